This is an optimization exercise on Yosys and OpenROAD, whose aim is small area and a short achievable clock period, not a production implementation.
RTL that was checked went through simulation tests only; none was proved equivalent to the original.
The runs stand in the order in which they began. Some may have run side by side, so a run need not build on the results above it, and the first need not be the original design.
Some runs may be left out. An edit can pass the tests and still lose a function that they never use.
For runs 3 to 6, 8, 11, 13 to 16, 18, 21, 22, 24 and 25, only the layout was checked, not whether the RTL still works.
Power and IR drop assume default switching activity.

==> design/flow/design.v <==
`timescale 1ns/1ps
module fir_low_pass_filter(Data_out,
                           Data_in,
                           clk,
                           rst);
      parameter order = 32;
      parameter word_size_in = 8;
      parameter word_size_out = 2*word_size_in;
      parameter b0 = 8'd0;
      parameter b1 = 8'd2;
      parameter b2 = 8'd3;
      parameter b3 = 8'd4;
      parameter b4 = 8'd4;
      parameter b5 = 8'd2;
      parameter b6 = 8'd0;
      parameter b7 = 8'd0;
      parameter b8 = 8'd0;
      parameter b9 = 8'd0;
      parameter b10 = 8'd0;
      parameter b11 = 8'd5;
      parameter b12 = 8'd18;
      parameter b13 = 8'd32;
      parameter b14 = 8'd44;
      parameter b15 = 8'd50;
      parameter b16 = 8'd50;
      parameter b17 = 8'd44;
      parameter b18 = 8'd32;
      parameter b19 = 8'd18;
      parameter b20 = 8'd5;
      parameter b21 = 8'd0;
      parameter b22 = 8'd0;
      parameter b23 = 8'd0;
      parameter b24 = 8'd0;
      parameter b25 = 8'd0;
      parameter b26 = 8'd2;
      parameter b27 = 8'd4;
      parameter b28 = 8'd4;
      parameter b29 = 8'd3;
      parameter b30 = 8'd2;
      parameter b31 = 8'd0;
      output [word_size_out-1:0] Data_out;
      input [word_size_in-1:0] Data_in;
      input clk,rst;
      reg [word_size_in-1:0] Samples [1:order];
      integer k;
      assign Data_out = b0 * Data_in +
                        b1 * Samples[1] +
                        b2 * Samples[2] +
                        b3 * Samples[3] +
                        b4 * Samples[4] +
                        b5 * Samples[5] +
                        b6 * Samples[6] +
                        b7 * Samples[7] +
                        b8 * Samples[8] +
                        b9 * Samples[9] +
                        b10 * Samples[10] +
                        b11 * Samples[11] +
                        b12 * Samples[12] +
                        b13 * Samples[13] +
                        b14 * Samples[14] +
                        b15 * Samples[15] +
                        b16 * Samples[16] +
                        b17 * Samples[17] +
                        b18 * Samples[18] +
                        b19 * Samples[19] +
                        b20 * Samples[20] +
                        b21 * Samples[21] +
                        b22 * Samples[22] +
                        b23 * Samples[23] +
                        b24 * Samples[24] +
                        b25 * Samples[25] +
                        b26 * Samples[26] +
                        b27 * Samples[27] +
                        b28 * Samples[28] +
                        b29 * Samples[29] +
                        b30 * Samples[30] +
        				b31 * Samples[31];
      always @ (posedge clk)
        if(rst == 1)
          begin
            for(k=1;k<=order;k=k+1)
              Samples[k] <= 0;
          end
      else
        begin
          Samples[1] <= Data_in;
          for(k=2;k<=order;k=k+1)
            Samples[k] <= Samples[k-1];
        end
endmodule
==> design/flow/run.sh <==
#!/bin/bash
# synth_recipe.tcl (not shown) runs the flow's synth.tcl, then flattens the netlist and writes it again
# the make line also repeats each setting of config.mk as NAME=value (left out here)
make -C /OpenROAD-flow-scripts/flow DESIGN_CONFIG=/design/flow/config.mk WORK_HOME=/design/flow/orfs CLKGATE_MAP_FILE= SYNTH_SCRIPT=/design/flow/synth_recipe.tcl finish
==> design/flow/config.mk <==
export PLATFORM = sky130hd
export DESIGN_NAME = fir_low_pass_filter
export DESIGN_NICKNAME = fir_low_pass_filter
export VERILOG_FILES = /design/flow/design.v
export SDC_FILE = /design/flow/constraint.sdc
export NUM_CORES = 4
export LEC_CHECK = 0
export CAP_MARGIN = 20
export CORE_MARGIN = 2
export CORE_UTILIZATION = 40
export SLEW_MARGIN = 20
==> design/flow/constraint.sdc <==
create_clock -name core_clock -period 11.0 [get_ports {clk}]
set_input_delay 2.2000 -clock core_clock [delete_from_list [all_inputs] [get_ports {clk}]]
set_output_delay 2.2000 -clock core_clock [all_outputs]
set_load 0.01 [all_outputs]
==> results of run 1 <==
[logic make-up (layout without fill, tap and decap cells)]
group / Yosys count / after routing / share of synthesized area (%)
compound gates: 83 / 83 / 3.52
xor+xnor: 52 / 52 / 3.00
fa+ha+maj: 386 / 386 / 41.9
buf+inv: 347 / 391 / 8.57
flops: 240 / 240 / 31.6
mux: 1 / 1 / 0.0659
simple gates: 306 / 306 / 11.3
[repair_timing]
item                                    CTS  global route
resized for setup                         0             7
endpoints found under the hold margin     0             0
endpoints found under the setup margin    0             4
[layout make-up]
type	instances	area, um2
clock inverters	6	110
fillers	3478	20700
flip-flops and latches	240	4800
clock buffers	37	723
well taps	511	639
inverters	321	1200
repair buffers	27	267
multi-input cells	828	9120
[synth_stat cells, types with 3 or more instances]
cell      number  area, um2
o21ai_0       20        100
xor2_1        17        149
a21o_1        11       82.6
nor2b_1      218       1360
ha_1         181       2260
a21oi_1       27        135
a211oi_1       3       22.5
inv_1        321       1200
xnor2_1       35        307
nor2_1        62        233
nor3_1         7       35.0
fa_1         205       4100
o21bai_1       4       30.0
dfxtp_1      240       4800
nand2_1       11       41.3
or3_1          3       18.8
clkbuf_1      25       93.8
[path summary, 6_finish.rpt]
path	from	end	slack, ns
hold / removal	Samples[23][5]	Samples[24][5]	0.43
hold reg to reg	Samples[23][5]	Samples[24][5]	0.43
setup reg to reg	Samples[17][4]	Samples[18][4]	10.10
setup / recovery	Samples[16][4]	Data_out[13]	0.41
[metrics by stage]
step           util, %  hold slack [ns]  cell area (um2)  instances
2_1_floorplan        -            0.414            15200       1415
3_3_place_gp      42.6            0.416            16000       1927
3_5_place_dp      42.6            0.420            16000       1927
4_1_cts           44.8            0.432            16800       1970
5_1_grt           44.9            0.451            16900       1970
6_report          44.9            0.427            16900       1970
[worst max-delay path, cell delays in order, from the launching register on]
cell and delay [ns]:
dfxtp_1 0.39, ha_1 0.25, ha_1 0.27, inv_1 0.05, fa_1 0.50, inv_1 0.04
ha_1 0.32, o21ai_0 0.21, nor2_1 0.10, nor2_1 0.19, xor2_2 0.23, fa_1 0.51
fa_1 0.51, inv_1 0.05, ha_1 0.29, fa_1 0.48, fa_1 0.53, fa_1 0.54
inv_1 0.05, fa_1 0.54, inv_1 0.05, ha_1 0.37, a21o_1 0.21, a31o_1 0.21
o21ai_0 0.23, mux2i_1 0.21, nand2_1 0.06, clkdlybuf4s50_1 0.47
[power groups by stage]
stage	Clock [mW]	Sequential (mW)	Combinational (mW)
after floorplan	0	0.896	0.0794
after global placement	0	0.898	0.126
after detailed placement	0	0.897	0.127
after CTS	0.888	0.878	0.128
after global routing	0.921	0.878	0.142
final	0.866	0.878	0.125
[layer usage]
metal	vias to the layer above	part of all wire, %
li1	4302	-
met1	4276	45
met2	146	47
met3	54	4.8
met4	0	3.3
met5	-	0
==> flow_summary.yaml, run 1 <==
die:
  ioPinCount: 26
  fp.coreArea_um2: 37600
  die_area_um2: 39600
  start_util_pct: 40.5
  row_count: 71
  die_w_um: 199
  die_h_um: 199
power:
  peakVddDrop_uv: 96.3
  swShare_pct: 22.4
  internal_power_mw: 1.45
  p_total_mw: 1.87
  power_density_nw_per_um2: 111
  cellLeakagePower_nw: 8.09
  clockPowerShare_pct: 46.3
  p_switching_mw: 0.418
  comb_power_share_pct: 6.7
  power_frac_seq_pct: 47.0
synth:
  ys_types: 35
  ys_seq_elements: 240
  seq_area_frac_synth_pct: 31.6
  synth_edf_count: 0
  synthArstFlopShare_pct: 0
  avgSynthCellArea_um2: 10.7
  ys_warn_count: 2
  syn_inst: 1415
  ys.flop_type: "dfxtp_1"
  netlist_area_um2: 15200
placement:
  gp_congestion: 0.884
  hpwl_um: 25000
  io_buffers: 25
  post-place-ws_ns: 0.834
final_layout:
  diodes: 0
  largestRegisters: "Samples: 240 flops"
  mostFrequentLayoutCells: "321 x inv_1, 240 x dfxtp_1, 217 x nor2b_1"
  largest_register_ffs: 240
  final_common_cell: "inv_1"
  drive_gt1_share_pct: 3.29
  regMostFlops: "Samples"
  fin_nets: 1840
  area_growth_pct: 11.0
clock_tree:
  clock_sinks: 240
  root_buffer: "clkbuf_16"
  clk_pin_slew_ns: 0.06
  post_cts_buffers: 0
  cts_buffers: 26
  htree_levels: 1
  cts_tree: "done"
  clk_latency_ns: 0.52
  cts_buffer_depth: 3
  cts_hold_buffers: 0
timing:
  post-route-min-period_ns: 10.59
  rsz0062_at_grt: "false"
  timing.fmax_mhz: 94.4
  setup_ws_ns: 0.407
  fin_tns_setup_ns: 0
  final-hold-violation-count: 0
  slew_headroom_pct: 34.9
  worstMarginPinSlew_ns: 0.976
  fin_skew_ns: 0.0100
  drv_slew: 0
  fin_crit_sh_pct: 96.3
  finalSetupViolCount: 0
job:
  drv_cap: 0
grt:
  use_met3_pct: 2.41
  met2_usage_pct: 27.5
  busiest_layer: "met2"
  grt_pass1_vias: 9556
  grt_pass1_wl_um: 50000
  grt_use_met1_pct: 22.5
  grt_usage_pct: 16.6
  overflow: 0
  antenna_found_initial: 0
  grt_start_max_net_pins: 90
hold_path:
  hold_path.class: "flop to flop"
  whs_path_depth: 1
routing:
  drtIter0Drc: 343
  drc: 0
  ant_nets: 0
  detail_route.wl_per_cell_um: 15.6
  drt_pre_antenna_iters: 4
  viasPerCell: 4.46
  routed_wl_um: 30600
  via_count: 8778
run_status:
  status: "complete, no violations"
setup_path:
  crit_path_end_kind: "output port"
  cp-start-kind: "flop"
  crit_fanout: 6
  worstPathRequired_ns: 8.80
  worstPathArrival_ns: 8.39
  rr_worst_depth: 1
  critical_path_class: "flop to output port"
==> run 2, diff against run 1 <==
==> design/flow/design.v (replaced) <==
`timescale 1ns/1ps
module fir_low_pass_filter(Data_out, Data_in, clk, rst);
  output [15:0] Data_out;
  input [7:0] Data_in;
  input clk, rst;
  reg [7:0] x1;
  reg [7:0] x2;
  reg [7:0] x3;
  reg [7:0] x4;
  reg [7:0] x5;
  reg [7:0] x6;
  reg [7:0] x7;
  reg [7:0] x8;
  reg [7:0] x9;
  reg [7:0] x10;
  reg [7:0] x11;
  reg [7:0] x12;
  reg [7:0] x13;
  reg [7:0] x14;
  reg [7:0] x15;
  reg [7:0] x16;
  reg [7:0] x17;
  reg [7:0] x18;
  reg [7:0] x19;
  reg [7:0] x20;
  reg [7:0] x21;
  reg [7:0] x22;
  reg [7:0] x23;
  reg [7:0] x24;
  reg [7:0] x25;
  reg [7:0] x26;
  reg [15:0] P1a;
  reg [15:0] P1b;
  reg [15:0] P2a;
  reg [15:0] P2b;
  reg [15:0] Q;
  reg [15:0] Y;
  wire hs_P1_1 = x11[0] ^ x11[3];
  wire hc_P1_2 = x11[0] & x11[3];
  wire x_P1_3 = x11[0] ^ x11[1];
  wire s_P1_4 = x_P1_3 ^ x11[4];
  wire c_P1_5 = (x11[0] & x11[1]) | (x_P1_3 & x11[4]);
  wire x_P1_6 = x12[0] ^ x12[1];
  wire s_P1_7 = x_P1_6 ^ x12[4];
  wire c_P1_8 = (x12[0] & x12[1]) | (x_P1_6 & x12[4]);
  wire hs_P1_9 = x22[4] ^ x23[3];
  wire hc_P1_10 = x22[4] & x23[3];
  wire x_P1_11 = x11[1] ^ x11[2];
  wire s_P1_12 = x_P1_11 ^ x11[5];
  wire c_P1_13 = (x11[1] & x11[2]) | (x_P1_11 & x11[5]);
  wire x_P1_14 = x12[1] ^ x12[2];
  wire s_P1_15 = x_P1_14 ^ x12[5];
  wire c_P1_16 = (x12[1] & x12[2]) | (x_P1_14 & x12[5]);
  wire x_P1_17 = x22[5] ^ x23[4];
  wire s_P1_18 = x_P1_17 ^ x24[4];
  wire c_P1_19 = (x22[5] & x23[4]) | (x_P1_17 & x24[4]);
  wire hs_P1_20 = x25[5] ^ x25[6];
  wire hc_P1_21 = x25[5] & x25[6];
  wire x_P1_22 = x11[2] ^ x11[3];
  wire s_P1_23 = x_P1_22 ^ x11[6];
  wire c_P1_24 = (x11[2] & x11[3]) | (x_P1_22 & x11[6]);
  wire x_P1_25 = x12[2] ^ x12[3];
  wire s_P1_26 = x_P1_25 ^ x12[6];
  wire c_P1_27 = (x12[2] & x12[3]) | (x_P1_25 & x12[6]);
  wire x_P1_28 = x22[6] ^ x23[5];
  wire s_P1_29 = x_P1_28 ^ x24[5];
  wire c_P1_30 = (x22[6] & x23[5]) | (x_P1_28 & x24[5]);
  wire x_P1_31 = x25[6] ^ x25[7];
  wire s_P1_32 = x_P1_31 ^ x26[6];
  wire c_P1_33 = (x25[6] & x25[7]) | (x_P1_31 & x26[6]);
  wire x_P1_34 = x11[3] ^ x11[4];
  wire s_P1_35 = x_P1_34 ^ x11[7];
  wire c_P1_36 = (x11[3] & x11[4]) | (x_P1_34 & x11[7]);
  wire x_P1_37 = x12[3] ^ x12[4];
  wire s_P1_38 = x_P1_37 ^ x12[7];
  wire c_P1_39 = (x12[3] & x12[4]) | (x_P1_37 & x12[7]);
  wire x_P1_40 = x22[7] ^ x23[6];
  wire s_P1_41 = x_P1_40 ^ x24[6];
  wire c_P1_42 = (x22[7] & x23[6]) | (x_P1_40 & x24[6]);
  wire hs_P1_43 = x25[7] ^ x26[7];
  wire hc_P1_44 = x25[7] & x26[7];
  wire x_P1_45 = x11[4] ^ x11[5];
  wire s_P1_46 = x_P1_45 ^ x12[4];
  wire c_P1_47 = (x11[4] & x11[5]) | (x_P1_45 & x12[4]);
  wire x_P1_48 = x11[1] ^ x12[1];
  wire s_P1_49 = x_P1_48 ^ x22[1];
  wire c_P1_50 = (x11[1] & x12[1]) | (x_P1_48 & x22[1]);
  wire x_P1_51 = x11[2] ^ x12[2];
  wire s_P1_52 = x_P1_51 ^ x22[2];
  wire c_P1_53 = (x11[2] & x12[2]) | (x_P1_51 & x22[2]);
  wire hs_P1_54 = x23[1] ^ x24[1];
  wire hc_P1_55 = x23[1] & x24[1];
  wire x_P1_56 = x12[0] ^ x12[3];
  wire s_P1_57 = x_P1_56 ^ x22[3];
  wire c_P1_58 = (x12[0] & x12[3]) | (x_P1_56 & x22[3]);
  wire x_P1_59 = x23[2] ^ x24[2];
  wire s_P1_60 = x_P1_59 ^ x25[3];
  wire c_P1_61 = (x23[2] & x24[2]) | (x_P1_59 & x25[3]);
  wire hs_P1_62 = x25[4] ^ x26[3];
  wire hc_P1_63 = x25[4] & x26[3];
  wire x_P1_64 = x24[3] ^ x25[4];
  wire s_P1_65 = x_P1_64 ^ x25[5];
  wire c_P1_66 = (x24[3] & x25[4]) | (x_P1_64 & x25[5]);
  wire x_P1_67 = x26[4] ^ x9[0];
  wire s_P1_68 = x_P1_67 ^ hc_P1_2;
  wire c_P1_69 = (x26[4] & x9[0]) | (x_P1_67 & hc_P1_2);
  wire x_P1_70 = hs_P1_9 ^ s_P1_4;
  wire s_P1_71 = x_P1_70 ^ s_P1_7;
  wire c_P1_72 = (hs_P1_9 & s_P1_4) | (x_P1_70 & s_P1_7);
  wire x_P1_73 = x26[5] ^ x9[1];
  wire s_P1_74 = x_P1_73 ^ hc_P1_10;
  wire c_P1_75 = (x26[5] & x9[1]) | (x_P1_73 & hc_P1_10);
  wire x_P1_76 = hs_P1_20 ^ c_P1_5;
  wire s_P1_77 = x_P1_76 ^ c_P1_8;
  wire c_P1_78 = (hs_P1_20 & c_P1_5) | (x_P1_76 & c_P1_8);
  wire x_P1_79 = s_P1_12 ^ s_P1_15;
  wire s_P1_80 = x_P1_79 ^ s_P1_18;
  wire c_P1_81 = (s_P1_12 & s_P1_15) | (x_P1_79 & s_P1_18);
  wire x_P1_82 = x9[2] ^ hc_P1_21;
  wire s_P1_83 = x_P1_82 ^ c_P1_13;
  wire c_P1_84 = (x9[2] & hc_P1_21) | (x_P1_82 & c_P1_13);
  wire x_P1_85 = c_P1_16 ^ c_P1_19;
  wire s_P1_86 = x_P1_85 ^ s_P1_23;
  wire c_P1_87 = (c_P1_16 & c_P1_19) | (x_P1_85 & s_P1_23);
  wire x_P1_88 = s_P1_26 ^ s_P1_29;
  wire s_P1_89 = x_P1_88 ^ s_P1_32;
  wire c_P1_90 = (s_P1_26 & s_P1_29) | (x_P1_88 & s_P1_32);
  wire x_P1_91 = x9[3] ^ hs_P1_43;
  wire s_P1_92 = x_P1_91 ^ c_P1_24;
  wire c_P1_93 = (x9[3] & hs_P1_43) | (x_P1_91 & c_P1_24);
  wire x_P1_94 = c_P1_27 ^ c_P1_30;
  wire s_P1_95 = x_P1_94 ^ c_P1_33;
  wire c_P1_96 = (c_P1_27 & c_P1_30) | (x_P1_94 & c_P1_33);
  wire x_P1_97 = s_P1_35 ^ s_P1_38;
  wire s_P1_98 = x_P1_97 ^ s_P1_41;
  wire c_P1_99 = (s_P1_35 & s_P1_38) | (x_P1_97 & s_P1_41);
  wire x_P1_100 = x12[5] ^ x23[7];
  wire s_P1_101 = x_P1_100 ^ x24[7];
  wire c_P1_102 = (x12[5] & x23[7]) | (x_P1_100 & x24[7]);
  wire x_P1_103 = x9[4] ^ hc_P1_44;
  wire s_P1_104 = x_P1_103 ^ c_P1_36;
  wire c_P1_105 = (x9[4] & hc_P1_44) | (x_P1_103 & c_P1_36);
  wire x_P1_106 = c_P1_39 ^ c_P1_42;
  wire s_P1_107 = x_P1_106 ^ s_P1_46;
  wire c_P1_108 = (c_P1_39 & c_P1_42) | (x_P1_106 & s_P1_46);
  wire x_P1_109 = x11[5] ^ x11[6];
  wire s_P1_110 = x_P1_109 ^ x12[5];
  wire c_P1_111 = (x11[5] & x11[6]) | (x_P1_109 & x12[5]);
  wire hs_P1_112 = x12[6] ^ x9[5];
  wire hc_P1_113 = x12[6] & x9[5];
  wire hs_P1_114 = x11[6] ^ x11[7];
  wire hc_P1_115 = x11[6] & x11[7];
  wire x_P1_116 = x11[0] ^ x12[0];
  wire s_P1_117 = x_P1_116 ^ x22[0];
  wire c_P1_118 = (x11[0] & x12[0]) | (x_P1_116 & x22[0]);
  wire x_P1_119 = x23[0] ^ x24[0];
  wire s_P1_120 = x_P1_119 ^ x25[1];
  wire c_P1_121 = (x23[0] & x24[0]) | (x_P1_119 & x25[1]);
  wire hs_P1_122 = x25[2] ^ x26[1];
  wire hc_P1_123 = x25[2] & x26[1];
  wire x_P1_124 = x25[2] ^ x25[3];
  wire s_P1_125 = x_P1_124 ^ x26[2];
  wire c_P1_126 = (x25[2] & x25[3]) | (x_P1_124 & x26[2]);
  wire x_P1_127 = hs_P1_54 ^ c_P1_50;
  wire s_P1_128 = x_P1_127 ^ s_P1_52;
  wire c_P1_129 = (hs_P1_54 & c_P1_50) | (x_P1_127 & s_P1_52);
  wire x_P1_130 = hc_P1_55 ^ hs_P1_1;
  wire s_P1_131 = x_P1_130 ^ hs_P1_62;
  wire c_P1_132 = (hc_P1_55 & hs_P1_1) | (x_P1_130 & hs_P1_62);
  wire x_P1_133 = c_P1_53 ^ s_P1_57;
  wire s_P1_134 = x_P1_133 ^ s_P1_60;
  wire c_P1_135 = (c_P1_53 & s_P1_57) | (x_P1_133 & s_P1_60);
  wire x_P1_136 = hc_P1_63 ^ c_P1_58;
  wire s_P1_137 = x_P1_136 ^ c_P1_61;
  wire c_P1_138 = (hc_P1_63 & c_P1_58) | (x_P1_136 & c_P1_61);
  wire x_P1_139 = s_P1_65 ^ s_P1_68;
  wire s_P1_140 = x_P1_139 ^ s_P1_71;
  wire c_P1_141 = (s_P1_65 & s_P1_68) | (x_P1_139 & s_P1_71);
  wire x_P1_142 = c_P1_66 ^ c_P1_69;
  wire s_P1_143 = x_P1_142 ^ s_P1_74;
  wire c_P1_144 = (c_P1_66 & c_P1_69) | (x_P1_142 & s_P1_74);
  wire x_P1_145 = c_P1_72 ^ s_P1_77;
  wire s_P1_146 = x_P1_145 ^ s_P1_80;
  wire c_P1_147 = (c_P1_72 & s_P1_77) | (x_P1_145 & s_P1_80);
  wire x_P1_148 = c_P1_75 ^ c_P1_78;
  wire s_P1_149 = x_P1_148 ^ c_P1_81;
  wire c_P1_150 = (c_P1_75 & c_P1_78) | (x_P1_148 & c_P1_81);
  wire x_P1_151 = s_P1_83 ^ s_P1_86;
  wire s_P1_152 = x_P1_151 ^ s_P1_89;
  wire c_P1_153 = (s_P1_83 & s_P1_86) | (x_P1_151 & s_P1_89);
  wire x_P1_154 = c_P1_84 ^ c_P1_87;
  wire s_P1_155 = x_P1_154 ^ c_P1_90;
  wire c_P1_156 = (c_P1_84 & c_P1_87) | (x_P1_154 & c_P1_90);
  wire x_P1_157 = s_P1_92 ^ s_P1_95;
  wire s_P1_158 = x_P1_157 ^ s_P1_98;
  wire c_P1_159 = (s_P1_92 & s_P1_95) | (x_P1_157 & s_P1_98);
  wire x_P1_160 = s_P1_101 ^ c_P1_93;
  wire s_P1_161 = x_P1_160 ^ c_P1_96;
  wire c_P1_162 = (s_P1_101 & c_P1_93) | (x_P1_160 & c_P1_96);
  wire x_P1_163 = c_P1_99 ^ s_P1_104;
  wire s_P1_164 = x_P1_163 ^ s_P1_107;
  wire c_P1_165 = (c_P1_99 & s_P1_104) | (x_P1_163 & s_P1_107);
  wire x_P1_166 = hs_P1_112 ^ c_P1_102;
  wire s_P1_167 = x_P1_166 ^ c_P1_47;
  wire c_P1_168 = (hs_P1_112 & c_P1_102) | (x_P1_166 & c_P1_47);
  wire x_P1_169 = s_P1_110 ^ c_P1_105;
  wire s_P1_170 = x_P1_169 ^ c_P1_108;
  wire c_P1_171 = (s_P1_110 & c_P1_105) | (x_P1_169 & c_P1_108);
  wire x_P1_172 = x12[6] ^ x12[7];
  wire s_P1_173 = x_P1_172 ^ x9[6];
  wire c_P1_174 = (x12[6] & x12[7]) | (x_P1_172 & x9[6]);
  wire x_P1_175 = hc_P1_113 ^ hs_P1_114;
  wire s_P1_176 = x_P1_175 ^ c_P1_111;
  wire c_P1_177 = (hc_P1_113 & hs_P1_114) | (x_P1_175 & c_P1_111);
  wire x_P1_178 = x11[7] ^ x12[7];
  wire s_P1_179 = x_P1_178 ^ x9[7];
  wire c_P1_180 = (x11[7] & x12[7]) | (x_P1_178 & x9[7]);
  wire hs_P1_181 = x25[0] ^ x25[1];
  wire hc_P1_182 = x25[0] & x25[1];
  wire x_P1_183 = hs_P1_122 ^ c_P1_118;
  wire s_P1_184 = x_P1_183 ^ s_P1_120;
  wire c_P1_185 = (hs_P1_122 & c_P1_118) | (x_P1_183 & s_P1_120);
  wire x_P1_186 = hc_P1_123 ^ c_P1_121;
  wire s_P1_187 = x_P1_186 ^ s_P1_125;
  wire c_P1_188 = (hc_P1_123 & c_P1_121) | (x_P1_186 & s_P1_125);
  wire x_P1_189 = c_P1_126 ^ s_P1_131;
  wire s_P1_190 = x_P1_189 ^ c_P1_129;
  wire c_P1_191 = (c_P1_126 & s_P1_131) | (x_P1_189 & c_P1_129);
  wire x_P1_192 = c_P1_132 ^ c_P1_135;
  wire s_P1_193 = x_P1_192 ^ s_P1_137;
  wire c_P1_194 = (c_P1_132 & c_P1_135) | (x_P1_192 & s_P1_137);
  wire x_P1_195 = c_P1_138 ^ s_P1_143;
  wire s_P1_196 = x_P1_195 ^ c_P1_141;
  wire c_P1_197 = (c_P1_138 & s_P1_143) | (x_P1_195 & c_P1_141);
  wire x_P1_198 = c_P1_144 ^ c_P1_147;
  wire s_P1_199 = x_P1_198 ^ s_P1_149;
  wire c_P1_200 = (c_P1_144 & c_P1_147) | (x_P1_198 & s_P1_149);
  wire x_P1_201 = c_P1_150 ^ c_P1_153;
  wire s_P1_202 = x_P1_201 ^ s_P1_155;
  wire c_P1_203 = (c_P1_150 & c_P1_153) | (x_P1_201 & s_P1_155);
  wire x_P1_204 = c_P1_156 ^ s_P1_161;
  wire s_P1_205 = x_P1_204 ^ c_P1_159;
  wire c_P1_206 = (c_P1_156 & s_P1_161) | (x_P1_204 & c_P1_159);
  wire x_P1_207 = s_P1_167 ^ c_P1_162;
  wire s_P1_208 = x_P1_207 ^ c_P1_165;
  wire c_P1_209 = (s_P1_167 & c_P1_162) | (x_P1_207 & c_P1_165);
  wire x_P1_210 = s_P1_173 ^ c_P1_168;
  wire s_P1_211 = x_P1_210 ^ s_P1_176;
  wire c_P1_212 = (s_P1_173 & c_P1_168) | (x_P1_210 & s_P1_176);
  wire x_P1_213 = hc_P1_115 ^ c_P1_174;
  wire s_P1_214 = x_P1_213 ^ s_P1_179;
  wire c_P1_215 = (hc_P1_115 & c_P1_174) | (x_P1_213 & s_P1_179);
  wire hs_P1_216 = x26[0] ^ hs_P1_181;
  wire hc_P1_217 = x26[0] & hs_P1_181;
  wire x_P1_218 = hc_P1_182 ^ s_P1_49;
  wire s_P1_219 = x_P1_218 ^ s_P1_184;
  wire c_P1_220 = (hc_P1_182 & s_P1_49) | (x_P1_218 & s_P1_184);
  wire x_P1_221 = c_P1_185 ^ s_P1_128;
  wire s_P1_222 = x_P1_221 ^ s_P1_187;
  wire c_P1_223 = (c_P1_185 & s_P1_128) | (x_P1_221 & s_P1_187);
  wire x_P1_224 = c_P1_188 ^ s_P1_134;
  wire s_P1_225 = x_P1_224 ^ s_P1_190;
  wire c_P1_226 = (c_P1_188 & s_P1_134) | (x_P1_224 & s_P1_190);
  wire x_P1_227 = c_P1_191 ^ s_P1_193;
  wire s_P1_228 = x_P1_227 ^ s_P1_140;
  wire c_P1_229 = (c_P1_191 & s_P1_193) | (x_P1_227 & s_P1_140);
  wire x_P1_230 = c_P1_194 ^ s_P1_146;
  wire s_P1_231 = x_P1_230 ^ s_P1_196;
  wire c_P1_232 = (c_P1_194 & s_P1_146) | (x_P1_230 & s_P1_196);
  wire x_P1_233 = s_P1_152 ^ c_P1_197;
  wire s_P1_234 = x_P1_233 ^ s_P1_199;
  wire c_P1_235 = (s_P1_152 & c_P1_197) | (x_P1_233 & s_P1_199);
  wire x_P1_236 = s_P1_158 ^ c_P1_200;
  wire s_P1_237 = x_P1_236 ^ s_P1_202;
  wire c_P1_238 = (s_P1_158 & c_P1_200) | (x_P1_236 & s_P1_202);
  wire x_P1_239 = s_P1_164 ^ c_P1_203;
  wire s_P1_240 = x_P1_239 ^ s_P1_205;
  wire c_P1_241 = (s_P1_164 & c_P1_203) | (x_P1_239 & s_P1_205);
  wire x_P1_242 = s_P1_170 ^ c_P1_206;
  wire s_P1_243 = x_P1_242 ^ s_P1_208;
  wire c_P1_244 = (s_P1_170 & c_P1_206) | (x_P1_242 & s_P1_208);
  wire x_P1_245 = c_P1_171 ^ s_P1_211;
  wire s_P1_246 = x_P1_245 ^ c_P1_209;
  wire c_P1_247 = (c_P1_171 & s_P1_211) | (x_P1_245 & c_P1_209);
  wire x_P1_248 = c_P1_177 ^ s_P1_214;
  wire s_P1_249 = x_P1_248 ^ c_P1_212;
  wire c_P1_250 = (c_P1_177 & s_P1_214) | (x_P1_248 & c_P1_212);
  wire hs_P1_251 = c_P1_180 ^ c_P1_215;
  wire hc_P1_252 = c_P1_180 & c_P1_215;
  wire [15:0] P1_na253 = {1'b0, hc_P1_252, c_P1_250, c_P1_247, c_P1_244, c_P1_241, c_P1_238, c_P1_235, c_P1_232, c_P1_229, c_P1_226, c_P1_223, c_P1_220, hc_P1_217, hs_P1_216, x25[0]};
  wire [15:0] P1_nb254 = {1'b0, 1'b0, hs_P1_251, s_P1_249, s_P1_246, s_P1_243, s_P1_240, s_P1_237, s_P1_234, s_P1_231, s_P1_228, s_P1_225, s_P1_222, s_P1_219, s_P1_117, 1'b0};
  wire hs_P2_255 = P1a[4] ^ P1b[4];
  wire hc_P2_256 = P1a[4] & P1b[4];
  wire x_P2_257 = P1a[5] ^ P1b[5];
  wire s_P2_258 = x_P2_257 ^ x11[0];
  wire c_P2_259 = (P1a[5] & P1b[5]) | (x_P2_257 & x11[0]);
  wire x_P2_260 = x11[2] ^ x11[3];
  wire s_P2_261 = x_P2_260 ^ x14[0];
  wire c_P2_262 = (x11[2] & x11[3]) | (x_P2_260 & x14[0]);
  wire hs_P2_263 = x14[2] ^ x14[3];
  wire hc_P2_264 = x14[2] & x14[3];
  wire x_P2_265 = P1a[6] ^ P1b[6];
  wire s_P2_266 = x_P2_265 ^ x11[1];
  wire c_P2_267 = (P1a[6] & P1b[6]) | (x_P2_265 & x11[1]);
  wire x_P2_268 = x11[3] ^ x11[4];
  wire s_P2_269 = x_P2_268 ^ x14[1];
  wire c_P2_270 = (x11[3] & x11[4]) | (x_P2_268 & x14[1]);
  wire x_P2_271 = x14[3] ^ x14[4];
  wire s_P2_272 = x_P2_271 ^ x15[1];
  wire c_P2_273 = (x14[3] & x14[4]) | (x_P2_271 & x15[1]);
  wire hs_P2_274 = x16[2] ^ x16[5];
  wire hc_P2_275 = x16[2] & x16[5];
  wire x_P2_276 = P1a[7] ^ P1b[7];
  wire s_P2_277 = x_P2_276 ^ x11[2];
  wire c_P2_278 = (P1a[7] & P1b[7]) | (x_P2_276 & x11[2]);
  wire x_P2_279 = x11[4] ^ x11[5];
  wire s_P2_280 = x_P2_279 ^ x14[2];
  wire c_P2_281 = (x11[4] & x11[5]) | (x_P2_279 & x14[2]);
  wire x_P2_282 = x14[4] ^ x14[5];
  wire s_P2_283 = x_P2_282 ^ x15[2];
  wire c_P2_284 = (x14[4] & x14[5]) | (x_P2_282 & x15[2]);
  wire x_P2_285 = x16[3] ^ x16[6];
  wire s_P2_286 = x_P2_285 ^ x9[3];
  wire c_P2_287 = (x16[3] & x16[6]) | (x_P2_285 & x9[3]);
  wire x_P2_288 = P1a[8] ^ P1b[8];
  wire s_P2_289 = x_P2_288 ^ x11[3];
  wire c_P2_290 = (P1a[8] & P1b[8]) | (x_P2_288 & x11[3]);
  wire x_P2_291 = x11[5] ^ x11[6];
  wire s_P2_292 = x_P2_291 ^ x14[3];
  wire c_P2_293 = (x11[5] & x11[6]) | (x_P2_291 & x14[3]);
  wire x_P2_294 = x14[5] ^ x14[6];
  wire s_P2_295 = x_P2_294 ^ x15[3];
  wire c_P2_296 = (x14[5] & x14[6]) | (x_P2_294 & x15[3]);
  wire x_P2_297 = x16[4] ^ x16[7];
  wire s_P2_298 = x_P2_297 ^ x9[4];
  wire c_P2_299 = (x16[4] & x16[7]) | (x_P2_297 & x9[4]);
  wire x_P2_300 = P1a[9] ^ P1b[9];
  wire s_P2_301 = x_P2_300 ^ x11[4];
  wire c_P2_302 = (P1a[9] & P1b[9]) | (x_P2_300 & x11[4]);
  wire x_P2_303 = x11[6] ^ x11[7];
  wire s_P2_304 = x_P2_303 ^ x14[4];
  wire c_P2_305 = (x11[6] & x11[7]) | (x_P2_303 & x14[4]);
  wire x_P2_306 = x14[6] ^ x14[7];
  wire s_P2_307 = x_P2_306 ^ x15[4];
  wire c_P2_308 = (x14[6] & x14[7]) | (x_P2_306 & x15[4]);
  wire x_P2_309 = P1a[10] ^ P1b[10];
  wire s_P2_310 = x_P2_309 ^ x11[5];
  wire c_P2_311 = (P1a[10] & P1b[10]) | (x_P2_309 & x11[5]);
  wire hs_P2_312 = x11[7] ^ x14[5];
  wire hc_P2_313 = x11[7] & x14[5];
  wire x_P2_314 = P1a[3] ^ P1b[3];
  wire s_P2_315 = x_P2_314 ^ x11[0];
  wire c_P2_316 = (P1a[3] & P1b[3]) | (x_P2_314 & x11[0]);
  wire x_P2_317 = x11[1] ^ x11[2];
  wire s_P2_318 = x_P2_317 ^ x14[1];
  wire c_P2_319 = (x11[1] & x11[2]) | (x_P2_317 & x14[1]);
  wire x_P2_320 = x14[2] ^ x16[0];
  wire s_P2_321 = x_P2_320 ^ x16[3];
  wire c_P2_322 = (x14[2] & x16[0]) | (x_P2_320 & x16[3]);
  wire x_P2_323 = x15[0] ^ x16[1];
  wire s_P2_324 = x_P2_323 ^ x16[4];
  wire c_P2_325 = (x15[0] & x16[1]) | (x_P2_323 & x16[4]);
  wire x_P2_326 = x9[1] ^ x9[4];
  wire s_P2_327 = x_P2_326 ^ hc_P2_256;
  wire c_P2_328 = (x9[1] & x9[4]) | (x_P2_326 & hc_P2_256);
  wire hs_P2_329 = hs_P2_263 ^ s_P2_258;
  wire hc_P2_330 = hs_P2_263 & s_P2_258;
  wire x_P2_331 = x9[2] ^ x9[5];
  wire s_P2_332 = x_P2_331 ^ hc_P2_264;
  wire c_P2_333 = (x9[2] & x9[5]) | (x_P2_331 & hc_P2_264);
  wire x_P2_334 = hs_P2_274 ^ c_P2_259;
  wire s_P2_335 = x_P2_334 ^ c_P2_262;
  wire c_P2_336 = (hs_P2_274 & c_P2_259) | (x_P2_334 & c_P2_262);
  wire x_P2_337 = s_P2_266 ^ s_P2_269;
  wire s_P2_338 = x_P2_337 ^ s_P2_272;
  wire c_P2_339 = (s_P2_266 & s_P2_269) | (x_P2_337 & s_P2_272);
  wire x_P2_340 = x9[6] ^ hc_P2_275;
  wire s_P2_341 = x_P2_340 ^ c_P2_267;
  wire c_P2_342 = (x9[6] & hc_P2_275) | (x_P2_340 & c_P2_267);
  wire x_P2_343 = c_P2_270 ^ c_P2_273;
  wire s_P2_344 = x_P2_343 ^ s_P2_277;
  wire c_P2_345 = (c_P2_270 & c_P2_273) | (x_P2_343 & s_P2_277);
  wire x_P2_346 = s_P2_280 ^ s_P2_283;
  wire s_P2_347 = x_P2_346 ^ s_P2_286;
  wire c_P2_348 = (s_P2_280 & s_P2_283) | (x_P2_346 & s_P2_286);
  wire x_P2_349 = x9[7] ^ c_P2_278;
  wire s_P2_350 = x_P2_349 ^ c_P2_281;
  wire c_P2_351 = (x9[7] & c_P2_278) | (x_P2_349 & c_P2_281);
  wire x_P2_352 = c_P2_284 ^ c_P2_287;
  wire s_P2_353 = x_P2_352 ^ s_P2_289;
  wire c_P2_354 = (c_P2_284 & c_P2_287) | (x_P2_352 & s_P2_289);
  wire x_P2_355 = s_P2_292 ^ s_P2_295;
  wire s_P2_356 = x_P2_355 ^ s_P2_298;
  wire c_P2_357 = (s_P2_292 & s_P2_295) | (x_P2_355 & s_P2_298);
  wire x_P2_358 = x16[5] ^ x9[5];
  wire s_P2_359 = x_P2_358 ^ c_P2_290;
  wire c_P2_360 = (x16[5] & x9[5]) | (x_P2_358 & c_P2_290);
  wire x_P2_361 = c_P2_293 ^ c_P2_296;
  wire s_P2_362 = x_P2_361 ^ c_P2_299;
  wire c_P2_363 = (c_P2_293 & c_P2_296) | (x_P2_361 & c_P2_299);
  wire x_P2_364 = s_P2_301 ^ s_P2_304;
  wire s_P2_365 = x_P2_364 ^ s_P2_307;
  wire c_P2_366 = (s_P2_301 & s_P2_304) | (x_P2_364 & s_P2_307);
  wire x_P2_367 = x14[7] ^ x15[5];
  wire s_P2_368 = x_P2_367 ^ x16[6];
  wire c_P2_369 = (x14[7] & x15[5]) | (x_P2_367 & x16[6]);
  wire x_P2_370 = x9[6] ^ hs_P2_312;
  wire s_P2_371 = x_P2_370 ^ c_P2_302;
  wire c_P2_372 = (x9[6] & hs_P2_312) | (x_P2_370 & c_P2_302);
  wire x_P2_373 = c_P2_305 ^ c_P2_308;
  wire s_P2_374 = x_P2_373 ^ s_P2_310;
  wire c_P2_375 = (c_P2_305 & c_P2_308) | (x_P2_373 & s_P2_310);
  wire x_P2_376 = P1a[11] ^ P1b[11];
  wire s_P2_377 = x_P2_376 ^ x11[6];
  wire c_P2_378 = (P1a[11] & P1b[11]) | (x_P2_376 & x11[6]);
  wire x_P2_379 = x14[6] ^ x15[6];
  wire s_P2_380 = x_P2_379 ^ x16[7];
  wire c_P2_381 = (x14[6] & x15[6]) | (x_P2_379 & x16[7]);
  wire x_P2_382 = x9[7] ^ hc_P2_313;
  wire s_P2_383 = x_P2_382 ^ c_P2_311;
  wire c_P2_384 = (x9[7] & hc_P2_313) | (x_P2_382 & c_P2_311);
  wire x_P2_385 = P1a[12] ^ P1b[12];
  wire s_P2_386 = x_P2_385 ^ x11[7];
  wire c_P2_387 = (P1a[12] & P1b[12]) | (x_P2_385 & x11[7]);
  wire x_P2_388 = P1a[2] ^ P1b[2];
  wire s_P2_389 = x_P2_388 ^ x11[0];
  wire c_P2_390 = (P1a[2] & P1b[2]) | (x_P2_388 & x11[0]);
  wire x_P2_391 = x11[1] ^ x14[0];
  wire s_P2_392 = x_P2_391 ^ x14[1];
  wire c_P2_393 = (x11[1] & x14[0]) | (x_P2_391 & x14[1]);
  wire hs_P2_394 = x16[2] ^ x9[2];
  wire hc_P2_395 = x16[2] & x9[2];
  wire x_P2_396 = x9[0] ^ x9[3];
  wire s_P2_397 = x_P2_396 ^ hs_P2_255;
  wire c_P2_398 = (x9[0] & x9[3]) | (x_P2_396 & hs_P2_255);
  wire x_P2_399 = c_P2_316 ^ s_P2_318;
  wire s_P2_400 = x_P2_399 ^ s_P2_321;
  wire c_P2_401 = (c_P2_316 & s_P2_318) | (x_P2_399 & s_P2_321);
  wire x_P2_402 = c_P2_319 ^ c_P2_322;
  wire s_P2_403 = x_P2_402 ^ s_P2_261;
  wire c_P2_404 = (c_P2_319 & c_P2_322) | (x_P2_402 & s_P2_261);
  wire x_P2_405 = s_P2_324 ^ hs_P2_329;
  wire s_P2_406 = x_P2_405 ^ s_P2_327;
  wire c_P2_407 = (s_P2_324 & hs_P2_329) | (x_P2_405 & s_P2_327);
  wire x_P2_408 = c_P2_325 ^ c_P2_328;
  wire s_P2_409 = x_P2_408 ^ hc_P2_330;
  wire c_P2_410 = (c_P2_325 & c_P2_328) | (x_P2_408 & hc_P2_330);
  wire x_P2_411 = s_P2_332 ^ s_P2_335;
  wire s_P2_412 = x_P2_411 ^ s_P2_338;
  wire c_P2_413 = (s_P2_332 & s_P2_335) | (x_P2_411 & s_P2_338);
  wire x_P2_414 = c_P2_333 ^ c_P2_336;
  wire s_P2_415 = x_P2_414 ^ c_P2_339;
  wire c_P2_416 = (c_P2_333 & c_P2_336) | (x_P2_414 & c_P2_339);
  wire x_P2_417 = s_P2_341 ^ s_P2_344;
  wire s_P2_418 = x_P2_417 ^ s_P2_347;
  wire c_P2_419 = (s_P2_341 & s_P2_344) | (x_P2_417 & s_P2_347);
  wire x_P2_420 = c_P2_342 ^ c_P2_345;
  wire s_P2_421 = x_P2_420 ^ c_P2_348;
  wire c_P2_422 = (c_P2_342 & c_P2_345) | (x_P2_420 & c_P2_348);
  wire x_P2_423 = s_P2_350 ^ s_P2_353;
  wire s_P2_424 = x_P2_423 ^ s_P2_356;
  wire c_P2_425 = (s_P2_350 & s_P2_353) | (x_P2_423 & s_P2_356);
  wire x_P2_426 = c_P2_351 ^ c_P2_354;
  wire s_P2_427 = x_P2_426 ^ c_P2_357;
  wire c_P2_428 = (c_P2_351 & c_P2_354) | (x_P2_426 & c_P2_357);
  wire x_P2_429 = s_P2_359 ^ s_P2_362;
  wire s_P2_430 = x_P2_429 ^ s_P2_365;
  wire c_P2_431 = (s_P2_359 & s_P2_362) | (x_P2_429 & s_P2_365);
  wire x_P2_432 = s_P2_368 ^ c_P2_360;
  wire s_P2_433 = x_P2_432 ^ c_P2_363;
  wire c_P2_434 = (s_P2_368 & c_P2_360) | (x_P2_432 & c_P2_363);
  wire x_P2_435 = c_P2_366 ^ s_P2_371;
  wire s_P2_436 = x_P2_435 ^ s_P2_374;
  wire c_P2_437 = (c_P2_366 & s_P2_371) | (x_P2_435 & s_P2_374);
  wire x_P2_438 = c_P2_369 ^ s_P2_377;
  wire s_P2_439 = x_P2_438 ^ s_P2_380;
  wire c_P2_440 = (c_P2_369 & s_P2_377) | (x_P2_438 & s_P2_380);
  wire x_P2_441 = c_P2_372 ^ c_P2_375;
  wire s_P2_442 = x_P2_441 ^ s_P2_383;
  wire c_P2_443 = (c_P2_372 & c_P2_375) | (x_P2_441 & s_P2_383);
  wire x_P2_444 = x14[7] ^ x15[7];
  wire s_P2_445 = x_P2_444 ^ c_P2_378;
  wire c_P2_446 = (x14[7] & x15[7]) | (x_P2_444 & c_P2_378);
  wire x_P2_447 = c_P2_381 ^ s_P2_386;
  wire s_P2_448 = x_P2_447 ^ c_P2_384;
  wire c_P2_449 = (c_P2_381 & s_P2_386) | (x_P2_447 & c_P2_384);
  wire hs_P2_450 = P1a[13] ^ P1b[13];
  wire hc_P2_451 = P1a[13] & P1b[13];
  wire hs_P2_452 = P1a[1] ^ P1b[1];
  wire hc_P2_453 = P1a[1] & P1b[1];
  wire x_P2_454 = x14[0] ^ x16[1];
  wire s_P2_455 = x_P2_454 ^ x9[1];
  wire c_P2_456 = (x14[0] & x16[1]) | (x_P2_454 & x9[1]);
  wire x_P2_457 = hs_P2_394 ^ c_P2_390;
  wire s_P2_458 = x_P2_457 ^ s_P2_315;
  wire c_P2_459 = (hs_P2_394 & c_P2_390) | (x_P2_457 & s_P2_315);
  wire x_P2_460 = hc_P2_395 ^ c_P2_393;
  wire s_P2_461 = x_P2_460 ^ s_P2_397;
  wire c_P2_462 = (hc_P2_395 & c_P2_393) | (x_P2_460 & s_P2_397);
  wire x_P2_463 = c_P2_398 ^ c_P2_401;
  wire s_P2_464 = x_P2_463 ^ s_P2_403;
  wire c_P2_465 = (c_P2_398 & c_P2_401) | (x_P2_463 & s_P2_403);
  wire x_P2_466 = c_P2_404 ^ c_P2_407;
  wire s_P2_467 = x_P2_466 ^ s_P2_409;
  wire c_P2_468 = (c_P2_404 & c_P2_407) | (x_P2_466 & s_P2_409);
  wire x_P2_469 = c_P2_410 ^ c_P2_413;
  wire s_P2_470 = x_P2_469 ^ s_P2_415;
  wire c_P2_471 = (c_P2_410 & c_P2_413) | (x_P2_469 & s_P2_415);
  wire x_P2_472 = c_P2_416 ^ c_P2_419;
  wire s_P2_473 = x_P2_472 ^ s_P2_421;
  wire c_P2_474 = (c_P2_416 & c_P2_419) | (x_P2_472 & s_P2_421);
  wire x_P2_475 = c_P2_422 ^ c_P2_425;
  wire s_P2_476 = x_P2_475 ^ s_P2_427;
  wire c_P2_477 = (c_P2_422 & c_P2_425) | (x_P2_475 & s_P2_427);
  wire x_P2_478 = c_P2_428 ^ s_P2_433;
  wire s_P2_479 = x_P2_478 ^ c_P2_431;
  wire c_P2_480 = (c_P2_428 & s_P2_433) | (x_P2_478 & c_P2_431);
  wire x_P2_481 = s_P2_439 ^ c_P2_434;
  wire s_P2_482 = x_P2_481 ^ c_P2_437;
  wire c_P2_483 = (s_P2_439 & c_P2_434) | (x_P2_481 & c_P2_437);
  wire x_P2_484 = c_P2_440 ^ s_P2_445;
  wire s_P2_485 = x_P2_484 ^ c_P2_443;
  wire c_P2_486 = (c_P2_440 & s_P2_445) | (x_P2_484 & c_P2_443);
  wire x_P2_487 = hs_P2_450 ^ c_P2_387;
  wire s_P2_488 = x_P2_487 ^ c_P2_446;
  wire c_P2_489 = (hs_P2_450 & c_P2_387) | (x_P2_487 & c_P2_446);
  wire hs_P2_490 = P1a[14] ^ P1b[14];
  wire hc_P2_491 = P1a[14] & P1b[14];
  wire hs_P2_492 = x16[0] ^ x9[0];
  wire hc_P2_493 = x16[0] & x9[0];
  wire x_P2_494 = hc_P2_453 ^ s_P2_389;
  wire s_P2_495 = x_P2_494 ^ s_P2_455;
  wire c_P2_496 = (hc_P2_453 & s_P2_389) | (x_P2_494 & s_P2_455);
  wire x_P2_497 = c_P2_456 ^ s_P2_392;
  wire s_P2_498 = x_P2_497 ^ s_P2_458;
  wire c_P2_499 = (c_P2_456 & s_P2_392) | (x_P2_497 & s_P2_458);
  wire x_P2_500 = c_P2_459 ^ s_P2_400;
  wire s_P2_501 = x_P2_500 ^ s_P2_461;
  wire c_P2_502 = (c_P2_459 & s_P2_400) | (x_P2_500 & s_P2_461);
  wire x_P2_503 = c_P2_462 ^ s_P2_406;
  wire s_P2_504 = x_P2_503 ^ s_P2_464;
  wire c_P2_505 = (c_P2_462 & s_P2_406) | (x_P2_503 & s_P2_464);
  wire x_P2_506 = c_P2_465 ^ s_P2_412;
  wire s_P2_507 = x_P2_506 ^ s_P2_467;
  wire c_P2_508 = (c_P2_465 & s_P2_412) | (x_P2_506 & s_P2_467);
  wire x_P2_509 = s_P2_418 ^ c_P2_468;
  wire s_P2_510 = x_P2_509 ^ s_P2_470;
  wire c_P2_511 = (s_P2_418 & c_P2_468) | (x_P2_509 & s_P2_470);
  wire x_P2_512 = s_P2_424 ^ c_P2_471;
  wire s_P2_513 = x_P2_512 ^ s_P2_473;
  wire c_P2_514 = (s_P2_424 & c_P2_471) | (x_P2_512 & s_P2_473);
  wire x_P2_515 = s_P2_430 ^ c_P2_474;
  wire s_P2_516 = x_P2_515 ^ s_P2_476;
  wire c_P2_517 = (s_P2_430 & c_P2_474) | (x_P2_515 & s_P2_476);
  wire x_P2_518 = s_P2_436 ^ c_P2_477;
  wire s_P2_519 = x_P2_518 ^ s_P2_479;
  wire c_P2_520 = (s_P2_436 & c_P2_477) | (x_P2_518 & s_P2_479);
  wire x_P2_521 = s_P2_442 ^ c_P2_480;
  wire s_P2_522 = x_P2_521 ^ s_P2_482;
  wire c_P2_523 = (s_P2_442 & c_P2_480) | (x_P2_521 & s_P2_482);
  wire x_P2_524 = s_P2_448 ^ c_P2_483;
  wire s_P2_525 = x_P2_524 ^ s_P2_485;
  wire c_P2_526 = (s_P2_448 & c_P2_483) | (x_P2_524 & s_P2_485);
  wire x_P2_527 = c_P2_449 ^ s_P2_488;
  wire s_P2_528 = x_P2_527 ^ c_P2_486;
  wire c_P2_529 = (c_P2_449 & s_P2_488) | (x_P2_527 & c_P2_486);
  wire x_P2_530 = hc_P2_451 ^ hs_P2_490;
  wire s_P2_531 = x_P2_530 ^ c_P2_489;
  wire c_P2_532 = (hc_P2_451 & hs_P2_490) | (x_P2_530 & c_P2_489);
  wire x_P2_533 = P1a[15] ^ P1b[15];
  wire s_P2_534 = x_P2_533 ^ hc_P2_491;
  wire c_P2_535 = (P1a[15] & P1b[15]) | (x_P2_533 & hc_P2_491);
  wire [15:0] P2_na536 = {c_P2_532, c_P2_529, c_P2_526, c_P2_523, c_P2_520, c_P2_517, c_P2_514, c_P2_511, c_P2_508, c_P2_505, c_P2_502, c_P2_499, c_P2_496, hc_P2_493, hs_P2_492, P1a[0]};
  wire [15:0] P2_nb537 = {s_P2_534, s_P2_531, s_P2_528, s_P2_525, s_P2_522, s_P2_519, s_P2_516, s_P2_513, s_P2_510, s_P2_507, s_P2_504, s_P2_501, s_P2_498, s_P2_495, hs_P2_452, P1b[0]};
  wire x_Q_538 = P2a[2] ^ P2b[2];
  wire s_Q_539 = x_Q_538 ^ x18[0];
  wire c_Q_540 = (P2a[2] & P2b[2]) | (x_Q_538 & x18[0]);
  wire hs_Q_541 = x18[2] ^ x1[0];
  wire hc_Q_542 = x18[2] & x1[0];
  wire x_Q_543 = P2a[3] ^ P2b[3];
  wire s_Q_544 = x_Q_543 ^ x18[1];
  wire c_Q_545 = (P2a[3] & P2b[3]) | (x_Q_543 & x18[1]);
  wire x_Q_546 = x18[3] ^ x1[1];
  wire s_Q_547 = x_Q_546 ^ x2[1];
  wire c_Q_548 = (x18[3] & x1[1]) | (x_Q_546 & x2[1]);
  wire hs_Q_549 = x3[2] ^ x9[1];
  wire hc_Q_550 = x3[2] & x9[1];
  wire x_Q_551 = P2a[4] ^ P2b[4];
  wire s_Q_552 = x_Q_551 ^ x18[2];
  wire c_Q_553 = (P2a[4] & P2b[4]) | (x_Q_551 & x18[2]);
  wire x_Q_554 = x18[4] ^ x1[2];
  wire s_Q_555 = x_Q_554 ^ x2[2];
  wire c_Q_556 = (x18[4] & x1[2]) | (x_Q_554 & x2[2]);
  wire x_Q_557 = x3[3] ^ x9[2];
  wire s_Q_558 = x_Q_557 ^ x9[4];
  wire c_Q_559 = (x3[3] & x9[2]) | (x_Q_557 & x9[4]);
  wire x_Q_560 = P2a[5] ^ P2b[5];
  wire s_Q_561 = x_Q_560 ^ x18[3];
  wire c_Q_562 = (P2a[5] & P2b[5]) | (x_Q_560 & x18[3]);
  wire x_Q_563 = x18[5] ^ x1[3];
  wire s_Q_564 = x_Q_563 ^ x2[3];
  wire c_Q_565 = (x18[5] & x1[3]) | (x_Q_563 & x2[3]);
  wire x_Q_566 = x3[4] ^ x9[3];
  wire s_Q_567 = x_Q_566 ^ x9[5];
  wire c_Q_568 = (x3[4] & x9[3]) | (x_Q_566 & x9[5]);
  wire x_Q_569 = P2a[6] ^ P2b[6];
  wire s_Q_570 = x_Q_569 ^ x18[4];
  wire c_Q_571 = (P2a[6] & P2b[6]) | (x_Q_569 & x18[4]);
  wire x_Q_572 = x18[6] ^ x1[4];
  wire s_Q_573 = x_Q_572 ^ x2[4];
  wire c_Q_574 = (x18[6] & x1[4]) | (x_Q_572 & x2[4]);
  wire x_Q_575 = x3[5] ^ x9[4];
  wire s_Q_576 = x_Q_575 ^ x9[6];
  wire c_Q_577 = (x3[5] & x9[4]) | (x_Q_575 & x9[6]);
  wire x_Q_578 = P2a[7] ^ P2b[7];
  wire s_Q_579 = x_Q_578 ^ x18[5];
  wire c_Q_580 = (P2a[7] & P2b[7]) | (x_Q_578 & x18[5]);
  wire x_Q_581 = x18[7] ^ x1[5];
  wire s_Q_582 = x_Q_581 ^ x2[5];
  wire c_Q_583 = (x18[7] & x1[5]) | (x_Q_581 & x2[5]);
  wire x_Q_584 = x3[6] ^ x9[5];
  wire s_Q_585 = x_Q_584 ^ x9[7];
  wire c_Q_586 = (x3[6] & x9[5]) | (x_Q_584 & x9[7]);
  wire x_Q_587 = P2a[8] ^ P2b[8];
  wire s_Q_588 = x_Q_587 ^ x18[6];
  wire c_Q_589 = (P2a[8] & P2b[8]) | (x_Q_587 & x18[6]);
  wire x_Q_590 = x1[6] ^ x2[6];
  wire s_Q_591 = x_Q_590 ^ x3[7];
  wire c_Q_592 = (x1[6] & x2[6]) | (x_Q_590 & x3[7]);
  wire x_Q_593 = P2a[9] ^ P2b[9];
  wire s_Q_594 = x_Q_593 ^ x18[7];
  wire c_Q_595 = (P2a[9] & P2b[9]) | (x_Q_593 & x18[7]);
  wire hs_Q_596 = P2a[1] ^ P2b[1];
  wire hc_Q_597 = P2a[1] & P2b[1];
  wire x_Q_598 = x2[0] ^ x3[1];
  wire s_Q_599 = x_Q_598 ^ x9[0];
  wire c_Q_600 = (x2[0] & x3[1]) | (x_Q_598 & x9[0]);
  wire hs_Q_601 = x9[2] ^ hs_Q_541;
  wire hc_Q_602 = x9[2] & hs_Q_541;
  wire x_Q_603 = x9[3] ^ hc_Q_542;
  wire s_Q_604 = x_Q_603 ^ hs_Q_549;
  wire c_Q_605 = (x9[3] & hc_Q_542) | (x_Q_603 & hs_Q_549);
  wire x_Q_606 = c_Q_540 ^ s_Q_544;
  wire s_Q_607 = x_Q_606 ^ s_Q_547;
  wire c_Q_608 = (c_Q_540 & s_Q_544) | (x_Q_606 & s_Q_547);
  wire x_Q_609 = hc_Q_550 ^ c_Q_545;
  wire s_Q_610 = x_Q_609 ^ c_Q_548;
  wire c_Q_611 = (hc_Q_550 & c_Q_545) | (x_Q_609 & c_Q_548);
  wire x_Q_612 = s_Q_552 ^ s_Q_555;
  wire s_Q_613 = x_Q_612 ^ s_Q_558;
  wire c_Q_614 = (s_Q_552 & s_Q_555) | (x_Q_612 & s_Q_558);
  wire x_Q_615 = c_Q_553 ^ c_Q_556;
  wire s_Q_616 = x_Q_615 ^ c_Q_559;
  wire c_Q_617 = (c_Q_553 & c_Q_556) | (x_Q_615 & c_Q_559);
  wire x_Q_618 = s_Q_561 ^ s_Q_564;
  wire s_Q_619 = x_Q_618 ^ s_Q_567;
  wire c_Q_620 = (s_Q_561 & s_Q_564) | (x_Q_618 & s_Q_567);
  wire x_Q_621 = c_Q_562 ^ c_Q_565;
  wire s_Q_622 = x_Q_621 ^ c_Q_568;
  wire c_Q_623 = (c_Q_562 & c_Q_565) | (x_Q_621 & c_Q_568);
  wire x_Q_624 = s_Q_570 ^ s_Q_573;
  wire s_Q_625 = x_Q_624 ^ s_Q_576;
  wire c_Q_626 = (s_Q_570 & s_Q_573) | (x_Q_624 & s_Q_576);
  wire x_Q_627 = c_Q_571 ^ c_Q_574;
  wire s_Q_628 = x_Q_627 ^ c_Q_577;
  wire c_Q_629 = (c_Q_571 & c_Q_574) | (x_Q_627 & c_Q_577);
  wire x_Q_630 = s_Q_579 ^ s_Q_582;
  wire s_Q_631 = x_Q_630 ^ s_Q_585;
  wire c_Q_632 = (s_Q_579 & s_Q_582) | (x_Q_630 & s_Q_585);
  wire x_Q_633 = x9[6] ^ c_Q_580;
  wire s_Q_634 = x_Q_633 ^ c_Q_583;
  wire c_Q_635 = (x9[6] & c_Q_580) | (x_Q_633 & c_Q_583);
  wire x_Q_636 = c_Q_586 ^ s_Q_588;
  wire s_Q_637 = x_Q_636 ^ s_Q_591;
  wire c_Q_638 = (c_Q_586 & s_Q_588) | (x_Q_636 & s_Q_591);
  wire x_Q_639 = x1[7] ^ x2[7];
  wire s_Q_640 = x_Q_639 ^ x9[7];
  wire c_Q_641 = (x1[7] & x2[7]) | (x_Q_639 & x9[7]);
  wire x_Q_642 = c_Q_589 ^ c_Q_592;
  wire s_Q_643 = x_Q_642 ^ s_Q_594;
  wire c_Q_644 = (c_Q_589 & c_Q_592) | (x_Q_642 & s_Q_594);
  wire hs_Q_645 = P2a[10] ^ P2b[10];
  wire hc_Q_646 = P2a[10] & P2b[10];
  wire hs_Q_647 = P2a[0] ^ P2b[0];
  wire hc_Q_648 = P2a[0] & P2b[0];
  wire x_Q_649 = x18[1] ^ x3[0];
  wire s_Q_650 = x_Q_649 ^ x9[1];
  wire c_Q_651 = (x18[1] & x3[0]) | (x_Q_649 & x9[1]);
  wire x_Q_652 = hc_Q_597 ^ hs_Q_601;
  wire s_Q_653 = x_Q_652 ^ s_Q_539;
  wire c_Q_654 = (hc_Q_597 & hs_Q_601) | (x_Q_652 & s_Q_539);
  wire x_Q_655 = c_Q_600 ^ hc_Q_602;
  wire s_Q_656 = x_Q_655 ^ s_Q_604;
  wire c_Q_657 = (c_Q_600 & hc_Q_602) | (x_Q_655 & s_Q_604);
  wire x_Q_658 = c_Q_605 ^ c_Q_608;
  wire s_Q_659 = x_Q_658 ^ s_Q_610;
  wire c_Q_660 = (c_Q_605 & c_Q_608) | (x_Q_658 & s_Q_610);
  wire x_Q_661 = c_Q_611 ^ c_Q_614;
  wire s_Q_662 = x_Q_661 ^ s_Q_616;
  wire c_Q_663 = (c_Q_611 & c_Q_614) | (x_Q_661 & s_Q_616);
  wire x_Q_664 = c_Q_617 ^ c_Q_620;
  wire s_Q_665 = x_Q_664 ^ s_Q_622;
  wire c_Q_666 = (c_Q_617 & c_Q_620) | (x_Q_664 & s_Q_622);
  wire x_Q_667 = c_Q_623 ^ c_Q_626;
  wire s_Q_668 = x_Q_667 ^ s_Q_628;
  wire c_Q_669 = (c_Q_623 & c_Q_626) | (x_Q_667 & s_Q_628);
  wire x_Q_670 = c_Q_629 ^ c_Q_632;
  wire s_Q_671 = x_Q_670 ^ s_Q_634;
  wire c_Q_672 = (c_Q_629 & c_Q_632) | (x_Q_670 & s_Q_634);
  wire x_Q_673 = s_Q_640 ^ c_Q_635;
  wire s_Q_674 = x_Q_673 ^ c_Q_638;
  wire c_Q_675 = (s_Q_640 & c_Q_635) | (x_Q_673 & c_Q_638);
  wire x_Q_676 = hs_Q_645 ^ c_Q_595;
  wire s_Q_677 = x_Q_676 ^ c_Q_641;
  wire c_Q_678 = (hs_Q_645 & c_Q_595) | (x_Q_676 & c_Q_641);
  wire hs_Q_679 = P2a[11] ^ P2b[11];
  wire hc_Q_680 = P2a[11] & P2b[11];
  wire hs_Q_681 = x18[0] ^ x9[0];
  wire hc_Q_682 = x18[0] & x9[0];
  wire x_Q_683 = hc_Q_648 ^ hs_Q_596;
  wire s_Q_684 = x_Q_683 ^ s_Q_650;
  wire c_Q_685 = (hc_Q_648 & hs_Q_596) | (x_Q_683 & s_Q_650);
  wire x_Q_686 = c_Q_651 ^ s_Q_599;
  wire s_Q_687 = x_Q_686 ^ s_Q_653;
  wire c_Q_688 = (c_Q_651 & s_Q_599) | (x_Q_686 & s_Q_653);
  wire x_Q_689 = c_Q_654 ^ s_Q_607;
  wire s_Q_690 = x_Q_689 ^ s_Q_656;
  wire c_Q_691 = (c_Q_654 & s_Q_607) | (x_Q_689 & s_Q_656);
  wire x_Q_692 = s_Q_613 ^ c_Q_657;
  wire s_Q_693 = x_Q_692 ^ s_Q_659;
  wire c_Q_694 = (s_Q_613 & c_Q_657) | (x_Q_692 & s_Q_659);
  wire x_Q_695 = s_Q_619 ^ c_Q_660;
  wire s_Q_696 = x_Q_695 ^ s_Q_662;
  wire c_Q_697 = (s_Q_619 & c_Q_660) | (x_Q_695 & s_Q_662);
  wire x_Q_698 = s_Q_625 ^ c_Q_663;
  wire s_Q_699 = x_Q_698 ^ s_Q_665;
  wire c_Q_700 = (s_Q_625 & c_Q_663) | (x_Q_698 & s_Q_665);
  wire x_Q_701 = s_Q_631 ^ c_Q_666;
  wire s_Q_702 = x_Q_701 ^ s_Q_668;
  wire c_Q_703 = (s_Q_631 & c_Q_666) | (x_Q_701 & s_Q_668);
  wire x_Q_704 = s_Q_637 ^ c_Q_669;
  wire s_Q_705 = x_Q_704 ^ s_Q_671;
  wire c_Q_706 = (s_Q_637 & c_Q_669) | (x_Q_704 & s_Q_671);
  wire x_Q_707 = s_Q_643 ^ c_Q_672;
  wire s_Q_708 = x_Q_707 ^ s_Q_674;
  wire c_Q_709 = (s_Q_643 & c_Q_672) | (x_Q_707 & s_Q_674);
  wire x_Q_710 = c_Q_644 ^ s_Q_677;
  wire s_Q_711 = x_Q_710 ^ c_Q_675;
  wire c_Q_712 = (c_Q_644 & s_Q_677) | (x_Q_710 & c_Q_675);
  wire x_Q_713 = hc_Q_646 ^ hs_Q_679;
  wire s_Q_714 = x_Q_713 ^ c_Q_678;
  wire c_Q_715 = (hc_Q_646 & hs_Q_679) | (x_Q_713 & c_Q_678);
  wire x_Q_716 = P2a[12] ^ P2b[12];
  wire s_Q_717 = x_Q_716 ^ hc_Q_680;
  wire c_Q_718 = (P2a[12] & P2b[12]) | (x_Q_716 & hc_Q_680);
  wire hs_Q_719 = P2a[13] ^ P2b[13];
  wire hc_Q_720 = P2a[13] & P2b[13];
  wire hs_Q_721 = P2a[14] ^ P2b[14];
  wire hc_Q_722 = P2a[14] & P2b[14];
  wire hs_Q_723 = P2a[15] ^ P2b[15];
  wire hc_Q_724 = P2a[15] & P2b[15];
  wire [15:0] Q_n = {hc_Q_722, hc_Q_720, c_Q_718, c_Q_715, c_Q_712, c_Q_709, c_Q_706, c_Q_703, c_Q_700, c_Q_697, c_Q_694, c_Q_691, c_Q_688, c_Q_685, hc_Q_682, hs_Q_681} + {hs_Q_723, hs_Q_721, hs_Q_719, s_Q_717, s_Q_714, s_Q_711, s_Q_708, s_Q_705, s_Q_702, s_Q_699, s_Q_696, s_Q_693, s_Q_690, s_Q_687, s_Q_684, hs_Q_647};
  wire hs_Y_725 = Q[1] ^ x1[0];
  wire hc_Y_726 = Q[1] & x1[0];
  wire x_Y_727 = Q[2] ^ x1[1];
  wire s_Y_728 = x_Y_727 ^ x1[2];
  wire c_Y_729 = (Q[2] & x1[1]) | (x_Y_727 & x1[2]);
  wire x_Y_730 = Q[3] ^ x1[2];
  wire s_Y_731 = x_Y_730 ^ x1[3];
  wire c_Y_732 = (Q[3] & x1[2]) | (x_Y_730 & x1[3]);
  wire x_Y_733 = Q[4] ^ x1[3];
  wire s_Y_734 = x_Y_733 ^ x1[4];
  wire c_Y_735 = (Q[4] & x1[3]) | (x_Y_733 & x1[4]);
  wire x_Y_736 = Q[5] ^ x1[4];
  wire s_Y_737 = x_Y_736 ^ x1[5];
  wire c_Y_738 = (Q[5] & x1[4]) | (x_Y_736 & x1[5]);
  wire x_Y_739 = Q[6] ^ x1[5];
  wire s_Y_740 = x_Y_739 ^ x1[6];
  wire c_Y_741 = (Q[6] & x1[5]) | (x_Y_739 & x1[6]);
  wire x_Y_742 = Q[7] ^ x1[6];
  wire s_Y_743 = x_Y_742 ^ x1[7];
  wire c_Y_744 = (Q[7] & x1[6]) | (x_Y_742 & x1[7]);
  wire hs_Y_745 = Q[8] ^ x1[7];
  wire hc_Y_746 = Q[8] & x1[7];
  wire [15:0] R = {Q[15], Q[14], Q[13], Q[12], Q[11], Q[10], hc_Y_746, c_Y_744, c_Y_741, c_Y_738, c_Y_735, c_Y_732, c_Y_729, hc_Y_726, hs_Y_725, Q[0]} + {1'b0, 1'b0, 1'b0, 1'b0, 1'b0, 1'b0, Q[9], hs_Y_745, s_Y_743, s_Y_740, s_Y_737, s_Y_734, s_Y_731, s_Y_728, x1[1], x1[0]};
  wire g_Y_747 = R[1] & Data_in[0];
  wire p_Y_748 = R[1] ^ Data_in[0];
  wire g_Y_749 = R[2] & Data_in[1];
  wire p_Y_750 = R[2] ^ Data_in[1];
  wire g_Y_751 = R[3] & Data_in[2];
  wire p_Y_752 = R[3] ^ Data_in[2];
  wire g_Y_753 = R[4] & Data_in[3];
  wire p_Y_754 = R[4] ^ Data_in[3];
  wire g_Y_755 = R[5] & Data_in[4];
  wire p_Y_756 = R[5] ^ Data_in[4];
  wire g_Y_757 = R[6] & Data_in[5];
  wire p_Y_758 = R[6] ^ Data_in[5];
  wire g_Y_759 = R[7] & Data_in[6];
  wire p_Y_760 = R[7] ^ Data_in[6];
  wire g_Y_761 = R[8] & Data_in[7];
  wire p_Y_762 = R[8] ^ Data_in[7];
  wire P_Y_763 = p_Y_748 & R[0];
  wire G_Y_764 = g_Y_751 | (p_Y_752 & g_Y_749);
  wire P_Y_765 = p_Y_752 & p_Y_750;
  wire G_Y_766 = g_Y_755 | (p_Y_756 & g_Y_753);
  wire P_Y_767 = p_Y_756 & p_Y_754;
  wire G_Y_768 = g_Y_759 | (p_Y_760 & g_Y_757);
  wire P_Y_769 = p_Y_760 & p_Y_758;
  wire G_Y_770 = R[9] & g_Y_761;
  wire P_Y_771 = R[9] & p_Y_762;
  wire P_Y_772 = R[11] & R[10];
  wire P_Y_773 = R[13] & R[12];
  wire G_Y_774 = g_Y_749 | (p_Y_750 & g_Y_747);
  wire P_Y_775 = p_Y_750 & P_Y_763;
  wire G_Y_776 = G_Y_764 | (P_Y_765 & g_Y_747);
  wire P_Y_777 = P_Y_765 & P_Y_763;
  wire G_Y_778 = g_Y_757 | (p_Y_758 & G_Y_766);
  wire P_Y_779 = p_Y_758 & P_Y_767;
  wire G_Y_780 = G_Y_768 | (P_Y_769 & G_Y_766);
  wire P_Y_781 = P_Y_769 & P_Y_767;
  wire G_Y_782 = R[10] & G_Y_770;
  wire P_Y_783 = R[10] & P_Y_771;
  wire G_Y_784 = P_Y_772 & G_Y_770;
  wire P_Y_785 = P_Y_772 & P_Y_771;
  wire P_Y_786 = R[14] & P_Y_773;
  wire G_Y_787 = g_Y_753 | (p_Y_754 & G_Y_776);
  wire P_Y_788 = p_Y_754 & P_Y_777;
  wire G_Y_789 = G_Y_766 | (P_Y_767 & G_Y_776);
  wire P_Y_790 = P_Y_767 & P_Y_777;
  wire G_Y_791 = G_Y_778 | (P_Y_779 & G_Y_776);
  wire P_Y_792 = P_Y_779 & P_Y_777;
  wire G_Y_793 = G_Y_780 | (P_Y_781 & G_Y_776);
  wire P_Y_794 = P_Y_781 & P_Y_777;
  wire G_Y_795 = R[12] & G_Y_784;
  wire P_Y_796 = R[12] & P_Y_785;
  wire G_Y_797 = P_Y_773 & G_Y_784;
  wire P_Y_798 = P_Y_773 & P_Y_785;
  wire G_Y_799 = P_Y_786 & G_Y_784;
  wire P_Y_800 = P_Y_786 & P_Y_785;
  wire G_Y_801 = R[15] & G_Y_784;
  wire G_Y_802 = g_Y_761 | (p_Y_762 & G_Y_793);
  wire P_Y_803 = p_Y_762 & P_Y_794;
  wire G_Y_804 = G_Y_770 | (P_Y_771 & G_Y_793);
  wire P_Y_805 = P_Y_771 & P_Y_794;
  wire G_Y_806 = G_Y_782 | (P_Y_783 & G_Y_793);
  wire P_Y_807 = P_Y_783 & P_Y_794;
  wire G_Y_808 = G_Y_784 | (P_Y_785 & G_Y_793);
  wire P_Y_809 = P_Y_785 & P_Y_794;
  wire G_Y_810 = G_Y_795 | (P_Y_796 & G_Y_793);
  wire P_Y_811 = P_Y_796 & P_Y_794;
  wire G_Y_812 = G_Y_797 | (P_Y_798 & G_Y_793);
  wire P_Y_813 = P_Y_798 & P_Y_794;
  wire G_Y_814 = G_Y_799 | (P_Y_800 & G_Y_793);
  wire P_Y_815 = P_Y_800 & P_Y_794;
  wire G_Y_816 = G_Y_801 | (R[15] & G_Y_793);
  wire S_Y_817 = p_Y_750 ^ g_Y_747;
  wire S_Y_818 = p_Y_752 ^ G_Y_774;
  wire S_Y_819 = p_Y_754 ^ G_Y_776;
  wire S_Y_820 = p_Y_756 ^ G_Y_787;
  wire S_Y_821 = p_Y_758 ^ G_Y_789;
  wire S_Y_822 = p_Y_760 ^ G_Y_791;
  wire S_Y_823 = p_Y_762 ^ G_Y_793;
  wire S_Y_824 = R[9] ^ G_Y_802;
  wire S_Y_825 = R[10] ^ G_Y_804;
  wire S_Y_826 = R[11] ^ G_Y_806;
  wire S_Y_827 = R[12] ^ G_Y_808;
  wire S_Y_828 = R[13] ^ G_Y_810;
  wire S_Y_829 = R[14] ^ G_Y_812;
  wire S_Y_830 = R[15] ^ G_Y_814;
  wire [15:0] Y_n = {S_Y_830, S_Y_829, S_Y_828, S_Y_827, S_Y_826, S_Y_825, S_Y_824, S_Y_823, S_Y_822, S_Y_821, S_Y_820, S_Y_819, S_Y_818, S_Y_817, p_Y_748, R[0]};
  always @(posedge clk)
    if (rst) begin
      x1 <= 8'd0;
      x2 <= 8'd0;
      x3 <= 8'd0;
      x4 <= 8'd0;
      x5 <= 8'd0;
      x6 <= 8'd0;
      x7 <= 8'd0;
      x8 <= 8'd0;
      x9 <= 8'd0;
      x10 <= 8'd0;
      x11 <= 8'd0;
      x12 <= 8'd0;
      x13 <= 8'd0;
      x14 <= 8'd0;
      x15 <= 8'd0;
      x16 <= 8'd0;
      x17 <= 8'd0;
      x18 <= 8'd0;
      x19 <= 8'd0;
      x20 <= 8'd0;
      x21 <= 8'd0;
      x22 <= 8'd0;
      x23 <= 8'd0;
      x24 <= 8'd0;
      x25 <= 8'd0;
      x26 <= 8'd0;
      P1a <= 16'd0;
      P1b <= 16'd0;
      P2a <= 16'd0;
      P2b <= 16'd0;
      Q <= 16'd0;
      Y <= 16'd0;
    end else begin
      x1 <= Data_in;
      x2 <= x1;
      x3 <= x2;
      x4 <= x3;
      x5 <= x4;
      x6 <= x5;
      x7 <= x6;
      x8 <= x7;
      x9 <= x8;
      x10 <= x9;
      x11 <= x10;
      x12 <= x11;
      x13 <= x12;
      x14 <= x13;
      x15 <= x14;
      x16 <= x15;
      x17 <= x16;
      x18 <= x17;
      x19 <= x18;
      x20 <= x19;
      x21 <= x20;
      x22 <= x21;
      x23 <= x22;
      x24 <= x23;
      x25 <= x24;
      x26 <= x25;
      P1a <= P1_na253;
      P1b <= P1_nb254;
      P2a <= P2_na536;
      P2b <= P2_nb537;
      Q <= Q_n;
      Y <= Y_n;
    end
  assign Data_out = Y;
endmodule
==> flow_summary.yaml, run 2 <==
grt:
  overflow: 0
  grt_pass1_wl_um: 44500
  antenna_found_initial: 1
  grt_pass1_vias: 8935
  grt_start_max_net_pins: 129
  grt_usage_pct: 14.3
timing:
  rsz0062_at_grt: "false"
  fin_tns_setup_ns: 0
  slew_headroom_pct: 30.6
  fin_skew_ns: 0.00731
  worstMarginPinSlew_ns: 1.04
  timing.fmax_mhz: 203
  post-route-min-period_ns: 4.93
  final-hold-violation-count: 0
  fin_crit_sh_pct: 44.8
  finalSetupViolCount: 0
  drv_slew: 0
setup_path:
  worstPathRequired_ns: 11.45
  crit_path_end_kind: "flop"
  critical_path_class: "flop to flop"
  worstPathArrival_ns: 5.38
  cp-start-kind: "flop"
  crit_fanout: 6
final_layout:
  area_growth_pct: 12.6
  fin_nets: 1673
  diodes: 0
  final_common_cell: "dfxtp_1"
  largestRegisters: "P2a: 16 flops, Q: 16 flops, Y: 16 flops"
  multiInputGateArea_um2: 8170
  drive_gt1_share_pct: 4.31
  seq_area_um2: 5950
  fin_cells: 1903
  num-fill-cells: 3515
  mostFrequentLayoutCells: "297 x dfxtp_1, 247 x inv_1, 227 x fa_1"
placement:
  hpwl_um: 19600
  io_buffers: 25
  gp_congestion: 0.783
  dp_cells: 1848
clock_tree:
  cts_buffers: 31
  clk_latency_ns: 0.57
  clock_sinks: 297
  htree_levels: 1
  post_cts_buffers: 0
  cts_hold_buffers: 0
  cts_buffer_depth: 3
  clk_pin_slew_ns: 0.06
  root_buffer: "clkbuf_16"
  cts_tree: "done"
  cts.repair.resized: 0
hold_path:
  hold_path.class: "flop to flop"
power:
  power_density_nw_per_um2: 144
  power_frac_seq_pct: 44.9
  cellLeakagePower_nw: 6.75
  p_switching_mw: 0.548
  peakVddDrop_uv: 111
  internal_power_mw: 1.92
  clockPowerShare_pct: 46.8
  swShare_pct: 22.3
  comb_power_share_pct: 8.3
synth:
  ys.flop_type: "dfxtp_1"
  netlist_area_um2: 15200
  synth_common_cells: "297 x dfxtp_1, 247 x inv_1, 227 x fa_1"
  syn_inst: 1345
  yosysTopAreaCell: "dfxtp_1"
  synth_edf_count: 0
  avgSynthCellArea_um2: 11.3
  synth_most_common_cell: "dfxtp_1"
  ys_types: 45
  seq_area_frac_synth_pct: 39.2
  ys_seq_elements: 297
  synth_top_area_share_pct: 39.2
  ys_warn_count: 1
  synthArstFlopShare_pct: 0
  synthTopCellsByArea: "dfxtp_1 39%, fa_1 30%, nor2b_1 9.2%"
die:
  die_w_um: 199
  start_util_pct: 40.5
  die_h_um: 199
  row_count: 71
  ioPinCount: 26
  die_area_um2: 39500
  fp.coreArea_um2: 37500
routing:
  routed_wl_um: 25700
  via_count: 8344
  detail_route.wl_per_cell_um: 13.5
  ant_nets: 0
  viasPerCell: 4.38
  drtIter0Drc: 262
  drc: 0
  drt_pre_antenna_iters: 4
run_status:
  status: "complete, no violations"
job:
  drv_cap: 0
## run 2: stage by stage
step / hold slack (ns) / util [%] / setup slack [ns] / power, mW / cell area (um2)
2_1_floorplan: 0.414 / - / 6.75 / 1.28 / 15200
3_5_place_dp: 0.420 / 42.5 / 5.96 / 1.34 / 16000
6_report: 0.432 / 45.6 / 6.07 / 2.46 / 17100
3_3_place_gp: 0.416 / 42.5 / 6.01 / 1.33 / 16000
5_1_grt: 0.446 / 45.6 / 5.76 / 2.57 / 17100
4_1_cts: 0.434 / 45.6 / 6.04 / 2.50 / 17100
## run 2: worst max-delay path, cell delays in order, from the launching register on
cell and delay, ns:
dfxtp_1 0.65, ha_1 0.35, fa_1 0.51, inv_1 0.06
fa_1 0.50, fa_1 0.54, inv_1 0.04, ha_1 0.34
o21ai_0 0.24, o21bai_1 0.14, a31oi_1 0.26, o21ai_0 0.22
o41ai_1 0.49, o21ai_0 0.18, mux2_2 0.29
## run 2: logic make-up after synthesis
family / count (synthesis) / synth area share, %
DFF: 297 / 39.2
muxes: 3 / 0.214
xor gates and xnor gates: 26 / 1.50
and+or+nand+nor: 368 / 13.4
buffers and inverters: 282 / 6.98
adders and majority gates: 293 / 35.4
AOI/OAI and AO/OA: 76 / 3.30
## run 2: area by class of cell
class                           instances  share of cell area, %
Timing Repair Buffer                   27                   1.58
Tap cell                              511                   3.74
Clock inverter                         16                   1.68
Sequential cell                       297                   34.8
Clock buffer                           39                   4.95
Inverter                              247                   5.43
Multi-Input combinational cell        766                   47.8
## run 2: path summary, 6_finish.rpt
check,startpoint,slack (ns),depth (start not counted),end
setup / recovery,x9[1],6.07,14,Q[14]
setup reg to reg,x9[1],6.07,14,Q[14]
hold reg to reg,x13[6],0.43,1,x14[6]
hold / removal,x13[6],0.43,1,x14[6]
## run 2: metal layers
layer | GRT usage (%) | up-vias | share of wire (%)
li1 | - | 4066 | -
met1 | 20.0 | 4154 | 47
met2 | 22.9 | 83 | 47
met3 | 2.63 | 41 | 3.8
met4 | 3.40 | 0 | 2.3
met5 | 0 | - | 0
## run 2: power by group through the flow
stage                     clock [mW]  combinational (mW)  sequential [mW]
after detailed placement           0               0.206             1.13
after global placement             0               0.202             1.13
after floorplan                    0               0.142             1.13
after CTS                       1.19               0.207             1.11
after global routing            1.23               0.234             1.11
final                           1.15               0.205             1.11
## Run 3: large edit since run 2, in outline
design/flow/design.v: 940 -> 975 lines; modules unchanged: 0
  fir_low_pass_filter: edited, 939 -> 946 lines, shown in part
  fir_fa: new, 6 lines
  fir_ha: new, 6 lines
  fir_add16: new, 5 lines
  fir_mul3: new, 5 lines
  fir_addy: new, 6 lines
==> module fir_low_pass_filter, changes in run 3, first 52 of 1821 lines <==
@@ -28,911 +28,918 @@
   reg [7:0] x24;
-  reg [7:0] x25;
-  reg [7:0] x26;
-  reg [15:0] P1a;
-  reg [15:0] P1b;
+  reg [12:0] P4a;
+  reg [12:0] P4b;
+  reg [15:0] P3a;
+  reg [15:0] P3b;
   reg [15:0] P2a;
   reg [15:0] P2b;
+  reg [15:0] Pa;
+  reg [15:0] Pb;
   reg [15:0] Q;
+  reg [9:0] V;
   reg [15:0] Y;
-  wire hs_P1_1 = x11[0] ^ x11[3];
-  wire hc_P1_2 = x11[0] & x11[3];
-  wire x_P1_3 = x11[0] ^ x11[1];
-  wire s_P1_4 = x_P1_3 ^ x11[4];
-  wire c_P1_5 = (x11[0] & x11[1]) | (x_P1_3 & x11[4]);
-  wire x_P1_6 = x12[0] ^ x12[1];
-  wire s_P1_7 = x_P1_6 ^ x12[4];
-  wire c_P1_8 = (x12[0] & x12[1]) | (x_P1_6 & x12[4]);
-  wire hs_P1_9 = x22[4] ^ x23[3];
-  wire hc_P1_10 = x22[4] & x23[3];
-  wire x_P1_11 = x11[1] ^ x11[2];
-  wire s_P1_12 = x_P1_11 ^ x11[5];
-  wire c_P1_13 = (x11[1] & x11[2]) | (x_P1_11 & x11[5]);
-  wire x_P1_14 = x12[1] ^ x12[2];
-  wire s_P1_15 = x_P1_14 ^ x12[5];
-  wire c_P1_16 = (x12[1] & x12[2]) | (x_P1_14 & x12[5]);
-  wire x_P1_17 = x22[5] ^ x23[4];
-  wire s_P1_18 = x_P1_17 ^ x24[4];
-  wire c_P1_19 = (x22[5] & x23[4]) | (x_P1_17 & x24[4]);
-  wire hs_P1_20 = x25[5] ^ x25[6];
-  wire hc_P1_21 = x25[5] & x25[6];
-  wire x_P1_22 = x11[2] ^ x11[3];
-  wire s_P1_23 = x_P1_22 ^ x11[6];
-  wire c_P1_24 = (x11[2] & x11[3]) | (x_P1_22 & x11[6]);
-  wire x_P1_25 = x12[2] ^ x12[3];
-  wire s_P1_26 = x_P1_25 ^ x12[6];
-  wire c_P1_27 = (x12[2] & x12[3]) | (x_P1_25 & x12[6]);
-  wire x_P1_28 = x22[6] ^ x23[5];
-  wire s_P1_29 = x_P1_28 ^ x24[5];
-  wire c_P1_30 = (x22[6] & x23[5]) | (x_P1_28 & x24[5]);
-  wire x_P1_31 = x25[6] ^ x25[7];
-  wire s_P1_32 = x_P1_31 ^ x26[6];
-  wire c_P1_33 = (x25[6] & x25[7]) | (x_P1_31 & x26[6]);
-  wire x_P1_34 = x11[3] ^ x11[4];
-  wire s_P1_35 = x_P1_34 ^ x11[7];
==> module fir_fa as of run 3 <==
module fir_fa(a, b, c, s, co);
  input a, b, c;
  output s, co;
  assign s = a ^ b ^ c;
  assign co = (a & b) | (a & c) | (b & c);
endmodule
==> module fir_ha as of run 3 <==
module fir_ha(a, b, s, co);
  input a, b;
  output s, co;
  assign s = a ^ b;
  assign co = a & b;
endmodule
==> module fir_add16 as of run 3 <==
module fir_add16(a, b, s);
  input [15:0] a, b;
  output [15:0] s;
  assign s = a + b;
endmodule
==> module fir_mul3 as of run 3 <==
module fir_mul3(d, v);
  input [7:0] d;
  output [9:0] v;
  assign v = {2'd0, d} + {1'd0, d, 1'b0};
endmodule
==> module fir_addy as of run 3 <==
module fir_addy(r, d, y);
  input [15:0] r;
  input [7:0] d;
  output [15:0] y;
  assign y = r + {7'd0, d, 1'b0};
endmodule
--- a/design/flow/config.mk
+++ b/design/flow/config.mk
@@ -11 +11,2 @@
 export SLEW_MARGIN = 20
+export SYNTH_HIERARCHICAL = 1
==> flow_summary.yaml, run 3 <==
routing:
  drc: 0
  drtIter0Drc: 466
  wl_met3_um: 1000
  drt_pre_antenna_iters: 5
  met2_wirelength_um: 13500
  detail_route.wl_per_cell_um: 14.3
  viasPerCell: 4.54
  ant_nets: 0
  wl_met1_um: 14100
  routed_wl_um: 29300
  via_count: 9296
  topRoutingLayerUsed: "met4"
setup_path:
  worstSetupEndpoint: "Y[15]"
  reg2reg_to: "Y[10]"
  crit_fanout: 4
  worstPathArrival_ns: 4.44
  r2r_slack_ns: 7.47
  startpoint: "Data_in[0]"
  rr_worst_depth: 13
  crit_path_end_kind: "flop"
  cp-start-kind: "input port"
  r2r_start: "Q[0]"
  worstPathRequired_ns: 11.39
  critical_path_class: "input port to flop"
die:
  start_util_pct: 40.7
  die_h_um: 209
  die_area_um2: 43500
  ioPinCount: 26
  die_w_um: 209
  fp.coreArea_um2: 41100
  row_count: 74
power:
  cellLeakagePower_nw: 8.34
  peakVddDrop_uv: 110
  power_density_nw_per_um2: 152
final_layout:
  fin_nets: 1809
  drive_gt1_share_pct: 5.34
  mostFrequentLayoutCells: "347 x dfxtp_1, 222 x fa_1, 176 x inv_1"
  finish.utilization_pct: 45.8
  diodes: 0
  area_growth_pct: 12.4
  final_common_cell: "dfxtp_1"
  num-fill-cells: 3826
grt:
  grt_start_max_net_pins: 131
  overflow: 0
  antenna_found_initial: 0
  grt_pass1_wl_um: 51100
  grt_usage_pct: 14.6
  grt_pass1_vias: 10200
clock_tree:
  post_cts_buffers: 0
  cts_tree: "done"
  htree_levels: 2
  cts_buffers: 38
  root_buffer: "clkbuf_16"
  clk_pin_slew_ns: 0.06
  clk_latency_ns: 0.53
  cts_buffer_depth: 3
  cts_hold_buffers: 0
  cts.repair.resized: 0
  clock_sinks: 347
synth:
  ys_types: 46
  synth_most_common_cell: "dfxtp_1"
  avgSynthCellArea_um2: 11.5
  syn_inst: 1452
  seq_area_frac_synth_pct: 41.5
  synth_top_area_share_pct: 41.5
  synthArstFlopShare_pct: 0
  synth_edf_count: 0
  yosysTopAreaCell: "dfxtp_1"
  netlist_area_um2: 16700
  ys.flop_type: "dfxtp_1"
  synth_common_cells: "347 x dfxtp_1, 222 x fa_1, 176 x inv_1"
  ys_seq_elements: 347
  ys_warn_count: 7
  synthTopCellsByArea: "dfxtp_1 41%, fa_1 27%, nand2b_1 6.5%"
timing:
  worstMarginPinSlew_ns: 0.795
  fin_hold_ws_ns: 0.373
  timing.fmax_mhz: 247
  fin_skew_ns: 0.0125
  fin_tns_setup_ns: 0
  final-hold-violation-count: 0
  slew_headroom_pct: 47.0
  finalSetupViolCount: 0
  drv_slew: 0
  rsz0062_at_grt: "false"
  fin_crit_sh_pct: 36.8
  post-route-min-period_ns: 4.05
placement:
  gp_congestion: 0.821
  hpwl_um: 21400
  io_buffers: 25
hold_path:
  hold_path.class: "flop to flop"
  worstHoldStart: "x10[5]"
job:
  drv_cap: 0
run_status:
  status: "complete, no violations"
-- run 3: cell types whose count changed after synthesis, moves of 21 or more --
cell / delta
dfxtp_1: +50
nand2b_1: +172
a21oi_1: +23
nor2_1: +56
nor2b_1: -172
inv_1: -71
ha_1: +21
-- run 3: kinds of logic after synthesis --
family / synth area share (%)
AND/OR/NAND/NOR: 13.4
flip-flops: 41.5
adder cells (fa/ha/maj): 33.0
buffers and inverters: 5.28
AO/OA/AOI/OAI: 4.23
XOR/XNOR: 2.46
multiplexers: 0.120
other: 0.0224
-- run 3: worst min-delay path by stage --
stage,to,depth (start not counted),slack (ns)
final,x11[5],1,0.37
after global routing,x15[0],1,0.38
after CTS,x15[6],1,0.37
after detailed placement,x9[5],1,0.36
after global placement,P3a[1],1,0.36
after floorplan,P3a[1],1,0.36
-- run 3: per-layer routing --
metal / global-route usage [%] / vias to the layer above
li1: - / 4525
met1: 20.4 / 4604
met2: 23.7 / 121
met3: 2.51 / 46
met4: 4.09 / 0
met5: 0 / -
-- run 3: worst max-delay path, cell delays in order --
cell	delay [ns]
clkdlybuf4s50_1	0.54
ha_1	0.23
inv_1	0.07
fa_1	0.39
nand2b_1	0.17
a21oi_1	0.19
nand3b_1	0.22
nand4_1	0.14
xnor2_1	0.15
nor2b_1	0.13
-- run 3: cell type report --
| cell class | count | area, um2 | area share, % |
|---|---|---|---|
| Clock inverter | 7 | 91.3 | 0.486 |
| Tap cell | 532 | 666 | 3.54 |
| Sequential cell | 347 | 6950 | 36.9 |
| Clock buffer | 60 | 1210 | 6.46 |
| Multi-Input combinational cell | 900 | 8950 | 47.6 |
| Inverter | 176 | 661 | 3.51 |
| Timing Repair Buffer | 27 | 278 | 1.48 |
-- run 3: power by group --
group / internal [mW] / switching [mW] / total [mW]
Clock: 0.802 / 0.495 / 1.30
Combinational: 0.124 / 0.136 / 0.260
Sequential: 1.29 / 0.0124 / 1.30
-- run 3: Yosys stat by module (local to each module, per instance) --
module               copies in the design  cells inside  cell area (um2)  flops+latches
fir_add16                               2            98              724              0
fir_low_pass_filter                     1           891             9590            347
fir_ha                                 40             1             12.5              0
fir_addy                                1            59              468              0
fir_mul3                                1            48              370              0
fir_fa                                218             1             20.0              0
-- run 3: metrics by stage --
step                cell area [um2]  worst slack (ns)  power [mW]  std cells
floorplan                     16800              7.24        1.52       1463
global placement              17500              6.41        1.58       1982
detailed placement            17500              6.42        1.59       1982
CTS                           18800              6.96        2.90       2049
global route                  18800              6.75        2.98       2049
finish                        18800              6.95        2.86       2049
## Run 4: large edit since run 3, in outline
design/flow/design.v: 975 -> 987 lines; modules unchanged: 5
  fir_low_pass_filter: edited, 946 -> 953 lines, shown in part
  fir_inv: new, 5 lines
==> module fir_low_pass_filter, changes in run 4, first 34 of 1292 lines <==
@@ -40,41 +40,41 @@
   wire fs1, fc1;
-  fir_fa u_fa1 (.a(x20[1]), .b(x22[0]), .c(x24[1]), .s(fs1), .co(fc1));
+  fir_fa u_fa1 (.a(x21[0]), .b(x23[1]), .c(x23[2]), .s(fs1), .co(fc1));
   wire fs2, fc2;
-  fir_fa u_fa2 (.a(x20[2]), .b(x22[1]), .c(x24[2]), .s(fs2), .co(fc2));
+  fir_fa u_fa2 (.a(x21[1]), .b(x23[2]), .c(x23[3]), .s(fs2), .co(fc2));
   wire hs3, hc3;
-  fir_ha u_ha3 (.a(~x21[1]), .b(~x23[2]), .s(hs3), .co(hc3));
+  fir_ha u_ha3 (.a(x5[1]), .b(x5[3]), .s(hs3), .co(hc3));
   wire fs4, fc4;
-  fir_fa u_fa4 (.a(x20[3]), .b(x22[2]), .c(x24[3]), .s(fs4), .co(fc4));
+  fir_fa u_fa4 (.a(x21[2]), .b(x23[3]), .c(x23[4]), .s(fs4), .co(fc4));
   wire fs5, fc5;
-  fir_fa u_fa5 (.a(x21[2]), .b(x23[3]), .c(x23[4]), .s(fs5), .co(fc5));
+  fir_fa u_fa5 (.a(x20[3]), .b(x22[2]), .c(x24[3]), .s(fs5), .co(fc5));
   wire fs6, fc6;
-  fir_fa u_fa6 (.a(x20[4]), .b(x22[3]), .c(x24[4]), .s(fs6), .co(fc6));
+  fir_fa u_fa6 (.a(x21[3]), .b(x23[4]), .c(x23[5]), .s(fs6), .co(fc6));
   wire fs7, fc7;
-  fir_fa u_fa7 (.a(x21[3]), .b(x23[4]), .c(x23[5]), .s(fs7), .co(fc7));
+  fir_fa u_fa7 (.a(x5[3]), .b(x5[5]), .c(x7[0]), .s(fs7), .co(fc7));
   wire hs8, hc8;
-  fir_ha u_ha8 (.a(~x5[3]), .b(~x5[5]), .s(hs8), .co(hc8));
+  fir_ha u_ha8 (.a(~x20[4]), .b(~x22[3]), .s(hs8), .co(hc8));
   wire fs9, fc9;
-  fir_fa u_fa9 (.a(x20[5]), .b(x22[4]), .c(x24[5]), .s(fs9), .co(fc9));
+  fir_fa u_fa9 (.a(x21[4]), .b(x23[5]), .c(x23[6]), .s(fs9), .co(fc9));
   wire fs10, fc10;
-  fir_fa u_fa10 (.a(x21[4]), .b(x23[5]), .c(x23[6]), .s(fs10), .co(fc10));
+  fir_fa u_fa10 (.a(x5[4]), .b(x5[6]), .c(x7[1]), .s(fs10), .co(fc10));
   wire fs11, fc11;
-  fir_fa u_fa11 (.a(x5[4]), .b(x5[6]), .c(x7[1]), .s(fs11), .co(fc11));
+  fir_fa u_fa11 (.a(x20[5]), .b(x22[4]), .c(x24[5]), .s(fs11), .co(fc11));
==> module fir_inv as of run 4 <==
module fir_inv(a, y);
  input a;
  output y;
  assign y = ~a;
endmodule
removed: design/flow/run.sh
==> design/flow/flow/run.sh (new file) <==
#!/bin/bash
set -euo pipefail
export BUFFER_PORTS_ARGS="-buffer_cell sky130_fd_sc_hd__buf_4"
bash standard.sh finish > layout.log 2>&1
==> design/flow/standard.sh (new file) <==
#!/bin/bash
# synth_recipe.tcl (not shown) runs the flow's synth.tcl, then flattens the netlist and writes it again
# the make line also repeats each setting of config.mk as NAME=value (left out here)
make -C /OpenROAD-flow-scripts/flow DESIGN_CONFIG=/design/flow/config.mk WORK_HOME=/design/flow/orfs CLKGATE_MAP_FILE= SYNTH_SCRIPT=/design/flow/synth_recipe.tcl "${@:-finish}"
--- a/design/flow/config.mk
+++ b/design/flow/config.mk
@@ -10,2 +10,3 @@
 export CORE_UTILIZATION = 40
+export CTS_BUF_LIST = sky130_fd_sc_hd__clkbuf_4 sky130_fd_sc_hd__clkbuf_8
 export SLEW_MARGIN = 20
==> flow_summary.yaml, run 4 <==
synth:
  syn_inst: 1413
  synth_top_area_share_pct: 42.8
  synth_common_cells: "349 x dfxtp_1, 222 x fa_1, 197 x nand2_1"
  ys_seq_elements: 349
  avgSynthCellArea_um2: 11.5
  ys_types: 42
  synthArstFlopShare_pct: 0
  netlist_area_um2: 16300
  synth_edf_count: 0
  ys_warn_count: 7
  yosysTopAreaCell: "dfxtp_1"
  synthTopCellsByArea: "dfxtp_1 43%, fa_1 27%, ha_1 6.7%"
  ys.flop_type: "dfxtp_1"
  seq_area_frac_synth_pct: 42.8
  synth_most_common_cell: "dfxtp_1"
die:
  fp.coreArea_um2: 40000
  die_w_um: 206
  start_util_pct: 40.8
  die_h_um: 206
  ioPinCount: 26
  row_count: 73
  die_area_um2: 42400
power:
  swShare_pct: 24.1
  internal_power_mw: 2.01
  comb_power_share_pct: 9.2
  peakVddDrop_uv: 116
  cellLeakagePower_nw: 8.39
  clockPowerShare_pct: 41.5
  power_density_nw_per_um2: 147
  p_switching_mw: 0.639
  p_total_mw: 2.65
  power_frac_seq_pct: 49.3
clock_tree:
  cts.repair.resized: 0
  cts_tree: "done"
  clk_pin_slew_ns: 0.06
  cts_hold_buffers: 0
  cts_buffers: 55
  post_cts_buffers: 0
  htree_levels: 2
  clk_latency_ns: 0.62
  clock_sinks: 349
  cts_buffer_depth: 3
  root_buffer: "clkbuf_8"
timing:
  fin_crit_sh_pct: 33.8
  post-route-min-period_ns: 3.71
  slew_headroom_pct: 37.9
  final-hold-violation-count: 0
  finalSetupViolCount: 0
  worstMarginPinSlew_ns: 0.931
  fin_tns_setup_ns: 0
  setup_ws_ns: 7.29
  fin_skew_ns: 0.0348
  rsz0062_at_grt: "false"
  timing.fmax_mhz: 269
  drv_slew: 0
placement:
  gp_congestion: 0.888
  place_area_um2: 16900
  post-place-ws_ns: 6.69
  io_buffers: 25
  hpwl_um: 20900
grt:
  grt_start_max_net_pins: 113
  grt_pass1_wl_um: 48900
  grt_usage_pct: 14.6
  overflow: 0
  grt_pass1_vias: 10000
  antenna_found_initial: 0
job:
  drv_cap: 0
routing:
  detail_route.wl_per_cell_um: 14.3
  via_count: 9170
  drtIter0Drc: 352
  drc: 0
  routed_wl_um: 28900
  ant_nets: 0
  viasPerCell: 4.52
  drt_pre_antenna_iters: 4
final_layout:
  diodes: 0
  final_common_cell: "dfxtp_1"
  fin_area_um2: 18000
  fin_nets: 1786
  area_growth_pct: 10.6
  num-fill-cells: 3718
  multiInputGateArea_um2: 8550
  seq_area_um2: 6990
  drive_gt1_share_pct: 9.12
  mostFrequentLayoutCells: "349 x dfxtp_1, 222 x fa_1, 197 x nand2_1"
setup_path:
  crit_fanout: 112
  worstPathRequired_ns: 11.46
  worstPathArrival_ns: 4.17
  r2r_slack_ns: 7.43
  critical_path_class: "input port to flop"
  crit_path_end_kind: "flop"
  cp-start-kind: "input port"
hold_path:
  hold_path.class: "flop to flop"
run_status:
  status: "complete, no violations"
-- run 4: critical path, stage by stage --
cell and delay (ns):
buf_6 0.25, inv_6 0.70, buf_4 0.67, nand2_1 0.13
-- run 4: cell families after synthesis --
group	Yosys count	synth area share, %
simple gates	417	11.1
flops	349	42.8
fa+ha+maj	309	33.9
buf+inv	181	5.02
compound gates	105	4.34
xor+xnor	49	2.63
mux	2	0.123
other cells	1	0.0230
-- run 4: layer usage --
metal	vias to the layer above	routed length, um	GRT usage, %
li1	4456	-	-
met1	4534	13300	19.0
met2	130	13800	24.7
met3	50	1190	2.76
met4	0	594	4.29
met5	-	0	0
-- run 4: cell type report --
type                    instances  area share [%]
clock buffers                  85            5.82
clock inverters                 8           0.361
inverters                     140            2.94
multi-input cells             894            47.4
flip-flops and latches        349            38.7
well taps                     525            3.64
repair buffers                 27            1.14
-- run 4: final timing paths --
kind,to,cells past startpoint,startpoint
min reg2reg,x11[6],1,x10[6]
max,P4b[1],4,rst
max reg2reg,Y[14],13,Q[0]
min,x11[6],1,x10[6]
-- run 4: per-stage QoR --
step | cells | util [%] | hold WS (ns)
after floorplan | 1424 | - | 0.343
after global placement | 1935 | 42.3 | 0.345
after detailed placement | 1935 | 42.3 | 0.349
after CTS | 2028 | 45.1 | 0.356
after global routing | 2028 | 45.1 | 0.371
final | 2028 | 45.1 | 0.361
-- run 4: power by group through the flow --
stage	sequential, mW	clock [mW]	combinational (mW)
after global placement	1.33	0	0.240
after detailed placement	1.33	0	0.244
after global routing	1.31	1.19	0.278
final	1.31	1.10	0.243
after CTS	1.31	1.14	0.245
after floorplan	1.34	0	0.183
-- run 4: modules after synthesis, one instance, submodules excluded --
module,cells inside,cell area (um2)
fir_add16,98,724
fir_addy,59,468
fir_fa,1,20.0
fir_ha,1,12.5
fir_inv,1,3.75
fir_low_pass_filter,864,9220
fir_mul3,35,312
==> run 5, diff against run 4 <==
--- a/design/flow/config.mk
+++ b/design/flow/config.mk
@@ -10,3 +10,2 @@
 export CORE_UTILIZATION = 40
-export CTS_BUF_LIST = sky130_fd_sc_hd__clkbuf_4 sky130_fd_sc_hd__clkbuf_8
 export SLEW_MARGIN = 20
==> flow_summary.yaml, run 5 <==
synth:
  seq_area_frac_synth_pct: 42.8
  yosysTopAreaCell: "dfxtp_1"
  synth_top_area_share_pct: 42.8
  synth-simple-area-share_pct: 11.1
  synthTopCellsByArea: "dfxtp_1 43%, fa_1 27%, ha_1 6.7%"
  synth_xor_area_share_pct: 2.63
  synth_most_common_cell: "dfxtp_1"
  ys_warn_count: 7
  synthArstFlopShare_pct: 0
  ys.flop_type: "dfxtp_1"
  synth_common_cells: "349 x dfxtp_1, 222 x fa_1, 197 x nand2_1"
  ys_seq_elements: 349
  syn_inst: 1413
  synth_edf_count: 0
  synth.area.mux_share_pct: 0.123
  ys_types: 42
  synth_fa_ha_area_share_pct: 33.9
  avgSynthCellArea_um2: 11.5
  synth_compound_area_share_pct: 4.34
  netlist_area_um2: 16300
  synth_top_family_by_area: "adder cells"
hold_path:
  hold_path.class: "flop to flop"
  worstHoldStart: "x7[7]"
  whs_path_depth: 1
  hold_end: "x8[7]"
power:
  swShare_pct: 22.6
  cellLeakagePower_nw: 8.48
  power_frac_seq_pct: 44.4
  peakVddDrop_uv: 121
  comb_power_share_pct: 8.3
  p_switching_mw: 0.664
  internal_power_mw: 2.28
  clockPowerShare_pct: 47.3
  p_total_mw: 2.94
  power_density_nw_per_um2: 161
placement:
  hpwl_um: 20900
  io_buffers: 25
  gp_congestion: 0.888
  place_area_um2: 16900
  post-place-ws_ns: 6.69
run_status:
  status: "complete, no violations"
timing:
  post-route-min-period_ns: 3.83
  drv_slew: 0
  final-hold-violation-count: 0
  fin_hold_ws_ns: 0.363
  finalSetupViolCount: 0
  timing.fmax_mhz: 261
  setup_ws_ns: 7.17
  rsz0062_at_grt: "false"
  slew_headroom_pct: 39.1
  fin_tns_setup_ns: 0
  fin_skew_ns: 0.0211
  worstMarginPinSlew_ns: 0.914
  fin_crit_sh_pct: 34.8
setup_path:
  reg2reg_to: "Y[10]"
  r2r_start: "Q[0]"
  critical_path_class: "input port to flop"
  worstPathArrival_ns: 4.21
  crit_path_end_kind: "flop"
  r2r_slack_ns: 7.43
  crit_fanout: 112
  cp_cell_sequence: "buf_6 -> inv_6 -> buf_4 -> nand2_1"
  rr_worst_depth: 13
  cpMaxStageDelayCell: "inv_6"
  worstPathRequired_ns: 11.38
  cp-start-kind: "input port"
  cpPeakStageDelay_ns: 0.71
job:
  drv_cap: 0
final_layout:
  area_growth_pct: 12.4
  final_common_cell: "dfxtp_1"
  fin_nets: 1770
  diodes: 0
  mostFrequentLayoutCells: "349 x dfxtp_1, 222 x fa_1, 197 x nand2_1"
  fin_area_um2: 18300
  num-fill-cells: 3673
  drive_gt1_share_pct: 7.49
clock_tree:
  post_cts_buffers: 0
  cts_buffer_depth: 3
  cts_hold_buffers: 0
  root_buffer: "clkbuf_16"
  clk_latency_ns: 0.54
  clock_sinks: 349
  clk_pin_slew_ns: 0.06
  cts_tree: "done"
  cts_buffers: 39
  htree_levels: 2
  cts.repair.resized: 0
routing:
  detail_route.wl_per_cell_um: 14.4
  via_count: 9104
  ant_nets: 0
  drt_pre_antenna_iters: 5
  routed_wl_um: 28900
  drc: 0
  drtIter0Drc: 340
  viasPerCell: 4.54
die:
  start_util_pct: 40.8
  ioPinCount: 26
  die_h_um: 206
  row_count: 73
  die_area_um2: 42400
  die_w_um: 206
  fp.coreArea_um2: 40000
grt:
  antenna_found_initial: 2
  grt_usage_pct: 14.7
  overflow: 0
  grt_start_max_net_pins: 113
  grt_pass1_vias: 9994
  grt_pass1_wl_um: 48900
## run 5: cell count changes in the layout (fill, tap and decap cells not counted)
| cell | change |
|---|---|
| bufinv_16 | +8 |
| clkbuf_1 | +4 |
| clkbuf_16 | +39 |
| clkbuf_4 | -19 |
| clkbuf_8 | -61 |
| clkinv_2 | +6 |
| clkinv_8 | +1 |
| clkinvlp_4 | +1 |
| inv_12 | -1 |
## run 5: metal layers
metal  GRT usage (%)  share of wire [%]
met5               0                  0
met3            2.43                3.7
met1            19.0                 46
met2            25.0                 48
met4            4.59                2.4
## run 5: logic make-up after synthesis
| kind of cell | after synthesis |
|---|---|
| XOR/XNOR | 49 |
| other | 1 |
| adder cells (fa/ha/maj) | 309 |
| multiplexers | 2 |
| AND/OR/NAND/NOR | 417 |
| AO/OA/AOI/OAI | 105 |
| buffers and inverters | 181 |
| flip-flops | 349 |
## run 5: per-module statistics from Yosys (local to each module, per instance), excerpt
module | cells inside | times used | area [um2] | flip-flops and latches
fir_add16 | 98 | 2 | 724 | 0
fir_mul3 | 35 | 1 | 312 | 0
fir_inv | 1 | 1 | 3.75 | 0
fir_fa | 1 | 218 | 20.0 | 0
fir_low_pass_filter | 864 | 1 | 9220 | 349
fir_addy | 59 | 1 | 468 | 0
## run 5: how the worst max path moves through the flow
stage	startpoint	cells past startpoint	end	slack, ns
CTS	rst	4	P3a[6]	7.22
global route	rst	4	x11[3]	7.02
floorplan	Data_in[0]	9	Y[11]	7.25
global placement	rst	4	x18[6]	6.73
finish	rst	4	P3a[6]	7.17
detailed placement	rst	4	x8[2]	6.69
## run 5: power by group through the flow
| stage | registers (mW) | logic, mW | clock network (mW) |
|---|---|---|---|
| 3_5_place_dp | 1.33 | 0.244 | 0 |
| 4_1_cts | 1.31 | 0.246 | 1.43 |
| 6_report | 1.31 | 0.243 | 1.39 |
| 5_1_grt | 1.31 | 0.278 | 1.48 |
| 2_1_floorplan | 1.34 | 0.183 | 0 |
| 3_3_place_gp | 1.33 | 0.240 | 0 |
## run 5: final cells by class
| cell class | instances | area [um2] | area share, % |
|---|---|---|---|
| clock buffer | 48 | 1060 | 5.78 |
| inverter | 140 | 531 | 2.89 |
| timing repair buffer | 27 | 206 | 1.13 |
| clock inverter | 23 | 343 | 1.87 |
| sequential | 349 | 6990 | 38.1 |
| tap | 525 | 657 | 3.58 |
| multi-input combinational | 894 | 8550 | 46.6 |
## run 5: per-stage QoR
| step | instances | util, % |
|---|---|---|
| final | 2006 | 45.8 |
| after global routing | 2006 | 45.8 |
| after CTS | 2006 | 45.8 |
| after detailed placement | 1935 | 42.3 |
| after global placement | 1935 | 42.3 |
| after floorplan | 1424 | - |
## run 5: critical path: cells and delay by family
family        cells  cell delay (ns)
buf+inv           3             1.63
simple gates      1             0.17
==> run 6, diff against run 5 <==
==> design/flow/design.v (replaced) <==
`timescale 1ns/1ps
module fir_low_pass_filter(Data_out, Data_in, clk, rst);
  output [15:0] Data_out;
  input [7:0] Data_in;
  input clk, rst;
  reg [7:0] x1;
  reg [7:0] x2;
  reg [7:0] x3;
  reg [7:0] x4;
  reg [7:0] x5;
  reg [7:0] x6;
  reg [7:0] x7;
  reg [7:0] x8;
  reg [7:0] x9;
  reg [7:0] x10;
  reg [7:0] x11;
  reg [7:0] x12;
  reg [7:0] x13;
  reg [7:0] x14;
  reg [7:0] x15;
  reg [7:0] x16;
  reg [7:0] x17;
  reg [7:0] x18;
  reg [7:0] x19;
  reg [7:0] x20;
  reg [7:0] x21;
  reg [7:0] x22;
  reg [7:0] x23;
  reg [7:0] x24;
  reg [7:0] x25;
  reg [13:0] P3a;
  reg [13:0] P3b;
  reg [15:0] P2a;
  reg [15:0] P2b;
  reg [15:0] Pa;
  reg [15:0] Pb;
  reg [15:0] Q;
  reg [9:0] V;
  reg [15:0] Y;
  wire hs1, hc1;
  fir_ha u_ha1 (.a(x21[2]), .b(x22[1]), .s(hs1), .co(hc1));
  wire fs2, fc2;
  fir_fa u_fa2 (.a(x21[3]), .b(x22[2]), .c(x24[3]), .s(fs2), .co(fc2));
  wire fs3, fc3;
  fir_fa u_fa3 (.a(x21[4]), .b(x22[3]), .c(x24[4]), .s(fs3), .co(fc3));
  wire fs4, fc4;
  fir_fa u_fa4 (.a(x24[5]), .b(x6[3]), .c(x6[5]), .s(fs4), .co(fc4));
  wire hs5, hc5;
  fir_ha u_ha5 (.a(x8[0]), .b(x9[0]), .s(hs5), .co(hc5));
  wire fs6, fc6;
  fir_fa u_fa6 (.a(x21[5]), .b(x22[4]), .c(x24[5]), .s(fs6), .co(fc6));
  wire fs7, fc7;
  fir_fa u_fa7 (.a(x24[6]), .b(x6[4]), .c(x6[6]), .s(fs7), .co(fc7));
  wire fs8, fc8;
  fir_fa u_fa8 (.a(x8[1]), .b(x9[1]), .c(x9[3]), .s(fs8), .co(fc8));
  wire hs9, hc9;
  fir_ha u_ha9 (.a(~x13[1]), .b(~x23[4]), .s(hs9), .co(hc9));
  wire fs10, fc10;
  fir_fa u_fa10 (.a(x21[6]), .b(x22[5]), .c(x24[6]), .s(fs10), .co(fc10));
  wire fs11, fc11;
  fir_fa u_fa11 (.a(x24[7]), .b(x6[5]), .c(x6[7]), .s(fs11), .co(fc11));
  wire fs12, fc12;
  fir_fa u_fa12 (.a(x8[2]), .b(x9[2]), .c(x9[4]), .s(fs12), .co(fc12));
  wire fs13, fc13;
  fir_fa u_fa13 (.a(x13[2]), .b(x23[5]), .c(x25[6]), .s(fs13), .co(fc13));
  wire fs14, fc14;
  fir_fa u_fa14 (.a(x21[7]), .b(x22[6]), .c(x24[7]), .s(fs14), .co(fc14));
  wire fs15, fc15;
  fir_fa u_fa15 (.a(x6[6]), .b(x8[3]), .c(x9[3]), .s(fs15), .co(fc15));
  wire fs16, fc16;
  fir_fa u_fa16 (.a(x13[3]), .b(x23[6]), .c(x25[7]), .s(fs16), .co(fc16));
  wire fs17, fc17;
  fir_fa u_fa17 (.a(x22[7]), .b(x6[7]), .c(x8[4]), .s(fs17), .co(fc17));
  wire fs18, fc18;
  fir_fa u_fa18 (.a(x21[1]), .b(x22[0]), .c(x24[1]), .s(fs18), .co(fc18));
  wire hs19, hc19;
  fir_ha u_ha19 (.a(x24[2]), .b(x6[0]), .s(hs19), .co(hc19));
  wire fs20, fc20;
  fir_fa u_fa20 (.a(x24[2]), .b(x24[3]), .c(x6[1]), .s(fs20), .co(fc20));
  wire fs21, fc21;
  fir_fa u_fa21 (.a(x6[3]), .b(x9[0]), .c(x9[1]), .s(fs21), .co(fc21));
  wire hs22, hc22;
  fir_ha u_ha22 (.a(~x23[1]), .b(~x25[2]), .s(hs22), .co(hc22));
  wire fs23, fc23;
  fir_fa u_fa23 (.a(x24[4]), .b(x6[2]), .c(x6[4]), .s(fs23), .co(fc23));
  wire fs24, fc24;
  fir_fa u_fa24 (.a(x9[1]), .b(x9[2]), .c(hc1), .s(fs24), .co(fc24));
  wire fs25, fc25;
  fir_fa u_fa25 (.a(x23[2]), .b(x25[3]), .c(~fs2), .s(fs25), .co(fc25));
  wire fs26, fc26;
  fir_fa u_fa26 (.a(x13[0]), .b(x23[3]), .c(x25[4]), .s(fs26), .co(fc26));
  wire fs27, fc27;
  fir_fa u_fa27 (.a(x9[2]), .b(x9[3]), .c(hs5), .s(fs27), .co(fc27));
  wire fs28, fc28;
  fir_fa u_fa28 (.a(fc2), .b(fs3), .c(fs4), .s(fs28), .co(fc28));
  wire fs29, fc29;
  fir_fa u_fa29 (.a(x9[4]), .b(hc5), .c(hs9), .s(fs29), .co(fc29));
  wire fs30, fc30;
  fir_fa u_fa30 (.a(fc3), .b(fc4), .c(fs6), .s(fs30), .co(fc30));
  wire fs31, fc31;
  fir_fa u_fa31 (.a(~x25[5]), .b(fs7), .c(fs8), .s(fs31), .co(fc31));
  wire fs32, fc32;
  fir_fa u_fa32 (.a(x9[5]), .b(hc9), .c(fc6), .s(fs32), .co(fc32));
  wire fs33, fc33;
  fir_fa u_fa33 (.a(fc7), .b(fc8), .c(fs10), .s(fs33), .co(fc33));
  wire fs34, fc34;
  fir_fa u_fa34 (.a(fs11), .b(fs12), .c(~fs13), .s(fs34), .co(fc34));
  wire fs35, fc35;
  fir_fa u_fa35 (.a(x9[5]), .b(x9[6]), .c(fc10), .s(fs35), .co(fc35));
  wire fs36, fc36;
  fir_fa u_fa36 (.a(fc11), .b(fc12), .c(fs14), .s(fs36), .co(fc36));
  wire fs37, fc37;
  fir_fa u_fa37 (.a(fc13), .b(~fs15), .c(fs16), .s(fs37), .co(fc37));
  wire fs38, fc38;
  fir_fa u_fa38 (.a(x9[4]), .b(x9[6]), .c(x9[7]), .s(fs38), .co(fc38));
  wire fs39, fc39;
  fir_fa u_fa39 (.a(x13[4]), .b(x23[7]), .c(fc16), .s(fs39), .co(fc39));
  wire fs40, fc40;
  fir_fa u_fa40 (.a(fc14), .b(fc15), .c(fs17), .s(fs40), .co(fc40));
  wire fs41, fc41;
  fir_fa u_fa41 (.a(x8[5]), .b(x9[5]), .c(x9[7]), .s(fs41), .co(fc41));
  wire hs42, hc42;
  fir_ha u_ha42 (.a(x21[0]), .b(x24[0]), .s(hs42), .co(hc42));
  wire fs43, fc43;
  fir_fa u_fa43 (.a(x6[2]), .b(x9[0]), .c(hs19), .s(fs43), .co(fc43));
  wire hs44, hc44;
  fir_ha u_ha44 (.a(~x23[0]), .b(~x25[1]), .s(hs44), .co(hc44));
  wire fs45, fc45;
  fir_fa u_fa45 (.a(hc19), .b(hs1), .c(hs22), .s(fs45), .co(fc45));
  wire fs46, fc46;
  fir_fa u_fa46 (.a(fc18), .b(fs20), .c(fs21), .s(fs46), .co(fc46));
  wire fs47, fc47;
  fir_fa u_fa47 (.a(hc22), .b(fc20), .c(fc21), .s(fs47), .co(fc47));
  wire fs48, fc48;
  fir_fa u_fa48 (.a(fs23), .b(fs24), .c(~fs25), .s(fs48), .co(fc48));
  wire fs49, fc49;
  fir_fa u_fa49 (.a(fc23), .b(fc24), .c(fs27), .s(fs49), .co(fc49));
  wire fs50, fc50;
  fir_fa u_fa50 (.a(fs26), .b(fc25), .c(~fs28), .s(fs50), .co(fc50));
  wire fs51, fc51;
  fir_fa u_fa51 (.a(fc27), .b(fs29), .c(fc28), .s(fs51), .co(fc51));
  wire fs52, fc52;
  fir_fa u_fa52 (.a(~fc26), .b(fs30), .c(fs31), .s(fs52), .co(fc52));
  wire fs53, fc53;
  fir_fa u_fa53 (.a(fc29), .b(fc30), .c(fc31), .s(fs53), .co(fc53));
  wire fs54, fc54;
  fir_fa u_fa54 (.a(fs32), .b(fs33), .c(fs34), .s(fs54), .co(fc54));
  wire fs55, fc55;
  fir_fa u_fa55 (.a(fc32), .b(fc33), .c(fc34), .s(fs55), .co(fc55));
  wire fs56, fc56;
  fir_fa u_fa56 (.a(fs35), .b(fs36), .c(~fs37), .s(fs56), .co(fc56));
  wire fs57, fc57;
  fir_fa u_fa57 (.a(fs38), .b(fc35), .c(fc36), .s(fs57), .co(fc57));
  wire fs58, fc58;
  fir_fa u_fa58 (.a(fc37), .b(fs39), .c(~fs40), .s(fs58), .co(fc58));
  wire fs59, fc59;
  fir_fa u_fa59 (.a(fc17), .b(fc38), .c(fs41), .s(fs59), .co(fc59));
  wire fs60, fc60;
  fir_fa u_fa60 (.a(x13[5]), .b(fc39), .c(~fc40), .s(fs60), .co(fc60));
  wire fs61, fc61;
  fir_fa u_fa61 (.a(x8[6]), .b(x9[6]), .c(fc41), .s(fs61), .co(fc61));
  wire hs62, hc62;
  fir_ha u_ha62 (.a(x24[1]), .b(x6[1]), .s(hs62), .co(hc62));
  wire fs63, fc63;
  fir_fa u_fa63 (.a(hc42), .b(hs44), .c(fs18), .s(fs63), .co(fc63));
  wire fs64, fc64;
  fir_fa u_fa64 (.a(hc44), .b(fc43), .c(fs45), .s(fs64), .co(fc64));
  wire fs65, fc65;
  fir_fa u_fa65 (.a(fc45), .b(fc46), .c(fs47), .s(fs65), .co(fc65));
  wire fs66, fc66;
  fir_fa u_fa66 (.a(fc47), .b(fs49), .c(fc48), .s(fs66), .co(fc66));
  wire fs67, fc67;
  fir_fa u_fa67 (.a(fc49), .b(fs51), .c(fs52), .s(fs67), .co(fc67));
  wire fs68, fc68;
  fir_fa u_fa68 (.a(fc51), .b(fc52), .c(fs53), .s(fs68), .co(fc68));
  wire fs69, fc69;
  fir_fa u_fa69 (.a(fc53), .b(fc54), .c(fs55), .s(fs69), .co(fc69));
  wire fs70, fc70;
  fir_fa u_fa70 (.a(fc55), .b(fc56), .c(fs57), .s(fs70), .co(fc70));
  wire fs71, fc71;
  fir_fa u_fa71 (.a(fs59), .b(fc57), .c(~fc58), .s(fs71), .co(fc71));
  wire fs72, fc72;
  fir_fa u_fa72 (.a(~x13[6]), .b(fc59), .c(fs61), .s(fs72), .co(fc72));
  wire fs73, fc73;
  fir_fa u_fa73 (.a(x8[7]), .b(x9[7]), .c(fc61), .s(fs73), .co(fc73));
  wire hs74, hc74;
  fir_ha u_ha74 (.a(hs42), .b(hs62), .s(hs74), .co(hc74));
  wire fs75, fc75;
  fir_fa u_fa75 (.a(hc62), .b(fs43), .c(fs63), .s(fs75), .co(fc75));
  wire fs76, fc76;
  fir_fa u_fa76 (.a(fc63), .b(fs46), .c(fs64), .s(fs76), .co(fc76));
  wire fs77, fc77;
  fir_fa u_fa77 (.a(fc64), .b(fs65), .c(fs48), .s(fs77), .co(fc77));
  wire fs78, fc78;
  fir_fa u_fa78 (.a(fc65), .b(~fs50), .c(fs66), .s(fs78), .co(fc78));
  wire fs79, fc79;
  fir_fa u_fa79 (.a(~fc50), .b(fc66), .c(fs67), .s(fs79), .co(fc79));
  wire fs80, fc80;
  fir_fa u_fa80 (.a(fs54), .b(fc67), .c(fs68), .s(fs80), .co(fc80));
  wire fs81, fc81;
  fir_fa u_fa81 (.a(fs56), .b(fc68), .c(fs69), .s(fs81), .co(fc81));
  wire fs82, fc82;
  fir_fa u_fa82 (.a(~fs58), .b(fc69), .c(fs70), .s(fs82), .co(fc82));
  wire fs83, fc83;
  fir_fa u_fa83 (.a(~fs60), .b(fc70), .c(fs71), .s(fs83), .co(fc83));
  wire fs84, fc84;
  fir_fa u_fa84 (.a(~fc60), .b(fs72), .c(fc71), .s(fs84), .co(fc84));
  wire fs85, fc85;
  fir_fa u_fa85 (.a(~x13[7]), .b(fc72), .c(fs73), .s(fs85), .co(fc85));
  wire hs86, hc86;
  fir_ha u_ha86 (.a(x12[0]), .b(x12[3]), .s(hs86), .co(hc86));
  wire fs87, fc87;
  fir_fa u_fa87 (.a(x12[0]), .b(x12[1]), .c(x12[4]), .s(fs87), .co(fc87));
  wire fs88, fc88;
  fir_fa u_fa88 (.a(P3a[5]), .b(P3b[5]), .c(x11[0]), .s(fs88), .co(fc88));
  wire hs89, hc89;
  fir_ha u_ha89 (.a(x8[1]), .b(x8[4]), .s(hs89), .co(hc89));
  wire fs90, fc90;
  fir_fa u_fa90 (.a(x12[1]), .b(x12[2]), .c(x12[5]), .s(fs90), .co(fc90));
  wire fs91, fc91;
  fir_fa u_fa91 (.a(P3a[6]), .b(P3b[6]), .c(x11[1]), .s(fs91), .co(fc91));
  wire fs92, fc92;
  fir_fa u_fa92 (.a(x11[2]), .b(x11[5]), .c(x13[1]), .s(fs92), .co(fc92));
  wire hs93, hc93;
  fir_ha u_ha93 (.a(x8[2]), .b(x8[5]), .s(hs93), .co(hc93));
  wire fs94, fc94;
  fir_fa u_fa94 (.a(x12[2]), .b(x12[3]), .c(x12[6]), .s(fs94), .co(fc94));
  wire fs95, fc95;
  fir_fa u_fa95 (.a(P3a[7]), .b(P3b[7]), .c(x11[2]), .s(fs95), .co(fc95));
  wire fs96, fc96;
  fir_fa u_fa96 (.a(x11[3]), .b(x11[6]), .c(x13[2]), .s(fs96), .co(fc96));
  wire fs97, fc97;
  fir_fa u_fa97 (.a(x13[4]), .b(x13[5]), .c(~x8[3]), .s(fs97), .co(fc97));
  wire fs98, fc98;
  fir_fa u_fa98 (.a(x12[3]), .b(x12[4]), .c(x12[7]), .s(fs98), .co(fc98));
  wire fs99, fc99;
  fir_fa u_fa99 (.a(P3a[8]), .b(P3b[8]), .c(x11[3]), .s(fs99), .co(fc99));
  wire fs100, fc100;
  fir_fa u_fa100 (.a(x11[4]), .b(x11[7]), .c(x13[3]), .s(fs100), .co(fc100));
  wire fs101, fc101;
  fir_fa u_fa101 (.a(x13[5]), .b(x13[6]), .c(~x8[4]), .s(fs101), .co(fc101));
  wire fs102, fc102;
  fir_fa u_fa102 (.a(x12[4]), .b(x12[5]), .c(x8[5]), .s(fs102), .co(fc102));
  wire fs103, fc103;
  fir_fa u_fa103 (.a(P3a[9]), .b(P3b[9]), .c(x11[4]), .s(fs103), .co(fc103));
  wire hs104, hc104;
  fir_ha u_ha104 (.a(~x11[5]), .b(~x13[4]), .s(hs104), .co(hc104));
  wire fs105, fc105;
  fir_fa u_fa105 (.a(x12[5]), .b(x12[6]), .c(x8[6]), .s(fs105), .co(fc105));
  wire hs106, hc106;
  fir_ha u_ha106 (.a(~P3a[10]), .b(~P3b[10]), .s(hs106), .co(hc106));
  wire hs107, hc107;
  fir_ha u_ha107 (.a(x12[6]), .b(x12[7]), .s(hs107), .co(hc107));
  wire hs108, hc108;
  fir_ha u_ha108 (.a(x12[2]), .b(x8[2]), .s(hs108), .co(hc108));
  wire fs109, fc109;
  fir_fa u_fa109 (.a(P3a[4]), .b(P3b[4]), .c(x11[0]), .s(fs109), .co(fc109));
  wire fs110, fc110;
  fir_fa u_fa110 (.a(x11[3]), .b(x13[1]), .c(x13[2]), .s(fs110), .co(fc110));
  wire fs111, fc111;
  fir_fa u_fa111 (.a(x11[1]), .b(x11[4]), .c(x13[0]), .s(fs111), .co(fc111));
  wire fs112, fc112;
  fir_fa u_fa112 (.a(hc86), .b(hs89), .c(fs87), .s(fs112), .co(fc112));
  wire hs113, hc113;
  fir_ha u_ha113 (.a(~x13[2]), .b(~x13[3]), .s(hs113), .co(hc113));
  wire fs114, fc114;
  fir_fa u_fa114 (.a(hc89), .b(hs93), .c(fc87), .s(fs114), .co(fc114));
  wire fs115, fc115;
  fir_fa u_fa115 (.a(x13[3]), .b(x13[4]), .c(fc88), .s(fs115), .co(fc115));
  wire fs116, fc116;
  fir_fa u_fa116 (.a(~fs90), .b(fs91), .c(fs92), .s(fs116), .co(fc116));
  wire fs117, fc117;
  fir_fa u_fa117 (.a(x8[6]), .b(hc93), .c(fc90), .s(fs117), .co(fc117));
  wire fs118, fc118;
  fir_fa u_fa118 (.a(fc91), .b(fc92), .c(fs95), .s(fs118), .co(fc118));
  wire fs119, fc119;
  fir_fa u_fa119 (.a(~fs94), .b(fs96), .c(fs97), .s(fs119), .co(fc119));
  wire fs120, fc120;
  fir_fa u_fa120 (.a(fc95), .b(fc96), .c(fc97), .s(fs120), .co(fc120));
  wire fs121, fc121;
  fir_fa u_fa121 (.a(x8[7]), .b(fc94), .c(fs98), .s(fs121), .co(fc121));
  wire fs122, fc122;
  fir_fa u_fa122 (.a(fs100), .b(fs101), .c(fs99), .s(fs122), .co(fc122));
  wire fs123, fc123;
  fir_fa u_fa123 (.a(x13[6]), .b(x13[7]), .c(fc100), .s(fs123), .co(fc123));
  wire fs124, fc124;
  fir_fa u_fa124 (.a(hs104), .b(fc98), .c(fs102), .s(fs124), .co(fc124));
  wire fs125, fc125;
  fir_fa u_fa125 (.a(fc101), .b(fc99), .c(fs103), .s(fs125), .co(fc125));
  wire fs126, fc126;
  fir_fa u_fa126 (.a(x11[5]), .b(x11[6]), .c(x13[5]), .s(fs126), .co(fc126));
  wire fs127, fc127;
  fir_fa u_fa127 (.a(hc104), .b(hs106), .c(fc102), .s(fs127), .co(fc127));
  wire fs128, fc128;
  fir_fa u_fa128 (.a(x13[7]), .b(fc103), .c(~fs105), .s(fs128), .co(fc128));
  wire fs129, fc129;
  fir_fa u_fa129 (.a(P3a[11]), .b(P3b[11]), .c(x11[6]), .s(fs129), .co(fc129));
  wire fs130, fc130;
  fir_fa u_fa130 (.a(x8[7]), .b(hc106), .c(hs107), .s(fs130), .co(fc130));
  wire fs131, fc131;
  fir_fa u_fa131 (.a(x11[7]), .b(x13[6]), .c(~fc105), .s(fs131), .co(fc131));
  wire fs132, fc132;
  fir_fa u_fa132 (.a(P3a[12]), .b(P3b[12]), .c(x11[7]), .s(fs132), .co(fc132));
  wire hs133, hc133;
  fir_ha u_ha133 (.a(x12[7]), .b(hc107), .s(hs133), .co(hc133));
  wire hs134, hc134;
  fir_ha u_ha134 (.a(P3a[1]), .b(x12[0]), .s(hs134), .co(hc134));
  wire fs135, fc135;
  fir_fa u_fa135 (.a(P3a[2]), .b(P3b[2]), .c(x11[1]), .s(fs135), .co(fc135));
  wire hs136, hc136;
  fir_ha u_ha136 (.a(x12[1]), .b(x8[1]), .s(hs136), .co(hc136));
  wire fs137, fc137;
  fir_fa u_fa137 (.a(P3a[3]), .b(P3b[3]), .c(x11[2]), .s(fs137), .co(fc137));
  wire fs138, fc138;
  fir_fa u_fa138 (.a(x13[0]), .b(x13[1]), .c(~hs108), .s(fs138), .co(fc138));
  wire fs139, fc139;
  fir_fa u_fa139 (.a(x8[0]), .b(x8[3]), .c(hc108), .s(fs139), .co(fc139));
  wire fs140, fc140;
  fir_fa u_fa140 (.a(~hs86), .b(fs109), .c(fs110), .s(fs140), .co(fc140));
  wire fs141, fc141;
  fir_fa u_fa141 (.a(fc109), .b(fc110), .c(fs111), .s(fs141), .co(fc141));
  wire fs142, fc142;
  fir_fa u_fa142 (.a(hs113), .b(~fs88), .c(fs112), .s(fs142), .co(fc142));
  wire fs143, fc143;
  fir_fa u_fa143 (.a(hc113), .b(fc112), .c(fs114), .s(fs143), .co(fc143));
  wire fs144, fc144;
  fir_fa u_fa144 (.a(fc111), .b(fs115), .c(fs116), .s(fs144), .co(fc144));
  wire fs145, fc145;
  fir_fa u_fa145 (.a(fc115), .b(fc116), .c(fs118), .s(fs145), .co(fc145));
  wire fs146, fc146;
  fir_fa u_fa146 (.a(fc114), .b(fs117), .c(~fs119), .s(fs146), .co(fc146));
  wire fs147, fc147;
  fir_fa u_fa147 (.a(fc118), .b(fc119), .c(fs120), .s(fs147), .co(fc147));
  wire fs148, fc148;
  fir_fa u_fa148 (.a(fc117), .b(fs121), .c(~fs122), .s(fs148), .co(fc148));
  wire fs149, fc149;
  fir_fa u_fa149 (.a(fc120), .b(fc122), .c(fs123), .s(fs149), .co(fc149));
  wire fs150, fc150;
  fir_fa u_fa150 (.a(fc121), .b(fs124), .c(~fs125), .s(fs150), .co(fc150));
  wire fs151, fc151;
  fir_fa u_fa151 (.a(fs126), .b(fc123), .c(fc125), .s(fs151), .co(fc151));
  wire fs152, fc152;
  fir_fa u_fa152 (.a(fc124), .b(fs127), .c(~fs128), .s(fs152), .co(fc152));
  wire fs153, fc153;
  fir_fa u_fa153 (.a(fc126), .b(fs129), .c(fc128), .s(fs153), .co(fc153));
  wire fs154, fc154;
  fir_fa u_fa154 (.a(fs130), .b(fc127), .c(~fs131), .s(fs154), .co(fc154));
  wire fs155, fc155;
  fir_fa u_fa155 (.a(x13[7]), .b(fc129), .c(fs132), .s(fs155), .co(fc155));
  wire fs156, fc156;
  fir_fa u_fa156 (.a(hs133), .b(fc130), .c(~fc131), .s(fs156), .co(fc156));
  wire fs157, fc157;
  fir_fa u_fa157 (.a(P3a[13]), .b(P3b[13]), .c(fc132), .s(fs157), .co(fc157));
  wire hs158, hc158;
  fir_ha u_ha158 (.a(x8[0]), .b(hs134), .s(hs158), .co(hc158));
  wire fs159, fc159;
  fir_fa u_fa159 (.a(~x13[0]), .b(hc134), .c(hs136), .s(fs159), .co(fc159));
  wire fs160, fc160;
  fir_fa u_fa160 (.a(fc135), .b(fs137), .c(fs138), .s(fs160), .co(fc160));
  wire fs161, fc161;
  fir_fa u_fa161 (.a(fc137), .b(fc138), .c(fs140), .s(fs161), .co(fc161));
  wire fs162, fc162;
  fir_fa u_fa162 (.a(~fc139), .b(fc140), .c(fs141), .s(fs162), .co(fc162));
  wire fs163, fc163;
  fir_fa u_fa163 (.a(~fc141), .b(fc142), .c(fs143), .s(fs163), .co(fc163));
  wire fs164, fc164;
  fir_fa u_fa164 (.a(~fc143), .b(fc144), .c(fs145), .s(fs164), .co(fc164));
  wire fs165, fc165;
  fir_fa u_fa165 (.a(fc145), .b(~fc146), .c(fs147), .s(fs165), .co(fc165));
  wire fs166, fc166;
  fir_fa u_fa166 (.a(fc147), .b(~fc148), .c(fs149), .s(fs166), .co(fc166));
  wire fs167, fc167;
  fir_fa u_fa167 (.a(fc149), .b(~fc150), .c(fs151), .s(fs167), .co(fc167));
  wire fs168, fc168;
  fir_fa u_fa168 (.a(fc151), .b(~fc152), .c(fs153), .s(fs168), .co(fc168));
  wire fs169, fc169;
  fir_fa u_fa169 (.a(fs155), .b(fc153), .c(~fc154), .s(fs169), .co(fc169));
  wire fs170, fc170;
  fir_fa u_fa170 (.a(~hc133), .b(fc155), .c(fs157), .s(fs170), .co(fc170));
  wire hs171, hc171;
  fir_ha u_ha171 (.a(1'b0), .b(1'b0), .s(hs171), .co(hc171));
  wire hs172, hc172;
  fir_ha u_ha172 (.a(~P3b[1]), .b(~x11[0]), .s(hs172), .co(hc172));
  wire fs173, fc173;
  fir_fa u_fa173 (.a(~fs135), .b(hc158), .c(fs159), .s(fs173), .co(fc173));
  wire fs174, fc174;
  fir_fa u_fa174 (.a(hc136), .b(fc159), .c(~fs160), .s(fs174), .co(fc174));
  wire fs175, fc175;
  fir_fa u_fa175 (.a(~fs139), .b(fc160), .c(fs161), .s(fs175), .co(fc175));
  wire fs176, fc176;
  fir_fa u_fa176 (.a(fc161), .b(~fs142), .c(fs162), .s(fs176), .co(fc176));
  wire fs177, fc177;
  fir_fa u_fa177 (.a(fc162), .b(fs144), .c(~fs163), .s(fs177), .co(fc177));
  wire fs178, fc178;
  fir_fa u_fa178 (.a(fs146), .b(fc163), .c(~fs164), .s(fs178), .co(fc178));
  wire fs179, fc179;
  fir_fa u_fa179 (.a(~fs148), .b(fc164), .c(fs165), .s(fs179), .co(fc179));
  wire fs180, fc180;
  fir_fa u_fa180 (.a(~fs150), .b(fc165), .c(fs166), .s(fs180), .co(fc180));
  wire fs181, fc181;
  fir_fa u_fa181 (.a(~fs152), .b(fc166), .c(fs167), .s(fs181), .co(fc181));
  wire fs182, fc182;
  fir_fa u_fa182 (.a(~fs154), .b(fc167), .c(fs168), .s(fs182), .co(fc182));
  wire fs183, fc183;
  fir_fa u_fa183 (.a(~fs156), .b(fs169), .c(fc168), .s(fs183), .co(fc183));
  wire fs184, fc184;
  fir_fa u_fa184 (.a(~fc156), .b(fs170), .c(fc169), .s(fs184), .co(fc184));
  wire fs185, fc185;
  fir_fa u_fa185 (.a(~hs171), .b(fc157), .c(fc170), .s(fs185), .co(fc185));
  wire fs186, fc186;
  fir_fa u_fa186 (.a(1'b0), .b(1'b0), .c(hc171), .s(fs186), .co(fc186));
  wire hs187, hc187;
  fir_ha u_ha187 (.a(P2b[4]), .b(x16[0]), .s(hs187), .co(hc187));
  wire fs188, fc188;
  fir_fa u_fa188 (.a(P2a[5]), .b(P2b[5]), .c(x16[1]), .s(fs188), .co(fc188));
  wire fs189, fc189;
  fir_fa u_fa189 (.a(P2a[6]), .b(P2b[6]), .c(x16[2]), .s(fs189), .co(fc189));
  wire fs190, fc190;
  fir_fa u_fa190 (.a(P2a[7]), .b(x16[3]), .c(x16[6]), .s(fs190), .co(fc190));
  wire hs191, hc191;
  fir_ha u_ha191 (.a(P2b[8]), .b(x16[4]), .s(hs191), .co(hc191));
  wire hs192, hc192;
  fir_ha u_ha192 (.a(x16[0]), .b(x17[1]), .s(hs192), .co(hc192));
  wire fs193, fc193;
  fir_fa u_fa193 (.a(x16[1]), .b(x17[0]), .c(x17[2]), .s(fs193), .co(fc193));
  wire hs194, hc194;
  fir_ha u_ha194 (.a(~P2a[2]), .b(~P2b[2]), .s(hs194), .co(hc194));
  wire fs195, fc195;
  fir_fa u_fa195 (.a(x16[2]), .b(x17[1]), .c(x17[3]), .s(fs195), .co(fc195));
  wire fs196, fc196;
  fir_fa u_fa196 (.a(P2a[3]), .b(P2b[3]), .c(~x2[2]), .s(fs196), .co(fc196));
  wire fs197, fc197;
  fir_fa u_fa197 (.a(x16[3]), .b(x17[2]), .c(x17[4]), .s(fs197), .co(fc197));
  wire fs198, fc198;
  fir_fa u_fa198 (.a(~P2a[4]), .b(x2[3]), .c(hs187), .s(fs198), .co(fc198));
  wire fs199, fc199;
  fir_fa u_fa199 (.a(x16[4]), .b(x17[3]), .c(x17[5]), .s(fs199), .co(fc199));
  wire fs200, fc200;
  fir_fa u_fa200 (.a(x2[4]), .b(hc187), .c(fs188), .s(fs200), .co(fc200));
  wire fs201, fc201;
  fir_fa u_fa201 (.a(x16[5]), .b(x17[4]), .c(x17[6]), .s(fs201), .co(fc201));
  wire fs202, fc202;
  fir_fa u_fa202 (.a(x2[5]), .b(fc188), .c(fs189), .s(fs202), .co(fc202));
  wire fs203, fc203;
  fir_fa u_fa203 (.a(x17[5]), .b(x17[7]), .c(x2[6]), .s(fs203), .co(fc203));
  wire fs204, fc204;
  fir_fa u_fa204 (.a(~P2b[7]), .b(fc189), .c(fs190), .s(fs204), .co(fc204));
  wire fs205, fc205;
  fir_fa u_fa205 (.a(x16[7]), .b(x17[6]), .c(x2[7]), .s(fs205), .co(fc205));
  wire fs206, fc206;
  fir_fa u_fa206 (.a(~P2a[8]), .b(hs191), .c(fc190), .s(fs206), .co(fc206));
  wire fs207, fc207;
  fir_fa u_fa207 (.a(P2a[9]), .b(P2b[9]), .c(x16[5]), .s(fs207), .co(fc207));
  wire hs208, hc208;
  fir_ha u_ha208 (.a(x17[7]), .b(hc191), .s(hs208), .co(hc208));
  wire hs209, hc209;
  fir_ha u_ha209 (.a(P2a[10]), .b(P2b[10]), .s(hs209), .co(hc209));
  wire hs210, hc210;
  fir_ha u_ha210 (.a(x2[0]), .b(hs192), .s(hs210), .co(hc210));
  wire fs211, fc211;
  fir_fa u_fa211 (.a(x2[1]), .b(hc192), .c(hs194), .s(fs211), .co(fc211));
  wire fs212, fc212;
  fir_fa u_fa212 (.a(hc194), .b(fc193), .c(fs195), .s(fs212), .co(fc212));
  wire fs213, fc213;
  fir_fa u_fa213 (.a(fc195), .b(fs197), .c(fs198), .s(fs213), .co(fc213));
  wire fs214, fc214;
  fir_fa u_fa214 (.a(fc197), .b(fs199), .c(fc198), .s(fs214), .co(fc214));
  wire fs215, fc215;
  fir_fa u_fa215 (.a(fc199), .b(fs201), .c(fc200), .s(fs215), .co(fc215));
  wire fs216, fc216;
  fir_fa u_fa216 (.a(fc201), .b(fs203), .c(fc202), .s(fs216), .co(fc216));
  wire fs217, fc217;
  fir_fa u_fa217 (.a(fc203), .b(fs205), .c(fc204), .s(fs217), .co(fc217));
  wire fs218, fc218;
  fir_fa u_fa218 (.a(fc205), .b(fs207), .c(hs208), .s(fs218), .co(fc218));
  wire fs219, fc219;
  fir_fa u_fa219 (.a(x16[6]), .b(hs209), .c(fc207), .s(fs219), .co(fc219));
  wire fs220, fc220;
  fir_fa u_fa220 (.a(P2a[11]), .b(P2b[11]), .c(x16[7]), .s(fs220), .co(fc220));
  wire hs221, hc221;
  fir_ha u_ha221 (.a(P2a[0]), .b(P2b[0]), .s(hs221), .co(hc221));
  wire fs222, fc222;
  fir_fa u_fa222 (.a(P2a[1]), .b(P2b[1]), .c(~hs210), .s(fs222), .co(fc222));
  wire fs223, fc223;
  fir_fa u_fa223 (.a(fs193), .b(hc210), .c(fs211), .s(fs223), .co(fc223));
  wire fs224, fc224;
  fir_fa u_fa224 (.a(~fs196), .b(fc211), .c(fs212), .s(fs224), .co(fc224));
  wire fs225, fc225;
  fir_fa u_fa225 (.a(~fc196), .b(fc212), .c(fs213), .s(fs225), .co(fc225));
  wire fs226, fc226;
  fir_fa u_fa226 (.a(fs200), .b(fc213), .c(fs214), .s(fs226), .co(fc226));
  wire fs227, fc227;
  fir_fa u_fa227 (.a(fs202), .b(fc214), .c(fs215), .s(fs227), .co(fc227));
  wire fs228, fc228;
  fir_fa u_fa228 (.a(fs204), .b(fc215), .c(fs216), .s(fs228), .co(fc228));
  wire fs229, fc229;
  fir_fa u_fa229 (.a(fs206), .b(fc216), .c(fs217), .s(fs229), .co(fc229));
  wire fs230, fc230;
  fir_fa u_fa230 (.a(fc206), .b(fs218), .c(fc217), .s(fs230), .co(fc230));
  wire fs231, fc231;
  fir_fa u_fa231 (.a(hc208), .b(fs219), .c(fc218), .s(fs231), .co(fc231));
  wire fs232, fc232;
  fir_fa u_fa232 (.a(hc209), .b(fs220), .c(fc219), .s(fs232), .co(fc232));
  wire fs233, fc233;
  fir_fa u_fa233 (.a(P2a[12]), .b(P2b[12]), .c(fc220), .s(fs233), .co(fc233));
  wire hs234, hc234;
  fir_ha u_ha234 (.a(P2a[13]), .b(P2b[13]), .s(hs234), .co(hc234));
  wire hs235, hc235;
  fir_ha u_ha235 (.a(P2a[14]), .b(P2b[14]), .s(hs235), .co(hc235));
  wire hs236, hc236;
  fir_ha u_ha236 (.a(~P2a[15]), .b(P2b[15]), .s(hs236), .co(hc236));
  wire hs237, hc237;
  fir_ha u_ha237 (.a(Pa[2]), .b(x2[0]), .s(hs237), .co(hc237));
  wire fs238, fc238;
  fir_fa u_fa238 (.a(Pa[3]), .b(Pb[3]), .c(x1[1]), .s(fs238), .co(fc238));
  wire fs239, fc239;
  fir_fa u_fa239 (.a(Pa[4]), .b(Pb[4]), .c(x1[2]), .s(fs239), .co(fc239));
  wire fs240, fc240;
  fir_fa u_fa240 (.a(Pa[5]), .b(Pb[5]), .c(x1[3]), .s(fs240), .co(fc240));
  wire fs241, fc241;
  fir_fa u_fa241 (.a(Pa[6]), .b(Pb[6]), .c(x1[4]), .s(fs241), .co(fc241));
  wire fs242, fc242;
  fir_fa u_fa242 (.a(Pa[7]), .b(Pb[7]), .c(x1[5]), .s(fs242), .co(fc242));
  wire fs243, fc243;
  fir_fa u_fa243 (.a(Pa[8]), .b(Pb[8]), .c(x1[6]), .s(fs243), .co(fc243));
  wire fs244, fc244;
  fir_fa u_fa244 (.a(Pa[9]), .b(Pb[9]), .c(x1[7]), .s(fs244), .co(fc244));
  wire hs245, hc245;
  fir_ha u_ha245 (.a(~Pb[2]), .b(~x1[0]), .s(hs245), .co(hc245));
  wire fs246, fc246;
  fir_fa u_fa246 (.a(x2[1]), .b(hc237), .c(~fs238), .s(fs246), .co(fc246));
  wire fs247, fc247;
  fir_fa u_fa247 (.a(~x2[2]), .b(fc238), .c(fs239), .s(fs247), .co(fc247));
  wire fs248, fc248;
  fir_fa u_fa248 (.a(~x2[3]), .b(fc239), .c(fs240), .s(fs248), .co(fc248));
  wire fs249, fc249;
  fir_fa u_fa249 (.a(~x2[4]), .b(fc240), .c(fs241), .s(fs249), .co(fc249));
  wire fs250, fc250;
  fir_fa u_fa250 (.a(~x2[5]), .b(fc241), .c(fs242), .s(fs250), .co(fc250));
  wire fs251, fc251;
  fir_fa u_fa251 (.a(~x2[6]), .b(fc242), .c(fs243), .s(fs251), .co(fc251));
  wire fs252, fc252;
  fir_fa u_fa252 (.a(~x2[7]), .b(fc243), .c(fs244), .s(fs252), .co(fc252));
  wire fs253, fc253;
  fir_fa u_fa253 (.a(Pa[10]), .b(Pb[10]), .c(fc244), .s(fs253), .co(fc253));
  wire hs254, hc254;
  fir_ha u_ha254 (.a(~Pa[11]), .b(~Pb[11]), .s(hs254), .co(hc254));
  wire hs255, hc255;
  fir_ha u_ha255 (.a(~Pa[12]), .b(~Pb[12]), .s(hs255), .co(hc255));
  wire hs256, hc256;
  fir_ha u_ha256 (.a(~Pa[13]), .b(~Pb[13]), .s(hs256), .co(hc256));
  wire hs257, hc257;
  fir_ha u_ha257 (.a(~Pa[14]), .b(~Pb[14]), .s(hs257), .co(hc257));
  wire hs258, hc258;
  fir_ha u_ha258 (.a(~Pa[15]), .b(~Pb[15]), .s(hs258), .co(hc258));
  wire [15:0] Q_sum;
  fir_add16 u_Q_add (.a({hc257, hc256, hc255, hc254, hs254, ~fc252, ~fc251, ~fc250, ~fc249, ~fc248, ~fc247, fc246, hc245, hs237, ~Pa[1], ~Pa[0]}), .b({hs258, hs257, hs256, hs255, ~fc253, ~fs253, ~fs252, ~fs251, ~fs250, ~fs249, ~fs248, ~fs247, fs246, hs245, Pb[1], ~Pb[0]}), .s(Q_sum));
  wire [9:0] V_n;
  fir_mul3 u_v (.d(Data_in), .v(V_n));
  wire [15:0] R;
  fir_add16 u_r_add (.a(Q), .b({6'd0, V}), .s(R));
  wire [15:0] Y_n;
  fir_addy u_y_add (.r(R), .d(Data_in), .y(Y_n));
  wire rst_n;
  fir_inv u_rst_n (.a(rst), .y(rst_n));
  reg rq, rqn;
  always @(posedge clk) begin
    rq <= rst;
    rqn <= ~rst;
  end
  always @(posedge clk) begin
    if (rst) begin
      V[0] <= 1'h0;
      V[1] <= 1'h0;
      V[2] <= 1'h0;
      V[3] <= 1'h0;
      V[4] <= 1'h0;
      V[5] <= 1'h0;
      V[6] <= 1'h0;
      V[7] <= 1'h0;
      V[8] <= 1'h0;
      V[9] <= 1'h0;
      Y[0] <= 1'h0;
      Y[1] <= 1'h0;
      Y[2] <= 1'h0;
      Y[3] <= 1'h0;
      Y[4] <= 1'h0;
      Y[5] <= 1'h0;
      Y[6] <= 1'h0;
      Y[7] <= 1'h0;
      Y[8] <= 1'h0;
      Y[9] <= 1'h0;
      Y[10] <= 1'h0;
      Y[11] <= 1'h0;
      Y[12] <= 1'h0;
      Y[13] <= 1'h0;
      Y[14] <= 1'h0;
      Y[15] <= 1'h0;
    end else begin
      V[0] <= V_n[0];
      V[1] <= V_n[1];
      V[2] <= V_n[2];
      V[3] <= V_n[3];
      V[4] <= V_n[4];
      V[5] <= V_n[5];
      V[6] <= V_n[6];
      V[7] <= V_n[7];
      V[8] <= V_n[8];
      V[9] <= V_n[9];
      Y[0] <= Y_n[0];
      Y[1] <= Y_n[1];
      Y[2] <= Y_n[2];
      Y[3] <= Y_n[3];
      Y[4] <= Y_n[4];
      Y[5] <= Y_n[5];
      Y[6] <= Y_n[6];
      Y[7] <= Y_n[7];
      Y[8] <= Y_n[8];
      Y[9] <= Y_n[9];
      Y[10] <= Y_n[10];
      Y[11] <= Y_n[11];
      Y[12] <= Y_n[12];
      Y[13] <= Y_n[13];
      Y[14] <= Y_n[14];
      Y[15] <= Y_n[15];
    end
  end
  always @(posedge clk) begin
    if (!rst_n) begin
      x1 <= 8'hff;
    end else begin
      x1 <= ~Data_in;
    end
  end
  always @(posedge clk) begin
    if (rst | rq) begin
      Q[0] <= 1'h0;
      Q[1] <= 1'h0;
      Q[2] <= 1'h0;
      Q[3] <= 1'h0;
      Q[4] <= 1'h0;
      Q[5] <= 1'h0;
      Q[6] <= 1'h0;
      Q[7] <= 1'h0;
      Q[8] <= 1'h0;
      Q[9] <= 1'h0;
      Q[10] <= 1'h0;
      Q[11] <= 1'h0;
      Q[12] <= 1'h0;
      Q[13] <= 1'h0;
      Q[14] <= 1'h0;
      Q[15] <= 1'h0;
    end else begin
      Q[0] <= Q_sum[0];
      Q[1] <= Q_sum[1];
      Q[2] <= Q_sum[2];
      Q[3] <= Q_sum[3];
      Q[4] <= Q_sum[4];
      Q[5] <= Q_sum[5];
      Q[6] <= Q_sum[6];
      Q[7] <= Q_sum[7];
      Q[8] <= Q_sum[8];
      Q[9] <= Q_sum[9];
      Q[10] <= Q_sum[10];
      Q[11] <= Q_sum[11];
      Q[12] <= Q_sum[12];
      Q[13] <= Q_sum[13];
      Q[14] <= Q_sum[14];
      Q[15] <= Q_sum[15];
    end
  end
  always @(posedge clk) begin
    if (rq) begin
      x2 <= 8'h0;
      x4 <= 8'h0;
      x6 <= 8'h0;
      x8 <= 8'h0;
      x9 <= 8'h0;
      x10 <= 8'h0;
      x12 <= 8'h0;
      x14 <= 8'h0;
      x16 <= 8'h0;
      x17 <= 8'h0;
      x19 <= 8'h0;
      x21 <= 8'h0;
      x22 <= 8'h0;
      x24 <= 8'h0;
      P3a[1] <= 1'h0;
      P2a[0] <= 1'h0;
      P2a[5] <= 1'h0;
      P2a[6] <= 1'h0;
      P2a[7] <= 1'h0;
      P2a[9] <= 1'h0;
      P2a[10] <= 1'h0;
      P2a[11] <= 1'h0;
      P2a[12] <= 1'h0;
      P2a[13] <= 1'h0;
      P2a[14] <= 1'h0;
      P2b[0] <= 1'h0;
      P2b[4] <= 1'h0;
      P2b[5] <= 1'h0;
      P2b[6] <= 1'h0;
      P2b[8] <= 1'h0;
      P2b[9] <= 1'h0;
      P2b[10] <= 1'h0;
      P2b[11] <= 1'h0;
      P2b[12] <= 1'h0;
      P2b[13] <= 1'h0;
      P2b[14] <= 1'h0;
      P2b[15] <= 1'h0;
      Pa[2] <= 1'h0;
      Pb[1] <= 1'h0;
    end else begin
      x2 <= ~x1;
      x4 <= ~x3;
      x6 <= ~x5;
      x8 <= ~x7;
      x9 <= x8;
      x10 <= x9;
      x12 <= ~x11;
      x14 <= ~x13;
      x16 <= ~x15;
      x17 <= x16;
      x19 <= ~x18;
      x21 <= ~x20;
      x22 <= x21;
      x24 <= ~x23;
      P3a[1] <= ~x25[0];
      P2a[0] <= ~P3a[0];
      P2a[5] <= ~fc175;
      P2a[6] <= ~fc176;
      P2a[7] <= ~fc177;
      P2a[9] <= ~fc179;
      P2a[10] <= ~fc180;
      P2a[11] <= ~fc181;
      P2a[12] <= ~fc182;
      P2a[13] <= ~fc183;
      P2a[14] <= ~fs185;
      P2b[0] <= ~P3b[0];
      P2b[4] <= ~fs175;
      P2b[5] <= ~fs176;
      P2b[6] <= ~fs177;
      P2b[8] <= ~fs179;
      P2b[9] <= ~fs180;
      P2b[10] <= ~fs181;
      P2b[11] <= ~fs182;
      P2b[12] <= ~fs183;
      P2b[13] <= ~fs184;
      P2b[14] <= ~fc184;
      P2b[15] <= ~fc185;
      Pa[2] <= ~fc222;
      Pb[1] <= ~fs222;
    end
  end
  always @(posedge clk) begin
    if (!rqn) begin
      x3 <= 8'hff;
      x5 <= 8'hff;
      x7 <= 8'hff;
      x11 <= 8'hff;
      x13 <= 8'hff;
      x15 <= 8'hff;
      x18 <= 8'hff;
      x20 <= 8'hff;
      x23 <= 8'hff;
      x25 <= 8'hff;
      P3a[0] <= 1'h1;
      P3a[2] <= 1'h1;
      P3a[3] <= 1'h1;
      P3a[4] <= 1'h1;
      P3a[5] <= 1'h1;
      P3a[6] <= 1'h1;
      P3a[7] <= 1'h1;
      P3a[8] <= 1'h1;
      P3a[9] <= 1'h1;
      P3a[10] <= 1'h1;
      P3a[11] <= 1'h1;
      P3a[12] <= 1'h1;
      P3a[13] <= 1'h1;
      P3b[0] <= 1'h1;
      P3b[1] <= 1'h1;
      P3b[2] <= 1'h1;
      P3b[3] <= 1'h1;
      P3b[4] <= 1'h1;
      P3b[5] <= 1'h1;
      P3b[6] <= 1'h1;
      P3b[7] <= 1'h1;
      P3b[8] <= 1'h1;
      P3b[9] <= 1'h1;
      P3b[10] <= 1'h1;
      P3b[11] <= 1'h1;
      P3b[12] <= 1'h1;
      P3b[13] <= 1'h1;
      P2a[1] <= 1'h1;
      P2a[2] <= 1'h1;
      P2a[3] <= 1'h1;
      P2a[4] <= 1'h1;
      P2a[8] <= 1'h1;
      P2a[15] <= 1'h1;
      P2b[1] <= 1'h1;
      P2b[2] <= 1'h1;
      P2b[3] <= 1'h1;
      P2b[7] <= 1'h1;
      Pa[0] <= 1'h1;
      Pa[1] <= 1'h1;
      Pa[3] <= 1'h1;
      Pa[4] <= 1'h1;
      Pa[5] <= 1'h1;
      Pa[6] <= 1'h1;
      Pa[7] <= 1'h1;
      Pa[8] <= 1'h1;
      Pa[9] <= 1'h1;
      Pa[10] <= 1'h1;
      Pa[11] <= 1'h1;
      Pa[12] <= 1'h1;
      Pa[13] <= 1'h1;
      Pa[14] <= 1'h1;
      Pa[15] <= 1'h1;
      Pb[0] <= 1'h1;
      Pb[2] <= 1'h1;
      Pb[3] <= 1'h1;
      Pb[4] <= 1'h1;
      Pb[5] <= 1'h1;
      Pb[6] <= 1'h1;
      Pb[7] <= 1'h1;
      Pb[8] <= 1'h1;
      Pb[9] <= 1'h1;
      Pb[10] <= 1'h1;
      Pb[11] <= 1'h1;
      Pb[12] <= 1'h1;
      Pb[13] <= 1'h1;
      Pb[14] <= 1'h1;
      Pb[15] <= 1'h1;
    end else begin
      x3 <= ~x2;
      x5 <= ~x4;
      x7 <= ~x6;
      x11 <= ~x10;
      x13 <= ~x12;
      x15 <= ~x14;
      x18 <= ~x17;
      x20 <= ~x19;
      x23 <= ~x22;
      x25 <= ~x24;
      P3a[0] <= ~x24[0];
      P3a[2] <= ~hc74;
      P3a[3] <= ~fc75;
      P3a[4] <= ~fc76;
      P3a[5] <= ~fc77;
      P3a[6] <= ~fc78;
      P3a[7] <= ~fc79;
      P3a[8] <= ~fc80;
      P3a[9] <= ~fc81;
      P3a[10] <= ~fc82;
      P3a[11] <= ~fc83;
      P3a[12] <= ~fs85;
      P3a[13] <= ~fc73;
      P3b[0] <= ~x6[0];
      P3b[1] <= ~hs74;
      P3b[2] <= ~fs75;
      P3b[3] <= ~fs76;
      P3b[4] <= ~fs77;
      P3b[5] <= ~fs78;
      P3b[6] <= ~fs79;
      P3b[7] <= ~fs80;
      P3b[8] <= ~fs81;
      P3b[9] <= ~fs82;
      P3b[10] <= ~fs83;
      P3b[11] <= ~fs84;
      P3b[12] <= ~fc84;
      P3b[13] <= ~fc85;
      P2a[1] <= ~hs172;
      P2a[2] <= ~hc172;
      P2a[3] <= ~fc173;
      P2a[4] <= ~fc174;
      P2a[8] <= ~fc178;
      P2a[15] <= ~fs186;
      P2b[1] <= ~hs158;
      P2b[2] <= ~fs173;
      P2b[3] <= ~fs174;
      P2b[7] <= ~fs178;
      Pa[0] <= ~x17[0];
      Pa[1] <= ~hc221;
      Pa[3] <= ~fc223;
      Pa[4] <= ~fc224;
      Pa[5] <= ~fs226;
      Pa[6] <= ~fc226;
      Pa[7] <= ~fc227;
      Pa[8] <= ~fc228;
      Pa[9] <= ~fs230;
      Pa[10] <= ~fs231;
      Pa[11] <= ~fs232;
      Pa[12] <= ~fs233;
      Pa[13] <= ~hs234;
      Pa[14] <= ~hc234;
      Pa[15] <= ~hc235;
      Pb[0] <= ~hs221;
      Pb[2] <= ~fs223;
      Pb[3] <= ~fs224;
      Pb[4] <= ~fs225;
      Pb[5] <= ~fc225;
      Pb[6] <= ~fs227;
      Pb[7] <= ~fs228;
      Pb[8] <= ~fs229;
      Pb[9] <= ~fc229;
      Pb[10] <= ~fc230;
      Pb[11] <= ~fc231;
      Pb[12] <= ~fc232;
      Pb[13] <= ~fc233;
      Pb[14] <= ~hs235;
      Pb[15] <= ~hs236;
    end
  end
  assign Data_out = Y;
endmodule
module fir_fa(a, b, c, s, co);
  input a, b, c;
  output s, co;
  assign s = a ^ b ^ c;
  assign co = (a & b) | (a & c) | (b & c);
endmodule
module fir_ha(a, b, s, co);
  input a, b;
  output s, co;
  assign s = a ^ b;
  assign co = a & b;
endmodule
module fir_add16(a, b, s);
  input [15:0] a, b;
  output [15:0] s;
  assign s = a + b;
endmodule
module fir_inv(a, y);
  input a;
  output y;
  assign y = ~a;
endmodule
module fir_mul3(d, v);
  input [7:0] d;
  output [9:0] v;
  assign v = {2'd0, d} + {1'd0, d, 1'b0};
endmodule
module fir_addy(r, d, y);
  input [15:0] r;
  input [7:0] d;
  output [15:0] y;
  assign y = r + {7'd0, d, 1'b0};
endmodule
--- a/design/flow/config.mk
+++ b/design/flow/config.mk
@@ -10,2 +10,3 @@
 export CORE_UTILIZATION = 40
+export CTS_BUF_LIST = sky130_fd_sc_hd__clkbuf_4 sky130_fd_sc_hd__clkbuf_8
 export SLEW_MARGIN = 20
==> flow_summary.yaml, run 6 <==
synth:
  syn_inst: 1368
  ys_seq_elements: 331
  synth_most_common_cell: "dfxtp_1"
  synthArstFlopShare_pct: 0
  synthTopCellsByArea: "dfxtp_1 42%, fa_1 28%, ha_1 6.9%"
  ys_warn_count: 7
  synth_edf_count: 0
  yosysTopAreaCell: "dfxtp_1"
  seq_area_frac_synth_pct: 41.6
  synth_top_area_share_pct: 41.6
  synth_common_cells: "331 x dfxtp_1, 221 x fa_1, 175 x nand2_1"
  ys.flop_type: "dfxtp_1"
  netlist_area_um2: 15900
  avgSynthCellArea_um2: 11.6
  ys_types: 45
placement:
  io_buffers: 25
  gp_congestion: 0.850
  dp_cells: 1890
  hpwl_um: 22300
routing:
  drc: 0
  drtIter0Drc: 448
  viasPerCell: 4.58
  routed_wl_um: 29800
  detail_route.wl_per_cell_um: 15.0
  via_count: 9139
  ant_nets: 0
  drt_pre_antenna_iters: 5
power:
  peakVddDrop_uv: 107
  power_density_nw_per_um2: 147
  cellLeakagePower_nw: 8.03
timing:
  finalSetupViolCount: 0
  final-hold-violation-count: 0
  timing.fmax_mhz: 276
  drv_slew: 0
  post-route-min-period_ns: 3.63
  fin_tns_setup_ns: 0
  worstMarginPinSlew_ns: 0.867
  rsz0062_at_grt: "false"
  fin_crit_sh_pct: 33.0
  fin_skew_ns: 0.0124
  slew_headroom_pct: 42.2
die:
  row_count: 73
  die_h_um: 204
  die_area_um2: 41400
  start_util_pct: 40.3
  ioPinCount: 26
  fp.coreArea_um2: 39500
  die_w_um: 204
final_layout:
  final_common_cell: "dfxtp_1"
  drive_gt1_share_pct: 10.1
  mostFrequentLayoutCells: "329 x dfxtp_1, 221 x fa_1, 175 x nand2_1"
  fin_cells: 1994
  fin_nets: 1741
  finish.utilization_pct: 45.0
  largestRegisters: "Pb: 16 flops, Q: 16 flops, Y: 16 flops"
  area_growth_pct: 11.7
clock_tree:
  cts_buffer_depth: 3
  clock_sinks: 331
  cts.repair.resized: 0
  clk_latency_ns: 0.60
  cts_tree: "done"
  post_cts_buffers: 0
  cts_buffers: 54
  clk_pin_slew_ns: 0.06
  htree_levels: 2
  cts_hold_buffers: 0
  root_buffer: "clkbuf_8"
setup_path:
  cpLargestDelayFamily: "compound AO/OA/AOI/OAI gates"
  worst-path-buf-inv: 1
  cpPeakStageDelay_ns: 0.40
  cp_cell_sequence: "buf_4 -> ha_1 -> fa_1 -> a21oi_1 -> o21ai_1 -> a211oi_2 -> nor3_1 -> xor2_1 -> nor2b_1"
  crit_fanout: 4
  critical_path_class: "input port to flop"
  worstPathArrival_ns: 4.09
  cpMaxStageDelayCell: "fa_1"
  worstPathRequired_ns: 11.47
  cp-start-kind: "input port"
  crit_path_end_kind: "flop"
grt:
  grt_pass1_vias: 9607
  grt_pass1_wl_um: 50600
  grt_usage_pct: 15.6
  overflow: 0
  antenna_found_initial: 1
  grt_start_max_net_pins: 98
hold_path:
  hold_path.class: "flop to flop"
job:
  drv_cap: 0
run_status:
  status: "complete, no violations"
-- run 6: final timing paths --
path,from,end,slack (ns),depth (start not counted)
max,Data_in[0],Y[13],7.37,9
min reg2reg,x4[0],x5[0],0.36,1
max reg2reg,Q[0],Y[13],7.57,12
min,x4[0],x5[0],0.36,1
-- run 6: area by class of cell --
cell class,count,area (um2)
Sequential cell,331,6630
Timing Repair Buffer,29,230
Antenna cell,1,2.50
Inverter,129,484
Clock inverter,14,131
Clock buffer,88,1100
Fill cell,3738,21800
Tap cell,525,657
Multi-Input combinational cell,877,8530
-- run 6: cells by family after synthesis --
| group | after synthesis | share of synthesized area [%] |
|---|---|---|
| compound gates | 114 | 4.86 |
| xor+xnor | 47 | 2.59 |
| fa+ha+maj | 309 | 34.7 |
| buf+inv | 169 | 4.99 |
| flops | 331 | 41.6 |
| mux | 2 | 0.126 |
| other cells | 1 | 0.0236 |
| simple gates | 395 | 11.1 |
-- run 6: where the power goes --
group / internal, mW / switching [mW]
Combinational: 0.0894 / 0.118
Clock: 0.685 / 0.487
Sequential: 1.22 / 0.0150
-- run 6: routing by layer --
metal	vias to the layer above	track usage, %	wire, um
met2	132	24.3	13700
met4	0	5.06	707
met5	-	0	0
met1	4562	22.4	14300
met3	50	2.48	1050
li1	4395	-	-
-- run 6: modules after synthesis (local to each module, per instance) --
module,flip-flops and latches,times used
fir_fa,0,217
fir_inv,0,1
fir_ha,0,41
fir_mul3,0,1
fir_low_pass_filter,331,1
fir_addy,0,1
fir_add16,0,2
-- run 6: per-stage QoR --
step / worst slack, ns / hold WS (ns) / area (um2) / power [mW]
final: 7.37 / 0.360 / 17800 / 2.62
after global routing: 7.26 / 0.371 / 17800 / 2.73
after CTS: 7.44 / 0.362 / 17800 / 2.65
after detailed placement: 6.78 / 0.348 / 16500 / 1.47
after global placement: 6.84 / 0.345 / 16500 / 1.47
after floorplan: 7.15 / 0.343 / 16000 / 1.42
==> run 7, diff against run 6 <==
==> design/flow/design.v (replaced) <==
`timescale 1ns/1ps
module fir_low_pass_filter(Data_out, Data_in, clk, rst);
  output [15:0] Data_out;
  input [7:0] Data_in;
  input clk, rst;
  reg [7:0] x1;
  reg [7:0] x2;
  reg [7:0] x3;
  reg [7:0] x4;
  reg [7:0] x5;
  reg [7:0] x6;
  reg [7:0] x7;
  reg [7:0] x8;
  reg [7:0] x9;
  reg [7:0] x10;
  reg [7:0] x11;
  reg [7:0] x12;
  reg [7:0] x13;
  reg [7:0] x14;
  reg [7:0] x15;
  reg [7:0] x16;
  reg [7:0] x17;
  reg [7:0] x18;
  reg [7:0] x19;
  reg [7:0] x20;
  reg [7:0] x21;
  reg [7:0] x22;
  reg [7:0] x23;
  reg [7:0] x24;
  reg [7:0] x25;
  reg [7:0] x26;
  reg [14:0] P2a;
  reg [14:0] P2b;
  reg [15:0] Pa;
  reg [15:0] Pb;
  reg [15:0] Q;
  reg [9:0] V;
  reg [15:0] Y;
  wire hs1, hc1;
  fir_ha u_ha1 (.a(x23[2]), .b(x25[3]), .s(hs1), .co(hc1));
  wire fs2, fc2;
  fir_fa u_fa2 (.a(x14[0]), .b(x23[3]), .c(x25[4]), .s(fs2), .co(fc2));
  wire fs3, fc3;
  fir_fa u_fa3 (.a(x10[0]), .b(x10[2]), .c(x10[3]), .s(fs3), .co(fc3));
  wire fs4, fc4;
  fir_fa u_fa4 (.a(x11[0]), .b(x11[1]), .c(x11[4]), .s(fs4), .co(fc4));
  wire hs5, hc5;
  fir_ha u_ha5 (.a(x25[5]), .b(x9[0]), .s(hs5), .co(hc5));
  wire fs6, fc6;
  fir_fa u_fa6 (.a(x14[1]), .b(x23[4]), .c(x25[5]), .s(fs6), .co(fc6));
  wire fs7, fc7;
  fir_fa u_fa7 (.a(x10[1]), .b(x10[3]), .c(x10[4]), .s(fs7), .co(fc7));
  wire fs8, fc8;
  fir_fa u_fa8 (.a(x11[1]), .b(x11[2]), .c(x11[5]), .s(fs8), .co(fc8));
  wire fs9, fc9;
  fir_fa u_fa9 (.a(x12[1]), .b(x12[2]), .c(x12[5]), .s(fs9), .co(fc9));
  wire fs10, fc10;
  fir_fa u_fa10 (.a(x22[5]), .b(x24[4]), .c(x26[5]), .s(fs10), .co(fc10));
  wire fs11, fc11;
  fir_fa u_fa11 (.a(x14[2]), .b(x23[5]), .c(x25[6]), .s(fs11), .co(fc11));
  wire fs12, fc12;
  fir_fa u_fa12 (.a(x10[2]), .b(x10[4]), .c(x10[5]), .s(fs12), .co(fc12));
  wire fs13, fc13;
  fir_fa u_fa13 (.a(x11[2]), .b(x11[3]), .c(x11[6]), .s(fs13), .co(fc13));
  wire fs14, fc14;
  fir_fa u_fa14 (.a(x12[2]), .b(x12[3]), .c(x12[6]), .s(fs14), .co(fc14));
  wire fs15, fc15;
  fir_fa u_fa15 (.a(x22[6]), .b(x24[5]), .c(x26[6]), .s(fs15), .co(fc15));
  wire hs16, hc16;
  fir_ha u_ha16 (.a(x25[7]), .b(x9[2]), .s(hs16), .co(hc16));
  wire fs17, fc17;
  fir_fa u_fa17 (.a(x14[3]), .b(x23[6]), .c(x25[7]), .s(fs17), .co(fc17));
  wire fs18, fc18;
  fir_fa u_fa18 (.a(x10[3]), .b(x10[5]), .c(x10[6]), .s(fs18), .co(fc18));
  wire fs19, fc19;
  fir_fa u_fa19 (.a(x11[3]), .b(x11[4]), .c(x11[7]), .s(fs19), .co(fc19));
  wire fs20, fc20;
  fir_fa u_fa20 (.a(x12[3]), .b(x12[4]), .c(x12[7]), .s(fs20), .co(fc20));
  wire fs21, fc21;
  fir_fa u_fa21 (.a(x22[7]), .b(x24[6]), .c(x26[7]), .s(fs21), .co(fc21));
  wire fs22, fc22;
  fir_fa u_fa22 (.a(x14[4]), .b(x23[7]), .c(x9[4]), .s(fs22), .co(fc22));
  wire fs23, fc23;
  fir_fa u_fa23 (.a(x10[4]), .b(x10[6]), .c(x10[7]), .s(fs23), .co(fc23));
  wire fs24, fc24;
  fir_fa u_fa24 (.a(x23[0]), .b(x25[1]), .c(x25[2]), .s(fs24), .co(fc24));
  wire fs25, fc25;
  fir_fa u_fa25 (.a(x23[1]), .b(x25[2]), .c(x25[3]), .s(fs25), .co(fc25));
  wire fs26, fc26;
  fir_fa u_fa26 (.a(x10[0]), .b(x10[1]), .c(x11[2]), .s(fs26), .co(fc26));
  wire fs27, fc27;
  fir_fa u_fa27 (.a(x10[1]), .b(x10[2]), .c(x11[0]), .s(fs27), .co(fc27));
  wire fs28, fc28;
  fir_fa u_fa28 (.a(x11[3]), .b(x12[0]), .c(x12[3]), .s(fs28), .co(fc28));
  wire fs29, fc29;
  fir_fa u_fa29 (.a(x22[3]), .b(x24[2]), .c(x26[3]), .s(fs29), .co(fc29));
  wire fs30, fc30;
  fir_fa u_fa30 (.a(x12[0]), .b(x12[1]), .c(x12[4]), .s(fs30), .co(fc30));
  wire fs31, fc31;
  fir_fa u_fa31 (.a(x22[4]), .b(x24[3]), .c(x26[4]), .s(fs31), .co(fc31));
  wire fs32, fc32;
  fir_fa u_fa32 (.a(hc1), .b(hs5), .c(fs2), .s(fs32), .co(fc32));
  wire hs33, hc33;
  fir_ha u_ha33 (.a(~x7[3]), .b(~x7[5]), .s(hs33), .co(hc33));
  wire fs34, fc34;
  fir_fa u_fa34 (.a(x25[6]), .b(x9[1]), .c(hc5), .s(fs34), .co(fc34));
  wire fs35, fc35;
  fir_fa u_fa35 (.a(x7[4]), .b(x7[6]), .c(fc3), .s(fs35), .co(fc35));
  wire fs36, fc36;
  fir_fa u_fa36 (.a(fc4), .b(fs10), .c(fs7), .s(fs36), .co(fc36));
  wire fs37, fc37;
  fir_fa u_fa37 (.a(fc2), .b(fs6), .c(~fs8), .s(fs37), .co(fc37));
  wire fs38, fc38;
  fir_fa u_fa38 (.a(x7[5]), .b(x7[7]), .c(fc10), .s(fs38), .co(fc38));
  wire fs39, fc39;
  fir_fa u_fa39 (.a(fc7), .b(fc8), .c(fc9), .s(fs39), .co(fc39));
  wire fs40, fc40;
  fir_fa u_fa40 (.a(hs16), .b(fc6), .c(fs11), .s(fs40), .co(fc40));
  wire fs41, fc41;
  fir_fa u_fa41 (.a(fs12), .b(fs13), .c(fs14), .s(fs41), .co(fc41));
  wire fs42, fc42;
  fir_fa u_fa42 (.a(x9[3]), .b(hc16), .c(fc11), .s(fs42), .co(fc42));
  wire fs43, fc43;
  fir_fa u_fa43 (.a(x7[6]), .b(fc12), .c(fc13), .s(fs43), .co(fc43));
  wire fs44, fc44;
  fir_fa u_fa44 (.a(fc14), .b(fc15), .c(fs18), .s(fs44), .co(fc44));
  wire fs45, fc45;
  fir_fa u_fa45 (.a(fs19), .b(fs20), .c(fs21), .s(fs45), .co(fc45));
  wire fs46, fc46;
  fir_fa u_fa46 (.a(x11[4]), .b(x11[5]), .c(x12[4]), .s(fs46), .co(fc46));
  wire fs47, fc47;
  fir_fa u_fa47 (.a(x12[5]), .b(x24[7]), .c(x7[7]), .s(fs47), .co(fc47));
  wire fs48, fc48;
  fir_fa u_fa48 (.a(fc18), .b(fc19), .c(fc20), .s(fs48), .co(fc48));
  wire fs49, fc49;
  fir_fa u_fa49 (.a(fc17), .b(~fc21), .c(fs22), .s(fs49), .co(fc49));
  wire fs50, fc50;
  fir_fa u_fa50 (.a(x10[5]), .b(x10[7]), .c(x11[5]), .s(fs50), .co(fc50));
  wire fs51, fc51;
  fir_fa u_fa51 (.a(x11[6]), .b(x12[5]), .c(x12[6]), .s(fs51), .co(fc51));
  wire hs52, hc52;
  fir_ha u_ha52 (.a(x14[5]), .b(x9[5]), .s(hs52), .co(hc52));
  wire hs53, hc53;
  fir_ha u_ha53 (.a(x14[6]), .b(x9[6]), .s(hs53), .co(hc53));
  wire hs54, hc54;
  fir_ha u_ha54 (.a(x25[0]), .b(x25[1]), .s(hs54), .co(hc54));
  wire fs55, fc55;
  fir_fa u_fa55 (.a(x10[0]), .b(x11[1]), .c(x12[1]), .s(fs55), .co(fc55));
  wire fs56, fc56;
  fir_fa u_fa56 (.a(x22[1]), .b(x24[0]), .c(x26[1]), .s(fs56), .co(fc56));
  wire fs57, fc57;
  fir_fa u_fa57 (.a(x12[2]), .b(x22[2]), .c(x24[1]), .s(fs57), .co(fc57));
  wire fs58, fc58;
  fir_fa u_fa58 (.a(x26[2]), .b(x7[1]), .c(x7[3]), .s(fs58), .co(fc58));
  wire hs59, hc59;
  fir_ha u_ha59 (.a(fc24), .b(fs25), .s(hs59), .co(hc59));
  wire fs60, fc60;
  fir_fa u_fa60 (.a(x25[4]), .b(hs1), .c(fc25), .s(fs60), .co(fc60));
  wire fs61, fc61;
  fir_fa u_fa61 (.a(x7[2]), .b(x7[4]), .c(fc26), .s(fs61), .co(fc61));
  wire fs62, fc62;
  fir_fa u_fa62 (.a(fs27), .b(fs28), .c(fs29), .s(fs62), .co(fc62));
  wire fs63, fc63;
  fir_fa u_fa63 (.a(fc27), .b(fc28), .c(fc29), .s(fs63), .co(fc63));
  wire fs64, fc64;
  fir_fa u_fa64 (.a(fs3), .b(fs30), .c(fs31), .s(fs64), .co(fc64));
  wire fs65, fc65;
  fir_fa u_fa65 (.a(hs33), .b(~fs4), .c(fs32), .s(fs65), .co(fc65));
  wire fs66, fc66;
  fir_fa u_fa66 (.a(fc30), .b(fc31), .c(fs9), .s(fs66), .co(fc66));
  wire fs67, fc67;
  fir_fa u_fa67 (.a(hc33), .b(fs34), .c(fc32), .s(fs67), .co(fc67));
  wire fs68, fc68;
  fir_fa u_fa68 (.a(fs35), .b(fs36), .c(~fs37), .s(fs68), .co(fc68));
  wire fs69, fc69;
  fir_fa u_fa69 (.a(fs15), .b(fc35), .c(fc36), .s(fs69), .co(fc69));
  wire fs70, fc70;
  fir_fa u_fa70 (.a(fc34), .b(fc37), .c(fs40), .s(fs70), .co(fc70));
  wire fs71, fc71;
  fir_fa u_fa71 (.a(fs38), .b(fs39), .c(fs41), .s(fs71), .co(fc71));
  wire fs72, fc72;
  fir_fa u_fa72 (.a(fs17), .b(fc40), .c(fs42), .s(fs72), .co(fc72));
  wire fs73, fc73;
  fir_fa u_fa73 (.a(fc38), .b(fc39), .c(fc41), .s(fs73), .co(fc73));
  wire fs74, fc74;
  fir_fa u_fa74 (.a(fs43), .b(fs44), .c(fs45), .s(fs74), .co(fc74));
  wire fs75, fc75;
  fir_fa u_fa75 (.a(fs23), .b(fs46), .c(fs47), .s(fs75), .co(fc75));
  wire fs76, fc76;
  fir_fa u_fa76 (.a(fc43), .b(fc44), .c(fc45), .s(fs76), .co(fc76));
  wire fs77, fc77;
  fir_fa u_fa77 (.a(fc42), .b(~fs48), .c(fs49), .s(fs77), .co(fc77));
  wire fs78, fc78;
  fir_fa u_fa78 (.a(fc23), .b(fc46), .c(fc47), .s(fs78), .co(fc78));
  wire fs79, fc79;
  fir_fa u_fa79 (.a(fs50), .b(fs51), .c(fc48), .s(fs79), .co(fc79));
  wire fs80, fc80;
  fir_fa u_fa80 (.a(hs52), .b(fc22), .c(fc49), .s(fs80), .co(fc80));
  wire fs81, fc81;
  fir_fa u_fa81 (.a(x10[6]), .b(x11[6]), .c(x11[7]), .s(fs81), .co(fc81));
  wire fs82, fc82;
  fir_fa u_fa82 (.a(x12[6]), .b(x12[7]), .c(fc50), .s(fs82), .co(fc82));
  wire fs83, fc83;
  fir_fa u_fa83 (.a(hc52), .b(hs53), .c(~fc51), .s(fs83), .co(fc83));
  wire fs84, fc84;
  fir_fa u_fa84 (.a(x10[7]), .b(x11[7]), .c(x12[7]), .s(fs84), .co(fc84));
  wire hs85, hc85;
  fir_ha u_ha85 (.a(x14[7]), .b(x9[7]), .s(hs85), .co(hc85));
  wire fs86, fc86;
  fir_fa u_fa86 (.a(x11[0]), .b(x12[0]), .c(x22[0]), .s(fs86), .co(fc86));
  wire fs87, fc87;
  fir_fa u_fa87 (.a(x7[0]), .b(x7[2]), .c(fs55), .s(fs87), .co(fc87));
  wire hs88, hc88;
  fir_ha u_ha88 (.a(hc54), .b(fs24), .s(hs88), .co(hc88));
  wire fs89, fc89;
  fir_fa u_fa89 (.a(fc55), .b(fc56), .c(fs26), .s(fs89), .co(fc89));
  wire fs90, fc90;
  fir_fa u_fa90 (.a(fs57), .b(fs58), .c(~hs59), .s(fs90), .co(fc90));
  wire fs91, fc91;
  fir_fa u_fa91 (.a(fc57), .b(fc58), .c(fs61), .s(fs91), .co(fc91));
  wire fs92, fc92;
  fir_fa u_fa92 (.a(hc59), .b(fs60), .c(~fs62), .s(fs92), .co(fc92));
  wire fs93, fc93;
  fir_fa u_fa93 (.a(fc61), .b(fc62), .c(fs63), .s(fs93), .co(fc93));
  wire fs94, fc94;
  fir_fa u_fa94 (.a(fc60), .b(~fs64), .c(fs65), .s(fs94), .co(fc94));
  wire fs95, fc95;
  fir_fa u_fa95 (.a(fc63), .b(fc64), .c(fs66), .s(fs95), .co(fc95));
  wire fs96, fc96;
  fir_fa u_fa96 (.a(fc65), .b(fs67), .c(~fs68), .s(fs96), .co(fc96));
  wire fs97, fc97;
  fir_fa u_fa97 (.a(fc66), .b(fc68), .c(fs69), .s(fs97), .co(fc97));
  wire fs98, fc98;
  fir_fa u_fa98 (.a(fc67), .b(fs70), .c(~fs71), .s(fs98), .co(fc98));
  wire fs99, fc99;
  fir_fa u_fa99 (.a(fc69), .b(fc71), .c(fs73), .s(fs99), .co(fc99));
  wire fs100, fc100;
  fir_fa u_fa100 (.a(fc70), .b(fs72), .c(~fs74), .s(fs100), .co(fc100));
  wire fs101, fc101;
  fir_fa u_fa101 (.a(fs75), .b(fc73), .c(fc74), .s(fs101), .co(fc101));
  wire fs102, fc102;
  fir_fa u_fa102 (.a(fc72), .b(~fs76), .c(fs77), .s(fs102), .co(fc102));
  wire fs103, fc103;
  fir_fa u_fa103 (.a(fc75), .b(fs78), .c(fc76), .s(fs103), .co(fc103));
  wire fs104, fc104;
  fir_fa u_fa104 (.a(~fs79), .b(fc77), .c(fs80), .s(fs104), .co(fc104));
  wire fs105, fc105;
  fir_fa u_fa105 (.a(fs81), .b(fc78), .c(fs82), .s(fs105), .co(fc105));
  wire fs106, fc106;
  fir_fa u_fa106 (.a(fs83), .b(~fc79), .c(fc80), .s(fs106), .co(fc106));
  wire fs107, fc107;
  fir_fa u_fa107 (.a(hc53), .b(hs85), .c(fc83), .s(fs107), .co(fc107));
  wire fs108, fc108;
  fir_fa u_fa108 (.a(fc81), .b(fs84), .c(fc82), .s(fs108), .co(fc108));
  wire hs109, hc109;
  fir_ha u_ha109 (.a(~x26[0]), .b(~x7[1]), .s(hs109), .co(hc109));
  wire fs110, fc110;
  fir_fa u_fa110 (.a(fc86), .b(fs56), .c(fs87), .s(fs110), .co(fc110));
  wire fs111, fc111;
  fir_fa u_fa111 (.a(fc87), .b(fs89), .c(fs90), .s(fs111), .co(fc111));
  wire fs112, fc112;
  fir_fa u_fa112 (.a(fc89), .b(fc90), .c(fs91), .s(fs112), .co(fc112));
  wire fs113, fc113;
  fir_fa u_fa113 (.a(fc91), .b(~fc92), .c(fs93), .s(fs113), .co(fc113));
  wire fs114, fc114;
  fir_fa u_fa114 (.a(fc93), .b(fs95), .c(~fc94), .s(fs114), .co(fc114));
  wire fs115, fc115;
  fir_fa u_fa115 (.a(fc95), .b(~fc96), .c(fs97), .s(fs115), .co(fc115));
  wire fs116, fc116;
  fir_fa u_fa116 (.a(fc97), .b(~fc98), .c(fs99), .s(fs116), .co(fc116));
  wire fs117, fc117;
  fir_fa u_fa117 (.a(fc99), .b(~fc100), .c(fs101), .s(fs117), .co(fc117));
  wire fs118, fc118;
  fir_fa u_fa118 (.a(fs103), .b(fc101), .c(~fc102), .s(fs118), .co(fc118));
  wire fs119, fc119;
  fir_fa u_fa119 (.a(fs105), .b(fc103), .c(~fs106), .s(fs119), .co(fc119));
  wire fs120, fc120;
  fir_fa u_fa120 (.a(fc105), .b(~fs107), .c(fs108), .s(fs120), .co(fc120));
  wire fs121, fc121;
  fir_fa u_fa121 (.a(hc85), .b(~fc84), .c(fc107), .s(fs121), .co(fc121));
  wire hs122, hc122;
  fir_ha u_ha122 (.a(hs109), .b(hs54), .s(hs122), .co(hc122));
  wire fs123, fc123;
  fir_fa u_fa123 (.a(hc109), .b(hs88), .c(~fs110), .s(fs123), .co(fc123));
  wire fs124, fc124;
  fir_fa u_fa124 (.a(~hc88), .b(fc110), .c(fs111), .s(fs124), .co(fc124));
  wire fs125, fc125;
  fir_fa u_fa125 (.a(~fs92), .b(fc111), .c(fs112), .s(fs125), .co(fc125));
  wire fs126, fc126;
  fir_fa u_fa126 (.a(fc112), .b(fs113), .c(~fs94), .s(fs126), .co(fc126));
  wire fs127, fc127;
  fir_fa u_fa127 (.a(fc113), .b(~fs96), .c(fs114), .s(fs127), .co(fc127));
  wire fs128, fc128;
  fir_fa u_fa128 (.a(~fs98), .b(fc114), .c(fs115), .s(fs128), .co(fc128));
  wire fs129, fc129;
  fir_fa u_fa129 (.a(~fs100), .b(fc115), .c(fs116), .s(fs129), .co(fc129));
  wire fs130, fc130;
  fir_fa u_fa130 (.a(~fs102), .b(fc116), .c(fs117), .s(fs130), .co(fc130));
  wire fs131, fc131;
  fir_fa u_fa131 (.a(~fs104), .b(fc117), .c(fs118), .s(fs131), .co(fc131));
  wire fs132, fc132;
  fir_fa u_fa132 (.a(~fc104), .b(fc118), .c(fs119), .s(fs132), .co(fc132));
  wire fs133, fc133;
  fir_fa u_fa133 (.a(~fc106), .b(fs120), .c(fc119), .s(fs133), .co(fc133));
  wire fs134, fc134;
  fir_fa u_fa134 (.a(fc108), .b(fc120), .c(~fs121), .s(fs134), .co(fc134));
  wire fs135, fc135;
  fir_fa u_fa135 (.a(P2a[4]), .b(P2b[4]), .c(x14[1]), .s(fs135), .co(fc135));
  wire fs136, fc136;
  fir_fa u_fa136 (.a(P2a[5]), .b(P2b[5]), .c(x14[0]), .s(fs136), .co(fc136));
  wire fs137, fc137;
  fir_fa u_fa137 (.a(x14[2]), .b(x14[3]), .c(x16[1]), .s(fs137), .co(fc137));
  wire fs138, fc138;
  fir_fa u_fa138 (.a(P2a[6]), .b(P2b[6]), .c(x14[1]), .s(fs138), .co(fc138));
  wire fs139, fc139;
  fir_fa u_fa139 (.a(x14[3]), .b(x14[4]), .c(x16[2]), .s(fs139), .co(fc139));
  wire hs140, hc140;
  fir_ha u_ha140 (.a(x16[5]), .b(x17[4]), .s(hs140), .co(hc140));
  wire fs141, fc141;
  fir_fa u_fa141 (.a(P2a[7]), .b(P2b[7]), .c(x14[2]), .s(fs141), .co(fc141));
  wire fs142, fc142;
  fir_fa u_fa142 (.a(x14[4]), .b(x14[5]), .c(x16[3]), .s(fs142), .co(fc142));
  wire fs143, fc143;
  fir_fa u_fa143 (.a(x16[6]), .b(x17[5]), .c(x17[7]), .s(fs143), .co(fc143));
  wire fs144, fc144;
  fir_fa u_fa144 (.a(P2a[8]), .b(P2b[8]), .c(x14[3]), .s(fs144), .co(fc144));
  wire fs145, fc145;
  fir_fa u_fa145 (.a(x14[5]), .b(x14[6]), .c(x16[4]), .s(fs145), .co(fc145));
  wire hs146, hc146;
  fir_ha u_ha146 (.a(x16[7]), .b(x17[6]), .s(hs146), .co(hc146));
  wire fs147, fc147;
  fir_fa u_fa147 (.a(P2a[9]), .b(P2b[9]), .c(x14[4]), .s(fs147), .co(fc147));
  wire fs148, fc148;
  fir_fa u_fa148 (.a(x14[0]), .b(x16[1]), .c(x17[0]), .s(fs148), .co(fc148));
  wire fs149, fc149;
  fir_fa u_fa149 (.a(P2b[3]), .b(x14[0]), .c(x14[1]), .s(fs149), .co(fc149));
  wire fs150, fc150;
  fir_fa u_fa150 (.a(x16[2]), .b(x17[1]), .c(x17[3]), .s(fs150), .co(fc150));
  wire fs151, fc151;
  fir_fa u_fa151 (.a(x14[2]), .b(x16[0]), .c(x16[3]), .s(fs151), .co(fc151));
  wire fs152, fc152;
  fir_fa u_fa152 (.a(x17[2]), .b(x17[4]), .c(x2[3]), .s(fs152), .co(fc152));
  wire hs153, hc153;
  fir_ha u_ha153 (.a(x9[0]), .b(x9[3]), .s(hs153), .co(hc153));
  wire fs154, fc154;
  fir_fa u_fa154 (.a(x16[4]), .b(x17[3]), .c(x17[5]), .s(fs154), .co(fc154));
  wire fs155, fc155;
  fir_fa u_fa155 (.a(x2[4]), .b(x9[1]), .c(x9[4]), .s(fs155), .co(fc155));
  wire fs156, fc156;
  fir_fa u_fa156 (.a(fc135), .b(fs136), .c(fs137), .s(fs156), .co(fc156));
  wire fs157, fc157;
  fir_fa u_fa157 (.a(x17[6]), .b(x2[5]), .c(x9[2]), .s(fs157), .co(fc157));
  wire fs158, fc158;
  fir_fa u_fa158 (.a(x9[5]), .b(hs140), .c(fc136), .s(fs158), .co(fc158));
  wire fs159, fc159;
  fir_fa u_fa159 (.a(fc137), .b(fs138), .c(fs139), .s(fs159), .co(fc159));
  wire fs160, fc160;
  fir_fa u_fa160 (.a(x2[6]), .b(x9[3]), .c(x9[6]), .s(fs160), .co(fc160));
  wire fs161, fc161;
  fir_fa u_fa161 (.a(hc140), .b(fc138), .c(fc139), .s(fs161), .co(fc161));
  wire fs162, fc162;
  fir_fa u_fa162 (.a(fs141), .b(fs142), .c(fs143), .s(fs162), .co(fc162));
  wire fs163, fc163;
  fir_fa u_fa163 (.a(x2[7]), .b(x9[4]), .c(x9[7]), .s(fs163), .co(fc163));
  wire fs164, fc164;
  fir_fa u_fa164 (.a(hs146), .b(fc141), .c(fc142), .s(fs164), .co(fc164));
  wire fs165, fc165;
  fir_fa u_fa165 (.a(fc143), .b(fs144), .c(fs145), .s(fs165), .co(fc165));
  wire fs166, fc166;
  fir_fa u_fa166 (.a(x14[6]), .b(x14[7]), .c(x16[5]), .s(fs166), .co(fc166));
  wire fs167, fc167;
  fir_fa u_fa167 (.a(x17[7]), .b(x9[5]), .c(hc146), .s(fs167), .co(fc167));
  wire fs168, fc168;
  fir_fa u_fa168 (.a(fc144), .b(fc145), .c(fs147), .s(fs168), .co(fc168));
  wire fs169, fc169;
  fir_fa u_fa169 (.a(P2a[10]), .b(P2b[10]), .c(x14[5]), .s(fs169), .co(fc169));
  wire fs170, fc170;
  fir_fa u_fa170 (.a(x14[7]), .b(x16[6]), .c(x9[6]), .s(fs170), .co(fc170));
  wire hs171, hc171;
  fir_ha u_ha171 (.a(P2a[11]), .b(P2b[11]), .s(hs171), .co(hc171));
  wire fs172, fc172;
  fir_fa u_fa172 (.a(P2a[1]), .b(x16[0]), .c(x17[1]), .s(fs172), .co(fc172));
  wire fs173, fc173;
  fir_fa u_fa173 (.a(x17[2]), .b(x2[1]), .c(x9[1]), .s(fs173), .co(fc173));
  wire hs174, hc174;
  fir_ha u_ha174 (.a(~P2a[2]), .b(~P2b[2]), .s(hs174), .co(hc174));
  wire fs175, fc175;
  fir_fa u_fa175 (.a(x2[2]), .b(x9[2]), .c(fc148), .s(fs175), .co(fc175));
  wire fs176, fc176;
  fir_fa u_fa176 (.a(~P2a[3]), .b(fs149), .c(fs150), .s(fs176), .co(fc176));
  wire fs177, fc177;
  fir_fa u_fa177 (.a(hs153), .b(fc149), .c(fc150), .s(fs177), .co(fc177));
  wire fs178, fc178;
  fir_fa u_fa178 (.a(fs135), .b(fs151), .c(fs152), .s(fs178), .co(fc178));
  wire fs179, fc179;
  fir_fa u_fa179 (.a(hc153), .b(fc151), .c(fc152), .s(fs179), .co(fc179));
  wire fs180, fc180;
  fir_fa u_fa180 (.a(fs154), .b(fs155), .c(fs156), .s(fs180), .co(fc180));
  wire fs181, fc181;
  fir_fa u_fa181 (.a(fc154), .b(fc155), .c(fs157), .s(fs181), .co(fc181));
  wire fs182, fc182;
  fir_fa u_fa182 (.a(fc156), .b(fs158), .c(fs159), .s(fs182), .co(fc182));
  wire fs183, fc183;
  fir_fa u_fa183 (.a(fc157), .b(fs160), .c(fc158), .s(fs183), .co(fc183));
  wire fs184, fc184;
  fir_fa u_fa184 (.a(fc159), .b(fs161), .c(fs162), .s(fs184), .co(fc184));
  wire fs185, fc185;
  fir_fa u_fa185 (.a(fc160), .b(fs163), .c(fc161), .s(fs185), .co(fc185));
  wire fs186, fc186;
  fir_fa u_fa186 (.a(fc162), .b(fs164), .c(fs165), .s(fs186), .co(fc186));
  wire fs187, fc187;
  fir_fa u_fa187 (.a(fc163), .b(fs166), .c(fs167), .s(fs187), .co(fc187));
  wire fs188, fc188;
  fir_fa u_fa188 (.a(fc164), .b(fc165), .c(fs168), .s(fs188), .co(fc188));
  wire fs189, fc189;
  fir_fa u_fa189 (.a(fc147), .b(fc166), .c(fs169), .s(fs189), .co(fc189));
  wire fs190, fc190;
  fir_fa u_fa190 (.a(fs170), .b(fc167), .c(fc168), .s(fs190), .co(fc190));
  wire fs191, fc191;
  fir_fa u_fa191 (.a(x14[6]), .b(x16[7]), .c(x9[7]), .s(fs191), .co(fc191));
  wire fs192, fc192;
  fir_fa u_fa192 (.a(hs171), .b(fc169), .c(fc170), .s(fs192), .co(fc192));
  wire fs193, fc193;
  fir_fa u_fa193 (.a(P2a[12]), .b(P2b[12]), .c(x14[7]), .s(fs193), .co(fc193));
  wire hs194, hc194;
  fir_ha u_ha194 (.a(x2[0]), .b(x9[0]), .s(hs194), .co(hc194));
  wire fs195, fc195;
  fir_fa u_fa195 (.a(hs174), .b(fc172), .c(fs148), .s(fs195), .co(fc195));
  wire fs196, fc196;
  fir_fa u_fa196 (.a(hc174), .b(fc173), .c(fs175), .s(fs196), .co(fc196));
  wire fs197, fc197;
  fir_fa u_fa197 (.a(fc175), .b(fc176), .c(fs177), .s(fs197), .co(fc197));
  wire fs198, fc198;
  fir_fa u_fa198 (.a(fc177), .b(fc178), .c(fs179), .s(fs198), .co(fc198));
  wire fs199, fc199;
  fir_fa u_fa199 (.a(fc179), .b(fs181), .c(fc180), .s(fs199), .co(fc199));
  wire fs200, fc200;
  fir_fa u_fa200 (.a(fc181), .b(fs183), .c(fc182), .s(fs200), .co(fc200));
  wire fs201, fc201;
  fir_fa u_fa201 (.a(fc183), .b(fs185), .c(fc184), .s(fs201), .co(fc201));
  wire fs202, fc202;
  fir_fa u_fa202 (.a(fs187), .b(fc185), .c(fc186), .s(fs202), .co(fc202));
  wire fs203, fc203;
  fir_fa u_fa203 (.a(fs189), .b(fc187), .c(fc188), .s(fs203), .co(fc203));
  wire fs204, fc204;
  fir_fa u_fa204 (.a(fs191), .b(fc189), .c(fs192), .s(fs204), .co(fc204));
  wire fs205, fc205;
  fir_fa u_fa205 (.a(hc171), .b(fc191), .c(fs193), .s(fs205), .co(fc205));
  wire hs206, hc206;
  fir_ha u_ha206 (.a(P2a[13]), .b(P2b[13]), .s(hs206), .co(hc206));
  wire hs207, hc207;
  fir_ha u_ha207 (.a(P2b[0]), .b(x17[0]), .s(hs207), .co(hc207));
  wire fs208, fc208;
  fir_fa u_fa208 (.a(~P2b[1]), .b(hs194), .c(fs172), .s(fs208), .co(fc208));
  wire fs209, fc209;
  fir_fa u_fa209 (.a(hc194), .b(fs173), .c(fs195), .s(fs209), .co(fc209));
  wire fs210, fc210;
  fir_fa u_fa210 (.a(fc195), .b(fs176), .c(fs196), .s(fs210), .co(fc210));
  wire fs211, fc211;
  fir_fa u_fa211 (.a(fs178), .b(fc196), .c(fs197), .s(fs211), .co(fc211));
  wire fs212, fc212;
  fir_fa u_fa212 (.a(fc197), .b(fs198), .c(fs180), .s(fs212), .co(fc212));
  wire fs213, fc213;
  fir_fa u_fa213 (.a(fc198), .b(fs182), .c(fs199), .s(fs213), .co(fc213));
  wire fs214, fc214;
  fir_fa u_fa214 (.a(fs184), .b(fc199), .c(fs200), .s(fs214), .co(fc214));
  wire fs215, fc215;
  fir_fa u_fa215 (.a(fs186), .b(fc200), .c(fs201), .s(fs215), .co(fc215));
  wire fs216, fc216;
  fir_fa u_fa216 (.a(fs188), .b(fc201), .c(fs202), .s(fs216), .co(fc216));
  wire fs217, fc217;
  fir_fa u_fa217 (.a(fs190), .b(fc202), .c(fs203), .s(fs217), .co(fc217));
  wire fs218, fc218;
  fir_fa u_fa218 (.a(fc190), .b(fs204), .c(fc203), .s(fs218), .co(fc218));
  wire fs219, fc219;
  fir_fa u_fa219 (.a(fc192), .b(fs205), .c(fc204), .s(fs219), .co(fc219));
  wire fs220, fc220;
  fir_fa u_fa220 (.a(hs206), .b(fc193), .c(fc205), .s(fs220), .co(fc220));
  wire fs221, fc221;
  fir_fa u_fa221 (.a(~P2a[14]), .b(P2b[14]), .c(hc206), .s(fs221), .co(fc221));
  wire hs222, hc222;
  fir_ha u_ha222 (.a(1'b0), .b(1'b0), .s(hs222), .co(hc222));
  wire hs223, hc223;
  fir_ha u_ha223 (.a(~Pa[2]), .b(~Pb[2]), .s(hs223), .co(hc223));
  wire fs224, fc224;
  fir_fa u_fa224 (.a(Pa[3]), .b(Pb[3]), .c(x1[1]), .s(fs224), .co(fc224));
  wire fs225, fc225;
  fir_fa u_fa225 (.a(Pa[4]), .b(Pb[4]), .c(x1[2]), .s(fs225), .co(fc225));
  wire fs226, fc226;
  fir_fa u_fa226 (.a(Pa[5]), .b(Pb[5]), .c(x1[3]), .s(fs226), .co(fc226));
  wire fs227, fc227;
  fir_fa u_fa227 (.a(Pa[6]), .b(Pb[6]), .c(x1[4]), .s(fs227), .co(fc227));
  wire fs228, fc228;
  fir_fa u_fa228 (.a(Pa[7]), .b(Pb[7]), .c(x1[5]), .s(fs228), .co(fc228));
  wire fs229, fc229;
  fir_fa u_fa229 (.a(Pa[8]), .b(Pb[8]), .c(x1[6]), .s(fs229), .co(fc229));
  wire fs230, fc230;
  fir_fa u_fa230 (.a(Pa[9]), .b(Pb[9]), .c(x1[7]), .s(fs230), .co(fc230));
  wire hs231, hc231;
  fir_ha u_ha231 (.a(x2[0]), .b(hs223), .s(hs231), .co(hc231));
  wire fs232, fc232;
  fir_fa u_fa232 (.a(x2[1]), .b(hc223), .c(~fs224), .s(fs232), .co(fc232));
  wire fs233, fc233;
  fir_fa u_fa233 (.a(~x2[2]), .b(fc224), .c(fs225), .s(fs233), .co(fc233));
  wire fs234, fc234;
  fir_fa u_fa234 (.a(~x2[3]), .b(fc225), .c(fs226), .s(fs234), .co(fc234));
  wire fs235, fc235;
  fir_fa u_fa235 (.a(~x2[4]), .b(fc226), .c(fs227), .s(fs235), .co(fc235));
  wire fs236, fc236;
  fir_fa u_fa236 (.a(~x2[5]), .b(fc227), .c(fs228), .s(fs236), .co(fc236));
  wire fs237, fc237;
  fir_fa u_fa237 (.a(~x2[6]), .b(fc228), .c(fs229), .s(fs237), .co(fc237));
  wire fs238, fc238;
  fir_fa u_fa238 (.a(~x2[7]), .b(fc229), .c(fs230), .s(fs238), .co(fc238));
  wire fs239, fc239;
  fir_fa u_fa239 (.a(Pa[10]), .b(Pb[10]), .c(fc230), .s(fs239), .co(fc239));
  wire hs240, hc240;
  fir_ha u_ha240 (.a(~Pa[11]), .b(~Pb[11]), .s(hs240), .co(hc240));
  wire hs241, hc241;
  fir_ha u_ha241 (.a(~Pa[12]), .b(~Pb[12]), .s(hs241), .co(hc241));
  wire hs242, hc242;
  fir_ha u_ha242 (.a(~Pa[13]), .b(~Pb[13]), .s(hs242), .co(hc242));
  wire hs243, hc243;
  fir_ha u_ha243 (.a(~Pa[14]), .b(~Pb[14]), .s(hs243), .co(hc243));
  wire hs244, hc244;
  fir_ha u_ha244 (.a(~Pa[15]), .b(~Pb[15]), .s(hs244), .co(hc244));
  wire [15:0] Q_sum;
  fir_add16 u_Q_add (.a({hc243, hc242, hc241, hc240, hs240, ~fc238, ~fc237, ~fc236, ~fc235, ~fc234, ~fc233, fc232, hc231, ~x1[0], ~Pa[1], Pa[0]}), .b({hs244, hs243, hs242, hs241, ~fc239, ~fs239, ~fs238, ~fs237, ~fs236, ~fs235, ~fs234, ~fs233, fs232, hs231, ~Pb[1], ~Pb[0]}), .s(Q_sum));
  wire [9:0] V_n;
  fir_mul3 u_v (.d(Data_in), .v(V_n));
  wire [15:0] R;
  fir_add16 u_r_add (.a(Q), .b({6'd0, V}), .s(R));
  wire [15:0] Y_n;
  fir_addy u_y_add (.r(R), .d(Data_in), .y(Y_n));
  wire rst_n;
  fir_inv u_rst_n (.a(rst), .y(rst_n));
  reg rq, rqn;
  always @(posedge clk) begin
    rq <= rst;
    rqn <= ~rst;
  end
  always @(posedge clk) begin
    if (rst) begin
      V[0] <= 1'h0;
      V[1] <= 1'h0;
      V[2] <= 1'h0;
      V[3] <= 1'h0;
      V[4] <= 1'h0;
      V[5] <= 1'h0;
      V[6] <= 1'h0;
      V[7] <= 1'h0;
      V[8] <= 1'h0;
      V[9] <= 1'h0;
      Y[0] <= 1'h0;
      Y[1] <= 1'h0;
      Y[2] <= 1'h0;
      Y[3] <= 1'h0;
      Y[4] <= 1'h0;
      Y[5] <= 1'h0;
      Y[6] <= 1'h0;
      Y[7] <= 1'h0;
      Y[8] <= 1'h0;
      Y[9] <= 1'h0;
      Y[10] <= 1'h0;
      Y[11] <= 1'h0;
      Y[12] <= 1'h0;
      Y[13] <= 1'h0;
      Y[14] <= 1'h0;
      Y[15] <= 1'h0;
    end else begin
      V[0] <= V_n[0];
      V[1] <= V_n[1];
      V[2] <= V_n[2];
      V[3] <= V_n[3];
      V[4] <= V_n[4];
      V[5] <= V_n[5];
      V[6] <= V_n[6];
      V[7] <= V_n[7];
      V[8] <= V_n[8];
      V[9] <= V_n[9];
      Y[0] <= Y_n[0];
      Y[1] <= Y_n[1];
      Y[2] <= Y_n[2];
      Y[3] <= Y_n[3];
      Y[4] <= Y_n[4];
      Y[5] <= Y_n[5];
      Y[6] <= Y_n[6];
      Y[7] <= Y_n[7];
      Y[8] <= Y_n[8];
      Y[9] <= Y_n[9];
      Y[10] <= Y_n[10];
      Y[11] <= Y_n[11];
      Y[12] <= Y_n[12];
      Y[13] <= Y_n[13];
      Y[14] <= Y_n[14];
      Y[15] <= Y_n[15];
    end
  end
  always @(posedge clk) begin
    if (!rst_n) begin
      x1 <= 8'hff;
    end else begin
      x1 <= ~Data_in;
    end
  end
  always @(posedge clk) begin
    if (rst | rq) begin
      Q[0] <= 1'h0;
      Q[1] <= 1'h0;
      Q[2] <= 1'h0;
      Q[3] <= 1'h0;
      Q[4] <= 1'h0;
      Q[5] <= 1'h0;
      Q[6] <= 1'h0;
      Q[7] <= 1'h0;
      Q[8] <= 1'h0;
      Q[9] <= 1'h0;
      Q[10] <= 1'h0;
      Q[11] <= 1'h0;
      Q[12] <= 1'h0;
      Q[13] <= 1'h0;
      Q[14] <= 1'h0;
      Q[15] <= 1'h0;
    end else begin
      Q[0] <= Q_sum[0];
      Q[1] <= Q_sum[1];
      Q[2] <= Q_sum[2];
      Q[3] <= Q_sum[3];
      Q[4] <= Q_sum[4];
      Q[5] <= Q_sum[5];
      Q[6] <= Q_sum[6];
      Q[7] <= Q_sum[7];
      Q[8] <= Q_sum[8];
      Q[9] <= Q_sum[9];
      Q[10] <= Q_sum[10];
      Q[11] <= Q_sum[11];
      Q[12] <= Q_sum[12];
      Q[13] <= Q_sum[13];
      Q[14] <= Q_sum[14];
      Q[15] <= Q_sum[15];
    end
  end
  always @(posedge clk) begin
    if (rq) begin
      x2 <= 8'h0;
      x4 <= 8'h0;
      x6 <= 8'h0;
      x9 <= 8'h0;
      x14 <= 8'h0;
      x16 <= 8'h0;
      x17 <= 8'h0;
      x19 <= 8'h0;
      x21 <= 8'h0;
      x23 <= 8'h0;
      x25 <= 8'h0;
      P2a[1] <= 1'h0;
      P2a[4] <= 1'h0;
      P2a[5] <= 1'h0;
      P2a[6] <= 1'h0;
      P2a[7] <= 1'h0;
      P2a[8] <= 1'h0;
      P2a[9] <= 1'h0;
      P2a[10] <= 1'h0;
      P2a[11] <= 1'h0;
      P2a[12] <= 1'h0;
      P2a[13] <= 1'h0;
      P2b[0] <= 1'h0;
      P2b[3] <= 1'h0;
      P2b[4] <= 1'h0;
      P2b[5] <= 1'h0;
      P2b[6] <= 1'h0;
      P2b[7] <= 1'h0;
      P2b[8] <= 1'h0;
      P2b[9] <= 1'h0;
      P2b[10] <= 1'h0;
      P2b[11] <= 1'h0;
      P2b[12] <= 1'h0;
      P2b[13] <= 1'h0;
      P2b[14] <= 1'h0;
      Pa[0] <= 1'h0;
    end else begin
      x2 <= ~x1;
      x4 <= ~x3;
      x6 <= ~x5;
      x9 <= ~x8;
      x14 <= ~x13;
      x16 <= ~x15;
      x17 <= x16;
      x19 <= ~x18;
      x21 <= ~x20;
      x23 <= ~x22;
      x25 <= ~x24;
      P2a[1] <= ~fs86;
      P2a[4] <= ~fc124;
      P2a[5] <= ~fc125;
      P2a[6] <= ~fc126;
      P2a[7] <= ~fc127;
      P2a[8] <= ~fc128;
      P2a[9] <= ~fc129;
      P2a[10] <= ~fc130;
      P2a[11] <= ~fc131;
      P2a[12] <= ~fc132;
      P2a[13] <= ~fs134;
      P2b[0] <= ~x7[0];
      P2b[3] <= ~fs124;
      P2b[4] <= ~fs125;
      P2b[5] <= ~fs126;
      P2b[6] <= ~fs127;
      P2b[7] <= ~fs128;
      P2b[8] <= ~fs129;
      P2b[9] <= ~fs130;
      P2b[10] <= ~fs131;
      P2b[11] <= ~fs132;
      P2b[12] <= ~fs133;
      P2b[13] <= ~fc133;
      P2b[14] <= ~fc134;
      Pa[0] <= ~P2a[0];
    end
  end
  always @(posedge clk) begin
    if (!rqn) begin
      x3 <= 8'hff;
      x5 <= 8'hff;
      x7 <= 8'hff;
      x8 <= 8'hff;
      x10 <= 8'hff;
      x11 <= 8'hff;
      x12 <= 8'hff;
      x13 <= 8'hff;
      x15 <= 8'hff;
      x18 <= 8'hff;
      x20 <= 8'hff;
      x22 <= 8'hff;
      x24 <= 8'hff;
      x26 <= 8'hff;
      P2a[0] <= 1'h1;
      P2a[2] <= 1'h1;
      P2a[3] <= 1'h1;
      P2a[14] <= 1'h1;
      P2b[1] <= 1'h1;
      P2b[2] <= 1'h1;
      Pa[1] <= 1'h1;
      Pa[2] <= 1'h1;
      Pa[3] <= 1'h1;
      Pa[4] <= 1'h1;
      Pa[5] <= 1'h1;
      Pa[6] <= 1'h1;
      Pa[7] <= 1'h1;
      Pa[8] <= 1'h1;
      Pa[9] <= 1'h1;
      Pa[10] <= 1'h1;
      Pa[11] <= 1'h1;
      Pa[12] <= 1'h1;
      Pa[13] <= 1'h1;
      Pa[14] <= 1'h1;
      Pa[15] <= 1'h1;
      Pb[0] <= 1'h1;
      Pb[1] <= 1'h1;
      Pb[2] <= 1'h1;
      Pb[3] <= 1'h1;
      Pb[4] <= 1'h1;
      Pb[5] <= 1'h1;
      Pb[6] <= 1'h1;
      Pb[7] <= 1'h1;
      Pb[8] <= 1'h1;
      Pb[9] <= 1'h1;
      Pb[10] <= 1'h1;
      Pb[11] <= 1'h1;
      Pb[12] <= 1'h1;
      Pb[13] <= 1'h1;
      Pb[14] <= 1'h1;
      Pb[15] <= 1'h1;
    end else begin
      x3 <= ~x2;
      x5 <= ~x4;
      x7 <= ~x6;
      x8 <= x7;
      x10 <= ~x9;
      x11 <= x10;
      x12 <= x11;
      x13 <= x12;
      x15 <= ~x14;
      x18 <= ~x17;
      x20 <= ~x19;
      x22 <= ~x21;
      x24 <= ~x23;
      x26 <= ~x25;
      P2a[0] <= ~x25[0];
      P2a[2] <= ~hc122;
      P2a[3] <= ~fc123;
      P2a[14] <= ~fc121;
      P2b[1] <= ~hs122;
      P2b[2] <= ~fs123;
      Pa[1] <= ~hc207;
      Pa[2] <= ~fc208;
      Pa[3] <= ~fc209;
      Pa[4] <= ~fc210;
      Pa[5] <= ~fc211;
      Pa[6] <= ~fc212;
      Pa[7] <= ~fc213;
      Pa[8] <= ~fc214;
      Pa[9] <= ~fc215;
      Pa[10] <= ~fc216;
      Pa[11] <= ~fc217;
      Pa[12] <= ~fs219;
      Pa[13] <= ~fs220;
      Pa[14] <= ~fs221;
      Pa[15] <= ~hs222;
      Pb[0] <= ~hs207;
      Pb[1] <= ~fs208;
      Pb[2] <= ~fs209;
      Pb[3] <= ~fs210;
      Pb[4] <= ~fs211;
      Pb[5] <= ~fs212;
      Pb[6] <= ~fs213;
      Pb[7] <= ~fs214;
      Pb[8] <= ~fs215;
      Pb[9] <= ~fs216;
      Pb[10] <= ~fs217;
      Pb[11] <= ~fs218;
      Pb[12] <= ~fc218;
      Pb[13] <= ~fc219;
      Pb[14] <= ~fc220;
      Pb[15] <= ~fc221;
    end
  end
  assign Data_out = Y;
endmodule
module fir_fa(a, b, c, s, co);
  input a, b, c;
  output s, co;
  assign s = a ^ b ^ c;
  assign co = (a & b) | (a & c) | (b & c);
endmodule
module fir_ha(a, b, s, co);
  input a, b;
  output s, co;
  assign s = a ^ b;
  assign co = a & b;
endmodule
module fir_add16(a, b, s);
  input [15:0] a, b;
  output [15:0] s;
  assign s = a + b;
endmodule
module fir_inv(a, y);
  input a;
  output y;
  assign y = ~a;
endmodule
module fir_mul3(d, v);
  input [7:0] d;
  output [9:0] v;
  assign v = {2'd0, d} + {1'd0, d, 1'b0};
endmodule
module fir_addy(r, d, y);
  input [15:0] r;
  input [7:0] d;
  output [15:0] y;
  assign y = r + {7'd0, d, 1'b0};
endmodule
==> flow_summary.yaml, run 7 <==
setup_path:
  worstPathArrival_ns: 4.19
  worstPathRequired_ns: 11.46
  r2r_slack_ns: 7.27
  cp_cell_sequence: "fa_1 -> fa_1 -> inv_1 -> fa_1 -> inv_1 -> fa_1 -> inv_1 -> fa_1 -> fa_1 -> nor2_1"
  critical_path_class: "flop to flop"
  reg2reg_to: "P2b[7]"
  r2r_start: "x14[1]"
  rr_worst_depth: 10
  cpPeakStageDelay_ns: 0.60
  crit_path_end_kind: "flop"
  cp-start-kind: "flop"
  worstSetupEndpoint: "P2b[7]"
  crit_path_frequent_cell: "fa_1"
  startpoint: "x14[1]"
  crit_fanout: 5
  cpMaxStageDelayCell: "dfxtp_1"
timing:
  worstMarginPinSlew_ns: 0.958
  fin_crit_sh_pct: 34.0
  fin_tns_setup_ns: 0
  timing.fmax_mhz: 268
  fin_skew_ns: 0.0301
  final-hold-violation-count: 0
  finalSetupViolCount: 0
  post-route-min-period_ns: 3.73
  rsz0062_at_grt: "false"
  slew_headroom_pct: 36.2
  setup_ws_ns: 7.27
  fin_hold_ws_ns: 0.359
  drv_slew: 0
final_layout:
  finish.utilization_pct: 45.3
  diodes: 0
  drive_gt1_share_pct: 10.7
  area_growth_pct: 12.0
  num-fill-cells: 3428
  fin_nets: 1631
  final_common_cell: "dfxtp_1"
  mostFrequentLayoutCells: "311 x dfxtp_1, 220 x fa_1, 146 x nand2_1"
power:
  swShare_pct: 22.7
  power_frac_seq_pct: 46.1
  p_total_mw: 2.55
  peakVddDrop_uv: 74.6
  cellLeakagePower_nw: 7.22
  p_switching_mw: 0.579
  power_density_nw_per_um2: 150
  comb_power_share_pct: 7.6
  clockPowerShare_pct: 46.3
  internal_power_mw: 1.97
synth:
  ys_warn_count: 7
  netlist_area_um2: 15200
  synthArstFlopShare_pct: 0
  ys_types: 49
  avgSynthCellArea_um2: 11.9
  synthTopCellsByArea: "dfxtp_1 41%, fa_1 29%, ha_1 6.2%"
  syn_inst: 1274
  synth_common_cells: "313 x dfxtp_1, 220 x fa_1, 146 x nand2_1"
  yosysTopAreaCell: "dfxtp_1"
  synth_most_common_cell: "dfxtp_1"
  ys_seq_elements: 313
  synth_edf_count: 0
  synth_top_area_share_pct: 41.2
  seq_area_frac_synth_pct: 41.2
  ys.flop_type: "dfxtp_1"
die:
  die_area_um2: 39600
  die_w_um: 199
  row_count: 71
  ioPinCount: 26
  start_util_pct: 40.4
  fp.coreArea_um2: 37600
  die_h_um: 199
placement:
  gp_congestion: 0.833
  hpwl_um: 20900
  io_buffers: 25
  post-place-ws_ns: 6.74
job:
  drv_cap: 0
grt:
  antenna_found_initial: 0
  grt_usage_pct: 15.4
  overflow: 0
  grt_pass1_vias: 8897
  grt_start_max_net_pins: 90
  grt_pass1_wl_um: 46700
run_status:
  status: "complete, no violations"
routing:
  drt_pre_antenna_iters: 5
  routed_wl_um: 28000
  via_count: 8644
  drc: 0
  drtIter0Drc: 389
  detail_route.wl_per_cell_um: 14.9
  viasPerCell: 4.60
  ant_nets: 0
clock_tree:
  clk_latency_ns: 0.62
  cts_tree: "done"
  cts_buffer_depth: 3
  cts_buffers: 53
  root_buffer: "clkbuf_8"
  clock_sinks: 313
  clk_pin_slew_ns: 0.06
  htree_levels: 2
  post_cts_buffers: 0
  cts.repair.resized: 0
  cts_hold_buffers: 0
hold_path:
  hold_path.class: "flop to flop"
==> run 7: cell count changes in the layout (fill, tap and decap cells not counted), sizes merged, moves of 6 or more <==
cell and delta:
ha -13, dfxtp -18, nand2 -29, nand2b +32
clkinv -6, inv -36, nor2b -24
==> run 7: cell type report <==
type	count	area, um2	share of cell area, %
multi-input combinational	839	8310	48.8
timing repair buffer	27	203	1.19
clock inverter	9	155	0.911
tap	511	639	3.76
clock buffer	87	1100	6.45
inverter	92	345	2.03
sequential	313	6270	36.9
==> run 7: critical path: cells and delay by family (launching register included) <==
family / cells / cell delay [ns]
adders and majority gates: 6 / 2.76
buffers and inverters: 3 / 0.18
DFF: 1 / 0.60
and+or+nand+nor: 1 / 0.05
==> run 7: metrics by stage <==
| step | cells | instance area (um2) |
|---|---|---|
| final | 1878 | 17000 |
| after CTS | 1878 | 17000 |
| after detailed placement | 1782 | 15800 |
| after floorplan | 1281 | 15200 |
| after global placement | 1782 | 15800 |
| after global routing | 1878 | 17000 |
==> run 7: Yosys stat by module (local to each module, per instance) <==
module	cell area, um2	flops+latches	copies in the design	cells
fir_inv	3.75	0	1	1
fir_fa	20.0	0	216	1
fir_ha	12.5	0	28	1
fir_low_pass_filter	8280	313	1	743
fir_addy	458	0	1	55
fir_add16	724	0	2	98
fir_mul3	325	0	1	35
==> run 7: how the worst min path moves through the flow <==
stage / start / end / cells after the start / slack [ns]
after floorplan: x19[0] / x20[0] / 1 / 0.34
after CTS: x6[6] / x7[6] / 1 / 0.36
after global placement: x4[5] / x5[5] / 1 / 0.35
after global routing: x21[1] / x22[1] / 1 / 0.37
final: x6[6] / x7[6] / 1 / 0.36
after detailed placement: x6[6] / x7[6] / 1 / 0.35
==> run 7: kinds of logic after synthesis <==
| family | synth area share, % |
|---|---|
| other cells | 0.0247 |
| simple gates | 11.5 |
| flops | 41.2 |
| buf+inv | 4.23 |
| xor+xnor | 2.77 |
| mux | 0.132 |
| fa+ha+maj | 35.2 |
| compound gates | 4.96 |
==> run 7: power groups by stage <==
stage / clock [mW] / sequential [mW] / combinational (mW)
after floorplan: 0 / 1.19 / 0.151
after global placement: 0 / 1.20 / 0.191
after detailed placement: 0 / 1.20 / 0.196
after CTS: 1.22 / 1.17 / 0.196
after global routing: 1.27 / 1.18 / 0.218
final: 1.18 / 1.17 / 0.194
==> run 7: layer usage <==
| metal | global-route usage [%] | routed length (um) | part of all wire (%) |
|---|---|---|---|
| met2 | 23.2 | 12800 | 46 |
| met5 | 0 | 0 | 0 |
| met3 | 3.71 | 1170 | 4.2 |
| met4 | 4.34 | 537 | 1.9 |
| met1 | 22.1 | 13500 | 48 |
## Run 8: large edit since run 7, in outline
design/flow/design.v: 861 -> 974 lines; modules unchanged: 5
  fir_low_pass_filter: edited, 827 -> 935 lines, shown in part
  fir_addlo: new, 6 lines
  fir_inc7: new, 5 lines
  removed: fir_addy
==> module fir_low_pass_filter, changes in run 8, first 46 of 1204 lines <==
@@ -29,5 +29,6 @@
   reg [7:0] x25;
-  reg [7:0] x26;
-  reg [14:0] P2a;
-  reg [14:0] P2b;
+  reg [13:0] P3a;
+  reg [13:0] P3b;
+  reg [15:0] P2a;
+  reg [15:0] P2b;
   reg [15:0] Pa;
@@ -36,493 +37,524 @@
   reg [9:0] V;
-  reg [15:0] Y;
+  reg [8:0] Y;
+  reg [0:0] C9;
+  reg [6:0] YH0;
+  reg [6:0] YH1;
   wire hs1, hc1;
-  fir_ha u_ha1 (.a(x23[2]), .b(x25[3]), .s(hs1), .co(hc1));
+  fir_ha u_ha1 (.a(x21[2]), .b(x22[1]), .s(hs1), .co(hc1));
   wire fs2, fc2;
-  fir_fa u_fa2 (.a(x14[0]), .b(x23[3]), .c(x25[4]), .s(fs2), .co(fc2));
+  fir_fa u_fa2 (.a(x21[3]), .b(x22[2]), .c(x24[3]), .s(fs2), .co(fc2));
   wire fs3, fc3;
-  fir_fa u_fa3 (.a(x10[0]), .b(x10[2]), .c(x10[3]), .s(fs3), .co(fc3));
+  fir_fa u_fa3 (.a(x21[4]), .b(x22[3]), .c(x24[4]), .s(fs3), .co(fc3));
   wire fs4, fc4;
-  fir_fa u_fa4 (.a(x11[0]), .b(x11[1]), .c(x11[4]), .s(fs4), .co(fc4));
+  fir_fa u_fa4 (.a(x24[5]), .b(x6[3]), .c(x6[5]), .s(fs4), .co(fc4));
   wire hs5, hc5;
-  fir_ha u_ha5 (.a(x25[5]), .b(x9[0]), .s(hs5), .co(hc5));
+  fir_ha u_ha5 (.a(x8[0]), .b(x9[0]), .s(hs5), .co(hc5));
   wire fs6, fc6;
-  fir_fa u_fa6 (.a(x14[1]), .b(x23[4]), .c(x25[5]), .s(fs6), .co(fc6));
+  fir_fa u_fa6 (.a(x21[5]), .b(x22[4]), .c(x24[5]), .s(fs6), .co(fc6));
   wire fs7, fc7;
-  fir_fa u_fa7 (.a(x10[1]), .b(x10[3]), .c(x10[4]), .s(fs7), .co(fc7));
+  fir_fa u_fa7 (.a(x24[6]), .b(x6[4]), .c(x6[6]), .s(fs7), .co(fc7));
   wire fs8, fc8;
-  fir_fa u_fa8 (.a(x11[1]), .b(x11[2]), .c(x11[5]), .s(fs8), .co(fc8));
-  wire fs9, fc9;
-  fir_fa u_fa9 (.a(x12[1]), .b(x12[2]), .c(x12[5]), .s(fs9), .co(fc9));
+  fir_fa u_fa8 (.a(x8[1]), .b(x9[1]), .c(x9[3]), .s(fs8), .co(fc8));
+  wire hs9, hc9;
+  fir_ha u_ha9 (.a(~x13[1]), .b(~x23[4]), .s(hs9), .co(hc9));
   wire fs10, fc10;
==> module fir_addlo as of run 8 <==
module fir_addlo(r, d, y);
  input [8:0] r;
  input [7:0] d;
  output [9:0] y;
  assign y = {1'b0, r} + {1'b0, d, 1'b0};
endmodule
==> module fir_inc7 as of run 8 <==
module fir_inc7(a, y);
  input [6:0] a;
  output [6:0] y;
  assign y = a + 7'd1;
endmodule
==> flow_summary.yaml, run 8 <==
job:
  drv_cap: 0
synth:
  avgSynthCellArea_um2: 11.6
  synth_most_common_cell: "dfxtp_1"
  ys.flop_type: "dfxtp_1"
  syn_inst: 1393
  ys_seq_elements: 339
  seq_area_frac_synth_pct: 42.0
  synthTopCellsByArea: "dfxtp_1 42%, fa_1 27%, ha_1 6.9%"
  netlist_area_um2: 16200
  synthArstFlopShare_pct: 0
  ys_types: 44
  yosysTopAreaCell: "dfxtp_1"
  synth_common_cells: "339 x dfxtp_1, 221 x fa_1, 174 x nand2_1"
  ys_warn_count: 7
  synth_edf_count: 0
  synth_top_area_share_pct: 42.0
final_layout:
  fin_nets: 1764
  finish.utilization_pct: 45.1
  drive_gt1_share_pct: 9.77
  diodes: 0
  mostFrequentLayoutCells: "337 x dfxtp_1, 221 x fa_1, 174 x nand2_1"
  largestRegisters: "Pb: 16 flops, Q: 16 flops"
  final_common_cell: "dfxtp_1"
  area_growth_pct: 11.1
grt:
  grt_pass1_vias: 9928
  overflow: 0
  grt_start_max_net_pins: 84
  grt_usage_pct: 15.4
  antenna_found_initial: 0
  grt_pass1_wl_um: 50600
clock_tree:
  cts.repair.resized: 0
  htree_levels: 2
  clk_latency_ns: 0.62
  cts_tree: "done"
  post_cts_buffers: 0
  cts_buffers: 55
  clock_sinks: 339
  cts_buffer_depth: 3
  root_buffer: "clkbuf_8"
  cts_hold_buffers: 0
  clk_pin_slew_ns: 0.06
hold_path:
  hold_end: "x20[1]"
  worstHoldStart: "x19[1]"
  whs_path_depth: 1
  hold_path.class: "flop to flop"
power:
  peakVddDrop_uv: 88.6
  power_density_nw_per_um2: 147
  cellLeakagePower_nw: 8.07
die:
  die_w_um: 205
  ioPinCount: 26
  die_area_um2: 42000
  row_count: 73
  fp.coreArea_um2: 39800
  die_h_um: 205
  start_util_pct: 40.6
timing:
  fin_tns_setup_ns: 0
  timing.fmax_mhz: 259
  drv_slew: 0
  final-hold-violation-count: 0
  worstMarginPinSlew_ns: 0.937
  setup_ws_ns: 7.13
  slew_headroom_pct: 37.6
  finalSetupViolCount: 0
  post-route-min-period_ns: 3.87
  fin_hold_ws_ns: 0.358
  rsz0062_at_grt: "false"
  fin_skew_ns: 0.0224
  fin_crit_sh_pct: 35.2
routing:
  viasPerCell: 4.60
  drc: 0
  ant_nets: 0
  drt_pre_antenna_iters: 5
  routed_wl_um: 29600
  detail_route.wl_per_cell_um: 14.8
  via_count: 9239
  drtIter0Drc: 386
setup_path:
  worstPathRequired_ns: 8.80
  cp-start-kind: "flop"
  startpoint: "C9"
  r2r_slack_ns: 7.70
  reg2reg_to: "Y[8]"
  crit_path_end_kind: "output port"
  rr_worst_depth: 12
  critical_path_class: "flop to output port"
  r2r_start: "Q[0]"
  worstPathArrival_ns: 1.67
  crit_fanout: 7
placement:
  io_buffers: 25
  gp_congestion: 0.838
  post-place-ws_ns: 7.19
  hpwl_um: 21600
run_status:
  status: "complete, no violations"
[run 8: cell count changes after synthesis, moves of 6 or more]
cell | previous run | this run
dfxtp_1 | 313 | 339
inv_1 | 92 | 131
nor3b_1 | 14 | 20
nand3_1 | 8 | 15
mux2_2 | 0 | 7
nor3b_2 | 6 | 0
nand2b_1 | 32 | 0
ha_1 | 75 | 89
nor2b_1 | 38 | 72
nand2_1 | 146 | 174
[run 8: modules after synthesis (local to each module, per instance)]
module | flops+latches | cells inside
fir_mul3 | 0 | 43
fir_ha | 0 | 1
fir_inv | 0 | 1
fir_inc7 | 0 | 12
fir_add16 | 0 | 98
fir_low_pass_filter | 339 | 840
fir_fa | 0 | 1
fir_addlo | 0 | 43
[run 8: per-stage QoR]
stage	std cells	cell area [um2]	power, mW
after floorplan	1402	16200	1.45
after global placement	1912	16800	1.49
after detailed placement	1912	16800	1.50
after CTS	2009	17900	2.67
after global routing	2009	17900	2.76
final	2009	17900	2.63
[run 8: area by class of cell]
class / count / area, um2
multi-input combinational: 889 / 8610
timing repair buffer: 27 / 203
sequential: 339 / 6790
tap: 525 / 657
clock inverter: 11 / 114
fill: 3776 / 21900
inverter: 132 / 495
clock buffer: 86 / 1070
[run 8: power breakdown]
group,total [mW],switching (mW),internal (mW)
clock,1.16,0.494,0.664
sequential,1.28,0.0211,1.25
combinational,0.197,0.107,0.0902
total,2.63,0.622,2.01
[run 8: how the worst max path moves through the flow]
stage / to / slack (ns)
after global routing: Data_out[14] / 7.04
after global placement: C9 / 7.21
after CTS: Data_out[10] / 7.07
after floorplan: C9 / 7.53
after detailed placement: V[9] / 7.19
final: Data_out[10] / 7.13
[run 8: kinds of logic after synthesis]
| kind of cell | count (synthesis) | synth area share (%) |
|---|---|---|
| fa+ha+maj | 310 | 34.3 |
| simple gates | 407 | 11.4 |
| xor+xnor | 43 | 2.33 |
| other cells | 1 | 0.0232 |
| mux | 10 | 0.674 |
| flops | 339 | 42.0 |
| compound gates | 109 | 4.43 |
| buf+inv | 174 | 4.91 |
[run 8: critical path, stage by stage, from the launching register on]
cell     delay (ns)
dfxtp_1        0.52
mux2_2         0.39
buf_4          0.14
[run 8: per-layer routing]
layer  wire, um  vias up  GRT usage [%]  share of wire [%]
met5          0        -              0                  0
met3       1360       57           3.48                4.6
li1           -     4459              -                  -
met1      13500     4568           20.6                 46
met4        733        0           4.98                2.5
met2      14000      155           24.7                 47
==> run 9, diff against run 8 <==
==> design/flow/design.v: back to that of run 7 <==
--- a/design/flow/config.mk
+++ b/design/flow/config.mk
@@ -10,3 +10,4 @@
 export CORE_UTILIZATION = 40
-export CTS_BUF_LIST = sky130_fd_sc_hd__clkbuf_4 sky130_fd_sc_hd__clkbuf_8
+export CTS_BUF_LIST = sky130_fd_sc_hd__clkbuf_2 sky130_fd_sc_hd__clkbuf_4 sky130_fd_sc_hd__clkbuf_8
+export CTS_CLUSTER_SIZE = 30
 export SLEW_MARGIN = 20
==> flow_summary.yaml, run 9 <==
power:
  p_switching_mw: 0.579
  cellLeakagePower_nw: 7.22
  clockPowerShare_pct: 46.3
  comb_power_share_pct: 7.6
  power_density_nw_per_um2: 150
  internal_power_mw: 1.97
  p_total_mw: 2.55
  power_frac_seq_pct: 46.1
  peakVddDrop_uv: 74.6
  swShare_pct: 22.7
synth:
  synthArstFlopShare_pct: 0
  ys.flop_type: "dfxtp_1"
  avgSynthCellArea_um2: 11.9
  seq_area_frac_synth_pct: 41.2
  synth.area.mux_share_pct: 0.132
  syn_inst: 1274
  synth-simple-area-share_pct: 11.5
  synth_common_cells: "313 x dfxtp_1, 220 x fa_1, 146 x nand2_1"
  netlist_area_um2: 15200
  yosysTopAreaCell: "dfxtp_1"
  ys_warn_count: 7
  synth_top_area_share_pct: 41.2
  synthTopCellsByArea: "dfxtp_1 41%, fa_1 29%, ha_1 6.2%"
  synth_xor_area_share_pct: 2.77
  synth_compound_area_share_pct: 4.96
  ys_types: 49
  ys_seq_elements: 313
  synth_most_common_cell: "dfxtp_1"
  synth_fa_ha_area_share_pct: 35.2
  synth_edf_count: 0
  synth_top_family_by_area: "adder cells"
die:
  start_util_pct: 40.4
  die_area_um2: 39600
  die_w_um: 199
  ioPinCount: 26
  row_count: 71
  die_h_um: 199
  fp.coreArea_um2: 37600
placement:
  gp_congestion: 0.833
  place_area_um2: 15800
  hpwl_um: 20900
  io_buffers: 25
routing:
  via_count: 8644
  ant_nets: 0
  drtIter0Drc: 389
  detail_route.wl_per_cell_um: 14.9
  routed_wl_um: 28000
  viasPerCell: 4.60
  drc: 0
  drt_pre_antenna_iters: 5
job:
  drv_cap: 0
clock_tree:
  clk_latency_ns: 0.62
  cts_buffer_depth: 3
  cts_hold_buffers: 0
  cts.repair.resized: 0
  clk_pin_slew_ns: 0.06
  post_cts_buffers: 0
  clock_sinks: 313
  cts_buffers: 53
  htree_levels: 2
  root_buffer: "clkbuf_8"
  cts_tree: "done"
grt:
  busiest_layer: "met2"
  use_met3_pct: 3.71
  grt_start_max_net_pins: 90
  antenna_found_initial: 0
  met2_usage_pct: 23.2
  overflow: 0
  grt_pass1_wl_um: 46700
  grt_pass1_vias: 8897
  grt_use_met1_pct: 22.1
  grt_usage_pct: 15.4
final_layout:
  final_common_cell: "dfxtp_1"
  fin_nets: 1631
  diodes: 0
  drive_gt1_share_pct: 10.7
  mostFrequentLayoutCells: "311 x dfxtp_1, 220 x fa_1, 146 x nand2_1"
  area_growth_pct: 12.0
  fin_area_um2: 17000
setup_path:
  crit_fanout: 5
  crit_path_end_kind: "flop"
  worstPathArrival_ns: 4.19
  cp-start-kind: "flop"
  worstPathRequired_ns: 11.46
  critical_path_class: "flop to flop"
timing:
  post-route-min-period_ns: 3.73
  timing.fmax_mhz: 268
  fin_tns_setup_ns: 0
  final-hold-violation-count: 0
  finalSetupViolCount: 0
  fin_skew_ns: 0.0301
  worstMarginPinSlew_ns: 0.958
  fin_crit_sh_pct: 34.0
  slew_headroom_pct: 36.2
  drv_slew: 0
  rsz0062_at_grt: "false"
run_status:
  status: "complete, no violations"
hold_path:
  hold_path.class: "flop to flop"
## run 9: final timing paths
check,startpoint,cells after the start,slack (ns),endpoint
worst max register to register,x14[1],10,7.27,P2b[7]
worst max-delay path,x14[1],10,7.27,P2b[7]
worst min register to register,x6[6],1,0.36,x7[6]
worst min-delay path,x6[6],1,0.36,x7[6]
## run 9: per-stage QoR
step	utilization, %	hold WS (ns)	worst slack [ns]	instances
2_1_floorplan	-	0.343	7.15	1281
3_3_place_gp	42.0	0.346	6.78	1782
3_5_place_dp	42.0	0.349	6.74	1782
4_1_cts	45.3	0.362	7.24	1878
5_1_grt	45.3	0.369	7.12	1878
6_report	45.3	0.359	7.27	1878
## run 9: modules after synthesis (local to each module, per instance)
module,flops+latches,cells inside,cell area (um2),copies in the design
fir_add16,0,98,724,2
fir_addy,0,55,458,1
fir_fa,0,1,20.0,216
fir_ha,0,1,12.5,28
fir_inv,0,1,3.75,1
fir_low_pass_filter,313,743,8280,1
fir_mul3,0,35,325,1
## run 9: cell type report
type                    count  area, um2
well taps                 511        639
repair buffers             27        203
flip-flops and latches    313       6270
clock inverters             9        155
inverters                  92        345
fillers                  3428      20600
multi-input cells         839       8310
clock buffers              87       1100
## run 9: power by group through the flow
stage / registers [mW] / logic, mW / clock network, mW
detailed placement: 1.20 / 0.196 / 0
floorplan: 1.19 / 0.151 / 0
global route: 1.18 / 0.218 / 1.27
global placement: 1.20 / 0.191 / 0
CTS: 1.17 / 0.196 / 1.22
finish: 1.17 / 0.194 / 1.18
## run 9: cell families (layout without fill, tap and decap cells)
group                    Yosys count  after routing
AND/OR/NAND/NOR                  375            375
flip-flops                       313            313
adder cells (fa/ha/maj)          295            295
buffers and inverters            129            215
AO/OA/AOI/OAI                    111            111
XOR/XNOR                          48             48
multiplexers                       2              2
other                              1              8
## run 9: metal layers
metal / up-vias / share of wire (%)
met1: 4358 / 48
met3: 45 / 4.2
met4: 0 / 1.9
met2: 113 / 46
met5: - / 0
li1: 4128 / -
## run 9: critical path, cell delays in order (launching register included)
cell	delay (ns)
dfxtp_1	0.60
fa_1	0.49
fa_1	0.52
inv_1	0.05
fa_1	0.47
inv_1	0.05
fa_1	0.35
inv_1	0.08
fa_1	0.44
fa_1	0.49
nor2_1	0.05
==> run 10, diff against run 9 <==
--- a/design/flow/config.mk
+++ b/design/flow/config.mk
@@ -10,4 +10,5 @@
 export CORE_UTILIZATION = 40
-export CTS_BUF_LIST = sky130_fd_sc_hd__clkbuf_2 sky130_fd_sc_hd__clkbuf_4 sky130_fd_sc_hd__clkbuf_8
-export CTS_CLUSTER_SIZE = 30
+export CTS_BUF_LIST = sky130_fd_sc_hd__clkbuf_8 sky130_fd_sc_hd__clkbuf_16
+export CTS_CLUSTER_DIAMETER = 80
+export CTS_CLUSTER_SIZE = 40
 export SLEW_MARGIN = 20
==> flow_summary.yaml, run 10 <==
synth:
  synth_top_area_share_pct: 41.2
  syn_inst: 1274
  synth_common_cells: "313 x dfxtp_1, 220 x fa_1, 146 x nand2_1"
  synth_xor_area_share_pct: 2.77
  avgSynthCellArea_um2: 11.9
  ys_types: 49
  synth_compound_area_share_pct: 4.96
  netlist_area_um2: 15200
  synth_top_family_by_area: "adder cells"
  seq_area_frac_synth_pct: 41.2
  synthTopCellsByArea: "dfxtp_1 41%, fa_1 29%, ha_1 6.2%"
  synthArstFlopShare_pct: 0
  ys_warn_count: 7
  synth.area.mux_share_pct: 0.132
  synth_edf_count: 0
  ys.flop_type: "dfxtp_1"
  synth_fa_ha_area_share_pct: 35.2
  synth_most_common_cell: "dfxtp_1"
  yosysTopAreaCell: "dfxtp_1"
  ys_seq_elements: 313
  synth-simple-area-share_pct: 11.5
clock_tree:
  clk_pin_slew_ns: 0.12
  cts_tree: "done"
  cts_buffer_depth: 3
  htree_levels: 1
  root_buffer: "clkbuf_16"
  post_cts_buffers: 0
  clock_sinks: 313
  cts.repair.resized: 0
  cts_buffers: 18
  clk_latency_ns: 0.54
  cts_hold_buffers: 0
die:
  die_area_um2: 39600
  die_h_um: 199
  fp.coreArea_um2: 37600
  row_count: 71
  die_w_um: 199
  ioPinCount: 26
  start_util_pct: 40.4
timing:
  drv_slew: 0
  fin_tns_setup_ns: 0
  final-hold-violation-count: 0
  rsz0062_at_grt: "false"
  fin_crit_sh_pct: 33.9
  post-route-min-period_ns: 3.73
  finalSetupViolCount: 0
  worstMarginPinSlew_ns: 0.943
  timing.fmax_mhz: 268
  slew_headroom_pct: 37.1
  fin_skew_ns: 0.0338
final_layout:
  seq_area_um2: 6270
  fin_cells: 1814
  mostFrequentLayoutCells: "311 x dfxtp_1, 220 x fa_1, 146 x nand2_1"
  drive_gt1_share_pct: 6.29
  fin_area_um2: 16500
  multiInputGateArea_um2: 8310
  final_common_cell: "dfxtp_1"
  num-fill-cells: 3463
  fin_nets: 1596
  diodes: 0
  area_growth_pct: 8.58
power:
  p_switching_mw: 0.584
  swShare_pct: 26.6
  p_total_mw: 2.19
  internal_power_mw: 1.61
  clockPowerShare_pct: 37.7
  cellLeakagePower_nw: 6.90
  comb_power_share_pct: 8.8
  power_frac_seq_pct: 53.4
  power_density_nw_per_um2: 133
  peakVddDrop_uv: 98.8
setup_path:
  crit_fanout: 5
  cp_cell_sequence: "fa_1 -> fa_1 -> inv_1 -> fa_1 -> inv_1 -> fa_1 -> inv_1 -> fa_1 -> fa_1 -> nor2_1"
  worstPathRequired_ns: 11.41
  worstPathArrival_ns: 4.14
  crit_path_frequent_cell: "fa_1"
  cp-start-kind: "flop"
  crit_path_end_kind: "flop"
  critical_path_class: "flop to flop"
  cpPeakStageDelay_ns: 0.62
  cpMaxStageDelayCell: "dfxtp_1"
grt:
  grt_pass1_vias: 8506
  grt_pass1_wl_um: 45300
  grt_start_max_net_pins: 90
  antenna_found_initial: 0
  overflow: 0
  grt_usage_pct: 14.8
routing:
  drtIter0Drc: 405
  via_count: 8412
  routed_wl_um: 27200
  detail_route.wl_per_cell_um: 15.0
  drc: 0
  viasPerCell: 4.64
  drt_pre_antenna_iters: 5
  ant_nets: 0
placement:
  hpwl_um: 20900
  io_buffers: 25
  dp_cells: 1782
  place_area_um2: 15800
  gp_congestion: 0.833
job:
  drv_cap: 0
run_status:
  status: "complete, no violations"
hold_path:
  hold_path.class: "flop to flop"
==> run 10: logic make-up after synthesis <==
kind of cell	count (synthesis)
AOI/OAI and AO/OA	111
xor gates and xnor gates	48
adders and majority gates	295
buffers and inverters	129
DFF	313
muxes	2
other	1
and+or+nand+nor	375
==> run 10: path summary, 6_finish.rpt <==
check	to	slack (ns)	depth (start not counted)	start
min	x14[4]	0.36	1	x13[4]
max reg2reg	P2b[7]	7.27	10	x14[1]
min reg2reg	x14[4]	0.36	1	x13[4]
max	P2b[7]	7.27	10	x14[1]
==> run 10: layout make-up <==
type / count / share of cell area (%)
repair buffers: 27 / 1.23
clock buffers: 19 / 2.88
multi-input cells: 839 / 50.4
well taps: 511 / 3.88
clock inverters: 13 / 1.52
inverters: 92 / 2.09
flip-flops and latches: 313 / 38.0
==> run 10: metal layers <==
metal,track usage [%],vias up,wire length [um]
met5,0,-,0
met4,3.32,0,509
met3,1.85,29,752
met2,22.9,86,12500
met1,22.1,4265,13400
li1,-,4032,-
==> run 10: modules after synthesis, one instance, submodules excluded <==
module | cells | cell area (um2)
fir_ha | 1 | 12.5
fir_inv | 1 | 3.75
fir_addy | 55 | 458
fir_add16 | 98 | 724
fir_low_pass_filter | 743 | 8280
fir_fa | 1 | 20.0
fir_mul3 | 35 | 325
==> run 10: stage by stage <==
step | hold WS [ns] | utilization, % | setup slack (ns)
after global routing | 0.364 | 43.9 | 7.11
after CTS | 0.359 | 43.9 | 7.24
final | 0.359 | 43.9 | 7.27
after global placement | 0.346 | 42.0 | 6.78
after floorplan | 0.343 | - | 7.15
after detailed placement | 0.349 | 42.0 | 6.74
==> run 10: critical path, delay by kind of cell, from the launching register on <==
family / cells / cell delay, ns
DFF: 1 / 0.62
and+or+nand+nor: 1 / 0.04
buffers and inverters: 3 / 0.18
adders and majority gates: 6 / 2.77
==> run 10: power by group through the flow <==
stage | clock, mW | combinational [mW] | sequential, mW
after floorplan | 0 | 0.151 | 1.19
after global placement | 0 | 0.191 | 1.20
after detailed placement | 0 | 0.196 | 1.20
after CTS | 0.860 | 0.196 | 1.17
after global routing | 0.896 | 0.218 | 1.18
final | 0.828 | 0.194 | 1.17
==> run 11: too many edits to list; what changed since run 10 <==
design/flow/design.v: 861 -> 976 lines; modules unchanged: 5
  fir_low_pass_filter: edited, 827 -> 932 lines, shown in part
  fir_addlo: new, 6 lines
  fir_ones7: new, 5 lines
  fir_inc7: new, 5 lines
  removed: fir_addy
==> module fir_low_pass_filter, changes in run 11, first 45 of 1201 lines <==
@@ -29,5 +29,6 @@
   reg [7:0] x25;
-  reg [7:0] x26;
-  reg [14:0] P2a;
-  reg [14:0] P2b;
+  reg [13:0] P3a;
+  reg [13:0] P3b;
+  reg [15:0] P2a;
+  reg [15:0] P2b;
   reg [15:0] Pa;
@@ -36,493 +37,523 @@
   reg [9:0] V;
-  reg [15:0] Y;
+  reg [8:0] Y;
+  reg [6:0] YH;
+  reg [6:0] T;
   wire hs1, hc1;
-  fir_ha u_ha1 (.a(x23[2]), .b(x25[3]), .s(hs1), .co(hc1));
+  fir_ha u_ha1 (.a(x21[2]), .b(x22[1]), .s(hs1), .co(hc1));
   wire fs2, fc2;
-  fir_fa u_fa2 (.a(x14[0]), .b(x23[3]), .c(x25[4]), .s(fs2), .co(fc2));
+  fir_fa u_fa2 (.a(x21[3]), .b(x22[2]), .c(x24[3]), .s(fs2), .co(fc2));
   wire fs3, fc3;
-  fir_fa u_fa3 (.a(x10[0]), .b(x10[2]), .c(x10[3]), .s(fs3), .co(fc3));
+  fir_fa u_fa3 (.a(x21[4]), .b(x22[3]), .c(x24[4]), .s(fs3), .co(fc3));
   wire fs4, fc4;
-  fir_fa u_fa4 (.a(x11[0]), .b(x11[1]), .c(x11[4]), .s(fs4), .co(fc4));
+  fir_fa u_fa4 (.a(x24[5]), .b(x6[3]), .c(x6[5]), .s(fs4), .co(fc4));
   wire hs5, hc5;
-  fir_ha u_ha5 (.a(x25[5]), .b(x9[0]), .s(hs5), .co(hc5));
+  fir_ha u_ha5 (.a(x8[0]), .b(x9[0]), .s(hs5), .co(hc5));
   wire fs6, fc6;
-  fir_fa u_fa6 (.a(x14[1]), .b(x23[4]), .c(x25[5]), .s(fs6), .co(fc6));
+  fir_fa u_fa6 (.a(x21[5]), .b(x22[4]), .c(x24[5]), .s(fs6), .co(fc6));
   wire fs7, fc7;
-  fir_fa u_fa7 (.a(x10[1]), .b(x10[3]), .c(x10[4]), .s(fs7), .co(fc7));
+  fir_fa u_fa7 (.a(x24[6]), .b(x6[4]), .c(x6[6]), .s(fs7), .co(fc7));
   wire fs8, fc8;
-  fir_fa u_fa8 (.a(x11[1]), .b(x11[2]), .c(x11[5]), .s(fs8), .co(fc8));
-  wire fs9, fc9;
-  fir_fa u_fa9 (.a(x12[1]), .b(x12[2]), .c(x12[5]), .s(fs9), .co(fc9));
+  fir_fa u_fa8 (.a(x8[1]), .b(x9[1]), .c(x9[3]), .s(fs8), .co(fc8));
+  wire hs9, hc9;
+  fir_ha u_ha9 (.a(~x13[1]), .b(~x23[4]), .s(hs9), .co(hc9));
   wire fs10, fc10;
==> module fir_addlo as of run 11 <==
module fir_addlo(r, d, y);
  input [8:0] r;
  input [7:0] d;
  output [9:0] y;
  assign y = {1'b0, r} + {1'b0, d, 1'b0};
endmodule
==> module fir_ones7 as of run 11 <==
module fir_ones7(a, k);
  input [6:0] a;
  output [6:0] k;
  assign k = {&a[5:0], &a[4:0], &a[3:0], &a[2:0], &a[1:0], a[0], 1'b1};
endmodule
==> module fir_inc7 as of run 11 <==
module fir_inc7(a, y);
  input [6:0] a;
  output [6:0] y;
  assign y = a + 7'd1;
endmodule
--- a/design/flow/config.mk
+++ b/design/flow/config.mk
@@ -12,3 +12,3 @@
 export CTS_CLUSTER_DIAMETER = 80
-export CTS_CLUSTER_SIZE = 40
+export CTS_CLUSTER_SIZE = 32
 export SLEW_MARGIN = 20
==> flow_summary.yaml, run 11 <==
synth:
  ys_warn_count: 7
  syn_inst: 1389
  synth_most_common_cell: "dfxtp_1"
  yosysTopAreaCell: "dfxtp_1"
  synthTopCellsByArea: "dfxtp_1 42%, fa_1 27%, ha_1 6.8%"
  ys_types: 48
  ys.flop_type: "dfxtp_1"
  netlist_area_um2: 16100
  synth_edf_count: 0
  synthArstFlopShare_pct: 0
  avgSynthCellArea_um2: 11.6
  synth_common_cells: "338 x dfxtp_1, 221 x fa_1, 174 x nand2_1"
  synth_top_area_share_pct: 41.9
  seq_area_frac_synth_pct: 41.9
  ys_seq_elements: 338
setup_path:
  r2r_start: "Q[0]"
  rr_worst_depth: 10
  critical_path_class: "input port to flop"
  r2r_slack_ns: 7.56
  reg2reg_to: "T[0]"
  worstPathArrival_ns: 3.93
  cp-start-kind: "input port"
  worstPathRequired_ns: 11.48
  crit_fanout: 7
  crit_path_end_kind: "flop"
  startpoint: "Data_in[4]"
clock_tree:
  clk_latency_ns: 0.55
  post_cts_buffers: 0
  cts_hold_buffers: 0
  htree_levels: 1
  cts_buffers: 21
  cts_tree: "done"
  clk_pin_slew_ns: 0.11
  cts.repair.resized: 0
  root_buffer: "clkbuf_16"
  clock_sinks: 338
  cts_buffer_depth: 3
die:
  fp.coreArea_um2: 39800
  die_area_um2: 42000
  row_count: 73
  ioPinCount: 26
  die_h_um: 205
  start_util_pct: 40.5
  die_w_um: 205
final_layout:
  diodes: 0
  multiInputGateArea_um2: 8590
  num-fill-cells: 3779
  final_common_cell: "dfxtp_1"
  area_growth_pct: 8.59
  fin_nets: 1724
  drive_gt1_share_pct: 5.64
  largestRegisters: "Pb: 16 flops, Q: 16 flops"
  seq_area_um2: 6770
  mostFrequentLayoutCells: "336 x dfxtp_1, 221 x fa_1, 174 x nand2_1"
routing:
  wl_met1_um: 13600
  met2_wirelength_um: 14200
  via_count: 9064
  drc: 0
  viasPerCell: 4.66
  wl_met3_um: 790
  detail_route.wl_per_cell_um: 14.9
  routed_wl_um: 29000
  drtIter0Drc: 377
  topRoutingLayerUsed: "met4"
  drt_pre_antenna_iters: 5
  ant_nets: 0
grt:
  overflow: 0
  grt_pass1_vias: 9424
  grt_usage_pct: 14.8
  antenna_found_initial: 0
  grt_pass1_wl_um: 49300
  grt_start_max_net_pins: 90
timing:
  fin_skew_ns: 0.0254
  finalSetupViolCount: 0
  drv_slew: 0
  setup_ws_ns: 7.55
  final-hold-violation-count: 0
  timing.fmax_mhz: 290
  slew_headroom_pct: 32.9
  rsz0062_at_grt: "false"
  fin_crit_sh_pct: 31.4
  fin_tns_setup_ns: 0
  worstMarginPinSlew_ns: 1.01
  post-route-min-period_ns: 3.45
hold_path:
  whs_path_depth: 1
  worstHoldStart: "x14[2]"
  hold_end: "x15[2]"
  hold_path.class: "flop to flop"
power:
  peakVddDrop_uv: 138
  p_total_mw: 2.38
  cellLeakagePower_nw: 7.87
  power_density_nw_per_um2: 136
job:
  drv_cap: 0
placement:
  gp_congestion: 0.869
  hpwl_um: 21500
  post-place-ws_ns: 7.01
  io_buffers: 25
run_status:
  status: "complete, no violations"
[run 11: cell types whose count changed in the layout (fill, tap and decap cells not counted), moves of 4 or more]
cell      change
nor3b_2       -6
a21oi_1       +4
a21o_1        -4
inv_1        +40
nand2_1      +28
xnor2_1       -6
nor2b_1      +25
dfxtp_1      +25
and3b_1       +7
nor3b_1       +6
ha_1         +13
nand2b_1     -32
nand3_1       +5
[run 11: per-stage QoR]
step	std cells	util [%]	hold WS, ns	instance area (um2)
5_1_grt	1944	44.0	0.365	17500
6_report	1944	44.0	0.351	17500
3_3_place_gp	1907	42.0	0.344	16700
3_5_place_dp	1907	42.0	0.347	16700
4_1_cts	1944	44.0	0.358	17500
2_1_floorplan	1398	-	0.343	16200
[run 11: cells by family after synthesis]
family,Yosys count,synth area share [%]
AOI/OAI and AO/OA,110,4.56
xor gates and xnor gates,45,2.44
adders and majority gates,309,34.2
buffers and inverters,175,5.12
DFF,338,41.9
muxes,4,0.248
other,2,0.0465
and+or+nand+nor,406,11.5
[run 11: per-module statistics from Yosys, one instance, submodules excluded]
module,copies in the design,area [um2]
fir_add16,2,724
fir_ha,41,12.5
fir_mul3,1,353
fir_inv,1,3.75
fir_low_pass_filter,1,9070
fir_ones7,1,62.6
fir_addlo,1,350
fir_fa,217,20.0
[run 11: worst max-delay path by stage]
stage | end | slack, ns
after floorplan | T[0] | 7.44
after global placement | T[0] | 7.04
after detailed placement | T[0] | 7.01
after CTS | Data_out[10] | 7.53
after global routing | T[0] | 7.34
final | T[0] | 7.55
[run 11: worst max-delay path, cell delays in order]
cell and delay [ns]:
buf_4 0.13, ha_1 0.37, a21o_1 0.19, a21oi_1 0.10
o21a_1 0.14, o31ai_1 0.55, and3b_1 0.26
[run 11: power breakdown]
part | switching, mW | leakage (nW) | internal (mW)
clock network | 0.515 | 0.387 | 0.406
logic | 0.110 | 4.74 | 0.0853
registers | 0.0181 | 2.74 | 1.25
[run 11: routing by layer]
metal  vias to the layer above  global-route usage, %
met5                         -                      0
met4                         0                   3.11
met3                        34                   1.94
met2                       105                   24.7
met1                      4570                   20.7
li1                       4355                      -
[run 11: area by class of cell]
class,count,share of cell area [%]
repair buffers,27,1.16
flip-flops and latches,338,38.6
clock buffers,21,3.00
clock inverters,16,1.66
inverters,132,2.83
multi-input cells,885,49.0
well taps,525,3.75
==> run 12, diff against run 11 <==
==> design/flow/design.v (replaced) <==
`timescale 1ns/1ps
module fir_low_pass_filter(Data_out, Data_in, clk, rst);
  output [15:0] Data_out;
  input [7:0] Data_in;
  input clk, rst;
  reg [7:0] x1;
  reg [7:0] x2;
  reg [7:0] x3;
  reg [7:0] x4;
  reg [7:0] x5;
  reg [7:0] x6;
  reg [7:0] x7;
  reg [7:0] x8;
  reg [7:0] x9;
  reg [7:0] x10;
  reg [7:0] x11;
  reg [7:0] x12;
  reg [7:0] x13;
  reg [7:0] x14;
  reg [7:0] x15;
  reg [7:0] x16;
  reg [7:0] x17;
  reg [7:0] x18;
  reg [7:0] x19;
  reg [7:0] x20;
  reg [7:0] x21;
  reg [7:0] x22;
  reg [7:0] x23;
  reg [7:0] x24;
  reg [7:0] x25;
  reg [7:0] x26;
  reg [14:0] P2a;
  reg [14:0] P2b;
  reg [15:0] Pa;
  reg [15:0] Pb;
  reg [15:0] Q;
  reg [9:0] V;
  reg [8:0] Y;
  reg [6:0] YH;
  reg [6:0] T;
  wire hs1, hc1;
  fir_ha u_ha1 (.a(x23[2]), .b(x25[3]), .s(hs1), .co(hc1));
  wire fs2, fc2;
  fir_fa u_fa2 (.a(x14[0]), .b(x23[3]), .c(x25[4]), .s(fs2), .co(fc2));
  wire fs3, fc3;
  fir_fa u_fa3 (.a(x10[0]), .b(x10[2]), .c(x10[3]), .s(fs3), .co(fc3));
  wire fs4, fc4;
  fir_fa u_fa4 (.a(x11[0]), .b(x11[1]), .c(x11[4]), .s(fs4), .co(fc4));
  wire hs5, hc5;
  fir_ha u_ha5 (.a(x25[5]), .b(x9[0]), .s(hs5), .co(hc5));
  wire fs6, fc6;
  fir_fa u_fa6 (.a(x14[1]), .b(x23[4]), .c(x25[5]), .s(fs6), .co(fc6));
  wire fs7, fc7;
  fir_fa u_fa7 (.a(x10[1]), .b(x10[3]), .c(x10[4]), .s(fs7), .co(fc7));
  wire fs8, fc8;
  fir_fa u_fa8 (.a(x11[1]), .b(x11[2]), .c(x11[5]), .s(fs8), .co(fc8));
  wire fs9, fc9;
  fir_fa u_fa9 (.a(x12[1]), .b(x12[2]), .c(x12[5]), .s(fs9), .co(fc9));
  wire fs10, fc10;
  fir_fa u_fa10 (.a(x22[5]), .b(x24[4]), .c(x26[5]), .s(fs10), .co(fc10));
  wire fs11, fc11;
  fir_fa u_fa11 (.a(x14[2]), .b(x23[5]), .c(x25[6]), .s(fs11), .co(fc11));
  wire fs12, fc12;
  fir_fa u_fa12 (.a(x10[2]), .b(x10[4]), .c(x10[5]), .s(fs12), .co(fc12));
  wire fs13, fc13;
  fir_fa u_fa13 (.a(x11[2]), .b(x11[3]), .c(x11[6]), .s(fs13), .co(fc13));
  wire fs14, fc14;
  fir_fa u_fa14 (.a(x12[2]), .b(x12[3]), .c(x12[6]), .s(fs14), .co(fc14));
  wire fs15, fc15;
  fir_fa u_fa15 (.a(x22[6]), .b(x24[5]), .c(x26[6]), .s(fs15), .co(fc15));
  wire hs16, hc16;
  fir_ha u_ha16 (.a(x25[7]), .b(x9[2]), .s(hs16), .co(hc16));
  wire fs17, fc17;
  fir_fa u_fa17 (.a(x14[3]), .b(x23[6]), .c(x25[7]), .s(fs17), .co(fc17));
  wire fs18, fc18;
  fir_fa u_fa18 (.a(x10[3]), .b(x10[5]), .c(x10[6]), .s(fs18), .co(fc18));
  wire fs19, fc19;
  fir_fa u_fa19 (.a(x11[3]), .b(x11[4]), .c(x11[7]), .s(fs19), .co(fc19));
  wire fs20, fc20;
  fir_fa u_fa20 (.a(x12[3]), .b(x12[4]), .c(x12[7]), .s(fs20), .co(fc20));
  wire fs21, fc21;
  fir_fa u_fa21 (.a(x22[7]), .b(x24[6]), .c(x26[7]), .s(fs21), .co(fc21));
  wire fs22, fc22;
  fir_fa u_fa22 (.a(x14[4]), .b(x23[7]), .c(x9[4]), .s(fs22), .co(fc22));
  wire fs23, fc23;
  fir_fa u_fa23 (.a(x10[4]), .b(x10[6]), .c(x10[7]), .s(fs23), .co(fc23));
  wire fs24, fc24;
  fir_fa u_fa24 (.a(x23[0]), .b(x25[1]), .c(x25[2]), .s(fs24), .co(fc24));
  wire fs25, fc25;
  fir_fa u_fa25 (.a(x23[1]), .b(x25[2]), .c(x25[3]), .s(fs25), .co(fc25));
  wire fs26, fc26;
  fir_fa u_fa26 (.a(x10[0]), .b(x10[1]), .c(x11[2]), .s(fs26), .co(fc26));
  wire fs27, fc27;
  fir_fa u_fa27 (.a(x10[1]), .b(x10[2]), .c(x11[0]), .s(fs27), .co(fc27));
  wire fs28, fc28;
  fir_fa u_fa28 (.a(x11[3]), .b(x12[0]), .c(x12[3]), .s(fs28), .co(fc28));
  wire fs29, fc29;
  fir_fa u_fa29 (.a(x22[3]), .b(x24[2]), .c(x26[3]), .s(fs29), .co(fc29));
  wire fs30, fc30;
  fir_fa u_fa30 (.a(x12[0]), .b(x12[1]), .c(x12[4]), .s(fs30), .co(fc30));
  wire fs31, fc31;
  fir_fa u_fa31 (.a(x22[4]), .b(x24[3]), .c(x26[4]), .s(fs31), .co(fc31));
  wire fs32, fc32;
  fir_fa u_fa32 (.a(hc1), .b(hs5), .c(fs2), .s(fs32), .co(fc32));
  wire hs33, hc33;
  fir_ha u_ha33 (.a(~x7[3]), .b(~x7[5]), .s(hs33), .co(hc33));
  wire fs34, fc34;
  fir_fa u_fa34 (.a(x25[6]), .b(x9[1]), .c(hc5), .s(fs34), .co(fc34));
  wire fs35, fc35;
  fir_fa u_fa35 (.a(x7[4]), .b(x7[6]), .c(fc3), .s(fs35), .co(fc35));
  wire fs36, fc36;
  fir_fa u_fa36 (.a(fc4), .b(fs10), .c(fs7), .s(fs36), .co(fc36));
  wire fs37, fc37;
  fir_fa u_fa37 (.a(fc2), .b(fs6), .c(~fs8), .s(fs37), .co(fc37));
  wire fs38, fc38;
  fir_fa u_fa38 (.a(x7[5]), .b(x7[7]), .c(fc10), .s(fs38), .co(fc38));
  wire fs39, fc39;
  fir_fa u_fa39 (.a(fc7), .b(fc8), .c(fc9), .s(fs39), .co(fc39));
  wire fs40, fc40;
  fir_fa u_fa40 (.a(hs16), .b(fc6), .c(fs11), .s(fs40), .co(fc40));
  wire fs41, fc41;
  fir_fa u_fa41 (.a(fs12), .b(fs13), .c(fs14), .s(fs41), .co(fc41));
  wire fs42, fc42;
  fir_fa u_fa42 (.a(x9[3]), .b(hc16), .c(fc11), .s(fs42), .co(fc42));
  wire fs43, fc43;
  fir_fa u_fa43 (.a(x7[6]), .b(fc12), .c(fc13), .s(fs43), .co(fc43));
  wire fs44, fc44;
  fir_fa u_fa44 (.a(fc14), .b(fc15), .c(fs18), .s(fs44), .co(fc44));
  wire fs45, fc45;
  fir_fa u_fa45 (.a(fs19), .b(fs20), .c(fs21), .s(fs45), .co(fc45));
  wire fs46, fc46;
  fir_fa u_fa46 (.a(x11[4]), .b(x11[5]), .c(x12[4]), .s(fs46), .co(fc46));
  wire fs47, fc47;
  fir_fa u_fa47 (.a(x12[5]), .b(x24[7]), .c(x7[7]), .s(fs47), .co(fc47));
  wire fs48, fc48;
  fir_fa u_fa48 (.a(fc18), .b(fc19), .c(fc20), .s(fs48), .co(fc48));
  wire fs49, fc49;
  fir_fa u_fa49 (.a(fc17), .b(~fc21), .c(fs22), .s(fs49), .co(fc49));
  wire fs50, fc50;
  fir_fa u_fa50 (.a(x10[5]), .b(x10[7]), .c(x11[5]), .s(fs50), .co(fc50));
  wire fs51, fc51;
  fir_fa u_fa51 (.a(x11[6]), .b(x12[5]), .c(x12[6]), .s(fs51), .co(fc51));
  wire hs52, hc52;
  fir_ha u_ha52 (.a(x14[5]), .b(x9[5]), .s(hs52), .co(hc52));
  wire hs53, hc53;
  fir_ha u_ha53 (.a(x14[6]), .b(x9[6]), .s(hs53), .co(hc53));
  wire hs54, hc54;
  fir_ha u_ha54 (.a(x25[0]), .b(x25[1]), .s(hs54), .co(hc54));
  wire fs55, fc55;
  fir_fa u_fa55 (.a(x10[0]), .b(x11[1]), .c(x12[1]), .s(fs55), .co(fc55));
  wire fs56, fc56;
  fir_fa u_fa56 (.a(x22[1]), .b(x24[0]), .c(x26[1]), .s(fs56), .co(fc56));
  wire fs57, fc57;
  fir_fa u_fa57 (.a(x12[2]), .b(x22[2]), .c(x24[1]), .s(fs57), .co(fc57));
  wire fs58, fc58;
  fir_fa u_fa58 (.a(x26[2]), .b(x7[1]), .c(x7[3]), .s(fs58), .co(fc58));
  wire hs59, hc59;
  fir_ha u_ha59 (.a(fc24), .b(fs25), .s(hs59), .co(hc59));
  wire fs60, fc60;
  fir_fa u_fa60 (.a(x25[4]), .b(hs1), .c(fc25), .s(fs60), .co(fc60));
  wire fs61, fc61;
  fir_fa u_fa61 (.a(x7[2]), .b(x7[4]), .c(fc26), .s(fs61), .co(fc61));
  wire fs62, fc62;
  fir_fa u_fa62 (.a(fs27), .b(fs28), .c(fs29), .s(fs62), .co(fc62));
  wire fs63, fc63;
  fir_fa u_fa63 (.a(fc27), .b(fc28), .c(fc29), .s(fs63), .co(fc63));
  wire fs64, fc64;
  fir_fa u_fa64 (.a(fs3), .b(fs30), .c(fs31), .s(fs64), .co(fc64));
  wire fs65, fc65;
  fir_fa u_fa65 (.a(hs33), .b(~fs4), .c(fs32), .s(fs65), .co(fc65));
  wire fs66, fc66;
  fir_fa u_fa66 (.a(fc30), .b(fc31), .c(fs9), .s(fs66), .co(fc66));
  wire fs67, fc67;
  fir_fa u_fa67 (.a(hc33), .b(fs34), .c(fc32), .s(fs67), .co(fc67));
  wire fs68, fc68;
  fir_fa u_fa68 (.a(fs35), .b(fs36), .c(~fs37), .s(fs68), .co(fc68));
  wire fs69, fc69;
  fir_fa u_fa69 (.a(fs15), .b(fc35), .c(fc36), .s(fs69), .co(fc69));
  wire fs70, fc70;
  fir_fa u_fa70 (.a(fc34), .b(fc37), .c(fs40), .s(fs70), .co(fc70));
  wire fs71, fc71;
  fir_fa u_fa71 (.a(fs38), .b(fs39), .c(fs41), .s(fs71), .co(fc71));
  wire fs72, fc72;
  fir_fa u_fa72 (.a(fs17), .b(fc40), .c(fs42), .s(fs72), .co(fc72));
  wire fs73, fc73;
  fir_fa u_fa73 (.a(fc38), .b(fc39), .c(fc41), .s(fs73), .co(fc73));
  wire fs74, fc74;
  fir_fa u_fa74 (.a(fs43), .b(fs44), .c(fs45), .s(fs74), .co(fc74));
  wire fs75, fc75;
  fir_fa u_fa75 (.a(fs23), .b(fs46), .c(fs47), .s(fs75), .co(fc75));
  wire fs76, fc76;
  fir_fa u_fa76 (.a(fc43), .b(fc44), .c(fc45), .s(fs76), .co(fc76));
  wire fs77, fc77;
  fir_fa u_fa77 (.a(fc42), .b(~fs48), .c(fs49), .s(fs77), .co(fc77));
  wire fs78, fc78;
  fir_fa u_fa78 (.a(fc23), .b(fc46), .c(fc47), .s(fs78), .co(fc78));
  wire fs79, fc79;
  fir_fa u_fa79 (.a(fs50), .b(fs51), .c(fc48), .s(fs79), .co(fc79));
  wire fs80, fc80;
  fir_fa u_fa80 (.a(hs52), .b(fc22), .c(fc49), .s(fs80), .co(fc80));
  wire fs81, fc81;
  fir_fa u_fa81 (.a(x10[6]), .b(x11[6]), .c(x11[7]), .s(fs81), .co(fc81));
  wire fs82, fc82;
  fir_fa u_fa82 (.a(x12[6]), .b(x12[7]), .c(fc50), .s(fs82), .co(fc82));
  wire fs83, fc83;
  fir_fa u_fa83 (.a(hc52), .b(hs53), .c(~fc51), .s(fs83), .co(fc83));
  wire fs84, fc84;
  fir_fa u_fa84 (.a(x10[7]), .b(x11[7]), .c(x12[7]), .s(fs84), .co(fc84));
  wire hs85, hc85;
  fir_ha u_ha85 (.a(x14[7]), .b(x9[7]), .s(hs85), .co(hc85));
  wire fs86, fc86;
  fir_fa u_fa86 (.a(x11[0]), .b(x12[0]), .c(x22[0]), .s(fs86), .co(fc86));
  wire fs87, fc87;
  fir_fa u_fa87 (.a(x7[0]), .b(x7[2]), .c(fs55), .s(fs87), .co(fc87));
  wire hs88, hc88;
  fir_ha u_ha88 (.a(hc54), .b(fs24), .s(hs88), .co(hc88));
  wire fs89, fc89;
  fir_fa u_fa89 (.a(fc55), .b(fc56), .c(fs26), .s(fs89), .co(fc89));
  wire fs90, fc90;
  fir_fa u_fa90 (.a(fs57), .b(fs58), .c(~hs59), .s(fs90), .co(fc90));
  wire fs91, fc91;
  fir_fa u_fa91 (.a(fc57), .b(fc58), .c(fs61), .s(fs91), .co(fc91));
  wire fs92, fc92;
  fir_fa u_fa92 (.a(hc59), .b(fs60), .c(~fs62), .s(fs92), .co(fc92));
  wire fs93, fc93;
  fir_fa u_fa93 (.a(fc61), .b(fc62), .c(fs63), .s(fs93), .co(fc93));
  wire fs94, fc94;
  fir_fa u_fa94 (.a(fc60), .b(~fs64), .c(fs65), .s(fs94), .co(fc94));
  wire fs95, fc95;
  fir_fa u_fa95 (.a(fc63), .b(fc64), .c(fs66), .s(fs95), .co(fc95));
  wire fs96, fc96;
  fir_fa u_fa96 (.a(fc65), .b(fs67), .c(~fs68), .s(fs96), .co(fc96));
  wire fs97, fc97;
  fir_fa u_fa97 (.a(fc66), .b(fc68), .c(fs69), .s(fs97), .co(fc97));
  wire fs98, fc98;
  fir_fa u_fa98 (.a(fc67), .b(fs70), .c(~fs71), .s(fs98), .co(fc98));
  wire fs99, fc99;
  fir_fa u_fa99 (.a(fc69), .b(fc71), .c(fs73), .s(fs99), .co(fc99));
  wire fs100, fc100;
  fir_fa u_fa100 (.a(fc70), .b(fs72), .c(~fs74), .s(fs100), .co(fc100));
  wire fs101, fc101;
  fir_fa u_fa101 (.a(fs75), .b(fc73), .c(fc74), .s(fs101), .co(fc101));
  wire fs102, fc102;
  fir_fa u_fa102 (.a(fc72), .b(~fs76), .c(fs77), .s(fs102), .co(fc102));
  wire fs103, fc103;
  fir_fa u_fa103 (.a(fc75), .b(fs78), .c(fc76), .s(fs103), .co(fc103));
  wire fs104, fc104;
  fir_fa u_fa104 (.a(~fs79), .b(fc77), .c(fs80), .s(fs104), .co(fc104));
  wire fs105, fc105;
  fir_fa u_fa105 (.a(fs81), .b(fc78), .c(fs82), .s(fs105), .co(fc105));
  wire fs106, fc106;
  fir_fa u_fa106 (.a(fs83), .b(~fc79), .c(fc80), .s(fs106), .co(fc106));
  wire fs107, fc107;
  fir_fa u_fa107 (.a(hc53), .b(hs85), .c(fc83), .s(fs107), .co(fc107));
  wire fs108, fc108;
  fir_fa u_fa108 (.a(fc81), .b(fs84), .c(fc82), .s(fs108), .co(fc108));
  wire hs109, hc109;
  fir_ha u_ha109 (.a(~x26[0]), .b(~x7[1]), .s(hs109), .co(hc109));
  wire fs110, fc110;
  fir_fa u_fa110 (.a(fc86), .b(fs56), .c(fs87), .s(fs110), .co(fc110));
  wire fs111, fc111;
  fir_fa u_fa111 (.a(fc87), .b(fs89), .c(fs90), .s(fs111), .co(fc111));
  wire fs112, fc112;
  fir_fa u_fa112 (.a(fc89), .b(fc90), .c(fs91), .s(fs112), .co(fc112));
  wire fs113, fc113;
  fir_fa u_fa113 (.a(fc91), .b(~fc92), .c(fs93), .s(fs113), .co(fc113));
  wire fs114, fc114;
  fir_fa u_fa114 (.a(fc93), .b(fs95), .c(~fc94), .s(fs114), .co(fc114));
  wire fs115, fc115;
  fir_fa u_fa115 (.a(fc95), .b(~fc96), .c(fs97), .s(fs115), .co(fc115));
  wire fs116, fc116;
  fir_fa u_fa116 (.a(fc97), .b(~fc98), .c(fs99), .s(fs116), .co(fc116));
  wire fs117, fc117;
  fir_fa u_fa117 (.a(fc99), .b(~fc100), .c(fs101), .s(fs117), .co(fc117));
  wire fs118, fc118;
  fir_fa u_fa118 (.a(fs103), .b(fc101), .c(~fc102), .s(fs118), .co(fc118));
  wire fs119, fc119;
  fir_fa u_fa119 (.a(fs105), .b(fc103), .c(~fs106), .s(fs119), .co(fc119));
  wire fs120, fc120;
  fir_fa u_fa120 (.a(fc105), .b(~fs107), .c(fs108), .s(fs120), .co(fc120));
  wire fs121, fc121;
  fir_fa u_fa121 (.a(hc85), .b(~fc84), .c(fc107), .s(fs121), .co(fc121));
  wire hs122, hc122;
  fir_ha u_ha122 (.a(hs109), .b(hs54), .s(hs122), .co(hc122));
  wire fs123, fc123;
  fir_fa u_fa123 (.a(hc109), .b(hs88), .c(~fs110), .s(fs123), .co(fc123));
  wire fs124, fc124;
  fir_fa u_fa124 (.a(~hc88), .b(fc110), .c(fs111), .s(fs124), .co(fc124));
  wire fs125, fc125;
  fir_fa u_fa125 (.a(~fs92), .b(fc111), .c(fs112), .s(fs125), .co(fc125));
  wire fs126, fc126;
  fir_fa u_fa126 (.a(fc112), .b(fs113), .c(~fs94), .s(fs126), .co(fc126));
  wire fs127, fc127;
  fir_fa u_fa127 (.a(fc113), .b(~fs96), .c(fs114), .s(fs127), .co(fc127));
  wire fs128, fc128;
  fir_fa u_fa128 (.a(~fs98), .b(fc114), .c(fs115), .s(fs128), .co(fc128));
  wire fs129, fc129;
  fir_fa u_fa129 (.a(~fs100), .b(fc115), .c(fs116), .s(fs129), .co(fc129));
  wire fs130, fc130;
  fir_fa u_fa130 (.a(~fs102), .b(fc116), .c(fs117), .s(fs130), .co(fc130));
  wire fs131, fc131;
  fir_fa u_fa131 (.a(~fs104), .b(fc117), .c(fs118), .s(fs131), .co(fc131));
  wire fs132, fc132;
  fir_fa u_fa132 (.a(~fc104), .b(fc118), .c(fs119), .s(fs132), .co(fc132));
  wire fs133, fc133;
  fir_fa u_fa133 (.a(~fc106), .b(fs120), .c(fc119), .s(fs133), .co(fc133));
  wire fs134, fc134;
  fir_fa u_fa134 (.a(fc108), .b(fc120), .c(~fs121), .s(fs134), .co(fc134));
  wire fs135, fc135;
  fir_fa u_fa135 (.a(P2a[4]), .b(P2b[4]), .c(x14[1]), .s(fs135), .co(fc135));
  wire fs136, fc136;
  fir_fa u_fa136 (.a(P2a[5]), .b(P2b[5]), .c(x14[0]), .s(fs136), .co(fc136));
  wire fs137, fc137;
  fir_fa u_fa137 (.a(x14[2]), .b(x14[3]), .c(x16[1]), .s(fs137), .co(fc137));
  wire fs138, fc138;
  fir_fa u_fa138 (.a(P2a[6]), .b(P2b[6]), .c(x14[1]), .s(fs138), .co(fc138));
  wire fs139, fc139;
  fir_fa u_fa139 (.a(x14[3]), .b(x14[4]), .c(x16[2]), .s(fs139), .co(fc139));
  wire hs140, hc140;
  fir_ha u_ha140 (.a(x16[5]), .b(x17[4]), .s(hs140), .co(hc140));
  wire fs141, fc141;
  fir_fa u_fa141 (.a(P2a[7]), .b(P2b[7]), .c(x14[2]), .s(fs141), .co(fc141));
  wire fs142, fc142;
  fir_fa u_fa142 (.a(x14[4]), .b(x14[5]), .c(x16[3]), .s(fs142), .co(fc142));
  wire fs143, fc143;
  fir_fa u_fa143 (.a(x16[6]), .b(x17[5]), .c(x17[7]), .s(fs143), .co(fc143));
  wire fs144, fc144;
  fir_fa u_fa144 (.a(P2a[8]), .b(P2b[8]), .c(x14[3]), .s(fs144), .co(fc144));
  wire fs145, fc145;
  fir_fa u_fa145 (.a(x14[5]), .b(x14[6]), .c(x16[4]), .s(fs145), .co(fc145));
  wire hs146, hc146;
  fir_ha u_ha146 (.a(x16[7]), .b(x17[6]), .s(hs146), .co(hc146));
  wire fs147, fc147;
  fir_fa u_fa147 (.a(P2a[9]), .b(P2b[9]), .c(x14[4]), .s(fs147), .co(fc147));
  wire fs148, fc148;
  fir_fa u_fa148 (.a(x14[0]), .b(x16[1]), .c(x17[0]), .s(fs148), .co(fc148));
  wire fs149, fc149;
  fir_fa u_fa149 (.a(P2b[3]), .b(x14[0]), .c(x14[1]), .s(fs149), .co(fc149));
  wire fs150, fc150;
  fir_fa u_fa150 (.a(x16[2]), .b(x17[1]), .c(x17[3]), .s(fs150), .co(fc150));
  wire fs151, fc151;
  fir_fa u_fa151 (.a(x14[2]), .b(x16[0]), .c(x16[3]), .s(fs151), .co(fc151));
  wire fs152, fc152;
  fir_fa u_fa152 (.a(x17[2]), .b(x17[4]), .c(x2[3]), .s(fs152), .co(fc152));
  wire hs153, hc153;
  fir_ha u_ha153 (.a(x9[0]), .b(x9[3]), .s(hs153), .co(hc153));
  wire fs154, fc154;
  fir_fa u_fa154 (.a(x16[4]), .b(x17[3]), .c(x17[5]), .s(fs154), .co(fc154));
  wire fs155, fc155;
  fir_fa u_fa155 (.a(x2[4]), .b(x9[1]), .c(x9[4]), .s(fs155), .co(fc155));
  wire fs156, fc156;
  fir_fa u_fa156 (.a(fc135), .b(fs136), .c(fs137), .s(fs156), .co(fc156));
  wire fs157, fc157;
  fir_fa u_fa157 (.a(x17[6]), .b(x2[5]), .c(x9[2]), .s(fs157), .co(fc157));
  wire fs158, fc158;
  fir_fa u_fa158 (.a(x9[5]), .b(hs140), .c(fc136), .s(fs158), .co(fc158));
  wire fs159, fc159;
  fir_fa u_fa159 (.a(fc137), .b(fs138), .c(fs139), .s(fs159), .co(fc159));
  wire fs160, fc160;
  fir_fa u_fa160 (.a(x2[6]), .b(x9[3]), .c(x9[6]), .s(fs160), .co(fc160));
  wire fs161, fc161;
  fir_fa u_fa161 (.a(hc140), .b(fc138), .c(fc139), .s(fs161), .co(fc161));
  wire fs162, fc162;
  fir_fa u_fa162 (.a(fs141), .b(fs142), .c(fs143), .s(fs162), .co(fc162));
  wire fs163, fc163;
  fir_fa u_fa163 (.a(x2[7]), .b(x9[4]), .c(x9[7]), .s(fs163), .co(fc163));
  wire fs164, fc164;
  fir_fa u_fa164 (.a(hs146), .b(fc141), .c(fc142), .s(fs164), .co(fc164));
  wire fs165, fc165;
  fir_fa u_fa165 (.a(fc143), .b(fs144), .c(fs145), .s(fs165), .co(fc165));
  wire fs166, fc166;
  fir_fa u_fa166 (.a(x14[6]), .b(x14[7]), .c(x16[5]), .s(fs166), .co(fc166));
  wire fs167, fc167;
  fir_fa u_fa167 (.a(x17[7]), .b(x9[5]), .c(hc146), .s(fs167), .co(fc167));
  wire fs168, fc168;
  fir_fa u_fa168 (.a(fc144), .b(fc145), .c(fs147), .s(fs168), .co(fc168));
  wire fs169, fc169;
  fir_fa u_fa169 (.a(P2a[10]), .b(P2b[10]), .c(x14[5]), .s(fs169), .co(fc169));
  wire fs170, fc170;
  fir_fa u_fa170 (.a(x14[7]), .b(x16[6]), .c(x9[6]), .s(fs170), .co(fc170));
  wire hs171, hc171;
  fir_ha u_ha171 (.a(P2a[11]), .b(P2b[11]), .s(hs171), .co(hc171));
  wire fs172, fc172;
  fir_fa u_fa172 (.a(P2a[1]), .b(x16[0]), .c(x17[1]), .s(fs172), .co(fc172));
  wire fs173, fc173;
  fir_fa u_fa173 (.a(x17[2]), .b(x2[1]), .c(x9[1]), .s(fs173), .co(fc173));
  wire hs174, hc174;
  fir_ha u_ha174 (.a(~P2a[2]), .b(~P2b[2]), .s(hs174), .co(hc174));
  wire fs175, fc175;
  fir_fa u_fa175 (.a(x2[2]), .b(x9[2]), .c(fc148), .s(fs175), .co(fc175));
  wire fs176, fc176;
  fir_fa u_fa176 (.a(~P2a[3]), .b(fs149), .c(fs150), .s(fs176), .co(fc176));
  wire fs177, fc177;
  fir_fa u_fa177 (.a(hs153), .b(fc149), .c(fc150), .s(fs177), .co(fc177));
  wire fs178, fc178;
  fir_fa u_fa178 (.a(fs135), .b(fs151), .c(fs152), .s(fs178), .co(fc178));
  wire fs179, fc179;
  fir_fa u_fa179 (.a(hc153), .b(fc151), .c(fc152), .s(fs179), .co(fc179));
  wire fs180, fc180;
  fir_fa u_fa180 (.a(fs154), .b(fs155), .c(fs156), .s(fs180), .co(fc180));
  wire fs181, fc181;
  fir_fa u_fa181 (.a(fc154), .b(fc155), .c(fs157), .s(fs181), .co(fc181));
  wire fs182, fc182;
  fir_fa u_fa182 (.a(fc156), .b(fs158), .c(fs159), .s(fs182), .co(fc182));
  wire fs183, fc183;
  fir_fa u_fa183 (.a(fc157), .b(fs160), .c(fc158), .s(fs183), .co(fc183));
  wire fs184, fc184;
  fir_fa u_fa184 (.a(fc159), .b(fs161), .c(fs162), .s(fs184), .co(fc184));
  wire fs185, fc185;
  fir_fa u_fa185 (.a(fc160), .b(fs163), .c(fc161), .s(fs185), .co(fc185));
  wire fs186, fc186;
  fir_fa u_fa186 (.a(fc162), .b(fs164), .c(fs165), .s(fs186), .co(fc186));
  wire fs187, fc187;
  fir_fa u_fa187 (.a(fc163), .b(fs166), .c(fs167), .s(fs187), .co(fc187));
  wire fs188, fc188;
  fir_fa u_fa188 (.a(fc164), .b(fc165), .c(fs168), .s(fs188), .co(fc188));
  wire fs189, fc189;
  fir_fa u_fa189 (.a(fc147), .b(fc166), .c(fs169), .s(fs189), .co(fc189));
  wire fs190, fc190;
  fir_fa u_fa190 (.a(fs170), .b(fc167), .c(fc168), .s(fs190), .co(fc190));
  wire fs191, fc191;
  fir_fa u_fa191 (.a(x14[6]), .b(x16[7]), .c(x9[7]), .s(fs191), .co(fc191));
  wire fs192, fc192;
  fir_fa u_fa192 (.a(hs171), .b(fc169), .c(fc170), .s(fs192), .co(fc192));
  wire fs193, fc193;
  fir_fa u_fa193 (.a(P2a[12]), .b(P2b[12]), .c(x14[7]), .s(fs193), .co(fc193));
  wire hs194, hc194;
  fir_ha u_ha194 (.a(x2[0]), .b(x9[0]), .s(hs194), .co(hc194));
  wire fs195, fc195;
  fir_fa u_fa195 (.a(hs174), .b(fc172), .c(fs148), .s(fs195), .co(fc195));
  wire fs196, fc196;
  fir_fa u_fa196 (.a(hc174), .b(fc173), .c(fs175), .s(fs196), .co(fc196));
  wire fs197, fc197;
  fir_fa u_fa197 (.a(fc175), .b(fc176), .c(fs177), .s(fs197), .co(fc197));
  wire fs198, fc198;
  fir_fa u_fa198 (.a(fc177), .b(fc178), .c(fs179), .s(fs198), .co(fc198));
  wire fs199, fc199;
  fir_fa u_fa199 (.a(fc179), .b(fs181), .c(fc180), .s(fs199), .co(fc199));
  wire fs200, fc200;
  fir_fa u_fa200 (.a(fc181), .b(fs183), .c(fc182), .s(fs200), .co(fc200));
  wire fs201, fc201;
  fir_fa u_fa201 (.a(fc183), .b(fs185), .c(fc184), .s(fs201), .co(fc201));
  wire fs202, fc202;
  fir_fa u_fa202 (.a(fs187), .b(fc185), .c(fc186), .s(fs202), .co(fc202));
  wire fs203, fc203;
  fir_fa u_fa203 (.a(fs189), .b(fc187), .c(fc188), .s(fs203), .co(fc203));
  wire fs204, fc204;
  fir_fa u_fa204 (.a(fs191), .b(fc189), .c(fs192), .s(fs204), .co(fc204));
  wire fs205, fc205;
  fir_fa u_fa205 (.a(hc171), .b(fc191), .c(fs193), .s(fs205), .co(fc205));
  wire hs206, hc206;
  fir_ha u_ha206 (.a(P2a[13]), .b(P2b[13]), .s(hs206), .co(hc206));
  wire hs207, hc207;
  fir_ha u_ha207 (.a(P2b[0]), .b(x17[0]), .s(hs207), .co(hc207));
  wire fs208, fc208;
  fir_fa u_fa208 (.a(~P2b[1]), .b(hs194), .c(fs172), .s(fs208), .co(fc208));
  wire fs209, fc209;
  fir_fa u_fa209 (.a(hc194), .b(fs173), .c(fs195), .s(fs209), .co(fc209));
  wire fs210, fc210;
  fir_fa u_fa210 (.a(fc195), .b(fs176), .c(fs196), .s(fs210), .co(fc210));
  wire fs211, fc211;
  fir_fa u_fa211 (.a(fs178), .b(fc196), .c(fs197), .s(fs211), .co(fc211));
  wire fs212, fc212;
  fir_fa u_fa212 (.a(fc197), .b(fs198), .c(fs180), .s(fs212), .co(fc212));
  wire fs213, fc213;
  fir_fa u_fa213 (.a(fc198), .b(fs182), .c(fs199), .s(fs213), .co(fc213));
  wire fs214, fc214;
  fir_fa u_fa214 (.a(fs184), .b(fc199), .c(fs200), .s(fs214), .co(fc214));
  wire fs215, fc215;
  fir_fa u_fa215 (.a(fs186), .b(fc200), .c(fs201), .s(fs215), .co(fc215));
  wire fs216, fc216;
  fir_fa u_fa216 (.a(fs188), .b(fc201), .c(fs202), .s(fs216), .co(fc216));
  wire fs217, fc217;
  fir_fa u_fa217 (.a(fs190), .b(fc202), .c(fs203), .s(fs217), .co(fc217));
  wire fs218, fc218;
  fir_fa u_fa218 (.a(fc190), .b(fs204), .c(fc203), .s(fs218), .co(fc218));
  wire fs219, fc219;
  fir_fa u_fa219 (.a(fc192), .b(fs205), .c(fc204), .s(fs219), .co(fc219));
  wire fs220, fc220;
  fir_fa u_fa220 (.a(hs206), .b(fc193), .c(fc205), .s(fs220), .co(fc220));
  wire fs221, fc221;
  fir_fa u_fa221 (.a(~P2a[14]), .b(P2b[14]), .c(hc206), .s(fs221), .co(fc221));
  wire hs222, hc222;
  fir_ha u_ha222 (.a(1'b0), .b(1'b0), .s(hs222), .co(hc222));
  wire hs223, hc223;
  fir_ha u_ha223 (.a(~Pa[2]), .b(~Pb[2]), .s(hs223), .co(hc223));
  wire fs224, fc224;
  fir_fa u_fa224 (.a(Pa[3]), .b(Pb[3]), .c(x1[1]), .s(fs224), .co(fc224));
  wire fs225, fc225;
  fir_fa u_fa225 (.a(Pa[4]), .b(Pb[4]), .c(x1[2]), .s(fs225), .co(fc225));
  wire fs226, fc226;
  fir_fa u_fa226 (.a(Pa[5]), .b(Pb[5]), .c(x1[3]), .s(fs226), .co(fc226));
  wire fs227, fc227;
  fir_fa u_fa227 (.a(Pa[6]), .b(Pb[6]), .c(x1[4]), .s(fs227), .co(fc227));
  wire fs228, fc228;
  fir_fa u_fa228 (.a(Pa[7]), .b(Pb[7]), .c(x1[5]), .s(fs228), .co(fc228));
  wire fs229, fc229;
  fir_fa u_fa229 (.a(Pa[8]), .b(Pb[8]), .c(x1[6]), .s(fs229), .co(fc229));
  wire fs230, fc230;
  fir_fa u_fa230 (.a(Pa[9]), .b(Pb[9]), .c(x1[7]), .s(fs230), .co(fc230));
  wire hs231, hc231;
  fir_ha u_ha231 (.a(x2[0]), .b(hs223), .s(hs231), .co(hc231));
  wire fs232, fc232;
  fir_fa u_fa232 (.a(x2[1]), .b(hc223), .c(~fs224), .s(fs232), .co(fc232));
  wire fs233, fc233;
  fir_fa u_fa233 (.a(~x2[2]), .b(fc224), .c(fs225), .s(fs233), .co(fc233));
  wire fs234, fc234;
  fir_fa u_fa234 (.a(~x2[3]), .b(fc225), .c(fs226), .s(fs234), .co(fc234));
  wire fs235, fc235;
  fir_fa u_fa235 (.a(~x2[4]), .b(fc226), .c(fs227), .s(fs235), .co(fc235));
  wire fs236, fc236;
  fir_fa u_fa236 (.a(~x2[5]), .b(fc227), .c(fs228), .s(fs236), .co(fc236));
  wire fs237, fc237;
  fir_fa u_fa237 (.a(~x2[6]), .b(fc228), .c(fs229), .s(fs237), .co(fc237));
  wire fs238, fc238;
  fir_fa u_fa238 (.a(~x2[7]), .b(fc229), .c(fs230), .s(fs238), .co(fc238));
  wire fs239, fc239;
  fir_fa u_fa239 (.a(Pa[10]), .b(Pb[10]), .c(fc230), .s(fs239), .co(fc239));
  wire hs240, hc240;
  fir_ha u_ha240 (.a(~Pa[11]), .b(~Pb[11]), .s(hs240), .co(hc240));
  wire hs241, hc241;
  fir_ha u_ha241 (.a(~Pa[12]), .b(~Pb[12]), .s(hs241), .co(hc241));
  wire hs242, hc242;
  fir_ha u_ha242 (.a(~Pa[13]), .b(~Pb[13]), .s(hs242), .co(hc242));
  wire hs243, hc243;
  fir_ha u_ha243 (.a(~Pa[14]), .b(~Pb[14]), .s(hs243), .co(hc243));
  wire hs244, hc244;
  fir_ha u_ha244 (.a(~Pa[15]), .b(~Pb[15]), .s(hs244), .co(hc244));
  wire [15:0] Q_sum;
  fir_add16 u_Q_add (.a({hc243, hc242, hc241, hc240, hs240, ~fc238, ~fc237, ~fc236, ~fc235, ~fc234, ~fc233, fc232, hc231, ~x1[0], ~Pa[1], Pa[0]}), .b({hs244, hs243, hs242, hs241, ~fc239, ~fs239, ~fs238, ~fs237, ~fs236, ~fs235, ~fs234, ~fs233, fs232, hs231, ~Pb[1], ~Pb[0]}), .s(Q_sum));
  wire [9:0] V_n;
  fir_mul3 u_v (.d(Data_in), .v(V_n));
  wire [15:0] R;
  fir_add16 u_r_add (.a(Q), .b({6'd0, V}), .s(R));
  wire [9:0] L_n;
  fir_addlo u_lo_add (.r(R[8:0]), .d(Data_in), .y(L_n));
  wire [6:0] K;
  fir_ones7 u_ones (.a(R[15:9]), .k(K));
  wire rst_n;
  fir_inv u_rst_n (.a(rst), .y(rst_n));
  reg rq, rqn;
  always @(posedge clk) begin
    rq <= rst;
    rqn <= ~rst;
  end
  always @(posedge clk) begin
    if (rst) begin
      V[0] <= 1'h0;
      V[1] <= 1'h0;
      V[2] <= 1'h0;
      V[3] <= 1'h0;
      V[4] <= 1'h0;
      V[5] <= 1'h0;
      V[6] <= 1'h0;
      V[7] <= 1'h0;
      V[8] <= 1'h0;
      V[9] <= 1'h0;
      Y[0] <= 1'h0;
      Y[1] <= 1'h0;
      Y[2] <= 1'h0;
      Y[3] <= 1'h0;
      Y[4] <= 1'h0;
      Y[5] <= 1'h0;
      Y[6] <= 1'h0;
      Y[7] <= 1'h0;
      Y[8] <= 1'h0;
      YH[0] <= 1'h0;
      YH[1] <= 1'h0;
      YH[2] <= 1'h0;
      YH[3] <= 1'h0;
      YH[4] <= 1'h0;
      YH[5] <= 1'h0;
      YH[6] <= 1'h0;
      T[0] <= 1'h0;
      T[1] <= 1'h0;
      T[2] <= 1'h0;
      T[3] <= 1'h0;
      T[4] <= 1'h0;
      T[5] <= 1'h0;
      T[6] <= 1'h0;
    end else begin
      V[0] <= V_n[0];
      V[1] <= V_n[1];
      V[2] <= V_n[2];
      V[3] <= V_n[3];
      V[4] <= V_n[4];
      V[5] <= V_n[5];
      V[6] <= V_n[6];
      V[7] <= V_n[7];
      V[8] <= V_n[8];
      V[9] <= V_n[9];
      Y[0] <= L_n[0];
      Y[1] <= L_n[1];
      Y[2] <= L_n[2];
      Y[3] <= L_n[3];
      Y[4] <= L_n[4];
      Y[5] <= L_n[5];
      Y[6] <= L_n[6];
      Y[7] <= L_n[7];
      Y[8] <= L_n[8];
      YH[0] <= R[9];
      YH[1] <= R[10];
      YH[2] <= R[11];
      YH[3] <= R[12];
      YH[4] <= R[13];
      YH[5] <= R[14];
      YH[6] <= R[15];
      T[0] <= (L_n[9] & K[0]);
      T[1] <= (L_n[9] & K[1]);
      T[2] <= (L_n[9] & K[2]);
      T[3] <= (L_n[9] & K[3]);
      T[4] <= (L_n[9] & K[4]);
      T[5] <= (L_n[9] & K[5]);
      T[6] <= (L_n[9] & K[6]);
    end
  end
  always @(posedge clk) begin
    if (!rst_n) begin
      x1 <= 8'hff;
    end else begin
      x1 <= ~Data_in;
    end
  end
  always @(posedge clk) begin
    if (rst | rq) begin
      Q[0] <= 1'h0;
      Q[1] <= 1'h0;
      Q[2] <= 1'h0;
      Q[3] <= 1'h0;
      Q[4] <= 1'h0;
      Q[5] <= 1'h0;
      Q[6] <= 1'h0;
      Q[7] <= 1'h0;
      Q[8] <= 1'h0;
      Q[9] <= 1'h0;
      Q[10] <= 1'h0;
      Q[11] <= 1'h0;
      Q[12] <= 1'h0;
      Q[13] <= 1'h0;
      Q[14] <= 1'h0;
      Q[15] <= 1'h0;
    end else begin
      Q[0] <= Q_sum[0];
      Q[1] <= Q_sum[1];
      Q[2] <= Q_sum[2];
      Q[3] <= Q_sum[3];
      Q[4] <= Q_sum[4];
      Q[5] <= Q_sum[5];
      Q[6] <= Q_sum[6];
      Q[7] <= Q_sum[7];
      Q[8] <= Q_sum[8];
      Q[9] <= Q_sum[9];
      Q[10] <= Q_sum[10];
      Q[11] <= Q_sum[11];
      Q[12] <= Q_sum[12];
      Q[13] <= Q_sum[13];
      Q[14] <= Q_sum[14];
      Q[15] <= Q_sum[15];
    end
  end
  always @(posedge clk) begin
    if (rq) begin
      x2 <= 8'h0;
      x4 <= 8'h0;
      x6 <= 8'h0;
      x9 <= 8'h0;
      x14 <= 8'h0;
      x16 <= 8'h0;
      x17 <= 8'h0;
      x19 <= 8'h0;
      x21 <= 8'h0;
      x23 <= 8'h0;
      x25 <= 8'h0;
      P2a[1] <= 1'h0;
      P2a[4] <= 1'h0;
      P2a[5] <= 1'h0;
      P2a[6] <= 1'h0;
      P2a[7] <= 1'h0;
      P2a[8] <= 1'h0;
      P2a[9] <= 1'h0;
      P2a[10] <= 1'h0;
      P2a[11] <= 1'h0;
      P2a[12] <= 1'h0;
      P2a[13] <= 1'h0;
      P2b[0] <= 1'h0;
      P2b[3] <= 1'h0;
      P2b[4] <= 1'h0;
      P2b[5] <= 1'h0;
      P2b[6] <= 1'h0;
      P2b[7] <= 1'h0;
      P2b[8] <= 1'h0;
      P2b[9] <= 1'h0;
      P2b[10] <= 1'h0;
      P2b[11] <= 1'h0;
      P2b[12] <= 1'h0;
      P2b[13] <= 1'h0;
      P2b[14] <= 1'h0;
      Pa[0] <= 1'h0;
    end else begin
      x2 <= ~x1;
      x4 <= ~x3;
      x6 <= ~x5;
      x9 <= ~x8;
      x14 <= ~x13;
      x16 <= ~x15;
      x17 <= x16;
      x19 <= ~x18;
      x21 <= ~x20;
      x23 <= ~x22;
      x25 <= ~x24;
      P2a[1] <= ~fs86;
      P2a[4] <= ~fc124;
      P2a[5] <= ~fc125;
      P2a[6] <= ~fc126;
      P2a[7] <= ~fc127;
      P2a[8] <= ~fc128;
      P2a[9] <= ~fc129;
      P2a[10] <= ~fc130;
      P2a[11] <= ~fc131;
      P2a[12] <= ~fc132;
      P2a[13] <= ~fs134;
      P2b[0] <= ~x7[0];
      P2b[3] <= ~fs124;
      P2b[4] <= ~fs125;
      P2b[5] <= ~fs126;
      P2b[6] <= ~fs127;
      P2b[7] <= ~fs128;
      P2b[8] <= ~fs129;
      P2b[9] <= ~fs130;
      P2b[10] <= ~fs131;
      P2b[11] <= ~fs132;
      P2b[12] <= ~fs133;
      P2b[13] <= ~fc133;
      P2b[14] <= ~fc134;
      Pa[0] <= ~P2a[0];
    end
  end
  always @(posedge clk) begin
    if (!rqn) begin
      x3 <= 8'hff;
      x5 <= 8'hff;
      x7 <= 8'hff;
      x8 <= 8'hff;
      x10 <= 8'hff;
      x11 <= 8'hff;
      x12 <= 8'hff;
      x13 <= 8'hff;
      x15 <= 8'hff;
      x18 <= 8'hff;
      x20 <= 8'hff;
      x22 <= 8'hff;
      x24 <= 8'hff;
      x26 <= 8'hff;
      P2a[0] <= 1'h1;
      P2a[2] <= 1'h1;
      P2a[3] <= 1'h1;
      P2a[14] <= 1'h1;
      P2b[1] <= 1'h1;
      P2b[2] <= 1'h1;
      Pa[1] <= 1'h1;
      Pa[2] <= 1'h1;
      Pa[3] <= 1'h1;
      Pa[4] <= 1'h1;
      Pa[5] <= 1'h1;
      Pa[6] <= 1'h1;
      Pa[7] <= 1'h1;
      Pa[8] <= 1'h1;
      Pa[9] <= 1'h1;
      Pa[10] <= 1'h1;
      Pa[11] <= 1'h1;
      Pa[12] <= 1'h1;
      Pa[13] <= 1'h1;
      Pa[14] <= 1'h1;
      Pa[15] <= 1'h1;
      Pb[0] <= 1'h1;
      Pb[1] <= 1'h1;
      Pb[2] <= 1'h1;
      Pb[3] <= 1'h1;
      Pb[4] <= 1'h1;
      Pb[5] <= 1'h1;
      Pb[6] <= 1'h1;
      Pb[7] <= 1'h1;
      Pb[8] <= 1'h1;
      Pb[9] <= 1'h1;
      Pb[10] <= 1'h1;
      Pb[11] <= 1'h1;
      Pb[12] <= 1'h1;
      Pb[13] <= 1'h1;
      Pb[14] <= 1'h1;
      Pb[15] <= 1'h1;
    end else begin
      x3 <= ~x2;
      x5 <= ~x4;
      x7 <= ~x6;
      x8 <= x7;
      x10 <= ~x9;
      x11 <= x10;
      x12 <= x11;
      x13 <= x12;
      x15 <= ~x14;
      x18 <= ~x17;
      x20 <= ~x19;
      x22 <= ~x21;
      x24 <= ~x23;
      x26 <= ~x25;
      P2a[0] <= ~x25[0];
      P2a[2] <= ~hc122;
      P2a[3] <= ~fc123;
      P2a[14] <= ~fc121;
      P2b[1] <= ~hs122;
      P2b[2] <= ~fs123;
      Pa[1] <= ~hc207;
      Pa[2] <= ~fc208;
      Pa[3] <= ~fc209;
      Pa[4] <= ~fc210;
      Pa[5] <= ~fc211;
      Pa[6] <= ~fc212;
      Pa[7] <= ~fc213;
      Pa[8] <= ~fc214;
      Pa[9] <= ~fc215;
      Pa[10] <= ~fc216;
      Pa[11] <= ~fc217;
      Pa[12] <= ~fs219;
      Pa[13] <= ~fs220;
      Pa[14] <= ~fs221;
      Pa[15] <= ~hs222;
      Pb[0] <= ~hs207;
      Pb[1] <= ~fs208;
      Pb[2] <= ~fs209;
      Pb[3] <= ~fs210;
      Pb[4] <= ~fs211;
      Pb[5] <= ~fs212;
      Pb[6] <= ~fs213;
      Pb[7] <= ~fs214;
      Pb[8] <= ~fs215;
      Pb[9] <= ~fs216;
      Pb[10] <= ~fs217;
      Pb[11] <= ~fs218;
      Pb[12] <= ~fc218;
      Pb[13] <= ~fc219;
      Pb[14] <= ~fc220;
      Pb[15] <= ~fc221;
    end
  end
  assign Data_out = {YH ^ T, Y};
endmodule
module fir_fa(a, b, c, s, co);
  input a, b, c;
  output s, co;
  assign s = a ^ b ^ c;
  assign co = (a & b) | (a & c) | (b & c);
endmodule
module fir_ha(a, b, s, co);
  input a, b;
  output s, co;
  assign s = a ^ b;
  assign co = a & b;
endmodule
module fir_add16(a, b, s);
  input [15:0] a, b;
  output [15:0] s;
  assign s = a + b;
endmodule
module fir_inv(a, y);
  input a;
  output y;
  assign y = ~a;
endmodule
module fir_mul3(d, v);
  input [7:0] d;
  output [9:0] v;
  assign v = {2'd0, d} + {1'd0, d, 1'b0};
endmodule
module fir_addlo(r, d, y);
  input [8:0] r;
  input [7:0] d;
  output [9:0] y;
  assign y = {1'b0, r} + {1'b0, d, 1'b0};
endmodule
module fir_ones7(a, k);
  input [6:0] a;
  output [6:0] k;
  assign k = {&a[5:0], &a[4:0], &a[3:0], &a[2:0], &a[1:0], a[0], 1'b1};
endmodule
module fir_inc7(a, y);
  input [6:0] a;
  output [6:0] y;
  assign y = a + 7'd1;
endmodule
==> flow_summary.yaml, run 12 <==
die:
  die_w_um: 200
  ioPinCount: 26
  die_h_um: 200
  die_area_um2: 40100
  fp.coreArea_um2: 37800
  start_util_pct: 40.8
  row_count: 71
synth:
  synthTopCellsByArea: "dfxtp_1 42%, fa_1 29%, ha_1 6.1%"
  ys_seq_elements: 320
  yosysTopAreaCell: "dfxtp_1"
  synthArstFlopShare_pct: 0
  synth_most_common_cell: "dfxtp_1"
  netlist_area_um2: 15400
  seq_area_frac_synth_pct: 41.6
  ys_warn_count: 7
  synth_common_cells: "320 x dfxtp_1, 220 x fa_1, 146 x nand2_1"
  synth_top_area_share_pct: 41.6
  syn_inst: 1295
  ys_types: 48
  avgSynthCellArea_um2: 11.9
  ys.flop_type: "dfxtp_1"
  synth_edf_count: 0
clock_tree:
  clk_latency_ns: 0.55
  clock_sinks: 320
  clk_pin_slew_ns: 0.10
  post_cts_buffers: 0
  root_buffer: "clkbuf_16"
  cts_buffer_depth: 3
  cts_tree: "done"
  cts_hold_buffers: 0
  htree_levels: 1
  cts_buffers: 19
  cts.repair.resized: 0
grt:
  grt_start_max_net_pins: 93
  grt_pass1_vias: 8960
  grt_usage_pct: 14.9
  antenna_found_initial: 0
  grt_pass1_wl_um: 47700
  overflow: 0
power:
  p_switching_mw: 0.571
  swShare_pct: 26.1
  cellLeakagePower_nw: 7.01
  power_density_nw_per_um2: 132
  internal_power_mw: 1.62
  comb_power_share_pct: 8.7
  p_total_mw: 2.19
  power_frac_seq_pct: 54.7
  peakVddDrop_uv: 129
  clockPowerShare_pct: 36.6
final_layout:
  mostFrequentLayoutCells: "318 x dfxtp_1, 220 x fa_1, 146 x nand2_1"
  drive_gt1_share_pct: 6.20
  largestRegisters: "Pa: 16 flops, Pb: 16 flops, Q: 16 flops"
  area_growth_pct: 7.97
  final_common_cell: "dfxtp_1"
  finish.utilization_pct: 44.0
  fin_cells: 1834
  fin_nets: 1615
  diodes: 0
setup_path:
  rr_worst_depth: 9
  cpMaxStageDelayCell: "dfxtp_1"
  cpLargestDelayFamily: "adder cells"
  crit_path_end_kind: "flop"
  worst-path-buf-inv: 2
  crit_path_frequent_cell: "fa_1"
  crit_fanout: 4
  critical_path_class: "flop to flop"
  cp_num_cells: 9
  cp-start-kind: "flop"
  cp_cell_sequence: "fa_1 -> fa_1 -> fa_1 -> inv_1 -> fa_1 -> inv_1 -> fa_1 -> fa_1 -> nor2_1"
  worstPathArrival_ns: 4.06
  worstPathRequired_ns: 11.41
  cpPeakStageDelay_ns: 0.54
routing:
  routed_wl_um: 28600
  via_count: 8487
  drtIter0Drc: 420
  detail_route.wl_per_cell_um: 15.6
  viasPerCell: 4.63
  drc: 0
  drt_pre_antenna_iters: 4
  ant_nets: 0
timing:
  drv_slew: 0
  worstMarginPinSlew_ns: 0.991
  fin_tns_setup_ns: 0
  timing.fmax_mhz: 274
  slew_headroom_pct: 34.0
  fin_skew_ns: 0.0318
  final-hold-violation-count: 0
  finalSetupViolCount: 0
  post-route-min-period_ns: 3.65
  fin_crit_sh_pct: 33.2
  rsz0062_at_grt: "false"
placement:
  gp_congestion: 0.818
  hpwl_um: 21900
  io_buffers: 25
  dp_cells: 1800
job:
  drv_cap: 0
hold_path:
  hold_path.class: "flop to flop"
  whs_path_depth: 1
run_status:
  status: "complete, no violations"
==> run 12: stage by stage <==
step                hold slack, ns  area [um2]  setup WS [ns]
floorplan                    0.343       15400           7.33
global placement             0.346       16000           6.98
detailed placement           0.348       16000           6.92
CTS                          0.367       16600           7.33
global route                 0.382       16600           7.19
finish                       0.369       16600           7.35
==> run 12: worst register-to-register path: stages (launching register included) <==
cell,delay (ns)
dfxtp_1,0.54
fa_1,0.50
fa_1,0.50
fa_1,0.50
inv_1,0.05
fa_1,0.36
inv_1,0.09
fa_1,0.44
fa_1,0.49
nor2_1,0.04
==> run 12: path summary, 6_finish.rpt <==
kind           from     end  slack [ns]
max reg2reg  x10[4]  P2b[8]        7.35
min reg2reg   x6[6]   x7[6]        0.37
max          x10[4]  P2b[8]        7.35
min           x6[6]   x7[6]        0.37
==> run 12: final cells by class <==
type                            instances  area [um2]
Fill cell                            3497       21100
Tap cell                              511         639
Multi-Input combinational cell        848        8350
Inverter                               94         353
Clock inverter                         15         194
Clock buffer                           19         475
Timing Repair Buffer                   27         203
Sequential cell                       320        6410
==> run 12: per-layer routing <==
| metal | global-route usage [%] | vias to the layer above | share of wire, % |
|---|---|---|---|
| li1 | - | 4104 | - |
| met1 | 21.4 | 4257 | 48 |
| met2 | 23.9 | 92 | 47 |
| met3 | 2.18 | 34 | 3.3 |
| met4 | 3.65 | 0 | 2.1 |
| met5 | 0 | - | 0 |
==> run 12: Yosys stat by module (local to each module, per instance) <==
module	cell area (um2)	times used
fir_fa	20.0	216
fir_low_pass_filter	8550	1
fir_ha	12.5	28
fir_add16	724	2
fir_ones7	62.6	1
fir_mul3	325	1
fir_inv	3.75	1
fir_addlo	332	1
==> run 12: cells by family after synthesis <==
group,Yosys count,synth area share [%]
adder cells (fa/ha/maj),295,34.7
buffers and inverters,134,4.36
other,2,0.0488
AND/OR/NAND/NOR,389,12.0
multiplexers,3,0.195
AO/OA/AOI/OAI,106,4.51
XOR/XNOR,46,2.62
flip-flops,320,41.6
==> run 12: power groups by stage <==
| stage | registers (mW) | clock network [mW] | logic (mW) |
|---|---|---|---|
| 2_1_floorplan | 1.22 | 0 | 0.146 |
| 3_3_place_gp | 1.23 | 0 | 0.188 |
| 3_5_place_dp | 1.23 | 0 | 0.190 |
| 4_1_cts | 1.20 | 0.829 | 0.192 |
| 5_1_grt | 1.20 | 0.866 | 0.214 |
| 6_report | 1.20 | 0.801 | 0.191 |
==> run 13, diff against run 12 <==
--- a/design/flow/design.v
+++ b/design/flow/design.v
@@ -105,3 +105,3 @@
   wire hs33, hc33;
-  fir_ha u_ha33 (.a(~x7[3]), .b(~x7[5]), .s(hs33), .co(hc33));
+  fir_han u_ha33 (.a(x7[3]), .b(x7[5]), .s(hs33), .co(hc33));
   wire fs34, fc34;
@@ -257,3 +257,3 @@
   wire hs109, hc109;
-  fir_ha u_ha109 (.a(~x26[0]), .b(~x7[1]), .s(hs109), .co(hc109));
+  fir_han u_ha109 (.a(x26[0]), .b(x7[1]), .s(hs109), .co(hc109));
   wire fs110, fc110;
@@ -387,3 +387,3 @@
   wire hs174, hc174;
-  fir_ha u_ha174 (.a(~P2a[2]), .b(~P2b[2]), .s(hs174), .co(hc174));
+  fir_han u_ha174 (.a(P2a[2]), .b(P2b[2]), .s(hs174), .co(hc174));
   wire fs175, fc175;
@@ -485,3 +485,3 @@
   wire hs223, hc223;
-  fir_ha u_ha223 (.a(~Pa[2]), .b(~Pb[2]), .s(hs223), .co(hc223));
+  fir_han u_ha223 (.a(Pa[2]), .b(Pb[2]), .s(hs223), .co(hc223));
   wire fs224, fc224;
@@ -519,11 +519,11 @@
   wire hs240, hc240;
-  fir_ha u_ha240 (.a(~Pa[11]), .b(~Pb[11]), .s(hs240), .co(hc240));
+  fir_han u_ha240 (.a(Pa[11]), .b(Pb[11]), .s(hs240), .co(hc240));
   wire hs241, hc241;
-  fir_ha u_ha241 (.a(~Pa[12]), .b(~Pb[12]), .s(hs241), .co(hc241));
+  fir_han u_ha241 (.a(Pa[12]), .b(Pb[12]), .s(hs241), .co(hc241));
   wire hs242, hc242;
-  fir_ha u_ha242 (.a(~Pa[13]), .b(~Pb[13]), .s(hs242), .co(hc242));
+  fir_han u_ha242 (.a(Pa[13]), .b(Pb[13]), .s(hs242), .co(hc242));
   wire hs243, hc243;
-  fir_ha u_ha243 (.a(~Pa[14]), .b(~Pb[14]), .s(hs243), .co(hc243));
+  fir_han u_ha243 (.a(Pa[14]), .b(Pb[14]), .s(hs243), .co(hc243));
   wire hs244, hc244;
-  fir_ha u_ha244 (.a(~Pa[15]), .b(~Pb[15]), .s(hs244), .co(hc244));
+  fir_han u_ha244 (.a(Pa[15]), .b(Pb[15]), .s(hs244), .co(hc244));
   wire [15:0] Q_sum;
@@ -535,5 +535,5 @@
   wire [9:0] L_n;
-  fir_addlo u_lo_add (.r(R[8:0]), .d(Data_in), .y(L_n));
   wire [6:0] K;
   fir_ones7 u_ones (.a(R[15:9]), .k(K));
+  fir_addlo u_lo_add (.r(R[8:0]), .d(Data_in), .y(L_n));
   wire rst_n;
@@ -858,2 +858,8 @@
 endmodule
+module fir_han(a, b, s, co);
+  input a, b;
+  output s, co;
+  assign s = a ^ b;
+  assign co = ~(a | b);
+endmodule
 module fir_add16(a, b, s);
@@ -879,2 +885,11 @@
 endmodule
+module fir_addlot(r, d, k, y, t);
+  input [8:0] r;
+  input [7:0] d;
+  input [6:0] k;
+  output [9:0] y;
+  output [6:0] t;
+  assign y = {1'b0, r} + {1'b0, d, 1'b0};
+  assign t = {7{y[9]}} & k;
+endmodule
 module fir_ones7(a, k);
==> flow_summary.yaml, run 13 <==
timing:
  drv_slew: 0
  finalSetupViolCount: 0
  slew_headroom_pct: 39.5
  timing.fmax_mhz: 273
  worstMarginPinSlew_ns: 0.908
  fin_crit_sh_pct: 33.3
  post-route-min-period_ns: 3.66
  final-hold-violation-count: 0
  fin_skew_ns: 0.0197
  fin_tns_setup_ns: 0
  rsz0062_at_grt: "false"
synth:
  ys_seq_elements: 320
  synth_compound_area_share_pct: 4.51
  avgSynthCellArea_um2: 11.9
  synth_edf_count: 0
  netlist_area_um2: 15400
  synthTopCellsByArea: "dfxtp_1 42%, fa_1 29%, ha_1 6.1%"
  seq_area_frac_synth_pct: 41.6
  synth_xor_area_share_pct: 2.62
  synth_fa_ha_area_share_pct: 34.7
  synth_most_common_cell: "dfxtp_1"
  synth_top_family_by_area: "adder cells"
  ys.flop_type: "dfxtp_1"
  synth.area.mux_share_pct: 0.195
  ys_types: 48
  synthArstFlopShare_pct: 0
  synth-simple-area-share_pct: 12.0
  synth_common_cells: "320 x dfxtp_1, 220 x fa_1, 146 x nand2_1"
  yosysTopAreaCell: "dfxtp_1"
  synth_top_area_share_pct: 41.6
  ys_warn_count: 7
  syn_inst: 1295
job:
  drv_cap: 0
routing:
  ant_nets: 0
  drc: 0
  drtIter0Drc: 457
  via_count: 8534
  routed_wl_um: 28700
  drt_pre_antenna_iters: 5
  viasPerCell: 4.66
  detail_route.wl_per_cell_um: 15.7
die:
  row_count: 71
  start_util_pct: 40.8
  ioPinCount: 26
  die_w_um: 200
  fp.coreArea_um2: 37800
  die_h_um: 200
  die_area_um2: 40100
final_layout:
  largestRegisters: "Pa: 16 flops, Pb: 16 flops, Q: 16 flops"
  area_growth_pct: 7.72
  final_common_cell: "dfxtp_1"
  mostFrequentLayoutCells: "318 x dfxtp_1, 220 x fa_1, 146 x nand2_1"
  finish.utilization_pct: 43.9
  drive_gt1_share_pct: 5.91
  diodes: 0
  fin_cells: 1830
  fin_nets: 1613
setup_path:
  cpMaxStageDelayCell: "dfxtp_1"
  crit_fanout: 5
  critical_path_class: "flop to flop"
  worst-path-buf-inv: 3
  cpLargestDelayFamily: "adder cells"
  worstPathRequired_ns: 11.39
  cp_cell_sequence: "fa_1 -> fa_1 -> inv_1 -> fa_1 -> inv_1 -> fa_1 -> inv_1 -> fa_1 -> fa_1 -> nor2_1"
  worstPathArrival_ns: 4.05
  cpPeakStageDelay_ns: 0.56
  crit_path_end_kind: "flop"
  crit_path_frequent_cell: "fa_1"
  cp-start-kind: "flop"
grt:
  grt_pass1_vias: 8972
  grt_usage_pct: 15.2
  grt_pass1_wl_um: 48600
  grt_start_max_net_pins: 89
  overflow: 0
  antenna_found_initial: 0
power:
  peakVddDrop_uv: 158
  power_density_nw_per_um2: 130
  cellLeakagePower_nw: 6.98
clock_tree:
  cts_hold_buffers: 0
  post_cts_buffers: 0
  clock_sinks: 320
  cts_buffer_depth: 3
  cts.repair.resized: 0
  clk_latency_ns: 0.53
  clk_pin_slew_ns: 0.11
  root_buffer: "clkbuf_16"
  cts_buffers: 17
  cts_tree: "done"
  htree_levels: 1
placement:
  hpwl_um: 22000
  dp_cells: 1800
  io_buffers: 25
  gp_congestion: 0.839
run_status:
  status: "complete, no violations"
hold_path:
  hold_path.class: "flop to flop"
## run 13: cell types whose count changed in the layout (fill, tap and decap cells not counted)
cell	previous run	this run
bufinv_16	0	1
clkbuf_16	19	17
clkinv_16	1	2
clkinv_2	3	1
clkinv_8	1	3
clkinvlp_4	0	1
inv_12	2	1
inv_16	2	0
inv_8	3	1
## run 13: area by class of cell
class                   instances  area, um2
multi-input cells             848       8350
fillers                      3574      21200
clock buffers                  17        425
inverters                      94        353
clock inverters                13        205
repair buffers                 27        203
flip-flops and latches        320       6410
well taps                     511        639
## run 13: per-layer routing
metal	part of all wire, %	track usage [%]	wire (um)
met1	47	21.5	13500
met2	48	24.6	13700
met3	3.1	2.05	880
met4	2.1	3.78	600
met5	0	0	0
## run 13: Yosys stat by module (local to each module, per instance), a selection
module / times used / flip-flops and latches / cells inside
fir_addlo: 1 / 0 / 43
fir_han: 9 / 0 / 3
fir_fa: 216 / 0 / 1
fir_mul3: 1 / 0 / 35
fir_ones7: 1 / 0 / 11
fir_low_pass_filter: 1 / 320 / 747
## run 13: worst paths after layout
| path | startpoint | cells after the start | slack [ns] | end |
|---|---|---|---|---|
| setup / recovery | x14[1] | 10 | 7.34 | P2b[7] |
| hold / removal | x15[4] | 1 | 0.37 | x16[4] |
| setup reg to reg | x14[1] | 10 | 7.34 | P2b[7] |
| hold reg to reg | x15[4] | 1 | 0.37 | x16[4] |
## run 13: per-stage QoR
stage	hold slack, ns	area [um2]	worst slack (ns)	power (mW)
final	0.369	16600	7.34	2.16
after global routing	0.387	16600	7.20	2.26
after CTS	0.370	16600	7.32	2.19
after detailed placement	0.347	16000	6.94	1.42
after global placement	0.345	16000	6.96	1.41
after floorplan	0.343	15400	7.33	1.37
## run 13: logic make-up after synthesis
| kind of cell | Yosys count |
|---|---|
| muxes | 3 |
| buffers and inverters | 134 |
| adders and majority gates | 295 |
| other | 2 |
| DFF | 320 |
| xor gates and xnor gates | 46 |
| AOI/OAI and AO/OA | 106 |
| and+or+nand+nor | 389 |
## run 13: where the power goes
group	switching (mW)	internal (mW)
Sequential	0.0180	1.18
Clock	0.430	0.338
Combinational	0.106	0.0839
Total	0.554	1.60
==> run 14: too many edits to list; what changed since run 13 <==
design/flow/design.v: 904 -> 989 lines; modules unchanged: 10
  fir_low_pass_filter: edited, 845 -> 930 lines, shown in part
==> module fir_low_pass_filter, changes in run 14, first 41 of 1114 lines <==
@@ -29,5 +29,6 @@
   reg [7:0] x25;
-  reg [7:0] x26;
-  reg [14:0] P2a;
-  reg [14:0] P2b;
+  reg [13:0] P3a;
+  reg [13:0] P3b;
+  reg [15:0] P2a;
+  reg [15:0] P2b;
   reg [15:0] Pa;
@@ -40,491 +41,517 @@
   wire hs1, hc1;
-  fir_ha u_ha1 (.a(x23[2]), .b(x25[3]), .s(hs1), .co(hc1));
+  fir_ha u_ha1 (.a(x21[2]), .b(x22[1]), .s(hs1), .co(hc1));
   wire fs2, fc2;
-  fir_fa u_fa2 (.a(x14[0]), .b(x23[3]), .c(x25[4]), .s(fs2), .co(fc2));
+  fir_fa u_fa2 (.a(x21[3]), .b(x22[2]), .c(x24[3]), .s(fs2), .co(fc2));
   wire fs3, fc3;
-  fir_fa u_fa3 (.a(x10[0]), .b(x10[2]), .c(x10[3]), .s(fs3), .co(fc3));
+  fir_fa u_fa3 (.a(x21[4]), .b(x22[3]), .c(x24[4]), .s(fs3), .co(fc3));
   wire fs4, fc4;
-  fir_fa u_fa4 (.a(x11[0]), .b(x11[1]), .c(x11[4]), .s(fs4), .co(fc4));
+  fir_fa u_fa4 (.a(x24[5]), .b(x6[3]), .c(x6[5]), .s(fs4), .co(fc4));
   wire hs5, hc5;
-  fir_ha u_ha5 (.a(x25[5]), .b(x9[0]), .s(hs5), .co(hc5));
+  fir_ha u_ha5 (.a(x8[0]), .b(x9[0]), .s(hs5), .co(hc5));
   wire fs6, fc6;
-  fir_fa u_fa6 (.a(x14[1]), .b(x23[4]), .c(x25[5]), .s(fs6), .co(fc6));
+  fir_fa u_fa6 (.a(x21[5]), .b(x22[4]), .c(x24[5]), .s(fs6), .co(fc6));
   wire fs7, fc7;
-  fir_fa u_fa7 (.a(x10[1]), .b(x10[3]), .c(x10[4]), .s(fs7), .co(fc7));
+  fir_fa u_fa7 (.a(x24[6]), .b(x6[4]), .c(x6[6]), .s(fs7), .co(fc7));
   wire fs8, fc8;
-  fir_fa u_fa8 (.a(x11[1]), .b(x11[2]), .c(x11[5]), .s(fs8), .co(fc8));
-  wire fs9, fc9;
-  fir_fa u_fa9 (.a(x12[1]), .b(x12[2]), .c(x12[5]), .s(fs9), .co(fc9));
+  fir_fa u_fa8 (.a(x8[1]), .b(x9[1]), .c(x9[3]), .s(fs8), .co(fc8));
+  wire hs9, hc9;
+  fir_han u_ha9 (.a(x13[1]), .b(x23[4]), .s(hs9), .co(hc9));
   wire fs10, fc10;
-  fir_fa u_fa10 (.a(x22[5]), .b(x24[4]), .c(x26[5]), .s(fs10), .co(fc10));
==> flow_summary.yaml, run 14 <==
clock_tree:
  clock_sinks: 338
  htree_levels: 1
  post_cts_buffers: 0
  cts_hold_buffers: 0
  cts_tree: "done"
  cts_buffers: 19
  cts_buffer_depth: 3
  clk_pin_slew_ns: 0.10
  root_buffer: "clkbuf_16"
  cts.repair.resized: 0
  clk_latency_ns: 0.53
final_layout:
  fin_cells: 1937
  finish.utilization_pct: 43.7
  drive_gt1_share_pct: 5.31
  mostFrequentLayoutCells: "336 x dfxtp_1, 220 x fa_1, 174 x nand2_1"
  diodes: 0
  area_growth_pct: 7.80
  num-fill-cells: 3763
  final_common_cell: "dfxtp_1"
  fin_nets: 1718
  largestRegisters: "Pb: 16 flops, Q: 16 flops"
  fin_area_um2: 17400
setup_path:
  startpoint: "Data_in[4]"
  cp_num_cells: 7
  cpLargestDelayFamily: "compound AO/OA/AOI/OAI gates"
  crit_fanout: 7
  worst-path-buf-inv: 1
  worstSetupEndpoint: "T[0]"
  worstPathRequired_ns: 11.48
  reg2reg_to: "T[0]"
  rr_worst_depth: 10
  critical_path_class: "input port to flop"
  cp_cell_sequence: "buf_4 -> ha_1 -> a21o_1 -> a21oi_1 -> o21a_1 -> o31ai_1 -> and3b_1"
  r2r_slack_ns: 7.56
  cpPeakStageDelay_ns: 0.63
  worstPathArrival_ns: 4.03
  r2r_start: "Q[0]"
  cp-start-kind: "input port"
  crit_path_end_kind: "flop"
  cpMaxStageDelayCell: "o31ai_1"
timing:
  final-hold-violation-count: 0
  finalSetupViolCount: 0
  rsz0062_at_grt: "false"
  setup_ws_ns: 7.45
  fin_tns_setup_ns: 0
  post-route-min-period_ns: 3.55
  drv_slew: 0
  timing.fmax_mhz: 282
  fin_hold_ws_ns: 0.366
  fin_crit_sh_pct: 32.3
  worstMarginPinSlew_ns: 1.05
  slew_headroom_pct: 30.1
  fin_skew_ns: 0.0285
die:
  die_area_um2: 41900
  ioPinCount: 26
  start_util_pct: 40.5
  fp.coreArea_um2: 39700
  die_h_um: 205
  die_w_um: 205
  row_count: 73
synth:
  ys_warn_count: 7
  synth_edf_count: 0
  synth_most_common_cell: "dfxtp_1"
  ys_seq_elements: 338
  synth_common_cells: "338 x dfxtp_1, 220 x fa_1, 174 x nand2_1"
  avgSynthCellArea_um2: 11.6
  syn_inst: 1388
  synth_top_area_share_pct: 42.0
  ys_types: 48
  synthArstFlopShare_pct: 0
  yosysTopAreaCell: "dfxtp_1"
  synthTopCellsByArea: "dfxtp_1 42%, fa_1 27%, ha_1 6.8%"
  netlist_area_um2: 16100
  seq_area_frac_synth_pct: 42.0
  ys.flop_type: "dfxtp_1"
hold_path:
  whs_path_depth: 1
  worstHoldStart: "x14[3]"
  hold_path.class: "flop to flop"
routing:
  via_count: 8885
  drc: 0
  ant_nets: 0
  routed_wl_um: 29300
  detail_route.wl_per_cell_um: 15.1
  drt_pre_antenna_iters: 5
  drtIter0Drc: 419
  viasPerCell: 4.59
grt:
  overflow: 0
  grt_usage_pct: 14.8
  antenna_found_initial: 0
  grt_pass1_vias: 8968
  grt_pass1_wl_um: 48300
  grt_start_max_net_pins: 95
power:
  p_total_mw: 2.28
  peakVddDrop_uv: 88.1
  cellLeakagePower_nw: 7.78
  power_density_nw_per_um2: 132
job:
  drv_cap: 0
placement:
  gp_congestion: 0.835
  post-place-ws_ns: 6.89
  hpwl_um: 22400
  io_buffers: 25
  dp_cells: 1904
  place_area_um2: 16700
run_status:
  status: "complete, no violations"
[run 14: cell count changes after synthesis, moves of 6 or more]
cell      before  now
nor3b_1       14   20
ha_1          75   88
nor3b_2        6    0
dfxtp_1      320  338
nor2b_1       40   63
inv_1         93  132
nand2_1      146  174
nand2b_1      32    0
[run 14: worst min path at each step]
stage,endpoint
2_1_floorplan,x11[0]
3_3_place_gp,x11[7]
3_5_place_dp,x15[4]
4_1_cts,x15[3]
5_1_grt,x15[4]
6_report,x15[3]
[run 14: layout make-up]
| cell class | instances | area, um2 | share of cell area, % |
|---|---|---|---|
| inverters | 132 | 495 | 2.85 |
| clock buffers | 19 | 475 | 2.74 |
| well taps | 525 | 657 | 3.78 |
| clock inverters | 14 | 195 | 1.12 |
| multi-input cells | 882 | 8560 | 49.3 |
| repair buffers | 27 | 203 | 1.17 |
| flip-flops and latches | 338 | 6770 | 39.0 |
[run 14: power breakdown]
part	switching, mW	total (mW)	internal, mW
combinational	0.111	0.195	0.0844
sequential	0.0196	1.27	1.25
clock	0.452	0.822	0.370
total	0.582	2.28	1.70
[run 14: Yosys stat by module, one instance, submodules excluded, a selection]
| module | times used | cells inside | area [um2] |
|---|---|---|---|
| fir_ha | 27 | 1 | 12.5 |
| fir_add16 | 2 | 98 | 724 |
| fir_han | 14 | 3 | 20.0 |
| fir_mul3 | 1 | 43 | 353 |
| fir_fa | 216 | 1 | 20.0 |
| fir_low_pass_filter | 1 | 809 | 8940 |
| fir_inv | 1 | 1 | 3.75 |
[run 14: cell families (layout without fill, tap and decap cells)]
kind of cell / count (synthesis) / after routing / share of synthesized area [%]
muxes: 4 / 4 / 0.249
adders and majority gates: 308 / 308 / 34.2
and+or+nand+nor: 406 / 406 / 11.5
AOI/OAI and AO/OA: 110 / 110 / 4.57
DFF: 338 / 338 / 42.0
other: 2 / 9 / 0.0466
buffers and inverters: 175 / 192 / 4.99
xor gates and xnor gates: 45 / 45 / 2.45
[run 14: per-layer routing]
| layer | global-route usage [%] | vias to the layer above | wire length (um) |
|---|---|---|---|
| li1 | - | 4347 | - |
| met3 | 1.46 | 26 | 669 |
| met5 | 0 | - | 0 |
| met4 | 3.78 | 0 | 533 |
| met2 | 23.8 | 93 | 14100 |
| met1 | 21.4 | 4419 | 14000 |
==> run 15, diff against run 14 <==
==> design/flow/design.v (replaced) <==
`timescale 1ns/1ps
module fir_low_pass_filter(Data_out, Data_in, clk, rst);
  output [15:0] Data_out;
  input [7:0] Data_in;
  input clk, rst;
  reg [7:0] x1;
  reg [7:0] x2;
  reg [7:0] x3;
  reg [7:0] x4;
  reg [7:0] x5;
  reg [7:0] x6;
  reg [7:0] x7;
  reg [7:0] x8;
  reg [7:0] x9;
  reg [7:0] x10;
  reg [7:0] x11;
  reg [7:0] x12;
  reg [7:0] x13;
  reg [7:0] x14;
  reg [7:0] x15;
  reg [7:0] x16;
  reg [7:0] x17;
  reg [7:0] x18;
  reg [7:0] x19;
  reg [7:0] x20;
  reg [7:0] x21;
  reg [7:0] x22;
  reg [7:0] x23;
  reg [7:0] x24;
  reg [7:0] x25;
  reg [7:0] x26;
  reg [14:0] P2a;
  reg [13:0] P2b;
  reg [12:0] P2c;
  reg [15:0] Pa;
  reg [15:0] Pb;
  reg [15:0] Q;
  reg [9:0] V;
  reg [8:0] Y;
  reg [6:0] YH;
  reg [6:0] T;
  wire hs1, hc1;
  fir_ha u_ha1 (.a(x12[0]), .b(x12[3]), .s(hs1), .co(hc1));
  wire fs2, fc2;
  fir_fa u_fa2 (.a(x12[0]), .b(x12[1]), .c(x12[4]), .s(fs2), .co(fc2));
  wire fs3, fc3;
  fir_fa u_fa3 (.a(x14[0]), .b(x23[3]), .c(x25[4]), .s(fs3), .co(fc3));
  wire fs4, fc4;
  fir_fa u_fa4 (.a(x10[0]), .b(x10[2]), .c(x10[3]), .s(fs4), .co(fc4));
  wire hs5, hc5;
  fir_ha u_ha5 (.a(x25[5]), .b(x9[0]), .s(hs5), .co(hc5));
  wire fs6, fc6;
  fir_fa u_fa6 (.a(x12[1]), .b(x12[2]), .c(x12[5]), .s(fs6), .co(fc6));
  wire fs7, fc7;
  fir_fa u_fa7 (.a(x14[1]), .b(x23[4]), .c(x25[5]), .s(fs7), .co(fc7));
  wire fs8, fc8;
  fir_fa u_fa8 (.a(x10[1]), .b(x10[3]), .c(x10[4]), .s(fs8), .co(fc8));
  wire fs9, fc9;
  fir_fa u_fa9 (.a(x11[1]), .b(x11[2]), .c(x11[5]), .s(fs9), .co(fc9));
  wire fs10, fc10;
  fir_fa u_fa10 (.a(x22[5]), .b(x24[4]), .c(x26[5]), .s(fs10), .co(fc10));
  wire fs11, fc11;
  fir_fa u_fa11 (.a(x12[2]), .b(x12[3]), .c(x12[6]), .s(fs11), .co(fc11));
  wire fs12, fc12;
  fir_fa u_fa12 (.a(x14[2]), .b(x23[5]), .c(x25[6]), .s(fs12), .co(fc12));
  wire fs13, fc13;
  fir_fa u_fa13 (.a(x10[2]), .b(x10[4]), .c(x10[5]), .s(fs13), .co(fc13));
  wire fs14, fc14;
  fir_fa u_fa14 (.a(x11[2]), .b(x11[3]), .c(x11[6]), .s(fs14), .co(fc14));
  wire fs15, fc15;
  fir_fa u_fa15 (.a(x22[6]), .b(x24[5]), .c(x26[6]), .s(fs15), .co(fc15));
  wire hs16, hc16;
  fir_ha u_ha16 (.a(x25[7]), .b(x9[2]), .s(hs16), .co(hc16));
  wire fs17, fc17;
  fir_fa u_fa17 (.a(x12[3]), .b(x12[4]), .c(x12[7]), .s(fs17), .co(fc17));
  wire fs18, fc18;
  fir_fa u_fa18 (.a(x14[3]), .b(x23[6]), .c(x25[7]), .s(fs18), .co(fc18));
  wire fs19, fc19;
  fir_fa u_fa19 (.a(x10[3]), .b(x10[5]), .c(x10[6]), .s(fs19), .co(fc19));
  wire fs20, fc20;
  fir_fa u_fa20 (.a(x11[3]), .b(x11[4]), .c(x11[7]), .s(fs20), .co(fc20));
  wire fs21, fc21;
  fir_fa u_fa21 (.a(x22[7]), .b(x24[6]), .c(x26[7]), .s(fs21), .co(fc21));
  wire fs22, fc22;
  fir_fa u_fa22 (.a(x12[4]), .b(x12[5]), .c(x14[4]), .s(fs22), .co(fc22));
  wire fs23, fc23;
  fir_fa u_fa23 (.a(x10[4]), .b(x10[6]), .c(x10[7]), .s(fs23), .co(fc23));
  wire fs24, fc24;
  fir_fa u_fa24 (.a(x12[1]), .b(x23[0]), .c(x25[1]), .s(fs24), .co(fc24));
  wire fs25, fc25;
  fir_fa u_fa25 (.a(x12[2]), .b(x23[1]), .c(x25[2]), .s(fs25), .co(fc25));
  wire fs26, fc26;
  fir_fa u_fa26 (.a(x10[0]), .b(x10[1]), .c(x11[2]), .s(fs26), .co(fc26));
  wire fs27, fc27;
  fir_fa u_fa27 (.a(x23[2]), .b(x25[3]), .c(x25[4]), .s(fs27), .co(fc27));
  wire fs28, fc28;
  fir_fa u_fa28 (.a(x10[1]), .b(x10[2]), .c(x11[0]), .s(fs28), .co(fc28));
  wire fs29, fc29;
  fir_fa u_fa29 (.a(x11[3]), .b(x22[3]), .c(x24[2]), .s(fs29), .co(fc29));
  wire fs30, fc30;
  fir_fa u_fa30 (.a(x11[0]), .b(x11[1]), .c(x11[4]), .s(fs30), .co(fc30));
  wire fs31, fc31;
  fir_fa u_fa31 (.a(x22[4]), .b(x24[3]), .c(x26[4]), .s(fs31), .co(fc31));
  wire fs32, fc32;
  fir_fa u_fa32 (.a(hc1), .b(hs5), .c(fs2), .s(fs32), .co(fc32));
  wire hs33, hc33;
  fir_han u_ha33 (.a(x7[3]), .b(x7[5]), .s(hs33), .co(hc33));
  wire fs34, fc34;
  fir_fa u_fa34 (.a(x25[6]), .b(x9[1]), .c(hc5), .s(fs34), .co(fc34));
  wire fs35, fc35;
  fir_fa u_fa35 (.a(x7[4]), .b(x7[6]), .c(fc4), .s(fs35), .co(fc35));
  wire fs36, fc36;
  fir_fa u_fa36 (.a(fc2), .b(fc3), .c(fs6), .s(fs36), .co(fc36));
  wire fs37, fc37;
  fir_fa u_fa37 (.a(fs10), .b(fs8), .c(fs9), .s(fs37), .co(fc37));
  wire fs38, fc38;
  fir_fa u_fa38 (.a(hs16), .b(fc6), .c(fc7), .s(fs38), .co(fc38));
  wire fs39, fc39;
  fir_fa u_fa39 (.a(x7[5]), .b(x7[7]), .c(fc10), .s(fs39), .co(fc39));
  wire fs40, fc40;
  fir_fa u_fa40 (.a(fc8), .b(fc9), .c(fs13), .s(fs40), .co(fc40));
  wire fs41, fc41;
  fir_fa u_fa41 (.a(fs11), .b(fs12), .c(~fs14), .s(fs41), .co(fc41));
  wire fs42, fc42;
  fir_fa u_fa42 (.a(x9[3]), .b(hc16), .c(fc11), .s(fs42), .co(fc42));
  wire fs43, fc43;
  fir_fa u_fa43 (.a(x7[6]), .b(fc13), .c(fc14), .s(fs43), .co(fc43));
  wire fs44, fc44;
  fir_fa u_fa44 (.a(fc12), .b(fs17), .c(fs18), .s(fs44), .co(fc44));
  wire fs45, fc45;
  fir_fa u_fa45 (.a(fc15), .b(fs19), .c(fs20), .s(fs45), .co(fc45));
  wire fs46, fc46;
  fir_fa u_fa46 (.a(x11[4]), .b(x11[5]), .c(x24[7]), .s(fs46), .co(fc46));
  wire fs47, fc47;
  fir_fa u_fa47 (.a(x23[7]), .b(x9[4]), .c(fc17), .s(fs47), .co(fc47));
  wire fs48, fc48;
  fir_fa u_fa48 (.a(x7[7]), .b(fc19), .c(fc20), .s(fs48), .co(fc48));
  wire fs49, fc49;
  fir_fa u_fa49 (.a(fc18), .b(~fc21), .c(fs22), .s(fs49), .co(fc49));
  wire fs50, fc50;
  fir_fa u_fa50 (.a(x12[5]), .b(x12[6]), .c(x14[5]), .s(fs50), .co(fc50));
  wire fs51, fc51;
  fir_fa u_fa51 (.a(x10[5]), .b(x10[7]), .c(x11[5]), .s(fs51), .co(fc51));
  wire hs52, hc52;
  fir_ha u_ha52 (.a(x9[5]), .b(fc22), .s(hs52), .co(hc52));
  wire hs53, hc53;
  fir_ha u_ha53 (.a(x12[6]), .b(x12[7]), .s(hs53), .co(hc53));
  wire hs54, hc54;
  fir_ha u_ha54 (.a(x12[0]), .b(x25[0]), .s(hs54), .co(hc54));
  wire fs55, fc55;
  fir_fa u_fa55 (.a(x10[0]), .b(x11[1]), .c(x22[1]), .s(fs55), .co(fc55));
  wire fs56, fc56;
  fir_fa u_fa56 (.a(x24[0]), .b(x26[1]), .c(x7[0]), .s(fs56), .co(fc56));
  wire fs57, fc57;
  fir_fa u_fa57 (.a(x22[2]), .b(x24[1]), .c(x26[2]), .s(fs57), .co(fc57));
  wire fs58, fc58;
  fir_fa u_fa58 (.a(x25[3]), .b(fc24), .c(fs25), .s(fs58), .co(fc58));
  wire hs59, hc59;
  fir_han u_ha59 (.a(x7[1]), .b(x7[3]), .s(hs59), .co(hc59));
  wire fs60, fc60;
  fir_fa u_fa60 (.a(x26[3]), .b(x7[2]), .c(x7[4]), .s(fs60), .co(fc60));
  wire fs61, fc61;
  fir_fa u_fa61 (.a(hs1), .b(fc25), .c(fs27), .s(fs61), .co(fc61));
  wire fs62, fc62;
  fir_fa u_fa62 (.a(fc26), .b(fs28), .c(fs29), .s(fs62), .co(fc62));
  wire fs63, fc63;
  fir_fa u_fa63 (.a(hs33), .b(fc27), .c(fs3), .s(fs63), .co(fc63));
  wire fs64, fc64;
  fir_fa u_fa64 (.a(fc28), .b(fc29), .c(fs30), .s(fs64), .co(fc64));
  wire fs65, fc65;
  fir_fa u_fa65 (.a(fs31), .b(fs4), .c(~fs32), .s(fs65), .co(fc65));
  wire fs66, fc66;
  fir_fa u_fa66 (.a(hc33), .b(fs7), .c(fs34), .s(fs66), .co(fc66));
  wire fs67, fc67;
  fir_fa u_fa67 (.a(fc30), .b(fc31), .c(fs35), .s(fs67), .co(fc67));
  wire fs68, fc68;
  fir_fa u_fa68 (.a(fc32), .b(fs36), .c(~fs37), .s(fs68), .co(fc68));
  wire fs69, fc69;
  fir_fa u_fa69 (.a(fc34), .b(fc36), .c(fs38), .s(fs69), .co(fc69));
  wire fs70, fc70;
  fir_fa u_fa70 (.a(fs15), .b(fc35), .c(fc37), .s(fs70), .co(fc70));
  wire fs71, fc71;
  fir_fa u_fa71 (.a(fs39), .b(fs40), .c(~fs41), .s(fs71), .co(fc71));
  wire fs72, fc72;
  fir_fa u_fa72 (.a(fc38), .b(fc41), .c(fs42), .s(fs72), .co(fc72));
  wire fs73, fc73;
  fir_fa u_fa73 (.a(fs21), .b(fc39), .c(fc40), .s(fs73), .co(fc73));
  wire fs74, fc74;
  fir_fa u_fa74 (.a(fs43), .b(~fs44), .c(fs45), .s(fs74), .co(fc74));
  wire fs75, fc75;
  fir_fa u_fa75 (.a(fs23), .b(fs46), .c(fc43), .s(fs75), .co(fc75));
  wire fs76, fc76;
  fir_fa u_fa76 (.a(fc42), .b(fc44), .c(fs47), .s(fs76), .co(fc76));
  wire fs77, fc77;
  fir_fa u_fa77 (.a(fc45), .b(fs48), .c(~fs49), .s(fs77), .co(fc77));
  wire fs78, fc78;
  fir_fa u_fa78 (.a(x11[6]), .b(fc23), .c(fc46), .s(fs78), .co(fc78));
  wire fs79, fc79;
  fir_fa u_fa79 (.a(fs50), .b(hs52), .c(fc47), .s(fs79), .co(fc79));
  wire fs80, fc80;
  fir_fa u_fa80 (.a(fs51), .b(fc48), .c(~fc49), .s(fs80), .co(fc80));
  wire fs81, fc81;
  fir_fa u_fa81 (.a(x10[6]), .b(x11[6]), .c(x11[7]), .s(fs81), .co(fc81));
  wire fs82, fc82;
  fir_fa u_fa82 (.a(x14[6]), .b(x9[6]), .c(hs53), .s(fs82), .co(fc82));
  wire fs83, fc83;
  fir_fa u_fa83 (.a(fc50), .b(~fc51), .c(hc52), .s(fs83), .co(fc83));
  wire fs84, fc84;
  fir_fa u_fa84 (.a(x12[7]), .b(x14[7]), .c(x9[7]), .s(fs84), .co(fc84));
  wire hs85, hc85;
  fir_han u_ha85 (.a(x10[7]), .b(x11[7]), .s(hs85), .co(hc85));
  wire fs86, fc86;
  fir_fa u_fa86 (.a(x11[0]), .b(x22[0]), .c(x26[0]), .s(fs86), .co(fc86));
  wire fs87, fc87;
  fir_fa u_fa87 (.a(x25[2]), .b(hc54), .c(fs24), .s(fs87), .co(fc87));
  wire hs88, hc88;
  fir_han u_ha88 (.a(x7[2]), .b(fs55), .s(hs88), .co(hc88));
  wire fs89, fc89;
  fir_fa u_fa89 (.a(fc55), .b(fc56), .c(fs26), .s(fs89), .co(fc89));
  wire fs90, fc90;
  fir_fa u_fa90 (.a(hs59), .b(~fs57), .c(fs58), .s(fs90), .co(fc90));
  wire fs91, fc91;
  fir_fa u_fa91 (.a(hc59), .b(fc58), .c(fs61), .s(fs91), .co(fc91));
  wire fs92, fc92;
  fir_fa u_fa92 (.a(fc57), .b(fs60), .c(fs62), .s(fs92), .co(fc92));
  wire fs93, fc93;
  fir_fa u_fa93 (.a(fc60), .b(fc62), .c(fs64), .s(fs93), .co(fc93));
  wire fs94, fc94;
  fir_fa u_fa94 (.a(fc61), .b(fs63), .c(~fs65), .s(fs94), .co(fc94));
  wire fs95, fc95;
  fir_fa u_fa95 (.a(fc64), .b(fc65), .c(fs67), .s(fs95), .co(fc95));
  wire fs96, fc96;
  fir_fa u_fa96 (.a(fc63), .b(fs66), .c(fs68), .s(fs96), .co(fc96));
  wire fs97, fc97;
  fir_fa u_fa97 (.a(fc66), .b(fc68), .c(fs69), .s(fs97), .co(fc97));
  wire fs98, fc98;
  fir_fa u_fa98 (.a(fc67), .b(fs70), .c(fs71), .s(fs98), .co(fc98));
  wire fs99, fc99;
  fir_fa u_fa99 (.a(fc70), .b(fc71), .c(fs73), .s(fs99), .co(fc99));
  wire fs100, fc100;
  fir_fa u_fa100 (.a(fc69), .b(fs72), .c(~fs74), .s(fs100), .co(fc100));
  wire fs101, fc101;
  fir_fa u_fa101 (.a(fc73), .b(fs75), .c(fc74), .s(fs101), .co(fc101));
  wire fs102, fc102;
  fir_fa u_fa102 (.a(fc72), .b(fs76), .c(~fs77), .s(fs102), .co(fc102));
  wire fs103, fc103;
  fir_fa u_fa103 (.a(fs78), .b(fc75), .c(fc77), .s(fs103), .co(fc103));
  wire fs104, fc104;
  fir_fa u_fa104 (.a(fc76), .b(fs79), .c(~fs80), .s(fs104), .co(fc104));
  wire fs105, fc105;
  fir_fa u_fa105 (.a(fs82), .b(fs83), .c(fc79), .s(fs105), .co(fc105));
  wire fs106, fc106;
  fir_fa u_fa106 (.a(fs81), .b(fc78), .c(fc80), .s(fs106), .co(fc106));
  wire fs107, fc107;
  fir_fa u_fa107 (.a(hc53), .b(hs85), .c(fs84), .s(fs107), .co(fc107));
  wire fs108, fc108;
  fir_fa u_fa108 (.a(~fc81), .b(fc82), .c(fc83), .s(fs108), .co(fc108));
  wire hs109, hc109;
  fir_ha u_ha109 (.a(x25[1]), .b(hs54), .s(hs109), .co(hc109));
  wire fs110, fc110;
  fir_fa u_fa110 (.a(fc86), .b(fs56), .c(~hs88), .s(fs110), .co(fc110));
  wire fs111, fc111;
  fir_fa u_fa111 (.a(hc88), .b(fc87), .c(fs90), .s(fs111), .co(fc111));
  wire fs112, fc112;
  fir_fa u_fa112 (.a(~fc89), .b(fc90), .c(fs91), .s(fs112), .co(fc112));
  wire fs113, fc113;
  fir_fa u_fa113 (.a(~fc91), .b(fc92), .c(fs93), .s(fs113), .co(fc113));
  wire fs114, fc114;
  fir_fa u_fa114 (.a(fc93), .b(~fc94), .c(fs95), .s(fs114), .co(fc114));
  wire fs115, fc115;
  fir_fa u_fa115 (.a(~fc95), .b(fc96), .c(fs97), .s(fs115), .co(fc115));
  wire fs116, fc116;
  fir_fa u_fa116 (.a(~fc97), .b(fc98), .c(fs99), .s(fs116), .co(fc116));
  wire fs117, fc117;
  fir_fa u_fa117 (.a(fc99), .b(~fc100), .c(fs101), .s(fs117), .co(fc117));
  wire fs118, fc118;
  fir_fa u_fa118 (.a(fc101), .b(~fc102), .c(fs103), .s(fs118), .co(fc118));
  wire fs119, fc119;
  fir_fa u_fa119 (.a(~fs105), .b(fs106), .c(fc103), .s(fs119), .co(fc119));
  wire fs120, fc120;
  fir_fa u_fa120 (.a(fs107), .b(fs108), .c(fc105), .s(fs120), .co(fc120));
  wire fs121, fc121;
  fir_fa u_fa121 (.a(hc85), .b(fc84), .c(fc107), .s(fs121), .co(fc121));
  wire hs122, hc122;
  fir_ha u_ha122 (.a(P2a[3]), .b(P2b[3]), .s(hs122), .co(hc122));
  wire fs123, fc123;
  fir_fa u_fa123 (.a(P2a[4]), .b(x14[1]), .c(x14[2]), .s(fs123), .co(fc123));
  wire fs124, fc124;
  fir_fa u_fa124 (.a(x16[0]), .b(x16[3]), .c(x17[2]), .s(fs124), .co(fc124));
  wire fs125, fc125;
  fir_fa u_fa125 (.a(P2b[5]), .b(x14[0]), .c(x14[2]), .s(fs125), .co(fc125));
  wire fs126, fc126;
  fir_fa u_fa126 (.a(x14[3]), .b(x16[1]), .c(x16[4]), .s(fs126), .co(fc126));
  wire fs127, fc127;
  fir_fa u_fa127 (.a(x17[3]), .b(x17[5]), .c(x2[4]), .s(fs127), .co(fc127));
  wire fs128, fc128;
  fir_fa u_fa128 (.a(P2a[6]), .b(P2c[5]), .c(x14[1]), .s(fs128), .co(fc128));
  wire fs129, fc129;
  fir_fa u_fa129 (.a(x14[3]), .b(x14[4]), .c(x16[2]), .s(fs129), .co(fc129));
  wire fs130, fc130;
  fir_fa u_fa130 (.a(x16[5]), .b(x17[4]), .c(x17[6]), .s(fs130), .co(fc130));
  wire hs131, hc131;
  fir_ha u_ha131 (.a(x2[5]), .b(x9[2]), .s(hs131), .co(hc131));
  wire fs132, fc132;
  fir_fa u_fa132 (.a(P2a[7]), .b(P2b[7]), .c(x14[2]), .s(fs132), .co(fc132));
  wire fs133, fc133;
  fir_fa u_fa133 (.a(x14[4]), .b(x14[5]), .c(x16[3]), .s(fs133), .co(fc133));
  wire fs134, fc134;
  fir_fa u_fa134 (.a(x16[6]), .b(x17[5]), .c(x17[7]), .s(fs134), .co(fc134));
  wire fs135, fc135;
  fir_fa u_fa135 (.a(x2[6]), .b(x9[3]), .c(x9[6]), .s(fs135), .co(fc135));
  wire fs136, fc136;
  fir_fa u_fa136 (.a(P2c[7]), .b(x14[3]), .c(x14[5]), .s(fs136), .co(fc136));
  wire fs137, fc137;
  fir_fa u_fa137 (.a(x14[6]), .b(x16[4]), .c(x16[7]), .s(fs137), .co(fc137));
  wire fs138, fc138;
  fir_fa u_fa138 (.a(x17[6]), .b(x2[7]), .c(x9[4]), .s(fs138), .co(fc138));
  wire hs139, hc139;
  fir_han u_ha139 (.a(P2a[8]), .b(P2b[8]), .s(hs139), .co(hc139));
  wire fs140, fc140;
  fir_fa u_fa140 (.a(P2b[9]), .b(P2c[8]), .c(x14[4]), .s(fs140), .co(fc140));
  wire fs141, fc141;
  fir_fa u_fa141 (.a(x14[6]), .b(x14[7]), .c(x16[5]), .s(fs141), .co(fc141));
  wire hs142, hc142;
  fir_ha u_ha142 (.a(P2a[1]), .b(P2b[1]), .s(hs142), .co(hc142));
  wire fs143, fc143;
  fir_fa u_fa143 (.a(P2c[1]), .b(x14[0]), .c(x16[1]), .s(fs143), .co(fc143));
  wire fs144, fc144;
  fir_fa u_fa144 (.a(x17[0]), .b(x17[2]), .c(x2[1]), .s(fs144), .co(fc144));
  wire fs145, fc145;
  fir_fa u_fa145 (.a(x14[0]), .b(x14[1]), .c(x16[2]), .s(fs145), .co(fc145));
  wire fs146, fc146;
  fir_fa u_fa146 (.a(x17[1]), .b(x17[3]), .c(x2[2]), .s(fs146), .co(fc146));
  wire hs147, hc147;
  fir_ha u_ha147 (.a(x9[2]), .b(hs122), .s(hs147), .co(hc147));
  wire fs148, fc148;
  fir_fa u_fa148 (.a(x17[4]), .b(x2[3]), .c(x9[0]), .s(fs148), .co(fc148));
  wire fs149, fc149;
  fir_fa u_fa149 (.a(x9[3]), .b(hc122), .c(fs123), .s(fs149), .co(fc149));
  wire fs150, fc150;
  fir_fa u_fa150 (.a(P2b[4]), .b(P2c[3]), .c(~fs124), .s(fs150), .co(fc150));
  wire fs151, fc151;
  fir_fa u_fa151 (.a(x9[1]), .b(x9[4]), .c(fc123), .s(fs151), .co(fc151));
  wire fs152, fc152;
  fir_fa u_fa152 (.a(fc124), .b(fs125), .c(fs126), .s(fs152), .co(fc152));
  wire fs153, fc153;
  fir_fa u_fa153 (.a(P2a[5]), .b(P2c[4]), .c(~fs127), .s(fs153), .co(fc153));
  wire fs154, fc154;
  fir_fa u_fa154 (.a(x9[5]), .b(hs131), .c(fc125), .s(fs154), .co(fc154));
  wire fs155, fc155;
  fir_fa u_fa155 (.a(fc126), .b(fc127), .c(fs128), .s(fs155), .co(fc155));
  wire fs156, fc156;
  fir_fa u_fa156 (.a(~P2b[6]), .b(fs129), .c(fs130), .s(fs156), .co(fc156));
  wire fs157, fc157;
  fir_fa u_fa157 (.a(hc131), .b(fc128), .c(fc129), .s(fs157), .co(fc157));
  wire fs158, fc158;
  fir_fa u_fa158 (.a(fc130), .b(fs132), .c(fs133), .s(fs158), .co(fc158));
  wire fs159, fc159;
  fir_fa u_fa159 (.a(~P2c[6]), .b(fs134), .c(fs135), .s(fs159), .co(fc159));
  wire fs160, fc160;
  fir_fa u_fa160 (.a(x9[7]), .b(hs139), .c(fc132), .s(fs160), .co(fc160));
  wire fs161, fc161;
  fir_fa u_fa161 (.a(fc133), .b(fc134), .c(fc135), .s(fs161), .co(fc161));
  wire fs162, fc162;
  fir_fa u_fa162 (.a(fs136), .b(fs137), .c(fs138), .s(fs162), .co(fc162));
  wire fs163, fc163;
  fir_fa u_fa163 (.a(x17[7]), .b(x9[5]), .c(hc139), .s(fs163), .co(fc163));
  wire fs164, fc164;
  fir_fa u_fa164 (.a(fc136), .b(fc137), .c(fc138), .s(fs164), .co(fc164));
  wire fs165, fc165;
  fir_fa u_fa165 (.a(~P2a[9]), .b(fs140), .c(fs141), .s(fs165), .co(fc165));
  wire fs166, fc166;
  fir_fa u_fa166 (.a(P2b[10]), .b(P2c[9]), .c(x14[5]), .s(fs166), .co(fc166));
  wire fs167, fc167;
  fir_fa u_fa167 (.a(x14[7]), .b(x16[6]), .c(x9[6]), .s(fs167), .co(fc167));
  wire fs168, fc168;
  fir_fa u_fa168 (.a(~P2a[10]), .b(fc140), .c(fc141), .s(fs168), .co(fc168));
  wire fs169, fc169;
  fir_fa u_fa169 (.a(P2b[11]), .b(P2c[10]), .c(x14[6]), .s(fs169), .co(fc169));
  wire hs170, hc170;
  fir_ha u_ha170 (.a(x16[7]), .b(x9[7]), .s(hs170), .co(hc170));
  wire fs171, fc171;
  fir_fa u_fa171 (.a(x16[0]), .b(x17[1]), .c(x2[0]), .s(fs171), .co(fc171));
  wire fs172, fc172;
  fir_fa u_fa172 (.a(x9[1]), .b(hc142), .c(fs143), .s(fs172), .co(fc172));
  wire hs173, hc173;
  fir_han u_ha173 (.a(P2a[2]), .b(P2b[2]), .s(hs173), .co(hc173));
  wire fs174, fc174;
  fir_fa u_fa174 (.a(fc143), .b(fc144), .c(fs145), .s(fs174), .co(fc174));
  wire fs175, fc175;
  fir_fa u_fa175 (.a(~P2c[2]), .b(fs146), .c(hs147), .s(fs175), .co(fc175));
  wire fs176, fc176;
  fir_fa u_fa176 (.a(fc145), .b(fc146), .c(fs148), .s(fs176), .co(fc176));
  wire fs177, fc177;
  fir_fa u_fa177 (.a(hc147), .b(fs149), .c(~fs150), .s(fs177), .co(fc177));
  wire fs178, fc178;
  fir_fa u_fa178 (.a(fc148), .b(fc149), .c(fs151), .s(fs178), .co(fc178));
  wire fs179, fc179;
  fir_fa u_fa179 (.a(fc150), .b(~fs152), .c(fs153), .s(fs179), .co(fc179));
  wire fs180, fc180;
  fir_fa u_fa180 (.a(fc151), .b(fc152), .c(fs154), .s(fs180), .co(fc180));
  wire fs181, fc181;
  fir_fa u_fa181 (.a(~fc153), .b(fs155), .c(fs156), .s(fs181), .co(fc181));
  wire fs182, fc182;
  fir_fa u_fa182 (.a(fc154), .b(fc155), .c(fc156), .s(fs182), .co(fc182));
  wire fs183, fc183;
  fir_fa u_fa183 (.a(fs157), .b(fs158), .c(fs159), .s(fs183), .co(fc183));
  wire fs184, fc184;
  fir_fa u_fa184 (.a(fc157), .b(fc158), .c(fc159), .s(fs184), .co(fc184));
  wire fs185, fc185;
  fir_fa u_fa185 (.a(fs160), .b(fs161), .c(fs162), .s(fs185), .co(fc185));
  wire fs186, fc186;
  fir_fa u_fa186 (.a(fs163), .b(fc160), .c(fc161), .s(fs186), .co(fc186));
  wire fs187, fc187;
  fir_fa u_fa187 (.a(fc162), .b(fs164), .c(fs165), .s(fs187), .co(fc187));
  wire fs188, fc188;
  fir_fa u_fa188 (.a(fs166), .b(fs167), .c(fc163), .s(fs188), .co(fc188));
  wire fs189, fc189;
  fir_fa u_fa189 (.a(fc164), .b(fc165), .c(fs168), .s(fs189), .co(fc189));
  wire fs190, fc190;
  fir_fa u_fa190 (.a(hs170), .b(fc166), .c(fc167), .s(fs190), .co(fc190));
  wire fs191, fc191;
  fir_fa u_fa191 (.a(~P2a[11]), .b(fs169), .c(fc168), .s(fs191), .co(fc191));
  wire fs192, fc192;
  fir_fa u_fa192 (.a(P2a[12]), .b(P2c[11]), .c(x14[7]), .s(fs192), .co(fc192));
  wire fs193, fc193;
  fir_fa u_fa193 (.a(~P2b[12]), .b(hc170), .c(fc169), .s(fs193), .co(fc193));
  wire hs194, hc194;
  fir_han u_ha194 (.a(P2a[13]), .b(P2b[13]), .s(hs194), .co(hc194));
  wire hs195, hc195;
  fir_ha u_ha195 (.a(1'b0), .b(P2b[0]), .s(hs195), .co(hc195));
  wire fs196, fc196;
  fir_fa u_fa196 (.a(x9[0]), .b(hs142), .c(fs171), .s(fs196), .co(fc196));
  wire fs197, fc197;
  fir_fa u_fa197 (.a(hs173), .b(fc171), .c(fs144), .s(fs197), .co(fc197));
  wire fs198, fc198;
  fir_fa u_fa198 (.a(hc173), .b(fc172), .c(fs174), .s(fs198), .co(fc198));
  wire fs199, fc199;
  fir_fa u_fa199 (.a(fc174), .b(fs176), .c(fc175), .s(fs199), .co(fc199));
  wire fs200, fc200;
  fir_fa u_fa200 (.a(fc176), .b(fc177), .c(fs178), .s(fs200), .co(fc200));
  wire fs201, fc201;
  fir_fa u_fa201 (.a(fc178), .b(fs180), .c(fs181), .s(fs201), .co(fc201));
  wire fs202, fc202;
  fir_fa u_fa202 (.a(fc180), .b(fc181), .c(fs182), .s(fs202), .co(fc202));
  wire fs203, fc203;
  fir_fa u_fa203 (.a(fc182), .b(fc183), .c(fs184), .s(fs203), .co(fc203));
  wire fs204, fc204;
  fir_fa u_fa204 (.a(fc184), .b(fs186), .c(fc185), .s(fs204), .co(fc204));
  wire fs205, fc205;
  fir_fa u_fa205 (.a(fs188), .b(fc186), .c(fc187), .s(fs205), .co(fc205));
  wire fs206, fc206;
  fir_fa u_fa206 (.a(fs190), .b(fc188), .c(fc189), .s(fs206), .co(fc206));
  wire fs207, fc207;
  fir_fa u_fa207 (.a(fs192), .b(fc190), .c(fs193), .s(fs207), .co(fc207));
  wire fs208, fc208;
  fir_fa u_fa208 (.a(hs194), .b(fc192), .c(fc193), .s(fs208), .co(fc208));
  wire fs209, fc209;
  fir_fa u_fa209 (.a(1'b0), .b(1'b0), .c(hc194), .s(fs209), .co(fc209));
  wire hs210, hc210;
  fir_ha u_ha210 (.a(1'b0), .b(1'b0), .s(hs210), .co(hc210));
  wire hs211, hc211;
  fir_ha u_ha211 (.a(x17[0]), .b(hs195), .s(hs211), .co(hc211));
  wire fs212, fc212;
  fir_fa u_fa212 (.a(~P2c[0]), .b(hc195), .c(fs196), .s(fs212), .co(fc212));
  wire fs213, fc213;
  fir_fa u_fa213 (.a(fc196), .b(fs172), .c(fs197), .s(fs213), .co(fc213));
  wire fs214, fc214;
  fir_fa u_fa214 (.a(fc197), .b(fs175), .c(fs198), .s(fs214), .co(fc214));
  wire fs215, fc215;
  fir_fa u_fa215 (.a(fc198), .b(fs177), .c(fs199), .s(fs215), .co(fc215));
  wire fs216, fc216;
  fir_fa u_fa216 (.a(~fs179), .b(fc199), .c(fs200), .s(fs216), .co(fc216));
  wire fs217, fc217;
  fir_fa u_fa217 (.a(~fc179), .b(fc200), .c(fs201), .s(fs217), .co(fc217));
  wire fs218, fc218;
  fir_fa u_fa218 (.a(fs183), .b(fc201), .c(fs202), .s(fs218), .co(fc218));
  wire fs219, fc219;
  fir_fa u_fa219 (.a(fs185), .b(fc202), .c(fs203), .s(fs219), .co(fc219));
  wire fs220, fc220;
  fir_fa u_fa220 (.a(fs187), .b(fc203), .c(fs204), .s(fs220), .co(fc220));
  wire fs221, fc221;
  fir_fa u_fa221 (.a(fs189), .b(fc204), .c(fs205), .s(fs221), .co(fc221));
  wire fs222, fc222;
  fir_fa u_fa222 (.a(fs191), .b(fs206), .c(fc205), .s(fs222), .co(fc222));
  wire fs223, fc223;
  fir_fa u_fa223 (.a(fc191), .b(fs207), .c(fc206), .s(fs223), .co(fc223));
  wire fs224, fc224;
  fir_fa u_fa224 (.a(~P2c[12]), .b(fc207), .c(fs208), .s(fs224), .co(fc224));
  wire fs225, fc225;
  fir_fa u_fa225 (.a(~P2a[14]), .b(fs209), .c(fc208), .s(fs225), .co(fc225));
  wire fs226, fc226;
  fir_fa u_fa226 (.a(1'b0), .b(hs210), .c(fc209), .s(fs226), .co(fc226));
  wire hs227, hc227;
  fir_han u_ha227 (.a(Pa[2]), .b(Pb[2]), .s(hs227), .co(hc227));
  wire fs228, fc228;
  fir_fa u_fa228 (.a(Pa[3]), .b(Pb[3]), .c(x1[1]), .s(fs228), .co(fc228));
  wire fs229, fc229;
  fir_fa u_fa229 (.a(Pa[4]), .b(Pb[4]), .c(x1[2]), .s(fs229), .co(fc229));
  wire fs230, fc230;
  fir_fa u_fa230 (.a(Pa[5]), .b(Pb[5]), .c(x1[3]), .s(fs230), .co(fc230));
  wire fs231, fc231;
  fir_fa u_fa231 (.a(Pa[6]), .b(Pb[6]), .c(x1[4]), .s(fs231), .co(fc231));
  wire fs232, fc232;
  fir_fa u_fa232 (.a(Pa[7]), .b(Pb[7]), .c(x1[5]), .s(fs232), .co(fc232));
  wire fs233, fc233;
  fir_fa u_fa233 (.a(Pa[8]), .b(Pb[8]), .c(x1[6]), .s(fs233), .co(fc233));
  wire fs234, fc234;
  fir_fa u_fa234 (.a(Pa[9]), .b(Pb[9]), .c(x1[7]), .s(fs234), .co(fc234));
  wire hs235, hc235;
  fir_ha u_ha235 (.a(x2[0]), .b(hs227), .s(hs235), .co(hc235));
  wire fs236, fc236;
  fir_fa u_fa236 (.a(x2[1]), .b(hc227), .c(~fs228), .s(fs236), .co(fc236));
  wire fs237, fc237;
  fir_fa u_fa237 (.a(~x2[2]), .b(fc228), .c(fs229), .s(fs237), .co(fc237));
  wire fs238, fc238;
  fir_fa u_fa238 (.a(~x2[3]), .b(fc229), .c(fs230), .s(fs238), .co(fc238));
  wire fs239, fc239;
  fir_fa u_fa239 (.a(~x2[4]), .b(fc230), .c(fs231), .s(fs239), .co(fc239));
  wire fs240, fc240;
  fir_fa u_fa240 (.a(~x2[5]), .b(fc231), .c(fs232), .s(fs240), .co(fc240));
  wire fs241, fc241;
  fir_fa u_fa241 (.a(~x2[6]), .b(fc232), .c(fs233), .s(fs241), .co(fc241));
  wire fs242, fc242;
  fir_fa u_fa242 (.a(~x2[7]), .b(fc233), .c(fs234), .s(fs242), .co(fc242));
  wire fs243, fc243;
  fir_fa u_fa243 (.a(Pa[10]), .b(Pb[10]), .c(fc234), .s(fs243), .co(fc243));
  wire hs244, hc244;
  fir_han u_ha244 (.a(Pa[11]), .b(Pb[11]), .s(hs244), .co(hc244));
  wire hs245, hc245;
  fir_han u_ha245 (.a(Pa[12]), .b(Pb[12]), .s(hs245), .co(hc245));
  wire hs246, hc246;
  fir_han u_ha246 (.a(Pa[13]), .b(Pb[13]), .s(hs246), .co(hc246));
  wire hs247, hc247;
  fir_han u_ha247 (.a(Pa[14]), .b(Pb[14]), .s(hs247), .co(hc247));
  wire hs248, hc248;
  fir_han u_ha248 (.a(Pa[15]), .b(Pb[15]), .s(hs248), .co(hc248));
  wire [15:0] Q_sum;
  fir_add16 u_Q_add (.a({hc247, hc246, hc245, hc244, hs244, ~fc242, ~fc241, ~fc240, ~fc239, ~fc238, ~fc237, fc236, hc235, ~x1[0], ~Pa[1], Pa[0]}), .b({hs248, hs247, hs246, hs245, ~fc243, ~fs243, ~fs242, ~fs241, ~fs240, ~fs239, ~fs238, ~fs237, fs236, hs235, ~Pb[1], ~Pb[0]}), .s(Q_sum));
  wire [9:0] V_n;
  fir_mul3 u_v (.d(Data_in), .v(V_n));
  wire [15:0] R;
  fir_add16 u_r_add (.a(Q), .b({6'd0, V}), .s(R));
  wire [9:0] L_n;
  wire [6:0] K;
  fir_ones7 u_ones (.a(R[15:9]), .k(K));
  fir_addlo u_lo_add (.r(R[8:0]), .d(Data_in), .y(L_n));
  wire rst_n;
  fir_inv u_rst_n (.a(rst), .y(rst_n));
  reg rq, rqn;
  always @(posedge clk) begin
    rq <= rst;
    rqn <= ~rst;
  end
  always @(posedge clk) begin
    if (rst) begin
      V[0] <= 1'h0;
      V[1] <= 1'h0;
      V[2] <= 1'h0;
      V[3] <= 1'h0;
      V[4] <= 1'h0;
      V[5] <= 1'h0;
      V[6] <= 1'h0;
      V[7] <= 1'h0;
      V[8] <= 1'h0;
      V[9] <= 1'h0;
      Y[0] <= 1'h0;
      Y[1] <= 1'h0;
      Y[2] <= 1'h0;
      Y[3] <= 1'h0;
      Y[4] <= 1'h0;
      Y[5] <= 1'h0;
      Y[6] <= 1'h0;
      Y[7] <= 1'h0;
      Y[8] <= 1'h0;
      YH[0] <= 1'h0;
      YH[1] <= 1'h0;
      YH[2] <= 1'h0;
      YH[3] <= 1'h0;
      YH[4] <= 1'h0;
      YH[5] <= 1'h0;
      YH[6] <= 1'h0;
      T[0] <= 1'h0;
      T[1] <= 1'h0;
      T[2] <= 1'h0;
      T[3] <= 1'h0;
      T[4] <= 1'h0;
      T[5] <= 1'h0;
      T[6] <= 1'h0;
    end else begin
      V[0] <= V_n[0];
      V[1] <= V_n[1];
      V[2] <= V_n[2];
      V[3] <= V_n[3];
      V[4] <= V_n[4];
      V[5] <= V_n[5];
      V[6] <= V_n[6];
      V[7] <= V_n[7];
      V[8] <= V_n[8];
      V[9] <= V_n[9];
      Y[0] <= L_n[0];
      Y[1] <= L_n[1];
      Y[2] <= L_n[2];
      Y[3] <= L_n[3];
      Y[4] <= L_n[4];
      Y[5] <= L_n[5];
      Y[6] <= L_n[6];
      Y[7] <= L_n[7];
      Y[8] <= L_n[8];
      YH[0] <= R[9];
      YH[1] <= R[10];
      YH[2] <= R[11];
      YH[3] <= R[12];
      YH[4] <= R[13];
      YH[5] <= R[14];
      YH[6] <= R[15];
      T[0] <= (L_n[9] & K[0]);
      T[1] <= (L_n[9] & K[1]);
      T[2] <= (L_n[9] & K[2]);
      T[3] <= (L_n[9] & K[3]);
      T[4] <= (L_n[9] & K[4]);
      T[5] <= (L_n[9] & K[5]);
      T[6] <= (L_n[9] & K[6]);
    end
  end
  always @(posedge clk) begin
    if (!rst_n) begin
      x1 <= 8'hff;
    end else begin
      x1 <= ~Data_in;
    end
  end
  always @(posedge clk) begin
    if (rst | rq) begin
      Q[0] <= 1'h0;
      Q[1] <= 1'h0;
      Q[2] <= 1'h0;
      Q[3] <= 1'h0;
      Q[4] <= 1'h0;
      Q[5] <= 1'h0;
      Q[6] <= 1'h0;
      Q[7] <= 1'h0;
      Q[8] <= 1'h0;
      Q[9] <= 1'h0;
      Q[10] <= 1'h0;
      Q[11] <= 1'h0;
      Q[12] <= 1'h0;
      Q[13] <= 1'h0;
      Q[14] <= 1'h0;
      Q[15] <= 1'h0;
    end else begin
      Q[0] <= Q_sum[0];
      Q[1] <= Q_sum[1];
      Q[2] <= Q_sum[2];
      Q[3] <= Q_sum[3];
      Q[4] <= Q_sum[4];
      Q[5] <= Q_sum[5];
      Q[6] <= Q_sum[6];
      Q[7] <= Q_sum[7];
      Q[8] <= Q_sum[8];
      Q[9] <= Q_sum[9];
      Q[10] <= Q_sum[10];
      Q[11] <= Q_sum[11];
      Q[12] <= Q_sum[12];
      Q[13] <= Q_sum[13];
      Q[14] <= Q_sum[14];
      Q[15] <= Q_sum[15];
    end
  end
  always @(posedge clk) begin
    if (rq) begin
      x2 <= 8'h0;
      x4 <= 8'h0;
      x6 <= 8'h0;
      x9 <= 8'h0;
      x12 <= 8'h0;
      x14 <= 8'h0;
      x16 <= 8'h0;
      x17 <= 8'h0;
      x19 <= 8'h0;
      x21 <= 8'h0;
      x23 <= 8'h0;
      x25 <= 8'h0;
      P2a[1] <= 1'h0;
      P2a[3] <= 1'h0;
      P2a[4] <= 1'h0;
      P2a[6] <= 1'h0;
      P2a[7] <= 1'h0;
      P2a[12] <= 1'h0;
      P2b[0] <= 1'h0;
      P2b[1] <= 1'h0;
      P2b[3] <= 1'h0;
      P2b[5] <= 1'h0;
      P2b[7] <= 1'h0;
      P2b[9] <= 1'h0;
      P2b[10] <= 1'h0;
      P2b[11] <= 1'h0;
      P2c[1] <= 1'h0;
      P2c[5] <= 1'h0;
      P2c[7] <= 1'h0;
      P2c[8] <= 1'h0;
      P2c[9] <= 1'h0;
      P2c[10] <= 1'h0;
      P2c[11] <= 1'h0;
      Pa[0] <= 1'h0;
    end else begin
      x2 <= ~x1;
      x4 <= ~x3;
      x6 <= ~x5;
      x9 <= ~x8;
      x12 <= ~x11;
      x14 <= ~x13;
      x16 <= ~x15;
      x17 <= x16;
      x19 <= ~x18;
      x21 <= ~x20;
      x23 <= ~x22;
      x25 <= ~x24;
      P2a[1] <= ~x7[1];
      P2a[3] <= ~fs89;
      P2a[4] <= ~fs92;
      P2a[6] <= ~fc113;
      P2a[7] <= ~fs98;
      P2a[12] <= ~fc106;
      P2b[0] <= ~x7[0];
      P2b[1] <= ~fs86;
      P2b[3] <= ~fc110;
      P2b[5] <= ~fs113;
      P2b[7] <= ~fc114;
      P2b[9] <= ~fc116;
      P2b[10] <= ~fc117;
      P2b[11] <= ~fc118;
      P2c[1] <= ~fs110;
      P2c[5] <= ~fs114;
      P2c[7] <= ~fs116;
      P2c[8] <= ~fs117;
      P2c[9] <= ~fs118;
      P2c[10] <= ~fs119;
      P2c[11] <= ~fc119;
      Pa[0] <= ~P2a[0];
    end
  end
  always @(posedge clk) begin
    if (!rqn) begin
      x3 <= 8'hff;
      x5 <= 8'hff;
      x7 <= 8'hff;
      x8 <= 8'hff;
      x10 <= 8'hff;
      x11 <= 8'hff;
      x13 <= 8'hff;
      x15 <= 8'hff;
      x18 <= 8'hff;
      x20 <= 8'hff;
      x22 <= 8'hff;
      x24 <= 8'hff;
      x26 <= 8'hff;
      P2a[0] <= 1'h1;
      P2a[2] <= 1'h1;
      P2a[5] <= 1'h1;
      P2a[8] <= 1'h1;
      P2a[9] <= 1'h1;
      P2a[10] <= 1'h1;
      P2a[11] <= 1'h1;
      P2a[13] <= 1'h1;
      P2a[14] <= 1'h1;
      P2b[2] <= 1'h1;
      P2b[4] <= 1'h1;
      P2b[6] <= 1'h1;
      P2b[8] <= 1'h1;
      P2b[12] <= 1'h1;
      P2b[13] <= 1'h1;
      P2c[0] <= 1'h1;
      P2c[2] <= 1'h1;
      P2c[3] <= 1'h1;
      P2c[4] <= 1'h1;
      P2c[6] <= 1'h1;
      P2c[12] <= 1'h1;
      Pa[1] <= 1'h1;
      Pa[2] <= 1'h1;
      Pa[3] <= 1'h1;
      Pa[4] <= 1'h1;
      Pa[5] <= 1'h1;
      Pa[6] <= 1'h1;
      Pa[7] <= 1'h1;
      Pa[8] <= 1'h1;
      Pa[9] <= 1'h1;
      Pa[10] <= 1'h1;
      Pa[11] <= 1'h1;
      Pa[12] <= 1'h1;
      Pa[13] <= 1'h1;
      Pa[14] <= 1'h1;
      Pa[15] <= 1'h1;
      Pb[0] <= 1'h1;
      Pb[1] <= 1'h1;
      Pb[2] <= 1'h1;
      Pb[3] <= 1'h1;
      Pb[4] <= 1'h1;
      Pb[5] <= 1'h1;
      Pb[6] <= 1'h1;
      Pb[7] <= 1'h1;
      Pb[8] <= 1'h1;
      Pb[9] <= 1'h1;
      Pb[10] <= 1'h1;
      Pb[11] <= 1'h1;
      Pb[12] <= 1'h1;
      Pb[13] <= 1'h1;
      Pb[14] <= 1'h1;
      Pb[15] <= 1'h1;
    end else begin
      x3 <= ~x2;
      x5 <= ~x4;
      x7 <= ~x6;
      x8 <= x7;
      x10 <= ~x9;
      x11 <= x10;
      x13 <= ~x12;
      x15 <= ~x14;
      x18 <= ~x17;
      x20 <= ~x19;
      x22 <= ~x21;
      x24 <= ~x23;
      x26 <= ~x25;
      P2a[0] <= ~x25[0];
      P2a[2] <= ~hc109;
      P2a[5] <= ~fc112;
      P2a[8] <= ~fs100;
      P2a[9] <= ~fs102;
      P2a[10] <= ~fs104;
      P2a[11] <= ~fc104;
      P2a[13] <= ~fs121;
      P2a[14] <= ~fc121;
      P2b[2] <= ~fs87;
      P2b[4] <= ~fc111;
      P2b[6] <= ~fs96;
      P2b[8] <= ~fc115;
      P2b[12] <= ~fs120;
      P2b[13] <= ~fc108;
      P2c[0] <= ~hs109;
      P2c[2] <= ~fs111;
      P2c[3] <= ~fs112;
      P2c[4] <= ~fs94;
      P2c[6] <= ~fs115;
      P2c[12] <= ~fc120;
      Pa[1] <= ~hc211;
      Pa[2] <= ~fc212;
      Pa[3] <= ~fc213;
      Pa[4] <= ~fc214;
      Pa[5] <= ~fc215;
      Pa[6] <= ~fc216;
      Pa[7] <= ~fc217;
      Pa[8] <= ~fc218;
      Pa[9] <= ~fc219;
      Pa[10] <= ~fc220;
      Pa[11] <= ~fc221;
      Pa[12] <= ~fc222;
      Pa[13] <= ~fs224;
      Pa[14] <= ~fc224;
      Pa[15] <= ~fs226;
      Pb[0] <= ~hs211;
      Pb[1] <= ~fs212;
      Pb[2] <= ~fs213;
      Pb[3] <= ~fs214;
      Pb[4] <= ~fs215;
      Pb[5] <= ~fs216;
      Pb[6] <= ~fs217;
      Pb[7] <= ~fs218;
      Pb[8] <= ~fs219;
      Pb[9] <= ~fs220;
      Pb[10] <= ~fs221;
      Pb[11] <= ~fs222;
      Pb[12] <= ~fs223;
      Pb[13] <= ~fc223;
      Pb[14] <= ~fs225;
      Pb[15] <= ~fc225;
    end
  end
  assign Data_out = {YH ^ T, Y};
endmodule
module fir_fa(a, b, c, s, co);
  input a, b, c;
  output s, co;
  assign s = a ^ b ^ c;
  assign co = (a & b) | (a & c) | (b & c);
endmodule
module fir_ha(a, b, s, co);
  input a, b;
  output s, co;
  assign s = a ^ b;
  assign co = a & b;
endmodule
module fir_han(a, b, s, co);
  input a, b;
  output s, co;
  assign s = a ^ b;
  assign co = ~(a | b);
endmodule
module fir_add16(a, b, s);
  input [15:0] a, b;
  output [15:0] s;
  assign s = a + b;
endmodule
module fir_inv(a, y);
  input a;
  output y;
  assign y = ~a;
endmodule
module fir_mul3(d, v);
  input [7:0] d;
  output [9:0] v;
  assign v = {2'd0, d} + {1'd0, d, 1'b0};
endmodule
module fir_addlo(r, d, y);
  input [8:0] r;
  input [7:0] d;
  output [9:0] y;
  assign y = {1'b0, r} + {1'b0, d, 1'b0};
endmodule
module fir_addlot(r, d, k, y, t);
  input [8:0] r;
  input [7:0] d;
  input [6:0] k;
  output [9:0] y;
  output [6:0] t;
  assign y = {1'b0, r} + {1'b0, d, 1'b0};
  assign t = {7{y[9]}} & k;
endmodule
module fir_ones7(a, k);
  input [6:0] a;
  output [6:0] k;
  assign k = {&a[5:0], &a[4:0], &a[3:0], &a[2:0], &a[1:0], a[0], 1'b1};
endmodule
module fir_inc7(a, y);
  input [6:0] a;
  output [6:0] y;
  assign y = a + 7'd1;
endmodule
==> flow_summary.yaml, run 15 <==
synth:
  synthTopCellsByArea: "dfxtp_1 42%, fa_1 28%, ha_1 6.0%"
  yosysTopAreaCell: "dfxtp_1"
  ys_types: 47
  synth_top_area_share_pct: 42.1
  synth_common_cells: "332 x dfxtp_1, 223 x fa_1, 170 x nand2_1"
  synthArstFlopShare_pct: 0
  synth_edf_count: 0
  seq_area_frac_synth_pct: 42.1
  ys_warn_count: 7
  ys.flop_type: "dfxtp_1"
  netlist_area_um2: 15800
  avgSynthCellArea_um2: 11.7
  syn_inst: 1343
  synth_most_common_cell: "dfxtp_1"
  ys_seq_elements: 332
clock_tree:
  cts_hold_buffers: 0
  clk_latency_ns: 0.52
  root_buffer: "clkbuf_16"
  cts.repair.resized: 0
  cts_tree: "done"
  clk_pin_slew_ns: 0.10
  htree_levels: 1
  post_cts_buffers: 0
  cts_buffers: 16
  clock_sinks: 332
  cts_buffer_depth: 3
timing:
  fin_crit_sh_pct: 32.0
  final-hold-violation-count: 0
  slew_headroom_pct: 39.4
  setup_ws_ns: 7.48
  finalSetupViolCount: 0
  drv_slew: 0
  timing.fmax_mhz: 284
  worstMarginPinSlew_ns: 0.908
  rsz0062_at_grt: "false"
  post-route-min-period_ns: 3.52
  fin_skew_ns: 0.0141
  fin_tns_setup_ns: 0
final_layout:
  largestRegisters: "Pa: 16 flops, Pb: 16 flops, Q: 16 flops"
  seq_area_um2: 6650
  drive_gt1_share_pct: 4.99
  mostFrequentLayoutCells: "330 x dfxtp_1, 223 x fa_1, 170 x nand2_1"
  num-fill-cells: 3653
  multiInputGateArea_um2: 8430
  diodes: 0
  final_common_cell: "dfxtp_1"
  fin_nets: 1666
  area_growth_pct: 7.06
hold_path:
  hold_path.class: "flop to flop"
  hold_end: "x22[7]"
  worstHoldStart: "x21[7]"
  whs_path_depth: 1
die:
  die_area_um2: 41100
  row_count: 72
  start_util_pct: 40.6
  fp.coreArea_um2: 38800
  ioPinCount: 26
  die_h_um: 203
  die_w_um: 203
grt:
  grt_use_met1_pct: 20.4
  grt_usage_pct: 15.3
  antenna_found_initial: 0
  use_met3_pct: 2.10
  met2_usage_pct: 26.9
  busiest_layer: "met2"
  grt_start_max_net_pins: 89
  grt_pass1_wl_um: 49800
  overflow: 0
  grt_pass1_vias: 9689
routing:
  ant_nets: 0
  viasPerCell: 4.66
  drc: 0
  routed_wl_um: 29400
  drt_pre_antenna_iters: 5
  detail_route.wl_per_cell_um: 15.6
  drtIter0Drc: 364
  via_count: 8771
setup_path:
  cpPeakStageDelay_ns: 0.41
  crit_fanout: 7
  cp_cell_sequence: "buf_4 -> ha_1 -> fa_1 -> a21oi_1 -> nor2_1 -> nor2_1 -> o21ai_0 -> and3b_1"
  r2r_start: "Pa[4]"
  worstPathRequired_ns: 11.42
  worstPathArrival_ns: 3.95
  cp-start-kind: "input port"
  rr_worst_depth: 10
  crit_path_end_kind: "flop"
  r2r_slack_ns: 7.70
  crit_path_frequent_cell: "nor2_1"
  reg2reg_to: "Q[10]"
  cpMaxStageDelayCell: "fa_1"
  critical_path_class: "input port to flop"
placement:
  io_buffers: 25
  hpwl_um: 22000
  gp_congestion: 0.805
  post-place-ws_ns: 6.92
power:
  peakVddDrop_uv: 104
  power_density_nw_per_um2: 129
  cellLeakagePower_nw: 7.57
job:
  drv_cap: 0
run_status:
  status: "complete, no violations"
run 15: cell count changes after synthesis, moves of 5 or more:
cell,delta
buf_2,-5
inv_1,-25
nor2b_1,-23
dfxtp_1,-6
ha_1,-12
nor2_1,+8
nand2b_1,+16
buf_6,+8
run 15: logic make-up after synthesis:
logic type,count (synthesis),synth area share [%]
AOI/OAI and AO/OA,109,4.54
xor gates and xnor gates,45,2.50
adders and majority gates,299,34.3
buffers and inverters,150,4.74
DFF,332,42.1
muxes,3,0.190
other,2,0.0476
and+or+nand+nor,403,11.5
run 15: power breakdown:
part / leakage [nW] / internal (mW) / switching (mW)
Combinational: 4.60 / 0.0857 / 0.107
Sequential: 2.70 / 1.23 / 0.0187
Clock: 0.271 / 0.324 / 0.415
Total: 7.57 / 1.63 / 0.541
run 15: worst max path at each step:
stage / endpoint / startpoint / cells after the start / slack (ns)
global placement: T[3] / Data_in[0] / 8 / 6.97
global route: T[4] / Data_in[0] / 8 / 7.27
finish: T[4] / Data_in[0] / 8 / 7.48
CTS: T[6] / Data_in[0] / 8 / 7.48
detailed placement: T[4] / Data_in[0] / 8 / 6.92
floorplan: T[1] / Data_in[0] / 7 / 7.35
run 15: metal layers:
metal,share of wire (%),up-vias
li1,-,4217
met1,46,4422
met3,3.1,33
met5,0,-
met4,1.6,0
met2,49,99
run 15: through the flow:
step / utilization, % / power (mW) / area [um2] / hold WS [ns] / cells
finish: 43.5 / 2.18 / 16900 / 0.371 / 1882
global route: 43.5 / 2.27 / 16900 / 0.383 / 1882
CTS: 43.5 / 2.20 / 16900 / 0.374 / 1882
detailed placement: 42.1 / 1.46 / 16300 / 0.348 / 1857
global placement: 42.1 / 1.46 / 16300 / 0.345 / 1857
floorplan: - / 1.42 / 15800 / 0.343 / 1354
run 15: per-module statistics from Yosys, one instance, submodules excluded, excerpt:
| module | cells | cell area (um2) |
|---|---|---|
| fir_add16 | 98 | 724 |
| fir_addlo | 43 | 332 |
| fir_han | 3 | 20.0 |
| fir_inv | 1 | 3.75 |
| fir_low_pass_filter | 775 | 8730 |
| fir_mul3 | 43 | 353 |
| fir_ones7 | 11 | 62.6 |
run 15: area by class of cell:
| cell class | instances | share of cell area, % |
|---|---|---|
| timing repair buffer | 27 | 1.20 |
| inverter | 108 | 2.40 |
| sequential | 332 | 39.4 |
| clock inverter | 6 | 0.548 |
| tap | 518 | 3.84 |
| multi-input combinational | 872 | 49.9 |
| clock buffer | 19 | 2.75 |
run 15: critical path: cells and delay by family:
kind,cells,cell delay (ns)
buf+inv,1,0.12
fa+ha+maj,2,0.63
simple gates,3,0.51
compound gates,2,0.49
==> run 16, diff against run 15 <==
==> design/flow/flow/run.sh (replaced) <==
#!/bin/bash
set -euo pipefail
export BUFFER_PORTS_ARGS="-buffer_cell sky130_fd_sc_hd__buf_4"
export CTS_ARGS="-sink_clustering_enable -repair_clock_nets -sink_clustering_size 32 -sink_clustering_max_diameter 80 -buf_list {sky130_fd_sc_hd__clkbuf_8 sky130_fd_sc_hd__clkbuf_16} -dont_use_dummy_load"
bash standard.sh finish > layout.log 2>&1
==> flow_summary.yaml, run 16 <==
run_status:
  status: "complete, no violations"
synth:
  synth_top_area_share_pct: 42.1
  synth_fa_ha_area_share_pct: 34.3
  synth_edf_count: 0
  syn_inst: 1343
  synth-simple-area-share_pct: 11.5
  ys_warn_count: 7
  synth_common_cells: "332 x dfxtp_1, 223 x fa_1, 170 x nand2_1"
  netlist_area_um2: 15800
  synth.area.mux_share_pct: 0.190
  synth_compound_area_share_pct: 4.54
  seq_area_frac_synth_pct: 42.1
  synthTopCellsByArea: "dfxtp_1 42%, fa_1 28%, ha_1 6.0%"
  yosysTopAreaCell: "dfxtp_1"
  synth_most_common_cell: "dfxtp_1"
  ys_types: 47
  ys.flop_type: "dfxtp_1"
  synthArstFlopShare_pct: 0
  ys_seq_elements: 332
  synth_xor_area_share_pct: 2.50
  avgSynthCellArea_um2: 11.7
  synth_top_family_by_area: "adder cells"
setup_path:
  crit_path_frequent_cell: "nor2_1"
  cpMaxStageDelayCell: "fa_1"
  worstPathRequired_ns: 11.40
  crit_path_end_kind: "flop"
  cp-start-kind: "input port"
  critical_path_class: "input port to flop"
  cpPeakStageDelay_ns: 0.41
  cp_cell_sequence: "buf_4 -> ha_1 -> fa_1 -> a21oi_1 -> nor2_1 -> nor2_1 -> o21ai_0 -> and3b_1"
  crit_fanout: 7
  worstPathArrival_ns: 3.95
clock_tree:
  cts_tree: "done"
  htree_levels: 1
  post_cts_buffers: 0
  root_buffer: "clkbuf_16"
  cts_buffer_depth: 3
  clk_latency_ns: 0.52
  cts_hold_buffers: 0
  cts_buffers: 16
  clk_pin_slew_ns: 0.11
  cts.repair.resized: 0
  clock_sinks: 332
routing:
  viasPerCell: 4.66
  via_count: 8736
  ant_nets: 0
  drtIter0Drc: 381
  drt_pre_antenna_iters: 5
  drc: 0
  routed_wl_um: 29300
  detail_route.wl_per_cell_um: 15.6
final_layout:
  largestRegisters: "Pa: 16 flops, Pb: 16 flops, Q: 16 flops"
  fin_cells: 1873
  diodes: 0
  drive_gt1_share_pct: 4.35
  mostFrequentLayoutCells: "330 x dfxtp_1, 223 x fa_1, 170 x nand2_1"
  num-fill-cells: 3668
  final_common_cell: "dfxtp_1"
  area_growth_pct: 6.07
  fin_nets: 1666
power:
  peakVddDrop_uv: 102
  p_total_mw: 2.06
  power_density_nw_per_um2: 123
  cellLeakagePower_nw: 7.49
die:
  die_area_um2: 41100
  start_util_pct: 40.6
  die_w_um: 203
  die_h_um: 203
  row_count: 72
  ioPinCount: 26
  fp.coreArea_um2: 38800
timing:
  worstMarginPinSlew_ns: 0.899
  fin_tns_setup_ns: 0
  fin_crit_sh_pct: 32.3
  final-hold-violation-count: 0
  drv_slew: 0
  timing.fmax_mhz: 282
  slew_headroom_pct: 40.0
  post-route-min-period_ns: 3.55
  setup_ws_ns: 7.45
  fin_skew_ns: 0.0410
  finalSetupViolCount: 0
  rsz0062_at_grt: "false"
hold_path:
  hold_path.class: "flop to flop"
placement:
  gp_congestion: 0.805
  post-place-ws_ns: 6.92
  hpwl_um: 22000
  io_buffers: 25
  dp_cells: 1857
grt:
  overflow: 0
  antenna_found_initial: 0
  grt_usage_pct: 15.3
  grt_pass1_wl_um: 49700
  grt_pass1_vias: 9691
  grt_start_max_net_pins: 89
job:
  drv_cap: 0
## run 16: layer usage
metal,GRT usage (%),wire [um],vias to the layer above
li1,-,-,4202
met1,20.3,13500,4407
met2,26.9,14400,94
met3,2.05,865,33
met4,2.82,481,0
met5,0,0,-
## run 16: Yosys stat by module, one instance, submodules excluded, excerpt
| module | times used | flops+latches |
|---|---|---|
| fir_low_pass_filter | 1 | 332 |
| fir_ha | 16 | 0 |
| fir_han | 13 | 0 |
| fir_fa | 219 | 0 |
| fir_add16 | 2 | 0 |
| fir_inv | 1 | 0 |
| fir_mul3 | 1 | 0 |
| fir_addlo | 1 | 0 |
## run 16: cell families after synthesis
logic type                 Yosys count
other                                2
adders and majority gates          299
buffers and inverters              150
muxes                                3
and+or+nand+nor                    403
DFF                                332
AOI/OAI and AO/OA                  109
xor gates and xnor gates            45
## run 16: cell type report
type                            count  area, um2  share of cell area, %
Multi-Input combinational cell    872       8430                   50.3
Sequential cell                   332       6650                   39.8
Tap cell                          518        648                   3.87
Inverter                          108        405                   2.42
Clock buffer                       16        400                   2.39
Timing Repair Buffer               27        203                   1.21
## run 16: worst paths after layout
path,cells after the start,slack [ns],startpoint,endpoint
hold / removal,1,0.34,x8[4],x9[4]
hold reg to reg,1,0.34,x8[4],x9[4]
setup reg to reg,10,7.68,Pa[4],Q[10]
setup / recovery,8,7.45,Data_in[0],T[4]
## run 16: stage by stage
stage / utilization, % / area [um2] / hold WS [ns]
floorplan: - / 15800 / 0.343
global placement: 42.1 / 16300 / 0.345
detailed placement: 42.1 / 16300 / 0.348
CTS: 43.1 / 16700 / 0.342
global route: 43.1 / 16700 / 0.354
finish: 43.1 / 16700 / 0.341
## run 16: power breakdown
group	switching [mW]	internal, mW
clock	0.363	0.263
combinational	0.107	0.0856
sequential	0.0188	1.23
total	0.489	1.57
## run 16: critical path: cells and delay by family
kind	cells	cell delay, ns
AO/OA/AOI/OAI	2	0.49
adder cells (fa/ha/maj)	2	0.63
buffers and inverters	1	0.12
AND/OR/NAND/NOR	3	0.51
==> run 17, diff against run 16 <==
--- a/design/flow/design.v
+++ b/design/flow/design.v
@@ -547,2 +547,4 @@
   fir_addlo u_lo_add (.r(R[8:0]), .d(Data_in), .y(L_n));
+  wire C9;
+  fir_gt8 u_c9 (.a(Data_in), .b(~R[8:1]), .gt(C9));
   wire rst_n;
@@ -616,9 +618,9 @@
       YH[6] <= R[15];
-      T[0] <= (L_n[9] & K[0]);
-      T[1] <= (L_n[9] & K[1]);
-      T[2] <= (L_n[9] & K[2]);
-      T[3] <= (L_n[9] & K[3]);
-      T[4] <= (L_n[9] & K[4]);
-      T[5] <= (L_n[9] & K[5]);
-      T[6] <= (L_n[9] & K[6]);
+      T[0] <= (C9 & K[0]);
+      T[1] <= (C9 & K[1]);
+      T[2] <= (C9 & K[2]);
+      T[3] <= (C9 & K[3]);
+      T[4] <= (C9 & K[4]);
+      T[5] <= (C9 & K[5]);
+      T[6] <= (C9 & K[6]);
     end
@@ -898,5 +900,60 @@
 module fir_add16(a, b, s);
-  input [15:0] a, b;
+  input [15:0] a;
+  input [15:0] b;
   output [15:0] s;
-  assign s = a + b;
+ wire [15:0] g0 = a & b;
+ wire [15:0] p0 = a ^ b;
+ wire G1 = g0[1] | (p0[1] & g0[0]);
+ wire P1 = p0[1] & p0[0];
+ wire G2 = g0[3] | (p0[3] & g0[2]);
+ wire P2 = p0[3] & p0[2];
+ wire G3 = g0[5] | (p0[5] & g0[4]);
+ wire P3 = p0[5] & p0[4];
+ wire G4 = g0[7] | (p0[7] & g0[6]);
+ wire P4 = p0[7] & p0[6];
+ wire G5 = g0[9] | (p0[9] & g0[8]);
+ wire P5 = p0[9] & p0[8];
+ wire G6 = g0[11] | (p0[11] & g0[10]);
+ wire P6 = p0[11] & p0[10];
+ wire G7 = g0[13] | (p0[13] & g0[12]);
+ wire P7 = p0[13] & p0[12];
+ wire G8 = g0[15] | (p0[15] & g0[14]);
+ wire P8 = p0[15] & p0[14];
+ wire G9 = G2 | (P2 & G1);
+ wire P9 = P2 & P1;
+ wire G10 = G4 | (P4 & G3);
+ wire P10 = P4 & P3;
+ wire G11 = G6 | (P6 & G5);
+ wire P11 = P6 & P5;
+ wire G12 = G8 | (P8 & G7);
+ wire P12 = P8 & P7;
+ wire G13 = G10 | (P10 & G9);
+ wire P13 = P10 & P9;
+ wire G14 = G12 | (P12 & G11);
+ wire P14 = P12 & P11;
+ wire G15 = G14 | (P14 & G13);
+ wire P15 = P14 & P13;
+ wire G16 = g0[2] | (p0[2] & G1);
+ wire P16 = p0[2] & P1;
+ wire G17 = g0[4] | (p0[4] & G9);
+ wire P17 = p0[4] & P9;
+ wire G18 = G3 | (P3 & G9);
+ wire P18 = P3 & P9;
+ wire G19 = g0[6] | (p0[6] & G18);
+ wire P19 = p0[6] & P18;
+ wire G20 = g0[8] | (p0[8] & G13);
+ wire P20 = p0[8] & P13;
+ wire G21 = G5 | (P5 & G13);
+ wire P21 = P5 & P13;
+ wire G22 = g0[10] | (p0[10] & G21);
+ wire P22 = p0[10] & P21;
+ wire G23 = G11 | (P11 & G13);
+ wire P23 = P11 & P13;
+ wire G24 = g0[12] | (p0[12] & G23);
+ wire P24 = p0[12] & P23;
+ wire G25 = G7 | (P7 & G23);
+ wire P25 = P7 & P23;
+ wire G26 = g0[14] | (p0[14] & G25);
+ wire P26 = p0[14] & P25;
+  assign s = {(p0[15] ^ G26), (p0[14] ^ G25), (p0[13] ^ G24), (p0[12] ^ G23), (p0[11] ^ G22), (p0[10] ^ G21), (p0[9] ^ G20), (p0[8] ^ G13), (p0[7] ^ G19), (p0[6] ^ G18), (p0[5] ^ G17), (p0[4] ^ G9), (p0[3] ^ G16), (p0[2] ^ G1), (p0[1] ^ g0[0]), p0[0]};
 endmodule
@@ -927,2 +984,7 @@
 endmodule
+module fir_gt8(a, b, gt);
+  input [7:0] a, b;
+  output gt;
+  assign gt = a > b;
+endmodule
 module fir_ones7(a, k);
==> flow_summary.yaml, run 17 <==
final_layout:
  fin_nets: 1667
  fin_cells: 1856
  mostFrequentLayoutCells: "330 x dfxtp_1, 237 x fa_1, 160 x nand2_1"
  final_common_cell: "dfxtp_1"
  diodes: 0
  fin_area_um2: 16800
  area_growth_pct: 6.47
  finish.utilization_pct: 43.3
  drive_gt1_share_pct: 5.23
  largestRegisters: "Pa: 16 flops, Pb: 16 flops, Q: 16 flops"
power:
  power_frac_seq_pct: 59.0
  p_switching_mw: 0.495
  clockPowerShare_pct: 31.5
  cellLeakagePower_nw: 7.65
  peakVddDrop_uv: 146
  power_density_nw_per_um2: 125
  swShare_pct: 23.5
  internal_power_mw: 1.61
  comb_power_share_pct: 9.5
routing:
  drtIter0Drc: 340
  viasPerCell: 4.48
  drt_pre_antenna_iters: 6
  ant_nets: 0
  drc: 0
  via_count: 8320
  routed_wl_um: 27600
  detail_route.wl_per_cell_um: 14.9
timing:
  rsz0062_at_grt: "false"
  fin_crit_sh_pct: 30.6
  fin_tns_setup_ns: 0
  post-route-min-period_ns: 3.37
  worstMarginPinSlew_ns: 1.02
  drv_slew: 0
  fin_skew_ns: 0.0324
  fin_hold_ws_ns: 0.343
  final-hold-violation-count: 0
  slew_headroom_pct: 32.1
  timing.fmax_mhz: 297
  finalSetupViolCount: 0
clock_tree:
  clk_latency_ns: 0.53
  cts_buffer_depth: 3
  cts_hold_buffers: 0
  clk_pin_slew_ns: 0.11
  clock_sinks: 332
  post_cts_buffers: 0
  cts.repair.resized: 0
  htree_levels: 1
  cts_buffers: 18
  root_buffer: "clkbuf_16"
  cts_tree: "done"
die:
  row_count: 72
  die_w_um: 203
  die_h_um: 203
  ioPinCount: 26
  start_util_pct: 40.7
  die_area_um2: 41100
  fp.coreArea_um2: 38800
setup_path:
  crit_path_end_kind: "flop"
  cpPeakStageDelay_ns: 0.48
  worstPathArrival_ns: 3.76
  crit_fanout: 7
  cp-start-kind: "flop"
  critical_path_class: "flop to flop"
  worstPathRequired_ns: 11.39
  cpMaxStageDelayCell: "fa_1"
  cp_cell_sequence: "ha_1 -> inv_1 -> fa_1 -> nand2b_1 -> a21oi_2 -> nand2b_4 -> a21boi_1 -> fa_1 -> inv_1 -> inv_1 -> inv_1 -> ha_1 -> a21oi_1 -> o21ai_0 -> o22a_1 -> and3b_1"
  crit_path_frequent_cell: "inv_1"
run_status:
  status: "complete, no violations"
placement:
  io_buffers: 25
  gp_congestion: 0.829
  dp_cells: 1838
  hpwl_um: 21000
  place_area_um2: 16400
grt:
  overflow: 0
  grt_pass1_vias: 9140
  antenna_found_initial: 0
  grt_start_max_net_pins: 95
  busiest_layer: "met2"
  grt_use_met1_pct: 19.7
  grt_pass1_wl_um: 47000
  grt_usage_pct: 14.5
  met2_usage_pct: 25.0
  use_met3_pct: 2.07
job:
  drv_cap: 0
synth:
  netlist_area_um2: 15800
  avgSynthCellArea_um2: 12.0
  syn_inst: 1321
  ys_warn_count: 7
hold_path:
  hold_path.class: "flop to flop"
## run 17: worst paths after layout
path	from	end	slack (ns)	cells after the start
hold reg to reg	x6[2]	x7[2]	0.34	1
setup reg to reg	Q[0]	T[6]	7.63	16
setup / recovery	Q[0]	T[6]	7.63	16
hold / removal	x6[2]	x7[2]	0.34	1
## run 17: stage by stage
step,setup WS (ns),power (mW)
2_1_floorplan,7.53,1.42
3_3_place_gp,7.25,1.47
3_5_place_dp,7.23,1.47
4_1_cts,7.56,2.13
5_1_grt,7.36,2.20
6_report,7.63,2.10
## run 17: power groups by stage
stage               logic (mW)  registers, mW  clock network, mW
detailed placement       0.203           1.27                  0
floorplan                0.159           1.27                  0
CTS                      0.204           1.24              0.688
global route             0.230           1.24              0.729
global placement         0.197           1.27                  0
finish                   0.201           1.24              0.662
## run 17: layout make-up
cell class / instances / area [um2]
inverter: 146 / 548
sequential: 332 / 6650
tap: 518 / 648
clock buffer: 18 / 450
timing repair buffer: 28 / 210
multi-input combinational: 814 / 8320
fill: 3621 / 22000
## run 17: per-layer routing
layer  routed length [um]  vias to the layer above  share of wire, %
li1                     -                     4029                 -
met1                12900                     4169                47
met2                13400                       93                48
met3                  902                       29               3.3
met4                  412                        0               1.5
met5                    0                        -                 0
## run 17: critical path: cells and delay by family (launching register included)
kind                       cells  cell delay [ns]
adders and majority gates      4             1.33
DFF                            1             0.32
and+or+nand+nor                3             0.60
AOI/OAI and AO/OA              5             0.85
buffers and inverters          4             0.17
==> run 18, diff against run 17 <==
--- a/design/flow/design.v
+++ b/design/flow/design.v
@@ -37,3 +37,2 @@
   reg [15:0] Q;
-  reg [9:0] V;
   reg [8:0] Y;
@@ -539,6 +538,20 @@
   fir_add16 u_Q_add (.a({hc247, hc246, hc245, hc244, hs244, ~fc242, ~fc241, ~fc240, ~fc239, ~fc238, ~fc237, fc236, hc235, ~x1[0], ~Pa[1], Pa[0]}), .b({hs248, hs247, hs246, hs245, ~fc243, ~fs243, ~fs242, ~fs241, ~fs240, ~fs239, ~fs238, ~fs237, fs236, hs235, ~Pb[1], ~Pb[0]}), .s(Q_sum));
-  wire [9:0] V_n;
-  fir_mul3 u_v (.d(Data_in), .v(V_n));
   wire [15:0] R;
-  fir_add16 u_r_add (.a(Q), .b({6'd0, V}), .s(R));
+  wire hs249, hc249;
+  fir_han u_ha249 (.a(x1[0]), .b(x1[1]), .s(hs249), .co(hc249));
+  wire fs250, fc250;
+  fir_fa u_fa250 (.a(~Q[2]), .b(x1[1]), .c(x1[2]), .s(fs250), .co(fc250));
+  wire fs251, fc251;
+  fir_fa u_fa251 (.a(~Q[3]), .b(x1[2]), .c(x1[3]), .s(fs251), .co(fc251));
+  wire fs252, fc252;
+  fir_fa u_fa252 (.a(~Q[4]), .b(x1[3]), .c(x1[4]), .s(fs252), .co(fc252));
+  wire fs253, fc253;
+  fir_fa u_fa253 (.a(~Q[5]), .b(x1[4]), .c(x1[5]), .s(fs253), .co(fc253));
+  wire fs254, fc254;
+  fir_fa u_fa254 (.a(~Q[6]), .b(x1[5]), .c(x1[6]), .s(fs254), .co(fc254));
+  wire fs255, fc255;
+  fir_fa u_fa255 (.a(~Q[7]), .b(x1[6]), .c(x1[7]), .s(fs255), .co(fc255));
+  wire hs256, hc256;
+  fir_ha u_ha256 (.a(Q[8]), .b(~x1[7]), .s(hs256), .co(hc256));
+  fir_add16 u_r_add (.a({Q[15], Q[14], Q[13], Q[12], Q[11], Q[10], Q[9], hs256, ~fc254, ~fc253, ~fc252, ~fc251, ~fc250, hc249, Q[1], Q[0]}), .b({1'b0, 1'b0, 1'b0, 1'b0, 1'b0, 1'b0, hc256, ~fc255, ~fs255, ~fs254, ~fs253, ~fs252, ~fs251, ~fs250, hs249, ~x1[0]}), .s(R));
   wire [9:0] L_n;
@@ -558,12 +571,2 @@
     if (rst) begin
-      V[0] <= 1'h0;
-      V[1] <= 1'h0;
-      V[2] <= 1'h0;
-      V[3] <= 1'h0;
-      V[4] <= 1'h0;
-      V[5] <= 1'h0;
-      V[6] <= 1'h0;
-      V[7] <= 1'h0;
-      V[8] <= 1'h0;
-      V[9] <= 1'h0;
       Y[0] <= 1'h0;
@@ -592,12 +595,2 @@
     end else begin
-      V[0] <= V_n[0];
-      V[1] <= V_n[1];
-      V[2] <= V_n[2];
-      V[3] <= V_n[3];
-      V[4] <= V_n[4];
-      V[5] <= V_n[5];
-      V[6] <= V_n[6];
-      V[7] <= V_n[7];
-      V[8] <= V_n[8];
-      V[9] <= V_n[9];
       Y[0] <= L_n[0];
@@ -964,7 +957,2 @@
 endmodule
-module fir_mul3(d, v);
-  input [7:0] d;
-  output [9:0] v;
-  assign v = {2'd0, d} + {1'd0, d, 1'b0};
-endmodule
 module fir_addlo(r, d, y);
==> flow_summary.yaml, run 18 <==
final_layout:
  fin_nets: 1627
  finish.utilization_pct: 43.4
  largestRegisters: "Pa: 16 flops, Pb: 16 flops, Q: 16 flops"
  area_growth_pct: 6.38
  diodes: 0
  final_common_cell: "dfxtp_1"
  multiInputGateArea_um2: 8080
  seq_area_um2: 6450
  mostFrequentLayoutCells: "320 x dfxtp_1, 242 x fa_1, 164 x inv_1"
  drive_gt1_share_pct: 6.08
  num-fill-cells: 3606
timing:
  worstMarginPinSlew_ns: 0.831
  fin_crit_sh_pct: 32.5
  timing.fmax_mhz: 280
  rsz0062_at_grt: "false"
  finalSetupViolCount: 0
  final-hold-violation-count: 0
  drv_slew: 0
  fin_skew_ns: 0.0407
  slew_headroom_pct: 44.6
  fin_tns_setup_ns: 0
  post-route-min-period_ns: 3.58
setup_path:
  rr_worst_depth: 17
  startpoint: "x1[1]"
  worstPathRequired_ns: 11.39
  crit_path_end_kind: "flop"
  r2r_start: "x1[1]"
  worstPathArrival_ns: 3.96
  crit_fanout: 7
  cp-start-kind: "flop"
  critical_path_class: "flop to flop"
die:
  ioPinCount: 26
  die_w_um: 200
  die_area_um2: 40200
  start_util_pct: 40.8
  row_count: 71
  fp.coreArea_um2: 37800
  die_h_um: 200
grt:
  antenna_found_initial: 0
  grt_start_max_net_pins: 77
  use_met3_pct: 1.98
  grt_use_met1_pct: 19.2
  busiest_layer: "met2"
  overflow: 0
  met2_usage_pct: 25.2
  grt_usage_pct: 14.4
  grt_pass1_vias: 9109
  grt_pass1_wl_um: 46500
clock_tree:
  cts_tree: "done"
  cts.repair.resized: 0
  clock_sinks: 322
  clk_latency_ns: 0.50
  root_buffer: "clkbuf_16"
  cts_buffer_depth: 3
  htree_levels: 1
  clk_pin_slew_ns: 0.11
  cts_hold_buffers: 0
  post_cts_buffers: 0
  cts_buffers: 17
synth:
  syn_inst: 1282
  netlist_area_um2: 15400
  avgSynthCellArea_um2: 12.0
  ys_warn_count: 7
job:
  drv_cap: 0
routing:
  drt_pre_antenna_iters: 4
  detail_route.wl_per_cell_um: 14.7
  routed_wl_um: 26700
  drc: 0
  via_count: 7891
  viasPerCell: 4.36
  ant_nets: 0
  drtIter0Drc: 354
placement:
  io_buffers: 25
  hpwl_um: 20700
  gp_congestion: 0.826
hold_path:
  worstHoldStart: "x19[2]"
  whs_path_depth: 1
  hold_path.class: "flop to flop"
power:
  cellLeakagePower_nw: 7.54
  peakVddDrop_uv: 90.5
  power_density_nw_per_um2: 124
run_status:
  status: "complete, no violations"
[run 18: worst max-delay path, stage by stage, from the launching register on]
cell and delay, ns:
dfxtp_1 0.42, inv_1 0.07, ha_1 0.28, inv_1 0.05, fa_1 0.43, nand2b_1 0.20
a21oi_2 0.19, nand2b_4 0.16, a21boi_1 0.07, fa_1 0.48, inv_1 0.05, inv_1 0.05
inv_1 0.03, ha_1 0.30, a21oi_1 0.15, o21ai_0 0.09, o22a_1 0.26, and3b_1 0.21
[run 18: layout make-up]
cell class | count | area share (%)
well taps | 511 | 3.89
multi-input cells | 769 | 49.2
clock buffers | 17 | 2.59
inverters | 164 | 3.75
repair buffers | 28 | 1.28
flip-flops and latches | 322 | 39.3
[run 18: final timing paths]
check / end / slack [ns]
setup / recovery: T[6] / 7.42
hold / removal: x20[2] / 0.34
setup reg to reg: T[6] / 7.42
hold reg to reg: x20[2] / 0.34
[run 18: metal layers]
metal  part of all wire, %  up-vias
met5                     0        -
met4                   1.8        0
met3                   2.7       29
met2                    48       73
met1                    47     3948
li1                      -     3841
[run 18: metrics by stage]
step	power (mW)	setup WS (ns)	hold slack, ns	instance area, um2	std cells
6_report	2.03	7.42	0.339	16400	1811
5_1_grt	2.13	7.14	0.353	16400	1811
4_1_cts	2.06	7.36	0.339	16400	1811
3_5_place_dp	1.43	7.26	0.347	16000	1794
3_3_place_gp	1.43	7.29	0.346	16000	1794
2_1_floorplan	1.39	7.48	0.343	15500	1295
[run 18: power breakdown]
part           switching, mW  leakage [nW]  internal (mW)
Combinational          0.107          4.71         0.0932
Clock                  0.350         0.209          0.278
Sequential            0.0172          2.61           1.19
Total                  0.474          7.54           1.56
==> run 19, diff against run 18 <==
--- a/design/flow/design.v
+++ b/design/flow/design.v
@@ -37,2 +37,3 @@
   reg [15:0] Q;
+  reg [9:0] V;
   reg [8:0] Y;
@@ -538,20 +539,6 @@
   fir_add16 u_Q_add (.a({hc247, hc246, hc245, hc244, hs244, ~fc242, ~fc241, ~fc240, ~fc239, ~fc238, ~fc237, fc236, hc235, ~x1[0], ~Pa[1], Pa[0]}), .b({hs248, hs247, hs246, hs245, ~fc243, ~fs243, ~fs242, ~fs241, ~fs240, ~fs239, ~fs238, ~fs237, fs236, hs235, ~Pb[1], ~Pb[0]}), .s(Q_sum));
+  wire [9:0] V_n;
+  fir_mul3 u_v (.d(Data_in), .v(V_n));
   wire [15:0] R;
-  wire hs249, hc249;
-  fir_han u_ha249 (.a(x1[0]), .b(x1[1]), .s(hs249), .co(hc249));
-  wire fs250, fc250;
-  fir_fa u_fa250 (.a(~Q[2]), .b(x1[1]), .c(x1[2]), .s(fs250), .co(fc250));
-  wire fs251, fc251;
-  fir_fa u_fa251 (.a(~Q[3]), .b(x1[2]), .c(x1[3]), .s(fs251), .co(fc251));
-  wire fs252, fc252;
-  fir_fa u_fa252 (.a(~Q[4]), .b(x1[3]), .c(x1[4]), .s(fs252), .co(fc252));
-  wire fs253, fc253;
-  fir_fa u_fa253 (.a(~Q[5]), .b(x1[4]), .c(x1[5]), .s(fs253), .co(fc253));
-  wire fs254, fc254;
-  fir_fa u_fa254 (.a(~Q[6]), .b(x1[5]), .c(x1[6]), .s(fs254), .co(fc254));
-  wire fs255, fc255;
-  fir_fa u_fa255 (.a(~Q[7]), .b(x1[6]), .c(x1[7]), .s(fs255), .co(fc255));
-  wire hs256, hc256;
-  fir_ha u_ha256 (.a(Q[8]), .b(~x1[7]), .s(hs256), .co(hc256));
-  fir_add16 u_r_add (.a({Q[15], Q[14], Q[13], Q[12], Q[11], Q[10], Q[9], hs256, ~fc254, ~fc253, ~fc252, ~fc251, ~fc250, hc249, Q[1], Q[0]}), .b({1'b0, 1'b0, 1'b0, 1'b0, 1'b0, 1'b0, hc256, ~fc255, ~fs255, ~fs254, ~fs253, ~fs252, ~fs251, ~fs250, hs249, ~x1[0]}), .s(R));
+  fir_add16 u_r_add (.a(Q), .b({6'd0, V}), .s(R));
   wire [9:0] L_n;
@@ -571,2 +558,12 @@
     if (rst) begin
+      V[0] <= 1'h0;
+      V[1] <= 1'h0;
+      V[2] <= 1'h0;
+      V[3] <= 1'h0;
+      V[4] <= 1'h0;
+      V[5] <= 1'h0;
+      V[6] <= 1'h0;
+      V[7] <= 1'h0;
+      V[8] <= 1'h0;
+      V[9] <= 1'h0;
       Y[0] <= 1'h0;
@@ -595,2 +592,12 @@
     end else begin
+      V[0] <= V_n[0];
+      V[1] <= V_n[1];
+      V[2] <= V_n[2];
+      V[3] <= V_n[3];
+      V[4] <= V_n[4];
+      V[5] <= V_n[5];
+      V[6] <= V_n[6];
+      V[7] <= V_n[7];
+      V[8] <= V_n[8];
+      V[9] <= V_n[9];
       Y[0] <= L_n[0];
@@ -957,2 +964,7 @@
 endmodule
+module fir_mul3(d, v);
+  input [7:0] d;
+  output [9:0] v;
+  assign v = {2'd0, d} + {1'd0, d, 1'b0};
+endmodule
 module fir_addlo(r, d, y);
--- a/design/flow/config.mk
+++ b/design/flow/config.mk
@@ -9,3 +9,3 @@
 export CORE_MARGIN = 2
-export CORE_UTILIZATION = 40
+export CORE_UTILIZATION = 55
 export CTS_BUF_LIST = sky130_fd_sc_hd__clkbuf_8 sky130_fd_sc_hd__clkbuf_16
@@ -13,2 +13,3 @@
 export CTS_CLUSTER_SIZE = 32
+export PLACE_DENSITY = 0.75
 export SLEW_MARGIN = 20
==> flow_summary.yaml, run 19 <==
grt:
  grt_usage_pct: 19.4
  overflow: 0
  grt_pass1_vias: 9246
  antenna_found_initial: 0
  grt_start_max_net_pins: 100
  grt_pass1_wl_um: 46300
final_layout:
  fin_cells: 1719
  area_growth_pct: 5.04
  finish.utilization_pct: 58.3
  diodes: 0
  mostFrequentLayoutCells: "330 x dfxtp_1, 237 x fa_1, 160 x nand2_1"
  drive_gt1_share_pct: 5.02
  fin_nets: 1664
  num-fill-cells: 2280
  largestRegisters: "Pa: 16 flops, Pb: 16 flops, Q: 16 flops"
  final_common_cell: "dfxtp_1"
  seq_area_um2: 6650
  multiInputGateArea_um2: 8320
setup_path:
  cp-start-kind: "flop"
  crit_path_end_kind: "flop"
  critical_path_class: "flop to flop"
  worstPathRequired_ns: 11.37
  worstPathArrival_ns: 3.83
  r2r_slack_ns: 7.54
  crit_fanout: 7
clock_tree:
  root_buffer: "clkbuf_16"
  post_cts_buffers: 0
  cts.repair.resized: 0
  clk_latency_ns: 0.52
  cts_buffers: 16
  cts_hold_buffers: 0
  htree_levels: 1
  cts_tree: "done"
  clock_sinks: 332
  clk_pin_slew_ns: 0.11
  cts_buffer_depth: 3
die:
  die_h_um: 174
  die_area_um2: 30100
  row_count: 62
  die_w_um: 174
  start_util_pct: 55.5
  fp.coreArea_um2: 28500
  ioPinCount: 26
run_status:
  status: "complete, no violations"
power:
  internal_power_mw: 1.58
  swShare_pct: 23.3
  cellLeakagePower_nw: 7.63
  power_frac_seq_pct: 60.4
  comb_power_share_pct: 9.6
  p_switching_mw: 0.479
  peakVddDrop_uv: 165
  clockPowerShare_pct: 30.0
  p_total_mw: 2.06
  power_density_nw_per_um2: 124
placement:
  io_buffers: 25
  gp_congestion: 0.861
  dp_cells: 1703
  hpwl_um: 20700
routing:
  via_count: 8415
  detail_route.wl_per_cell_um: 15.9
  drtIter0Drc: 480
  drt_pre_antenna_iters: 4
  viasPerCell: 4.90
  routed_wl_um: 27300
  ant_nets: 0
  drc: 0
job:
  drv_cap: 0
timing:
  fin_tns_setup_ns: 0
  drv_slew: 0
  worstMarginPinSlew_ns: 0.998
  timing.fmax_mhz: 289
  fin_crit_sh_pct: 31.4
  slew_headroom_pct: 33.5
  finalSetupViolCount: 0
  rsz0062_at_grt: "false"
  post-route-min-period_ns: 3.46
  final-hold-violation-count: 0
  fin_skew_ns: 0.0577
hold_path:
  hold_path.class: "flop to flop"
synth:
  netlist_area_um2: 15800
  ys_warn_count: 7
  syn_inst: 1321
  avgSynthCellArea_um2: 12.0
## run 19: final timing paths
| check | startpoint | end | cells past startpoint |
|---|---|---|---|
| min reg2reg | x19[2] | x20[2] | 1 |
| min | x19[2] | x20[2] | 1 |
| max reg2reg | V[0] | T[4] | 16 |
| max | V[0] | T[4] | 16 |
## run 19: area by class of cell
cell class / instances / area share, %
multi-input combinational: 814 / 50.1
sequential: 332 / 40.1
timing repair buffer: 27 / 1.22
tap: 384 / 2.89
inverter: 146 / 3.30
clock buffer: 16 / 2.41
## run 19: metal layers
metal / up-vias / share of wire, % / GRT usage (%)
li1: 4023 / - / -
met1: 4233 / 44 / 24.9
met2: 107 / 50 / 34.3
met3: 52 / 2.9 / 2.63
met4: 0 / 3.0 / 5.69
met5: - / 0 / 0
## run 19: worst max-delay path: stages (launching register included)
cell and delay, ns:
dfxtp_1 0.32, ha_1 0.14, inv_1 0.04, fa_1 0.41
nand2b_1 0.20, a21oi_2 0.26, nand2b_4 0.19, a21boi_1 0.07
fa_1 0.48, inv_1 0.06, inv_1 0.05, inv_1 0.03
ha_1 0.31, a21oi_1 0.17, o21ai_0 0.14, o22a_1 0.29
and3b_1 0.22
## run 19: through the flow
| step | setup slack (ns) | instance area, um2 | hold slack, ns |
|---|---|---|---|
| after global routing | 7.28 | 16600 | 0.310 |
| after detailed placement | 7.24 | 16200 | 0.347 |
| after global placement | 7.26 | 16200 | 0.344 |
| after floorplan | 7.53 | 15900 | 0.343 |
| final | 7.54 | 16600 | 0.308 |
| after CTS | 7.49 | 16600 | 0.313 |
## run 19: power groups by stage
stage                     clock (mW)  combinational [mW]  sequential, mW
after floorplan                    0               0.159            1.27
after detailed placement           0               0.199            1.27
final                          0.616               0.198            1.24
after CTS                      0.636               0.200            1.24
after global placement             0               0.192            1.27
after global routing           0.679               0.227            1.25
==> run 20, diff against run 19 <==
--- a/design/flow/config.mk
+++ b/design/flow/config.mk
@@ -9,3 +9,3 @@
 export CORE_MARGIN = 2
-export CORE_UTILIZATION = 55
+export CORE_UTILIZATION = 65
 export CTS_BUF_LIST = sky130_fd_sc_hd__clkbuf_8 sky130_fd_sc_hd__clkbuf_16
@@ -13,3 +13,3 @@
 export CTS_CLUSTER_SIZE = 32
-export PLACE_DENSITY = 0.75
+export PLACE_DENSITY = 0.85
 export SLEW_MARGIN = 20
==> flow_summary.yaml, run 20 <==
placement:
  hpwl_um: 21700
  gp_congestion: 0.910
  dp_cells: 1643
  io_buffers: 25
setup_path:
  r2r_slack_ns: 7.64
  cp_num_cells: 16
  cpLargestDelayFamily: "adder cells"
  worst-path-buf-inv: 4
  crit_fanout: 7
  rr_worst_depth: 16
  r2r_start: "Q[0]"
  critical_path_class: "flop to flop"
  cpMaxStageDelayCell: "fa_1"
  crit_path_end_kind: "flop"
  worstPathArrival_ns: 3.73
  reg2reg_to: "T[5]"
  crit_path_frequent_cell: "inv_1"
  worstPathRequired_ns: 11.37
  startpoint: "Q[0]"
  cpPeakStageDelay_ns: 0.49
  cp_cell_sequence: "ha_1 -> inv_1 -> fa_1 -> nand2b_1 -> a21oi_2 -> nand2b_4 -> a21boi_1 -> fa_1 -> inv_1 -> inv_1 -> inv_1 -> ha_1 -> a21oi_1 -> o21ai_0 -> o22a_1 -> and3b_1"
  cp-start-kind: "flop"
routing:
  viasPerCell: 5.18
  detail_route.wl_per_cell_um: 17.2
  drc: 0
  routed_wl_um: 28500
  via_count: 8598
  drt_pre_antenna_iters: 4
  drtIter0Drc: 528
  ant_nets: 0
grt:
  grt_pass1_vias: 9724
  grt_start_max_net_pins: 88
  grt_pass1_wl_um: 48100
  antenna_found_initial: 1
  grt_usage_pct: 24.1
  overflow: 0
clock_tree:
  cts_buffers: 16
  cts_hold_buffers: 0
  cts_buffer_depth: 3
  cts.repair.resized: 0
  clk_latency_ns: 0.52
  clk_pin_slew_ns: 0.11
  root_buffer: "clkbuf_16"
  clock_sinks: 332
  post_cts_buffers: 0
  htree_levels: 1
  cts_tree: "done"
timing:
  fin_tns_setup_ns: 0
  drv_slew: 0
  rsz0062_at_grt: "false"
  fin_skew_ns: 0.0515
  finalSetupViolCount: 0
  post-route-min-period_ns: 3.36
  worstMarginPinSlew_ns: 0.938
  slew_headroom_pct: 37.5
  final-hold-violation-count: 0
  timing.fmax_mhz: 298
  fin_crit_sh_pct: 30.5
power:
  p_total_mw: 2.06
  swShare_pct: 23.3
  power_frac_seq_pct: 60.4
  peakVddDrop_uv: 144
  cellLeakagePower_nw: 7.63
  p_switching_mw: 0.479
  power_density_nw_per_um2: 125
  comb_power_share_pct: 9.7
  internal_power_mw: 1.58
  clockPowerShare_pct: 29.9
hold_path:
  hold_end: "x21[4]"
  worstHoldStart: "x20[4]"
  hold_path.class: "flop to flop"
  whs_path_depth: 1
die:
  die_area_um2: 25600
  die_h_um: 160
  ioPinCount: 26
  start_util_pct: 65.6
  fp.coreArea_um2: 24100
  row_count: 57
  die_w_um: 160
final_layout:
  num-fill-cells: 1699
  final_common_cell: "dfxtp_1"
  drive_gt1_share_pct: 5.02
  area_growth_pct: 4.57
  finish.utilization_pct: 68.6
  mostFrequentLayoutCells: "330 x dfxtp_1, 237 x fa_1, 160 x nand2_1"
  largestRegisters: "Pa: 16 flops, Pb: 16 flops, Q: 16 flops"
  fin_cells: 1659
  diodes: 0
  fin_nets: 1664
synth:
  syn_inst: 1321
  ys_warn_count: 7
  netlist_area_um2: 15800
  avgSynthCellArea_um2: 12.0
job:
  drv_cap: 0
run_status:
  status: "complete, no violations"
-- run 20: cell counts in the layout (fill, tap and decap cells not counted) --
No cell type changed its count.
-- run 20: how the worst max path moves through the flow --
stage                     endpoint  slack, ns
after detailed placement      V[9]       7.24
final                         T[5]       7.64
after CTS                     T[5]       7.62
after floorplan               V[9]       7.53
after global routing          T[5]       7.37
after global placement        V[9]       7.27
-- run 20: metal layers --
| metal | share of wire (%) | vias to the layer above | global-route usage (%) | wire length [um] |
|---|---|---|---|---|
| met2 | 53 | 148 | 45.0 | 15100 |
| li1 | - | 4017 | - | - |
| met5 | 0.046 | - | 0 | 13 |
| met3 | 3.1 | 73 | 3.17 | 878 |
| met1 | 40 | 4358 | 28.7 | 11400 |
| met4 | 4.0 | 2 | 8.56 | 1130 |
-- run 20: metrics by stage --
stage	hold WS, ns	worst slack, ns	area, um2
finish	0.331	7.64	16500
global route	0.349	7.37	16500
CTS	0.337	7.62	16500
detailed placement	0.349	7.24	16100
global placement	0.345	7.27	16100
floorplan	0.343	7.53	15900
-- run 20: power groups by stage --
stage                     Sequential (mW)  Clock (mW)  Combinational (mW)
after floorplan                      1.27           0               0.159
after global placement               1.27           0               0.191
after detailed placement             1.27           0               0.200
after CTS                            1.24       0.632               0.201
after global routing                 1.25       0.669               0.229
final                                1.24       0.615               0.200
-- run 20: cell type report --
type	instances	area (um2)	share of cell area, %
Clock buffer	16	400	2.42
Sequential cell	332	6650	40.3
Inverter	146	548	3.32
Tap cell	324	405	2.45
Multi-Input combinational cell	814	8320	50.3
Timing Repair Buffer	27	203	1.23
-- run 20: worst reg2reg max path: stages (launching register included) --
cell and delay (ns):
dfxtp_1 0.32, ha_1 0.13, inv_1 0.04, fa_1 0.40, nand2b_1 0.19, a21oi_2 0.25, nand2b_4 0.19, a21boi_1 0.07
fa_1 0.49, inv_1 0.06, inv_1 0.05, inv_1 0.03, ha_1 0.31, a21oi_1 0.15, o21ai_0 0.10, o22a_1 0.26
and3b_1 0.21
==> run 21, diff against run 20 <==
--- a/design/flow/design.v
+++ b/design/flow/design.v
@@ -539,5 +539,5 @@
   fir_add16 u_Q_add (.a({hc247, hc246, hc245, hc244, hs244, ~fc242, ~fc241, ~fc240, ~fc239, ~fc238, ~fc237, fc236, hc235, ~x1[0], ~Pa[1], Pa[0]}), .b({hs248, hs247, hs246, hs245, ~fc243, ~fs243, ~fs242, ~fs241, ~fs240, ~fs239, ~fs238, ~fs237, fs236, hs235, ~Pb[1], ~Pb[0]}), .s(Q_sum));
+  wire [15:0] R;
   wire [9:0] V_n;
   fir_mul3 u_v (.d(Data_in), .v(V_n));
-  wire [15:0] R;
   fir_add16 u_r_add (.a(Q), .b({6'd0, V}), .s(R));
@@ -548,3 +548,3 @@
   wire C9;
-  fir_gt8 u_c9 (.a(Data_in), .b(~R[8:1]), .gt(C9));
+  fir_gt8 u_c9 (.a(Data_in), .r(R[8:1]), .gt(C9));
   wire rst_n;
@@ -984,6 +984,6 @@
 endmodule
-module fir_gt8(a, b, gt);
-  input [7:0] a, b;
+module fir_gt8(a, r, gt);
+  input [7:0] a, r;
   output gt;
-  assign gt = a > b;
+  assign gt = a > ~r;
 endmodule
--- a/design/flow/config.mk
+++ b/design/flow/config.mk
@@ -9,3 +9,3 @@
 export CORE_MARGIN = 2
-export CORE_UTILIZATION = 65
+export CORE_UTILIZATION = 40
 export CTS_BUF_LIST = sky130_fd_sc_hd__clkbuf_8 sky130_fd_sc_hd__clkbuf_16
@@ -13,3 +13,2 @@
 export CTS_CLUSTER_SIZE = 32
-export PLACE_DENSITY = 0.85
 export SLEW_MARGIN = 20
==> flow_summary.yaml, run 21 <==
run_status:
  status: "complete, no violations"
clock_tree:
  cts.repair.resized: 0
  clock_sinks: 332
  post_cts_buffers: 0
  cts_buffer_depth: 3
  htree_levels: 1
  cts_buffers: 19
  root_buffer: "clkbuf_16"
  clk_latency_ns: 0.53
  cts_tree: "done"
  cts_hold_buffers: 0
  clk_pin_slew_ns: 0.10
final_layout:
  drive_gt1_share_pct: 5.14
  largestRegisters: "Pa: 16 flops, Pb: 16 flops, Q: 16 flops"
  finish.utilization_pct: 43.3
  area_growth_pct: 6.60
  fin_area_um2: 16800
  fin_nets: 1653
  mostFrequentLayoutCells: "330 x dfxtp_1, 237 x fa_1, 159 x nand2_1"
  diodes: 0
  final_common_cell: "dfxtp_1"
die:
  die_w_um: 202
  die_h_um: 202
  die_area_um2: 41000
  row_count: 72
  fp.coreArea_um2: 38700
  start_util_pct: 40.6
  ioPinCount: 26
setup_path:
  cpLargestDelayFamily: "adder cells"
  cp-start-kind: "flop"
  cpMaxStageDelayCell: "fa_1"
  cp_num_cells: 14
  startpoint: "Q[0]"
  cp_cell_sequence: "ha_1 -> inv_1 -> fa_1 -> nand2b_1 -> a21oi_2 -> nand2b_4 -> a21boi_1 -> fa_1 -> inv_1 -> ha_1 -> and4_1 -> a21boi_1 -> o31a_1 -> and3b_1"
  worst-path-buf-inv: 2
  rr_worst_depth: 14
  r2r_start: "Q[0]"
  worstPathArrival_ns: 3.77
  worstPathRequired_ns: 11.38
  crit_path_end_kind: "flop"
  crit_fanout: 7
  worstSetupEndpoint: "T[3]"
  critical_path_class: "flop to flop"
  reg2reg_to: "T[3]"
  cpPeakStageDelay_ns: 0.48
  r2r_slack_ns: 7.60
routing:
  drc: 0
  ant_nets: 0
  drt_pre_antenna_iters: 4
  viasPerCell: 4.49
  via_count: 8272
  detail_route.wl_per_cell_um: 15.1
  drtIter0Drc: 312
  routed_wl_um: 27800
timing:
  drv_slew: 0
  fin_hold_ws_ns: 0.340
  fin_tns_setup_ns: 0
  worstMarginPinSlew_ns: 1.01
  slew_headroom_pct: 33.0
  post-route-min-period_ns: 3.40
  final-hold-violation-count: 0
  rsz0062_at_grt: "false"
  timing.fmax_mhz: 294
  fin_skew_ns: 0.0531
  finalSetupViolCount: 0
  fin_crit_sh_pct: 30.9
synth:
  netlist_area_um2: 15700
  avgSynthCellArea_um2: 12.0
  syn_inst: 1307
  ys_warn_count: 7
hold_path:
  hold_path.class: "flop to flop"
  whs_path_depth: 1
placement:
  gp_congestion: 0.835
  io_buffers: 25
  hpwl_um: 21100
  place_area_um2: 16300
power:
  peakVddDrop_uv: 112
  p_total_mw: 2.11
  cellLeakagePower_nw: 7.58
  power_density_nw_per_um2: 126
grt:
  overflow: 0
  grt_pass1_vias: 9275
  antenna_found_initial: 0
  grt_pass1_wl_um: 47400
  grt_start_max_net_pins: 96
  grt_usage_pct: 14.5
job:
  drv_cap: 0
[run 21: final cells by class]
cell class | instances | area (um2)
clock buffers | 19 | 475
fillers | 3623 | 22000
inverters | 132 | 495
multi-input cells | 814 | 8310
flip-flops and latches | 332 | 6650
well taps | 518 | 648
repair buffers | 27 | 203
[run 21: metal layers]
| metal | GRT usage, % | wire length [um] | vias up |
|---|---|---|---|
| met1 | 19.4 | 13000 | 4148 |
| met2 | 25.3 | 13500 | 83 |
| li1 | - | - | 4004 |
| met3 | 1.74 | 750 | 37 |
| met5 | 0 | 0 | - |
| met4 | 2.87 | 529 | 0 |
[run 21: worst min-delay path by stage]
stage               slack [ns]  endpoint   start
detailed placement        0.35    x20[4]  x19[4]
finish                    0.34     x5[6]   x4[6]
CTS                       0.34     x5[6]   x4[6]
floorplan                 0.34    x20[0]  x19[0]
global placement          0.34     x5[0]   x4[0]
global route              0.35     x5[6]   x4[6]
[run 21: report_power, final]
part	internal [mW]	switching, mW	leakage (nW)
logic	0.0876	0.104	4.65
clock network	0.309	0.370	0.234
registers	1.22	0.0179	2.70
total	1.62	0.492	7.58
[run 21: metrics by stage]
stage          instances  worst slack, ns
2_1_floorplan       1320             7.53
3_3_place_gp        1823             7.26
3_5_place_dp        1823             7.22
4_1_cts             1842             7.54
5_1_grt             1842             7.35
6_report            1842             7.60
==> run 22, diff against run 21 <==
--- a/design/flow/design.v
+++ b/design/flow/design.v
@@ -967,3 +967,33 @@
   output [9:0] v;
-  assign v = {2'd0, d} + {1'd0, d, 1'b0};
+ wire [9:0] g0 = {2'd0, d} & {1'd0, d, 1'b0};
+ wire [9:0] p0 = {2'd0, d} ^ {1'd0, d, 1'b0};
+ wire G1 = g0[1] | (p0[1] & g0[0]);
+ wire P1 = p0[1] & p0[0];
+ wire G2 = g0[3] | (p0[3] & g0[2]);
+ wire P2 = p0[3] & p0[2];
+ wire G3 = g0[5] | (p0[5] & g0[4]);
+ wire P3 = p0[5] & p0[4];
+ wire G4 = g0[7] | (p0[7] & g0[6]);
+ wire P4 = p0[7] & p0[6];
+ wire G5 = g0[9] | (p0[9] & g0[8]);
+ wire P5 = p0[9] & p0[8];
+ wire G6 = G2 | (P2 & G1);
+ wire P6 = P2 & P1;
+ wire G7 = G4 | (P4 & G3);
+ wire P7 = P4 & P3;
+ wire G8 = G7 | (P7 & G6);
+ wire P8 = P7 & P6;
+ wire G9 = g0[2] | (p0[2] & G1);
+ wire P9 = p0[2] & P1;
+ wire G10 = g0[4] | (p0[4] & G6);
+ wire P10 = p0[4] & P6;
+ wire G11 = G3 | (P3 & G6);
+ wire P11 = P3 & P6;
+ wire G12 = g0[6] | (p0[6] & G11);
+ wire P12 = p0[6] & P11;
+ wire G13 = g0[8] | (p0[8] & G8);
+ wire P13 = p0[8] & P8;
+ wire G14 = G5 | (P5 & G8);
+ wire P14 = P5 & P8;
+  assign v = {(p0[9] ^ G13), (p0[8] ^ G8), (p0[7] ^ G12), (p0[6] ^ G11), (p0[5] ^ G10), (p0[4] ^ G6), (p0[3] ^ G9), (p0[2] ^ G1), (p0[1] ^ g0[0]), p0[0]};
 endmodule
==> flow_summary.yaml, run 22 <==
timing:
  timing.fmax_mhz: 292
  slew_headroom_pct: 34.6
  rsz0062_at_grt: "false"
  post-route-min-period_ns: 3.42
  final-hold-violation-count: 0
  fin_crit_sh_pct: 31.1
  worstMarginPinSlew_ns: 0.981
  drv_slew: 0
  finalSetupViolCount: 0
  fin_skew_ns: 0.0450
  fin_hold_ws_ns: 0.349
  fin_tns_setup_ns: 0
grt:
  overflow: 0
  antenna_found_initial: 1
  grt_pass1_wl_um: 46500
  grt_start_max_net_pins: 90
  grt_usage_pct: 14.3
  grt_pass1_vias: 9111
power:
  clockPowerShare_pct: 31.0
  internal_power_mw: 1.59
  comb_power_share_pct: 8.9
  power_density_nw_per_um2: 124
  p_total_mw: 2.07
  cellLeakagePower_nw: 7.53
  p_switching_mw: 0.478
  swShare_pct: 23.1
  power_frac_seq_pct: 60.2
  peakVddDrop_uv: 101
synth:
  syn_inst: 1295
  netlist_area_um2: 15700
  avgSynthCellArea_um2: 12.1
  ys_warn_count: 7
clock_tree:
  htree_levels: 1
  clock_sinks: 332
  post_cts_buffers: 0
  root_buffer: "clkbuf_16"
  cts_buffers: 17
  clk_latency_ns: 0.52
  cts_hold_buffers: 0
  cts_buffer_depth: 3
  cts_tree: "done"
  cts.repair.resized: 0
  clk_pin_slew_ns: 0.11
die:
  row_count: 72
  die_area_um2: 40800
  die_w_um: 202
  fp.coreArea_um2: 38600
  ioPinCount: 26
  die_h_um: 202
  start_util_pct: 40.5
job:
  drv_cap: 0
setup_path:
  cpLargestDelayFamily: "adder cells"
  worstPathRequired_ns: 11.36
  worstPathArrival_ns: 3.79
  startpoint: "V[0]"
  cp-start-kind: "flop"
  cp_cell_sequence: "ha_1 -> inv_1 -> fa_1 -> nand2b_1 -> a21oi_2 -> nand2b_4 -> fa_1 -> ha_1 -> a21oi_2 -> nand2_1 -> a221o_1 -> a211o_1 -> nor2b_1"
  cpMaxStageDelayCell: "fa_1"
  r2r_start: "V[0]"
  crit_fanout: 5
  cpPeakStageDelay_ns: 0.45
  crit_path_end_kind: "flop"
  worst-path-buf-inv: 1
  critical_path_class: "flop to flop"
final_layout:
  largestRegisters: "Pa: 16 flops, Pb: 16 flops, Q: 16 flops"
  area_growth_pct: 6.27
  fin_nets: 1639
  mostFrequentLayoutCells: "330 x dfxtp_1, 239 x fa_1, 159 x nand2_1"
  drive_gt1_share_pct: 4.81
  num-fill-cells: 3632
  diodes: 0
  final_common_cell: "dfxtp_1"
routing:
  viasPerCell: 4.44
  detail_route.wl_per_cell_um: 14.9
  routed_wl_um: 27200
  drt_pre_antenna_iters: 4
  drc: 0
  via_count: 8109
  ant_nets: 0
  drtIter0Drc: 266
placement:
  gp_congestion: 0.837
  hpwl_um: 20800
  io_buffers: 25
run_status:
  status: "complete, no violations"
hold_path:
  hold_path.class: "flop to flop"
  worstHoldStart: "x20[6]"
-- run 22: metal layers --
metal / GRT usage [%] / vias up / share of wire (%)
met5: 0 / - / 0
met2: 24.6 / 74 / 48
met4: 2.94 / 0 / 2.1
li1: - / 3924 / -
met3: 1.97 / 30 / 2.6
met1: 19.2 / 4081 / 48
-- run 22: area by class of cell --
| cell class | count | area, um2 | area share [%] |
|---|---|---|---|
| Inverter | 134 | 503 | 3.02 |
| Timing Repair Buffer | 27 | 203 | 1.22 |
| Sequential cell | 332 | 6650 | 40.0 |
| Multi-Input combinational cell | 799 | 8220 | 49.4 |
| Tap cell | 518 | 648 | 3.89 |
| Clock buffer | 17 | 425 | 2.55 |
-- run 22: power groups by stage --
stage               Combinational [mW]  Clock (mW)  Sequential, mW
global placement                 0.181           0            1.27
finish                           0.183       0.641            1.24
detailed placement               0.186           0            1.27
CTS                              0.187       0.667            1.24
global route                     0.210       0.707            1.25
floorplan                        0.147           0            1.27
-- run 22: per-stage QoR --
step                      worst slack (ns)  std cells  util [%]  instance area, um2
final                                 7.58       1827      43.1               16700
after global routing                  7.38       1827      43.1               16700
after CTS                             7.56       1827      43.1               16700
after detailed placement              7.19       1810      42.0               16200
after global placement                7.23       1810      42.0               16200
after floorplan                       7.47       1308         -               15700
-- run 22: worst paths after layout --
kind	to	slack [ns]	cells past startpoint
hold / removal	x21[6]	0.35	1
setup reg to reg	Y[8]	7.58	13
hold reg to reg	x21[6]	0.35	1
setup / recovery	Y[8]	7.58	13
==> run 23, diff against run 22 <==
--- a/design/flow/design.v
+++ b/design/flow/design.v
@@ -1017,3 +1017,16 @@
   output gt;
-  assign gt = a > ~r;
+  wire [7:0] g = a & r;
+  wire [7:0] t = a | r;
+  wire G10 = g[1] | (t[1] & g[0]);
+  wire T10 = t[1] & t[0];
+  wire G32 = g[3] | (t[3] & g[2]);
+  wire T32 = t[3] & t[2];
+  wire G54 = g[5] | (t[5] & g[4]);
+  wire T54 = t[5] & t[4];
+  wire G76 = g[7] | (t[7] & g[6]);
+  wire T76 = t[7] & t[6];
+  wire G30 = G32 | (T32 & G10);
+  wire G74 = G76 | (T76 & G54);
+  wire T74 = T76 & T54;
+  assign gt = G74 | (T74 & G30);
 endmodule
==> flow_summary.yaml, run 23 <==
final_layout:
  largestRegisters: "Pa: 16 flops, Pb: 16 flops, Q: 16 flops"
  seq_area_um2: 6650
  drive_gt1_share_pct: 5.27
  multiInputGateArea_um2: 8150
  mostFrequentLayoutCells: "330 x dfxtp_1, 239 x fa_1, 161 x nand2_1"
  fin_nets: 1632
  final_common_cell: "dfxtp_1"
  num-fill-cells: 3665
  diodes: 0
  area_growth_pct: 6.45
power:
  power_density_nw_per_um2: 125
  cellLeakagePower_nw: 7.50
  peakVddDrop_uv: 88.4
clock_tree:
  cts_tree: "done"
  clk_latency_ns: 0.54
  root_buffer: "clkbuf_16"
  post_cts_buffers: 0
  cts.repair.resized: 0
  cts_buffers: 18
  cts_hold_buffers: 0
  htree_levels: 1
  cts_buffer_depth: 3
  clock_sinks: 332
  clk_pin_slew_ns: 0.11
die:
  fp.coreArea_um2: 38600
  die_w_um: 202
  die_area_um2: 40600
  ioPinCount: 26
  start_util_pct: 40.5
  die_h_um: 202
  row_count: 72
timing:
  timing.fmax_mhz: 302
  final-hold-violation-count: 0
  setup_ws_ns: 7.69
  post-route-min-period_ns: 3.31
  slew_headroom_pct: 36.8
  drv_slew: 0
  fin_tns_setup_ns: 0
  fin_crit_sh_pct: 30.1
  finalSetupViolCount: 0
  fin_skew_ns: 0.0491
  rsz0062_at_grt: "false"
  worstMarginPinSlew_ns: 0.948
grt:
  overflow: 0
  grt_usage_pct: 14.7
  grt_pass1_vias: 8960
  grt_pass1_wl_um: 47200
  grt_start_max_net_pins: 83
  antenna_found_initial: 0
setup_path:
  cpPeakStageDelay_ns: 0.33
  cpMaxStageDelayCell: "dfxtp_1"
  crit_fanout: 1
  worstPathArrival_ns: 1.11
  rr_worst_depth: 12
  crit_path_end_kind: "output port"
  cp-start-kind: "flop"
  worstPathRequired_ns: 8.80
  critical_path_class: "flop to output port"
  cp_cell_sequence: "xor2_1 -> buf_4"
run_status:
  status: "complete, no violations"
hold_path:
  whs_path_depth: 1
  hold_path.class: "flop to flop"
routing:
  drt_pre_antenna_iters: 4
  detail_route.wl_per_cell_um: 15.0
  viasPerCell: 4.39
  via_count: 8030
  routed_wl_um: 27400
  drc: 0
  ant_nets: 0
  drtIter0Drc: 296
synth:
  netlist_area_um2: 15600
  ys_warn_count: 7
  syn_inst: 1295
  avgSynthCellArea_um2: 12.1
placement:
  post-place-ws_ns: 7.19
  io_buffers: 25
  hpwl_um: 20900
  gp_congestion: 0.837
job:
  drv_cap: 0
==> run 23: cell count changes in the layout (fill, tap and decap cells not counted), sizes merged, moves of 2 or more <==
cell | previous run | this run
a211oi | 5 | 3
a21oi | 24 | 26
ha | 79 | 71
inv | 134 | 139
nand2 | 159 | 161
nor2b | 38 | 36
nor3b | 16 | 18
o211ai | 3 | 5
o21a | 3 | 5
==> run 23: cell type report <==
| type | count | share of cell area [%] |
|---|---|---|
| multi-input cells | 794 | 49.0 |
| clock buffers | 18 | 2.71 |
| inverters | 139 | 3.14 |
| well taps | 518 | 3.90 |
| flip-flops and latches | 332 | 40.0 |
| repair buffers | 27 | 1.22 |
==> run 23: path summary, 6_finish.rpt <==
check / from / end / slack [ns]
min reg2reg: x6[2] / x7[2] / 0.34
max: T[5] / Data_out[14] / 7.69
max reg2reg: Pa[5] / Q[15] / 7.70
min: x6[2] / x7[2] / 0.34
==> run 23: routing by layer <==
layer / track usage [%] / vias up / part of all wire (%)
li1: - / 3918 / -
met1: 20.0 / 3995 / 48
met4: 3.10 / 0 / 2.2
met2: 24.7 / 82 / 47
met5: 0 / - / 0
met3: 2.33 / 35 / 2.9
==> run 23: through the flow <==
stage	hold slack [ns]	total power [mW]	instances	utilization, %	cell area [um2]
floorplan	0.343	1.41	1308	-	15700
global placement	0.346	1.45	1810	41.9	16200
detailed placement	0.349	1.45	1810	41.9	16200
CTS	0.350	2.12	1828	43.1	16600
global route	0.354	2.19	1828	43.1	16600
finish	0.341	2.08	1828	43.1	16600
==> run 23: report_power, final <==
group          total, mW  internal, mW  switching, mW
Combinational      0.178        0.0830         0.0947
Clock              0.663         0.293          0.370
Sequential          1.24          1.23         0.0180
==> run 23: worst max-delay path, delay by kind of cell, from the launching register on <==
family	cells	cell delay, ns
xor+xnor	1	0.14
flops	1	0.33
buf+inv	1	0.14
==> run 24, diff against run 23 <==
--- a/design/flow/design.v
+++ b/design/flow/design.v
@@ -538,3 +538,3 @@
   wire [15:0] Q_sum;
-  fir_add16 u_Q_add (.a({hc247, hc246, hc245, hc244, hs244, ~fc242, ~fc241, ~fc240, ~fc239, ~fc238, ~fc237, fc236, hc235, ~x1[0], ~Pa[1], Pa[0]}), .b({hs248, hs247, hs246, hs245, ~fc243, ~fs243, ~fs242, ~fs241, ~fs240, ~fs239, ~fs238, ~fs237, fs236, hs235, ~Pb[1], ~Pb[0]}), .s(Q_sum));
+  fir_cpa_Q u_Q_add (.a({hc247, hc246, hc245, hc244, hs244, ~fc242, ~fc241, ~fc240, ~fc239, ~fc238, ~fc237, fc236, hc235, ~x1[0], ~Pa[1], Pa[0]}), .b({hs248, hs247, hs246, hs245, ~fc243, ~fs243, ~fs242, ~fs241, ~fs240, ~fs239, ~fs238, ~fs237, fs236, hs235, ~Pb[1], ~Pb[0]}), .s(Q_sum));
   wire [15:0] R;
@@ -542,3 +542,3 @@
   fir_mul3 u_v (.d(Data_in), .v(V_n));
-  fir_add16 u_r_add (.a(Q), .b({6'd0, V}), .s(R));
+  fir_addr u_r_add (.a(Q), .v(V), .s(R));
   wire [9:0] L_n;
@@ -899,3 +899,3 @@
 endmodule
-module fir_add16(a, b, s);
+module fir_cpa_Q(a, b, s);
   input [15:0] a;
@@ -903,4 +903,64 @@
   output [15:0] s;
- wire [15:0] g0 = a & b;
- wire [15:0] p0 = a ^ b;
+ wire [15:0] g0 = {a[15], a[14], a[13], a[12], a[11], a[10], a[9], a[8], a[7], a[6], a[5], a[4], a[3], a[2], a[1], a[0]} & {b[15], b[14], b[13], b[12], b[11], b[10], b[9], b[8], b[7], b[6], b[5], b[4], b[3], b[2], b[1], b[0]};
+ wire [15:0] p0 = {a[15], a[14], a[13], a[12], a[11], a[10], a[9], a[8], a[7], a[6], a[5], a[4], a[3], a[2], a[1], a[0]} ^ {b[15], b[14], b[13], b[12], b[11], b[10], b[9], b[8], b[7], b[6], b[5], b[4], b[3], b[2], b[1], b[0]};
+ wire G1 = g0[1] | (p0[1] & g0[0]);
+ wire P1 = p0[1] & p0[0];
+ wire G2 = g0[3] | (p0[3] & g0[2]);
+ wire P2 = p0[3] & p0[2];
+ wire G3 = g0[5] | (p0[5] & g0[4]);
+ wire P3 = p0[5] & p0[4];
+ wire G4 = g0[7] | (p0[7] & g0[6]);
+ wire P4 = p0[7] & p0[6];
+ wire G5 = g0[9] | (p0[9] & g0[8]);
+ wire P5 = p0[9] & p0[8];
+ wire G6 = g0[11] | (p0[11] & g0[10]);
+ wire P6 = p0[11] & p0[10];
+ wire G7 = g0[13] | (p0[13] & g0[12]);
+ wire P7 = p0[13] & p0[12];
+ wire G8 = g0[15] | (p0[15] & g0[14]);
+ wire P8 = p0[15] & p0[14];
+ wire G9 = G2 | (P2 & G1);
+ wire P9 = P2 & P1;
+ wire G10 = G4 | (P4 & G3);
+ wire P10 = P4 & P3;
+ wire G11 = G6 | (P6 & G5);
+ wire P11 = P6 & P5;
+ wire G12 = G8 | (P8 & G7);
+ wire P12 = P8 & P7;
+ wire G13 = G10 | (P10 & G9);
+ wire P13 = P10 & P9;
+ wire G14 = G12 | (P12 & G11);
+ wire P14 = P12 & P11;
+ wire G15 = G14 | (P14 & G13);
+ wire P15 = P14 & P13;
+ wire G16 = g0[2] | (p0[2] & G1);
+ wire P16 = p0[2] & P1;
+ wire G17 = g0[4] | (p0[4] & G9);
+ wire P17 = p0[4] & P9;
+ wire G18 = G3 | (P3 & G9);
+ wire P18 = P3 & P9;
+ wire G19 = g0[6] | (p0[6] & G18);
+ wire P19 = p0[6] & P18;
+ wire G20 = g0[8] | (p0[8] & G13);
+ wire P20 = p0[8] & P13;
+ wire G21 = G5 | (P5 & G13);
+ wire P21 = P5 & P13;
+ wire G22 = g0[10] | (p0[10] & G21);
+ wire P22 = p0[10] & P21;
+ wire G23 = G11 | (P11 & G13);
+ wire P23 = P11 & P13;
+ wire G24 = g0[12] | (p0[12] & G23);
+ wire P24 = p0[12] & P23;
+ wire G25 = G7 | (P7 & G23);
+ wire P25 = P7 & P23;
+ wire G26 = g0[14] | (p0[14] & G25);
+ wire P26 = p0[14] & P25;
+  assign s = {(p0[15] ^ G26), (p0[14] ^ G25), (p0[13] ^ G24), (p0[12] ^ G23), (p0[11] ^ G22), (p0[10] ^ G21), (p0[9] ^ G20), (p0[8] ^ G13), (p0[7] ^ G19), (p0[6] ^ G18), (p0[5] ^ G17), (p0[4] ^ G9), (p0[3] ^ G16), (p0[2] ^ G1), (p0[1] ^ g0[0]), p0[0]};
+endmodule
+module fir_addr(a, v, s);
+  input [15:0] a;
+  input [9:0] v;
+  output [15:0] s;
+ wire [15:0] g0 = a & {6'd0, v};
+ wire [15:0] p0 = a ^ {6'd0, v};
  wire G1 = g0[1] | (p0[1] & g0[0]);
==> flow_summary.yaml, run 24 <==
final_layout:
  area_growth_pct: 6.14
  diodes: 0
  mostFrequentLayoutCells: "330 x dfxtp_1, 236 x fa_1, 158 x nand2_1"
  drive_gt1_share_pct: 4.97
  fin_nets: 1606
  final_common_cell: "dfxtp_1"
  largestRegisters: "Pa: 16 flops, Pb: 16 flops, Q: 16 flops"
  fin_cells: 1806
power:
  p_switching_mw: 0.470
  cellLeakagePower_nw: 7.44
  swShare_pct: 22.9
  power_frac_seq_pct: 60.5
  comb_power_share_pct: 8.4
  internal_power_mw: 1.58
  power_density_nw_per_um2: 125
  clockPowerShare_pct: 31.1
  p_total_mw: 2.05
  peakVddDrop_uv: 96.9
clock_tree:
  htree_levels: 1
  cts_buffer_depth: 3
  root_buffer: "clkbuf_16"
  clock_sinks: 332
  post_cts_buffers: 0
  cts_hold_buffers: 0
  cts_tree: "done"
  clk_latency_ns: 0.52
  cts_buffers: 17
  cts.repair.resized: 0
  clk_pin_slew_ns: 0.11
run_status:
  status: "complete, no violations"
timing:
  final-hold-violation-count: 0
  fin_crit_sh_pct: 30.6
  fin_tns_setup_ns: 0
  worstMarginPinSlew_ns: 1.01
  finalSetupViolCount: 0
  rsz0062_at_grt: "false"
  fin_skew_ns: 0.0374
  timing.fmax_mhz: 297
  post-route-min-period_ns: 3.37
  slew_headroom_pct: 32.7
  drv_slew: 0
grt:
  antenna_found_initial: 0
  grt_usage_pct: 13.9
  grt_start_max_net_pins: 98
  overflow: 0
  grt_pass1_vias: 8734
  grt_pass1_wl_um: 45100
synth:
  syn_inst: 1282
  ys_warn_count: 7
  netlist_area_um2: 15500
  avgSynthCellArea_um2: 12.1
routing:
  viasPerCell: 4.41
  ant_nets: 0
  drtIter0Drc: 362
  drt_pre_antenna_iters: 4
  detail_route.wl_per_cell_um: 14.8
  routed_wl_um: 26800
  via_count: 7966
  drc: 0
die:
  ioPinCount: 26
  start_util_pct: 40.3
  fp.coreArea_um2: 38500
  row_count: 72
  die_area_um2: 40400
  die_w_um: 201
  die_h_um: 201
placement:
  dp_cells: 1789
  gp_congestion: 0.823
  hpwl_um: 20500
  io_buffers: 25
hold_path:
  hold_path.class: "flop to flop"
  whs_path_depth: 1
job:
  drv_cap: 0
setup_path:
  worstPathArrival_ns: 3.77
  worstPathRequired_ns: 11.40
  rr_worst_depth: 12
  cp-start-kind: "flop"
  critical_path_class: "flop to flop"
  crit_path_end_kind: "flop"
  crit_fanout: 3
## run 24: through the flow
step                      worst slack, ns  hold WS, ns  area, um2  util (%)
after CTS                            7.56        0.327      16500      42.8
final                                7.63        0.324      16500      42.8
after detailed placement             7.22        0.348      16000      41.7
after floorplan                      7.48        0.343      15500         -
after global placement               7.22        0.345      16000      41.7
after global routing                 7.38        0.345      16500      42.8
## run 24: cell type report
cell class,count,area [um2]
clock buffers,17,425
multi-input cells,777,8020
flip-flops and latches,332,6650
repair buffers,27,203
well taps,518,648
inverters,135,507
fillers,3623,22000
## run 24: path summary, 6_finish.rpt
kind	startpoint	endpoint	slack, ns
setup / recovery	Pa[4]	Q[15]	7.63
hold / removal	x21[5]	x22[5]	0.32
setup reg to reg	Pa[4]	Q[15]	7.63
hold reg to reg	x21[5]	x22[5]	0.32
## run 24: worst max-delay path: stages (launching register included)
cell	delay, ns
dfxtp_1	0.33
fa_1	0.45
fa_1	0.51
inv_1	0.04
ha_1	0.32
a21oi_2	0.27
nand2_1	0.11
o21ai_1	0.22
a21oi_2	0.09
fa_1	0.38
xnor2_1	0.17
xnor2_1	0.13
nor3b_1	0.22
## run 24: power by group through the flow
stage,combinational [mW],clock (mW),sequential [mW]
2_1_floorplan,0.140,0,1.26
4_1_cts,0.175,0.664,1.24
3_5_place_dp,0.174,0,1.27
3_3_place_gp,0.169,0,1.27
6_report,0.172,0.637,1.24
5_1_grt,0.196,0.701,1.25
## run 24: routing by layer
layer / vias to the layer above / global-route usage [%] / share of wire [%]
met5: - / 0 / 0
met1: 4000 / 18.9 / 48
met4: 0 / 2.25 / 1.5
met3: 26 / 1.79 / 2.4
li1: 3876 / - / -
met2: 64 / 24.4 / 48
## Run 25: large edit since run 24, in outline
design/flow/design.v: 1102 -> 1109 lines; modules unchanged: 11
  fir_low_pass_filter: edited, 880 -> 893 lines, shown in part
  removed: fir_han
==> module fir_low_pass_filter, changes in run 25, first 35 of 858 lines <==
@@ -105,435 +105,448 @@
   wire hs33, hc33;
-  fir_han u_ha33 (.a(x7[3]), .b(x7[5]), .s(hs33), .co(hc33));
-  wire fs34, fc34;
-  fir_fa u_fa34 (.a(x25[6]), .b(x9[1]), .c(hc5), .s(fs34), .co(fc34));
+  fir_ha u_ha33 (.a(x7[3]), .b(x7[5]), .s(hs33), .co(hc33));
+  wire hn34 = ~(hs33 | hc33);
   wire fs35, fc35;
-  fir_fa u_fa35 (.a(x7[4]), .b(x7[6]), .c(fc4), .s(fs35), .co(fc35));
+  fir_fa u_fa35 (.a(x25[6]), .b(x9[1]), .c(hc5), .s(fs35), .co(fc35));
   wire fs36, fc36;
-  fir_fa u_fa36 (.a(fc2), .b(fc3), .c(fs6), .s(fs36), .co(fc36));
+  fir_fa u_fa36 (.a(x7[4]), .b(x7[6]), .c(fc4), .s(fs36), .co(fc36));
   wire fs37, fc37;
-  fir_fa u_fa37 (.a(fs10), .b(fs8), .c(fs9), .s(fs37), .co(fc37));
+  fir_fa u_fa37 (.a(fc2), .b(fc3), .c(fs6), .s(fs37), .co(fc37));
   wire fs38, fc38;
-  fir_fa u_fa38 (.a(hs16), .b(fc6), .c(fc7), .s(fs38), .co(fc38));
+  fir_fa u_fa38 (.a(fs10), .b(fs8), .c(fs9), .s(fs38), .co(fc38));
   wire fs39, fc39;
-  fir_fa u_fa39 (.a(x7[5]), .b(x7[7]), .c(fc10), .s(fs39), .co(fc39));
+  fir_fa u_fa39 (.a(hs16), .b(fc6), .c(fc7), .s(fs39), .co(fc39));
   wire fs40, fc40;
-  fir_fa u_fa40 (.a(fc8), .b(fc9), .c(fs13), .s(fs40), .co(fc40));
+  fir_fa u_fa40 (.a(x7[5]), .b(x7[7]), .c(fc10), .s(fs40), .co(fc40));
   wire fs41, fc41;
-  fir_fa u_fa41 (.a(fs11), .b(fs12), .c(~fs14), .s(fs41), .co(fc41));
+  fir_fa u_fa41 (.a(fc8), .b(fc9), .c(fs13), .s(fs41), .co(fc41));
   wire fs42, fc42;
-  fir_fa u_fa42 (.a(x9[3]), .b(hc16), .c(fc11), .s(fs42), .co(fc42));
+  fir_fa u_fa42 (.a(fs11), .b(fs12), .c(~fs14), .s(fs42), .co(fc42));
   wire fs43, fc43;
-  fir_fa u_fa43 (.a(x7[6]), .b(fc13), .c(fc14), .s(fs43), .co(fc43));
+  fir_fa u_fa43 (.a(x9[3]), .b(hc16), .c(fc11), .s(fs43), .co(fc43));
   wire fs44, fc44;
==> flow_summary.yaml, run 25 <==
run_status:
  status: "complete, no violations"
timing:
  fin_skew_ns: 0.0447
  finalSetupViolCount: 0
  setup_ws_ns: 7.63
  fin_crit_sh_pct: 30.6
  fin_tns_setup_ns: 0
  timing.fmax_mhz: 297
  fin_hold_ws_ns: 0.339
  final-hold-violation-count: 0
  rsz0062_at_grt: "false"
  post-route-min-period_ns: 3.37
  slew_headroom_pct: 36.4
  worstMarginPinSlew_ns: 0.953
  drv_slew: 0
final_layout:
  fin_area_um2: 16400
  finish.utilization_pct: 43.3
  diodes: 0
  num-fill-cells: 3553
  fin_nets: 1591
  final_common_cell: "dfxtp_1"
  drive_gt1_share_pct: 4.95
  largestRegisters: "Pa: 16 flops, Pb: 16 flops, Q: 16 flops"
  mostFrequentLayoutCells: "330 x dfxtp_1, 236 x fa_1, 158 x nand2_1"
  area_growth_pct: 5.94
routing:
  via_count: 8029
  drc: 0
  ant_nets: 0
  detail_route.wl_per_cell_um: 15.1
  routed_wl_um: 27000
  viasPerCell: 4.50
  drtIter0Drc: 313
  drt_pre_antenna_iters: 4
hold_path:
  whs_path_depth: 1
  hold_path.class: "flop to flop"
clock_tree:
  cts_buffer_depth: 3
  cts_hold_buffers: 0
  clk_latency_ns: 0.51
  htree_levels: 1
  clk_pin_slew_ns: 0.11
  cts.repair.resized: 0
  cts_buffers: 16
  clock_sinks: 332
  root_buffer: "clkbuf_16"
  cts_tree: "done"
  post_cts_buffers: 0
die:
  die_area_um2: 40200
  die_w_um: 201
  ioPinCount: 26
  start_util_pct: 40.8
  die_h_um: 201
  row_count: 71
  fp.coreArea_um2: 37800
setup_path:
  worstPathRequired_ns: 11.39
  critical_path_class: "flop to flop"
  crit_path_end_kind: "flop"
  crit_fanout: 3
  cp-start-kind: "flop"
  rr_worst_depth: 12
  worstPathArrival_ns: 3.76
placement:
  place_area_um2: 16000
  gp_congestion: 0.798
  io_buffers: 25
  hpwl_um: 20500
  post-place-ws_ns: 7.21
synth:
  ys_warn_count: 7
  syn_inst: 1268
  netlist_area_um2: 15500
  avgSynthCellArea_um2: 12.2
grt:
  grt_usage_pct: 14.0
  overflow: 0
  grt_start_max_net_pins: 89
  antenna_found_initial: 0
  grt_pass1_wl_um: 45200
  grt_pass1_vias: 8609
power:
  peakVddDrop_uv: 95.3
  power_density_nw_per_um2: 125
  cellLeakagePower_nw: 7.13
job:
  drv_cap: 0
[run 25: worst max-delay path, stage by stage, from the launching register on]
cell and delay (ns):
dfxtp_1 0.33, fa_1 0.46, fa_1 0.51, inv_1 0.04, ha_1 0.32, a21oi_2 0.26, nand2_1 0.10, o21ai_1 0.25
a21oi_2 0.10, fa_1 0.38, xnor2_1 0.17, xnor2_1 0.14, nor3b_1 0.18
[run 25: power breakdown]
| group | leakage, nW | total (mW) | switching (mW) | internal [mW] |
|---|---|---|---|---|
| clock network | 0.197 | 0.622 | 0.360 | 0.263 |
| registers | 2.69 | 1.24 | 0.0175 | 1.22 |
| logic | 4.24 | 0.179 | 0.0969 | 0.0819 |
| total | 7.13 | 2.04 | 0.474 | 1.57 |
[run 25: per-layer routing]
metal  vias up  global-route usage, %  wire length, um
li1       3864                      -                -
met1      4068                   19.3            12700
met2        74                   23.6            13000
met3        23                   2.21              881
met4         0                   2.78              453
met5         -                      0                0
[run 25: area by class of cell]
cell class	count	area, um2	area share [%]
Clock buffer	16	400	2.45
Inverter	109	409	2.50
Multi-Input combinational cell	789	8070	49.3
Sequential cell	332	6650	40.6
Tap cell	511	639	3.91
Timing Repair Buffer	27	203	1.24
[run 25: worst paths after layout]
check,to,slack [ns],startpoint
worst max-delay path,Q[15],7.63,Pa[4]
worst min-delay path,x5[6],0.34,x4[6]
worst max register to register,Q[15],7.63,Pa[4]
worst min register to register,x5[6],0.34,x4[6]
[run 25: metrics by stage]
stage,power (mW),instances
after floorplan,1.41,1273
after global placement,1.45,1768
after detailed placement,1.45,1768
after CTS,2.07,1784
after global routing,2.14,1784
final,2.04,1784

==> afterwards: timing with drivers on the ports <==
No port has a modelled driver above. Below, the same layouts with a new extraction and two added sets of constraints.
Step 1 (the two cells are an assumption about what drives the block):
set clk [get_ports {clk}]
set_driving_cell -lib_cell sky130_fd_sc_hd__clkbuf_16 $clk
set_driving_cell -lib_cell sky130_fd_sc_hd__buf_2 [delete_from_list [all_inputs] $clk]
Step 2 also shifts input and output timing later by t, the mid clock arrival at the registers, as if the neighbouring blocks saw the same clock.
Slacks: ideal ports / drivers / drivers and shift; pairs: ideal ports / drivers.
| run | t, ns | setup WS [ns] | worst setup path after step 2 | clock arrival spread, ns |
|---|---|---|---|---|
| run 1 | 0.570 | 0.407 / 0.357 / 0.926 | register to output | 0.015 / 0.015 |
| run 2 | 0.615 | 6.071 / 6.071 / 5.959 | input to register | 0.008 / 0.008 |
| run 3 | 0.566 | 6.950 / 6.964 / 6.398 | input to register | 0.013 / 0.014 |
| run 4 | 0.647 | 7.285 / 7.300 / 6.653 | input to register | 0.036 / 0.035 |
| run 5 | 0.581 | 7.173 / 7.197 / 6.615 | input to register | 0.023 / 0.023 |
| run 6 | 0.640 | 7.374 / 7.404 / 6.764 | input to register | 0.014 / 0.014 |
| run 7 | 0.651 | 7.265 / 7.265 / 6.708 | input to register | 0.030 / 0.031 |
| run 8 | 0.663 | 7.132 / 7.083 / 7.157 | input to register | 0.023 / 0.023 |
| run 9 | 0.651 | 7.265 / 7.265 / 6.708 | input to register | 0.030 / 0.031 |
| run 10 | 0.577 | 7.268 / 7.268 / 6.725 | input to register | 0.040 / 0.040 |
| run 11 | 0.591 | 7.548 / 7.529 / 6.990 | input to register | 0.028 / 0.028 |
| run 12 | 0.585 | 7.346 / 7.346 / 6.902 | input to register | 0.034 / 0.034 |
| run 13 | 0.577 | 7.338 / 7.338 / 6.923 | input to register | 0.024 / 0.024 |
| run 14 | 0.571 | 7.449 / 7.483 / 6.912 | input to register | 0.034 / 0.034 |
| run 15 | 0.565 | 7.476 / 7.495 / 6.931 | input to register | 0.015 / 0.015 |
| run 16 | 0.547 | 7.448 / 7.468 / 6.921 | input to register | 0.042 / 0.041 |
| run 17 | 0.562 | 7.633 / 7.602 / 7.205 | input to register | 0.036 / 0.036 |
| run 18 | 0.538 | 7.423 / 7.423 / 7.213 | input to register | 0.053 / 0.054 |
| run 19 | 0.541 | 7.541 / 7.541 / 7.224 | input to register | 0.060 / 0.060 |
| run 20 | 0.536 | 7.641 / 7.641 / 7.214 | input to register | 0.053 / 0.052 |
| run 21 | 0.552 | 7.601 / 7.590 / 7.181 | input to register | 0.055 / 0.054 |
| run 22 | 0.545 | 7.575 / 7.575 / 7.174 | input to register | 0.046 / 0.046 |
| run 23 | 0.566 | 7.689 / 7.638 / 7.159 | input to register | 0.049 / 0.050 |
| run 24 | 0.549 | 7.629 / 7.611 / 7.211 | input to register | 0.042 / 0.042 |
| run 25 | 0.544 | 7.633 / 7.592 / 7.210 | input to register | 0.045 / 0.045 |
After both steps setup and hold are still met in every run listed. The setup slack of run 4, which loses most, moves by +0.015 ns with the drivers and by -0.632 ns with both steps.
